Context: an optimization exercise on an open-source flow, tuned for small area. The choices shown serve that exercise and are no tape-out recipe.
Where RTL was checked, it was by simulation tests only, not by an equivalence proof against the original.
Order is by start time. A run may have started before the one above it ended, and the first run may already hold edits.
The series may have gaps, and a smaller design here may also do less where the tests do not look.
No functional check of the RTL was part of run 1.

`design/flow/config.mk`:
```
export PLATFORM = sky130hd
export DESIGN_NAME = filter
export DESIGN_NICKNAME = filter
export VERILOG_FILES = /design/flow/design.v
export SDC_FILE = /design/flow/constraint.sdc
export NUM_CORES = 4
export LEC_CHECK = 0
export CAP_MARGIN = 20
export CORE_MARGIN = 2
export CORE_UTILIZATION = 40
export SLEW_MARGIN = 20
```
`design/flow/run.sh`:
```
#!/bin/bash
# synth_recipe.tcl (not shown) runs the flow's synth.tcl, then flattens the netlist and writes it again
# the make line also repeats each setting of config.mk as NAME=value (left out here)
make -C /OpenROAD-flow-scripts/flow DESIGN_CONFIG=/design/flow/config.mk WORK_HOME=/design/flow/orfs CLKGATE_MAP_FILE= SYNTH_SCRIPT=/design/flow/synth_recipe.tcl finish
```
`design/flow/design.v`:
```
`timescale 1ns/1ps
module therm_to_bin #(
    parameter THERM_BITS = 255
)
(
    input logic [THERM_BITS-1:0] thermometer_code,
    output logic [$clog2(THERM_BITS + 1)-1 : 0] binary_representation
);
    always_comb begin
        integer i;
        logic stop;  
        binary_representation = 8'sd127;
        stop = 1'b0;
        for (i = 0; i < THERM_BITS; i = i + 1) begin
            if (!stop) begin
                if (i == 0 && thermometer_code[i] == 0 && thermometer_code > 1) begin
                    binary_representation = {($clog2(THERM_BITS + 1)-1){1'b1}};
                end
                if(thermometer_code[i])
                    binary_representation = binary_representation - 1;
                else begin
                    binary_representation = binary_representation;
                    stop = 1'b1;
                end
            end
        end
    end
endmodule
module epu#(
    parameter ERR_SIZE = 8, 
    parameter N_SIZE = 8,
    parameter TDC_SIZE = 255
)(
    input logic clk_ref, 
    input logic n_rst,
    input logic enable,
    input logic [1 : 0] freq_lock_range,
    input logic [N_SIZE - 1: 0] n,
    input logic [TDC_SIZE - 1:0] tdc_therm,
    input logic [7:0] freq,                   
    output logic [ERR_SIZE - 1:0] epu_out,
    output logic [ERR_SIZE - 1:0] therm_to_bin_out,
    output logic freq_locked,                
    output logic phase_locked
);
    logic signed [ERR_SIZE - 1:0] tdc_error;  
    therm_to_bin #(.THERM_BITS(TDC_SIZE))
    THERM_TO_BIN(.thermometer_code(tdc_therm), .binary_representation(tdc_error));
    assign therm_to_bin_out = tdc_error;
    typedef enum logic [1:0] {RESET, F_LOCKED, F_SLOW, F_FAST} freq_mode;
    freq_mode f_mode, next_f_mode;
    logic [9:0] freq_locked_count, next_freq_locked_count;
    logic [9:0] phase_locked_count, next_phase_locked_count;
    logic signed [ERR_SIZE - 1:0] next_epu_out;
    always_comb begin
        next_f_mode = f_mode;
        next_epu_out = epu_out;
        if (freq >= (n - freq_lock_range) && freq <= (n + freq_lock_range)) begin
            next_f_mode = F_LOCKED;
            next_epu_out = tdc_error;
        end
        else if (freq < n) begin
            next_f_mode = F_SLOW;
            next_epu_out =  8'sd127;
        end
        else begin
            next_f_mode = F_FAST;
            next_epu_out = -8'sd128;
        end
        if (next_f_mode == F_LOCKED && f_mode == F_LOCKED) begin
            if (freq_locked_count == 1000) begin
                next_freq_locked_count = 1000;
            end
            else begin
                next_freq_locked_count = freq_locked_count + 1;
            end
            if (tdc_error >= -10 && tdc_error <= 10) begin
                if (phase_locked_count == 1000) begin
                    next_phase_locked_count = 1000;
                end
                else begin
                next_phase_locked_count = phase_locked_count + 1;
                end
            end
            else begin
                next_phase_locked_count = 0;
            end
        end
        else begin 
            next_freq_locked_count = 0;
            next_phase_locked_count = 0;
        end
    end
    always_ff @ (posedge clk_ref, negedge n_rst) begin
        if (!n_rst) begin
            f_mode <= RESET;
            epu_out <= 0;
            freq_locked_count <= 0;
            phase_locked_count <= 0;
        end
        else begin
            f_mode <= next_f_mode;
            epu_out <= next_epu_out;
            freq_locked_count <= next_freq_locked_count;
            phase_locked_count <= next_phase_locked_count;
        end
    end
    assign freq_locked = freq_locked_count == 1000? 1: 0;
    assign phase_locked = phase_locked_count == 1000? 1: 0;
endmodule
`timescale 1ns/1ps
module lf #(
    parameter ERR_SIZE = 8,
    parameter ACCUMULATOR_SIZE = 24,
    parameter K_INT_SIZE = 8,
    parameter K_FRAC_SIZE = 8,
    parameter LF_OUT_SIZE = 16
) (
    input wire clk_ref,
    input wire n_rst,
    input logic enable,
    input signed [ERR_SIZE - 1:0] lf_in,                 
    input signed [(K_INT_SIZE + K_FRAC_SIZE) - 1:0] Kp,  
    input signed [(K_INT_SIZE + K_FRAC_SIZE)- 1:0] Ki,   
    output logic [LF_OUT_SIZE - 1:0] lf_out              
);
logic signed [ACCUMULATOR_SIZE - 1 : 0] accumulator;
logic signed [ACCUMULATOR_SIZE - 1 : 0] temp_next_accumulator;
logic signed [ACCUMULATOR_SIZE - 1 : 0] next_accumulator;
logic signed [LF_OUT_SIZE - 1:0] intermediate_lf_out;
logic [LF_OUT_SIZE - 1:0] next_lf_out;
always_ff @ (posedge clk_ref,negedge n_rst) begin
    if (!n_rst) begin
        accumulator <= 0;
        lf_out <= 0;
    end
    else if (enable) begin
        accumulator <= next_accumulator;
        lf_out <= next_lf_out;
    end
end
always_comb begin
    temp_next_accumulator = accumulator + lf_in;
    if (!accumulator[ACCUMULATOR_SIZE-1] && !lf_in[ERR_SIZE-1] && (temp_next_accumulator) < 0)
        next_accumulator = {1'b0, {ACCUMULATOR_SIZE-1{1'b1}}};  
    else if (accumulator[ACCUMULATOR_SIZE-1] && lf_in[ERR_SIZE-1] && (temp_next_accumulator) >= 0)
        next_accumulator = {1'b1, {ACCUMULATOR_SIZE-1{1'b0}}};  
    else
        next_accumulator = accumulator + lf_in;
    intermediate_lf_out = ((lf_in * Kp) >> K_FRAC_SIZE) + ((accumulator * Ki) >> K_FRAC_SIZE);
    next_lf_out = $unsigned(intermediate_lf_out) + (1 << (LF_OUT_SIZE - 1));
end
endmodule
module dsdac_mod
	#(
		parameter DIN_W = 16,
		parameter DOUT_BITS = 5,
		parameter DOUT_W = 2**DOUT_BITS
	)
	(
		input logic clk_ref,
		input logic n_rst,
		input logic enable,
		input logic [DIN_W-1:0] din,
		input logic [DOUT_BITS-1:0] out_set,
		output logic [DOUT_BITS-1:0] mod_out,
		output logic signed [DIN_W-DOUT_BITS:0] mod_err,
		output logic [DOUT_W-1:0] dout,
		output logic [DOUT_W-1:0] dout_neg
	);
	localparam DOUT_RESET = {{(DOUT_W/2){1'b0}} , 1'b1, {(DOUT_W/2 -1){1'b0}}};
	localparam W_QUANT = DIN_W-DOUT_BITS+1;  
	localparam QUANT_THRESH = 2**(W_QUANT-1);
	logic signed [W_QUANT-1:0] accum;
	logic [DOUT_W-1:0] dout_next;
	logic signed [W_QUANT-1:0] accum_next;
	logic signed [W_QUANT:0] quant_in;
	logic quant_out;
	logic [DOUT_BITS-1:0] tw;
	logic [DOUT_BITS-1:0] din_int;
	logic signed [W_QUANT-1:0] din_frac;
	assign din_int = din[DIN_W-1:W_QUANT-1];
	assign din_frac = $signed({1'b0,din[W_QUANT-2:0]});
	integer i;
	always_comb begin
		if(enable == 1'b1) begin
			quant_in = din_frac + accum;
			quant_out = (quant_in >= QUANT_THRESH) ? 1'b1 : 1'b0;
			accum_next = {1'b0, quant_in[(DIN_W - DOUT_BITS-1):0]};
			tw = (&din_int) ? (DOUT_W-1) : din_int + quant_out;
		end else begin
			quant_in = 0;
			quant_out = 0;
			accum_next = accum;
			tw = out_set;
		end
		for(i=0; i< DOUT_W; i=i+1) begin
			if(tw == i) begin
				dout_next[i] = 1'b1;
			end else begin
				dout_next[i] = 1'b0;
			end
		end
	end
	always_ff @ (posedge clk_ref, negedge n_rst) begin
		if(n_rst == 1'b0) begin
			dout <= DOUT_RESET;
			dout_neg <= ~DOUT_RESET;
			accum <= 0;
		end else begin
			dout <= dout_next;
			dout_neg <= ~dout_next;
			accum <= accum_next;
		end
	end
	assign mod_out = tw;
	assign mod_err = $signed({quant_out, din[W_QUANT-2:0]});
endmodule
module filter#(
    parameter ERR_SIZE = 8, 
    parameter N_SIZE = 8,
    parameter TDC_SIZE = 255,
    parameter K_INT_SIZE = 8,
    parameter K_FRAC_SIZE = 8,
    parameter ACCUMULATOR_SIZE = 24,
    parameter LF_OUT_SIZE = 16,
    parameter FILTER_OUT_SIZE = 5,
    parameter DOUT_SIZE = 32
)(
    input logic clk_ref, 
    input logic n_rst,
    input logic enable,
    input logic [1 : 0] freq_lock_range,
    input logic [N_SIZE - 1: 0] n,                       
    input logic [TDC_SIZE - 1:0] tdc_therm,
    input logic [7:0] freq,                              
    input signed [(K_INT_SIZE + K_FRAC_SIZE) - 1:0] kp,  
    input signed [(K_INT_SIZE + K_FRAC_SIZE)- 1:0] ki,
    output logic [FILTER_OUT_SIZE - 1 : 0] filter_out,   
    output logic [DOUT_SIZE - 1: 0] dout,
    output logic [DOUT_SIZE - 1: 0] dout_neg,
    output logic [LF_OUT_SIZE - 1 : 0] lf_out,           
    output logic [ERR_SIZE - 1: 0] therm_to_bin_out,
    output logic freq_locked,
    output logic phase_locked
);
    logic signed [ERR_SIZE - 1:0] lf_in;
    logic [LF_OUT_SIZE - 1 : 0] int_lf_out;
    epu #(  .ERR_SIZE(ERR_SIZE), .N_SIZE(N_SIZE), .TDC_SIZE(TDC_SIZE))                                                                                                       
    epu0 (                                  
            .clk_ref(clk_ref), .n_rst(n_rst), .n(n), .enable(enable),.freq_lock_range(freq_lock_range), .tdc_therm(tdc_therm), .freq(freq),      
            .epu_out(lf_in), .therm_to_bin_out(therm_to_bin_out), .freq_locked(freq_locked), .phase_locked(phase_locked));                                                   
    lf #(   .ERR_SIZE(ERR_SIZE), .ACCUMULATOR_SIZE(ACCUMULATOR_SIZE), .K_INT_SIZE(K_INT_SIZE), .K_FRAC_SIZE(K_FRAC_SIZE), .LF_OUT_SIZE(LF_OUT_SIZE))     
    lf0 (   
            .lf_in(lf_in), .Kp(kp), .Ki(ki), .clk_ref(clk_ref), .n_rst(n_rst), .enable(enable),                                    
            .lf_out(int_lf_out));                                                                                                                        
    assign lf_out = int_lf_out;
    dsdac_mod dsdac_mod0(
            .clk_ref(clk_ref), .n_rst(n_rst), .enable(enable), .din(int_lf_out), .out_set({FILTER_OUT_SIZE{1'b0}}),                
            .mod_out(filter_out), .mod_err(), .dout(dout), .dout_neg(dout_neg));                                                                         
endmodule
```
`design/flow/constraint.sdc`:
```
create_clock -name core_clock -period 500.0 [get_ports {clk_ref}]
set_input_delay 100.0000 -clock core_clock [delete_from_list [all_inputs] [get_ports {clk_ref}]]
set_output_delay 100.0000 -clock core_clock [all_outputs]
set_load 0.01 [all_outputs]
```
==> results of run 1 <==
flip-flops by register name, indices dropped and copies added, names as in the netlist:
signal	flops
epu0.freq_locked_count	10
epu0.f_mode	2
epu0.epu_out	8
dsdac_mod0.dout_neg	32
dsdac_mod0.dout	32
lf0.lf_out	16
dsdac_mod0.accum	11
epu0.phase_locked_count	10
lf0.accumulator	24
area by class of cell:
| type | count | area (um2) | share of cell area |
|---|---|---|---|
| multi-input combinational | 7774 | 57700 | 0.803 |
| timing repair buffer | 461 | 4460 | 0.0621 |
| sequential | 145 | 3670 | 0.0511 |
| tap | 2160 | 2700 | 0.0376 |
| inverter | 715 | 2680 | 0.0374 |
| clock buffer | 17 | 425 | 0.00592 |
| clock inverter | 15 | 164 | 0.00228 |
| antenna | 12 | 30.0 | 0.000418 |
per-stage QoR:
| step | cells | hold slack, ps | worst slack, ps | instance area (um2) |
|---|---|---|---|---|
| 2_1_floorplan | 8887 | 481 | 148730 | 65000 |
| 3_3_place_gp | 11300 | 493 | 135130 | 71200 |
| 3_5_place_dp | 11300 | 503 | 129620 | 71200 |
| 4_1_cts | 11300 | 519 | 128890 | 71800 |
| 5_1_grt | 11300 | 530 | 113220 | 71800 |
| 6_report | 11300 | 514 | 127110 | 71800 |
cells in the mapped netlist (284+ instances only):
cell,count
nand3_1,359
nor3_1,284
ha_1,465
fa_1,297
nor2_1,804
o21ai_0,396
and2_1,328
nand2_1,1236
inv_1,715
a21oi_1,417
xnor2_1,656
xor2_1,354
cells by family after synthesis:
kind of cell,after synthesis,share of synthesized area
adder cells (fa/ha/maj),783,0.184
XOR/XNOR,1245,0.214
other,1,0.0000577
AND/OR/NAND/NOR,3911,0.293
flip-flops,145,0.0564
multiplexers,247,0.0397
AO/OA/AOI/OAI,1583,0.156
buffers and inverters,968,0.0569
metal layers:
layer	part of all wire	GRT usage
met5	0.0013	0
met4	0.026	0.0692
met3	0.063	0.0319
met2	0.47	0.454
met1	0.44	0.350
layout by cell type, fill, tap and decap left out, types with 58 or more instances in the layout:
master,n
nand2_1,1236
nor2_1,804
inv_1,715
xnor2_1,656
ha_1,465
a21oi_1,417
clkdlybuf4s50_1,400
o21ai_0,396
nand3_1,359
xor2_1,354
and2_1,328
fa_1,297
nor3_1,282
mux2i_1,178
nand4_1,136
and3_1,125
nand2b_1,113
xnor3_1,113
dfrtp_1,113
nor2b_1,97
a21o_1,87
o21a_1,83
nor4_1,68
mux2_2,64
or3_1,62
or2_2,62
buf_4,59
a31oi_1,58
==> out/metrics.yaml, run 1 <==
die:
  die_x_um: 407
  chipHeight_um: 407
  initial_core_util: 0.404
  die_area_mm2: 0.166
  core_area_mm2: 0.161
  rows: 147
  ios: 403
timing:
  post-route-min-period_ps: 372890
  timing.fmax_mhz: 2.68
  rsz0062_at_grt: "false"
  post-route-period-util: 0.746
  slew_headroom: 0.164
  clock_skew_ps: 16.0
  drv_slew: 0
  worstMarginPinSlew_ps: 1240
  finalHoldViolCount: 0
  finalSetupViolCount: 0
  setup_tns_ps: 0
logic_synthesis:
  netlist.area_leader.share: 0.0915
  synthArstFlopShare: 1.00
  synth_seq_cells: 145
  yosysSeqAreaShare: 0.0564
  synthCells: 8883
  synth_area_mm2: 0.0650
  ys_top_cells_by_area: "fa_1 (9.1%), ha_1 (9.0%), xnor2_1 (8.8%), nand2_1 (7.1%), xor2_1 (4.8%)"
  synthFlopType: "dfrtp_1"
  synth.avg_cell_area_um2: 7.32
  yosysWarnings: 4
  ys_types: 121
  synth_edf_count: 0
  yosys.area.top_type: "fa_1"
critical_path:
  crit_cells: 1116
  cp.buffers_inverters: 55
  path_max_fanout: 7
  crit_slowest_cell: "o21ai_0"
  critPathCaptureType: "primary output"
  worstSetupPathType: "in -> out"
  cp-start-kind: "primary input"
  regToRegEndpoint: "lf0.lf_out[15]"
  rrSetupSlack_ps: 490370
  worst_path_largest_cell_delay_ps: 600
  r2r_cells: 39
  arrival_ps: 272890
  timing.critical_path.to: "therm_to_bin_out[6]"
  r2r-start: "lf0.accumulator[6]"
  crit_family: "adder cells"
  required_ps: 400000
  startpoint: "tdc_therm[3]"
  crit_top_cell: "ha_1"
drt:
  drt_iter0_drc: 4781
  firstDrtPassIters: 6
  wirelength_mm: 225
  via_per_inst: 5.72
  num_vias: 64600
  drc_errors: 0
  post_drt_wl_per_cell_um: 19.9
  ant_nets: 0
finish:
  fillers: 16500
  nets: 10200
  drive_gt1_frac: 0.0461
  area_growth_pct: 10.5
  utilization: 0.446
cts:
  cts_hold_buffers: 0
  numCtsBuffers: 17
  clkLatencyLatePin_ps: 440
  cts_sinks: 145
  cts.repair.resized: 0
  clockBufferDepth: 2
  htree_num_levels: 4
  clkTransAtPathRegs_ps: 60
  cts_tree: "built"
  post_cts_buffers: 0
  root_buffer: "clkbuf_16"
place:
  dpl.hpwl_mm: 188
  place.gp.congestion: 0.986
  port_buffers: 402
min_path:
  hp-start: "dsdac_mod0.accum[9]"
  whs_path_depth: 1
  whs_endpoint: "dsdac_mod0.accum[9]"
  holdCritPathClass: "reg -> reg"
global_route:
  grt_pass1_vias: 62500
  grt_overflow: 0
  antenna_found_initial: 35
  grt_pass1_wl_mm: 351
  track_usage: 0.264
  grt_max_degree: 83
flow_run:
  cap_violations: 0
outcome:
  status: "no timing/DRC/antenna violations"
Power of run 1 is not shown: the default activity estimate is doubtful for this run.
==> run 2: changes to the inputs <==
==> design/flow/design.v (replaced) <==
module therm_to_bin #(
    parameter THERM_BITS = 255
)
(
    input  logic [THERM_BITS-1:0] thermometer_code,
    output logic [7:0] binary_representation
);
    logic [255:0] x;
    assign x = {{(256-THERM_BITS){1'b0}}, thermometer_code};
    genvar l, b;
    generate
        for (l = 0; l <= 8; l = l + 1) begin : lv
            logic [(256>>l)-1:0] a;
            logic [7:0] k [0:(256>>l)-1];
            for (b = 0; b < (256>>l); b = b + 1) begin : bk
                if (l == 0) begin : leaf
                    assign a[b] = x[b];
                    assign k[b] = 8'd0;
                end else begin : node
                    assign a[b] = lv[l-1].a[2*b] & lv[l-1].a[2*b+1];
                    assign k[b] = lv[l-1].a[2*b] ? (lv[l-1].k[2*b+1] | (8'd1 << (l-1)))
                                                 : lv[l-1].k[2*b];
                end
            end
        end
    endgenerate
    logic [7:0] cnt;
    assign cnt = lv[8].k[0];
    assign binary_representation = {cnt[7], ~cnt[6:0]};
endmodule
module epu (
    input  logic         clk_ref,
    input  logic         n_rst,
    input  logic [1:0]   freq_lock_range,
    input  logic [7:0]   n,
    input  logic [254:0] tdc_therm,
    input  logic [7:0]   freq,
    output logic [7:0]   epu_out,
    output logic [7:0]   therm_to_bin_out,
    output logic         freq_locked,
    output logic         phase_locked
);
    logic [7:0] tdc_error;
    therm_to_bin #(.THERM_BITS(255)) THERM_TO_BIN (
        .thermometer_code(tdc_therm), .binary_representation(tdc_error));
    assign therm_to_bin_out = tdc_error;
    logic [8:0] d;
    logic [8:0] bc;
    assign bc[0] = 1'b1;
    genvar gi;
    generate for (gi = 0; gi < 8; gi = gi + 1) begin : g_sub
        assign d[gi] = freq[gi] ^ ~n[gi] ^ bc[gi];
        assign bc[gi+1] = (freq[gi] & ~n[gi]) | (freq[gi] & bc[gi]) | (~n[gi] & bc[gi]);
    end endgenerate
    assign d[8] = ~bc[8];
    logic [1:0] r;
    logic lo_wrap, hi_wrap, d_small_pos, d_small_neg, in_win, slow;
    assign r = freq_lock_range;
    assign lo_wrap = (n[7:2] == 6'd0) & (n[1:0] < r);
    assign hi_wrap = (n[7:2] == 6'h3f) & ({1'b0, n[1:0]} + {1'b0, r} > 3'd3);
    assign d_small_pos = (d[8:2] == 7'd0) & (d[1:0] <= r);
    assign d_small_neg = (d[8:2] == 7'h7f) & ({1'b0, d[1:0]} + {1'b0, r} >= 3'd4);
    assign in_win = ~lo_wrap & ~hi_wrap & (d_small_pos | d_small_neg);
    assign slow = d[8];
    logic small_err;
    assign small_err = ($signed(tdc_error) >= -8'sd10) & ($signed(tdc_error) <= 8'sd10);
    logic locked_q;              
    logic [9:0] fcnt, pcnt;      
    logic fsat, psat, both;
    assign fsat = fcnt[9] & fcnt[8] & fcnt[7] & fcnt[6] & fcnt[5] & fcnt[3];
    assign psat = pcnt[9] & pcnt[8] & pcnt[7] & pcnt[6] & pcnt[5] & pcnt[3];
    assign both = in_win & locked_q;
    logic [10:0] fc, pc;
    logic [9:0] finc, pinc;
    assign fc[0] = ~fsat;
    assign pc[0] = ~psat;
    generate for (gi = 0; gi < 10; gi = gi + 1) begin : g_inc
        assign finc[gi] = fcnt[gi] ^ fc[gi];
        assign fc[gi+1] = fcnt[gi] & fc[gi];
        assign pinc[gi] = pcnt[gi] ^ pc[gi];
        assign pc[gi+1] = pcnt[gi] & pc[gi];
    end endgenerate
    always_ff @(posedge clk_ref, negedge n_rst) begin
        if (!n_rst) begin
            locked_q <= 1'b0;
            epu_out <= 8'd0;
            fcnt <= 10'd0;
            pcnt <= 10'd0;
        end else begin
            locked_q <= in_win;
            epu_out <= in_win ? tdc_error : {~slow, {7{slow}}};
            fcnt <= both ? finc : 10'd0;
            pcnt <= (both & small_err) ? pinc : 10'd0;
        end
    end
    assign freq_locked = fsat;
    assign phase_locked = psat;
endmodule
module lf (
    input  logic        clk_ref,
    input  logic        n_rst,
    input  logic        enable,
    input  logic [7:0]  lf_in,
    input  logic [15:0] Kp,
    input  logic [15:0] Ki,
    output logic [15:0] lf_out
);
    logic [23:0] accumulator;
    logic [23:0] next_accumulator;
    logic [15:0] sum;
    logic [7:0]  e;
    logic [24:0] ac;
    logic [23:0] t;
    logic        ovf_pos, ovf_neg;
    assign e = lf_in & {8{enable}};
    assign ac[0] = 1'b0;
    genvar gi;
    generate for (gi = 0; gi < 24; gi = gi + 1) begin : g_acc
        wire eb = e[gi < 8 ? gi : 7];
        assign t[gi] = accumulator[gi] ^ eb ^ ac[gi];
        assign ac[gi+1] = (accumulator[gi] & eb) | (accumulator[gi] & ac[gi]) | (eb & ac[gi]);
    end endgenerate
    assign ovf_pos = ~accumulator[23] & ~e[7] & t[23];
    assign ovf_neg = accumulator[23] & e[7] & ~t[23];
    assign next_accumulator[22:0] = ovf_pos ? {23{1'b1}} : (ovf_neg ? 23'd0 : t[22:0]);
    assign next_accumulator[23] = ovf_pos ? 1'b0 : (ovf_neg ? 1'b1 : t[23]);
    wire pp1;
    wire pp2;
    wire pp3;
    wire pp4;
    wire pp5;
    wire pp6;
    wire pp7;
    wire pp8;
    wire pp9;
    wire pp10;
    wire pp11;
    wire pp12;
    wire pp13;
    wire pp14;
    wire pp15;
    wire pp16;
    wire pp17;
    wire pp18;
    wire pp19;
    wire pp20;
    wire pp21;
    wire pp22;
    wire pp23;
    wire pp24;
    wire pp25;
    wire pp26;
    wire pp27;
    wire pp28;
    wire pp29;
    wire pp30;
    wire pp31;
    wire pp32;
    wire pp33;
    wire pp34;
    wire pp35;
    wire pp36;
    wire pp37;
    wire pp38;
    wire pp39;
    wire pp40;
    wire pp41;
    wire pp42;
    wire pp43;
    wire pp44;
    wire pp45;
    wire pp46;
    wire pp47;
    wire pp48;
    wire pp49;
    wire pp50;
    wire pp51;
    wire pp52;
    wire pp53;
    wire pp54;
    wire pp55;
    wire pp56;
    wire pp57;
    wire pp58;
    wire pp59;
    wire pp60;
    wire pp61;
    wire pp62;
    wire pp63;
    wire pp64;
    wire pp65;
    wire pp66;
    wire pp67;
    wire pp68;
    wire pp69;
    wire pp70;
    wire pp71;
    wire pp72;
    wire pp73;
    wire pp74;
    wire pp75;
    wire pp76;
    wire pp77;
    wire pp78;
    wire pp79;
    wire pp80;
    wire pp81;
    wire pp82;
    wire pp83;
    wire pp84;
    wire pp85;
    wire pp86;
    wire pp87;
    wire pp88;
    wire pp89;
    wire pp90;
    wire pp91;
    wire pp92;
    wire pp93;
    wire pp94;
    wire pp95;
    wire pp96;
    wire pp97;
    wire pp98;
    wire pp99;
    wire pp100;
    wire pp101;
    wire pp102;
    wire pp103;
    wire pp104;
    wire pp105;
    wire pp106;
    wire pp107;
    wire pp108;
    wire pp109;
    wire pp110;
    wire pp111;
    wire pp112;
    wire pp113;
    wire pp114;
    wire pp115;
    wire pp116;
    wire pp117;
    wire pp118;
    wire pp119;
    wire pp120;
    wire pp121;
    wire pp122;
    wire pp123;
    wire pp124;
    wire pp125;
    wire pp126;
    wire pp127;
    wire pp128;
    wire pp129;
    wire pp130;
    wire pp131;
    wire pp132;
    wire pp133;
    wire pp134;
    wire pp135;
    wire pp136;
    wire pp137;
    wire pp138;
    wire pp139;
    wire pp140;
    wire pp141;
    wire pp142;
    wire pp143;
    wire pp144;
    wire pp145;
    wire pp146;
    wire pp147;
    wire pp148;
    wire pp149;
    wire pp150;
    wire pp151;
    wire pp152;
    wire pp153;
    wire pp154;
    wire pp155;
    wire pp156;
    wire pp157;
    wire pp158;
    wire pp159;
    wire pp160;
    wire pp161;
    wire pp162;
    wire pp163;
    wire pp164;
    wire pp165;
    wire pp166;
    wire pp167;
    wire pp168;
    wire pp169;
    wire pp170;
    wire pp171;
    wire pp172;
    wire pp173;
    wire pp174;
    wire pp175;
    wire pp176;
    wire pp177;
    wire pp178;
    wire pp179;
    wire pp180;
    wire pp181;
    wire pp182;
    wire pp183;
    wire pp184;
    wire pp185;
    wire pp186;
    wire pp187;
    wire pp188;
    wire pp189;
    wire pp190;
    wire pp191;
    wire pp192;
    wire pp193;
    wire pp194;
    wire pp195;
    wire pp196;
    wire pp197;
    wire pp198;
    wire pp199;
    wire pp200;
    wire pp201;
    wire pp202;
    wire pp203;
    wire pp204;
    wire pp205;
    wire pp206;
    wire pp207;
    wire pp208;
    wire pp209;
    wire pp210;
    wire pp211;
    wire pp212;
    wire pp213;
    wire pp214;
    wire pp215;
    wire pp216;
    wire pp217;
    wire pp218;
    wire pp219;
    wire pp220;
    wire pp221;
    wire pp222;
    wire pp223;
    wire pp224;
    wire pp225;
    wire pp226;
    wire pp227;
    wire pp228;
    wire pp229;
    wire pp230;
    wire pp231;
    wire pp232;
    wire pp233;
    wire pp234;
    wire pp235;
    wire pp236;
    wire pp237;
    wire pp238;
    wire pp239;
    wire pp240;
    wire pp241;
    wire pp242;
    wire pp243;
    wire pp244;
    wire pp245;
    wire pp246;
    wire pp247;
    wire pp248;
    wire pp249;
    wire pp250;
    wire pp251;
    wire pp252;
    wire pp253;
    wire pp254;
    wire pp255;
    wire pp256;
    wire pp257;
    wire pp258;
    wire pp259;
    wire pp260;
    wire pp261;
    wire pp262;
    wire pp263;
    wire pp264;
    wire pp265;
    wire pp266;
    wire pp267;
    wire pp268;
    wire pp269;
    wire pp270;
    wire pp271;
    wire pp272;
    wire pp273;
    wire pp274;
    wire pp275;
    wire pp276;
    wire pp277;
    wire pp278;
    wire pp279;
    wire pp280;
    wire pp281;
    wire pp282;
    wire pp283;
    wire pp284;
    wire pp285;
    wire pp286;
    wire pp287;
    wire pp288;
    wire pp289;
    wire pp290;
    wire pp291;
    wire pp292;
    wire pp293;
    wire pp294;
    wire pp295;
    wire pp296;
    wire pp297;
    wire pp298;
    wire pp299;
    wire pp300;
    wire pp301;
    wire pp302;
    wire pp303;
    wire pp304;
    wire pp305;
    wire pp306;
    wire pp307;
    wire pp308;
    wire pp309;
    wire pp310;
    wire pp311;
    wire pp312;
    wire pp313;
    wire pp314;
    wire pp315;
    wire pp316;
    wire pp317;
    wire pp318;
    wire pp319;
    wire pp320;
    wire pp321;
    wire pp322;
    wire pp323;
    wire pp324;
    wire pp325;
    wire pp326;
    wire pp327;
    wire pp328;
    wire pp329;
    wire pp330;
    wire pp331;
    wire pp332;
    wire pp333;
    wire pp334;
    wire pp335;
    wire pp336;
    wire pp337;
    wire pp338;
    wire pp339;
    wire pp340;
    wire pp341;
    wire pp342;
    wire pp343;
    wire pp344;
    wire pp345;
    wire pp346;
    wire pp347;
    wire pp348;
    wire pp349;
    wire pp350;
    wire pp351;
    wire pp352;
    wire pp353;
    wire pp354;
    wire pp355;
    wire pp356;
    wire pp357;
    wire pp358;
    wire pp359;
    wire pp360;
    wire pp361;
    wire pp362;
    wire pp363;
    wire pp364;
    wire pp365;
    wire pp366;
    wire pp367;
    wire pp368;
    wire pp369;
    wire pp370;
    wire pp371;
    wire pp372;
    wire pp373;
    wire pp374;
    wire pp375;
    wire pp376;
    wire pp377;
    wire pp378;
    wire pp379;
    wire pp380;
    wire pp381;
    wire pp382;
    wire pp383;
    wire pp384;
    wire pp385;
    wire pp386;
    wire pp387;
    wire pp388;
    wire pp389;
    wire pp390;
    wire pp391;
    wire pp392;
    wire c393;
    wire c394;
    wire s395;
    wire c396;
    wire c397;
    wire s398;
    wire c399;
    wire s400;
    wire c401;
    wire c402;
    wire s403;
    wire c404;
    wire s405;
    wire c406;
    wire s407;
    wire c408;
    wire c409;
    wire s410;
    wire c411;
    wire s412;
    wire c413;
    wire s414;
    wire c415;
    wire s416;
    wire c417;
    wire c418;
    wire s419;
    wire c420;
    wire s421;
    wire c422;
    wire s423;
    wire c424;
    wire s425;
    wire c426;
    wire s427;
    wire c428;
    wire c429;
    wire s430;
    wire c431;
    wire s432;
    wire c433;
    wire s434;
    wire c435;
    wire s436;
    wire c437;
    wire s438;
    wire c439;
    wire s440;
    wire c441;
    wire c442;
    wire c443;
    wire s444;
    wire c445;
    wire c446;
    wire s447;
    wire c448;
    wire s449;
    wire c450;
    wire c451;
    wire s452;
    wire c453;
    wire s454;
    wire c455;
    wire s456;
    wire c457;
    wire c458;
    wire s459;
    wire c460;
    wire s461;
    wire c462;
    wire s463;
    wire c464;
    wire s465;
    wire c466;
    wire c467;
    wire s468;
    wire c469;
    wire s470;
    wire c471;
    wire s472;
    wire c473;
    wire s474;
    wire c475;
    wire s476;
    wire c477;
    wire c478;
    wire s479;
    wire c480;
    wire s481;
    wire c482;
    wire s483;
    wire c484;
    wire s485;
    wire c486;
    wire s487;
    wire c488;
    wire s489;
    wire c490;
    wire c491;
    wire s492;
    wire c493;
    wire s494;
    wire c495;
    wire s496;
    wire c497;
    wire s498;
    wire c499;
    wire s500;
    wire c501;
    wire s502;
    wire c503;
    wire s504;
    wire c505;
    wire s506;
    wire c507;
    wire s508;
    wire c509;
    wire s510;
    wire c511;
    wire s512;
    wire c513;
    wire s514;
    wire c515;
    wire s516;
    wire c517;
    wire s518;
    wire c519;
    wire s520;
    wire c521;
    wire s522;
    wire c523;
    wire s524;
    wire c525;
    wire s526;
    wire c527;
    wire s528;
    wire c529;
    wire s530;
    wire c531;
    wire s532;
    wire c533;
    wire s534;
    wire c535;
    wire s536;
    wire c537;
    wire s538;
    wire c539;
    wire s540;
    wire c541;
    wire s542;
    wire c543;
    wire s544;
    wire c545;
    wire s546;
    wire c547;
    wire s548;
    wire c549;
    wire s550;
    wire c551;
    wire s552;
    wire c553;
    wire s554;
    wire c555;
    wire s556;
    wire c557;
    wire s558;
    wire c559;
    wire s560;
    wire c561;
    wire s562;
    wire c563;
    wire s564;
    wire c565;
    wire s566;
    wire c567;
    wire s568;
    wire c569;
    wire s570;
    wire c571;
    wire s572;
    wire c573;
    wire s574;
    wire c575;
    wire s576;
    wire c577;
    wire s578;
    wire c579;
    wire s580;
    wire c581;
    wire s582;
    wire c583;
    wire s584;
    wire c585;
    wire s586;
    wire c587;
    wire s588;
    wire c589;
    wire s590;
    wire c591;
    wire s592;
    wire c593;
    wire s594;
    wire c595;
    wire s596;
    wire c597;
    wire s598;
    wire c599;
    wire s600;
    wire c601;
    wire s602;
    wire c603;
    wire s604;
    wire c605;
    wire s606;
    wire c607;
    wire s608;
    wire c609;
    wire s610;
    wire c611;
    wire s612;
    wire c613;
    wire s614;
    wire c615;
    wire s616;
    wire c617;
    wire s618;
    wire c619;
    wire s620;
    wire c621;
    wire s622;
    wire c623;
    wire s624;
    wire c625;
    wire s626;
    wire c627;
    wire s628;
    wire c629;
    wire s630;
    wire c631;
    wire s632;
    wire c633;
    wire s634;
    wire c635;
    wire s636;
    wire c637;
    wire s638;
    wire c639;
    wire s640;
    wire c641;
    wire s642;
    wire c643;
    wire s644;
    wire c645;
    wire s646;
    wire c647;
    wire s648;
    wire c649;
    wire s650;
    wire c651;
    wire s652;
    wire c653;
    wire s654;
    wire c655;
    wire s656;
    wire c657;
    wire s658;
    wire c659;
    wire s660;
    wire c661;
    wire s662;
    wire c663;
    wire s664;
    wire c665;
    wire s666;
    wire c667;
    wire s668;
    wire c669;
    wire s670;
    wire c671;
    wire s672;
    wire c673;
    wire s674;
    wire c675;
    wire s676;
    wire c677;
    wire s678;
    wire c679;
    wire s680;
    wire c681;
    wire s682;
    wire c683;
    wire s684;
    wire c685;
    wire s686;
    wire c687;
    wire s688;
    wire c689;
    wire s690;
    wire c691;
    wire s692;
    wire c693;
    wire s694;
    wire c695;
    wire s696;
    wire c697;
    wire s698;
    wire c699;
    wire s700;
    wire c701;
    wire s702;
    wire c703;
    wire s704;
    wire c705;
    wire s706;
    wire c707;
    wire s708;
    wire c709;
    wire s710;
    wire c711;
    wire s712;
    wire c713;
    wire s714;
    wire c715;
    wire s716;
    wire c717;
    wire s718;
    wire c719;
    wire s720;
    wire c721;
    wire s722;
    wire c723;
    wire s724;
    wire c725;
    wire s726;
    wire c727;
    wire s728;
    wire c729;
    wire s730;
    wire c731;
    wire s732;
    wire c733;
    wire s734;
    wire c735;
    wire s736;
    wire c737;
    wire s738;
    wire c739;
    wire s740;
    wire c741;
    wire s742;
    wire c743;
    wire s744;
    wire c745;
    wire s746;
    wire c747;
    wire s748;
    wire c749;
    wire s750;
    wire c751;
    wire s752;
    wire c753;
    wire s754;
    wire c755;
    wire s756;
    wire c757;
    wire s758;
    wire c759;
    wire s760;
    wire c761;
    wire s762;
    wire c763;
    wire s764;
    wire c765;
    wire s766;
    wire c767;
    wire s768;
    wire c769;
    wire s770;
    wire c771;
    wire s772;
    wire c773;
    wire s774;
    wire c775;
    wire s776;
    wire c777;
    wire s778;
    wire c779;
    wire s780;
    wire c781;
    wire s782;
    wire c783;
    wire s784;
    wire c785;
    wire s786;
    wire c787;
    wire s788;
    wire c789;
    wire s790;
    wire c791;
    wire s792;
    wire c793;
    wire s794;
    wire c795;
    wire s796;
    wire c797;
    wire s798;
    wire c799;
    wire s800;
    wire c801;
    wire s802;
    wire c803;
    wire s804;
    wire c805;
    wire s806;
    wire c807;
    wire s808;
    wire c809;
    wire s810;
    wire c811;
    wire s812;
    wire c813;
    wire s814;
    wire c815;
    wire s816;
    wire c817;
    wire s818;
    wire c819;
    wire s820;
    wire c821;
    wire s822;
    wire c823;
    wire s824;
    wire c825;
    wire s826;
    wire c827;
    wire s828;
    wire c829;
    wire s830;
    wire c831;
    wire s832;
    wire c833;
    wire s834;
    wire c835;
    wire s836;
    wire c837;
    wire s838;
    wire c839;
    wire s840;
    wire c841;
    wire s842;
    wire c843;
    wire s844;
    wire c845;
    wire s846;
    wire c847;
    wire s848;
    wire c849;
    wire s850;
    wire c851;
    wire s852;
    wire c853;
    wire s854;
    wire c855;
    wire s856;
    wire c857;
    wire s858;
    wire c859;
    wire s860;
    wire c861;
    wire s862;
    wire c863;
    wire s864;
    wire c865;
    wire s866;
    wire c867;
    wire s868;
    wire c869;
    wire s870;
    wire c871;
    wire s872;
    wire c873;
    wire s874;
    wire c875;
    wire s876;
    wire c877;
    wire s878;
    wire c879;
    wire s880;
    wire c881;
    wire s882;
    wire c883;
    wire s884;
    wire c885;
    wire s886;
    wire c887;
    wire s888;
    wire c889;
    wire s890;
    wire c891;
    wire s892;
    wire c893;
    wire s894;
    wire c895;
    wire s896;
    wire c897;
    wire s898;
    wire c899;
    wire s900;
    wire c901;
    wire s902;
    wire c903;
    wire s904;
    wire c905;
    wire s906;
    wire c907;
    wire s908;
    wire c909;
    wire s910;
    wire c911;
    wire s912;
    wire c913;
    wire s914;
    wire c915;
    wire s916;
    wire c917;
    wire s918;
    wire c919;
    wire s920;
    wire c921;
    wire s922;
    wire c923;
    wire s924;
    wire c925;
    wire s926;
    wire c927;
    wire s928;
    wire c929;
    wire s930;
    wire c931;
    wire s932;
    wire c933;
    wire s934;
    wire c935;
    wire s936;
    wire c937;
    wire s938;
    wire c939;
    wire s940;
    wire c941;
    wire s942;
    wire c943;
    wire s944;
    wire c945;
    wire s946;
    wire c947;
    wire s948;
    wire c949;
    wire s950;
    wire c951;
    wire s952;
    wire c953;
    wire s954;
    wire c955;
    wire s956;
    wire c957;
    wire s958;
    wire c959;
    wire s960;
    wire c961;
    wire s962;
    wire c963;
    wire s964;
    wire c965;
    wire s966;
    wire c967;
    wire s968;
    wire c969;
    wire s970;
    wire c971;
    wire s972;
    wire c973;
    wire s974;
    wire c975;
    wire s976;
    wire c977;
    wire s978;
    wire c979;
    wire s980;
    wire c981;
    wire s982;
    wire c983;
    wire s984;
    wire c985;
    wire s986;
    wire c987;
    wire s988;
    wire c989;
    wire s990;
    wire c991;
    wire s992;
    wire c993;
    wire s994;
    wire c995;
    wire s996;
    wire c997;
    wire s998;
    wire c999;
    wire s1000;
    wire c1001;
    wire s1002;
    wire c1003;
    wire s1004;
    wire c1005;
    wire s1006;
    wire c1007;
    wire s1008;
    wire c1009;
    wire s1010;
    wire c1011;
    wire s1012;
    wire c1013;
    wire s1014;
    wire c1015;
    wire s1016;
    wire c1017;
    wire s1018;
    wire c1019;
    wire s1020;
    wire c1021;
    wire s1022;
    wire c1023;
    wire s1024;
    wire c1025;
    wire s1026;
    wire c1027;
    wire s1028;
    wire c1029;
    wire s1030;
    wire c1031;
    wire s1032;
    wire c1033;
    wire s1034;
    wire c1035;
    wire s1036;
    wire c1037;
    wire s1038;
    wire c1039;
    wire s1040;
    wire c1041;
    wire s1042;
    wire c1043;
    wire s1044;
    wire c1045;
    wire s1046;
    wire c1047;
    wire s1048;
    wire c1049;
    wire s1050;
    wire c1051;
    wire s1052;
    wire c1053;
    wire s1054;
    wire c1055;
    wire s1056;
    wire c1057;
    wire s1058;
    wire c1059;
    wire s1060;
    wire c1061;
    wire s1062;
    wire c1063;
    wire s1064;
    wire c1065;
    wire s1066;
    wire c1067;
    wire s1068;
    wire s1069;
    wire s1070;
    wire s1071;
    wire s1072;
    wire s1073;
    wire s1074;
    wire s1075;
    wire s1076;
    wire s1077;
    wire s1078;
    wire s1079;
    wire s1080;
    wire s1081;
    wire s1082;
    wire s1083;
    wire s1084;
    wire s1085;
    assign pp1 = lf_in[0] & Kp[0];
    assign pp2 = lf_in[0] & Kp[1];
    assign pp3 = lf_in[0] & Kp[2];
    assign pp4 = lf_in[0] & Kp[3];
    assign pp5 = lf_in[0] & Kp[4];
    assign pp6 = lf_in[0] & Kp[5];
    assign pp7 = lf_in[0] & Kp[6];
    assign pp8 = lf_in[0] & Kp[7];
    assign pp9 = lf_in[0] & Kp[8];
    assign pp10 = lf_in[0] & Kp[9];
    assign pp11 = lf_in[0] & Kp[10];
    assign pp12 = lf_in[0] & Kp[11];
    assign pp13 = lf_in[0] & Kp[12];
    assign pp14 = lf_in[0] & Kp[13];
    assign pp15 = lf_in[0] & Kp[14];
    assign pp16 = ~(lf_in[0] & Kp[15]);
    assign pp17 = lf_in[1] & Kp[0];
    assign pp18 = lf_in[1] & Kp[1];
    assign pp19 = lf_in[1] & Kp[2];
    assign pp20 = lf_in[1] & Kp[3];
    assign pp21 = lf_in[1] & Kp[4];
    assign pp22 = lf_in[1] & Kp[5];
    assign pp23 = lf_in[1] & Kp[6];
    assign pp24 = lf_in[1] & Kp[7];
    assign pp25 = lf_in[1] & Kp[8];
    assign pp26 = lf_in[1] & Kp[9];
    assign pp27 = lf_in[1] & Kp[10];
    assign pp28 = lf_in[1] & Kp[11];
    assign pp29 = lf_in[1] & Kp[12];
    assign pp30 = lf_in[1] & Kp[13];
    assign pp31 = lf_in[1] & Kp[14];
    assign pp32 = ~(lf_in[1] & Kp[15]);
    assign pp33 = lf_in[2] & Kp[0];
    assign pp34 = lf_in[2] & Kp[1];
    assign pp35 = lf_in[2] & Kp[2];
    assign pp36 = lf_in[2] & Kp[3];
    assign pp37 = lf_in[2] & Kp[4];
    assign pp38 = lf_in[2] & Kp[5];
    assign pp39 = lf_in[2] & Kp[6];
    assign pp40 = lf_in[2] & Kp[7];
    assign pp41 = lf_in[2] & Kp[8];
    assign pp42 = lf_in[2] & Kp[9];
    assign pp43 = lf_in[2] & Kp[10];
    assign pp44 = lf_in[2] & Kp[11];
    assign pp45 = lf_in[2] & Kp[12];
    assign pp46 = lf_in[2] & Kp[13];
    assign pp47 = lf_in[2] & Kp[14];
    assign pp48 = ~(lf_in[2] & Kp[15]);
    assign pp49 = lf_in[3] & Kp[0];
    assign pp50 = lf_in[3] & Kp[1];
    assign pp51 = lf_in[3] & Kp[2];
    assign pp52 = lf_in[3] & Kp[3];
    assign pp53 = lf_in[3] & Kp[4];
    assign pp54 = lf_in[3] & Kp[5];
    assign pp55 = lf_in[3] & Kp[6];
    assign pp56 = lf_in[3] & Kp[7];
    assign pp57 = lf_in[3] & Kp[8];
    assign pp58 = lf_in[3] & Kp[9];
    assign pp59 = lf_in[3] & Kp[10];
    assign pp60 = lf_in[3] & Kp[11];
    assign pp61 = lf_in[3] & Kp[12];
    assign pp62 = lf_in[3] & Kp[13];
    assign pp63 = lf_in[3] & Kp[14];
    assign pp64 = ~(lf_in[3] & Kp[15]);
    assign pp65 = lf_in[4] & Kp[0];
    assign pp66 = lf_in[4] & Kp[1];
    assign pp67 = lf_in[4] & Kp[2];
    assign pp68 = lf_in[4] & Kp[3];
    assign pp69 = lf_in[4] & Kp[4];
    assign pp70 = lf_in[4] & Kp[5];
    assign pp71 = lf_in[4] & Kp[6];
    assign pp72 = lf_in[4] & Kp[7];
    assign pp73 = lf_in[4] & Kp[8];
    assign pp74 = lf_in[4] & Kp[9];
    assign pp75 = lf_in[4] & Kp[10];
    assign pp76 = lf_in[4] & Kp[11];
    assign pp77 = lf_in[4] & Kp[12];
    assign pp78 = lf_in[4] & Kp[13];
    assign pp79 = lf_in[4] & Kp[14];
    assign pp80 = ~(lf_in[4] & Kp[15]);
    assign pp81 = lf_in[5] & Kp[0];
    assign pp82 = lf_in[5] & Kp[1];
    assign pp83 = lf_in[5] & Kp[2];
    assign pp84 = lf_in[5] & Kp[3];
    assign pp85 = lf_in[5] & Kp[4];
    assign pp86 = lf_in[5] & Kp[5];
    assign pp87 = lf_in[5] & Kp[6];
    assign pp88 = lf_in[5] & Kp[7];
    assign pp89 = lf_in[5] & Kp[8];
    assign pp90 = lf_in[5] & Kp[9];
    assign pp91 = lf_in[5] & Kp[10];
    assign pp92 = lf_in[5] & Kp[11];
    assign pp93 = lf_in[5] & Kp[12];
    assign pp94 = lf_in[5] & Kp[13];
    assign pp95 = lf_in[5] & Kp[14];
    assign pp96 = ~(lf_in[5] & Kp[15]);
    assign pp97 = lf_in[6] & Kp[0];
    assign pp98 = lf_in[6] & Kp[1];
    assign pp99 = lf_in[6] & Kp[2];
    assign pp100 = lf_in[6] & Kp[3];
    assign pp101 = lf_in[6] & Kp[4];
    assign pp102 = lf_in[6] & Kp[5];
    assign pp103 = lf_in[6] & Kp[6];
    assign pp104 = lf_in[6] & Kp[7];
    assign pp105 = lf_in[6] & Kp[8];
    assign pp106 = lf_in[6] & Kp[9];
    assign pp107 = lf_in[6] & Kp[10];
    assign pp108 = lf_in[6] & Kp[11];
    assign pp109 = lf_in[6] & Kp[12];
    assign pp110 = lf_in[6] & Kp[13];
    assign pp111 = lf_in[6] & Kp[14];
    assign pp112 = ~(lf_in[6] & Kp[15]);
    assign pp113 = ~(lf_in[7] & Kp[0]);
    assign pp114 = ~(lf_in[7] & Kp[1]);
    assign pp115 = ~(lf_in[7] & Kp[2]);
    assign pp116 = ~(lf_in[7] & Kp[3]);
    assign pp117 = ~(lf_in[7] & Kp[4]);
    assign pp118 = ~(lf_in[7] & Kp[5]);
    assign pp119 = ~(lf_in[7] & Kp[6]);
    assign pp120 = ~(lf_in[7] & Kp[7]);
    assign pp121 = ~(lf_in[7] & Kp[8]);
    assign pp122 = ~(lf_in[7] & Kp[9]);
    assign pp123 = ~(lf_in[7] & Kp[10]);
    assign pp124 = ~(lf_in[7] & Kp[11]);
    assign pp125 = ~(lf_in[7] & Kp[12]);
    assign pp126 = ~(lf_in[7] & Kp[13]);
    assign pp127 = ~(lf_in[7] & Kp[14]);
    assign pp128 = lf_in[7] & Kp[15];
    assign pp129 = accumulator[0] & Ki[0];
    assign pp130 = accumulator[0] & Ki[1];
    assign pp131 = accumulator[0] & Ki[2];
    assign pp132 = accumulator[0] & Ki[3];
    assign pp133 = accumulator[0] & Ki[4];
    assign pp134 = accumulator[0] & Ki[5];
    assign pp135 = accumulator[0] & Ki[6];
    assign pp136 = accumulator[0] & Ki[7];
    assign pp137 = accumulator[0] & Ki[8];
    assign pp138 = accumulator[0] & Ki[9];
    assign pp139 = accumulator[0] & Ki[10];
    assign pp140 = accumulator[0] & Ki[11];
    assign pp141 = accumulator[0] & Ki[12];
    assign pp142 = accumulator[0] & Ki[13];
    assign pp143 = accumulator[0] & Ki[14];
    assign pp144 = ~(accumulator[0] & Ki[15]);
    assign pp145 = accumulator[1] & Ki[0];
    assign pp146 = accumulator[1] & Ki[1];
    assign pp147 = accumulator[1] & Ki[2];
    assign pp148 = accumulator[1] & Ki[3];
    assign pp149 = accumulator[1] & Ki[4];
    assign pp150 = accumulator[1] & Ki[5];
    assign pp151 = accumulator[1] & Ki[6];
    assign pp152 = accumulator[1] & Ki[7];
    assign pp153 = accumulator[1] & Ki[8];
    assign pp154 = accumulator[1] & Ki[9];
    assign pp155 = accumulator[1] & Ki[10];
    assign pp156 = accumulator[1] & Ki[11];
    assign pp157 = accumulator[1] & Ki[12];
    assign pp158 = accumulator[1] & Ki[13];
    assign pp159 = accumulator[1] & Ki[14];
    assign pp160 = ~(accumulator[1] & Ki[15]);
    assign pp161 = accumulator[2] & Ki[0];
    assign pp162 = accumulator[2] & Ki[1];
    assign pp163 = accumulator[2] & Ki[2];
    assign pp164 = accumulator[2] & Ki[3];
    assign pp165 = accumulator[2] & Ki[4];
    assign pp166 = accumulator[2] & Ki[5];
    assign pp167 = accumulator[2] & Ki[6];
    assign pp168 = accumulator[2] & Ki[7];
    assign pp169 = accumulator[2] & Ki[8];
    assign pp170 = accumulator[2] & Ki[9];
    assign pp171 = accumulator[2] & Ki[10];
    assign pp172 = accumulator[2] & Ki[11];
    assign pp173 = accumulator[2] & Ki[12];
    assign pp174 = accumulator[2] & Ki[13];
    assign pp175 = accumulator[2] & Ki[14];
    assign pp176 = ~(accumulator[2] & Ki[15]);
    assign pp177 = accumulator[3] & Ki[0];
    assign pp178 = accumulator[3] & Ki[1];
    assign pp179 = accumulator[3] & Ki[2];
    assign pp180 = accumulator[3] & Ki[3];
    assign pp181 = accumulator[3] & Ki[4];
    assign pp182 = accumulator[3] & Ki[5];
    assign pp183 = accumulator[3] & Ki[6];
    assign pp184 = accumulator[3] & Ki[7];
    assign pp185 = accumulator[3] & Ki[8];
    assign pp186 = accumulator[3] & Ki[9];
    assign pp187 = accumulator[3] & Ki[10];
    assign pp188 = accumulator[3] & Ki[11];
    assign pp189 = accumulator[3] & Ki[12];
    assign pp190 = accumulator[3] & Ki[13];
    assign pp191 = accumulator[3] & Ki[14];
    assign pp192 = ~(accumulator[3] & Ki[15]);
    assign pp193 = accumulator[4] & Ki[0];
    assign pp194 = accumulator[4] & Ki[1];
    assign pp195 = accumulator[4] & Ki[2];
    assign pp196 = accumulator[4] & Ki[3];
    assign pp197 = accumulator[4] & Ki[4];
    assign pp198 = accumulator[4] & Ki[5];
    assign pp199 = accumulator[4] & Ki[6];
    assign pp200 = accumulator[4] & Ki[7];
    assign pp201 = accumulator[4] & Ki[8];
    assign pp202 = accumulator[4] & Ki[9];
    assign pp203 = accumulator[4] & Ki[10];
    assign pp204 = accumulator[4] & Ki[11];
    assign pp205 = accumulator[4] & Ki[12];
    assign pp206 = accumulator[4] & Ki[13];
    assign pp207 = accumulator[4] & Ki[14];
    assign pp208 = ~(accumulator[4] & Ki[15]);
    assign pp209 = accumulator[5] & Ki[0];
    assign pp210 = accumulator[5] & Ki[1];
    assign pp211 = accumulator[5] & Ki[2];
    assign pp212 = accumulator[5] & Ki[3];
    assign pp213 = accumulator[5] & Ki[4];
    assign pp214 = accumulator[5] & Ki[5];
    assign pp215 = accumulator[5] & Ki[6];
    assign pp216 = accumulator[5] & Ki[7];
    assign pp217 = accumulator[5] & Ki[8];
    assign pp218 = accumulator[5] & Ki[9];
    assign pp219 = accumulator[5] & Ki[10];
    assign pp220 = accumulator[5] & Ki[11];
    assign pp221 = accumulator[5] & Ki[12];
    assign pp222 = accumulator[5] & Ki[13];
    assign pp223 = accumulator[5] & Ki[14];
    assign pp224 = ~(accumulator[5] & Ki[15]);
    assign pp225 = accumulator[6] & Ki[0];
    assign pp226 = accumulator[6] & Ki[1];
    assign pp227 = accumulator[6] & Ki[2];
    assign pp228 = accumulator[6] & Ki[3];
    assign pp229 = accumulator[6] & Ki[4];
    assign pp230 = accumulator[6] & Ki[5];
    assign pp231 = accumulator[6] & Ki[6];
    assign pp232 = accumulator[6] & Ki[7];
    assign pp233 = accumulator[6] & Ki[8];
    assign pp234 = accumulator[6] & Ki[9];
    assign pp235 = accumulator[6] & Ki[10];
    assign pp236 = accumulator[6] & Ki[11];
    assign pp237 = accumulator[6] & Ki[12];
    assign pp238 = accumulator[6] & Ki[13];
    assign pp239 = accumulator[6] & Ki[14];
    assign pp240 = ~(accumulator[6] & Ki[15]);
    assign pp241 = accumulator[7] & Ki[0];
    assign pp242 = accumulator[7] & Ki[1];
    assign pp243 = accumulator[7] & Ki[2];
    assign pp244 = accumulator[7] & Ki[3];
    assign pp245 = accumulator[7] & Ki[4];
    assign pp246 = accumulator[7] & Ki[5];
    assign pp247 = accumulator[7] & Ki[6];
    assign pp248 = accumulator[7] & Ki[7];
    assign pp249 = accumulator[7] & Ki[8];
    assign pp250 = accumulator[7] & Ki[9];
    assign pp251 = accumulator[7] & Ki[10];
    assign pp252 = accumulator[7] & Ki[11];
    assign pp253 = accumulator[7] & Ki[12];
    assign pp254 = accumulator[7] & Ki[13];
    assign pp255 = accumulator[7] & Ki[14];
    assign pp256 = ~(accumulator[7] & Ki[15]);
    assign pp257 = accumulator[8] & Ki[0];
    assign pp258 = accumulator[8] & Ki[1];
    assign pp259 = accumulator[8] & Ki[2];
    assign pp260 = accumulator[8] & Ki[3];
    assign pp261 = accumulator[8] & Ki[4];
    assign pp262 = accumulator[8] & Ki[5];
    assign pp263 = accumulator[8] & Ki[6];
    assign pp264 = accumulator[8] & Ki[7];
    assign pp265 = accumulator[8] & Ki[8];
    assign pp266 = accumulator[8] & Ki[9];
    assign pp267 = accumulator[8] & Ki[10];
    assign pp268 = accumulator[8] & Ki[11];
    assign pp269 = accumulator[8] & Ki[12];
    assign pp270 = accumulator[8] & Ki[13];
    assign pp271 = accumulator[8] & Ki[14];
    assign pp272 = ~(accumulator[8] & Ki[15]);
    assign pp273 = accumulator[9] & Ki[0];
    assign pp274 = accumulator[9] & Ki[1];
    assign pp275 = accumulator[9] & Ki[2];
    assign pp276 = accumulator[9] & Ki[3];
    assign pp277 = accumulator[9] & Ki[4];
    assign pp278 = accumulator[9] & Ki[5];
    assign pp279 = accumulator[9] & Ki[6];
    assign pp280 = accumulator[9] & Ki[7];
    assign pp281 = accumulator[9] & Ki[8];
    assign pp282 = accumulator[9] & Ki[9];
    assign pp283 = accumulator[9] & Ki[10];
    assign pp284 = accumulator[9] & Ki[11];
    assign pp285 = accumulator[9] & Ki[12];
    assign pp286 = accumulator[9] & Ki[13];
    assign pp287 = accumulator[9] & Ki[14];
    assign pp288 = accumulator[10] & Ki[0];
    assign pp289 = accumulator[10] & Ki[1];
    assign pp290 = accumulator[10] & Ki[2];
    assign pp291 = accumulator[10] & Ki[3];
    assign pp292 = accumulator[10] & Ki[4];
    assign pp293 = accumulator[10] & Ki[5];
    assign pp294 = accumulator[10] & Ki[6];
    assign pp295 = accumulator[10] & Ki[7];
    assign pp296 = accumulator[10] & Ki[8];
    assign pp297 = accumulator[10] & Ki[9];
    assign pp298 = accumulator[10] & Ki[10];
    assign pp299 = accumulator[10] & Ki[11];
    assign pp300 = accumulator[10] & Ki[12];
    assign pp301 = accumulator[10] & Ki[13];
    assign pp302 = accumulator[11] & Ki[0];
    assign pp303 = accumulator[11] & Ki[1];
    assign pp304 = accumulator[11] & Ki[2];
    assign pp305 = accumulator[11] & Ki[3];
    assign pp306 = accumulator[11] & Ki[4];
    assign pp307 = accumulator[11] & Ki[5];
    assign pp308 = accumulator[11] & Ki[6];
    assign pp309 = accumulator[11] & Ki[7];
    assign pp310 = accumulator[11] & Ki[8];
    assign pp311 = accumulator[11] & Ki[9];
    assign pp312 = accumulator[11] & Ki[10];
    assign pp313 = accumulator[11] & Ki[11];
    assign pp314 = accumulator[11] & Ki[12];
    assign pp315 = accumulator[12] & Ki[0];
    assign pp316 = accumulator[12] & Ki[1];
    assign pp317 = accumulator[12] & Ki[2];
    assign pp318 = accumulator[12] & Ki[3];
    assign pp319 = accumulator[12] & Ki[4];
    assign pp320 = accumulator[12] & Ki[5];
    assign pp321 = accumulator[12] & Ki[6];
    assign pp322 = accumulator[12] & Ki[7];
    assign pp323 = accumulator[12] & Ki[8];
    assign pp324 = accumulator[12] & Ki[9];
    assign pp325 = accumulator[12] & Ki[10];
    assign pp326 = accumulator[12] & Ki[11];
    assign pp327 = accumulator[13] & Ki[0];
    assign pp328 = accumulator[13] & Ki[1];
    assign pp329 = accumulator[13] & Ki[2];
    assign pp330 = accumulator[13] & Ki[3];
    assign pp331 = accumulator[13] & Ki[4];
    assign pp332 = accumulator[13] & Ki[5];
    assign pp333 = accumulator[13] & Ki[6];
    assign pp334 = accumulator[13] & Ki[7];
    assign pp335 = accumulator[13] & Ki[8];
    assign pp336 = accumulator[13] & Ki[9];
    assign pp337 = accumulator[13] & Ki[10];
    assign pp338 = accumulator[14] & Ki[0];
    assign pp339 = accumulator[14] & Ki[1];
    assign pp340 = accumulator[14] & Ki[2];
    assign pp341 = accumulator[14] & Ki[3];
    assign pp342 = accumulator[14] & Ki[4];
    assign pp343 = accumulator[14] & Ki[5];
    assign pp344 = accumulator[14] & Ki[6];
    assign pp345 = accumulator[14] & Ki[7];
    assign pp346 = accumulator[14] & Ki[8];
    assign pp347 = accumulator[14] & Ki[9];
    assign pp348 = accumulator[15] & Ki[0];
    assign pp349 = accumulator[15] & Ki[1];
    assign pp350 = accumulator[15] & Ki[2];
    assign pp351 = accumulator[15] & Ki[3];
    assign pp352 = accumulator[15] & Ki[4];
    assign pp353 = accumulator[15] & Ki[5];
    assign pp354 = accumulator[15] & Ki[6];
    assign pp355 = accumulator[15] & Ki[7];
    assign pp356 = accumulator[15] & Ki[8];
    assign pp357 = accumulator[16] & Ki[0];
    assign pp358 = accumulator[16] & Ki[1];
    assign pp359 = accumulator[16] & Ki[2];
    assign pp360 = accumulator[16] & Ki[3];
    assign pp361 = accumulator[16] & Ki[4];
    assign pp362 = accumulator[16] & Ki[5];
    assign pp363 = accumulator[16] & Ki[6];
    assign pp364 = accumulator[16] & Ki[7];
    assign pp365 = accumulator[17] & Ki[0];
    assign pp366 = accumulator[17] & Ki[1];
    assign pp367 = accumulator[17] & Ki[2];
    assign pp368 = accumulator[17] & Ki[3];
    assign pp369 = accumulator[17] & Ki[4];
    assign pp370 = accumulator[17] & Ki[5];
    assign pp371 = accumulator[17] & Ki[6];
    assign pp372 = accumulator[18] & Ki[0];
    assign pp373 = accumulator[18] & Ki[1];
    assign pp374 = accumulator[18] & Ki[2];
    assign pp375 = accumulator[18] & Ki[3];
    assign pp376 = accumulator[18] & Ki[4];
    assign pp377 = accumulator[18] & Ki[5];
    assign pp378 = accumulator[19] & Ki[0];
    assign pp379 = accumulator[19] & Ki[1];
    assign pp380 = accumulator[19] & Ki[2];
    assign pp381 = accumulator[19] & Ki[3];
    assign pp382 = accumulator[19] & Ki[4];
    assign pp383 = accumulator[20] & Ki[0];
    assign pp384 = accumulator[20] & Ki[1];
    assign pp385 = accumulator[20] & Ki[2];
    assign pp386 = accumulator[20] & Ki[3];
    assign pp387 = accumulator[21] & Ki[0];
    assign pp388 = accumulator[21] & Ki[1];
    assign pp389 = accumulator[21] & Ki[2];
    assign pp390 = accumulator[22] & Ki[0];
    assign pp391 = accumulator[22] & Ki[1];
    assign pp392 = ~(accumulator[23] & Ki[0]);
    assign c393 = pp2 & pp17;
    assign c394 = (pp3 & pp18) | (pp3 & pp33) | (pp18 & pp33);
    assign s395 = pp3 ^ pp18 ^ pp33;
    assign c396 = c393 & s395;
    assign c397 = (pp4 & pp19) | (pp4 & pp34) | (pp19 & pp34);
    assign s398 = pp4 ^ pp19 ^ pp34;
    assign c399 = (pp49 & c394) | (pp49 & c396) | (c394 & c396);
    assign s400 = pp49 ^ c394 ^ c396;
    assign c401 = s398 & s400;
    assign c402 = (pp5 & pp20) | (pp5 & pp35) | (pp20 & pp35);
    assign s403 = pp5 ^ pp20 ^ pp35;
    assign c404 = (pp50 & pp65) | (pp50 & c397) | (pp65 & c397);
    assign s405 = pp50 ^ pp65 ^ c397;
    assign c406 = (c399 & c401) | (c399 & s403) | (c401 & s403);
    assign s407 = c399 ^ c401 ^ s403;
    assign c408 = s405 & s407;
    assign c409 = (pp6 & pp21) | (pp6 & pp36) | (pp21 & pp36);
    assign s410 = pp6 ^ pp21 ^ pp36;
    assign c411 = (pp51 & pp66) | (pp51 & pp81) | (pp66 & pp81);
    assign s412 = pp51 ^ pp66 ^ pp81;
    assign c413 = (c402 & c404) | (c402 & c406) | (c404 & c406);
    assign s414 = c402 ^ c404 ^ c406;
    assign c415 = (c408 & s410) | (c408 & s412) | (s410 & s412);
    assign s416 = c408 ^ s410 ^ s412;
    assign c417 = s414 & s416;
    assign c418 = (pp7 & pp22) | (pp7 & pp37) | (pp22 & pp37);
    assign s419 = pp7 ^ pp22 ^ pp37;
    assign c420 = (pp52 & pp67) | (pp52 & pp82) | (pp67 & pp82);
    assign s421 = pp52 ^ pp67 ^ pp82;
    assign c422 = (pp97 & c409) | (pp97 & c411) | (c409 & c411);
    assign s423 = pp97 ^ c409 ^ c411;
    assign c424 = (c413 & c415) | (c413 & c417) | (c415 & c417);
    assign s425 = c413 ^ c415 ^ c417;
    assign c426 = (s419 & s421) | (s419 & s423) | (s421 & s423);
    assign s427 = s419 ^ s421 ^ s423;
    assign c428 = s425 & s427;
    assign c429 = (pp8 & pp23) | (pp8 & pp38) | (pp23 & pp38);
    assign s430 = pp8 ^ pp23 ^ pp38;
    assign c431 = (pp53 & pp68) | (pp53 & pp83) | (pp68 & pp83);
    assign s432 = pp53 ^ pp68 ^ pp83;
    assign c433 = (pp98 & pp113) | (pp98 & 1'b1) | (pp113 & 1'b1);
    assign s434 = pp98 ^ pp113 ^ 1'b1;
    assign c435 = (c418 & c420) | (c418 & c422) | (c420 & c422);
    assign s436 = c418 ^ c420 ^ c422;
    assign c437 = (c424 & c426) | (c424 & c428) | (c426 & c428);
    assign s438 = c424 ^ c426 ^ c428;
    assign c439 = (s430 & s432) | (s430 & s434) | (s432 & s434);
    assign s440 = s430 ^ s432 ^ s434;
    assign c441 = (s436 & s438) | (s436 & s440) | (s438 & s440);
    assign c442 = pp130 & pp145;
    assign c443 = (pp131 & pp146) | (pp131 & pp161) | (pp146 & pp161);
    assign s444 = pp131 ^ pp146 ^ pp161;
    assign c445 = c442 & s444;
    assign c446 = (pp132 & pp147) | (pp132 & pp162) | (pp147 & pp162);
    assign s447 = pp132 ^ pp147 ^ pp162;
    assign c448 = (pp177 & c443) | (pp177 & c445) | (c443 & c445);
    assign s449 = pp177 ^ c443 ^ c445;
    assign c450 = s447 & s449;
    assign c451 = (pp133 & pp148) | (pp133 & pp163) | (pp148 & pp163);
    assign s452 = pp133 ^ pp148 ^ pp163;
    assign c453 = (pp178 & pp193) | (pp178 & c446) | (pp193 & c446);
    assign s454 = pp178 ^ pp193 ^ c446;
    assign c455 = (c448 & c450) | (c448 & s452) | (c450 & s452);
    assign s456 = c448 ^ c450 ^ s452;
    assign c457 = s454 & s456;
    assign c458 = (pp134 & pp149) | (pp134 & pp164) | (pp149 & pp164);
    assign s459 = pp134 ^ pp149 ^ pp164;
    assign c460 = (pp179 & pp194) | (pp179 & pp209) | (pp194 & pp209);
    assign s461 = pp179 ^ pp194 ^ pp209;
    assign c462 = (c451 & c453) | (c451 & c455) | (c453 & c455);
    assign s463 = c451 ^ c453 ^ c455;
    assign c464 = (c457 & s459) | (c457 & s461) | (s459 & s461);
    assign s465 = c457 ^ s459 ^ s461;
    assign c466 = s463 & s465;
    assign c467 = (pp135 & pp150) | (pp135 & pp165) | (pp150 & pp165);
    assign s468 = pp135 ^ pp150 ^ pp165;
    assign c469 = (pp180 & pp195) | (pp180 & pp210) | (pp195 & pp210);
    assign s470 = pp180 ^ pp195 ^ pp210;
    assign c471 = (pp225 & c458) | (pp225 & c460) | (c458 & c460);
    assign s472 = pp225 ^ c458 ^ c460;
    assign c473 = (c462 & c464) | (c462 & c466) | (c464 & c466);
    assign s474 = c462 ^ c464 ^ c466;
    assign c475 = (s468 & s470) | (s468 & s472) | (s470 & s472);
    assign s476 = s468 ^ s470 ^ s472;
    assign c477 = s474 & s476;
    assign c478 = (pp136 & pp151) | (pp136 & pp166) | (pp151 & pp166);
    assign s479 = pp136 ^ pp151 ^ pp166;
    assign c480 = (pp181 & pp196) | (pp181 & pp211) | (pp196 & pp211);
    assign s481 = pp181 ^ pp196 ^ pp211;
    assign c482 = (pp226 & pp241) | (pp226 & c467) | (pp241 & c467);
    assign s483 = pp226 ^ pp241 ^ c467;
    assign c484 = (c469 & c471) | (c469 & c473) | (c471 & c473);
    assign s485 = c469 ^ c471 ^ c473;
    assign c486 = (c475 & c477) | (c475 & s479) | (c477 & s479);
    assign s487 = c475 ^ c477 ^ s479;
    assign c488 = (s481 & s483) | (s481 & s485) | (s483 & s485);
    assign s489 = s481 ^ s483 ^ s485;
    assign c490 = s487 & s489;
    assign c491 = (c429 & c431) | (c429 & c433) | (c431 & c433);
    assign s492 = c429 ^ c431 ^ c433;
    assign c493 = (c435 & c437) | (c435 & c439) | (c437 & c439);
    assign s494 = c435 ^ c437 ^ c439;
    assign c495 = (c441 & c478) | (c441 & c480) | (c478 & c480);
    assign s496 = c441 ^ c478 ^ c480;
    assign c497 = (c482 & c484) | (c482 & c486) | (c484 & c486);
    assign s498 = c482 ^ c484 ^ c486;
    assign c499 = (c488 & c490) | (c488 & pp9) | (c490 & pp9);
    assign s500 = c488 ^ c490 ^ pp9;
    assign c501 = (pp24 & pp39) | (pp24 & pp54) | (pp39 & pp54);
    assign s502 = pp24 ^ pp39 ^ pp54;
    assign c503 = (pp69 & pp84) | (pp69 & pp99) | (pp84 & pp99);
    assign s504 = pp69 ^ pp84 ^ pp99;
    assign c505 = (pp114 & pp137) | (pp114 & pp152) | (pp137 & pp152);
    assign s506 = pp114 ^ pp137 ^ pp152;
    assign c507 = (pp167 & pp182) | (pp167 & pp197) | (pp182 & pp197);
    assign s508 = pp167 ^ pp182 ^ pp197;
    assign c509 = (pp212 & pp227) | (pp212 & pp242) | (pp227 & pp242);
    assign s510 = pp212 ^ pp227 ^ pp242;
    assign c511 = (pp257 & s492) | (pp257 & s494) | (s492 & s494);
    assign s512 = pp257 ^ s492 ^ s494;
    assign c513 = (s496 & s498) | (s496 & s500) | (s498 & s500);
    assign s514 = s496 ^ s498 ^ s500;
    assign c515 = (s502 & s504) | (s502 & s506) | (s504 & s506);
    assign s516 = s502 ^ s504 ^ s506;
    assign c517 = (s508 & s510) | (s508 & s512) | (s510 & s512);
    assign s518 = s508 ^ s510 ^ s512;
    assign c519 = (s514 & s516) | (s514 & s518) | (s516 & s518);
    assign s520 = s514 ^ s516 ^ s518;
    assign c521 = (pp10 & pp25) | (pp10 & pp40) | (pp25 & pp40);
    assign s522 = pp10 ^ pp25 ^ pp40;
    assign c523 = (pp55 & pp70) | (pp55 & pp85) | (pp70 & pp85);
    assign s524 = pp55 ^ pp70 ^ pp85;
    assign c525 = (pp100 & pp115) | (pp100 & pp138) | (pp115 & pp138);
    assign s526 = pp100 ^ pp115 ^ pp138;
    assign c527 = (pp153 & pp168) | (pp153 & pp183) | (pp168 & pp183);
    assign s528 = pp153 ^ pp168 ^ pp183;
    assign c529 = (pp198 & pp213) | (pp198 & pp228) | (pp213 & pp228);
    assign s530 = pp198 ^ pp213 ^ pp228;
    assign c531 = (pp243 & pp258) | (pp243 & pp273) | (pp258 & pp273);
    assign s532 = pp243 ^ pp258 ^ pp273;
    assign c533 = (c491 & c493) | (c491 & c495) | (c493 & c495);
    assign s534 = c491 ^ c493 ^ c495;
    assign c535 = (c497 & c499) | (c497 & c501) | (c499 & c501);
    assign s536 = c497 ^ c499 ^ c501;
    assign c537 = (c503 & c505) | (c503 & c507) | (c505 & c507);
    assign s538 = c503 ^ c505 ^ c507;
    assign c539 = (c509 & c511) | (c509 & c513) | (c511 & c513);
    assign s540 = c509 ^ c511 ^ c513;
    assign c541 = (c515 & c517) | (c515 & c519) | (c517 & c519);
    assign s542 = c515 ^ c517 ^ c519;
    assign c543 = (s522 & s524) | (s522 & s526) | (s524 & s526);
    assign s544 = s522 ^ s524 ^ s526;
    assign c545 = (s528 & s530) | (s528 & s532) | (s530 & s532);
    assign s546 = s528 ^ s530 ^ s532;
    assign c547 = (s534 & s536) | (s534 & s538) | (s536 & s538);
    assign s548 = s534 ^ s536 ^ s538;
    assign c549 = (s540 & s542) | (s540 & s544) | (s542 & s544);
    assign s550 = s540 ^ s542 ^ s544;
    assign c551 = (s546 & s548) | (s546 & s550) | (s548 & s550);
    assign s552 = s546 ^ s548 ^ s550;
    assign c553 = (pp11 & pp26) | (pp11 & pp41) | (pp26 & pp41);
    assign s554 = pp11 ^ pp26 ^ pp41;
    assign c555 = (pp56 & pp71) | (pp56 & pp86) | (pp71 & pp86);
    assign s556 = pp56 ^ pp71 ^ pp86;
    assign c557 = (pp101 & pp116) | (pp101 & pp139) | (pp116 & pp139);
    assign s558 = pp101 ^ pp116 ^ pp139;
    assign c559 = (pp154 & pp169) | (pp154 & pp184) | (pp169 & pp184);
    assign s560 = pp154 ^ pp169 ^ pp184;
    assign c561 = (pp199 & pp214) | (pp199 & pp229) | (pp214 & pp229);
    assign s562 = pp199 ^ pp214 ^ pp229;
    assign c563 = (pp244 & pp259) | (pp244 & pp274) | (pp259 & pp274);
    assign s564 = pp244 ^ pp259 ^ pp274;
    assign c565 = (pp288 & c521) | (pp288 & c523) | (c521 & c523);
    assign s566 = pp288 ^ c521 ^ c523;
    assign c567 = (c525 & c527) | (c525 & c529) | (c527 & c529);
    assign s568 = c525 ^ c527 ^ c529;
    assign c569 = (c531 & c533) | (c531 & c535) | (c533 & c535);
    assign s570 = c531 ^ c533 ^ c535;
    assign c571 = (c537 & c539) | (c537 & c541) | (c539 & c541);
    assign s572 = c537 ^ c539 ^ c541;
    assign c573 = (c543 & c545) | (c543 & c547) | (c545 & c547);
    assign s574 = c543 ^ c545 ^ c547;
    assign c575 = (c549 & c551) | (c549 & s554) | (c551 & s554);
    assign s576 = c549 ^ c551 ^ s554;
    assign c577 = (s556 & s558) | (s556 & s560) | (s558 & s560);
    assign s578 = s556 ^ s558 ^ s560;
    assign c579 = (s562 & s564) | (s562 & s566) | (s564 & s566);
    assign s580 = s562 ^ s564 ^ s566;
    assign c581 = (s568 & s570) | (s568 & s572) | (s570 & s572);
    assign s582 = s568 ^ s570 ^ s572;
    assign c583 = (s574 & s576) | (s574 & s578) | (s576 & s578);
    assign s584 = s574 ^ s576 ^ s578;
    assign c585 = (s580 & s582) | (s580 & s584) | (s582 & s584);
    assign s586 = s580 ^ s582 ^ s584;
    assign c587 = (pp12 & pp27) | (pp12 & pp42) | (pp27 & pp42);
    assign s588 = pp12 ^ pp27 ^ pp42;
    assign c589 = (pp57 & pp72) | (pp57 & pp87) | (pp72 & pp87);
    assign s590 = pp57 ^ pp72 ^ pp87;
    assign c591 = (pp102 & pp117) | (pp102 & pp140) | (pp117 & pp140);
    assign s592 = pp102 ^ pp117 ^ pp140;
    assign c593 = (pp155 & pp170) | (pp155 & pp185) | (pp170 & pp185);
    assign s594 = pp155 ^ pp170 ^ pp185;
    assign c595 = (pp200 & pp215) | (pp200 & pp230) | (pp215 & pp230);
    assign s596 = pp200 ^ pp215 ^ pp230;
    assign c597 = (pp245 & pp260) | (pp245 & pp275) | (pp260 & pp275);
    assign s598 = pp245 ^ pp260 ^ pp275;
    assign c599 = (pp289 & pp302) | (pp289 & c553) | (pp302 & c553);
    assign s600 = pp289 ^ pp302 ^ c553;
    assign c601 = (c555 & c557) | (c555 & c559) | (c557 & c559);
    assign s602 = c555 ^ c557 ^ c559;
    assign c603 = (c561 & c563) | (c561 & c565) | (c563 & c565);
    assign s604 = c561 ^ c563 ^ c565;
    assign c605 = (c567 & c569) | (c567 & c571) | (c569 & c571);
    assign s606 = c567 ^ c569 ^ c571;
    assign c607 = (c573 & c575) | (c573 & c577) | (c575 & c577);
    assign s608 = c573 ^ c575 ^ c577;
    assign c609 = (c579 & c581) | (c579 & c583) | (c581 & c583);
    assign s610 = c579 ^ c581 ^ c583;
    assign c611 = (c585 & s588) | (c585 & s590) | (s588 & s590);
    assign s612 = c585 ^ s588 ^ s590;
    assign c613 = (s592 & s594) | (s592 & s596) | (s594 & s596);
    assign s614 = s592 ^ s594 ^ s596;
    assign c615 = (s598 & s600) | (s598 & s602) | (s600 & s602);
    assign s616 = s598 ^ s600 ^ s602;
    assign c617 = (s604 & s606) | (s604 & s608) | (s606 & s608);
    assign s618 = s604 ^ s606 ^ s608;
    assign c619 = (s610 & s612) | (s610 & s614) | (s612 & s614);
    assign s620 = s610 ^ s612 ^ s614;
    assign c621 = (s616 & s618) | (s616 & s620) | (s618 & s620);
    assign s622 = s616 ^ s618 ^ s620;
    assign c623 = (pp13 & pp28) | (pp13 & pp43) | (pp28 & pp43);
    assign s624 = pp13 ^ pp28 ^ pp43;
    assign c625 = (pp58 & pp73) | (pp58 & pp88) | (pp73 & pp88);
    assign s626 = pp58 ^ pp73 ^ pp88;
    assign c627 = (pp103 & pp118) | (pp103 & pp141) | (pp118 & pp141);
    assign s628 = pp103 ^ pp118 ^ pp141;
    assign c629 = (pp156 & pp171) | (pp156 & pp186) | (pp171 & pp186);
    assign s630 = pp156 ^ pp171 ^ pp186;
    assign c631 = (pp201 & pp216) | (pp201 & pp231) | (pp216 & pp231);
    assign s632 = pp201 ^ pp216 ^ pp231;
    assign c633 = (pp246 & pp261) | (pp246 & pp276) | (pp261 & pp276);
    assign s634 = pp246 ^ pp261 ^ pp276;
    assign c635 = (pp290 & pp303) | (pp290 & pp315) | (pp303 & pp315);
    assign s636 = pp290 ^ pp303 ^ pp315;
    assign c637 = (c587 & c589) | (c587 & c591) | (c589 & c591);
    assign s638 = c587 ^ c589 ^ c591;
    assign c639 = (c593 & c595) | (c593 & c597) | (c595 & c597);
    assign s640 = c593 ^ c595 ^ c597;
    assign c641 = (c599 & c601) | (c599 & c603) | (c601 & c603);
    assign s642 = c599 ^ c601 ^ c603;
    assign c643 = (c605 & c607) | (c605 & c609) | (c607 & c609);
    assign s644 = c605 ^ c607 ^ c609;
    assign c645 = (c611 & c613) | (c611 & c615) | (c613 & c615);
    assign s646 = c611 ^ c613 ^ c615;
    assign c647 = (c617 & c619) | (c617 & c621) | (c619 & c621);
    assign s648 = c617 ^ c619 ^ c621;
    assign c649 = (s624 & s626) | (s624 & s628) | (s626 & s628);
    assign s650 = s624 ^ s626 ^ s628;
    assign c651 = (s630 & s632) | (s630 & s634) | (s632 & s634);
    assign s652 = s630 ^ s632 ^ s634;
    assign c653 = (s636 & s638) | (s636 & s640) | (s638 & s640);
    assign s654 = s636 ^ s638 ^ s640;
    assign c655 = (s642 & s644) | (s642 & s646) | (s644 & s646);
    assign s656 = s642 ^ s644 ^ s646;
    assign c657 = (s648 & s650) | (s648 & s652) | (s650 & s652);
    assign s658 = s648 ^ s650 ^ s652;
    assign c659 = (s654 & s656) | (s654 & s658) | (s656 & s658);
    assign s660 = s654 ^ s656 ^ s658;
    assign c661 = (pp14 & pp29) | (pp14 & pp44) | (pp29 & pp44);
    assign s662 = pp14 ^ pp29 ^ pp44;
    assign c663 = (pp59 & pp74) | (pp59 & pp89) | (pp74 & pp89);
    assign s664 = pp59 ^ pp74 ^ pp89;
    assign c665 = (pp104 & pp119) | (pp104 & pp142) | (pp119 & pp142);
    assign s666 = pp104 ^ pp119 ^ pp142;
    assign c667 = (pp157 & pp172) | (pp157 & pp187) | (pp172 & pp187);
    assign s668 = pp157 ^ pp172 ^ pp187;
    assign c669 = (pp202 & pp217) | (pp202 & pp232) | (pp217 & pp232);
    assign s670 = pp202 ^ pp217 ^ pp232;
    assign c671 = (pp247 & pp262) | (pp247 & pp277) | (pp262 & pp277);
    assign s672 = pp247 ^ pp262 ^ pp277;
    assign c673 = (pp291 & pp304) | (pp291 & pp316) | (pp304 & pp316);
    assign s674 = pp291 ^ pp304 ^ pp316;
    assign c675 = (pp327 & c623) | (pp327 & c625) | (c623 & c625);
    assign s676 = pp327 ^ c623 ^ c625;
    assign c677 = (c627 & c629) | (c627 & c631) | (c629 & c631);
    assign s678 = c627 ^ c629 ^ c631;
    assign c679 = (c633 & c635) | (c633 & c637) | (c635 & c637);
    assign s680 = c633 ^ c635 ^ c637;
    assign c681 = (c639 & c641) | (c639 & c643) | (c641 & c643);
    assign s682 = c639 ^ c641 ^ c643;
    assign c683 = (c645 & c647) | (c645 & c649) | (c647 & c649);
    assign s684 = c645 ^ c647 ^ c649;
    assign c685 = (c651 & c653) | (c651 & c655) | (c653 & c655);
    assign s686 = c651 ^ c653 ^ c655;
    assign c687 = (c657 & c659) | (c657 & s662) | (c659 & s662);
    assign s688 = c657 ^ c659 ^ s662;
    assign c689 = (s664 & s666) | (s664 & s668) | (s666 & s668);
    assign s690 = s664 ^ s666 ^ s668;
    assign c691 = (s670 & s672) | (s670 & s674) | (s672 & s674);
    assign s692 = s670 ^ s672 ^ s674;
    assign c693 = (s676 & s678) | (s676 & s680) | (s678 & s680);
    assign s694 = s676 ^ s678 ^ s680;
    assign c695 = (s682 & s684) | (s682 & s686) | (s684 & s686);
    assign s696 = s682 ^ s684 ^ s686;
    assign c697 = (s688 & s690) | (s688 & s692) | (s690 & s692);
    assign s698 = s688 ^ s690 ^ s692;
    assign c699 = (s694 & s696) | (s694 & s698) | (s696 & s698);
    assign s700 = s694 ^ s696 ^ s698;
    assign c701 = (pp15 & pp30) | (pp15 & pp45) | (pp30 & pp45);
    assign s702 = pp15 ^ pp30 ^ pp45;
    assign c703 = (pp60 & pp75) | (pp60 & pp90) | (pp75 & pp90);
    assign s704 = pp60 ^ pp75 ^ pp90;
    assign c705 = (pp105 & pp120) | (pp105 & pp143) | (pp120 & pp143);
    assign s706 = pp105 ^ pp120 ^ pp143;
    assign c707 = (pp158 & pp173) | (pp158 & pp188) | (pp173 & pp188);
    assign s708 = pp158 ^ pp173 ^ pp188;
    assign c709 = (pp203 & pp218) | (pp203 & pp233) | (pp218 & pp233);
    assign s710 = pp203 ^ pp218 ^ pp233;
    assign c711 = (pp248 & pp263) | (pp248 & pp278) | (pp263 & pp278);
    assign s712 = pp248 ^ pp263 ^ pp278;
    assign c713 = (pp292 & pp305) | (pp292 & pp317) | (pp305 & pp317);
    assign s714 = pp292 ^ pp305 ^ pp317;
    assign c715 = (pp328 & pp338) | (pp328 & c661) | (pp338 & c661);
    assign s716 = pp328 ^ pp338 ^ c661;
    assign c717 = (c663 & c665) | (c663 & c667) | (c665 & c667);
    assign s718 = c663 ^ c665 ^ c667;
    assign c719 = (c669 & c671) | (c669 & c673) | (c671 & c673);
    assign s720 = c669 ^ c671 ^ c673;
    assign c721 = (c675 & c677) | (c675 & c679) | (c677 & c679);
    assign s722 = c675 ^ c677 ^ c679;
    assign c723 = (c681 & c683) | (c681 & c685) | (c683 & c685);
    assign s724 = c681 ^ c683 ^ c685;
    assign c725 = (c687 & c689) | (c687 & c691) | (c689 & c691);
    assign s726 = c687 ^ c689 ^ c691;
    assign c727 = (c693 & c695) | (c693 & c697) | (c695 & c697);
    assign s728 = c693 ^ c695 ^ c697;
    assign c729 = (c699 & s702) | (c699 & s704) | (s702 & s704);
    assign s730 = c699 ^ s702 ^ s704;
    assign c731 = (s706 & s708) | (s706 & s710) | (s708 & s710);
    assign s732 = s706 ^ s708 ^ s710;
    assign c733 = (s712 & s714) | (s712 & s716) | (s714 & s716);
    assign s734 = s712 ^ s714 ^ s716;
    assign c735 = (s718 & s720) | (s718 & s722) | (s720 & s722);
    assign s736 = s718 ^ s720 ^ s722;
    assign c737 = (s724 & s726) | (s724 & s728) | (s726 & s728);
    assign s738 = s724 ^ s726 ^ s728;
    assign c739 = (s730 & s732) | (s730 & s734) | (s732 & s734);
    assign s740 = s730 ^ s732 ^ s734;
    assign c741 = (s736 & s738) | (s736 & s740) | (s738 & s740);
    assign s742 = s736 ^ s738 ^ s740;
    assign c743 = (pp16 & pp31) | (pp16 & pp46) | (pp31 & pp46);
    assign s744 = pp16 ^ pp31 ^ pp46;
    assign c745 = (pp61 & pp76) | (pp61 & pp91) | (pp76 & pp91);
    assign s746 = pp61 ^ pp76 ^ pp91;
    assign c747 = (pp106 & pp121) | (pp106 & 1'b1) | (pp121 & 1'b1);
    assign s748 = pp106 ^ pp121 ^ 1'b1;
    assign c749 = (pp144 & pp159) | (pp144 & pp174) | (pp159 & pp174);
    assign s750 = pp144 ^ pp159 ^ pp174;
    assign c751 = (pp189 & pp204) | (pp189 & pp219) | (pp204 & pp219);
    assign s752 = pp189 ^ pp204 ^ pp219;
    assign c753 = (pp234 & pp249) | (pp234 & pp264) | (pp249 & pp264);
    assign s754 = pp234 ^ pp249 ^ pp264;
    assign c755 = (pp279 & pp293) | (pp279 & pp306) | (pp293 & pp306);
    assign s756 = pp279 ^ pp293 ^ pp306;
    assign c757 = (pp318 & pp329) | (pp318 & pp339) | (pp329 & pp339);
    assign s758 = pp318 ^ pp329 ^ pp339;
    assign c759 = (pp348 & 1'b1) | (pp348 & c701) | (1'b1 & c701);
    assign s760 = pp348 ^ 1'b1 ^ c701;
    assign c761 = (c703 & c705) | (c703 & c707) | (c705 & c707);
    assign s762 = c703 ^ c705 ^ c707;
    assign c763 = (c709 & c711) | (c709 & c713) | (c711 & c713);
    assign s764 = c709 ^ c711 ^ c713;
    assign c765 = (c715 & c717) | (c715 & c719) | (c717 & c719);
    assign s766 = c715 ^ c717 ^ c719;
    assign c767 = (c721 & c723) | (c721 & c725) | (c723 & c725);
    assign s768 = c721 ^ c723 ^ c725;
    assign c769 = (c727 & c729) | (c727 & c731) | (c729 & c731);
    assign s770 = c727 ^ c729 ^ c731;
    assign c771 = (c733 & c735) | (c733 & c737) | (c735 & c737);
    assign s772 = c733 ^ c735 ^ c737;
    assign c773 = (c739 & c741) | (c739 & s744) | (c741 & s744);
    assign s774 = c739 ^ c741 ^ s744;
    assign c775 = (s746 & s748) | (s746 & s750) | (s748 & s750);
    assign s776 = s746 ^ s748 ^ s750;
    assign c777 = (s752 & s754) | (s752 & s756) | (s754 & s756);
    assign s778 = s752 ^ s754 ^ s756;
    assign c779 = (s758 & s760) | (s758 & s762) | (s760 & s762);
    assign s780 = s758 ^ s760 ^ s762;
    assign c781 = (s764 & s766) | (s764 & s768) | (s766 & s768);
    assign s782 = s764 ^ s766 ^ s768;
    assign c783 = (s770 & s772) | (s770 & s774) | (s772 & s774);
    assign s784 = s770 ^ s772 ^ s774;
    assign c785 = (s776 & s778) | (s776 & s780) | (s778 & s780);
    assign s786 = s776 ^ s778 ^ s780;
    assign c787 = (s782 & s784) | (s782 & s786) | (s784 & s786);
    assign s788 = s782 ^ s784 ^ s786;
    assign c789 = (pp32 & pp47) | (pp32 & pp62) | (pp47 & pp62);
    assign s790 = pp32 ^ pp47 ^ pp62;
    assign c791 = (pp77 & pp92) | (pp77 & pp107) | (pp92 & pp107);
    assign s792 = pp77 ^ pp92 ^ pp107;
    assign c793 = (pp122 & pp160) | (pp122 & pp175) | (pp160 & pp175);
    assign s794 = pp122 ^ pp160 ^ pp175;
    assign c795 = (pp190 & pp205) | (pp190 & pp220) | (pp205 & pp220);
    assign s796 = pp190 ^ pp205 ^ pp220;
    assign c797 = (pp235 & pp250) | (pp235 & pp265) | (pp250 & pp265);
    assign s798 = pp235 ^ pp250 ^ pp265;
    assign c799 = (pp280 & pp294) | (pp280 & pp307) | (pp294 & pp307);
    assign s800 = pp280 ^ pp294 ^ pp307;
    assign c801 = (pp319 & pp330) | (pp319 & pp340) | (pp330 & pp340);
    assign s802 = pp319 ^ pp330 ^ pp340;
    assign c803 = (pp349 & pp357) | (pp349 & c743) | (pp357 & c743);
    assign s804 = pp349 ^ pp357 ^ c743;
    assign c805 = (c745 & c747) | (c745 & c749) | (c747 & c749);
    assign s806 = c745 ^ c747 ^ c749;
    assign c807 = (c751 & c753) | (c751 & c755) | (c753 & c755);
    assign s808 = c751 ^ c753 ^ c755;
    assign c809 = (c757 & c759) | (c757 & c761) | (c759 & c761);
    assign s810 = c757 ^ c759 ^ c761;
    assign c811 = (c763 & c765) | (c763 & c767) | (c765 & c767);
    assign s812 = c763 ^ c765 ^ c767;
    assign c813 = (c769 & c771) | (c769 & c773) | (c771 & c773);
    assign s814 = c769 ^ c771 ^ c773;
    assign c815 = (c775 & c777) | (c775 & c779) | (c777 & c779);
    assign s816 = c775 ^ c777 ^ c779;
    assign c817 = (c781 & c783) | (c781 & c785) | (c783 & c785);
    assign s818 = c781 ^ c783 ^ c785;
    assign c819 = (c787 & s790) | (c787 & s792) | (s790 & s792);
    assign s820 = c787 ^ s790 ^ s792;
    assign c821 = (s794 & s796) | (s794 & s798) | (s796 & s798);
    assign s822 = s794 ^ s796 ^ s798;
    assign c823 = (s800 & s802) | (s800 & s804) | (s802 & s804);
    assign s824 = s800 ^ s802 ^ s804;
    assign c825 = (s806 & s808) | (s806 & s810) | (s808 & s810);
    assign s826 = s806 ^ s808 ^ s810;
    assign c827 = (s812 & s814) | (s812 & s816) | (s814 & s816);
    assign s828 = s812 ^ s814 ^ s816;
    assign c829 = (s818 & s820) | (s818 & s822) | (s820 & s822);
    assign s830 = s818 ^ s820 ^ s822;
    assign c831 = (s824 & s826) | (s824 & s828) | (s826 & s828);
    assign s832 = s824 ^ s826 ^ s828;
    assign c833 = s830 & s832;
    assign s834 = s830 ^ s832;
    assign c835 = (pp48 & pp63) | (pp48 & pp78) | (pp63 & pp78);
    assign s836 = pp48 ^ pp63 ^ pp78;
    assign c837 = (pp93 & pp108) | (pp93 & pp123) | (pp108 & pp123);
    assign s838 = pp93 ^ pp108 ^ pp123;
    assign c839 = (pp176 & pp191) | (pp176 & pp206) | (pp191 & pp206);
    assign s840 = pp176 ^ pp191 ^ pp206;
    assign c841 = (pp221 & pp236) | (pp221 & pp251) | (pp236 & pp251);
    assign s842 = pp221 ^ pp236 ^ pp251;
    assign c843 = (pp266 & pp281) | (pp266 & pp295) | (pp281 & pp295);
    assign s844 = pp266 ^ pp281 ^ pp295;
    assign c845 = (pp308 & pp320) | (pp308 & pp331) | (pp320 & pp331);
    assign s846 = pp308 ^ pp320 ^ pp331;
    assign c847 = (pp341 & pp350) | (pp341 & pp358) | (pp350 & pp358);
    assign s848 = pp341 ^ pp350 ^ pp358;
    assign c849 = (pp365 & c789) | (pp365 & c791) | (c789 & c791);
    assign s850 = pp365 ^ c789 ^ c791;
    assign c851 = (c793 & c795) | (c793 & c797) | (c795 & c797);
    assign s852 = c793 ^ c795 ^ c797;
    assign c853 = (c799 & c801) | (c799 & c803) | (c801 & c803);
    assign s854 = c799 ^ c801 ^ c803;
    assign c855 = (c805 & c807) | (c805 & c809) | (c807 & c809);
    assign s856 = c805 ^ c807 ^ c809;
    assign c857 = (c811 & c813) | (c811 & c815) | (c813 & c815);
    assign s858 = c811 ^ c813 ^ c815;
    assign c859 = (c817 & c819) | (c817 & c821) | (c819 & c821);
    assign s860 = c817 ^ c819 ^ c821;
    assign c861 = (c823 & c825) | (c823 & c827) | (c825 & c827);
    assign s862 = c823 ^ c825 ^ c827;
    assign c863 = (c829 & c831) | (c829 & c833) | (c831 & c833);
    assign s864 = c829 ^ c831 ^ c833;
    assign c865 = (s836 & s838) | (s836 & s840) | (s838 & s840);
    assign s866 = s836 ^ s838 ^ s840;
    assign c867 = (s842 & s844) | (s842 & s846) | (s844 & s846);
    assign s868 = s842 ^ s844 ^ s846;
    assign c869 = (s848 & s850) | (s848 & s852) | (s850 & s852);
    assign s870 = s848 ^ s850 ^ s852;
    assign c871 = (s854 & s856) | (s854 & s858) | (s856 & s858);
    assign s872 = s854 ^ s856 ^ s858;
    assign c873 = (s860 & s862) | (s860 & s864) | (s862 & s864);
    assign s874 = s860 ^ s862 ^ s864;
    assign c875 = (s866 & s868) | (s866 & s870) | (s868 & s870);
    assign s876 = s866 ^ s868 ^ s870;
    assign c877 = (s872 & s874) | (s872 & s876) | (s874 & s876);
    assign s878 = s872 ^ s874 ^ s876;
    assign c879 = (pp64 & pp79) | (pp64 & pp94) | (pp79 & pp94);
    assign s880 = pp64 ^ pp79 ^ pp94;
    assign c881 = (pp109 & pp124) | (pp109 & pp192) | (pp124 & pp192);
    assign s882 = pp109 ^ pp124 ^ pp192;
    assign c883 = (pp207 & pp222) | (pp207 & pp237) | (pp222 & pp237);
    assign s884 = pp207 ^ pp222 ^ pp237;
    assign c885 = (pp252 & pp267) | (pp252 & pp282) | (pp267 & pp282);
    assign s886 = pp252 ^ pp267 ^ pp282;
    assign c887 = (pp296 & pp309) | (pp296 & pp321) | (pp309 & pp321);
    assign s888 = pp296 ^ pp309 ^ pp321;
    assign c889 = (pp332 & pp342) | (pp332 & pp351) | (pp342 & pp351);
    assign s890 = pp332 ^ pp342 ^ pp351;
    assign c891 = (pp359 & pp366) | (pp359 & pp372) | (pp366 & pp372);
    assign s892 = pp359 ^ pp366 ^ pp372;
    assign c893 = (c835 & c837) | (c835 & c839) | (c837 & c839);
    assign s894 = c835 ^ c837 ^ c839;
    assign c895 = (c841 & c843) | (c841 & c845) | (c843 & c845);
    assign s896 = c841 ^ c843 ^ c845;
    assign c897 = (c847 & c849) | (c847 & c851) | (c849 & c851);
    assign s898 = c847 ^ c849 ^ c851;
    assign c899 = (c853 & c855) | (c853 & c857) | (c855 & c857);
    assign s900 = c853 ^ c855 ^ c857;
    assign c901 = (c859 & c861) | (c859 & c863) | (c861 & c863);
    assign s902 = c859 ^ c861 ^ c863;
    assign c903 = (c865 & c867) | (c865 & c869) | (c867 & c869);
    assign s904 = c865 ^ c867 ^ c869;
    assign c905 = (c871 & c873) | (c871 & c875) | (c873 & c875);
    assign s906 = c871 ^ c873 ^ c875;
    assign c907 = (c877 & s880) | (c877 & s882) | (s880 & s882);
    assign s908 = c877 ^ s880 ^ s882;
    assign c909 = (s884 & s886) | (s884 & s888) | (s886 & s888);
    assign s910 = s884 ^ s886 ^ s888;
    assign c911 = (s890 & s892) | (s890 & s894) | (s892 & s894);
    assign s912 = s890 ^ s892 ^ s894;
    assign c913 = (s896 & s898) | (s896 & s900) | (s898 & s900);
    assign s914 = s896 ^ s898 ^ s900;
    assign c915 = (s902 & s904) | (s902 & s906) | (s904 & s906);
    assign s916 = s902 ^ s904 ^ s906;
    assign c917 = (s908 & s910) | (s908 & s912) | (s910 & s912);
    assign s918 = s908 ^ s910 ^ s912;
    assign c919 = (s914 & s916) | (s914 & s918) | (s916 & s918);
    assign s920 = s914 ^ s916 ^ s918;
    assign c921 = (pp80 & pp95) | (pp80 & pp110) | (pp95 & pp110);
    assign s922 = pp80 ^ pp95 ^ pp110;
    assign c923 = (pp125 & pp208) | (pp125 & pp223) | (pp208 & pp223);
    assign s924 = pp125 ^ pp208 ^ pp223;
    assign c925 = (pp238 & pp253) | (pp238 & pp268) | (pp253 & pp268);
    assign s926 = pp238 ^ pp253 ^ pp268;
    assign c927 = (pp283 & pp297) | (pp283 & pp310) | (pp297 & pp310);
    assign s928 = pp283 ^ pp297 ^ pp310;
    assign c929 = (pp322 & pp333) | (pp322 & pp343) | (pp333 & pp343);
    assign s930 = pp322 ^ pp333 ^ pp343;
    assign c931 = (pp352 & pp360) | (pp352 & pp367) | (pp360 & pp367);
    assign s932 = pp352 ^ pp360 ^ pp367;
    assign c933 = (pp373 & pp378) | (pp373 & c879) | (pp378 & c879);
    assign s934 = pp373 ^ pp378 ^ c879;
    assign c935 = (c881 & c883) | (c881 & c885) | (c883 & c885);
    assign s936 = c881 ^ c883 ^ c885;
    assign c937 = (c887 & c889) | (c887 & c891) | (c889 & c891);
    assign s938 = c887 ^ c889 ^ c891;
    assign c939 = (c893 & c895) | (c893 & c897) | (c895 & c897);
    assign s940 = c893 ^ c895 ^ c897;
    assign c941 = (c899 & c901) | (c899 & c903) | (c901 & c903);
    assign s942 = c899 ^ c901 ^ c903;
    assign c943 = (c905 & c907) | (c905 & c909) | (c907 & c909);
    assign s944 = c905 ^ c907 ^ c909;
    assign c945 = (c911 & c913) | (c911 & c915) | (c913 & c915);
    assign s946 = c911 ^ c913 ^ c915;
    assign c947 = (c917 & c919) | (c917 & s922) | (c919 & s922);
    assign s948 = c917 ^ c919 ^ s922;
    assign c949 = (s924 & s926) | (s924 & s928) | (s926 & s928);
    assign s950 = s924 ^ s926 ^ s928;
    assign c951 = (s930 & s932) | (s930 & s934) | (s932 & s934);
    assign s952 = s930 ^ s932 ^ s934;
    assign c953 = (s936 & s938) | (s936 & s940) | (s938 & s940);
    assign s954 = s936 ^ s938 ^ s940;
    assign c955 = (s942 & s944) | (s942 & s946) | (s944 & s946);
    assign s956 = s942 ^ s944 ^ s946;
    assign c957 = (s948 & s950) | (s948 & s952) | (s950 & s952);
    assign s958 = s948 ^ s950 ^ s952;
    assign c959 = (s954 & s956) | (s954 & s958) | (s956 & s958);
    assign s960 = s954 ^ s956 ^ s958;
    assign c961 = (pp96 & pp111) | (pp96 & pp126) | (pp111 & pp126);
    assign s962 = pp96 ^ pp111 ^ pp126;
    assign c963 = (pp224 & pp239) | (pp224 & pp254) | (pp239 & pp254);
    assign s964 = pp224 ^ pp239 ^ pp254;
    assign c965 = (pp269 & pp284) | (pp269 & pp298) | (pp284 & pp298);
    assign s966 = pp269 ^ pp284 ^ pp298;
    assign c967 = (pp311 & pp323) | (pp311 & pp334) | (pp323 & pp334);
    assign s968 = pp311 ^ pp323 ^ pp334;
    assign c969 = (pp344 & pp353) | (pp344 & pp361) | (pp353 & pp361);
    assign s970 = pp344 ^ pp353 ^ pp361;
    assign c971 = (pp368 & pp374) | (pp368 & pp379) | (pp374 & pp379);
    assign s972 = pp368 ^ pp374 ^ pp379;
    assign c973 = (pp383 & c921) | (pp383 & c923) | (c921 & c923);
    assign s974 = pp383 ^ c921 ^ c923;
    assign c975 = (c925 & c927) | (c925 & c929) | (c927 & c929);
    assign s976 = c925 ^ c927 ^ c929;
    assign c977 = (c931 & c933) | (c931 & c935) | (c933 & c935);
    assign s978 = c931 ^ c933 ^ c935;
    assign c979 = (c937 & c939) | (c937 & c941) | (c939 & c941);
    assign s980 = c937 ^ c939 ^ c941;
    assign c981 = (c943 & c945) | (c943 & c947) | (c945 & c947);
    assign s982 = c943 ^ c945 ^ c947;
    assign c983 = (c949 & c951) | (c949 & c953) | (c951 & c953);
    assign s984 = c949 ^ c951 ^ c953;
    assign c985 = (c955 & c957) | (c955 & c959) | (c957 & c959);
    assign s986 = c955 ^ c957 ^ c959;
    assign c987 = (s962 & s964) | (s962 & s966) | (s964 & s966);
    assign s988 = s962 ^ s964 ^ s966;
    assign c989 = (s968 & s970) | (s968 & s972) | (s970 & s972);
    assign s990 = s968 ^ s970 ^ s972;
    assign c991 = (s974 & s976) | (s974 & s978) | (s976 & s978);
    assign s992 = s974 ^ s976 ^ s978;
    assign c993 = (s980 & s982) | (s980 & s984) | (s982 & s984);
    assign s994 = s980 ^ s982 ^ s984;
    assign c995 = (s986 & s988) | (s986 & s990) | (s988 & s990);
    assign s996 = s986 ^ s988 ^ s990;
    assign c997 = (s992 & s994) | (s992 & s996) | (s994 & s996);
    assign s998 = s992 ^ s994 ^ s996;
    assign c999 = (pp112 & pp127) | (pp112 & pp240) | (pp127 & pp240);
    assign s1000 = pp112 ^ pp127 ^ pp240;
    assign c1001 = (pp255 & pp270) | (pp255 & pp285) | (pp270 & pp285);
    assign s1002 = pp255 ^ pp270 ^ pp285;
    assign c1003 = (pp299 & pp312) | (pp299 & pp324) | (pp312 & pp324);
    assign s1004 = pp299 ^ pp312 ^ pp324;
    assign c1005 = (pp335 & pp345) | (pp335 & pp354) | (pp345 & pp354);
    assign s1006 = pp335 ^ pp345 ^ pp354;
    assign c1007 = (pp362 & pp369) | (pp362 & pp375) | (pp369 & pp375);
    assign s1008 = pp362 ^ pp369 ^ pp375;
    assign c1009 = (pp380 & pp384) | (pp380 & pp387) | (pp384 & pp387);
    assign s1010 = pp380 ^ pp384 ^ pp387;
    assign c1011 = (c961 & c963) | (c961 & c965) | (c963 & c965);
    assign s1012 = c961 ^ c963 ^ c965;
    assign c1013 = (c967 & c969) | (c967 & c971) | (c969 & c971);
    assign s1014 = c967 ^ c969 ^ c971;
    assign c1015 = (c973 & c975) | (c973 & c977) | (c975 & c977);
    assign s1016 = c973 ^ c975 ^ c977;
    assign c1017 = (c979 & c981) | (c979 & c983) | (c981 & c983);
    assign s1018 = c979 ^ c981 ^ c983;
    assign c1019 = (c985 & c987) | (c985 & c989) | (c987 & c989);
    assign s1020 = c985 ^ c987 ^ c989;
    assign c1021 = (c991 & c993) | (c991 & c995) | (c993 & c995);
    assign s1022 = c991 ^ c993 ^ c995;
    assign c1023 = (c997 & s1000) | (c997 & s1002) | (s1000 & s1002);
    assign s1024 = c997 ^ s1000 ^ s1002;
    assign c1025 = (s1004 & s1006) | (s1004 & s1008) | (s1006 & s1008);
    assign s1026 = s1004 ^ s1006 ^ s1008;
    assign c1027 = (s1010 & s1012) | (s1010 & s1014) | (s1012 & s1014);
    assign s1028 = s1010 ^ s1012 ^ s1014;
    assign c1029 = (s1016 & s1018) | (s1016 & s1020) | (s1018 & s1020);
    assign s1030 = s1016 ^ s1018 ^ s1020;
    assign c1031 = (s1022 & s1024) | (s1022 & s1026) | (s1024 & s1026);
    assign s1032 = s1022 ^ s1024 ^ s1026;
    assign c1033 = (s1028 & s1030) | (s1028 & s1032) | (s1030 & s1032);
    assign s1034 = s1028 ^ s1030 ^ s1032;
    assign c1035 = (pp128 & pp256) | (pp128 & pp271) | (pp256 & pp271);
    assign s1036 = pp128 ^ pp256 ^ pp271;
    assign c1037 = (pp286 & pp300) | (pp286 & pp313) | (pp300 & pp313);
    assign s1038 = pp286 ^ pp300 ^ pp313;
    assign c1039 = (pp325 & pp336) | (pp325 & pp346) | (pp336 & pp346);
    assign s1040 = pp325 ^ pp336 ^ pp346;
    assign c1041 = (pp355 & pp363) | (pp355 & pp370) | (pp363 & pp370);
    assign s1042 = pp355 ^ pp363 ^ pp370;
    assign c1043 = (pp376 & pp381) | (pp376 & pp385) | (pp381 & pp385);
    assign s1044 = pp376 ^ pp381 ^ pp385;
    assign c1045 = (pp388 & pp390) | (pp388 & c999) | (pp390 & c999);
    assign s1046 = pp388 ^ pp390 ^ c999;
    assign c1047 = (c1001 & c1003) | (c1001 & c1005) | (c1003 & c1005);
    assign s1048 = c1001 ^ c1003 ^ c1005;
    assign c1049 = (c1007 & c1009) | (c1007 & c1011) | (c1009 & c1011);
    assign s1050 = c1007 ^ c1009 ^ c1011;
    assign c1051 = (c1013 & c1015) | (c1013 & c1017) | (c1015 & c1017);
    assign s1052 = c1013 ^ c1015 ^ c1017;
    assign c1053 = (c1019 & c1021) | (c1019 & c1023) | (c1021 & c1023);
    assign s1054 = c1019 ^ c1021 ^ c1023;
    assign c1055 = (c1025 & c1027) | (c1025 & c1029) | (c1027 & c1029);
    assign s1056 = c1025 ^ c1027 ^ c1029;
    assign c1057 = (c1031 & c1033) | (c1031 & s1036) | (c1033 & s1036);
    assign s1058 = c1031 ^ c1033 ^ s1036;
    assign c1059 = (s1038 & s1040) | (s1038 & s1042) | (s1040 & s1042);
    assign s1060 = s1038 ^ s1040 ^ s1042;
    assign c1061 = (s1044 & s1046) | (s1044 & s1048) | (s1046 & s1048);
    assign s1062 = s1044 ^ s1046 ^ s1048;
    assign c1063 = (s1050 & s1052) | (s1050 & s1054) | (s1052 & s1054);
    assign s1064 = s1050 ^ s1052 ^ s1054;
    assign c1065 = (s1056 & s1058) | (s1056 & s1060) | (s1058 & s1060);
    assign s1066 = s1056 ^ s1058 ^ s1060;
    assign c1067 = (s1062 & s1064) | (s1062 & s1066) | (s1064 & s1066);
    assign s1068 = s1062 ^ s1064 ^ s1066;
    assign s1069 = 1'b1 ^ pp272 ^ pp287;
    assign s1070 = pp301 ^ pp314 ^ pp326;
    assign s1071 = pp337 ^ pp347 ^ pp356;
    assign s1072 = pp364 ^ pp371 ^ pp377;
    assign s1073 = pp382 ^ pp386 ^ pp389;
    assign s1074 = pp391 ^ pp392 ^ 1'b1;
    assign s1075 = c1035 ^ c1037 ^ c1039;
    assign s1076 = c1041 ^ c1043 ^ c1045;
    assign s1077 = c1047 ^ c1049 ^ c1051;
    assign s1078 = c1053 ^ c1055 ^ c1057;
    assign s1079 = c1059 ^ c1061 ^ c1063;
    assign s1080 = c1065 ^ c1067 ^ s1069;
    assign s1081 = s1070 ^ s1071 ^ s1072;
    assign s1082 = s1073 ^ s1074 ^ s1075;
    assign s1083 = s1076 ^ s1077 ^ s1078;
    assign s1084 = s1079 ^ s1080 ^ s1081;
    assign s1085 = s1082 ^ s1083 ^ s1084;
    assign sum = {s1085, s1068, s1034, s998, s960, s920, s878, s834, s788, s742, s700, s660, s622, s586, s552, s520};
    always_ff @(posedge clk_ref, negedge n_rst) begin
        if (!n_rst) begin
            accumulator <= 24'd0;
            lf_out <= 16'd0;
        end else begin
            accumulator <= next_accumulator;
            if (enable)
                lf_out <= {~sum[15], sum[14:0]};
        end
    end
endmodule
module dsdac_mod (
    input  logic        clk_ref,
    input  logic        n_rst,
    input  logic        enable,
    input  logic [15:0] din,
    output logic [4:0]  mod_out,
    output logic [31:0] dout,
    output logic [31:0] dout_neg
);
    logic [10:0] accum;
    logic [10:0] f;
    logic [11:0] c;
    logic [10:0] s;
    assign f = din[10:0] & {11{enable}};
    assign c[0] = 1'b0;
    genvar gi;
    generate for (gi = 0; gi < 11; gi = gi + 1) begin : g_add
        assign s[gi] = accum[gi] ^ f[gi] ^ c[gi];
        assign c[gi+1] = (accum[gi] & f[gi]) | (accum[gi] & c[gi]) | (f[gi] & c[gi]);
    end endgenerate
    logic [4:0] di;
    logic [5:0] ic;
    logic [4:0] inc;
    assign di = din[15:11];
    assign ic[0] = c[11] & ~(&di);
    generate for (gi = 0; gi < 5; gi = gi + 1) begin : g_inc
        assign inc[gi] = di[gi] ^ ic[gi];
        assign ic[gi+1] = di[gi] & ic[gi];
    end endgenerate
    assign mod_out = inc & {5{enable}};
    logic [4:0] tw_q;    
    always_ff @(posedge clk_ref, negedge n_rst) begin
        if (!n_rst) begin
            accum <= 11'd0;
            tw_q <= 5'd15;
        end else begin
            accum <= s;
            tw_q <= mod_out;
        end
    end
    genvar gj;
    generate for (gj = 0; gj < 32; gj = gj + 1) begin : g_dec
        assign dout[gj] = (tw_q == gj);
    end endgenerate
    assign dout_neg = ~dout;
endmodule
module filter #(
    parameter ERR_SIZE = 8,
    parameter N_SIZE = 8,
    parameter TDC_SIZE = 255,
    parameter K_INT_SIZE = 8,
    parameter K_FRAC_SIZE = 8,
    parameter ACCUMULATOR_SIZE = 24,
    parameter LF_OUT_SIZE = 16,
    parameter FILTER_OUT_SIZE = 5,
    parameter DOUT_SIZE = 32
)(
    input logic clk_ref,
    input logic n_rst,
    input logic enable,
    input logic [1 : 0] freq_lock_range,
    input logic [N_SIZE - 1: 0] n,
    input logic [TDC_SIZE - 1:0] tdc_therm,
    input logic [7:0] freq,
    input signed [(K_INT_SIZE + K_FRAC_SIZE) - 1:0] kp,
    input signed [(K_INT_SIZE + K_FRAC_SIZE)- 1:0] ki,
    output logic [FILTER_OUT_SIZE - 1 : 0] filter_out,
    output logic [DOUT_SIZE - 1: 0] dout,
    output logic [DOUT_SIZE - 1: 0] dout_neg,
    output logic [LF_OUT_SIZE - 1 : 0] lf_out,
    output logic [ERR_SIZE - 1: 0] therm_to_bin_out,
    output logic freq_locked,
    output logic phase_locked
);
    logic [7:0] lf_in;
    epu epu0 (
        .clk_ref(clk_ref), .n_rst(n_rst), .freq_lock_range(freq_lock_range), .n(n),
        .tdc_therm(tdc_therm), .freq(freq),
        .epu_out(lf_in), .therm_to_bin_out(therm_to_bin_out),
        .freq_locked(freq_locked), .phase_locked(phase_locked));
    lf lf0 (
        .clk_ref(clk_ref), .n_rst(n_rst), .enable(enable), .lf_in(lf_in),
        .Kp(kp), .Ki(ki), .lf_out(lf_out));
    dsdac_mod dsdac_mod0 (
        .clk_ref(clk_ref), .n_rst(n_rst), .enable(enable), .din(lf_out),
        .mod_out(filter_out), .dout(dout), .dout_neg(dout_neg));
endmodule
==> run 2 against run 1 <==
Utilization up 6.8 points. Design area shrank 68%. Worst hold slack worse by 41 ps. Die area fell by 71%. Register-to-register slack worse by 18000 ps. Via count fell by 76%. Worst setup slack gained 170000 ps. Sequential share of layout area up 4.1 points. Flip-flop and latch count decreased by 60.
==> out/metrics.yaml, run 2 <==
outcome:
  status: "no timing/DRC/antenna violations"
finish:
  drive_gt1_frac: 0.0402
  layout.cells.most_common: "inv_1"
  top_regs: "lf0.accumulator (24), lf0.lf_out (16), dsdac_mod0.accum (11)"
  mostFrequentLayoutCells: "inv_1 (408), clkdlybuf4s50_1 (401), fa_1 (367), and2_1 (277), nand2_1 (268)"
  area_growth_pct: 27.5
  nets: 3121
  fillers: 4233
  largest_reg_flops: 24
  antenna_cells: 0
  regMostFlops: "lf0.accumulator"
cts:
  htree_num_levels: 3
  cts.repair.resized: 0
  cts_sinks: 85
  clockBufferDepth: 2
  post_cts_buffers: 0
  cts_tree: "built"
  clkLatencyLatePin_ps: 370
  clkTransAtPathRegs_ps: 70
  numCtsBuffers: 9
  cts_hold_buffers: 0
  root_buffer: "clkbuf_16"
logic_synthesis:
  synthCells: 2029
  synth_edf_count: 0
  muxShareOfSynthArea: 0.00981
  yosys.area.top_type: "fa_1"
  synth.top_cells.by_count: "inv_1 (408), fa_1 (367), and2_1 (276)"
  synthAdderAreaFrac: 0.428
  synth_compound_area_frac: 0.0946
  netlist.area_leader.share: 0.403
  synthFlopType: "dfrtp_1"
  synthXorXnorAreaFrac: 0.0168
  yosysSeqAreaShare: 0.117
  ys_top_cells_by_area: "fa_1 (40%), dfrtp_1 (11%), and2_1 (9.5%), inv_1 (8.4%), nand2_1 (5.5%)"
  synth_top_family_by_area: "adder cells"
  synth.avg_cell_area_um2: 8.99
  yosysWarnings: 13
  ys_types: 77
  synthArstFlopShare: 1.00
  yosys.area_share.simple: 0.237
  synth_area_mm2: 0.0182
  synth_seq_cells: 85
  yosysMostFrequentCell: "inv_1"
timing:
  finalHoldViolCount: 0
  post-route-period-util: 0.414
  timing.fmax_mhz: 4.83
  finalSetupViolCount: 0
  slew_headroom: 0.331
  clock_skew_ps: 12.3
  setup_slack_ps: 292860
  drv_slew: 0
  rsz0062_at_grt: "false"
  setup_tns_ps: 0
  worstMarginPinSlew_ps: 1000
  post-route-min-period_ps: 207140
critical_path:
  r2r-start: "epu0.epu_out[2]"
  critPathCaptureType: "primary output"
  arrival_ps: 107140
  required_ps: 400000
  worstSetupPathType: "in -> out"
  path_max_fanout: 8
  cp-start-kind: "primary input"
  startpoint: "enable"
  r2r_cells: 85
global_route:
  grt_pass1_vias: 17500
  grt_pass1_wl_mm: 97.2
  grt_max_degree: 54
  track_usage: 0.268
  antenna_found_initial: 0
  grt_overflow: 0
place:
  post-place-ws_ps: 292730
  place.gp.congestion: 0.949
  dpl.hpwl_mm: 51.0
  port_buffers: 402
min_path:
  holdCritPathClass: "reg -> reg"
  whs_path_depth: 1
  hp-start: "dsdac_mod0.accum[0]"
drt:
  ant_nets: 0
  via_per_inst: 5.22
  num_vias: 15700
  wirelength_mm: 61.4
  drc_errors: 0
  firstDrtPassIters: 7
  post_drt_wl_per_cell_um: 20.4
  drt_iter0_drc: 797
die:
  chipHeight_um: 218
  rows: 78
  ios: 403
  die_area_mm2: 0.0473
  die_x_um: 218
  core_area_mm2: 0.0452
  initial_core_util: 0.404
flow_run:
  cap_violations: 0
run 2: critical path, cell delays in order:
cell	delay [ps]
clkdlybuf4s50_1	650
and2_1	260
ha_1	210
fa_1	420
fa_1	440
fa_1	440
fa_1	440
fa_1	430
fa_1	430
fa_1	440
fa_1	430
fa_1	430
fa_1	420
o21a_1	120
ha_1	190
ha_1	180
ha_1	180
ha_1	180
xor2_1	130
and2_1	160
clkdlybuf4s50_1	550
run 2: area by class of cell:
type | count | area, um2 | share of cell area
clock buffer | 10 | 229 | 0.00985
inverter | 409 | 1540 | 0.0662
sequential | 85 | 2130 | 0.0917
tap | 600 | 751 | 0.0323
timing repair buffer | 425 | 4190 | 0.180
clock inverter | 6 | 57.6 | 0.00248
multi-input combinational | 1479 | 14300 | 0.617
run 2: stage by stage:
step | instances | instance area [um2] | hold slack [ps] | util
floorplan | 2029 | 18200 | 443 | -
global placement | 2998 | 23000 | 455 | 0.508
detailed placement | 2998 | 23000 | 461 | 0.508
CTS | 3014 | 23200 | 476 | 0.515
global route | 3014 | 23200 | 508 | 0.515
finish | 3014 | 23200 | 473 | 0.515
run 2: logic make-up after synthesis:
kind of cell | count (synthesis)
compound gates | 246
flops | 85
simple gates | 778
mux | 16
fa+ha+maj | 404
buf+inv | 465
xor+xnor | 35
run 2: worst paths after layout:
| path | endpoint | slack, ps |
|---|---|---|
| max reg2reg | lf0.lf_out[15] | 472270 |
| max in group asynchronous | epu0.fcnt[5] | 399340 |
| min reg2reg | dsdac_mod0.accum[0] | 470 |
| min | dsdac_mod0.accum[0] | 470 |
| max | filter_out[4] | 292860 |
| min in group asynchronous | lf0.lf_out[2] | 99600 |
run 2: metal layers:
metal,part of all wire,GRT usage,vias to the layer above
met5,0,0,-
met3,0.068,0.0544,96
met4,0.029,0.0804,0
li1,-,-,7129
met1,0.38,0.308,7946
met2,0.53,0.499,566
Power of run 2 is not shown: default switching activity piles up to over one toggle a cycle in this logic, so the estimate is an artifact.
==> run 3: changes to the inputs <==
==> design/flow/design.v (replaced) <==
module therm_to_bin #(
    parameter THERM_BITS = 255
)
(
    input  logic [THERM_BITS-1:0] thermometer_code,
    output logic [7:0] binary_representation
);
    logic [255:0] x;
    assign x = {{(256-THERM_BITS){1'b0}}, thermometer_code};
    genvar l, b;
    generate
        for (l = 0; l <= 8; l = l + 1) begin : lv
            logic [(256>>l)-1:0] a;
            logic [7:0] k [0:(256>>l)-1];
            for (b = 0; b < (256>>l); b = b + 1) begin : bk
                if (l == 0) begin : leaf
                    assign a[b] = x[b];
                    assign k[b] = 8'd0;
                end else begin : node
                    assign a[b] = lv[l-1].a[2*b] & lv[l-1].a[2*b+1];
                    assign k[b] = lv[l-1].a[2*b] ? (lv[l-1].k[2*b+1] | (8'd1 << (l-1)))
                                                 : lv[l-1].k[2*b];
                end
            end
        end
    endgenerate
    logic [7:0] cnt;
    assign cnt = lv[8].k[0];
    assign binary_representation = {cnt[7], ~cnt[6:0]};
endmodule
module epu (
    input  logic         clk_ref,
    input  logic         n_rst,
    input  logic [1:0]   freq_lock_range,
    input  logic [7:0]   n,
    input  logic [254:0] tdc_therm,
    input  logic [7:0]   freq,
    output logic [7:0]   epu_out,
    output logic [7:0]   therm_to_bin_out,
    output logic         freq_locked,
    output logic         phase_locked
);
    logic [7:0] tdc_error;
    therm_to_bin #(.THERM_BITS(255)) THERM_TO_BIN (
        .thermometer_code(tdc_therm), .binary_representation(tdc_error));
    assign therm_to_bin_out = tdc_error;
    logic [8:0] d;
    logic [8:0] bc;
    assign d[0] = freq[0] ^ n[0];
    assign bc[1] = freq[0] | ~n[0];
    genvar gi;
    generate for (gi = 1; gi < 8; gi = gi + 1) begin : g_sub
        fa_cell u (.a(freq[gi]), .b(~n[gi]), .c(bc[gi]), .s(d[gi]), .co(bc[gi+1]));
    end endgenerate
    assign d[8] = ~bc[8];
    logic [1:0] r;
    logic lo_wrap, hi_wrap, d_small_pos, d_small_neg, in_win, slow;
    assign r = freq_lock_range;
    assign lo_wrap = (n[7:2] == 6'd0) & (n[1:0] < r);
    assign hi_wrap = (n[7:2] == 6'h3f) & ({1'b0, n[1:0]} + {1'b0, r} > 3'd3);
    assign d_small_pos = (d[8:2] == 7'd0) & (d[1:0] <= r);
    assign d_small_neg = (d[8:2] == 7'h7f) & ({1'b0, d[1:0]} + {1'b0, r} >= 3'd4);
    assign in_win = ~lo_wrap & ~hi_wrap & (d_small_pos | d_small_neg);
    assign slow = d[8];
    logic small_err;
    assign small_err = ($signed(tdc_error) >= -8'sd10) & ($signed(tdc_error) <= 8'sd10);
    logic locked_q;              
    logic [9:0] fcnt, pcnt;      
    logic fsat, psat, both;
    assign fsat = fcnt[9] & fcnt[8] & fcnt[7] & fcnt[6] & fcnt[5] & fcnt[3];
    assign psat = pcnt[9] & pcnt[8] & pcnt[7] & pcnt[6] & pcnt[5] & pcnt[3];
    assign both = in_win & locked_q;
    logic [10:0] fc, pc;
    logic [9:0] finc, pinc;
    assign fc[0] = ~fsat;
    assign pc[0] = ~psat;
    generate for (gi = 0; gi < 10; gi = gi + 1) begin : g_inc
        ha_cell uf (.a(fcnt[gi]), .b(fc[gi]), .s(finc[gi]), .co(fc[gi+1]));
        ha_cell up (.a(pcnt[gi]), .b(pc[gi]), .s(pinc[gi]), .co(pc[gi+1]));
    end endgenerate
    always_ff @(posedge clk_ref, negedge n_rst) begin
        if (!n_rst) begin
            locked_q <= 1'b0;
            epu_out <= 8'd0;
            fcnt <= 10'd0;
            pcnt <= 10'd0;
        end else begin
            locked_q <= in_win;
            epu_out <= in_win ? tdc_error : {~slow, {7{slow}}};
            fcnt <= both ? finc : 10'd0;
            pcnt <= (both & small_err) ? pinc : 10'd0;
        end
    end
    assign freq_locked = fsat;
    assign phase_locked = psat;
endmodule
module lf (
    input  logic        clk_ref,
    input  logic        n_rst,
    input  logic        enable,
    input  logic [7:0]  lf_in,
    input  logic [15:0] Kp,
    input  logic [15:0] Ki,
    output logic [15:0] lf_out
);
    logic [23:0] accumulator;
    logic [23:0] next_accumulator;
    logic [15:0] sum;
    logic [7:0]  e;
    logic [24:0] ac;
    logic [23:0] t;
    logic        ovf_pos, ovf_neg;
    assign e = lf_in & {8{enable}};
    assign ac[0] = 1'b0;   
    genvar gi;
    generate for (gi = 0; gi < 24; gi = gi + 1) begin : g_acc
        wire eb = e[gi < 8 ? gi : 7];
        if (gi == 0) begin : g_h
            ha_cell u (.a(accumulator[gi]), .b(eb), .s(t[gi]), .co(ac[gi+1]));
        end else if (gi == 23) begin : g_x
            assign t[gi] = accumulator[gi] ^ eb ^ ac[gi];
        end else begin : g_f
            fa_cell u (.a(accumulator[gi]), .b(eb), .c(ac[gi]), .s(t[gi]), .co(ac[gi+1]));
        end
    end endgenerate
    assign ovf_pos = ~accumulator[23] & ~e[7] & t[23];
    assign ovf_neg = accumulator[23] & e[7] & ~t[23];
    assign next_accumulator[22:0] = ovf_pos ? {23{1'b1}} : (ovf_neg ? 23'd0 : t[22:0]);
    assign next_accumulator[23] = ovf_pos ? 1'b0 : (ovf_neg ? 1'b1 : t[23]);
    wire pp1;
    wire pp2;
    wire pp3;
    wire pp4;
    wire pp5;
    wire pp6;
    wire pp7;
    wire pp8;
    wire pp9;
    wire pp10;
    wire pp11;
    wire pp12;
    wire pp13;
    wire pp14;
    wire pp15;
    wire pp16;
    wire pp17;
    wire pp18;
    wire pp19;
    wire pp20;
    wire pp21;
    wire pp22;
    wire pp23;
    wire pp24;
    wire pp25;
    wire pp26;
    wire pp27;
    wire pp28;
    wire pp29;
    wire pp30;
    wire pp31;
    wire pp32;
    wire pp33;
    wire pp34;
    wire pp35;
    wire pp36;
    wire pp37;
    wire pp38;
    wire pp39;
    wire pp40;
    wire pp41;
    wire pp42;
    wire pp43;
    wire pp44;
    wire pp45;
    wire pp46;
    wire pp47;
    wire pp48;
    wire pp49;
    wire pp50;
    wire pp51;
    wire pp52;
    wire pp53;
    wire pp54;
    wire pp55;
    wire pp56;
    wire pp57;
    wire pp58;
    wire pp59;
    wire pp60;
    wire pp61;
    wire pp62;
    wire pp63;
    wire pp64;
    wire pp65;
    wire pp66;
    wire pp67;
    wire pp68;
    wire pp69;
    wire pp70;
    wire pp71;
    wire pp72;
    wire pp73;
    wire pp74;
    wire pp75;
    wire pp76;
    wire pp77;
    wire pp78;
    wire pp79;
    wire pp80;
    wire pp81;
    wire pp82;
    wire pp83;
    wire pp84;
    wire pp85;
    wire pp86;
    wire pp87;
    wire pp88;
    wire pp89;
    wire pp90;
    wire pp91;
    wire pp92;
    wire pp93;
    wire pp94;
    wire pp95;
    wire pp96;
    wire pp97;
    wire pp98;
    wire pp99;
    wire pp100;
    wire pp101;
    wire pp102;
    wire pp103;
    wire pp104;
    wire pp105;
    wire pp106;
    wire pp107;
    wire pp108;
    wire pp109;
    wire pp110;
    wire pp111;
    wire pp112;
    wire pp113;
    wire pp114;
    wire pp115;
    wire pp116;
    wire pp117;
    wire pp118;
    wire pp119;
    wire pp120;
    wire pp121;
    wire pp122;
    wire pp123;
    wire pp124;
    wire pp125;
    wire pp126;
    wire pp127;
    wire pp128;
    wire pp129;
    wire pp130;
    wire pp131;
    wire pp132;
    wire pp133;
    wire pp134;
    wire pp135;
    wire pp136;
    wire pp137;
    wire pp138;
    wire pp139;
    wire pp140;
    wire pp141;
    wire pp142;
    wire pp143;
    wire pp144;
    wire pp145;
    wire pp146;
    wire pp147;
    wire pp148;
    wire pp149;
    wire pp150;
    wire pp151;
    wire pp152;
    wire pp153;
    wire pp154;
    wire pp155;
    wire pp156;
    wire pp157;
    wire pp158;
    wire pp159;
    wire pp160;
    wire pp161;
    wire pp162;
    wire pp163;
    wire pp164;
    wire pp165;
    wire pp166;
    wire pp167;
    wire pp168;
    wire pp169;
    wire pp170;
    wire pp171;
    wire pp172;
    wire pp173;
    wire pp174;
    wire pp175;
    wire pp176;
    wire pp177;
    wire pp178;
    wire pp179;
    wire pp180;
    wire pp181;
    wire pp182;
    wire pp183;
    wire pp184;
    wire pp185;
    wire pp186;
    wire pp187;
    wire pp188;
    wire pp189;
    wire pp190;
    wire pp191;
    wire pp192;
    wire pp193;
    wire pp194;
    wire pp195;
    wire pp196;
    wire pp197;
    wire pp198;
    wire pp199;
    wire pp200;
    wire pp201;
    wire pp202;
    wire pp203;
    wire pp204;
    wire pp205;
    wire pp206;
    wire pp207;
    wire pp208;
    wire pp209;
    wire pp210;
    wire pp211;
    wire pp212;
    wire pp213;
    wire pp214;
    wire pp215;
    wire pp216;
    wire pp217;
    wire pp218;
    wire pp219;
    wire pp220;
    wire pp221;
    wire pp222;
    wire pp223;
    wire pp224;
    wire pp225;
    wire pp226;
    wire pp227;
    wire pp228;
    wire pp229;
    wire pp230;
    wire pp231;
    wire pp232;
    wire pp233;
    wire pp234;
    wire pp235;
    wire pp236;
    wire pp237;
    wire pp238;
    wire pp239;
    wire pp240;
    wire pp241;
    wire pp242;
    wire pp243;
    wire pp244;
    wire pp245;
    wire pp246;
    wire pp247;
    wire pp248;
    wire pp249;
    wire pp250;
    wire pp251;
    wire pp252;
    wire pp253;
    wire pp254;
    wire pp255;
    wire pp256;
    wire pp257;
    wire pp258;
    wire pp259;
    wire pp260;
    wire pp261;
    wire pp262;
    wire pp263;
    wire pp264;
    wire pp265;
    wire pp266;
    wire pp267;
    wire pp268;
    wire pp269;
    wire pp270;
    wire pp271;
    wire pp272;
    wire pp273;
    wire pp274;
    wire pp275;
    wire pp276;
    wire pp277;
    wire pp278;
    wire pp279;
    wire pp280;
    wire pp281;
    wire pp282;
    wire pp283;
    wire pp284;
    wire pp285;
    wire pp286;
    wire pp287;
    wire pp288;
    wire pp289;
    wire pp290;
    wire pp291;
    wire pp292;
    wire pp293;
    wire pp294;
    wire pp295;
    wire pp296;
    wire pp297;
    wire pp298;
    wire pp299;
    wire pp300;
    wire pp301;
    wire pp302;
    wire pp303;
    wire pp304;
    wire pp305;
    wire pp306;
    wire pp307;
    wire pp308;
    wire pp309;
    wire pp310;
    wire pp311;
    wire pp312;
    wire pp313;
    wire pp314;
    wire pp315;
    wire pp316;
    wire pp317;
    wire pp318;
    wire pp319;
    wire pp320;
    wire pp321;
    wire pp322;
    wire pp323;
    wire pp324;
    wire pp325;
    wire pp326;
    wire pp327;
    wire pp328;
    wire pp329;
    wire pp330;
    wire pp331;
    wire pp332;
    wire pp333;
    wire pp334;
    wire pp335;
    wire pp336;
    wire pp337;
    wire pp338;
    wire pp339;
    wire pp340;
    wire pp341;
    wire pp342;
    wire pp343;
    wire pp344;
    wire pp345;
    wire pp346;
    wire pp347;
    wire pp348;
    wire pp349;
    wire pp350;
    wire pp351;
    wire pp352;
    wire pp353;
    wire pp354;
    wire pp355;
    wire pp356;
    wire pp357;
    wire pp358;
    wire pp359;
    wire pp360;
    wire pp361;
    wire pp362;
    wire pp363;
    wire pp364;
    wire pp365;
    wire pp366;
    wire pp367;
    wire pp368;
    wire pp369;
    wire pp370;
    wire pp371;
    wire pp372;
    wire pp373;
    wire pp374;
    wire pp375;
    wire pp376;
    wire pp377;
    wire pp378;
    wire pp379;
    wire pp380;
    wire pp381;
    wire pp382;
    wire pp383;
    wire pp384;
    wire pp385;
    wire pp386;
    wire pp387;
    wire pp388;
    wire pp389;
    wire pp390;
    wire pp391;
    wire pp392;
    wire c393;
    wire s394;
    wire c395;
    wire c396;
    wire s397;
    wire c398;
    wire s399;
    wire c400;
    wire c401;
    wire s402;
    wire c403;
    wire s404;
    wire c405;
    wire s406;
    wire c407;
    wire c408;
    wire s409;
    wire c410;
    wire s411;
    wire c412;
    wire s413;
    wire c414;
    wire s415;
    wire c416;
    wire c417;
    wire s418;
    wire c419;
    wire s420;
    wire c421;
    wire s422;
    wire c423;
    wire s424;
    wire c425;
    wire s426;
    wire c427;
    wire c428;
    wire s429;
    wire c430;
    wire s431;
    wire c432;
    wire s433;
    wire c434;
    wire s435;
    wire c436;
    wire s437;
    wire c438;
    wire s439;
    wire c440;
    wire c441;
    wire c442;
    wire s443;
    wire c444;
    wire c445;
    wire s446;
    wire c447;
    wire s448;
    wire c449;
    wire c450;
    wire s451;
    wire c452;
    wire s453;
    wire c454;
    wire s455;
    wire c456;
    wire c457;
    wire s458;
    wire c459;
    wire s460;
    wire c461;
    wire s462;
    wire c463;
    wire s464;
    wire c465;
    wire c466;
    wire s467;
    wire c468;
    wire s469;
    wire c470;
    wire s471;
    wire c472;
    wire s473;
    wire c474;
    wire s475;
    wire c476;
    wire c477;
    wire s478;
    wire c479;
    wire s480;
    wire c481;
    wire s482;
    wire c483;
    wire s484;
    wire c485;
    wire s486;
    wire c487;
    wire s488;
    wire c489;
    wire c490;
    wire s491;
    wire c492;
    wire s493;
    wire c494;
    wire s495;
    wire c496;
    wire s497;
    wire c498;
    wire s499;
    wire c500;
    wire s501;
    wire c502;
    wire s503;
    wire c504;
    wire s505;
    wire c506;
    wire s507;
    wire c508;
    wire s509;
    wire c510;
    wire s511;
    wire c512;
    wire s513;
    wire c514;
    wire s515;
    wire c516;
    wire s517;
    wire c518;
    wire s519;
    wire c520;
    wire s521;
    wire c522;
    wire s523;
    wire c524;
    wire s525;
    wire c526;
    wire s527;
    wire c528;
    wire s529;
    wire c530;
    wire s531;
    wire c532;
    wire s533;
    wire c534;
    wire s535;
    wire c536;
    wire s537;
    wire c538;
    wire s539;
    wire c540;
    wire s541;
    wire c542;
    wire s543;
    wire c544;
    wire s545;
    wire c546;
    wire s547;
    wire c548;
    wire s549;
    wire c550;
    wire s551;
    wire c552;
    wire s553;
    wire c554;
    wire s555;
    wire c556;
    wire s557;
    wire c558;
    wire s559;
    wire c560;
    wire s561;
    wire c562;
    wire s563;
    wire c564;
    wire s565;
    wire c566;
    wire s567;
    wire c568;
    wire s569;
    wire c570;
    wire s571;
    wire c572;
    wire s573;
    wire c574;
    wire s575;
    wire c576;
    wire s577;
    wire c578;
    wire s579;
    wire c580;
    wire s581;
    wire c582;
    wire s583;
    wire c584;
    wire s585;
    wire c586;
    wire s587;
    wire c588;
    wire s589;
    wire c590;
    wire s591;
    wire c592;
    wire s593;
    wire c594;
    wire s595;
    wire c596;
    wire s597;
    wire c598;
    wire s599;
    wire c600;
    wire s601;
    wire c602;
    wire s603;
    wire c604;
    wire s605;
    wire c606;
    wire s607;
    wire c608;
    wire s609;
    wire c610;
    wire s611;
    wire c612;
    wire s613;
    wire c614;
    wire s615;
    wire c616;
    wire s617;
    wire c618;
    wire s619;
    wire c620;
    wire s621;
    wire c622;
    wire s623;
    wire c624;
    wire s625;
    wire c626;
    wire s627;
    wire c628;
    wire s629;
    wire c630;
    wire s631;
    wire c632;
    wire s633;
    wire c634;
    wire s635;
    wire c636;
    wire s637;
    wire c638;
    wire s639;
    wire c640;
    wire s641;
    wire c642;
    wire s643;
    wire c644;
    wire s645;
    wire c646;
    wire s647;
    wire c648;
    wire s649;
    wire c650;
    wire s651;
    wire c652;
    wire s653;
    wire c654;
    wire s655;
    wire c656;
    wire s657;
    wire c658;
    wire s659;
    wire c660;
    wire s661;
    wire c662;
    wire s663;
    wire c664;
    wire s665;
    wire c666;
    wire s667;
    wire c668;
    wire s669;
    wire c670;
    wire s671;
    wire c672;
    wire s673;
    wire c674;
    wire s675;
    wire c676;
    wire s677;
    wire c678;
    wire s679;
    wire c680;
    wire s681;
    wire c682;
    wire s683;
    wire c684;
    wire s685;
    wire c686;
    wire s687;
    wire c688;
    wire s689;
    wire c690;
    wire s691;
    wire c692;
    wire s693;
    wire c694;
    wire s695;
    wire c696;
    wire s697;
    wire c698;
    wire s699;
    wire c700;
    wire s701;
    wire c702;
    wire s703;
    wire c704;
    wire s705;
    wire c706;
    wire s707;
    wire c708;
    wire s709;
    wire c710;
    wire s711;
    wire c712;
    wire s713;
    wire c714;
    wire s715;
    wire c716;
    wire s717;
    wire c718;
    wire s719;
    wire c720;
    wire s721;
    wire c722;
    wire s723;
    wire c724;
    wire s725;
    wire c726;
    wire s727;
    wire c728;
    wire s729;
    wire c730;
    wire s731;
    wire c732;
    wire s733;
    wire c734;
    wire s735;
    wire c736;
    wire s737;
    wire c738;
    wire s739;
    wire c740;
    wire s741;
    wire c742;
    wire s743;
    wire c744;
    wire s745;
    wire c746;
    wire s747;
    wire c748;
    wire s749;
    wire c750;
    wire s751;
    wire c752;
    wire s753;
    wire c754;
    wire s755;
    wire c756;
    wire s757;
    wire c758;
    wire s759;
    wire c760;
    wire s761;
    wire c762;
    wire s763;
    wire c764;
    wire s765;
    wire c766;
    wire s767;
    wire c768;
    wire s769;
    wire c770;
    wire s771;
    wire c772;
    wire s773;
    wire c774;
    wire s775;
    wire c776;
    wire s777;
    wire c778;
    wire s779;
    wire c780;
    wire s781;
    wire c782;
    wire s783;
    wire c784;
    wire s785;
    wire c786;
    wire s787;
    wire c788;
    wire s789;
    wire c790;
    wire s791;
    wire c792;
    wire s793;
    wire c794;
    wire s795;
    wire c796;
    wire s797;
    wire c798;
    wire s799;
    wire c800;
    wire s801;
    wire c802;
    wire s803;
    wire c804;
    wire s805;
    wire c806;
    wire s807;
    wire c808;
    wire s809;
    wire c810;
    wire s811;
    wire c812;
    wire s813;
    wire c814;
    wire s815;
    wire c816;
    wire s817;
    wire c818;
    wire s819;
    wire c820;
    wire s821;
    wire c822;
    wire s823;
    wire c824;
    wire s825;
    wire c826;
    wire s827;
    wire c828;
    wire s829;
    wire c830;
    wire s831;
    wire c832;
    wire s833;
    wire c834;
    wire s835;
    wire c836;
    wire s837;
    wire c838;
    wire s839;
    wire c840;
    wire s841;
    wire c842;
    wire s843;
    wire c844;
    wire s845;
    wire c846;
    wire s847;
    wire c848;
    wire s849;
    wire c850;
    wire s851;
    wire c852;
    wire s853;
    wire c854;
    wire s855;
    wire c856;
    wire s857;
    wire c858;
    wire s859;
    wire c860;
    wire s861;
    wire c862;
    wire s863;
    wire c864;
    wire s865;
    wire c866;
    wire s867;
    wire c868;
    wire s869;
    wire c870;
    wire s871;
    wire c872;
    wire s873;
    wire c874;
    wire s875;
    wire c876;
    wire s877;
    wire c878;
    wire s879;
    wire c880;
    wire s881;
    wire c882;
    wire s883;
    wire c884;
    wire s885;
    wire c886;
    wire s887;
    wire c888;
    wire s889;
    wire c890;
    wire s891;
    wire c892;
    wire s893;
    wire c894;
    wire s895;
    wire c896;
    wire s897;
    wire c898;
    wire s899;
    wire c900;
    wire s901;
    wire c902;
    wire s903;
    wire c904;
    wire s905;
    wire c906;
    wire s907;
    wire c908;
    wire s909;
    wire c910;
    wire s911;
    wire c912;
    wire s913;
    wire c914;
    wire s915;
    wire c916;
    wire s917;
    wire c918;
    wire s919;
    wire c920;
    wire s921;
    wire c922;
    wire s923;
    wire c924;
    wire s925;
    wire c926;
    wire s927;
    wire c928;
    wire s929;
    wire c930;
    wire s931;
    wire c932;
    wire s933;
    wire c934;
    wire s935;
    wire c936;
    wire s937;
    wire c938;
    wire s939;
    wire c940;
    wire s941;
    wire c942;
    wire s943;
    wire c944;
    wire s945;
    wire c946;
    wire s947;
    wire c948;
    wire s949;
    wire c950;
    wire s951;
    wire c952;
    wire s953;
    wire c954;
    wire s955;
    wire c956;
    wire s957;
    wire c958;
    wire s959;
    wire c960;
    wire s961;
    wire c962;
    wire s963;
    wire c964;
    wire s965;
    wire c966;
    wire s967;
    wire c968;
    wire s969;
    wire c970;
    wire s971;
    wire c972;
    wire s973;
    wire c974;
    wire s975;
    wire c976;
    wire s977;
    wire c978;
    wire s979;
    wire c980;
    wire s981;
    wire c982;
    wire s983;
    wire c984;
    wire s985;
    wire c986;
    wire s987;
    wire c988;
    wire s989;
    wire c990;
    wire s991;
    wire c992;
    wire s993;
    wire c994;
    wire s995;
    wire c996;
    wire s997;
    wire c998;
    wire s999;
    wire c1000;
    wire s1001;
    wire c1002;
    wire s1003;
    wire c1004;
    wire s1005;
    wire c1006;
    wire s1007;
    wire c1008;
    wire s1009;
    wire c1010;
    wire s1011;
    wire c1012;
    wire s1013;
    wire c1014;
    wire s1015;
    wire c1016;
    wire s1017;
    wire c1018;
    wire s1019;
    wire c1020;
    wire s1021;
    wire c1022;
    wire s1023;
    wire c1024;
    wire s1025;
    wire c1026;
    wire s1027;
    wire c1028;
    wire s1029;
    wire c1030;
    wire s1031;
    wire c1032;
    wire s1033;
    wire c1034;
    wire s1035;
    wire c1036;
    wire s1037;
    wire c1038;
    wire s1039;
    wire c1040;
    wire s1041;
    wire c1042;
    wire s1043;
    wire c1044;
    wire s1045;
    wire c1046;
    wire s1047;
    wire c1048;
    wire s1049;
    wire c1050;
    wire s1051;
    wire c1052;
    wire s1053;
    wire c1054;
    wire s1055;
    wire c1056;
    wire s1057;
    wire c1058;
    wire s1059;
    wire c1060;
    wire s1061;
    wire c1062;
    wire s1063;
    wire c1064;
    wire s1065;
    wire c1066;
    wire s1067;
    wire c1068;
    wire s1069;
    wire s1070;
    wire s1071;
    wire s1072;
    wire s1073;
    wire s1074;
    wire s1075;
    wire s1076;
    wire s1077;
    wire s1078;
    wire s1079;
    wire s1080;
    wire s1081;
    wire s1082;
    wire s1083;
    wire s1084;
    wire s1085;
    assign pp1 = lf_in[0] & Kp[0];
    assign pp2 = lf_in[0] & Kp[1];
    assign pp3 = lf_in[0] & Kp[2];
    assign pp4 = lf_in[0] & Kp[3];
    assign pp5 = lf_in[0] & Kp[4];
    assign pp6 = lf_in[0] & Kp[5];
    assign pp7 = lf_in[0] & Kp[6];
    assign pp8 = lf_in[0] & Kp[7];
    assign pp9 = lf_in[0] & Kp[8];
    assign pp10 = lf_in[0] & Kp[9];
    assign pp11 = lf_in[0] & Kp[10];
    assign pp12 = lf_in[0] & Kp[11];
    assign pp13 = lf_in[0] & Kp[12];
    assign pp14 = lf_in[0] & Kp[13];
    assign pp15 = lf_in[0] & Kp[14];
    assign pp16 = ~(lf_in[0] & Kp[15]);
    assign pp17 = lf_in[1] & Kp[0];
    assign pp18 = lf_in[1] & Kp[1];
    assign pp19 = lf_in[1] & Kp[2];
    assign pp20 = lf_in[1] & Kp[3];
    assign pp21 = lf_in[1] & Kp[4];
    assign pp22 = lf_in[1] & Kp[5];
    assign pp23 = lf_in[1] & Kp[6];
    assign pp24 = lf_in[1] & Kp[7];
    assign pp25 = lf_in[1] & Kp[8];
    assign pp26 = lf_in[1] & Kp[9];
    assign pp27 = lf_in[1] & Kp[10];
    assign pp28 = lf_in[1] & Kp[11];
    assign pp29 = lf_in[1] & Kp[12];
    assign pp30 = lf_in[1] & Kp[13];
    assign pp31 = lf_in[1] & Kp[14];
    assign pp32 = ~(lf_in[1] & Kp[15]);
    assign pp33 = lf_in[2] & Kp[0];
    assign pp34 = lf_in[2] & Kp[1];
    assign pp35 = lf_in[2] & Kp[2];
    assign pp36 = lf_in[2] & Kp[3];
    assign pp37 = lf_in[2] & Kp[4];
    assign pp38 = lf_in[2] & Kp[5];
    assign pp39 = lf_in[2] & Kp[6];
    assign pp40 = lf_in[2] & Kp[7];
    assign pp41 = lf_in[2] & Kp[8];
    assign pp42 = lf_in[2] & Kp[9];
    assign pp43 = lf_in[2] & Kp[10];
    assign pp44 = lf_in[2] & Kp[11];
    assign pp45 = lf_in[2] & Kp[12];
    assign pp46 = lf_in[2] & Kp[13];
    assign pp47 = lf_in[2] & Kp[14];
    assign pp48 = ~(lf_in[2] & Kp[15]);
    assign pp49 = lf_in[3] & Kp[0];
    assign pp50 = lf_in[3] & Kp[1];
    assign pp51 = lf_in[3] & Kp[2];
    assign pp52 = lf_in[3] & Kp[3];
    assign pp53 = lf_in[3] & Kp[4];
    assign pp54 = lf_in[3] & Kp[5];
    assign pp55 = lf_in[3] & Kp[6];
    assign pp56 = lf_in[3] & Kp[7];
    assign pp57 = lf_in[3] & Kp[8];
    assign pp58 = lf_in[3] & Kp[9];
    assign pp59 = lf_in[3] & Kp[10];
    assign pp60 = lf_in[3] & Kp[11];
    assign pp61 = lf_in[3] & Kp[12];
    assign pp62 = lf_in[3] & Kp[13];
    assign pp63 = lf_in[3] & Kp[14];
    assign pp64 = ~(lf_in[3] & Kp[15]);
    assign pp65 = lf_in[4] & Kp[0];
    assign pp66 = lf_in[4] & Kp[1];
    assign pp67 = lf_in[4] & Kp[2];
    assign pp68 = lf_in[4] & Kp[3];
    assign pp69 = lf_in[4] & Kp[4];
    assign pp70 = lf_in[4] & Kp[5];
    assign pp71 = lf_in[4] & Kp[6];
    assign pp72 = lf_in[4] & Kp[7];
    assign pp73 = lf_in[4] & Kp[8];
    assign pp74 = lf_in[4] & Kp[9];
    assign pp75 = lf_in[4] & Kp[10];
    assign pp76 = lf_in[4] & Kp[11];
    assign pp77 = lf_in[4] & Kp[12];
    assign pp78 = lf_in[4] & Kp[13];
    assign pp79 = lf_in[4] & Kp[14];
    assign pp80 = ~(lf_in[4] & Kp[15]);
    assign pp81 = lf_in[5] & Kp[0];
    assign pp82 = lf_in[5] & Kp[1];
    assign pp83 = lf_in[5] & Kp[2];
    assign pp84 = lf_in[5] & Kp[3];
    assign pp85 = lf_in[5] & Kp[4];
    assign pp86 = lf_in[5] & Kp[5];
    assign pp87 = lf_in[5] & Kp[6];
    assign pp88 = lf_in[5] & Kp[7];
    assign pp89 = lf_in[5] & Kp[8];
    assign pp90 = lf_in[5] & Kp[9];
    assign pp91 = lf_in[5] & Kp[10];
    assign pp92 = lf_in[5] & Kp[11];
    assign pp93 = lf_in[5] & Kp[12];
    assign pp94 = lf_in[5] & Kp[13];
    assign pp95 = lf_in[5] & Kp[14];
    assign pp96 = ~(lf_in[5] & Kp[15]);
    assign pp97 = lf_in[6] & Kp[0];
    assign pp98 = lf_in[6] & Kp[1];
    assign pp99 = lf_in[6] & Kp[2];
    assign pp100 = lf_in[6] & Kp[3];
    assign pp101 = lf_in[6] & Kp[4];
    assign pp102 = lf_in[6] & Kp[5];
    assign pp103 = lf_in[6] & Kp[6];
    assign pp104 = lf_in[6] & Kp[7];
    assign pp105 = lf_in[6] & Kp[8];
    assign pp106 = lf_in[6] & Kp[9];
    assign pp107 = lf_in[6] & Kp[10];
    assign pp108 = lf_in[6] & Kp[11];
    assign pp109 = lf_in[6] & Kp[12];
    assign pp110 = lf_in[6] & Kp[13];
    assign pp111 = lf_in[6] & Kp[14];
    assign pp112 = ~(lf_in[6] & Kp[15]);
    assign pp113 = ~(lf_in[7] & Kp[0]);
    assign pp114 = ~(lf_in[7] & Kp[1]);
    assign pp115 = ~(lf_in[7] & Kp[2]);
    assign pp116 = ~(lf_in[7] & Kp[3]);
    assign pp117 = ~(lf_in[7] & Kp[4]);
    assign pp118 = ~(lf_in[7] & Kp[5]);
    assign pp119 = ~(lf_in[7] & Kp[6]);
    assign pp120 = ~(lf_in[7] & Kp[7]);
    assign pp121 = ~(lf_in[7] & Kp[8]);
    assign pp122 = ~(lf_in[7] & Kp[9]);
    assign pp123 = ~(lf_in[7] & Kp[10]);
    assign pp124 = ~(lf_in[7] & Kp[11]);
    assign pp125 = ~(lf_in[7] & Kp[12]);
    assign pp126 = ~(lf_in[7] & Kp[13]);
    assign pp127 = ~(lf_in[7] & Kp[14]);
    assign pp128 = lf_in[7] & Kp[15];
    assign pp129 = accumulator[0] & Ki[0];
    assign pp130 = accumulator[0] & Ki[1];
    assign pp131 = accumulator[0] & Ki[2];
    assign pp132 = accumulator[0] & Ki[3];
    assign pp133 = accumulator[0] & Ki[4];
    assign pp134 = accumulator[0] & Ki[5];
    assign pp135 = accumulator[0] & Ki[6];
    assign pp136 = accumulator[0] & Ki[7];
    assign pp137 = accumulator[0] & Ki[8];
    assign pp138 = accumulator[0] & Ki[9];
    assign pp139 = accumulator[0] & Ki[10];
    assign pp140 = accumulator[0] & Ki[11];
    assign pp141 = accumulator[0] & Ki[12];
    assign pp142 = accumulator[0] & Ki[13];
    assign pp143 = accumulator[0] & Ki[14];
    assign pp144 = ~(accumulator[0] & Ki[15]);
    assign pp145 = accumulator[1] & Ki[0];
    assign pp146 = accumulator[1] & Ki[1];
    assign pp147 = accumulator[1] & Ki[2];
    assign pp148 = accumulator[1] & Ki[3];
    assign pp149 = accumulator[1] & Ki[4];
    assign pp150 = accumulator[1] & Ki[5];
    assign pp151 = accumulator[1] & Ki[6];
    assign pp152 = accumulator[1] & Ki[7];
    assign pp153 = accumulator[1] & Ki[8];
    assign pp154 = accumulator[1] & Ki[9];
    assign pp155 = accumulator[1] & Ki[10];
    assign pp156 = accumulator[1] & Ki[11];
    assign pp157 = accumulator[1] & Ki[12];
    assign pp158 = accumulator[1] & Ki[13];
    assign pp159 = accumulator[1] & Ki[14];
    assign pp160 = ~(accumulator[1] & Ki[15]);
    assign pp161 = accumulator[2] & Ki[0];
    assign pp162 = accumulator[2] & Ki[1];
    assign pp163 = accumulator[2] & Ki[2];
    assign pp164 = accumulator[2] & Ki[3];
    assign pp165 = accumulator[2] & Ki[4];
    assign pp166 = accumulator[2] & Ki[5];
    assign pp167 = accumulator[2] & Ki[6];
    assign pp168 = accumulator[2] & Ki[7];
    assign pp169 = accumulator[2] & Ki[8];
    assign pp170 = accumulator[2] & Ki[9];
    assign pp171 = accumulator[2] & Ki[10];
    assign pp172 = accumulator[2] & Ki[11];
    assign pp173 = accumulator[2] & Ki[12];
    assign pp174 = accumulator[2] & Ki[13];
    assign pp175 = accumulator[2] & Ki[14];
    assign pp176 = ~(accumulator[2] & Ki[15]);
    assign pp177 = accumulator[3] & Ki[0];
    assign pp178 = accumulator[3] & Ki[1];
    assign pp179 = accumulator[3] & Ki[2];
    assign pp180 = accumulator[3] & Ki[3];
    assign pp181 = accumulator[3] & Ki[4];
    assign pp182 = accumulator[3] & Ki[5];
    assign pp183 = accumulator[3] & Ki[6];
    assign pp184 = accumulator[3] & Ki[7];
    assign pp185 = accumulator[3] & Ki[8];
    assign pp186 = accumulator[3] & Ki[9];
    assign pp187 = accumulator[3] & Ki[10];
    assign pp188 = accumulator[3] & Ki[11];
    assign pp189 = accumulator[3] & Ki[12];
    assign pp190 = accumulator[3] & Ki[13];
    assign pp191 = accumulator[3] & Ki[14];
    assign pp192 = ~(accumulator[3] & Ki[15]);
    assign pp193 = accumulator[4] & Ki[0];
    assign pp194 = accumulator[4] & Ki[1];
    assign pp195 = accumulator[4] & Ki[2];
    assign pp196 = accumulator[4] & Ki[3];
    assign pp197 = accumulator[4] & Ki[4];
    assign pp198 = accumulator[4] & Ki[5];
    assign pp199 = accumulator[4] & Ki[6];
    assign pp200 = accumulator[4] & Ki[7];
    assign pp201 = accumulator[4] & Ki[8];
    assign pp202 = accumulator[4] & Ki[9];
    assign pp203 = accumulator[4] & Ki[10];
    assign pp204 = accumulator[4] & Ki[11];
    assign pp205 = accumulator[4] & Ki[12];
    assign pp206 = accumulator[4] & Ki[13];
    assign pp207 = accumulator[4] & Ki[14];
    assign pp208 = ~(accumulator[4] & Ki[15]);
    assign pp209 = accumulator[5] & Ki[0];
    assign pp210 = accumulator[5] & Ki[1];
    assign pp211 = accumulator[5] & Ki[2];
    assign pp212 = accumulator[5] & Ki[3];
    assign pp213 = accumulator[5] & Ki[4];
    assign pp214 = accumulator[5] & Ki[5];
    assign pp215 = accumulator[5] & Ki[6];
    assign pp216 = accumulator[5] & Ki[7];
    assign pp217 = accumulator[5] & Ki[8];
    assign pp218 = accumulator[5] & Ki[9];
    assign pp219 = accumulator[5] & Ki[10];
    assign pp220 = accumulator[5] & Ki[11];
    assign pp221 = accumulator[5] & Ki[12];
    assign pp222 = accumulator[5] & Ki[13];
    assign pp223 = accumulator[5] & Ki[14];
    assign pp224 = ~(accumulator[5] & Ki[15]);
    assign pp225 = accumulator[6] & Ki[0];
    assign pp226 = accumulator[6] & Ki[1];
    assign pp227 = accumulator[6] & Ki[2];
    assign pp228 = accumulator[6] & Ki[3];
    assign pp229 = accumulator[6] & Ki[4];
    assign pp230 = accumulator[6] & Ki[5];
    assign pp231 = accumulator[6] & Ki[6];
    assign pp232 = accumulator[6] & Ki[7];
    assign pp233 = accumulator[6] & Ki[8];
    assign pp234 = accumulator[6] & Ki[9];
    assign pp235 = accumulator[6] & Ki[10];
    assign pp236 = accumulator[6] & Ki[11];
    assign pp237 = accumulator[6] & Ki[12];
    assign pp238 = accumulator[6] & Ki[13];
    assign pp239 = accumulator[6] & Ki[14];
    assign pp240 = ~(accumulator[6] & Ki[15]);
    assign pp241 = accumulator[7] & Ki[0];
    assign pp242 = accumulator[7] & Ki[1];
    assign pp243 = accumulator[7] & Ki[2];
    assign pp244 = accumulator[7] & Ki[3];
    assign pp245 = accumulator[7] & Ki[4];
    assign pp246 = accumulator[7] & Ki[5];
    assign pp247 = accumulator[7] & Ki[6];
    assign pp248 = accumulator[7] & Ki[7];
    assign pp249 = accumulator[7] & Ki[8];
    assign pp250 = accumulator[7] & Ki[9];
    assign pp251 = accumulator[7] & Ki[10];
    assign pp252 = accumulator[7] & Ki[11];
    assign pp253 = accumulator[7] & Ki[12];
    assign pp254 = accumulator[7] & Ki[13];
    assign pp255 = accumulator[7] & Ki[14];
    assign pp256 = ~(accumulator[7] & Ki[15]);
    assign pp257 = accumulator[8] & Ki[0];
    assign pp258 = accumulator[8] & Ki[1];
    assign pp259 = accumulator[8] & Ki[2];
    assign pp260 = accumulator[8] & Ki[3];
    assign pp261 = accumulator[8] & Ki[4];
    assign pp262 = accumulator[8] & Ki[5];
    assign pp263 = accumulator[8] & Ki[6];
    assign pp264 = accumulator[8] & Ki[7];
    assign pp265 = accumulator[8] & Ki[8];
    assign pp266 = accumulator[8] & Ki[9];
    assign pp267 = accumulator[8] & Ki[10];
    assign pp268 = accumulator[8] & Ki[11];
    assign pp269 = accumulator[8] & Ki[12];
    assign pp270 = accumulator[8] & Ki[13];
    assign pp271 = accumulator[8] & Ki[14];
    assign pp272 = ~(accumulator[8] & Ki[15]);
    assign pp273 = accumulator[9] & Ki[0];
    assign pp274 = accumulator[9] & Ki[1];
    assign pp275 = accumulator[9] & Ki[2];
    assign pp276 = accumulator[9] & Ki[3];
    assign pp277 = accumulator[9] & Ki[4];
    assign pp278 = accumulator[9] & Ki[5];
    assign pp279 = accumulator[9] & Ki[6];
    assign pp280 = accumulator[9] & Ki[7];
    assign pp281 = accumulator[9] & Ki[8];
    assign pp282 = accumulator[9] & Ki[9];
    assign pp283 = accumulator[9] & Ki[10];
    assign pp284 = accumulator[9] & Ki[11];
    assign pp285 = accumulator[9] & Ki[12];
    assign pp286 = accumulator[9] & Ki[13];
    assign pp287 = accumulator[9] & Ki[14];
    assign pp288 = accumulator[10] & Ki[0];
    assign pp289 = accumulator[10] & Ki[1];
    assign pp290 = accumulator[10] & Ki[2];
    assign pp291 = accumulator[10] & Ki[3];
    assign pp292 = accumulator[10] & Ki[4];
    assign pp293 = accumulator[10] & Ki[5];
    assign pp294 = accumulator[10] & Ki[6];
    assign pp295 = accumulator[10] & Ki[7];
    assign pp296 = accumulator[10] & Ki[8];
    assign pp297 = accumulator[10] & Ki[9];
    assign pp298 = accumulator[10] & Ki[10];
    assign pp299 = accumulator[10] & Ki[11];
    assign pp300 = accumulator[10] & Ki[12];
    assign pp301 = accumulator[10] & Ki[13];
    assign pp302 = accumulator[11] & Ki[0];
    assign pp303 = accumulator[11] & Ki[1];
    assign pp304 = accumulator[11] & Ki[2];
    assign pp305 = accumulator[11] & Ki[3];
    assign pp306 = accumulator[11] & Ki[4];
    assign pp307 = accumulator[11] & Ki[5];
    assign pp308 = accumulator[11] & Ki[6];
    assign pp309 = accumulator[11] & Ki[7];
    assign pp310 = accumulator[11] & Ki[8];
    assign pp311 = accumulator[11] & Ki[9];
    assign pp312 = accumulator[11] & Ki[10];
    assign pp313 = accumulator[11] & Ki[11];
    assign pp314 = accumulator[11] & Ki[12];
    assign pp315 = accumulator[12] & Ki[0];
    assign pp316 = accumulator[12] & Ki[1];
    assign pp317 = accumulator[12] & Ki[2];
    assign pp318 = accumulator[12] & Ki[3];
    assign pp319 = accumulator[12] & Ki[4];
    assign pp320 = accumulator[12] & Ki[5];
    assign pp321 = accumulator[12] & Ki[6];
    assign pp322 = accumulator[12] & Ki[7];
    assign pp323 = accumulator[12] & Ki[8];
    assign pp324 = accumulator[12] & Ki[9];
    assign pp325 = accumulator[12] & Ki[10];
    assign pp326 = accumulator[12] & Ki[11];
    assign pp327 = accumulator[13] & Ki[0];
    assign pp328 = accumulator[13] & Ki[1];
    assign pp329 = accumulator[13] & Ki[2];
    assign pp330 = accumulator[13] & Ki[3];
    assign pp331 = accumulator[13] & Ki[4];
    assign pp332 = accumulator[13] & Ki[5];
    assign pp333 = accumulator[13] & Ki[6];
    assign pp334 = accumulator[13] & Ki[7];
    assign pp335 = accumulator[13] & Ki[8];
    assign pp336 = accumulator[13] & Ki[9];
    assign pp337 = accumulator[13] & Ki[10];
    assign pp338 = accumulator[14] & Ki[0];
    assign pp339 = accumulator[14] & Ki[1];
    assign pp340 = accumulator[14] & Ki[2];
    assign pp341 = accumulator[14] & Ki[3];
    assign pp342 = accumulator[14] & Ki[4];
    assign pp343 = accumulator[14] & Ki[5];
    assign pp344 = accumulator[14] & Ki[6];
    assign pp345 = accumulator[14] & Ki[7];
    assign pp346 = accumulator[14] & Ki[8];
    assign pp347 = accumulator[14] & Ki[9];
    assign pp348 = accumulator[15] & Ki[0];
    assign pp349 = accumulator[15] & Ki[1];
    assign pp350 = accumulator[15] & Ki[2];
    assign pp351 = accumulator[15] & Ki[3];
    assign pp352 = accumulator[15] & Ki[4];
    assign pp353 = accumulator[15] & Ki[5];
    assign pp354 = accumulator[15] & Ki[6];
    assign pp355 = accumulator[15] & Ki[7];
    assign pp356 = accumulator[15] & Ki[8];
    assign pp357 = accumulator[16] & Ki[0];
    assign pp358 = accumulator[16] & Ki[1];
    assign pp359 = accumulator[16] & Ki[2];
    assign pp360 = accumulator[16] & Ki[3];
    assign pp361 = accumulator[16] & Ki[4];
    assign pp362 = accumulator[16] & Ki[5];
    assign pp363 = accumulator[16] & Ki[6];
    assign pp364 = accumulator[16] & Ki[7];
    assign pp365 = accumulator[17] & Ki[0];
    assign pp366 = accumulator[17] & Ki[1];
    assign pp367 = accumulator[17] & Ki[2];
    assign pp368 = accumulator[17] & Ki[3];
    assign pp369 = accumulator[17] & Ki[4];
    assign pp370 = accumulator[17] & Ki[5];
    assign pp371 = accumulator[17] & Ki[6];
    assign pp372 = accumulator[18] & Ki[0];
    assign pp373 = accumulator[18] & Ki[1];
    assign pp374 = accumulator[18] & Ki[2];
    assign pp375 = accumulator[18] & Ki[3];
    assign pp376 = accumulator[18] & Ki[4];
    assign pp377 = accumulator[18] & Ki[5];
    assign pp378 = accumulator[19] & Ki[0];
    assign pp379 = accumulator[19] & Ki[1];
    assign pp380 = accumulator[19] & Ki[2];
    assign pp381 = accumulator[19] & Ki[3];
    assign pp382 = accumulator[19] & Ki[4];
    assign pp383 = accumulator[20] & Ki[0];
    assign pp384 = accumulator[20] & Ki[1];
    assign pp385 = accumulator[20] & Ki[2];
    assign pp386 = accumulator[20] & Ki[3];
    assign pp387 = accumulator[21] & Ki[0];
    assign pp388 = accumulator[21] & Ki[1];
    assign pp389 = accumulator[21] & Ki[2];
    assign pp390 = accumulator[22] & Ki[0];
    assign pp391 = accumulator[22] & Ki[1];
    assign pp392 = ~(accumulator[23] & Ki[0]);
    assign c393 = pp2 & pp17;
    assign c396 = c393 & s394;
    assign c401 = s397 & s399;
    assign c408 = s404 & s406;
    assign c417 = s413 & s415;
    assign c428 = s424 & s426;
    assign c441 = (s435 & s437) | (s435 & s439) | (s437 & s439);
    assign c442 = pp130 & pp145;
    assign c445 = c442 & s443;
    assign c450 = s446 & s448;
    assign c457 = s453 & s455;
    assign c466 = s462 & s464;
    assign c477 = s473 & s475;
    assign c490 = s486 & s488;
    assign s1069 = 1'b1 ^ pp272 ^ pp287;
    assign s1070 = pp301 ^ pp314 ^ pp326;
    assign s1071 = pp337 ^ pp347 ^ pp356;
    assign s1072 = pp364 ^ pp371 ^ pp377;
    assign s1073 = pp382 ^ pp386 ^ pp389;
    assign s1074 = pp391 ^ pp392 ^ 1'b1;
    assign s1075 = c1036 ^ c1038 ^ c1040;
    assign s1076 = c1042 ^ c1044 ^ c1046;
    assign s1077 = c1048 ^ c1050 ^ c1052;
    assign s1078 = c1054 ^ c1056 ^ c1058;
    assign s1079 = c1060 ^ c1062 ^ c1064;
    assign s1080 = c1066 ^ c1068 ^ s1069;
    assign s1081 = s1070 ^ s1071 ^ s1072;
    assign s1082 = s1073 ^ s1074 ^ s1075;
    assign s1083 = s1076 ^ s1077 ^ s1078;
    assign s1084 = s1079 ^ s1080 ^ s1081;
    assign s1085 = s1082 ^ s1083 ^ s1084;
    fa_cell u_s394 (.a(pp3), .b(pp18), .c(pp33), .s(s394), .co(c395));
    fa_cell u_s397 (.a(pp4), .b(pp19), .c(pp34), .s(s397), .co(c398));
    fa_cell u_s399 (.a(pp49), .b(c395), .c(c396), .s(s399), .co(c400));
    fa_cell u_s402 (.a(pp5), .b(pp20), .c(pp35), .s(s402), .co(c403));
    fa_cell u_s404 (.a(pp50), .b(pp65), .c(c398), .s(s404), .co(c405));
    fa_cell u_s406 (.a(c400), .b(c401), .c(s402), .s(s406), .co(c407));
    fa_cell u_s409 (.a(pp6), .b(pp21), .c(pp36), .s(s409), .co(c410));
    fa_cell u_s411 (.a(pp51), .b(pp66), .c(pp81), .s(s411), .co(c412));
    fa_cell u_s413 (.a(c403), .b(c405), .c(c407), .s(s413), .co(c414));
    fa_cell u_s415 (.a(c408), .b(s409), .c(s411), .s(s415), .co(c416));
    fa_cell u_s418 (.a(pp7), .b(pp22), .c(pp37), .s(s418), .co(c419));
    fa_cell u_s420 (.a(pp52), .b(pp67), .c(pp82), .s(s420), .co(c421));
    fa_cell u_s422 (.a(pp97), .b(c410), .c(c412), .s(s422), .co(c423));
    fa_cell u_s424 (.a(c414), .b(c416), .c(c417), .s(s424), .co(c425));
    fa_cell u_s426 (.a(s418), .b(s420), .c(s422), .s(s426), .co(c427));
    fa_cell u_s429 (.a(pp8), .b(pp23), .c(pp38), .s(s429), .co(c430));
    fa_cell u_s431 (.a(pp53), .b(pp68), .c(pp83), .s(s431), .co(c432));
    fa_cell u_s433 (.a(pp98), .b(pp113), .c(1'b1), .s(s433), .co(c434));
    fa_cell u_s435 (.a(c419), .b(c421), .c(c423), .s(s435), .co(c436));
    fa_cell u_s437 (.a(c425), .b(c427), .c(c428), .s(s437), .co(c438));
    fa_cell u_s439 (.a(s429), .b(s431), .c(s433), .s(s439), .co(c440));
    fa_cell u_s443 (.a(pp131), .b(pp146), .c(pp161), .s(s443), .co(c444));
    fa_cell u_s446 (.a(pp132), .b(pp147), .c(pp162), .s(s446), .co(c447));
    fa_cell u_s448 (.a(pp177), .b(c444), .c(c445), .s(s448), .co(c449));
    fa_cell u_s451 (.a(pp133), .b(pp148), .c(pp163), .s(s451), .co(c452));
    fa_cell u_s453 (.a(pp178), .b(pp193), .c(c447), .s(s453), .co(c454));
    fa_cell u_s455 (.a(c449), .b(c450), .c(s451), .s(s455), .co(c456));
    fa_cell u_s458 (.a(pp134), .b(pp149), .c(pp164), .s(s458), .co(c459));
    fa_cell u_s460 (.a(pp179), .b(pp194), .c(pp209), .s(s460), .co(c461));
    fa_cell u_s462 (.a(c452), .b(c454), .c(c456), .s(s462), .co(c463));
    fa_cell u_s464 (.a(c457), .b(s458), .c(s460), .s(s464), .co(c465));
    fa_cell u_s467 (.a(pp135), .b(pp150), .c(pp165), .s(s467), .co(c468));
    fa_cell u_s469 (.a(pp180), .b(pp195), .c(pp210), .s(s469), .co(c470));
    fa_cell u_s471 (.a(pp225), .b(c459), .c(c461), .s(s471), .co(c472));
    fa_cell u_s473 (.a(c463), .b(c465), .c(c466), .s(s473), .co(c474));
    fa_cell u_s475 (.a(s467), .b(s469), .c(s471), .s(s475), .co(c476));
    fa_cell u_s478 (.a(pp136), .b(pp151), .c(pp166), .s(s478), .co(c479));
    fa_cell u_s480 (.a(pp181), .b(pp196), .c(pp211), .s(s480), .co(c481));
    fa_cell u_s482 (.a(pp226), .b(pp241), .c(c468), .s(s482), .co(c483));
    fa_cell u_s484 (.a(c470), .b(c472), .c(c474), .s(s484), .co(c485));
    fa_cell u_s486 (.a(c476), .b(c477), .c(s478), .s(s486), .co(c487));
    fa_cell u_s488 (.a(s480), .b(s482), .c(s484), .s(s488), .co(c489));
    fa_cell u_s491 (.a(c430), .b(c432), .c(c434), .s(s491), .co(c492));
    fa_cell u_s493 (.a(c436), .b(c438), .c(c440), .s(s493), .co(c494));
    fa_cell u_s495 (.a(c441), .b(c479), .c(c481), .s(s495), .co(c496));
    fa_cell u_s497 (.a(c483), .b(c485), .c(c487), .s(s497), .co(c498));
    fa_cell u_s499 (.a(c489), .b(c490), .c(pp9), .s(s499), .co(c500));
    fa_cell u_s501 (.a(pp24), .b(pp39), .c(pp54), .s(s501), .co(c502));
    fa_cell u_s503 (.a(pp69), .b(pp84), .c(pp99), .s(s503), .co(c504));
    fa_cell u_s505 (.a(pp114), .b(pp137), .c(pp152), .s(s505), .co(c506));
    fa_cell u_s507 (.a(pp167), .b(pp182), .c(pp197), .s(s507), .co(c508));
    fa_cell u_s509 (.a(pp212), .b(pp227), .c(pp242), .s(s509), .co(c510));
    fa_cell u_s511 (.a(pp257), .b(s491), .c(s493), .s(s511), .co(c512));
    fa_cell u_s513 (.a(s495), .b(s497), .c(s499), .s(s513), .co(c514));
    fa_cell u_s515 (.a(s501), .b(s503), .c(s505), .s(s515), .co(c516));
    fa_cell u_s517 (.a(s507), .b(s509), .c(s511), .s(s517), .co(c518));
    fa_cell u_s519 (.a(s513), .b(s515), .c(s517), .s(s519), .co(c520));
    fa_cell u_s521 (.a(pp10), .b(pp25), .c(pp40), .s(s521), .co(c522));
    fa_cell u_s523 (.a(pp55), .b(pp70), .c(pp85), .s(s523), .co(c524));
    fa_cell u_s525 (.a(pp100), .b(pp115), .c(pp138), .s(s525), .co(c526));
    fa_cell u_s527 (.a(pp153), .b(pp168), .c(pp183), .s(s527), .co(c528));
    fa_cell u_s529 (.a(pp198), .b(pp213), .c(pp228), .s(s529), .co(c530));
    fa_cell u_s531 (.a(pp243), .b(pp258), .c(pp273), .s(s531), .co(c532));
    fa_cell u_s533 (.a(c492), .b(c494), .c(c496), .s(s533), .co(c534));
    fa_cell u_s535 (.a(c498), .b(c500), .c(c502), .s(s535), .co(c536));
    fa_cell u_s537 (.a(c504), .b(c506), .c(c508), .s(s537), .co(c538));
    fa_cell u_s539 (.a(c510), .b(c512), .c(c514), .s(s539), .co(c540));
    fa_cell u_s541 (.a(c516), .b(c518), .c(c520), .s(s541), .co(c542));
    fa_cell u_s543 (.a(s521), .b(s523), .c(s525), .s(s543), .co(c544));
    fa_cell u_s545 (.a(s527), .b(s529), .c(s531), .s(s545), .co(c546));
    fa_cell u_s547 (.a(s533), .b(s535), .c(s537), .s(s547), .co(c548));
    fa_cell u_s549 (.a(s539), .b(s541), .c(s543), .s(s549), .co(c550));
    fa_cell u_s551 (.a(s545), .b(s547), .c(s549), .s(s551), .co(c552));
    fa_cell u_s553 (.a(pp11), .b(pp26), .c(pp41), .s(s553), .co(c554));
    fa_cell u_s555 (.a(pp56), .b(pp71), .c(pp86), .s(s555), .co(c556));
    fa_cell u_s557 (.a(pp101), .b(pp116), .c(pp139), .s(s557), .co(c558));
    fa_cell u_s559 (.a(pp154), .b(pp169), .c(pp184), .s(s559), .co(c560));
    fa_cell u_s561 (.a(pp199), .b(pp214), .c(pp229), .s(s561), .co(c562));
    fa_cell u_s563 (.a(pp244), .b(pp259), .c(pp274), .s(s563), .co(c564));
    fa_cell u_s565 (.a(pp288), .b(c522), .c(c524), .s(s565), .co(c566));
    fa_cell u_s567 (.a(c526), .b(c528), .c(c530), .s(s567), .co(c568));
    fa_cell u_s569 (.a(c532), .b(c534), .c(c536), .s(s569), .co(c570));
    fa_cell u_s571 (.a(c538), .b(c540), .c(c542), .s(s571), .co(c572));
    fa_cell u_s573 (.a(c544), .b(c546), .c(c548), .s(s573), .co(c574));
    fa_cell u_s575 (.a(c550), .b(c552), .c(s553), .s(s575), .co(c576));
    fa_cell u_s577 (.a(s555), .b(s557), .c(s559), .s(s577), .co(c578));
    fa_cell u_s579 (.a(s561), .b(s563), .c(s565), .s(s579), .co(c580));
    fa_cell u_s581 (.a(s567), .b(s569), .c(s571), .s(s581), .co(c582));
    fa_cell u_s583 (.a(s573), .b(s575), .c(s577), .s(s583), .co(c584));
    fa_cell u_s585 (.a(s579), .b(s581), .c(s583), .s(s585), .co(c586));
    fa_cell u_s587 (.a(pp12), .b(pp27), .c(pp42), .s(s587), .co(c588));
    fa_cell u_s589 (.a(pp57), .b(pp72), .c(pp87), .s(s589), .co(c590));
    fa_cell u_s591 (.a(pp102), .b(pp117), .c(pp140), .s(s591), .co(c592));
    fa_cell u_s593 (.a(pp155), .b(pp170), .c(pp185), .s(s593), .co(c594));
    fa_cell u_s595 (.a(pp200), .b(pp215), .c(pp230), .s(s595), .co(c596));
    fa_cell u_s597 (.a(pp245), .b(pp260), .c(pp275), .s(s597), .co(c598));
    fa_cell u_s599 (.a(pp289), .b(pp302), .c(c554), .s(s599), .co(c600));
    fa_cell u_s601 (.a(c556), .b(c558), .c(c560), .s(s601), .co(c602));
    fa_cell u_s603 (.a(c562), .b(c564), .c(c566), .s(s603), .co(c604));
    fa_cell u_s605 (.a(c568), .b(c570), .c(c572), .s(s605), .co(c606));
    fa_cell u_s607 (.a(c574), .b(c576), .c(c578), .s(s607), .co(c608));
    fa_cell u_s609 (.a(c580), .b(c582), .c(c584), .s(s609), .co(c610));
    fa_cell u_s611 (.a(c586), .b(s587), .c(s589), .s(s611), .co(c612));
    fa_cell u_s613 (.a(s591), .b(s593), .c(s595), .s(s613), .co(c614));
    fa_cell u_s615 (.a(s597), .b(s599), .c(s601), .s(s615), .co(c616));
    fa_cell u_s617 (.a(s603), .b(s605), .c(s607), .s(s617), .co(c618));
    fa_cell u_s619 (.a(s609), .b(s611), .c(s613), .s(s619), .co(c620));
    fa_cell u_s621 (.a(s615), .b(s617), .c(s619), .s(s621), .co(c622));
    fa_cell u_s623 (.a(pp13), .b(pp28), .c(pp43), .s(s623), .co(c624));
    fa_cell u_s625 (.a(pp58), .b(pp73), .c(pp88), .s(s625), .co(c626));
    fa_cell u_s627 (.a(pp103), .b(pp118), .c(pp141), .s(s627), .co(c628));
    fa_cell u_s629 (.a(pp156), .b(pp171), .c(pp186), .s(s629), .co(c630));
    fa_cell u_s631 (.a(pp201), .b(pp216), .c(pp231), .s(s631), .co(c632));
    fa_cell u_s633 (.a(pp246), .b(pp261), .c(pp276), .s(s633), .co(c634));
    fa_cell u_s635 (.a(pp290), .b(pp303), .c(pp315), .s(s635), .co(c636));
    fa_cell u_s637 (.a(c588), .b(c590), .c(c592), .s(s637), .co(c638));
    fa_cell u_s639 (.a(c594), .b(c596), .c(c598), .s(s639), .co(c640));
    fa_cell u_s641 (.a(c600), .b(c602), .c(c604), .s(s641), .co(c642));
    fa_cell u_s643 (.a(c606), .b(c608), .c(c610), .s(s643), .co(c644));
    fa_cell u_s645 (.a(c612), .b(c614), .c(c616), .s(s645), .co(c646));
    fa_cell u_s647 (.a(c618), .b(c620), .c(c622), .s(s647), .co(c648));
    fa_cell u_s649 (.a(s623), .b(s625), .c(s627), .s(s649), .co(c650));
    fa_cell u_s651 (.a(s629), .b(s631), .c(s633), .s(s651), .co(c652));
    fa_cell u_s653 (.a(s635), .b(s637), .c(s639), .s(s653), .co(c654));
    fa_cell u_s655 (.a(s641), .b(s643), .c(s645), .s(s655), .co(c656));
    fa_cell u_s657 (.a(s647), .b(s649), .c(s651), .s(s657), .co(c658));
    fa_cell u_s659 (.a(s653), .b(s655), .c(s657), .s(s659), .co(c660));
    fa_cell u_s661 (.a(pp14), .b(pp29), .c(pp44), .s(s661), .co(c662));
    fa_cell u_s663 (.a(pp59), .b(pp74), .c(pp89), .s(s663), .co(c664));
    fa_cell u_s665 (.a(pp104), .b(pp119), .c(pp142), .s(s665), .co(c666));
    fa_cell u_s667 (.a(pp157), .b(pp172), .c(pp187), .s(s667), .co(c668));
    fa_cell u_s669 (.a(pp202), .b(pp217), .c(pp232), .s(s669), .co(c670));
    fa_cell u_s671 (.a(pp247), .b(pp262), .c(pp277), .s(s671), .co(c672));
    fa_cell u_s673 (.a(pp291), .b(pp304), .c(pp316), .s(s673), .co(c674));
    fa_cell u_s675 (.a(pp327), .b(c624), .c(c626), .s(s675), .co(c676));
    fa_cell u_s677 (.a(c628), .b(c630), .c(c632), .s(s677), .co(c678));
    fa_cell u_s679 (.a(c634), .b(c636), .c(c638), .s(s679), .co(c680));
    fa_cell u_s681 (.a(c640), .b(c642), .c(c644), .s(s681), .co(c682));
    fa_cell u_s683 (.a(c646), .b(c648), .c(c650), .s(s683), .co(c684));
    fa_cell u_s685 (.a(c652), .b(c654), .c(c656), .s(s685), .co(c686));
    fa_cell u_s687 (.a(c658), .b(c660), .c(s661), .s(s687), .co(c688));
    fa_cell u_s689 (.a(s663), .b(s665), .c(s667), .s(s689), .co(c690));
    fa_cell u_s691 (.a(s669), .b(s671), .c(s673), .s(s691), .co(c692));
    fa_cell u_s693 (.a(s675), .b(s677), .c(s679), .s(s693), .co(c694));
    fa_cell u_s695 (.a(s681), .b(s683), .c(s685), .s(s695), .co(c696));
    fa_cell u_s697 (.a(s687), .b(s689), .c(s691), .s(s697), .co(c698));
    fa_cell u_s699 (.a(s693), .b(s695), .c(s697), .s(s699), .co(c700));
    fa_cell u_s701 (.a(pp15), .b(pp30), .c(pp45), .s(s701), .co(c702));
    fa_cell u_s703 (.a(pp60), .b(pp75), .c(pp90), .s(s703), .co(c704));
    fa_cell u_s705 (.a(pp105), .b(pp120), .c(pp143), .s(s705), .co(c706));
    fa_cell u_s707 (.a(pp158), .b(pp173), .c(pp188), .s(s707), .co(c708));
    fa_cell u_s709 (.a(pp203), .b(pp218), .c(pp233), .s(s709), .co(c710));
    fa_cell u_s711 (.a(pp248), .b(pp263), .c(pp278), .s(s711), .co(c712));
    fa_cell u_s713 (.a(pp292), .b(pp305), .c(pp317), .s(s713), .co(c714));
    fa_cell u_s715 (.a(pp328), .b(pp338), .c(c662), .s(s715), .co(c716));
    fa_cell u_s717 (.a(c664), .b(c666), .c(c668), .s(s717), .co(c718));
    fa_cell u_s719 (.a(c670), .b(c672), .c(c674), .s(s719), .co(c720));
    fa_cell u_s721 (.a(c676), .b(c678), .c(c680), .s(s721), .co(c722));
    fa_cell u_s723 (.a(c682), .b(c684), .c(c686), .s(s723), .co(c724));
    fa_cell u_s725 (.a(c688), .b(c690), .c(c692), .s(s725), .co(c726));
    fa_cell u_s727 (.a(c694), .b(c696), .c(c698), .s(s727), .co(c728));
    fa_cell u_s729 (.a(c700), .b(s701), .c(s703), .s(s729), .co(c730));
    fa_cell u_s731 (.a(s705), .b(s707), .c(s709), .s(s731), .co(c732));
    fa_cell u_s733 (.a(s711), .b(s713), .c(s715), .s(s733), .co(c734));
    fa_cell u_s735 (.a(s717), .b(s719), .c(s721), .s(s735), .co(c736));
    fa_cell u_s737 (.a(s723), .b(s725), .c(s727), .s(s737), .co(c738));
    fa_cell u_s739 (.a(s729), .b(s731), .c(s733), .s(s739), .co(c740));
    fa_cell u_s741 (.a(s735), .b(s737), .c(s739), .s(s741), .co(c742));
    fa_cell u_s743 (.a(pp16), .b(pp31), .c(pp46), .s(s743), .co(c744));
    fa_cell u_s745 (.a(pp61), .b(pp76), .c(pp91), .s(s745), .co(c746));
    fa_cell u_s747 (.a(pp106), .b(pp121), .c(1'b1), .s(s747), .co(c748));
    fa_cell u_s749 (.a(pp144), .b(pp159), .c(pp174), .s(s749), .co(c750));
    fa_cell u_s751 (.a(pp189), .b(pp204), .c(pp219), .s(s751), .co(c752));
    fa_cell u_s753 (.a(pp234), .b(pp249), .c(pp264), .s(s753), .co(c754));
    fa_cell u_s755 (.a(pp279), .b(pp293), .c(pp306), .s(s755), .co(c756));
    fa_cell u_s757 (.a(pp318), .b(pp329), .c(pp339), .s(s757), .co(c758));
    fa_cell u_s759 (.a(pp348), .b(1'b1), .c(c702), .s(s759), .co(c760));
    fa_cell u_s761 (.a(c704), .b(c706), .c(c708), .s(s761), .co(c762));
    fa_cell u_s763 (.a(c710), .b(c712), .c(c714), .s(s763), .co(c764));
    fa_cell u_s765 (.a(c716), .b(c718), .c(c720), .s(s765), .co(c766));
    fa_cell u_s767 (.a(c722), .b(c724), .c(c726), .s(s767), .co(c768));
    fa_cell u_s769 (.a(c728), .b(c730), .c(c732), .s(s769), .co(c770));
    fa_cell u_s771 (.a(c734), .b(c736), .c(c738), .s(s771), .co(c772));
    fa_cell u_s773 (.a(c740), .b(c742), .c(s743), .s(s773), .co(c774));
    fa_cell u_s775 (.a(s745), .b(s747), .c(s749), .s(s775), .co(c776));
    fa_cell u_s777 (.a(s751), .b(s753), .c(s755), .s(s777), .co(c778));
    fa_cell u_s779 (.a(s757), .b(s759), .c(s761), .s(s779), .co(c780));
    fa_cell u_s781 (.a(s763), .b(s765), .c(s767), .s(s781), .co(c782));
    fa_cell u_s783 (.a(s769), .b(s771), .c(s773), .s(s783), .co(c784));
    fa_cell u_s785 (.a(s775), .b(s777), .c(s779), .s(s785), .co(c786));
    fa_cell u_s787 (.a(s781), .b(s783), .c(s785), .s(s787), .co(c788));
    fa_cell u_s789 (.a(pp32), .b(pp47), .c(pp62), .s(s789), .co(c790));
    fa_cell u_s791 (.a(pp77), .b(pp92), .c(pp107), .s(s791), .co(c792));
    fa_cell u_s793 (.a(pp122), .b(pp160), .c(pp175), .s(s793), .co(c794));
    fa_cell u_s795 (.a(pp190), .b(pp205), .c(pp220), .s(s795), .co(c796));
    fa_cell u_s797 (.a(pp235), .b(pp250), .c(pp265), .s(s797), .co(c798));
    fa_cell u_s799 (.a(pp280), .b(pp294), .c(pp307), .s(s799), .co(c800));
    fa_cell u_s801 (.a(pp319), .b(pp330), .c(pp340), .s(s801), .co(c802));
    fa_cell u_s803 (.a(pp349), .b(pp357), .c(c744), .s(s803), .co(c804));
    fa_cell u_s805 (.a(c746), .b(c748), .c(c750), .s(s805), .co(c806));
    fa_cell u_s807 (.a(c752), .b(c754), .c(c756), .s(s807), .co(c808));
    fa_cell u_s809 (.a(c758), .b(c760), .c(c762), .s(s809), .co(c810));
    fa_cell u_s811 (.a(c764), .b(c766), .c(c768), .s(s811), .co(c812));
    fa_cell u_s813 (.a(c770), .b(c772), .c(c774), .s(s813), .co(c814));
    fa_cell u_s815 (.a(c776), .b(c778), .c(c780), .s(s815), .co(c816));
    fa_cell u_s817 (.a(c782), .b(c784), .c(c786), .s(s817), .co(c818));
    fa_cell u_s819 (.a(c788), .b(s789), .c(s791), .s(s819), .co(c820));
    fa_cell u_s821 (.a(s793), .b(s795), .c(s797), .s(s821), .co(c822));
    fa_cell u_s823 (.a(s799), .b(s801), .c(s803), .s(s823), .co(c824));
    fa_cell u_s825 (.a(s805), .b(s807), .c(s809), .s(s825), .co(c826));
    fa_cell u_s827 (.a(s811), .b(s813), .c(s815), .s(s827), .co(c828));
    fa_cell u_s829 (.a(s817), .b(s819), .c(s821), .s(s829), .co(c830));
    fa_cell u_s831 (.a(s823), .b(s825), .c(s827), .s(s831), .co(c832));
    ha_cell u_s833 (.a(s829), .b(s831), .s(s833), .co(c834));
    fa_cell u_s835 (.a(pp48), .b(pp63), .c(pp78), .s(s835), .co(c836));
    fa_cell u_s837 (.a(pp93), .b(pp108), .c(pp123), .s(s837), .co(c838));
    fa_cell u_s839 (.a(pp176), .b(pp191), .c(pp206), .s(s839), .co(c840));
    fa_cell u_s841 (.a(pp221), .b(pp236), .c(pp251), .s(s841), .co(c842));
    fa_cell u_s843 (.a(pp266), .b(pp281), .c(pp295), .s(s843), .co(c844));
    fa_cell u_s845 (.a(pp308), .b(pp320), .c(pp331), .s(s845), .co(c846));
    fa_cell u_s847 (.a(pp341), .b(pp350), .c(pp358), .s(s847), .co(c848));
    fa_cell u_s849 (.a(pp365), .b(c790), .c(c792), .s(s849), .co(c850));
    fa_cell u_s851 (.a(c794), .b(c796), .c(c798), .s(s851), .co(c852));
    fa_cell u_s853 (.a(c800), .b(c802), .c(c804), .s(s853), .co(c854));
    fa_cell u_s855 (.a(c806), .b(c808), .c(c810), .s(s855), .co(c856));
    fa_cell u_s857 (.a(c812), .b(c814), .c(c816), .s(s857), .co(c858));
    fa_cell u_s859 (.a(c818), .b(c820), .c(c822), .s(s859), .co(c860));
    fa_cell u_s861 (.a(c824), .b(c826), .c(c828), .s(s861), .co(c862));
    fa_cell u_s863 (.a(c830), .b(c832), .c(c834), .s(s863), .co(c864));
    fa_cell u_s865 (.a(s835), .b(s837), .c(s839), .s(s865), .co(c866));
    fa_cell u_s867 (.a(s841), .b(s843), .c(s845), .s(s867), .co(c868));
    fa_cell u_s869 (.a(s847), .b(s849), .c(s851), .s(s869), .co(c870));
    fa_cell u_s871 (.a(s853), .b(s855), .c(s857), .s(s871), .co(c872));
    fa_cell u_s873 (.a(s859), .b(s861), .c(s863), .s(s873), .co(c874));
    fa_cell u_s875 (.a(s865), .b(s867), .c(s869), .s(s875), .co(c876));
    fa_cell u_s877 (.a(s871), .b(s873), .c(s875), .s(s877), .co(c878));
    fa_cell u_s879 (.a(pp64), .b(pp79), .c(pp94), .s(s879), .co(c880));
    fa_cell u_s881 (.a(pp109), .b(pp124), .c(pp192), .s(s881), .co(c882));
    fa_cell u_s883 (.a(pp207), .b(pp222), .c(pp237), .s(s883), .co(c884));
    fa_cell u_s885 (.a(pp252), .b(pp267), .c(pp282), .s(s885), .co(c886));
    fa_cell u_s887 (.a(pp296), .b(pp309), .c(pp321), .s(s887), .co(c888));
    fa_cell u_s889 (.a(pp332), .b(pp342), .c(pp351), .s(s889), .co(c890));
    fa_cell u_s891 (.a(pp359), .b(pp366), .c(pp372), .s(s891), .co(c892));
    fa_cell u_s893 (.a(c836), .b(c838), .c(c840), .s(s893), .co(c894));
    fa_cell u_s895 (.a(c842), .b(c844), .c(c846), .s(s895), .co(c896));
    fa_cell u_s897 (.a(c848), .b(c850), .c(c852), .s(s897), .co(c898));
    fa_cell u_s899 (.a(c854), .b(c856), .c(c858), .s(s899), .co(c900));
    fa_cell u_s901 (.a(c860), .b(c862), .c(c864), .s(s901), .co(c902));
    fa_cell u_s903 (.a(c866), .b(c868), .c(c870), .s(s903), .co(c904));
    fa_cell u_s905 (.a(c872), .b(c874), .c(c876), .s(s905), .co(c906));
    fa_cell u_s907 (.a(c878), .b(s879), .c(s881), .s(s907), .co(c908));
    fa_cell u_s909 (.a(s883), .b(s885), .c(s887), .s(s909), .co(c910));
    fa_cell u_s911 (.a(s889), .b(s891), .c(s893), .s(s911), .co(c912));
    fa_cell u_s913 (.a(s895), .b(s897), .c(s899), .s(s913), .co(c914));
    fa_cell u_s915 (.a(s901), .b(s903), .c(s905), .s(s915), .co(c916));
    fa_cell u_s917 (.a(s907), .b(s909), .c(s911), .s(s917), .co(c918));
    fa_cell u_s919 (.a(s913), .b(s915), .c(s917), .s(s919), .co(c920));
    fa_cell u_s921 (.a(pp80), .b(pp95), .c(pp110), .s(s921), .co(c922));
    fa_cell u_s923 (.a(pp125), .b(pp208), .c(pp223), .s(s923), .co(c924));
    fa_cell u_s925 (.a(pp238), .b(pp253), .c(pp268), .s(s925), .co(c926));
    fa_cell u_s927 (.a(pp283), .b(pp297), .c(pp310), .s(s927), .co(c928));
    fa_cell u_s929 (.a(pp322), .b(pp333), .c(pp343), .s(s929), .co(c930));
    fa_cell u_s931 (.a(pp352), .b(pp360), .c(pp367), .s(s931), .co(c932));
    fa_cell u_s933 (.a(pp373), .b(pp378), .c(c880), .s(s933), .co(c934));
    fa_cell u_s935 (.a(c882), .b(c884), .c(c886), .s(s935), .co(c936));
    fa_cell u_s937 (.a(c888), .b(c890), .c(c892), .s(s937), .co(c938));
    fa_cell u_s939 (.a(c894), .b(c896), .c(c898), .s(s939), .co(c940));
    fa_cell u_s941 (.a(c900), .b(c902), .c(c904), .s(s941), .co(c942));
    fa_cell u_s943 (.a(c906), .b(c908), .c(c910), .s(s943), .co(c944));
    fa_cell u_s945 (.a(c912), .b(c914), .c(c916), .s(s945), .co(c946));
    fa_cell u_s947 (.a(c918), .b(c920), .c(s921), .s(s947), .co(c948));
    fa_cell u_s949 (.a(s923), .b(s925), .c(s927), .s(s949), .co(c950));
    fa_cell u_s951 (.a(s929), .b(s931), .c(s933), .s(s951), .co(c952));
    fa_cell u_s953 (.a(s935), .b(s937), .c(s939), .s(s953), .co(c954));
    fa_cell u_s955 (.a(s941), .b(s943), .c(s945), .s(s955), .co(c956));
    fa_cell u_s957 (.a(s947), .b(s949), .c(s951), .s(s957), .co(c958));
    fa_cell u_s959 (.a(s953), .b(s955), .c(s957), .s(s959), .co(c960));
    fa_cell u_s961 (.a(pp96), .b(pp111), .c(pp126), .s(s961), .co(c962));
    fa_cell u_s963 (.a(pp224), .b(pp239), .c(pp254), .s(s963), .co(c964));
    fa_cell u_s965 (.a(pp269), .b(pp284), .c(pp298), .s(s965), .co(c966));
    fa_cell u_s967 (.a(pp311), .b(pp323), .c(pp334), .s(s967), .co(c968));
    fa_cell u_s969 (.a(pp344), .b(pp353), .c(pp361), .s(s969), .co(c970));
    fa_cell u_s971 (.a(pp368), .b(pp374), .c(pp379), .s(s971), .co(c972));
    fa_cell u_s973 (.a(pp383), .b(c922), .c(c924), .s(s973), .co(c974));
    fa_cell u_s975 (.a(c926), .b(c928), .c(c930), .s(s975), .co(c976));
    fa_cell u_s977 (.a(c932), .b(c934), .c(c936), .s(s977), .co(c978));
    fa_cell u_s979 (.a(c938), .b(c940), .c(c942), .s(s979), .co(c980));
    fa_cell u_s981 (.a(c944), .b(c946), .c(c948), .s(s981), .co(c982));
    fa_cell u_s983 (.a(c950), .b(c952), .c(c954), .s(s983), .co(c984));
    fa_cell u_s985 (.a(c956), .b(c958), .c(c960), .s(s985), .co(c986));
    fa_cell u_s987 (.a(s961), .b(s963), .c(s965), .s(s987), .co(c988));
    fa_cell u_s989 (.a(s967), .b(s969), .c(s971), .s(s989), .co(c990));
    fa_cell u_s991 (.a(s973), .b(s975), .c(s977), .s(s991), .co(c992));
    fa_cell u_s993 (.a(s979), .b(s981), .c(s983), .s(s993), .co(c994));
    fa_cell u_s995 (.a(s985), .b(s987), .c(s989), .s(s995), .co(c996));
    fa_cell u_s997 (.a(s991), .b(s993), .c(s995), .s(s997), .co(c998));
    fa_cell u_s999 (.a(pp112), .b(pp127), .c(pp240), .s(s999), .co(c1000));
    fa_cell u_s1001 (.a(pp255), .b(pp270), .c(pp285), .s(s1001), .co(c1002));
    fa_cell u_s1003 (.a(pp299), .b(pp312), .c(pp324), .s(s1003), .co(c1004));
    fa_cell u_s1005 (.a(pp335), .b(pp345), .c(pp354), .s(s1005), .co(c1006));
    fa_cell u_s1007 (.a(pp362), .b(pp369), .c(pp375), .s(s1007), .co(c1008));
    fa_cell u_s1009 (.a(pp380), .b(pp384), .c(pp387), .s(s1009), .co(c1010));
    fa_cell u_s1011 (.a(c962), .b(c964), .c(c966), .s(s1011), .co(c1012));
    fa_cell u_s1013 (.a(c968), .b(c970), .c(c972), .s(s1013), .co(c1014));
    fa_cell u_s1015 (.a(c974), .b(c976), .c(c978), .s(s1015), .co(c1016));
    fa_cell u_s1017 (.a(c980), .b(c982), .c(c984), .s(s1017), .co(c1018));
    fa_cell u_s1019 (.a(c986), .b(c988), .c(c990), .s(s1019), .co(c1020));
    fa_cell u_s1021 (.a(c992), .b(c994), .c(c996), .s(s1021), .co(c1022));
    fa_cell u_s1023 (.a(c998), .b(s999), .c(s1001), .s(s1023), .co(c1024));
    fa_cell u_s1025 (.a(s1003), .b(s1005), .c(s1007), .s(s1025), .co(c1026));
    fa_cell u_s1027 (.a(s1009), .b(s1011), .c(s1013), .s(s1027), .co(c1028));
    fa_cell u_s1029 (.a(s1015), .b(s1017), .c(s1019), .s(s1029), .co(c1030));
    fa_cell u_s1031 (.a(s1021), .b(s1023), .c(s1025), .s(s1031), .co(c1032));
    fa_cell u_s1033 (.a(s1027), .b(s1029), .c(s1031), .s(s1033), .co(c1034));
    fa_cell u_s1035 (.a(pp128), .b(pp256), .c(pp271), .s(s1035), .co(c1036));
    fa_cell u_s1037 (.a(pp286), .b(pp300), .c(pp313), .s(s1037), .co(c1038));
    fa_cell u_s1039 (.a(pp325), .b(pp336), .c(pp346), .s(s1039), .co(c1040));
    fa_cell u_s1041 (.a(pp355), .b(pp363), .c(pp370), .s(s1041), .co(c1042));
    fa_cell u_s1043 (.a(pp376), .b(pp381), .c(pp385), .s(s1043), .co(c1044));
    fa_cell u_s1045 (.a(pp388), .b(pp390), .c(c1000), .s(s1045), .co(c1046));
    fa_cell u_s1047 (.a(c1002), .b(c1004), .c(c1006), .s(s1047), .co(c1048));
    fa_cell u_s1049 (.a(c1008), .b(c1010), .c(c1012), .s(s1049), .co(c1050));
    fa_cell u_s1051 (.a(c1014), .b(c1016), .c(c1018), .s(s1051), .co(c1052));
    fa_cell u_s1053 (.a(c1020), .b(c1022), .c(c1024), .s(s1053), .co(c1054));
    fa_cell u_s1055 (.a(c1026), .b(c1028), .c(c1030), .s(s1055), .co(c1056));
    fa_cell u_s1057 (.a(c1032), .b(c1034), .c(s1035), .s(s1057), .co(c1058));
    fa_cell u_s1059 (.a(s1037), .b(s1039), .c(s1041), .s(s1059), .co(c1060));
    fa_cell u_s1061 (.a(s1043), .b(s1045), .c(s1047), .s(s1061), .co(c1062));
    fa_cell u_s1063 (.a(s1049), .b(s1051), .c(s1053), .s(s1063), .co(c1064));
    fa_cell u_s1065 (.a(s1055), .b(s1057), .c(s1059), .s(s1065), .co(c1066));
    fa_cell u_s1067 (.a(s1061), .b(s1063), .c(s1065), .s(s1067), .co(c1068));
    assign sum = {s1085, s1067, s1033, s997, s959, s919, s877, s833, s787, s741, s699, s659, s621, s585, s551, s519};
    always_ff @(posedge clk_ref, negedge n_rst) begin
        if (!n_rst) begin
            accumulator <= 24'd0;
            lf_out <= 16'd0;
        end else begin
            accumulator <= next_accumulator;
            if (enable)
                lf_out <= {~sum[15], sum[14:0]};
        end
    end
endmodule
module fa_cell (input logic a, input logic b, input logic c, output logic s, output logic co);
    assign s = a ^ b ^ c;
    assign co = (a & b) | (a & c) | (b & c);
endmodule
module ha_cell (input logic a, input logic b, output logic s, output logic co);
    assign s = a ^ b;
    assign co = a & b;
endmodule
module dsdac_mod (
    input  logic        clk_ref,
    input  logic        n_rst,
    input  logic        enable,
    input  logic [15:0] din,
    output logic [4:0]  mod_out,
    output logic [31:0] dout,
    output logic [31:0] dout_neg
);
    logic [10:0] accum;
    logic [10:0] f;
    logic [11:0] c;
    logic [10:0] s;
    assign f = din[10:0] & {11{enable}};
    assign c[0] = 1'b0;   
    genvar gi;
    generate for (gi = 0; gi < 11; gi = gi + 1) begin : g_add
        if (gi == 0) begin : g_h
            ha_cell u (.a(accum[gi]), .b(f[gi]), .s(s[gi]), .co(c[gi+1]));
        end else begin : g_f
            fa_cell u (.a(accum[gi]), .b(f[gi]), .c(c[gi]), .s(s[gi]), .co(c[gi+1]));
        end
    end endgenerate
    logic [4:0] di;
    logic [5:0] ic;
    logic [4:0] inc;
    assign di = din[15:11];
    assign ic[0] = c[11] & ~(&di);
    generate for (gi = 0; gi < 5; gi = gi + 1) begin : g_inc
        ha_cell u (.a(di[gi]), .b(ic[gi]), .s(inc[gi]), .co(ic[gi+1]));
    end endgenerate
    assign mod_out = inc & {5{enable}};
    logic [4:0] tw_q;    
    always_ff @(posedge clk_ref, negedge n_rst) begin
        if (!n_rst) begin
            accum <= 11'd0;
            tw_q <= 5'd15;
        end else begin
            accum <= s;
            tw_q <= mod_out;
        end
    end
    genvar gj;
    generate for (gj = 0; gj < 32; gj = gj + 1) begin : g_dec
        assign dout[gj] = (tw_q == gj);
    end endgenerate
    assign dout_neg = ~dout;
endmodule
module filter #(
    parameter ERR_SIZE = 8,
    parameter N_SIZE = 8,
    parameter TDC_SIZE = 255,
    parameter K_INT_SIZE = 8,
    parameter K_FRAC_SIZE = 8,
    parameter ACCUMULATOR_SIZE = 24,
    parameter LF_OUT_SIZE = 16,
    parameter FILTER_OUT_SIZE = 5,
    parameter DOUT_SIZE = 32
)(
    input logic clk_ref,
    input logic n_rst,
    input logic enable,
    input logic [1 : 0] freq_lock_range,
    input logic [N_SIZE - 1: 0] n,
    input logic [TDC_SIZE - 1:0] tdc_therm,
    input logic [7:0] freq,
    input signed [(K_INT_SIZE + K_FRAC_SIZE) - 1:0] kp,
    input signed [(K_INT_SIZE + K_FRAC_SIZE)- 1:0] ki,
    output logic [FILTER_OUT_SIZE - 1 : 0] filter_out,
    output logic [DOUT_SIZE - 1: 0] dout,
    output logic [DOUT_SIZE - 1: 0] dout_neg,
    output logic [LF_OUT_SIZE - 1 : 0] lf_out,
    output logic [ERR_SIZE - 1: 0] therm_to_bin_out,
    output logic freq_locked,
    output logic phase_locked
);
    logic [7:0] lf_in;
    epu epu0 (
        .clk_ref(clk_ref), .n_rst(n_rst), .freq_lock_range(freq_lock_range), .n(n),
        .tdc_therm(tdc_therm), .freq(freq),
        .epu_out(lf_in), .therm_to_bin_out(therm_to_bin_out),
        .freq_locked(freq_locked), .phase_locked(phase_locked));
    lf lf0 (
        .clk_ref(clk_ref), .n_rst(n_rst), .enable(enable), .lf_in(lf_in),
        .Kp(kp), .Ki(ki), .lf_out(lf_out));
    dsdac_mod dsdac_mod0 (
        .clk_ref(clk_ref), .n_rst(n_rst), .enable(enable), .din(lf_out),
        .mod_out(filter_out), .dout(dout), .dout_neg(dout_neg));
endmodule
==> design/flow/flow/run.sh (new file) <==
#!/bin/bash
# Layout flow: the standard ORFS layout, with each port buffered by the
# smallest buffer cell instead of the cell buffer_ports picks by default.
set -euo pipefail
bash standard.sh BUFFER_PORTS_ARGS="-buffer_cell sky130_fd_sc_hd__buf_1" finish > standard_make.log 2>&1
==> design/flow/standard.sh (new file) <==
#!/bin/bash
# synth_recipe.tcl (not shown) runs the flow's synth.tcl, then flattens the netlist and writes it again
# the make line also repeats each setting of config.mk as NAME=value (left out here)
make -C /OpenROAD-flow-scripts/flow DESIGN_CONFIG=/design/flow/config.mk WORK_HOME=/design/flow/orfs CLKGATE_MAP_FILE= SYNTH_SCRIPT=/design/flow/synth_recipe.tcl "${@:-finish}"
--- a/design/flow/config.mk
+++ b/design/flow/config.mk
@@ -9,3 +9,5 @@
 export CORE_MARGIN = 2
 export CORE_UTILIZATION = 40
 export SLEW_MARGIN = 20
+export SYNTH_HIERARCHICAL = 1
+export SYNTH_MINIMUM_KEEP_SIZE = 0
removed: design/flow/run.sh
==> run 3 against run 2 <==
Fmax grew 0.38%. Largest cell class unchanged. Global-route usage shrank 0.66 points. Clock skew grew 5.7 ps. Flip-flop and latch count is the same. Die area shrank 5.7%. Worst setup slack gained 790 ps. Wire length shrank 7.9%. Still clean on timing, DRC and antenna. Design area shrank 16%. Utilization shrank 4.9 points. Worst hold slack gained 13 ps. Critical path type unchanged.
==> out/metrics.yaml, run 3 <==
outcome:
  status: "no timing/DRC/antenna violations"
critical_path:
  required_ps: 400000
  path_max_fanout: 41
  startpoint: "enable"
  cp-start-kind: "primary input"
  r2r_cells: 64
  critPathCaptureType: "primary output"
  r2r-start: "epu0.epu_out[1]"
  arrival_ps: 106350
  worstSetupPathType: "in -> out"
  regToRegEndpoint: "lf0.lf_out[15]"
  rrSetupSlack_ps: 472240
drt:
  wirelength_mm: 56.6
  drt-met1-wl_mm: 21.6
  firstDrtPassIters: 8
  top_layer: "met4"
  wl_met2_mm: 29.1
  drt_iter0_drc: 862
  ant_nets: 0
  via_per_inst: 5.47
  post_drt_wl_per_cell_um: 21.4
  drc_errors: 0
  dr_wl_met3_mm: 3.35
  num_vias: 14500
cts:
  root_buffer: "clkbuf_16"
  clkLatencyLatePin_ps: 370
  htree_num_levels: 3
  numCtsBuffers: 9
  clockBufferDepth: 2
  clkTransAtPathRegs_ps: 80
  cts.repair.resized: 0
  post_cts_buffers: 0
  cts_tree: "built"
  cts_sinks: 85
  cts_hold_buffers: 0
logic_synthesis:
  synth_seq_cells: 85
  synth_edf_count: 0
  synthArstFlopShare: 1.00
  yosysSeqAreaShare: 0.124
  synthFlopType: "dfrtp_1"
  synth.top_cells.by_count: "and2_1 (370), fa_1 (369), nand2_1 (166)"
  yosys.area.top_type: "fa_1"
  yosysMostFrequentCell: "and2_1"
  ys_types: 82
  ys_top_cells_by_area: "fa_1 (43%), and2_1 (13%), dfrtp_1 (12%), nand2_1 (3.6%), ha_1 (2.7%)"
  yosysWarnings: 19
  synth.avg_cell_area_um2: 9.96
  synthCells: 1725
  netlist.area_leader.share: 0.430
  synth_area_mm2: 0.0172
min_path:
  holdCritPathClass: "reg -> reg"
  hp-start: "dsdac_mod0.accum[0]"
  whs_endpoint: "dsdac_mod0.accum[0]"
  whs_path_depth: 1
timing:
  post-route-min-period_ps: 206360
  drv_slew: 0
  post-route-period-util: 0.413
  rsz0062_at_grt: "false"
  finalSetupViolCount: 0
  worstMarginPinSlew_ps: 961
  slew_headroom: 0.356
  finalHoldViolCount: 0
  timing.fmax_mhz: 4.85
  setup_tns_ps: 0
  clock_skew_ps: 18.0
finish:
  top_regs: "lf0.accumulator (24), lf0.lf_out (16), dsdac_mod0.accum (11)"
  fin_cells: 2649
  mostFrequentLayoutCells: "buf_1 (400), and2_1 (370), fa_1 (369), nand2_1 (166), dfrtp_1 (81)"
  nets: 2813
  drive_gt1_frac: 0.0556
  regMostFlops: "lf0.accumulator"
  largest_reg_flops: 24
  layout.cells.most_common: "buf_1"
  area_growth_pct: 14.1
die:
  initial_core_util: 0.408
  rows: 75
  die_area_mm2: 0.0446
  die_x_um: 211
  core_area_mm2: 0.0421
  ios: 403
  chipHeight_um: 211
global_route:
  grt_overflow: 0
  grt_pass1_vias: 15800
  grt_pass1_wl_mm: 88.5
  track_usage: 0.261
  antenna_found_initial: 7
  grt_max_degree: 54
place:
  dpl.hpwl_mm: 46.4
  port_buffers: 402
  place.gp.congestion: 0.924
  place_inst: 2627
flow_run:
  cap_violations: 0
[run 3: how the worst max path moves through the flow]
stage               depth (start not counted)            end
finish                                     21  filter_out[4]
global route                               21  filter_out[4]
global placement                           21  filter_out[4]
detailed placement                         21  filter_out[4]
floorplan                                  19  filter_out[4]
CTS                                        21  filter_out[4]
[run 3: metrics by stage]
stage,hold slack (ps),utilization,setup slack [ps],instance area (um2)
floorplan,456,-,294710,17200
global placement,468,0.458,293650,19300
detailed placement,471,0.458,293570,19300
CTS,490,0.465,293590,19600
global route,492,0.465,293330,19600
finish,486,0.465,293650,19600
[run 3: routing by layer]
| layer | GRT usage | vias to the layer above |
|---|---|---|
| met5 | 0 | - |
| met4 | 0.117 | 0 |
| met3 | 0.0400 | 98 |
| met2 | 0.468 | 578 |
| met1 | 0.309 | 7364 |
| li1 | - | 6451 |
[run 3: layout make-up]
cell class,count,area (um2)
fill,4023,22500
multi-input combinational,1498,14500
sequential,85,2130
timing repair buffer,427,1700
tap,539,674
inverter,78,293
clock buffer,9,225
clock inverter,7,80.1
antenna,6,15.0
[run 3: cell families after synthesis]
| family | synth area share |
|---|---|
| other cells | 0.000218 |
| flops | 0.124 |
| xor+xnor | 0.0179 |
| buf+inv | 0.0332 |
| simple gates | 0.266 |
| mux | 0.0154 |
| compound gates | 0.0857 |
| fa+ha+maj | 0.458 |
[run 3: critical path, stage by stage]
cell,delay (ps)
clkbuf_2,470
and2_1,330
ha_1,190
fa_1,390
fa_1,400
fa_1,410
fa_1,400
fa_1,400
fa_1,410
fa_1,400
fa_1,400
fa_1,400
fa_1,380
o21a_1,110
ha_1,170
ha_1,180
ha_1,180
ha_1,170
ha_1,260
and2_1,150
buf_1,160
[run 3: per-module statistics from Yosys (local to each module, per instance), excerpt]
module,flops+latches,cells inside,cell area [um2]
ha_cell,0,1,12.5
lf,40,576,4350
fa_cell,0,1,20.0
dsdac_mod,16,133,992
epu,29,122,1340
Power of run 3 is left out for the same reason.
==> run 4: changes to the inputs <==
==> design/flow/run.sh (new file) <==
#!/bin/bash
# synth_recipe.tcl (not shown) runs the flow's synth.tcl, then flattens the netlist and writes it again
# the make line also repeats each setting of config.mk as NAME=value (left out here)
make -C /OpenROAD-flow-scripts/flow DESIGN_CONFIG=/design/flow/config.mk WORK_HOME=/design/flow/orfs CLKGATE_MAP_FILE= SYNTH_SCRIPT=/design/flow/synth_recipe.tcl finish
removed: design/flow/flow/run.sh
removed: design/flow/standard.sh
==> run 4 against run 3 <==
Clock skew shrank 4.2 ps. Via count fell by 0.44%. Worst hold slack better by 16 ps. Worst setup slack lost 390 ps. Synthesized area unchanged. Global-route usage is 0.98 points higher. Register-to-register slack better by 160 ps. First-iteration DRC count is 0.93% lower. Synthesized cell count is the same. Non-clock buffer count unchanged. Largest cell class unchanged.
==> out/metrics.yaml, run 4 <==
drt:
  drt_iter0_drc: 854
  ant_nets: 0
  drt-met1-wl_mm: 22.8
  num_vias: 14400
  drc_errors: 0
  wl_met2_mm: 29.7
  post_drt_wl_per_cell_um: 22.1
  via_per_inst: 5.45
  top_layer: "met5"
  firstDrtPassIters: 5
  dr_wl_met3_mm: 3.80
  wirelength_mm: 58.4
critical_path:
  path_max_fanout: 41
  critPathCaptureType: "primary output"
  arrival_ps: 106750
  cp-start-kind: "primary input"
  required_ps: 400000
  worstSetupPathType: "in -> out"
die:
  core_area_mm2: 0.0421
  chipHeight_um: 211
  die_x_um: 211
  rows: 75
  initial_core_util: 0.408
  ios: 403
  die_area_mm2: 0.0446
cts:
  post_cts_buffers: 0
  cts_tree: "built"
  clkTransAtPathRegs_ps: 80
  htree_num_levels: 3
  cts_sinks: 85
  clockBufferDepth: 2
  cts_hold_buffers: 0
  root_buffer: "clkbuf_16"
  clkLatencyLatePin_ps: 360
  numCtsBuffers: 9
  cts.repair.resized: 0
finish:
  regMostFlops: "lf0.accumulator"
  stdcell_area_mm2: 0.0221
  drive_gt1_frac: 0.0551
  layout.cells.most_common: "clkdlybuf4s50_1"
  largest_reg_flops: 24
  utilization: 0.525
  area_growth_pct: 28.8
  top_regs: "lf0.accumulator (24), lf0.lf_out (16), dsdac_mod0.accum (11)"
  mostFrequentLayoutCells: "clkdlybuf4s50_1 (401), and2_1 (370), fa_1 (369), nand2_1 (166), dfrtp_1 (81)"
  fillers: 3870
  nets: 2813
logic_synthesis:
  synth_seq_cells: 85
  synth_area_mm2: 0.0172
  netlist.area_leader.share: 0.430
  synthFlopType: "dfrtp_1"
  yosysSeqAreaShare: 0.124
  yosysWarnings: 19
  synthArstFlopShare: 1.00
  synth.avg_cell_area_um2: 9.96
  yosys.area.top_type: "fa_1"
  synth.top_cells.by_count: "and2_1 (370), fa_1 (369), nand2_1 (166)"
  yosysMostFrequentCell: "and2_1"
  ys_top_cells_by_area: "fa_1 (43%), and2_1 (13%), dfrtp_1 (12%), nand2_1 (3.6%), ha_1 (2.7%)"
  synthCells: 1725
  synth_edf_count: 0
  ys_types: 82
timing:
  post-route-min-period_ps: 206750
  rsz0062_at_grt: "false"
  clock_skew_ps: 13.8
  drv_slew: 0
  finalSetupViolCount: 0
  finalHoldViolCount: 0
  timing.fmax_mhz: 4.84
  post-route-period-util: 0.413
  setup_tns_ps: 0
  slew_headroom: 0.333
  worstMarginPinSlew_ps: 1000
global_route:
  grt_pass1_wl_mm: 91.7
  grt_overflow: 0
  antenna_found_initial: 6
  grt_pass1_vias: 16100
  grt_max_degree: 73
  track_usage: 0.271
place:
  place.gp.congestion: 0.954
  dpl-instance-area_mm2: 0.0218
  dpl.hpwl_mm: 48.4
  port_buffers: 402
min_path:
  holdCritPathClass: "reg -> reg"
flow_run:
  cap_violations: 0
outcome:
  status: "no timing/DRC/antenna violations"
-- run 4: cell types whose count changed in the layout (fill, tap and decap cells not counted), sizes merged --
cell / change
buf: -399
clkinv: -3
diode: -2
inv: +2
bufinv: +1
clkdlybuf4s50: +401
clkbuf: -2
-- run 4: cells by family after synthesis --
group | share of synthesized area
AOI/OAI and AO/OA | 0.0857
xor gates and xnor gates | 0.0179
adders and majority gates | 0.458
buffers and inverters | 0.0332
DFF | 0.124
muxes | 0.0154
other | 0.000218
and+or+nand+nor | 0.266
-- run 4: layer usage --
metal | track usage | vias to the layer above
met1 | 0.325 | 7301
met2 | 0.486 | 549
met4 | 0.0993 | 4
li1 | - | 6456
met5 | 0 | -
met3 | 0.0497 | 117
-- run 4: final timing paths --
kind	start	end	slack, ps	cells past startpoint
min	dsdac_mod0.accum[0]	dsdac_mod0.accum[0]	500	1
max reg2reg	epu0.epu_out[2]	lf0.lf_out[15]	472400	64
max in group asynchronous	n_rst	epu0.epu_out[0]	399290	2
min in group asynchronous	n_rst	dsdac_mod0.accum[2]	99470	1
max	enable	filter_out[4]	293250	22
min reg2reg	dsdac_mod0.accum[0]	dsdac_mod0.accum[0]	500	1
-- run 4: per-module statistics from Yosys, one instance, submodules excluded, excerpt --
module,flops+latches,copies in the design,cell area (um2)
lf,40,1,4350
epu,29,1,1340
dsdac_mod,16,1,992
fa_cell,0,369,20.0
ha_cell,0,28,12.5
-- run 4: worst max-delay path, cell delays in order --
cell,delay (ps)
clkdlybuf4s50_1,400
buf_4,260
and2_1,200
ha_1,190
fa_1,390
fa_1,400
fa_1,400
fa_1,400
fa_1,390
fa_1,410
fa_1,400
fa_1,390
fa_1,390
fa_1,380
o21a_1,120
ha_1,170
ha_1,180
ha_1,170
ha_1,180
ha_1,260
and2_1,130
clkdlybuf4s50_1,530
-- run 4: stage by stage --
stage	hold slack [ps]	setup WS (ps)	std cells
finish	502	293250	2647
global route	523	292940	2647
CTS	514	293210	2643
detailed placement	496	293200	2627
global placement	467	293220	2627
floorplan	456	294710	1727
-- run 4: final cells by class --
cell class / count / area [um2] / share of cell area
sequential: 85 / 2130 / 0.0964
timing repair buffer: 427 / 4210 / 0.190
tap: 539 / 674 / 0.0305
clock inverter: 7 / 86.3 / 0.00390
multi-input combinational: 1498 / 14500 / 0.655
inverter: 78 / 293 / 0.0132
clock buffer: 9 / 225 / 0.0102
antenna: 4 / 10.0 / 0.000453
Power of run 4 is left out for the same reason.
==> run 5: changes to the inputs <==
==> design/flow/design.v (replaced) <==
module therm_to_bin #(
    parameter THERM_BITS = 255
)
(
    input  logic [THERM_BITS-1:0] thermometer_code,
    output logic [7:0] binary_representation
);
    logic [255:0] x;
    assign x = {{(256-THERM_BITS){1'b0}}, thermometer_code};
    genvar l, b;
    generate
        for (l = 0; l <= 8; l = l + 1) begin : lv
            logic [(256>>l)-1:0] a;
            logic [7:0] k [0:(256>>l)-1];
            for (b = 0; b < (256>>l); b = b + 1) begin : bk
                if (l == 0) begin : leaf
                    assign a[b] = x[b];
                    assign k[b] = 8'd0;
                end else begin : node
                    assign a[b] = lv[l-1].a[2*b] & lv[l-1].a[2*b+1];
                    assign k[b] = lv[l-1].a[2*b] ? (lv[l-1].k[2*b+1] | (8'd1 << (l-1)))
                                                 : lv[l-1].k[2*b];
                end
            end
        end
    endgenerate
    logic [7:0] cnt;
    assign cnt = lv[8].k[0];
    assign binary_representation = {cnt[7], ~cnt[6:0]};
endmodule
module epu (
    input  logic         clk_ref,
    input  logic         n_rst,
    input  logic [1:0]   freq_lock_range,
    input  logic [7:0]   n,
    input  logic [254:0] tdc_therm,
    input  logic [7:0]   freq,
    output logic [7:0]   epu_out,
    output logic [7:0]   therm_to_bin_out,
    output logic         freq_locked,
    output logic         phase_locked
);
    logic [7:0] tdc_error;
    therm_to_bin #(.THERM_BITS(255)) THERM_TO_BIN (
        .thermometer_code(tdc_therm), .binary_representation(tdc_error));
    assign therm_to_bin_out = tdc_error;
    logic [8:0] d;
    logic [8:0] bc;
    assign d[0] = freq[0] ^ n[0];
    assign bc[1] = freq[0] | ~n[0];
    genvar gi;
    generate for (gi = 1; gi < 8; gi = gi + 1) begin : g_sub
        fa_cell u (.a(freq[gi]), .b(~n[gi]), .c(bc[gi]), .s(d[gi]), .co(bc[gi+1]));
    end endgenerate
    assign d[8] = ~bc[8];
    logic [1:0] r;
    logic lo_wrap, hi_wrap, d_small_pos, d_small_neg, in_win, slow;
    assign r = freq_lock_range;
    assign lo_wrap = (n[7:2] == 6'd0) & (n[1:0] < r);
    assign hi_wrap = (n[7:2] == 6'h3f) & ({1'b0, n[1:0]} + {1'b0, r} > 3'd3);
    assign d_small_pos = (d[8:2] == 7'd0) & (d[1:0] <= r);
    assign d_small_neg = (d[8:2] == 7'h7f) & ({1'b0, d[1:0]} + {1'b0, r} >= 3'd4);
    assign in_win = ~lo_wrap & ~hi_wrap & (d_small_pos | d_small_neg);
    assign slow = d[8];
    logic small_err;
    assign small_err = ($signed(tdc_error) >= -8'sd10) & ($signed(tdc_error) <= 8'sd10);
    logic locked_q;              
    logic [9:0] fcnt, pcnt;      
    logic fsat, psat, both;
    assign fsat = fcnt[9] & fcnt[8] & fcnt[7] & fcnt[6] & fcnt[5] & fcnt[3];
    assign psat = pcnt[9] & pcnt[8] & pcnt[7] & pcnt[6] & pcnt[5] & pcnt[3];
    assign both = in_win & locked_q;
    logic [10:0] fc, pc;
    logic [9:0] finc, pinc;
    assign fc[0] = ~fsat;
    assign pc[0] = ~psat;
    generate for (gi = 0; gi < 10; gi = gi + 1) begin : g_inc
        ha_cell uf (.a(fcnt[gi]), .b(fc[gi]), .s(finc[gi]), .co(fc[gi+1]));
        ha_cell up (.a(pcnt[gi]), .b(pc[gi]), .s(pinc[gi]), .co(pc[gi+1]));
    end endgenerate
    always_ff @(posedge clk_ref, negedge n_rst) begin
        if (!n_rst) begin
            locked_q <= 1'b0;
            epu_out <= 8'd0;
            fcnt <= 10'd0;
            pcnt <= 10'd0;
        end else begin
            locked_q <= in_win;
            epu_out <= in_win ? tdc_error : {~slow, {7{slow}}};
            fcnt <= both ? finc : 10'd0;
            pcnt <= (both & small_err) ? pinc : 10'd0;
        end
    end
    assign freq_locked = fsat;
    assign phase_locked = psat;
endmodule
module lf (
    input  logic        clk_ref,
    input  logic        n_rst,
    input  logic        enable,
    input  logic [7:0]  lf_in,
    input  logic [15:0] Kp,
    input  logic [15:0] Ki,
    output logic [15:0] lf_out
);
    logic [23:0] accumulator;
    logic [23:0] next_accumulator;
    logic [15:0] sum;
    logic [7:0]  e;
    logic [24:0] ac;
    logic [23:0] t;
    logic        ovf_pos, ovf_neg;
    assign e = lf_in & {8{enable}};
    assign ac[0] = 1'b0;   
    genvar gi;
    generate for (gi = 0; gi < 24; gi = gi + 1) begin : g_acc
        wire eb = e[gi < 8 ? gi : 7];
        if (gi == 0) begin : g_h
            ha_cell u (.a(accumulator[gi]), .b(eb), .s(t[gi]), .co(ac[gi+1]));
        end else if (gi == 23) begin : g_x
            assign t[gi] = accumulator[gi] ^ eb ^ ac[gi];
        end else begin : g_f
            fa_cell u (.a(accumulator[gi]), .b(eb), .c(ac[gi]), .s(t[gi]), .co(ac[gi+1]));
        end
    end endgenerate
    assign ovf_pos = ~accumulator[23] & ~e[7] & t[23];
    assign ovf_neg = accumulator[23] & e[7] & ~t[23];
    assign next_accumulator[22:0] = ovf_pos ? {23{1'b1}} : (ovf_neg ? 23'd0 : t[22:0]);
    assign next_accumulator[23] = ovf_pos ? 1'b0 : (ovf_neg ? 1'b1 : t[23]);
    wire bo1;
    wire bt2;
    wire bp3;
    wire bp4;
    wire bp5;
    wire bp6;
    wire bp7;
    wire bp8;
    wire bp9;
    wire bp10;
    wire bp11;
    wire bp12;
    wire bp13;
    wire bp14;
    wire bp15;
    wire bp16;
    wire bp17;
    wire bp18;
    wire bs19;
    wire bo20;
    wire bt21;
    wire bp22;
    wire bp23;
    wire bp24;
    wire bp25;
    wire bp26;
    wire bp27;
    wire bp28;
    wire bp29;
    wire bp30;
    wire bp31;
    wire bp32;
    wire bp33;
    wire bp34;
    wire bp35;
    wire bp36;
    wire bp37;
    wire bs38;
    wire bo39;
    wire bt40;
    wire bp41;
    wire bp42;
    wire bp43;
    wire bp44;
    wire bp45;
    wire bp46;
    wire bp47;
    wire bp48;
    wire bp49;
    wire bp50;
    wire bp51;
    wire bp52;
    wire bp53;
    wire bp54;
    wire bp55;
    wire bp56;
    wire bs57;
    wire bo58;
    wire bt59;
    wire bp60;
    wire bp61;
    wire bp62;
    wire bp63;
    wire bp64;
    wire bp65;
    wire bp66;
    wire bp67;
    wire bp68;
    wire bp69;
    wire bp70;
    wire bp71;
    wire bp72;
    wire bp73;
    wire bp74;
    wire bp75;
    wire bs76;
    wire bo77;
    wire bt78;
    wire bp79;
    wire bp80;
    wire bp81;
    wire bp82;
    wire bp83;
    wire bp84;
    wire bp85;
    wire bp86;
    wire bp87;
    wire bp88;
    wire bp89;
    wire bp90;
    wire bp91;
    wire bp92;
    wire bp93;
    wire bp94;
    wire bp95;
    wire bp96;
    wire bp97;
    wire bp98;
    wire bp99;
    wire bp100;
    wire bp101;
    wire bp102;
    wire bo103;
    wire bt104;
    wire bp105;
    wire bp106;
    wire bp107;
    wire bp108;
    wire bp109;
    wire bp110;
    wire bp111;
    wire bp112;
    wire bp113;
    wire bp114;
    wire bp115;
    wire bp116;
    wire bp117;
    wire bp118;
    wire bp119;
    wire bp120;
    wire bp121;
    wire bp122;
    wire bp123;
    wire bp124;
    wire bp125;
    wire bp126;
    wire bo127;
    wire bt128;
    wire bp129;
    wire bp130;
    wire bp131;
    wire bp132;
    wire bp133;
    wire bp134;
    wire bp135;
    wire bp136;
    wire bp137;
    wire bp138;
    wire bp139;
    wire bp140;
    wire bp141;
    wire bp142;
    wire bp143;
    wire bp144;
    wire bp145;
    wire bp146;
    wire bp147;
    wire bp148;
    wire bo149;
    wire bt150;
    wire bp151;
    wire bp152;
    wire bp153;
    wire bp154;
    wire bp155;
    wire bp156;
    wire bp157;
    wire bp158;
    wire bp159;
    wire bp160;
    wire bp161;
    wire bp162;
    wire bp163;
    wire bp164;
    wire bp165;
    wire bp166;
    wire bp167;
    wire bp168;
    wire bo169;
    wire bt170;
    wire bp171;
    wire bp172;
    wire bp173;
    wire bp174;
    wire bp175;
    wire bp176;
    wire bp177;
    wire bp178;
    wire bp179;
    wire bp180;
    wire bp181;
    wire bp182;
    wire bp183;
    wire bp184;
    wire bp185;
    wire bp186;
    wire bo187;
    wire bt188;
    wire bp189;
    wire bp190;
    wire bp191;
    wire bp192;
    wire bp193;
    wire bp194;
    wire bp195;
    wire bp196;
    wire bp197;
    wire bp198;
    wire bp199;
    wire bp200;
    wire bp201;
    wire bp202;
    wire bo203;
    wire bt204;
    wire bp205;
    wire bp206;
    wire bp207;
    wire bp208;
    wire bp209;
    wire bp210;
    wire bp211;
    wire bp212;
    wire bp213;
    wire bp214;
    wire bp215;
    wire bp216;
    wire bo217;
    wire bt218;
    wire bp219;
    wire bp220;
    wire bp221;
    wire bp222;
    wire bp223;
    wire bp224;
    wire bp225;
    wire bp226;
    wire bp227;
    wire bp228;
    wire c229;
    wire c230;
    wire s231;
    wire c232;
    wire c233;
    wire s234;
    wire c235;
    wire c236;
    wire s237;
    wire c238;
    wire s239;
    wire c240;
    wire c241;
    wire s242;
    wire c243;
    wire s244;
    wire c245;
    wire c246;
    wire s247;
    wire c248;
    wire s249;
    wire c250;
    wire s251;
    wire c252;
    wire c253;
    wire s254;
    wire c255;
    wire s256;
    wire c257;
    wire s258;
    wire c259;
    wire c260;
    wire c261;
    wire c262;
    wire s263;
    wire c264;
    wire c265;
    wire s266;
    wire c267;
    wire c268;
    wire s269;
    wire c270;
    wire s271;
    wire c272;
    wire c273;
    wire s274;
    wire c275;
    wire s276;
    wire c277;
    wire c278;
    wire s279;
    wire c280;
    wire s281;
    wire c282;
    wire s283;
    wire c284;
    wire c285;
    wire s286;
    wire c287;
    wire s288;
    wire c289;
    wire s290;
    wire c291;
    wire c292;
    wire s293;
    wire c294;
    wire s295;
    wire c296;
    wire s297;
    wire c298;
    wire s299;
    wire c300;
    wire s301;
    wire c302;
    wire s303;
    wire c304;
    wire s305;
    wire c306;
    wire s307;
    wire c308;
    wire s309;
    wire c310;
    wire s311;
    wire c312;
    wire s313;
    wire c314;
    wire s315;
    wire c316;
    wire s317;
    wire c318;
    wire s319;
    wire c320;
    wire s321;
    wire c322;
    wire s323;
    wire c324;
    wire s325;
    wire c326;
    wire s327;
    wire c328;
    wire s329;
    wire c330;
    wire s331;
    wire c332;
    wire s333;
    wire c334;
    wire s335;
    wire c336;
    wire s337;
    wire c338;
    wire s339;
    wire c340;
    wire s341;
    wire c342;
    wire s343;
    wire c344;
    wire s345;
    wire c346;
    wire s347;
    wire c348;
    wire s349;
    wire c350;
    wire s351;
    wire c352;
    wire s353;
    wire c354;
    wire s355;
    wire c356;
    wire s357;
    wire c358;
    wire s359;
    wire c360;
    wire s361;
    wire c362;
    wire s363;
    wire c364;
    wire s365;
    wire c366;
    wire s367;
    wire c368;
    wire s369;
    wire c370;
    wire s371;
    wire c372;
    wire s373;
    wire c374;
    wire s375;
    wire c376;
    wire s377;
    wire c378;
    wire s379;
    wire c380;
    wire s381;
    wire c382;
    wire s383;
    wire c384;
    wire s385;
    wire c386;
    wire s387;
    wire c388;
    wire s389;
    wire c390;
    wire s391;
    wire c392;
    wire s393;
    wire c394;
    wire s395;
    wire c396;
    wire s397;
    wire c398;
    wire s399;
    wire c400;
    wire s401;
    wire c402;
    wire s403;
    wire c404;
    wire s405;
    wire c406;
    wire s407;
    wire c408;
    wire s409;
    wire c410;
    wire s411;
    wire c412;
    wire s413;
    wire c414;
    wire s415;
    wire c416;
    wire s417;
    wire c418;
    wire s419;
    wire c420;
    wire s421;
    wire c422;
    wire s423;
    wire c424;
    wire s425;
    wire c426;
    wire s427;
    wire c428;
    wire s429;
    wire c430;
    wire s431;
    wire c432;
    wire s433;
    wire c434;
    wire s435;
    wire c436;
    wire s437;
    wire c438;
    wire s439;
    wire c440;
    wire s441;
    wire c442;
    wire s443;
    wire c444;
    wire s445;
    wire c446;
    wire s447;
    wire c448;
    wire s449;
    wire c450;
    wire s451;
    wire c452;
    wire s453;
    wire c454;
    wire s455;
    wire c456;
    wire s457;
    wire c458;
    wire s459;
    wire c460;
    wire s461;
    wire c462;
    wire s463;
    wire c464;
    wire s465;
    wire c466;
    wire s467;
    wire c468;
    wire s469;
    wire c470;
    wire s471;
    wire c472;
    wire s473;
    wire c474;
    wire s475;
    wire c476;
    wire s477;
    wire c478;
    wire s479;
    wire c480;
    wire s481;
    wire c482;
    wire s483;
    wire c484;
    wire s485;
    wire c486;
    wire s487;
    wire c488;
    wire s489;
    wire c490;
    wire s491;
    wire c492;
    wire s493;
    wire c494;
    wire s495;
    wire c496;
    wire s497;
    wire c498;
    wire s499;
    wire c500;
    wire s501;
    wire c502;
    wire s503;
    wire c504;
    wire s505;
    wire c506;
    wire s507;
    wire c508;
    wire s509;
    wire c510;
    wire s511;
    wire c512;
    wire s513;
    wire c514;
    wire s515;
    wire c516;
    wire s517;
    wire c518;
    wire s519;
    wire c520;
    wire s521;
    wire c522;
    wire s523;
    wire c524;
    wire s525;
    wire c526;
    wire s527;
    wire c528;
    wire s529;
    wire c530;
    wire s531;
    wire c532;
    wire s533;
    wire c534;
    wire s535;
    wire c536;
    wire s537;
    wire c538;
    wire s539;
    wire c540;
    wire s541;
    wire c542;
    wire s543;
    wire c544;
    wire s545;
    wire c546;
    wire s547;
    wire c548;
    wire s549;
    wire c550;
    wire s551;
    wire c552;
    wire s553;
    wire c554;
    wire s555;
    wire c556;
    wire s557;
    wire c558;
    wire s559;
    wire c560;
    wire s561;
    wire c562;
    wire s563;
    wire c564;
    wire s565;
    wire c566;
    wire s567;
    wire c568;
    wire s569;
    wire c570;
    wire s571;
    wire c572;
    wire s573;
    wire c574;
    wire s575;
    wire c576;
    wire s577;
    wire c578;
    wire s579;
    wire c580;
    wire s581;
    wire c582;
    wire s583;
    wire c584;
    wire s585;
    wire c586;
    wire s587;
    wire c588;
    wire s589;
    wire c590;
    wire s591;
    wire c592;
    wire s593;
    wire c594;
    wire s595;
    wire c596;
    wire s597;
    wire c598;
    wire s599;
    wire c600;
    wire s601;
    wire c602;
    wire s603;
    wire c604;
    wire s605;
    wire c606;
    wire s607;
    wire c608;
    wire s609;
    wire c610;
    wire s611;
    wire s612;
    wire s613;
    wire s614;
    wire s615;
    wire s616;
    wire s617;
    wire s618;
    wire s619;
    assign bo1 = lf_in[0] ^ 1'b0;
    assign bt2 = (lf_in[1] & ~lf_in[0] & ~1'b0) | (~lf_in[1] & lf_in[0] & 1'b0);
    assign bp3 = (bo1 & Kp[0]) ^ lf_in[1];
    assign bp4 = ((bo1 & Kp[1]) | (bt2 & Kp[0])) ^ lf_in[1];
    assign bp5 = ((bo1 & Kp[2]) | (bt2 & Kp[1])) ^ lf_in[1];
    assign bp6 = ((bo1 & Kp[3]) | (bt2 & Kp[2])) ^ lf_in[1];
    assign bp7 = ((bo1 & Kp[4]) | (bt2 & Kp[3])) ^ lf_in[1];
    assign bp8 = ((bo1 & Kp[5]) | (bt2 & Kp[4])) ^ lf_in[1];
    assign bp9 = ((bo1 & Kp[6]) | (bt2 & Kp[5])) ^ lf_in[1];
    assign bp10 = ((bo1 & Kp[7]) | (bt2 & Kp[6])) ^ lf_in[1];
    assign bp11 = ((bo1 & Kp[8]) | (bt2 & Kp[7])) ^ lf_in[1];
    assign bp12 = ((bo1 & Kp[9]) | (bt2 & Kp[8])) ^ lf_in[1];
    assign bp13 = ((bo1 & Kp[10]) | (bt2 & Kp[9])) ^ lf_in[1];
    assign bp14 = ((bo1 & Kp[11]) | (bt2 & Kp[10])) ^ lf_in[1];
    assign bp15 = ((bo1 & Kp[12]) | (bt2 & Kp[11])) ^ lf_in[1];
    assign bp16 = ((bo1 & Kp[13]) | (bt2 & Kp[12])) ^ lf_in[1];
    assign bp17 = ((bo1 & Kp[14]) | (bt2 & Kp[13])) ^ lf_in[1];
    assign bp18 = ((bo1 & Kp[15]) | (bt2 & Kp[14])) ^ lf_in[1];
    assign bs19 = ~(((bo1 & Kp[15]) | (bt2 & Kp[15])) ^ lf_in[1]);
    assign bo20 = lf_in[2] ^ lf_in[1];
    assign bt21 = (lf_in[3] & ~lf_in[2] & ~lf_in[1]) | (~lf_in[3] & lf_in[2] & lf_in[1]);
    assign bp22 = (bo20 & Kp[0]) ^ lf_in[3];
    assign bp23 = ((bo20 & Kp[1]) | (bt21 & Kp[0])) ^ lf_in[3];
    assign bp24 = ((bo20 & Kp[2]) | (bt21 & Kp[1])) ^ lf_in[3];
    assign bp25 = ((bo20 & Kp[3]) | (bt21 & Kp[2])) ^ lf_in[3];
    assign bp26 = ((bo20 & Kp[4]) | (bt21 & Kp[3])) ^ lf_in[3];
    assign bp27 = ((bo20 & Kp[5]) | (bt21 & Kp[4])) ^ lf_in[3];
    assign bp28 = ((bo20 & Kp[6]) | (bt21 & Kp[5])) ^ lf_in[3];
    assign bp29 = ((bo20 & Kp[7]) | (bt21 & Kp[6])) ^ lf_in[3];
    assign bp30 = ((bo20 & Kp[8]) | (bt21 & Kp[7])) ^ lf_in[3];
    assign bp31 = ((bo20 & Kp[9]) | (bt21 & Kp[8])) ^ lf_in[3];
    assign bp32 = ((bo20 & Kp[10]) | (bt21 & Kp[9])) ^ lf_in[3];
    assign bp33 = ((bo20 & Kp[11]) | (bt21 & Kp[10])) ^ lf_in[3];
    assign bp34 = ((bo20 & Kp[12]) | (bt21 & Kp[11])) ^ lf_in[3];
    assign bp35 = ((bo20 & Kp[13]) | (bt21 & Kp[12])) ^ lf_in[3];
    assign bp36 = ((bo20 & Kp[14]) | (bt21 & Kp[13])) ^ lf_in[3];
    assign bp37 = ((bo20 & Kp[15]) | (bt21 & Kp[14])) ^ lf_in[3];
    assign bs38 = ~(((bo20 & Kp[15]) | (bt21 & Kp[15])) ^ lf_in[3]);
    assign bo39 = lf_in[4] ^ lf_in[3];
    assign bt40 = (lf_in[5] & ~lf_in[4] & ~lf_in[3]) | (~lf_in[5] & lf_in[4] & lf_in[3]);
    assign bp41 = (bo39 & Kp[0]) ^ lf_in[5];
    assign bp42 = ((bo39 & Kp[1]) | (bt40 & Kp[0])) ^ lf_in[5];
    assign bp43 = ((bo39 & Kp[2]) | (bt40 & Kp[1])) ^ lf_in[5];
    assign bp44 = ((bo39 & Kp[3]) | (bt40 & Kp[2])) ^ lf_in[5];
    assign bp45 = ((bo39 & Kp[4]) | (bt40 & Kp[3])) ^ lf_in[5];
    assign bp46 = ((bo39 & Kp[5]) | (bt40 & Kp[4])) ^ lf_in[5];
    assign bp47 = ((bo39 & Kp[6]) | (bt40 & Kp[5])) ^ lf_in[5];
    assign bp48 = ((bo39 & Kp[7]) | (bt40 & Kp[6])) ^ lf_in[5];
    assign bp49 = ((bo39 & Kp[8]) | (bt40 & Kp[7])) ^ lf_in[5];
    assign bp50 = ((bo39 & Kp[9]) | (bt40 & Kp[8])) ^ lf_in[5];
    assign bp51 = ((bo39 & Kp[10]) | (bt40 & Kp[9])) ^ lf_in[5];
    assign bp52 = ((bo39 & Kp[11]) | (bt40 & Kp[10])) ^ lf_in[5];
    assign bp53 = ((bo39 & Kp[12]) | (bt40 & Kp[11])) ^ lf_in[5];
    assign bp54 = ((bo39 & Kp[13]) | (bt40 & Kp[12])) ^ lf_in[5];
    assign bp55 = ((bo39 & Kp[14]) | (bt40 & Kp[13])) ^ lf_in[5];
    assign bp56 = ((bo39 & Kp[15]) | (bt40 & Kp[14])) ^ lf_in[5];
    assign bs57 = ~(((bo39 & Kp[15]) | (bt40 & Kp[15])) ^ lf_in[5]);
    assign bo58 = lf_in[6] ^ lf_in[5];
    assign bt59 = (lf_in[7] & ~lf_in[6] & ~lf_in[5]) | (~lf_in[7] & lf_in[6] & lf_in[5]);
    assign bp60 = (bo58 & Kp[0]) ^ lf_in[7];
    assign bp61 = ((bo58 & Kp[1]) | (bt59 & Kp[0])) ^ lf_in[7];
    assign bp62 = ((bo58 & Kp[2]) | (bt59 & Kp[1])) ^ lf_in[7];
    assign bp63 = ((bo58 & Kp[3]) | (bt59 & Kp[2])) ^ lf_in[7];
    assign bp64 = ((bo58 & Kp[4]) | (bt59 & Kp[3])) ^ lf_in[7];
    assign bp65 = ((bo58 & Kp[5]) | (bt59 & Kp[4])) ^ lf_in[7];
    assign bp66 = ((bo58 & Kp[6]) | (bt59 & Kp[5])) ^ lf_in[7];
    assign bp67 = ((bo58 & Kp[7]) | (bt59 & Kp[6])) ^ lf_in[7];
    assign bp68 = ((bo58 & Kp[8]) | (bt59 & Kp[7])) ^ lf_in[7];
    assign bp69 = ((bo58 & Kp[9]) | (bt59 & Kp[8])) ^ lf_in[7];
    assign bp70 = ((bo58 & Kp[10]) | (bt59 & Kp[9])) ^ lf_in[7];
    assign bp71 = ((bo58 & Kp[11]) | (bt59 & Kp[10])) ^ lf_in[7];
    assign bp72 = ((bo58 & Kp[12]) | (bt59 & Kp[11])) ^ lf_in[7];
    assign bp73 = ((bo58 & Kp[13]) | (bt59 & Kp[12])) ^ lf_in[7];
    assign bp74 = ((bo58 & Kp[14]) | (bt59 & Kp[13])) ^ lf_in[7];
    assign bp75 = ((bo58 & Kp[15]) | (bt59 & Kp[14])) ^ lf_in[7];
    assign bs76 = ~(((bo58 & Kp[15]) | (bt59 & Kp[15])) ^ lf_in[7]);
    assign bo77 = Ki[0] ^ 1'b0;
    assign bt78 = (Ki[1] & ~Ki[0] & ~1'b0) | (~Ki[1] & Ki[0] & 1'b0);
    assign bp79 = (bo77 & accumulator[0]) ^ Ki[1];
    assign bp80 = ((bo77 & accumulator[1]) | (bt78 & accumulator[0])) ^ Ki[1];
    assign bp81 = ((bo77 & accumulator[2]) | (bt78 & accumulator[1])) ^ Ki[1];
    assign bp82 = ((bo77 & accumulator[3]) | (bt78 & accumulator[2])) ^ Ki[1];
    assign bp83 = ((bo77 & accumulator[4]) | (bt78 & accumulator[3])) ^ Ki[1];
    assign bp84 = ((bo77 & accumulator[5]) | (bt78 & accumulator[4])) ^ Ki[1];
    assign bp85 = ((bo77 & accumulator[6]) | (bt78 & accumulator[5])) ^ Ki[1];
    assign bp86 = ((bo77 & accumulator[7]) | (bt78 & accumulator[6])) ^ Ki[1];
    assign bp87 = ((bo77 & accumulator[8]) | (bt78 & accumulator[7])) ^ Ki[1];
    assign bp88 = ((bo77 & accumulator[9]) | (bt78 & accumulator[8])) ^ Ki[1];
    assign bp89 = ((bo77 & accumulator[10]) | (bt78 & accumulator[9])) ^ Ki[1];
    assign bp90 = ((bo77 & accumulator[11]) | (bt78 & accumulator[10])) ^ Ki[1];
    assign bp91 = ((bo77 & accumulator[12]) | (bt78 & accumulator[11])) ^ Ki[1];
    assign bp92 = ((bo77 & accumulator[13]) | (bt78 & accumulator[12])) ^ Ki[1];
    assign bp93 = ((bo77 & accumulator[14]) | (bt78 & accumulator[13])) ^ Ki[1];
    assign bp94 = ((bo77 & accumulator[15]) | (bt78 & accumulator[14])) ^ Ki[1];
    assign bp95 = ((bo77 & accumulator[16]) | (bt78 & accumulator[15])) ^ Ki[1];
    assign bp96 = ((bo77 & accumulator[17]) | (bt78 & accumulator[16])) ^ Ki[1];
    assign bp97 = ((bo77 & accumulator[18]) | (bt78 & accumulator[17])) ^ Ki[1];
    assign bp98 = ((bo77 & accumulator[19]) | (bt78 & accumulator[18])) ^ Ki[1];
    assign bp99 = ((bo77 & accumulator[20]) | (bt78 & accumulator[19])) ^ Ki[1];
    assign bp100 = ((bo77 & accumulator[21]) | (bt78 & accumulator[20])) ^ Ki[1];
    assign bp101 = ((bo77 & accumulator[22]) | (bt78 & accumulator[21])) ^ Ki[1];
    assign bp102 = ((bo77 & accumulator[23]) | (bt78 & accumulator[22])) ^ Ki[1];
    assign bo103 = Ki[2] ^ Ki[1];
    assign bt104 = (Ki[3] & ~Ki[2] & ~Ki[1]) | (~Ki[3] & Ki[2] & Ki[1]);
    assign bp105 = (bo103 & accumulator[0]) ^ Ki[3];
    assign bp106 = ((bo103 & accumulator[1]) | (bt104 & accumulator[0])) ^ Ki[3];
    assign bp107 = ((bo103 & accumulator[2]) | (bt104 & accumulator[1])) ^ Ki[3];
    assign bp108 = ((bo103 & accumulator[3]) | (bt104 & accumulator[2])) ^ Ki[3];
    assign bp109 = ((bo103 & accumulator[4]) | (bt104 & accumulator[3])) ^ Ki[3];
    assign bp110 = ((bo103 & accumulator[5]) | (bt104 & accumulator[4])) ^ Ki[3];
    assign bp111 = ((bo103 & accumulator[6]) | (bt104 & accumulator[5])) ^ Ki[3];
    assign bp112 = ((bo103 & accumulator[7]) | (bt104 & accumulator[6])) ^ Ki[3];
    assign bp113 = ((bo103 & accumulator[8]) | (bt104 & accumulator[7])) ^ Ki[3];
    assign bp114 = ((bo103 & accumulator[9]) | (bt104 & accumulator[8])) ^ Ki[3];
    assign bp115 = ((bo103 & accumulator[10]) | (bt104 & accumulator[9])) ^ Ki[3];
    assign bp116 = ((bo103 & accumulator[11]) | (bt104 & accumulator[10])) ^ Ki[3];
    assign bp117 = ((bo103 & accumulator[12]) | (bt104 & accumulator[11])) ^ Ki[3];
    assign bp118 = ((bo103 & accumulator[13]) | (bt104 & accumulator[12])) ^ Ki[3];
    assign bp119 = ((bo103 & accumulator[14]) | (bt104 & accumulator[13])) ^ Ki[3];
    assign bp120 = ((bo103 & accumulator[15]) | (bt104 & accumulator[14])) ^ Ki[3];
    assign bp121 = ((bo103 & accumulator[16]) | (bt104 & accumulator[15])) ^ Ki[3];
    assign bp122 = ((bo103 & accumulator[17]) | (bt104 & accumulator[16])) ^ Ki[3];
    assign bp123 = ((bo103 & accumulator[18]) | (bt104 & accumulator[17])) ^ Ki[3];
    assign bp124 = ((bo103 & accumulator[19]) | (bt104 & accumulator[18])) ^ Ki[3];
    assign bp125 = ((bo103 & accumulator[20]) | (bt104 & accumulator[19])) ^ Ki[3];
    assign bp126 = ((bo103 & accumulator[21]) | (bt104 & accumulator[20])) ^ Ki[3];
    assign bo127 = Ki[4] ^ Ki[3];
    assign bt128 = (Ki[5] & ~Ki[4] & ~Ki[3]) | (~Ki[5] & Ki[4] & Ki[3]);
    assign bp129 = (bo127 & accumulator[0]) ^ Ki[5];
    assign bp130 = ((bo127 & accumulator[1]) | (bt128 & accumulator[0])) ^ Ki[5];
    assign bp131 = ((bo127 & accumulator[2]) | (bt128 & accumulator[1])) ^ Ki[5];
    assign bp132 = ((bo127 & accumulator[3]) | (bt128 & accumulator[2])) ^ Ki[5];
    assign bp133 = ((bo127 & accumulator[4]) | (bt128 & accumulator[3])) ^ Ki[5];
    assign bp134 = ((bo127 & accumulator[5]) | (bt128 & accumulator[4])) ^ Ki[5];
    assign bp135 = ((bo127 & accumulator[6]) | (bt128 & accumulator[5])) ^ Ki[5];
    assign bp136 = ((bo127 & accumulator[7]) | (bt128 & accumulator[6])) ^ Ki[5];
    assign bp137 = ((bo127 & accumulator[8]) | (bt128 & accumulator[7])) ^ Ki[5];
    assign bp138 = ((bo127 & accumulator[9]) | (bt128 & accumulator[8])) ^ Ki[5];
    assign bp139 = ((bo127 & accumulator[10]) | (bt128 & accumulator[9])) ^ Ki[5];
    assign bp140 = ((bo127 & accumulator[11]) | (bt128 & accumulator[10])) ^ Ki[5];
    assign bp141 = ((bo127 & accumulator[12]) | (bt128 & accumulator[11])) ^ Ki[5];
    assign bp142 = ((bo127 & accumulator[13]) | (bt128 & accumulator[12])) ^ Ki[5];
    assign bp143 = ((bo127 & accumulator[14]) | (bt128 & accumulator[13])) ^ Ki[5];
    assign bp144 = ((bo127 & accumulator[15]) | (bt128 & accumulator[14])) ^ Ki[5];
    assign bp145 = ((bo127 & accumulator[16]) | (bt128 & accumulator[15])) ^ Ki[5];
    assign bp146 = ((bo127 & accumulator[17]) | (bt128 & accumulator[16])) ^ Ki[5];
    assign bp147 = ((bo127 & accumulator[18]) | (bt128 & accumulator[17])) ^ Ki[5];
    assign bp148 = ((bo127 & accumulator[19]) | (bt128 & accumulator[18])) ^ Ki[5];
    assign bo149 = Ki[6] ^ Ki[5];
    assign bt150 = (Ki[7] & ~Ki[6] & ~Ki[5]) | (~Ki[7] & Ki[6] & Ki[5]);
    assign bp151 = (bo149 & accumulator[0]) ^ Ki[7];
    assign bp152 = ((bo149 & accumulator[1]) | (bt150 & accumulator[0])) ^ Ki[7];
    assign bp153 = ((bo149 & accumulator[2]) | (bt150 & accumulator[1])) ^ Ki[7];
    assign bp154 = ((bo149 & accumulator[3]) | (bt150 & accumulator[2])) ^ Ki[7];
    assign bp155 = ((bo149 & accumulator[4]) | (bt150 & accumulator[3])) ^ Ki[7];
    assign bp156 = ((bo149 & accumulator[5]) | (bt150 & accumulator[4])) ^ Ki[7];
    assign bp157 = ((bo149 & accumulator[6]) | (bt150 & accumulator[5])) ^ Ki[7];
    assign bp158 = ((bo149 & accumulator[7]) | (bt150 & accumulator[6])) ^ Ki[7];
    assign bp159 = ((bo149 & accumulator[8]) | (bt150 & accumulator[7])) ^ Ki[7];
    assign bp160 = ((bo149 & accumulator[9]) | (bt150 & accumulator[8])) ^ Ki[7];
    assign bp161 = ((bo149 & accumulator[10]) | (bt150 & accumulator[9])) ^ Ki[7];
    assign bp162 = ((bo149 & accumulator[11]) | (bt150 & accumulator[10])) ^ Ki[7];
    assign bp163 = ((bo149 & accumulator[12]) | (bt150 & accumulator[11])) ^ Ki[7];
    assign bp164 = ((bo149 & accumulator[13]) | (bt150 & accumulator[12])) ^ Ki[7];
    assign bp165 = ((bo149 & accumulator[14]) | (bt150 & accumulator[13])) ^ Ki[7];
    assign bp166 = ((bo149 & accumulator[15]) | (bt150 & accumulator[14])) ^ Ki[7];
    assign bp167 = ((bo149 & accumulator[16]) | (bt150 & accumulator[15])) ^ Ki[7];
    assign bp168 = ((bo149 & accumulator[17]) | (bt150 & accumulator[16])) ^ Ki[7];
    assign bo169 = Ki[8] ^ Ki[7];
    assign bt170 = (Ki[9] & ~Ki[8] & ~Ki[7]) | (~Ki[9] & Ki[8] & Ki[7]);
    assign bp171 = (bo169 & accumulator[0]) ^ Ki[9];
    assign bp172 = ((bo169 & accumulator[1]) | (bt170 & accumulator[0])) ^ Ki[9];
    assign bp173 = ((bo169 & accumulator[2]) | (bt170 & accumulator[1])) ^ Ki[9];
    assign bp174 = ((bo169 & accumulator[3]) | (bt170 & accumulator[2])) ^ Ki[9];
    assign bp175 = ((bo169 & accumulator[4]) | (bt170 & accumulator[3])) ^ Ki[9];
    assign bp176 = ((bo169 & accumulator[5]) | (bt170 & accumulator[4])) ^ Ki[9];
    assign bp177 = ((bo169 & accumulator[6]) | (bt170 & accumulator[5])) ^ Ki[9];
    assign bp178 = ((bo169 & accumulator[7]) | (bt170 & accumulator[6])) ^ Ki[9];
    assign bp179 = ((bo169 & accumulator[8]) | (bt170 & accumulator[7])) ^ Ki[9];
    assign bp180 = ((bo169 & accumulator[9]) | (bt170 & accumulator[8])) ^ Ki[9];
    assign bp181 = ((bo169 & accumulator[10]) | (bt170 & accumulator[9])) ^ Ki[9];
    assign bp182 = ((bo169 & accumulator[11]) | (bt170 & accumulator[10])) ^ Ki[9];
    assign bp183 = ((bo169 & accumulator[12]) | (bt170 & accumulator[11])) ^ Ki[9];
    assign bp184 = ((bo169 & accumulator[13]) | (bt170 & accumulator[12])) ^ Ki[9];
    assign bp185 = ((bo169 & accumulator[14]) | (bt170 & accumulator[13])) ^ Ki[9];
    assign bp186 = ((bo169 & accumulator[15]) | (bt170 & accumulator[14])) ^ Ki[9];
    assign bo187 = Ki[10] ^ Ki[9];
    assign bt188 = (Ki[11] & ~Ki[10] & ~Ki[9]) | (~Ki[11] & Ki[10] & Ki[9]);
    assign bp189 = (bo187 & accumulator[0]) ^ Ki[11];
    assign bp190 = ((bo187 & accumulator[1]) | (bt188 & accumulator[0])) ^ Ki[11];
    assign bp191 = ((bo187 & accumulator[2]) | (bt188 & accumulator[1])) ^ Ki[11];
    assign bp192 = ((bo187 & accumulator[3]) | (bt188 & accumulator[2])) ^ Ki[11];
    assign bp193 = ((bo187 & accumulator[4]) | (bt188 & accumulator[3])) ^ Ki[11];
    assign bp194 = ((bo187 & accumulator[5]) | (bt188 & accumulator[4])) ^ Ki[11];
    assign bp195 = ((bo187 & accumulator[6]) | (bt188 & accumulator[5])) ^ Ki[11];
    assign bp196 = ((bo187 & accumulator[7]) | (bt188 & accumulator[6])) ^ Ki[11];
    assign bp197 = ((bo187 & accumulator[8]) | (bt188 & accumulator[7])) ^ Ki[11];
    assign bp198 = ((bo187 & accumulator[9]) | (bt188 & accumulator[8])) ^ Ki[11];
    assign bp199 = ((bo187 & accumulator[10]) | (bt188 & accumulator[9])) ^ Ki[11];
    assign bp200 = ((bo187 & accumulator[11]) | (bt188 & accumulator[10])) ^ Ki[11];
    assign bp201 = ((bo187 & accumulator[12]) | (bt188 & accumulator[11])) ^ Ki[11];
    assign bp202 = ((bo187 & accumulator[13]) | (bt188 & accumulator[12])) ^ Ki[11];
    assign bo203 = Ki[12] ^ Ki[11];
    assign bt204 = (Ki[13] & ~Ki[12] & ~Ki[11]) | (~Ki[13] & Ki[12] & Ki[11]);
    assign bp205 = (bo203 & accumulator[0]) ^ Ki[13];
    assign bp206 = ((bo203 & accumulator[1]) | (bt204 & accumulator[0])) ^ Ki[13];
    assign bp207 = ((bo203 & accumulator[2]) | (bt204 & accumulator[1])) ^ Ki[13];
    assign bp208 = ((bo203 & accumulator[3]) | (bt204 & accumulator[2])) ^ Ki[13];
    assign bp209 = ((bo203 & accumulator[4]) | (bt204 & accumulator[3])) ^ Ki[13];
    assign bp210 = ((bo203 & accumulator[5]) | (bt204 & accumulator[4])) ^ Ki[13];
    assign bp211 = ((bo203 & accumulator[6]) | (bt204 & accumulator[5])) ^ Ki[13];
    assign bp212 = ((bo203 & accumulator[7]) | (bt204 & accumulator[6])) ^ Ki[13];
    assign bp213 = ((bo203 & accumulator[8]) | (bt204 & accumulator[7])) ^ Ki[13];
    assign bp214 = ((bo203 & accumulator[9]) | (bt204 & accumulator[8])) ^ Ki[13];
    assign bp215 = ((bo203 & accumulator[10]) | (bt204 & accumulator[9])) ^ Ki[13];
    assign bp216 = ((bo203 & accumulator[11]) | (bt204 & accumulator[10])) ^ Ki[13];
    assign bo217 = Ki[14] ^ Ki[13];
    assign bt218 = (Ki[15] & ~Ki[14] & ~Ki[13]) | (~Ki[15] & Ki[14] & Ki[13]);
    assign bp219 = (bo217 & accumulator[0]) ^ Ki[15];
    assign bp220 = ((bo217 & accumulator[1]) | (bt218 & accumulator[0])) ^ Ki[15];
    assign bp221 = ((bo217 & accumulator[2]) | (bt218 & accumulator[1])) ^ Ki[15];
    assign bp222 = ((bo217 & accumulator[3]) | (bt218 & accumulator[2])) ^ Ki[15];
    assign bp223 = ((bo217 & accumulator[4]) | (bt218 & accumulator[3])) ^ Ki[15];
    assign bp224 = ((bo217 & accumulator[5]) | (bt218 & accumulator[4])) ^ Ki[15];
    assign bp225 = ((bo217 & accumulator[6]) | (bt218 & accumulator[5])) ^ Ki[15];
    assign bp226 = ((bo217 & accumulator[7]) | (bt218 & accumulator[6])) ^ Ki[15];
    assign bp227 = ((bo217 & accumulator[8]) | (bt218 & accumulator[7])) ^ Ki[15];
    assign bp228 = ((bo217 & accumulator[9]) | (bt218 & accumulator[8])) ^ Ki[15];
    assign c229 = bp3 & lf_in[1];
    assign c230 = bp4 & c229;
    assign c233 = c230 & s231;
    assign c236 = c233 & s234;
    assign c241 = s237 & s239;
    assign c246 = s242 & s244;
    assign c253 = s249 & s251;
    assign c260 = s256 & s258;
    assign c261 = bp79 & Ki[1];
    assign c262 = bp80 & c261;
    assign c265 = c262 & s263;
    assign c268 = c265 & s266;
    assign c273 = s269 & s271;
    assign c278 = s274 & s276;
    assign c285 = s281 & s283;
    assign c292 = s288 & s290;
    assign s611 = 1'b1 ^ bp102 ^ bp126;
    assign s612 = bp148 ^ bp168 ^ bp186;
    assign s613 = bp202 ^ bp216 ^ bp228;
    assign s614 = c594 ^ c596 ^ c598;
    assign s615 = c600 ^ c602 ^ c604;
    assign s616 = c606 ^ c608 ^ c610;
    assign s617 = s611 ^ s612 ^ s613;
    assign s618 = s614 ^ s615 ^ s616;
    assign s619 = s617 ^ s618;
    fa_cell u_s231 (.a(bp5), .b(bp22), .c(lf_in[3]), .s(s231), .co(c232));
    fa_cell u_s234 (.a(bp6), .b(bp23), .c(c232), .s(s234), .co(c235));
    fa_cell u_s237 (.a(bp7), .b(bp24), .c(bp41), .s(s237), .co(c238));
    fa_cell u_s239 (.a(lf_in[5]), .b(c235), .c(c236), .s(s239), .co(c240));
    fa_cell u_s242 (.a(bp8), .b(bp25), .c(bp42), .s(s242), .co(c243));
    fa_cell u_s244 (.a(c238), .b(c240), .c(c241), .s(s244), .co(c245));
    fa_cell u_s247 (.a(bp9), .b(bp26), .c(bp43), .s(s247), .co(c248));
    fa_cell u_s249 (.a(bp60), .b(lf_in[7]), .c(c243), .s(s249), .co(c250));
    fa_cell u_s251 (.a(c245), .b(c246), .c(s247), .s(s251), .co(c252));
    fa_cell u_s254 (.a(bp10), .b(bp27), .c(bp44), .s(s254), .co(c255));
    fa_cell u_s256 (.a(bp61), .b(c248), .c(c250), .s(s256), .co(c257));
    fa_cell u_s258 (.a(c252), .b(c253), .c(s254), .s(s258), .co(c259));
    fa_cell u_s263 (.a(bp81), .b(bp105), .c(Ki[3]), .s(s263), .co(c264));
    fa_cell u_s266 (.a(bp82), .b(bp106), .c(c264), .s(s266), .co(c267));
    fa_cell u_s269 (.a(bp83), .b(bp107), .c(bp129), .s(s269), .co(c270));
    fa_cell u_s271 (.a(Ki[5]), .b(c267), .c(c268), .s(s271), .co(c272));
    fa_cell u_s274 (.a(bp84), .b(bp108), .c(bp130), .s(s274), .co(c275));
    fa_cell u_s276 (.a(c270), .b(c272), .c(c273), .s(s276), .co(c277));
    fa_cell u_s279 (.a(bp85), .b(bp109), .c(bp131), .s(s279), .co(c280));
    fa_cell u_s281 (.a(bp151), .b(Ki[7]), .c(c275), .s(s281), .co(c282));
    fa_cell u_s283 (.a(c277), .b(c278), .c(s279), .s(s283), .co(c284));
    fa_cell u_s286 (.a(bp86), .b(bp110), .c(bp132), .s(s286), .co(c287));
    fa_cell u_s288 (.a(bp152), .b(c280), .c(c282), .s(s288), .co(c289));
    fa_cell u_s290 (.a(c284), .b(c285), .c(s286), .s(s290), .co(c291));
    fa_cell u_s293 (.a(c255), .b(c257), .c(c259), .s(s293), .co(c294));
    fa_cell u_s295 (.a(c260), .b(c287), .c(c289), .s(s295), .co(c296));
    fa_cell u_s297 (.a(c291), .b(c292), .c(bp11), .s(s297), .co(c298));
    fa_cell u_s299 (.a(bp28), .b(bp45), .c(bp62), .s(s299), .co(c300));
    fa_cell u_s301 (.a(bp87), .b(bp111), .c(bp133), .s(s301), .co(c302));
    fa_cell u_s303 (.a(bp153), .b(bp171), .c(Ki[9]), .s(s303), .co(c304));
    fa_cell u_s305 (.a(s293), .b(s295), .c(s297), .s(s305), .co(c306));
    fa_cell u_s307 (.a(s299), .b(s301), .c(s303), .s(s307), .co(c308));
    ha_cell u_s309 (.a(s305), .b(s307), .s(s309), .co(c310));
    fa_cell u_s311 (.a(bp12), .b(bp29), .c(bp46), .s(s311), .co(c312));
    fa_cell u_s313 (.a(bp63), .b(bp88), .c(bp112), .s(s313), .co(c314));
    fa_cell u_s315 (.a(bp134), .b(bp154), .c(bp172), .s(s315), .co(c316));
    fa_cell u_s317 (.a(c294), .b(c296), .c(c298), .s(s317), .co(c318));
    fa_cell u_s319 (.a(c300), .b(c302), .c(c304), .s(s319), .co(c320));
    fa_cell u_s321 (.a(c306), .b(c308), .c(c310), .s(s321), .co(c322));
    fa_cell u_s323 (.a(s311), .b(s313), .c(s315), .s(s323), .co(c324));
    fa_cell u_s325 (.a(s317), .b(s319), .c(s321), .s(s325), .co(c326));
    ha_cell u_s327 (.a(s323), .b(s325), .s(s327), .co(c328));
    fa_cell u_s329 (.a(bp13), .b(bp30), .c(bp47), .s(s329), .co(c330));
    fa_cell u_s331 (.a(bp64), .b(bp89), .c(bp113), .s(s331), .co(c332));
    fa_cell u_s333 (.a(bp135), .b(bp155), .c(bp173), .s(s333), .co(c334));
    fa_cell u_s335 (.a(bp189), .b(Ki[11]), .c(c312), .s(s335), .co(c336));
    fa_cell u_s337 (.a(c314), .b(c316), .c(c318), .s(s337), .co(c338));
    fa_cell u_s339 (.a(c320), .b(c322), .c(c324), .s(s339), .co(c340));
    fa_cell u_s341 (.a(c326), .b(c328), .c(s329), .s(s341), .co(c342));
    fa_cell u_s343 (.a(s331), .b(s333), .c(s335), .s(s343), .co(c344));
    fa_cell u_s345 (.a(s337), .b(s339), .c(s341), .s(s345), .co(c346));
    ha_cell u_s347 (.a(s343), .b(s345), .s(s347), .co(c348));
    fa_cell u_s349 (.a(bp14), .b(bp31), .c(bp48), .s(s349), .co(c350));
    fa_cell u_s351 (.a(bp65), .b(bp90), .c(bp114), .s(s351), .co(c352));
    fa_cell u_s353 (.a(bp136), .b(bp156), .c(bp174), .s(s353), .co(c354));
    fa_cell u_s355 (.a(bp190), .b(c330), .c(c332), .s(s355), .co(c356));
    fa_cell u_s357 (.a(c334), .b(c336), .c(c338), .s(s357), .co(c358));
    fa_cell u_s359 (.a(c340), .b(c342), .c(c344), .s(s359), .co(c360));
    fa_cell u_s361 (.a(c346), .b(c348), .c(s349), .s(s361), .co(c362));
    fa_cell u_s363 (.a(s351), .b(s353), .c(s355), .s(s363), .co(c364));
    fa_cell u_s365 (.a(s357), .b(s359), .c(s361), .s(s365), .co(c366));
    ha_cell u_s367 (.a(s363), .b(s365), .s(s367), .co(c368));
    fa_cell u_s369 (.a(bp15), .b(bp32), .c(bp49), .s(s369), .co(c370));
    fa_cell u_s371 (.a(bp66), .b(bp91), .c(bp115), .s(s371), .co(c372));
    fa_cell u_s373 (.a(bp137), .b(bp157), .c(bp175), .s(s373), .co(c374));
    fa_cell u_s375 (.a(bp191), .b(bp205), .c(Ki[13]), .s(s375), .co(c376));
    fa_cell u_s377 (.a(c350), .b(c352), .c(c354), .s(s377), .co(c378));
    fa_cell u_s379 (.a(c356), .b(c358), .c(c360), .s(s379), .co(c380));
    fa_cell u_s381 (.a(c362), .b(c364), .c(c366), .s(s381), .co(c382));
    fa_cell u_s383 (.a(c368), .b(s369), .c(s371), .s(s383), .co(c384));
    fa_cell u_s385 (.a(s373), .b(s375), .c(s377), .s(s385), .co(c386));
    fa_cell u_s387 (.a(s379), .b(s381), .c(s383), .s(s387), .co(c388));
    ha_cell u_s389 (.a(s385), .b(s387), .s(s389), .co(c390));
    fa_cell u_s391 (.a(bp16), .b(bp33), .c(bp50), .s(s391), .co(c392));
    fa_cell u_s393 (.a(bp67), .b(bp92), .c(bp116), .s(s393), .co(c394));
    fa_cell u_s395 (.a(bp138), .b(bp158), .c(bp176), .s(s395), .co(c396));
    fa_cell u_s397 (.a(bp192), .b(bp206), .c(c370), .s(s397), .co(c398));
    fa_cell u_s399 (.a(c372), .b(c374), .c(c376), .s(s399), .co(c400));
    fa_cell u_s401 (.a(c378), .b(c380), .c(c382), .s(s401), .co(c402));
    fa_cell u_s403 (.a(c384), .b(c386), .c(c388), .s(s403), .co(c404));
    fa_cell u_s405 (.a(c390), .b(s391), .c(s393), .s(s405), .co(c406));
    fa_cell u_s407 (.a(s395), .b(s397), .c(s399), .s(s407), .co(c408));
    fa_cell u_s409 (.a(s401), .b(s403), .c(s405), .s(s409), .co(c410));
    ha_cell u_s411 (.a(s407), .b(s409), .s(s411), .co(c412));
    fa_cell u_s413 (.a(bp17), .b(bp34), .c(bp51), .s(s413), .co(c414));
    fa_cell u_s415 (.a(bp68), .b(bp93), .c(bp117), .s(s415), .co(c416));
    fa_cell u_s417 (.a(bp139), .b(bp159), .c(bp177), .s(s417), .co(c418));
    fa_cell u_s419 (.a(bp193), .b(bp207), .c(bp219), .s(s419), .co(c420));
    fa_cell u_s421 (.a(Ki[15]), .b(c392), .c(c394), .s(s421), .co(c422));
    fa_cell u_s423 (.a(c396), .b(c398), .c(c400), .s(s423), .co(c424));
    fa_cell u_s425 (.a(c402), .b(c404), .c(c406), .s(s425), .co(c426));
    fa_cell u_s427 (.a(c408), .b(c410), .c(c412), .s(s427), .co(c428));
    fa_cell u_s429 (.a(s413), .b(s415), .c(s417), .s(s429), .co(c430));
    fa_cell u_s431 (.a(s419), .b(s421), .c(s423), .s(s431), .co(c432));
    fa_cell u_s433 (.a(s425), .b(s427), .c(s429), .s(s433), .co(c434));
    ha_cell u_s435 (.a(s431), .b(s433), .s(s435), .co(c436));
    fa_cell u_s437 (.a(bp18), .b(bp35), .c(bp52), .s(s437), .co(c438));
    fa_cell u_s439 (.a(bp69), .b(bp94), .c(bp118), .s(s439), .co(c440));
    fa_cell u_s441 (.a(bp140), .b(bp160), .c(bp178), .s(s441), .co(c442));
    fa_cell u_s443 (.a(bp194), .b(bp208), .c(bp220), .s(s443), .co(c444));
    fa_cell u_s445 (.a(c414), .b(c416), .c(c418), .s(s445), .co(c446));
    fa_cell u_s447 (.a(c420), .b(c422), .c(c424), .s(s447), .co(c448));
    fa_cell u_s449 (.a(c426), .b(c428), .c(c430), .s(s449), .co(c450));
    fa_cell u_s451 (.a(c432), .b(c434), .c(c436), .s(s451), .co(c452));
    fa_cell u_s453 (.a(s437), .b(s439), .c(s441), .s(s453), .co(c454));
    fa_cell u_s455 (.a(s443), .b(s445), .c(s447), .s(s455), .co(c456));
    fa_cell u_s457 (.a(s449), .b(s451), .c(s453), .s(s457), .co(c458));
    ha_cell u_s459 (.a(s455), .b(s457), .s(s459), .co(c460));
    fa_cell u_s461 (.a(bs19), .b(bp36), .c(bp53), .s(s461), .co(c462));
    fa_cell u_s463 (.a(bp70), .b(1'b1), .c(bp95), .s(s463), .co(c464));
    fa_cell u_s465 (.a(bp119), .b(bp141), .c(bp161), .s(s465), .co(c466));
    fa_cell u_s467 (.a(bp179), .b(bp195), .c(bp209), .s(s467), .co(c468));
    fa_cell u_s469 (.a(bp221), .b(c438), .c(c440), .s(s469), .co(c470));
    fa_cell u_s471 (.a(c442), .b(c444), .c(c446), .s(s471), .co(c472));
    fa_cell u_s473 (.a(c448), .b(c450), .c(c452), .s(s473), .co(c474));
    fa_cell u_s475 (.a(c454), .b(c456), .c(c458), .s(s475), .co(c476));
    fa_cell u_s477 (.a(c460), .b(s461), .c(s463), .s(s477), .co(c478));
    fa_cell u_s479 (.a(s465), .b(s467), .c(s469), .s(s479), .co(c480));
    fa_cell u_s481 (.a(s471), .b(s473), .c(s475), .s(s481), .co(c482));
    fa_cell u_s483 (.a(s477), .b(s479), .c(s481), .s(s483), .co(c484));
    fa_cell u_s485 (.a(bp37), .b(bp54), .c(bp71), .s(s485), .co(c486));
    fa_cell u_s487 (.a(1'b1), .b(bp96), .c(bp120), .s(s487), .co(c488));
    fa_cell u_s489 (.a(bp142), .b(bp162), .c(bp180), .s(s489), .co(c490));
    fa_cell u_s491 (.a(bp196), .b(bp210), .c(bp222), .s(s491), .co(c492));
    fa_cell u_s493 (.a(c462), .b(c464), .c(c466), .s(s493), .co(c494));
    fa_cell u_s495 (.a(c468), .b(c470), .c(c472), .s(s495), .co(c496));
    fa_cell u_s497 (.a(c474), .b(c476), .c(c478), .s(s497), .co(c498));
    fa_cell u_s499 (.a(c480), .b(c482), .c(c484), .s(s499), .co(c500));
    fa_cell u_s501 (.a(s485), .b(s487), .c(s489), .s(s501), .co(c502));
    fa_cell u_s503 (.a(s491), .b(s493), .c(s495), .s(s503), .co(c504));
    fa_cell u_s505 (.a(s497), .b(s499), .c(s501), .s(s505), .co(c506));
    ha_cell u_s507 (.a(s503), .b(s505), .s(s507), .co(c508));
    fa_cell u_s509 (.a(bs38), .b(bp55), .c(bp72), .s(s509), .co(c510));
    fa_cell u_s511 (.a(bp97), .b(bp121), .c(bp143), .s(s511), .co(c512));
    fa_cell u_s513 (.a(bp163), .b(bp181), .c(bp197), .s(s513), .co(c514));
    fa_cell u_s515 (.a(bp211), .b(bp223), .c(c486), .s(s515), .co(c516));
    fa_cell u_s517 (.a(c488), .b(c490), .c(c492), .s(s517), .co(c518));
    fa_cell u_s519 (.a(c494), .b(c496), .c(c498), .s(s519), .co(c520));
    fa_cell u_s521 (.a(c500), .b(c502), .c(c504), .s(s521), .co(c522));
    fa_cell u_s523 (.a(c506), .b(c508), .c(s509), .s(s523), .co(c524));
    fa_cell u_s525 (.a(s511), .b(s513), .c(s515), .s(s525), .co(c526));
    fa_cell u_s527 (.a(s517), .b(s519), .c(s521), .s(s527), .co(c528));
    fa_cell u_s529 (.a(s523), .b(s525), .c(s527), .s(s529), .co(c530));
    fa_cell u_s531 (.a(bp56), .b(bp73), .c(1'b1), .s(s531), .co(c532));
    fa_cell u_s533 (.a(bp98), .b(bp122), .c(bp144), .s(s533), .co(c534));
    fa_cell u_s535 (.a(bp164), .b(bp182), .c(bp198), .s(s535), .co(c536));
    fa_cell u_s537 (.a(bp212), .b(bp224), .c(c510), .s(s537), .co(c538));
    fa_cell u_s539 (.a(c512), .b(c514), .c(c516), .s(s539), .co(c540));
    fa_cell u_s541 (.a(c518), .b(c520), .c(c522), .s(s541), .co(c542));
    fa_cell u_s543 (.a(c524), .b(c526), .c(c528), .s(s543), .co(c544));
    fa_cell u_s545 (.a(c530), .b(s531), .c(s533), .s(s545), .co(c546));
    fa_cell u_s547 (.a(s535), .b(s537), .c(s539), .s(s547), .co(c548));
    fa_cell u_s549 (.a(s541), .b(s543), .c(s545), .s(s549), .co(c550));
    ha_cell u_s551 (.a(s547), .b(s549), .s(s551), .co(c552));
    fa_cell u_s553 (.a(bs57), .b(bp74), .c(bp99), .s(s553), .co(c554));
    fa_cell u_s555 (.a(bp123), .b(bp145), .c(bp165), .s(s555), .co(c556));
    fa_cell u_s557 (.a(bp183), .b(bp199), .c(bp213), .s(s557), .co(c558));
    fa_cell u_s559 (.a(bp225), .b(c532), .c(c534), .s(s559), .co(c560));
    fa_cell u_s561 (.a(c536), .b(c538), .c(c540), .s(s561), .co(c562));
    fa_cell u_s563 (.a(c542), .b(c544), .c(c546), .s(s563), .co(c564));
    fa_cell u_s565 (.a(c548), .b(c550), .c(c552), .s(s565), .co(c566));
    fa_cell u_s567 (.a(s553), .b(s555), .c(s557), .s(s567), .co(c568));
    fa_cell u_s569 (.a(s559), .b(s561), .c(s563), .s(s569), .co(c570));
    fa_cell u_s571 (.a(s565), .b(s567), .c(s569), .s(s571), .co(c572));
    fa_cell u_s573 (.a(bp75), .b(1'b1), .c(bp100), .s(s573), .co(c574));
    fa_cell u_s575 (.a(bp124), .b(bp146), .c(bp166), .s(s575), .co(c576));
    fa_cell u_s577 (.a(bp184), .b(bp200), .c(bp214), .s(s577), .co(c578));
    fa_cell u_s579 (.a(bp226), .b(c554), .c(c556), .s(s579), .co(c580));
    fa_cell u_s581 (.a(c558), .b(c560), .c(c562), .s(s581), .co(c582));
    fa_cell u_s583 (.a(c564), .b(c566), .c(c568), .s(s583), .co(c584));
    fa_cell u_s585 (.a(c570), .b(c572), .c(s573), .s(s585), .co(c586));
    fa_cell u_s587 (.a(s575), .b(s577), .c(s579), .s(s587), .co(c588));
    fa_cell u_s589 (.a(s581), .b(s583), .c(s585), .s(s589), .co(c590));
    ha_cell u_s591 (.a(s587), .b(s589), .s(s591), .co(c592));
    fa_cell u_s593 (.a(bs76), .b(bp101), .c(bp125), .s(s593), .co(c594));
    fa_cell u_s595 (.a(bp147), .b(bp167), .c(bp185), .s(s595), .co(c596));
    fa_cell u_s597 (.a(bp201), .b(bp215), .c(bp227), .s(s597), .co(c598));
    fa_cell u_s599 (.a(c574), .b(c576), .c(c578), .s(s599), .co(c600));
    fa_cell u_s601 (.a(c580), .b(c582), .c(c584), .s(s601), .co(c602));
    fa_cell u_s603 (.a(c586), .b(c588), .c(c590), .s(s603), .co(c604));
    fa_cell u_s605 (.a(c592), .b(s593), .c(s595), .s(s605), .co(c606));
    fa_cell u_s607 (.a(s597), .b(s599), .c(s601), .s(s607), .co(c608));
    fa_cell u_s609 (.a(s603), .b(s605), .c(s607), .s(s609), .co(c610));
    assign sum = {s619, s609, s591, s571, s551, s529, s507, s483, s459, s435, s411, s389, s367, s347, s327, s309};
    always_ff @(posedge clk_ref, negedge n_rst) begin
        if (!n_rst) begin
            accumulator <= 24'd0;
            lf_out <= 16'd0;
        end else begin
            accumulator <= next_accumulator;
            if (enable)
                lf_out <= {~sum[15], sum[14:0]};
        end
    end
endmodule
module fa_cell (input logic a, input logic b, input logic c, output logic s, output logic co);
    assign s = a ^ b ^ c;
    assign co = (a & b) | (a & c) | (b & c);
endmodule
module ha_cell (input logic a, input logic b, output logic s, output logic co);
    assign s = a ^ b;
    assign co = a & b;
endmodule
module dsdac_mod (
    input  logic        clk_ref,
    input  logic        n_rst,
    input  logic        enable,
    input  logic [15:0] din,
    output logic [4:0]  mod_out,
    output logic [31:0] dout,
    output logic [31:0] dout_neg
);
    logic [10:0] accum;
    logic [10:0] f;
    logic [11:0] c;
    logic [10:0] s;
    assign f = din[10:0] & {11{enable}};
    assign c[0] = 1'b0;   
    genvar gi;
    generate for (gi = 0; gi < 11; gi = gi + 1) begin : g_add
        if (gi == 0) begin : g_h
            ha_cell u (.a(accum[gi]), .b(f[gi]), .s(s[gi]), .co(c[gi+1]));
        end else begin : g_f
            fa_cell u (.a(accum[gi]), .b(f[gi]), .c(c[gi]), .s(s[gi]), .co(c[gi+1]));
        end
    end endgenerate
    logic [4:0] di;
    logic [5:0] ic;
    logic [4:0] inc;
    assign di = din[15:11];
    assign ic[0] = c[11] & ~(&di);
    generate for (gi = 0; gi < 5; gi = gi + 1) begin : g_inc
        ha_cell u (.a(di[gi]), .b(ic[gi]), .s(inc[gi]), .co(ic[gi+1]));
    end endgenerate
    assign mod_out = inc & {5{enable}};
    logic [4:0] tw_q;    
    always_ff @(posedge clk_ref, negedge n_rst) begin
        if (!n_rst) begin
            accum <= 11'd0;
            tw_q <= 5'd15;
        end else begin
            accum <= s;
            tw_q <= mod_out;
        end
    end
    genvar gj;
    generate for (gj = 0; gj < 32; gj = gj + 1) begin : g_dec
        assign dout[gj] = (tw_q == gj);
    end endgenerate
    assign dout_neg = ~dout;
endmodule
module filter #(
    parameter ERR_SIZE = 8,
    parameter N_SIZE = 8,
    parameter TDC_SIZE = 255,
    parameter K_INT_SIZE = 8,
    parameter K_FRAC_SIZE = 8,
    parameter ACCUMULATOR_SIZE = 24,
    parameter LF_OUT_SIZE = 16,
    parameter FILTER_OUT_SIZE = 5,
    parameter DOUT_SIZE = 32
)(
    input logic clk_ref,
    input logic n_rst,
    input logic enable,
    input logic [1 : 0] freq_lock_range,
    input logic [N_SIZE - 1: 0] n,
    input logic [TDC_SIZE - 1:0] tdc_therm,
    input logic [7:0] freq,
    input signed [(K_INT_SIZE + K_FRAC_SIZE) - 1:0] kp,
    input signed [(K_INT_SIZE + K_FRAC_SIZE)- 1:0] ki,
    output logic [FILTER_OUT_SIZE - 1 : 0] filter_out,
    output logic [DOUT_SIZE - 1: 0] dout,
    output logic [DOUT_SIZE - 1: 0] dout_neg,
    output logic [LF_OUT_SIZE - 1 : 0] lf_out,
    output logic [ERR_SIZE - 1: 0] therm_to_bin_out,
    output logic freq_locked,
    output logic phase_locked
);
    logic [7:0] lf_in;
    epu epu0 (
        .clk_ref(clk_ref), .n_rst(n_rst), .freq_lock_range(freq_lock_range), .n(n),
        .tdc_therm(tdc_therm), .freq(freq),
        .epu_out(lf_in), .therm_to_bin_out(therm_to_bin_out),
        .freq_locked(freq_locked), .phase_locked(phase_locked));
    lf lf0 (
        .clk_ref(clk_ref), .n_rst(n_rst), .enable(enable), .lf_in(lf_in),
        .Kp(kp), .Ki(ki), .lf_out(lf_out));
    dsdac_mod dsdac_mod0 (
        .clk_ref(clk_ref), .n_rst(n_rst), .enable(enable), .din(lf_out),
        .mod_out(filter_out), .dout(dout), .dout_neg(dout_neg));
endmodule
==> design/flow/flow/run.sh (new file) <==
#!/bin/bash
# Layout flow: the standard ORFS layout with two changes:
#  - synthesis maps with an area-oriented abc script (flow/synth.tcl);
#  - each port is buffered by the smallest buffer cell (buf_1) instead of the
#    cell buffer_ports picks by default.
set -euo pipefail
work=$(pwd)
export FLOW_WORK=$work
export FLOW_ABC_SCRIPT=$work/flow/abc_area.script
bash standard.sh SYNTH_SCRIPT=$work/flow/synth.tcl \
  BUFFER_PORTS_ARGS="-buffer_cell sky130_fd_sc_hd__buf_1" finish > standard_make.log 2>&1
==> design/flow/flow/abc_area.script (new file) <==
strash
dch -f
map -a
topo
==> design/flow/flow/synth.tcl (new file) <==
# The standard flow's synthesis script (synth_recipe.tcl in the work folder) run unchanged,
# except that the final technology mapping by abc uses an area-oriented abc
# script (flow/abc_area.script) in place of ORFS's delay-oriented one.
proc abc {args} {
  set i [lsearch -exact $args -script]
  if {$i >= 0} { lset args [expr {$i + 1}] $::env(FLOW_ABC_SCRIPT) }
  yosys abc {*}$args
}
source $::env(FLOW_WORK)/synth_recipe.tcl
==> design/flow/standard.sh (new file) <==
#!/bin/bash
# synth_recipe.tcl (not shown) runs the flow's synth.tcl, then flattens the netlist and writes it again
# the make line also repeats each setting of config.mk as NAME=value (left out here)
make -C /OpenROAD-flow-scripts/flow DESIGN_CONFIG=/design/flow/config.mk WORK_HOME=/design/flow/orfs CLKGATE_MAP_FILE= SYNTH_SCRIPT=/design/flow/synth_recipe.tcl "${@:-finish}"
removed: design/flow/run.sh
==> run 5 against run 4 <==
Still clean. Clock-buffer cell count grew 1. Final cell count down 0.15%. First-iteration DRC count rose by 14%. Non-clock buffer count is 3 lower. Worst hold slack worse by 12 ps. Critical path depth up 2. Critical endpoint unchanged.
==> out/metrics.yaml, run 5 <==
outcome:
  status: "no timing/DRC/antenna violations"
finish:
  mostFrequentLayoutCells: "buf_1 (400), clkinv_1 (270), nand2_1 (216), fa_1 (212), xor2_1 (201)"
  top_regs: "lf0.accumulator (24), lf0.lf_out (16), dsdac_mod0.accum (11)"
  drive_gt1_frac: 0.0285
  layout.cells.most_common: "buf_1"
  area_growth_pct: 17.6
  nets: 2741
  largest_reg_flops: 24
  regMostFlops: "lf0.accumulator"
logic_synthesis:
  synth_area_mm2: 0.0145
  synthFlopType: "dfrtp_1"
  synthCells: 1737
  yosysWarnings: 19
  netlist.area_leader.share: 0.293
  yosysMostFrequentCell: "clkinv_1"
  yosys.area.top_type: "fa_1"
  ys_top_cells_by_area: "fa_1 (29%), dfrtp_1 (14%), xor2_1 (12%), o22ai_1 (7.9%), clkinv_1 (7.0%)"
  yosysSeqAreaShare: 0.147
  synth.avg_cell_area_um2: 8.35
  synth_edf_count: 0
  synth.top_cells.by_count: "clkinv_1 (270), nand2_1 (216), fa_1 (212)"
  synth_seq_cells: 85
  synthArstFlopShare: 1.00
  ys_types: 42
die:
  ios: 403
  die_x_um: 194
  die_area_mm2: 0.0378
  core_area_mm2: 0.0357
  initial_core_util: 0.407
  chipHeight_um: 194
  rows: 69
cts:
  clockBufferDepth: 2
  htree_num_levels: 3
  clkLatencyLatePin_ps: 350
  post_cts_buffers: 0
  cts_sinks: 85
  cts_tree: "built"
  clkTransAtPathRegs_ps: 60
  root_buffer: "clkbuf_16"
  cts_hold_buffers: 0
  cts.repair.resized: 0
  numCtsBuffers: 9
timing:
  rsz0062_at_grt: "false"
  drv_slew: 0
  worstMarginPinSlew_ps: 1120
  setup_tns_ps: 0
  finalHoldViolCount: 0
  clock_skew_ps: 6.20
  slew_headroom: 0.253
  post-route-period-util: 0.413
  timing.fmax_mhz: 4.85
  post-route-min-period_ps: 206250
  finalSetupViolCount: 0
global_route:
  grt_max_degree: 78
  grt_pass1_vias: 14500
  grt_pass1_wl_mm: 76.2
  grt_overflow: 0
  track_usage: 0.252
  antenna_found_initial: 2
min_path:
  holdCritPathClass: "reg -> reg"
critical_path:
  required_ps: 400000
  worst_path_largest_cell_delay_ps: 400
  cp-start-kind: "primary input"
  critPathCaptureType: "primary output"
  crit_slowest_cell: "fa_1"
  cp.buffers_inverters: 5
  crit_top_cell: "fa_1"
  worstSetupPathType: "in -> out"
  arrival_ps: 106250
  rrSetupSlack_ps: 476540
  crit_family: "adder cells"
  path_cells: "buf_1 -> buf_4 -> clkinv_1 -> nor2_1 -> ha_1 -> fa_1 -> fa_1 -> fa_1 -> fa_1 -> fa_1 -> fa_1 -> fa_1 -> fa_1 -> fa_1 -> fa_1 -> o21a_1 -> ha_1 -> ha_1 -> ha_1 -> ha_1 -> ha_1 -> clkinv_1 -> nor2_1 -> buf_1"
  path_max_fanout: 17
drt:
  num_vias: 14400
  drt_iter0_drc: 972
  drc_errors: 0
  post_drt_wl_per_cell_um: 17.9
  firstDrtPassIters: 26
  ant_nets: 0
  wirelength_mm: 47.2
  via_per_inst: 5.46
place:
  dpl.hpwl_mm: 39.9
  port_buffers: 402
  place.gp.congestion: 0.965
flow_run:
  cap_violations: 0
run 5: area by class of cell:
type	instances	area, um2
fillers	3596	18600
multi-input cells	1384	11400
flip-flops and latches	85	2130
repair buffers	424	1680
inverters	270	1010
well taps	461	577
clock buffers	10	239
clock inverters	6	45.0
diodes	3	7.51
run 5: worst paths after layout:
kind	from	to	depth (start not counted)
worst max register to register	epu0.epu_out[3]	lf0.lf_out[15]	64
min in group asynchronous	n_rst	epu0.fcnt[9]	1
worst min register to register	dsdac_mod0.accum[0]	dsdac_mod0.accum[0]	1
worst max-delay path	enable	filter_out[4]	24
worst min-delay path	dsdac_mod0.accum[0]	dsdac_mod0.accum[0]	1
max in group asynchronous	n_rst	epu0.epu_out[0]	2
run 5: worst reg2reg max path: cells and delay by family, from the launching register on:
family | cells | cell delay (ps)
AND/OR/NAND/NOR | 7 | 1090
AO/OA/AOI/OAI | 3 | 420
XOR/XNOR | 6 | 1130
flip-flops | 1 | 1010
adder cells (fa/ha/maj) | 46 | 19010
buffers and inverters | 2 | 700
run 5: cell families after synthesis:
group / count (synthesis) / share of synthesized area
AO/OA/AOI/OAI: 413 / 0.175
XOR/XNOR: 211 / 0.127
adder cells (fa/ha/maj): 259 / 0.333
buffers and inverters: 271 / 0.0704
flip-flops: 85 / 0.147
multiplexers: 1 / 0.000690
other: 1 / 0.000259
AND/OR/NAND/NOR: 496 / 0.146
run 5: modules after synthesis, one instance, submodules excluded, excerpt:
module	copies in the design	cells	flip-flops and latches
lf	1	700	40
epu	1	142	29
dsdac_mod	1	147	16
fa_cell	211	1	0
ha_cell	38	1	0
run 5: metrics by stage:
| stage | util | hold WS (ps) | worst slack [ps] | cell area (um2) | instances |
|---|---|---|---|---|---|
| CTS | 0.478 | 495 | 293690 | 17000 | 2640 |
| global placement | 0.470 | 482 | 293760 | 16800 | 2624 |
| global route | 0.478 | 505 | 293390 | 17100 | 2642 |
| floorplan | - | 456 | 294510 | 14500 | 1740 |
| detailed placement | 0.470 | 480 | 293700 | 16800 | 2624 |
| finish | 0.478 | 490 | 293750 | 17100 | 2643 |
run 5: metal layers:
metal,wire length (um),GRT usage,share of wire,vias up
li1,-,-,-,6806
met1,19300,0.314,0.41,6972
met2,23400,0.442,0.50,567
met3,2790,0.0347,0.059,77
met4,1780,0.101,0.038,0
met5,0,0,0,-
Power of run 5 is left out for the same reason.
==> run 6: changes to the inputs <==
--- a/design/flow/design.v
+++ b/design/flow/design.v
@@ -82,17 +82,17 @@
         if (!n_rst) begin
             locked_q <= 1'b0;
             epu_out <= 8'd0;
-            fcnt <= 10'd0;
-            pcnt <= 10'd0;
         end else begin
             locked_q <= in_win;
             epu_out <= in_win ? tdc_error : {~slow, {7{slow}}};
-            fcnt <= both ? finc : 10'd0;
-            pcnt <= (both & small_err) ? pinc : 10'd0;
         end
     end
-    assign freq_locked = fsat;
-    assign phase_locked = psat;
+    always_ff @(posedge clk_ref) begin
+        fcnt <= both ? finc : 10'd0;
+        pcnt <= (both & small_err) ? pinc : 10'd0;
+    end
+    assign freq_locked = fsat & locked_q;
+    assign phase_locked = psat & locked_q;
 endmodule
 module lf (
     input  logic        clk_ref,
@@ -990,7 +990,15 @@
     assign c278 = s274 & s276;
     assign c285 = s281 & s283;
     assign c292 = s288 & s290;
-    assign s611 = 1'b1 ^ bp102 ^ bp126;
+    assign s463 = ~(bp70 ^ bp95);
+    assign c464 = bp70 | bp95;
+    assign s487 = ~(bp96 ^ bp120);
+    assign c488 = bp96 | bp120;
+    assign s531 = ~(bp56 ^ bp73);
+    assign c532 = bp56 | bp73;
+    assign s573 = ~(bp75 ^ bp100);
+    assign c574 = bp75 | bp100;
+    assign s611 = ~(bp102 ^ bp126);
     assign s612 = bp148 ^ bp168 ^ bp186;
     assign s613 = bp202 ^ bp216 ^ bp228;
     assign s614 = c594 ^ c596 ^ c598;
@@ -1108,7 +1116,6 @@
     fa_cell u_s457 (.a(s449), .b(s451), .c(s453), .s(s457), .co(c458));
     ha_cell u_s459 (.a(s455), .b(s457), .s(s459), .co(c460));
     fa_cell u_s461 (.a(bs19), .b(bp36), .c(bp53), .s(s461), .co(c462));
-    fa_cell u_s463 (.a(bp70), .b(1'b1), .c(bp95), .s(s463), .co(c464));
     fa_cell u_s465 (.a(bp119), .b(bp141), .c(bp161), .s(s465), .co(c466));
     fa_cell u_s467 (.a(bp179), .b(bp195), .c(bp209), .s(s467), .co(c468));
     fa_cell u_s469 (.a(bp221), .b(c438), .c(c440), .s(s469), .co(c470));
@@ -1120,7 +1127,6 @@
     fa_cell u_s481 (.a(s471), .b(s473), .c(s475), .s(s481), .co(c482));
     fa_cell u_s483 (.a(s477), .b(s479), .c(s481), .s(s483), .co(c484));
     fa_cell u_s485 (.a(bp37), .b(bp54), .c(bp71), .s(s485), .co(c486));
-    fa_cell u_s487 (.a(1'b1), .b(bp96), .c(bp120), .s(s487), .co(c488));
     fa_cell u_s489 (.a(bp142), .b(bp162), .c(bp180), .s(s489), .co(c490));
     fa_cell u_s491 (.a(bp196), .b(bp210), .c(bp222), .s(s491), .co(c492));
     fa_cell u_s493 (.a(c462), .b(c464), .c(c466), .s(s493), .co(c494));
@@ -1142,7 +1148,6 @@
     fa_cell u_s525 (.a(s511), .b(s513), .c(s515), .s(s525), .co(c526));
     fa_cell u_s527 (.a(s517), .b(s519), .c(s521), .s(s527), .co(c528));
     fa_cell u_s529 (.a(s523), .b(s525), .c(s527), .s(s529), .co(c530));
-    fa_cell u_s531 (.a(bp56), .b(bp73), .c(1'b1), .s(s531), .co(c532));
     fa_cell u_s533 (.a(bp98), .b(bp122), .c(bp144), .s(s533), .co(c534));
     fa_cell u_s535 (.a(bp164), .b(bp182), .c(bp198), .s(s535), .co(c536));
     fa_cell u_s537 (.a(bp212), .b(bp224), .c(c510), .s(s537), .co(c538));
@@ -1163,7 +1168,6 @@
     fa_cell u_s567 (.a(s553), .b(s555), .c(s557), .s(s567), .co(c568));
     fa_cell u_s569 (.a(s559), .b(s561), .c(s563), .s(s569), .co(c570));
     fa_cell u_s571 (.a(s565), .b(s567), .c(s569), .s(s571), .co(c572));
-    fa_cell u_s573 (.a(bp75), .b(1'b1), .c(bp100), .s(s573), .co(c574));
     fa_cell u_s575 (.a(bp124), .b(bp146), .c(bp166), .s(s575), .co(c576));
     fa_cell u_s577 (.a(bp184), .b(bp200), .c(bp214), .s(s577), .co(c578));
     fa_cell u_s579 (.a(bp226), .b(c554), .c(c556), .s(s579), .co(c580));
==> design/flow/flow/abc_area.script (replaced) <==
&get -n
&st
&dch -f
&nf -a -R 1000
&put
==> run 6 against run 5 <==
Synthesized cell count is 14% lower. Via count is 6.4% lower. Still clean. Worst hold slack better by 11 ps. Synthesized area is 2.3% lower. Sequential share of layout area is 0.39 points lower. Critical endpoint unchanged. Critical path depth is 2 lower. Die area is 2.2% lower. Final cell count is 8.9% lower.
==> out/metrics.yaml, run 6 <==
outcome:
  status: "no timing/DRC/antenna violations"
critical_path:
  worstSetupPathType: "in -> out"
  arrival_ps: 106170
  rrSetupSlack_ps: 477250
  regToRegEndpoint: "lf0.lf_out[15]"
  required_ps: 400000
  r2r_cells: 65
  critPathCaptureType: "primary output"
  cp-start-kind: "primary input"
  startpoint: "enable"
  r2r-start: "epu0.epu_out[1]"
  path_max_fanout: 41
drt:
  via_per_inst: 5.61
  num_vias: 13500
  post_drt_wl_per_cell_um: 19.2
  wirelength_mm: 46.3
  ant_nets: 0
  drt_iter0_drc: 1015
  firstDrtPassIters: 6
  drc_errors: 0
place:
  dpl.hpwl_mm: 38.0
  post-place-ws_ps: 293760
  place.gp.congestion: 0.906
  port_buffers: 402
global_route:
  antenna_found_initial: 3
  track_usage: 0.255
  grt_pass1_vias: 13600
  grt_overflow: 0
  grt_max_degree: 66
  grt_pass1_wl_mm: 73.8
finish:
  drive_gt1_frac: 0.0292
  mostFrequentLayoutCells: "buf_1 (397), fa_1 (208), xnor2_1 (198), a22oi_1 (185), nand2_1 (166)"
  utilization: 0.483
  nets: 2513
  area_growth_pct: 18.4
  regMostFlops: "lf0.accumulator"
  layout.cells.most_common: "buf_1"
  largest_reg_flops: 24
  top_regs: "lf0.accumulator (24), lf0.lf_out (16), dsdac_mod0.accum (11)"
timing:
  worstMarginPinSlew_ps: 1020
  drv_slew: 0
  finalHoldViolCount: 0
  setup_tns_ps: 0
  rsz0062_at_grt: "false"
  post-route-min-period_ps: 206170
  slew_headroom: 0.315
  finalSetupViolCount: 0
  setup_slack_ps: 293830
  timing.fmax_mhz: 4.85
  post-route-period-util: 0.412
  clock_skew_ps: 17.7
logic_synthesis:
  netlist.area_leader.share: 0.294
  yosys.area.top_type: "fa_1"
  synth_seq_cells: 85
  synth_area_mm2: 0.0142
  ys_types: 43
  synth.top_cells.by_count: "fa_1 (208), xnor2_1 (198), a22oi_1 (185)"
  synthArstFlopShare: 0.765
  synth.avg_cell_area_um2: 9.43
  yosysWarnings: 19
  synth_edf_count: 0
  yosysMostFrequentCell: "fa_1"
  synthFlopType: "dfrtp_1"
  synthCells: 1502
  ys_top_cells_by_area: "fa_1 (29%), xnor2_1 (12%), dfrtp_1 (11%), a22oi_1 (9.8%), ha_1 (4.5%)"
  yosysSeqAreaShare: 0.143
min_path:
  holdCritPathClass: "reg -> reg"
  whs_path_depth: 1
  hp-start: "dsdac_mod0.accum[0]"
  whs_endpoint: "dsdac_mod0.accum[0]"
die:
  die_x_um: 192
  rows: 68
  initial_core_util: 0.408
  ios: 403
  die_area_mm2: 0.0369
  chipHeight_um: 192
  core_area_mm2: 0.0347
cts:
  htree_num_levels: 3
  cts_hold_buffers: 0
  clkTransAtPathRegs_ps: 90
  numCtsBuffers: 9
  post_cts_buffers: 0
  root_buffer: "clkbuf_16"
  clkLatencyLatePin_ps: 360
  clockBufferDepth: 2
  cts_sinks: 85
  cts_tree: "built"
  cts.repair.resized: 0
flow_run:
  cap_violations: 0
==> run 6: cell types whose count changed in the layout (fill, tap and decap cells not counted), sizes merged, moves of 25 or more <==
| cell | change |
|---|---|
| and3 | +29 |
| clkinv | -192 |
| xnor2 | +188 |
| and2 | +32 |
| xor2 | -177 |
| nand3 | -25 |
| nor2 | -114 |
| a22oi | +183 |
| nand2 | -50 |
| o22ai | -182 |
==> run 6: worst max-delay path, stage by stage <==
cell and delay (ps):
clkbuf_2 80, buf_4 260, and2_0 200, ha_1 200, fa_1 390, fa_1 400, fa_1 400, fa_1 390
fa_1 410, fa_1 400, fa_1 390, fa_1 390, fa_1 410, fa_1 370, o21a_1 110, ha_1 180
ha_1 180, ha_1 190, ha_1 190, ha_1 260, and2_0 170, buf_1 170
==> run 6: layout make-up <==
class	count	area, um2
diodes	1	2.50
clock buffers	9	225
clock inverters	7	63.8
fillers	3479	17900
inverters	81	304
multi-input cells	1335	11800
flip-flops and latches	85	2030
well taps	455	569
repair buffers	434	1760
==> run 6: through the flow <==
stage	hold slack [ps]	instances	instance area, um2
2_1_floorplan	456	1502	14200
3_3_place_gp	469	2390	16500
3_5_place_dp	488	2390	16500
4_1_cts	509	2406	16800
5_1_grt	517	2407	16800
6_report	501	2407	16800
==> run 6: per-layer routing <==
metal	up-vias	routed length, um	GRT usage
met5	-	29	0
li1	6341	-	-
met2	512	22400	0.432
met3	60	3210	0.0391
met1	6587	19500	0.338
met4	4	1200	0.0740
==> run 6: kinds of logic after synthesis <==
group	after synthesis	share of synthesized area
buffers and inverters	82	0.0220
AO/OA/AOI/OAI	428	0.202
flip-flops	85	0.143
multiplexers	16	0.0127
AND/OR/NAND/NOR	410	0.143
adder cells (fa/ha/maj)	259	0.339
XOR/XNOR	222	0.137
==> run 6: modules after synthesis, one instance, submodules excluded, a selection <==
module     copies in the design  cell area, um2  flops+latches  cells
epu                           1            1130             29    109
lf                            1            5230             40    611
ha_cell                      38            12.5              0      1
fa_cell                     207            20.0              0      1
dsdac_mod                     1             910             16    114
==> run 6: worst max-delay path by stage <==
stage                     cells past startpoint       endpoint  slack (ps)
after floorplan                              19  filter_out[4]      294690
final                                        22  filter_out[4]      293830
after detailed placement                     22  filter_out[4]      293760
after global placement                       22  filter_out[4]      293890
after global routing                         22  filter_out[4]      293560
after CTS                                    22  filter_out[4]      293750
Power of run 6 is left out for the same reason.
==> run 7: changes to the inputs <==
--- a/design/flow/design.v
+++ b/design/flow/design.v
@@ -18,8 +18,9 @@
                     assign k[b] = 8'd0;
                 end else begin : node
                     assign a[b] = lv[l-1].a[2*b] & lv[l-1].a[2*b+1];
-                    assign k[b] = lv[l-1].a[2*b] ? (lv[l-1].k[2*b+1] | (8'd1 << (l-1)))
-                                                 : lv[l-1].k[2*b];
+                    assign k[b] = (lv[l-1].k[2*b] & (~{8{lv[l-1].a[2*b]}} | lv[l-1].k[2*b+1])
+                                   & ~(8'd1 << (l-1)))
+                                | (lv[l-1].a[2*b] ? (8'd1 << (l-1)) : 8'd0);
                 end
             end
         end
@@ -1238,21 +1239,30 @@
         ha_cell u (.a(di[gi]), .b(ic[gi]), .s(inc[gi]), .co(ic[gi+1]));
     end endgenerate
     assign mod_out = inc & {5{enable}};
-    logic [4:0] tw_q;    
+    logic [4:0] tw_x, tw_q;
     always_ff @(posedge clk_ref, negedge n_rst) begin
         if (!n_rst) begin
             accum <= 11'd0;
-            tw_q <= 5'd15;
+            tw_x <= 5'd0;
         end else begin
             accum <= s;
-            tw_q <= mod_out;
+            tw_x <= mod_out ^ 5'd15;
         end
     end
+    assign tw_q = tw_x ^ 5'd15;
+    logic [3:0] lo;
+    logic [7:0] hi;
     genvar gj;
+    generate for (gj = 0; gj < 4; gj = gj + 1) begin : g_lo
+        assign lo[gj] = (tw_q[1:0] == gj);
+    end endgenerate
+    generate for (gj = 0; gj < 8; gj = gj + 1) begin : g_hi
+        assign hi[gj] = (tw_q[4:2] == gj);
+    end endgenerate
     generate for (gj = 0; gj < 32; gj = gj + 1) begin : g_dec
-        assign dout[gj] = (tw_q == gj);
+        assign dout[gj] = lo[gj % 4] & hi[gj / 4];
+        assign dout_neg[gj] = ~(lo[gj % 4] & hi[gj / 4]);
     end endgenerate
-    assign dout_neg = ~dout;
 endmodule
 module filter #(
     parameter ERR_SIZE = 8,
==> design/flow/flow/run.sh (replaced) <==
#!/bin/bash
# Layout flow: the standard ORFS layout with these changes:
#  - synthesis maps with an area-oriented abc script (flow/synth.tcl);
#  - each port is buffered by the smallest buffer cell (buf_1) instead of the
#    cell buffer_ports picks by default;
#  - clock tree synthesis uses clkbuf_4 (clkbuf_8 at the root) and inserts
#    no dummy loads.
set -euo pipefail
work=$(pwd)
export FLOW_WORK=$work
export FLOW_ABC_SCRIPT=$work/flow/abc_area.script
bash standard.sh SYNTH_SCRIPT=$work/flow/synth.tcl \
  BUFFER_PORTS_ARGS="-buffer_cell sky130_fd_sc_hd__buf_1" \
  CTS_ARGS="-sink_clustering_enable -repair_clock_nets -dont_use_dummy_load -root_buf sky130_fd_sc_hd__clkbuf_8 -buf_list sky130_fd_sc_hd__clkbuf_4" \
  finish > standard_make.log 2>&1
==> design/flow/config.mk (replaced) <==
export PLATFORM = sky130hd
export DESIGN_NAME = filter
export DESIGN_NICKNAME = filter
export VERILOG_FILES = /design/flow/design.v
export SDC_FILE = /design/flow/constraint.sdc
export NUM_CORES = 4
export LEC_CHECK = 0
export CAP_MARGIN = 0
export CORE_MARGIN = 2
export CORE_UTILIZATION = 70
export GPL_TIMING_DRIVEN = 0
export PLACE_DENSITY = 0.8
export SLEW_MARGIN = 0
export SYNTH_HIERARCHICAL = 1
export SYNTH_MINIMUM_KEEP_SIZE = 0
==> run 7 against run 6 <==
Highest routed layer unchanged. Utilization grew 34 points. Flip-flop and latch count unchanged. Worst hold slack improved by 18 ps. Largest cell class unchanged. Critical endpoint unchanged. Final cell count decreased by 7.0%. First-iteration DRC count rose by 130%. Clock-buffer cell count is the same. Via count increased by 16%. Register-to-register slack lost 2700 ps. Global-route usage rose by 26 points. Die area is 42% lower. Now fails the layout checks on max-capacitance violations, max-slew violations. Critical path type unchanged.
==> out/metrics.yaml, run 7 <==
outcome:
  status: "finished with violations"
  so_faults: "max-capacitance violations, max-slew violations"
drt:
  post_drt_wl_per_cell_um: 24.7
  drt_iter0_drc: 2286
  drc_errors: 0
  wirelength_mm: 55.4
  ant_nets: 0
  via_per_inst: 6.97
  num_vias: 15600
  firstDrtPassIters: 13
timing:
  timing.fmax_mhz: 4.85
  rsz0062_at_grt: "false"
  post-route-min-period_ps: 206370
  finalHoldViolCount: 0
  drv_slew: 61
  finalSetupViolCount: 0
  clock_skew_ps: 48.7
  worstMarginPinSlew_ps: 1560
  slew_headroom: -0.0430
  setup_tns_ps: 0
  post-route-period-util: 0.413
die:
  die_x_um: 146
  rows: 51
  chipHeight_um: 146
  die_area_mm2: 0.0212
  initial_core_util: 0.718
  core_area_mm2: 0.0196
  ios: 403
finish:
  drive_gt1_frac: 0.0163
  mostFrequentLayoutCells: "buf_1 (395), nand2_1 (222), fa_1 (208), xnor2_1 (200), a22oi_1 (185)"
  regMostFlops: "lf0.accumulator"
  largest_reg_flops: 24
  nets: 2538
  fin_cells: 2239
  layout.cells.most_common: "buf_1"
  top_regs: "lf0.accumulator (24), lf0.lf_out (16), dsdac_mod0.accum (11)"
  area_growth_pct: 15.0
critical_path:
  critPathCaptureType: "primary output"
  r2r_cells: 64
  worstSetupPathType: "in -> out"
  cp-start-kind: "primary input"
  crit_top_cell: "fa_1"
  arrival_ps: 106370
  worst_path_largest_cell_delay_ps: 440
  r2r-start: "epu0.epu_out[1]"
  regToRegEndpoint: "lf0.lf_out[15]"
  crit_slowest_cell: "fa_1"
  path_cells: "buf_2 -> and2_0 -> ha_1 -> fa_1 -> fa_1 -> fa_1 -> fa_1 -> fa_1 -> fa_1 -> fa_1 -> fa_1 -> fa_1 -> fa_1 -> o21a_1 -> ha_1 -> ha_1 -> ha_1 -> ha_1 -> ha_1 -> and2_0 -> buf_1"
  path_max_fanout: 41
  required_ps: 400000
  rrSetupSlack_ps: 474560
cts:
  htree_num_levels: 3
  clkLatencyLatePin_ps: 430
  cts.repair.resized: 0
  root_buffer: "clkbuf_8"
  post_cts_buffers: 0
  clockBufferDepth: 2
  cts_sinks: 85
  clkTransAtPathRegs_ps: 60
  cts_tree: "built"
  numCtsBuffers: 9
  cts_hold_buffers: 0
global_route:
  grt_overflow: 0
  grt_pass1_vias: 15900
  antenna_found_initial: 10
  grt_max_degree: 42
  track_usage: 0.519
  grt_pass1_wl_mm: 84.8
flow_run:
  cap_violations: 3
logic_synthesis:
  yosysMostFrequentCell: "nand2_1"
  synthCells: 1550
  synth_edf_count: 0
  synth.top_cells.by_count: "nand2_1 (222), fa_1 (208), xnor2_1 (200)"
  synthArstFlopShare: 0.765
  netlist.area_leader.share: 0.296
  ys_types: 38
  synthFlopType: "dfrtp_1"
  yosys.area.top_type: "fa_1"
  synth_area_mm2: 0.0141
  yosysWarnings: 19
  synth.avg_cell_area_um2: 9.07
  synth_seq_cells: 85
  ys_top_cells_by_area: "fa_1 (30%), xnor2_1 (12%), dfrtp_1 (12%), a22oi_1 (9.9%), nand2_1 (5.9%)"
  yosysSeqAreaShare: 0.144
place:
  place.gp.congestion: 0.989
  place_inst: 2225
  port_buffers: 402
  dpl.hpwl_mm: 44.3
min_path:
  whs_path_depth: 1
  holdCritPathClass: "reg -> reg"
  whs_endpoint: "lf0.lf_out[6]"
  hp-start: "lf0.lf_out[6]"
run 7: cell type report:
type	instances	area (um2)
timing repair buffer	410	1600
fill	1133	3420
antenna	5	12.5
clock buffer	9	124
inverter	91	342
sequential	85	2030
tap	265	332
buffer	1	7.51
multi-input combinational	1373	11700
run 7: how the worst max path moves through the flow:
| stage | start | depth (start not counted) | endpoint |
|---|---|---|---|
| after floorplan | enable | 19 | filter_out[4] |
| final | enable | 21 | filter_out[4] |
| after CTS | enable | 21 | filter_out[4] |
| after detailed placement | enable | 21 | filter_out[4] |
| after global routing | enable | 21 | filter_out[4] |
| after global placement | enable | 21 | filter_out[4] |
run 7: kinds of logic (layout without fill, tap and decap cells):
logic type / Yosys count / in the layout / share of synthesized area
adder cells (fa/ha/maj): 259 / 259 / 0.341
AND/OR/NAND/NOR: 412 / 412 / 0.136
multiplexers: 16 / 16 / 0.0128
other: 0 / 5 / 0
AO/OA/AOI/OAI: 464 / 464 / 0.203
buffers and inverters: 92 / 511 / 0.0248
XOR/XNOR: 222 / 222 / 0.138
flip-flops: 85 / 85 / 0.144
run 7: through the flow:
step,worst slack (ps),hold slack (ps),area (um2),utilization
after floorplan,294690,456,14100,-
final,293630,519,16200,0.825
after detailed placement,293670,503,16000,0.818
after global routing,293460,550,16200,0.825
after global placement,293350,463,15900,0.812
after CTS,293680,516,16100,0.824
run 7: worst max-delay path, delay by kind of cell:
kind / cells / cell delay [ps]
compound gates: 1 / 120
simple gates: 2 / 440
fa+ha+maj: 16 / 5250
buf+inv: 2 / 530
run 7: routing by layer:
layer  up-vias  global-route usage  share of wire
li1       6340                   -              -
met3       547               0.226           0.15
met2      1495               0.814           0.44
met4         6               0.327          0.089
met1      7226               0.584           0.32
met5         -                   0        0.00067
run 7: per-module statistics from Yosys, one instance, submodules excluded, excerpt:
module | flops+latches | cells | area [um2]
dsdac_mod | 16 | 117 | 846
epu | 29 | 113 | 1150
ha_cell | 0 | 1 | 12.5
lf | 40 | 611 | 5230
fa_cell | 0 | 1 | 20.0
Power of run 7 is left out for the same reason.
==> run 8: changes to the inputs <==
==> design/flow/flow/run.sh (replaced) <==
#!/bin/bash
# Layout flow: the standard ORFS layout with these changes:
#  - synthesis maps with an area-oriented abc script (flow/synth.tcl);
#  - each port is buffered by the smallest buffer cell (buf_1) instead of the
#    cell buffer_ports picks by default;
#  - clock tree synthesis uses clkbuf_8 and inserts
#    no dummy loads.
set -euo pipefail
work=$(pwd)
export FLOW_WORK=$work
export FLOW_ABC_SCRIPT=$work/flow/abc_area.script
bash standard.sh SYNTH_SCRIPT=$work/flow/synth.tcl \
  BUFFER_PORTS_ARGS="-buffer_cell sky130_fd_sc_hd__buf_1" \
  CTS_ARGS="-sink_clustering_enable -repair_clock_nets -dont_use_dummy_load -root_buf sky130_fd_sc_hd__clkbuf_8 -buf_list sky130_fd_sc_hd__clkbuf_8" \
  finish > standard_make.log 2>&1
==> design/flow/flow/abc_area.script (replaced) <==
&get -n
&st
&dch -f
&nf -a -p -F 8 -A 4 -C 32 -R 1000
&put
==> design/flow/config.mk (replaced) <==
export PLATFORM = sky130hd
export DESIGN_NAME = filter
export DESIGN_NICKNAME = filter
export VERILOG_FILES = /design/flow/design.v
export SDC_FILE = /design/flow/constraint.sdc
export NUM_CORES = 4
export LEC_CHECK = 0
export CAP_MARGIN = 10
export CORE_MARGIN = 2
export CORE_UTILIZATION = 50
export GPL_TIMING_DRIVEN = 0
export SLEW_MARGIN = 10
export SYNTH_HIERARCHICAL = 1
export SYNTH_MINIMUM_KEEP_SIZE = 0
==> run 8 against run 7 <==
Now clean on timing, DRC and antenna. Design area grew 0.84%. First-iteration DRC count shrank 62%. Synthesized cell count shrank 1.5%. Clock-buffer cell count is the same. Worst setup slack gained 130 ps. Non-clock buffer count grew 4. Fmax is essentially flat. Register-to-register slack gained 1400 ps. Synthesized area shrank 0.43%. Utilization shrank 24 points.
==> out/metrics.yaml, run 8 <==
finish:
  layout.cells.most_common: "buf_1"
  mostFrequentLayoutCells: "buf_1 (394), nand2_1 (218), fa_1 (208), xnor2_1 (200), a22oi_1 (185)"
  nets: 2518
  fin_cells: 2329
  top_regs: "lf0.accumulator (24), lf0.lf_out (16), dsdac_mod0.accum (11)"
  stdcell_area_mm2: 0.0163
  regMostFlops: "lf0.accumulator"
  largest_reg_flops: 24
  area_growth_pct: 16.4
  drive_gt1_frac: 0.0205
place:
  dpl.hpwl_mm: 36.2
  place_inst: 2317
  place.gp.congestion: 0.930
  port_buffers: 402
  dpl-instance-area_mm2: 0.0162
timing:
  hold_slack_ps: 488
  clock_skew_ps: 32.5
  drv_slew: 0
  setup_tns_ps: 0
  worstMarginPinSlew_ps: 1240
  finalHoldViolCount: 0
  post-route-period-util: 0.412
  slew_headroom: 0.171
  finalSetupViolCount: 0
  post-route-min-period_ps: 206240
  rsz0062_at_grt: "false"
  timing.fmax_mhz: 4.85
logic_synthesis:
  yosysMostFrequentCell: "nand2_1"
  yosysSeqAreaShare: 0.145
  ys_types: 40
  synthArstFlopShare: 0.765
  ys_top_cells_by_area: "fa_1 (30%), xnor2_1 (13%), dfrtp_1 (12%), a22oi_1 (9.9%), nand2_1 (5.8%)"
  synth_area_mm2: 0.0140
  synth_seq_cells: 85
  synth.avg_cell_area_um2: 9.18
  synthCells: 1526
  synth_edf_count: 0
  netlist.area_leader.share: 0.297
  yosys.area.top_type: "fa_1"
  synth.top_cells.by_count: "nand2_1 (218), fa_1 (208), xnor2_1 (200)"
  synthFlopType: "dfrtp_1"
  yosysWarnings: 19
critical_path:
  rrSetupSlack_ps: 476010
  cp-start-kind: "primary input"
  required_ps: 400000
  worstSetupPathType: "in -> out"
  arrival_ps: 106240
  r2r_cells: 63
  path_max_fanout: 41
  critPathCaptureType: "primary output"
die:
  rows: 61
  chipHeight_um: 171
  ios: 403
  die_x_um: 171
  die_area_mm2: 0.0294
  initial_core_util: 0.505
  core_area_mm2: 0.0277
global_route:
  grt_pass1_vias: 13000
  track_usage: 0.303
  antenna_found_initial: 0
  grt_max_degree: 42
  grt_pass1_wl_mm: 69.3
  grt_overflow: 0
flow_run:
  cap_violations: 0
min_path:
  whs_path_depth: 1
  holdCritPathClass: "reg -> reg"
cts:
  numCtsBuffers: 9
  post_cts_buffers: 0
  cts_tree: "built"
  cts_hold_buffers: 0
  cts_sinks: 85
  htree_num_levels: 3
  clkTransAtPathRegs_ps: 70
  clockBufferDepth: 2
  clkLatencyLatePin_ps: 390
  root_buffer: "clkbuf_8"
  cts.repair.resized: 0
drt:
  via_per_inst: 5.74
  post_drt_wl_per_cell_um: 18.8
  firstDrtPassIters: 5
  drc_errors: 0
  num_vias: 13400
  wirelength_mm: 43.9
  ant_nets: 0
  drt_iter0_drc: 870
outcome:
  status: "no timing/DRC/antenna violations"
## run 8: cell count changes in the layout (fill, tap and decap cells not counted), moves of 5 or more
cell,delta
nand4_1,-20
nand4b_1,+19
clkinv_1,-17
nor2b_1,+15
and2_0,-10
buf_6,+5
nor2b_2,+5
## run 8: worst max-delay path: stages
cell	delay, ps
buf_2	360
and2_0	270
ha_1	190
fa_1	390
fa_1	390
fa_1	400
fa_1	400
fa_1	400
fa_1	390
fa_1	410
fa_1	400
fa_1	400
fa_1	390
o21a_1	120
ha_1	180
ha_1	180
ha_1	180
ha_1	180
ha_1	270
and2_0	150
buf_1	160
## run 8: cell type report
class / instances / area (um2)
multi-input combinational: 1366 / 11700
clock buffer: 9 / 124
inverter: 74 / 278
fill: 2596 / 11400
tap: 378 / 473
timing repair buffer: 414 / 1670
antenna: 2 / 5.00
sequential: 85 / 2030
buffer: 1 / 7.51
## run 8: kinds of logic (layout without fill, tap and decap cells)
family	count (synthesis)	after routing	synth area share
compound gates	463	463	0.204
buf+inv	75	498	0.0204
other cells	0	2	0
fa+ha+maj	259	259	0.343
simple gates	414	414	0.142
mux	16	16	0.0129
flops	85	85	0.145
xor+xnor	214	214	0.134
## run 8: path summary, 6_finish.rpt
check	from	to
worst max-delay path	enable	filter_out[4]
worst min-delay path	dsdac_mod0.accum[0]	dsdac_mod0.accum[0]
worst max register to register	epu0.epu_out[1]	lf0.lf_out[15]
worst min register to register	dsdac_mod0.accum[0]	dsdac_mod0.accum[0]
max in group asynchronous	n_rst	lf0.accumulator[16]
min in group asynchronous	n_rst	dsdac_mod0.accum[0]
## run 8: per-module statistics from Yosys (local to each module, per instance), excerpt
module	copies in the design	cell area [um2]
dsdac_mod	1	846
lf	1	5200
fa_cell	207	20.0
ha_cell	38	12.5
epu	1	1150
## run 8: through the flow
step                worst slack (ps)  utilization
floorplan                     294690            -
global placement              293170        0.577
detailed placement            293650        0.583
CTS                           293660        0.588
global route                  293440        0.588
finish                        293760        0.589
## run 8: metal layers
| metal | vias up | GRT usage | share of wire | wire length (um) |
|---|---|---|---|---|
| li1 | 6290 | - | - | - |
| met1 | 6511 | 0.397 | 0.42 | 18400 |
| met2 | 510 | 0.529 | 0.50 | 21900 |
| met3 | 64 | 0.0370 | 0.055 | 2410 |
| met4 | 0 | 0.0851 | 0.027 | 1200 |
| met5 | - | 0 | 0 | 0 |
Power of run 8 is left out for the same reason.
==> run 9: changes to the inputs <==
==> design/flow/config.mk (replaced) <==
export PLATFORM = sky130hd
export DESIGN_NAME = filter
export DESIGN_NICKNAME = filter
export VERILOG_FILES = /design/flow/design.v
export SDC_FILE = /design/flow/constraint.sdc
export NUM_CORES = 4
export LEC_CHECK = 0
export CAP_MARGIN = 20
export CORE_MARGIN = 2
export CORE_UTILIZATION = 50
export GPL_TIMING_DRIVEN = 0
export SLEW_MARGIN = 20
export SYNTH_HIERARCHICAL = 1
export SYNTH_MINIMUM_KEEP_SIZE = 0
==> run 9 against run 8 <==
Synthesized area unchanged. Wire length is 0.30% higher. Global-route usage about the same. Critical path type unchanged.
==> out/metrics.yaml, run 9 <==
die:
  ios: 403
  die_area_mm2: 0.0294
  core_area_mm2: 0.0277
  die_x_um: 171
  chipHeight_um: 171
  initial_core_util: 0.505
  rows: 61
finish:
  mostFrequentLayoutCells: "buf_1 (392), nand2_1 (218), fa_1 (208), xnor2_1 (200), a22oi_1 (185)"
  regMostFlops: "lf0.accumulator"
  fin_cells: 2333
  area_growth_pct: 16.9
  top_regs: "lf0.accumulator (24), lf0.lf_out (16), dsdac_mod0.accum (11)"
  drive_gt1_frac: 0.0251
  nets: 2519
  layout.cells.most_common: "buf_1"
  utilization: 0.591
  largest_reg_flops: 24
  fillers: 2644
place:
  post-place-ws_ps: 293820
  place.gp.congestion: 0.930
  place_inst: 2319
  port_buffers: 402
  dpl.hpwl_mm: 36.4
flow_run:
  cap_violations: 0
cts:
  clockBufferDepth: 2
  cts_sinks: 85
  cts.repair.resized: 0
  numCtsBuffers: 9
  cts_tree: "built"
  root_buffer: "clkbuf_8"
  clkTransAtPathRegs_ps: 70
  clkLatencyLatePin_ps: 380
  cts_hold_buffers: 0
  htree_num_levels: 3
  post_cts_buffers: 0
timing:
  finalSetupViolCount: 0
  drv_slew: 0
  clock_skew_ps: 27.8
  setup_tns_ps: 0
  post-route-min-period_ps: 206130
  setup_slack_ps: 293870
  finalHoldViolCount: 0
  worstMarginPinSlew_ps: 1150
  slew_headroom: 0.236
  post-route-period-util: 0.412
  rsz0062_at_grt: "false"
  timing.fmax_mhz: 4.85
drt:
  drc_errors: 0
  firstDrtPassIters: 8
  num_vias: 13400
  via_per_inst: 5.73
  post_drt_wl_per_cell_um: 18.9
  ant_nets: 0
  wirelength_mm: 44.0
  drt_iter0_drc: 952
critical_path:
  startpoint: "enable"
  rrSetupSlack_ps: 476070
  path_max_fanout: 35
  worstSetupPathType: "in -> out"
  regToRegEndpoint: "lf0.lf_out[15]"
  arrival_ps: 106130
  required_ps: 400000
  critPathCaptureType: "primary output"
  r2r-start: "epu0.epu_out[1]"
  r2r_cells: 63
  cp-start-kind: "primary input"
logic_synthesis:
  synthCells: 1526
  ys_top_cells_by_area: "fa_1 (30%), xnor2_1 (13%), dfrtp_1 (12%), a22oi_1 (9.9%), nand2_1 (5.8%)"
  synth.avg_cell_area_um2: 9.18
  ys_types: 40
  yosysMostFrequentCell: "nand2_1"
  synthFlopType: "dfrtp_1"
  synthArstFlopShare: 0.765
  yosysWarnings: 19
  yosysSeqAreaShare: 0.145
  synth.top_cells.by_count: "nand2_1 (218), fa_1 (208), xnor2_1 (200)"
  synth_edf_count: 0
  synth_seq_cells: 85
  synth_area_mm2: 0.0140
  netlist.area_leader.share: 0.297
  yosys.area.top_type: "fa_1"
min_path:
  whs_path_depth: 1
  holdCritPathClass: "reg -> reg"
  whs_endpoint: "dsdac_mod0.accum[0]"
  hp-start: "dsdac_mod0.accum[0]"
global_route:
  track_usage: 0.303
  grt_overflow: 0
  grt_pass1_vias: 12900
  antenna_found_initial: 1
  grt_pass1_wl_mm: 68.9
  grt_max_degree: 36
outcome:
  status: "no timing/DRC/antenna violations"
run 9: cell count changes in the layout (fill, tap and decap cells not counted), sizes merged:
cell,before,now
diode,2,5
buf,415,414
clkbuf,9,11
run 9: worst max-delay path by stage:
| stage | endpoint | slack (ps) | depth (start not counted) |
|---|---|---|---|
| floorplan | filter_out[4] | 294690 | 19 |
| global placement | filter_out[4] | 293170 | 21 |
| detailed placement | filter_out[4] | 293820 | 22 |
| CTS | filter_out[4] | 293810 | 22 |
| global route | filter_out[4] | 293640 | 22 |
| finish | filter_out[4] | 293870 | 22 |
run 9: kinds of logic after synthesis:
family	count (synthesis)	share of synthesized area
xor+xnor	214	0.134
compound gates	463	0.204
mux	16	0.0129
buf+inv	75	0.0204
fa+ha+maj	259	0.343
flops	85	0.145
simple gates	414	0.142
run 9: cell type report:
cell class,count,area [um2],share of cell area
Antenna cell,5,12.5,0.000765
Timing Repair Buffer,415,1710,0.104
Inverter,74,278,0.0170
Clock buffer,9,124,0.00757
Multi-Input combinational cell,1366,11700,0.717
Tap cell,378,473,0.0289
Buffer,1,7.51,0.000459
Sequential cell,85,2030,0.124
run 9: worst max-delay path, stage by stage:
cell and delay [ps]:
buf_2 160, buf_12 180, and2_0 160, ha_1 180, fa_1 390, fa_1 400, fa_1 400, fa_1 400
fa_1 400, fa_1 390, fa_1 400, fa_1 400, fa_1 400, fa_1 390, o21a_1 120, ha_1 180
ha_1 180, ha_1 180, ha_1 180, ha_1 270, and2_0 160, buf_1 160
run 9: routing by layer:
metal,global-route usage,vias to the layer above,routed length [um],part of all wire
met5,0,-,0,0
met4,0.109,0,1670,0.038
met3,0.0387,75,2640,0.060
met2,0.518,524,21500,0.49
met1,0.396,6464,18200,0.41
li1,-,6297,-,-
run 9: per-module statistics from Yosys (local to each module, per instance), excerpt:
module | times used | area [um2] | flip-flops and latches
dsdac_mod | 1 | 846 | 16
fa_cell | 207 | 20.0 | 0
epu | 1 | 1150 | 29
ha_cell | 38 | 12.5 | 0
lf | 1 | 5200 | 40
run 9: metrics by stage:
step	cell area (um2)	hold slack, ps
after floorplan	14000	456
after global placement	16000	465
after detailed placement	16200	471
after CTS	16400	489
after global routing	16400	512
final	16400	481
Power of run 9 is left out for the same reason.
==> run 10: changes to the inputs <==
==> design/flow/config.mk (replaced) <==
export PLATFORM = sky130hd
export DESIGN_NAME = filter
export DESIGN_NICKNAME = filter
export VERILOG_FILES = /design/flow/design.v
export SDC_FILE = /design/flow/constraint.sdc
export NUM_CORES = 4
export LEC_CHECK = 0
export CAP_MARGIN = 5
export CORE_MARGIN = 2
export CORE_UTILIZATION = 50
export GPL_TIMING_DRIVEN = 0
export SLEW_MARGIN = 5
export SYNTH_HIERARCHICAL = 1
export SYNTH_MINIMUM_KEEP_SIZE = 0
==> run 10 against run 9 <==
Clock-buffer cell count unchanged. Still clean on timing, DRC and antenna. Critical path type unchanged. Global-route usage is 0.12 points higher. Clock skew rose by 12 ps. Flip-flop and latch count stayed put. Synthesized area unchanged. Final cell count decreased by 0.30%. Synthesized cell count is the same.
==> out/metrics.yaml, run 10 <==
outcome:
  status: "no timing/DRC/antenna violations"
logic_synthesis:
  synthCells: 1526
  synth_edf_count: 0
  synth_compound_area_frac: 0.204
  yosysWarnings: 19
  synth_area_mm2: 0.0140
  yosys.area_share.simple: 0.142
  synth.avg_cell_area_um2: 9.18
  synth.top_cells.by_count: "nand2_1 (218), fa_1 (208), xnor2_1 (200)"
  synthXorXnorAreaFrac: 0.134
  yosysSeqAreaShare: 0.145
  yosysMostFrequentCell: "nand2_1"
  netlist.area_leader.share: 0.297
  yosys.area.top_type: "fa_1"
  synthAdderAreaFrac: 0.343
  synth_seq_cells: 85
  synthArstFlopShare: 0.765
  ys_top_cells_by_area: "fa_1 (30%), xnor2_1 (13%), dfrtp_1 (12%), a22oi_1 (9.9%), nand2_1 (5.8%)"
  ys_types: 40
  synth_top_family_by_area: "adder cells"
  muxShareOfSynthArea: 0.0129
  synthFlopType: "dfrtp_1"
die:
  core_area_mm2: 0.0277
  chipHeight_um: 171
  ios: 403
  rows: 61
  initial_core_util: 0.505
  die_x_um: 171
  die_area_mm2: 0.0294
place:
  dpl.hpwl_mm: 36.2
  place.gp.congestion: 0.930
  port_buffers: 402
global_route:
  grt_max_degree: 42
  antenna_found_initial: 0
  grt_pass1_vias: 13100
  grt_overflow: 0
  track_usage: 0.304
  grt_pass1_wl_mm: 69.7
timing:
  setup_tns_ps: 0
  post-route-min-period_ps: 206250
  finalHoldViolCount: 0
  slew_headroom: 0.134
  finalSetupViolCount: 0
  worstMarginPinSlew_ps: 1300
  timing.fmax_mhz: 4.85
  drv_slew: 0
  post-route-period-util: 0.413
  clock_skew_ps: 39.7
  rsz0062_at_grt: "false"
critical_path:
  arrival_ps: 106250
  worstSetupPathType: "in -> out"
  required_ps: 400000
  path_max_fanout: 41
  critPathCaptureType: "primary output"
  cp-start-kind: "primary input"
finish:
  largest_reg_flops: 24
  mostFrequentLayoutCells: "buf_1 (394), nand2_1 (218), fa_1 (208), xnor2_1 (200), a22oi_1 (185)"
  layout.cells.most_common: "buf_1"
  fillers: 2602
  regMostFlops: "lf0.accumulator"
  nets: 2514
  area_growth_pct: 16.0
  top_regs: "lf0.accumulator (24), lf0.lf_out (16), dsdac_mod0.accum (11)"
  drive_gt1_frac: 0.0185
cts:
  clkLatencyLatePin_ps: 390
  clockBufferDepth: 2
  cts.repair.resized: 0
  cts_tree: "built"
  htree_num_levels: 3
  numCtsBuffers: 9
  root_buffer: "clkbuf_8"
  clkTransAtPathRegs_ps: 70
  cts_hold_buffers: 0
  cts_sinks: 85
  post_cts_buffers: 0
drt:
  drt_iter0_drc: 1011
  num_vias: 13400
  drc_errors: 0
  via_per_inst: 5.75
  wirelength_mm: 44.2
  ant_nets: 0
  post_drt_wl_per_cell_um: 19.0
  firstDrtPassIters: 6
flow_run:
  cap_violations: 0
min_path:
  holdCritPathClass: "reg -> reg"
[run 10: cell counts after synthesis]
Identical to the previous run, type by type.
[run 10: per-module statistics from Yosys, one instance, submodules excluded, excerpt]
module	cells inside	area [um2]
ha_cell	1	12.5
fa_cell	1	20.0
epu	112	1150
lf	611	5200
dsdac_mod	117	846
[run 10: metrics by stage]
stage | hold WS [ps] | area, um2 | utilization | worst slack [ps] | std cells
finish | 482 | 16300 | 0.587 | 293750 | 2326
global route | 512 | 16200 | 0.586 | 293460 | 2323
CTS | 489 | 16200 | 0.586 | 293680 | 2323
detailed placement | 471 | 16100 | 0.582 | 293670 | 2314
global placement | 465 | 16000 | 0.577 | 293170 | 2306
floorplan | 456 | 14000 | - | 294690 | 1526
[run 10: path summary, 6_finish.rpt]
path	start	endpoint	slack, ps	depth (start not counted)
setup / recovery	enable	filter_out[4]	293750	21
hold / removal	dsdac_mod0.accum[0]	dsdac_mod0.accum[0]	480	1
setup reg to reg	epu0.epu_out[1]	lf0.lf_out[15]	475990	63
hold reg to reg	dsdac_mod0.accum[0]	dsdac_mod0.accum[0]	480	1
max in group asynchronous	n_rst	lf0.accumulator[5]	399670	2
min in group asynchronous	n_rst	lf0.lf_out[8]	99660	1
[run 10: logic make-up after synthesis]
logic type	count (synthesis)
flops	85
xor+xnor	214
compound gates	463
buf+inv	75
mux	16
fa+ha+maj	259
simple gates	414
[run 10: routing by layer]
| layer | global-route usage | vias up | share of wire | wire (um) |
|---|---|---|---|---|
| met5 | 0 | - | 0 | 0 |
| met4 | 0.0844 | 0 | 0.025 | 1120 |
| met3 | 0.0288 | 55 | 0.055 | 2440 |
| met2 | 0.533 | 521 | 0.50 | 22000 |
| met1 | 0.403 | 6515 | 0.42 | 18600 |
| li1 | - | 6282 | - | - |
[run 10: layout make-up]
type,count,area [um2],share of cell area
Tap cell,378,473,0.0291
Clock buffer,9,124,0.00762
Multi-Input combinational cell,1366,11700,0.721
Antenna cell,3,7.51,0.000462
Inverter,74,278,0.0171
Buffer,1,7.51,0.000462
Sequential cell,85,2030,0.125
Timing Repair Buffer,410,1610,0.0993
[run 10: critical path: stages]
cell    delay, ps
buf_2         350
and2_0        270
ha_1          190
fa_1          390
fa_1          390
fa_1          400
fa_1          400
fa_1          400
fa_1          390
fa_1          410
fa_1          410
fa_1          400
fa_1          390
o21a_1        120
ha_1          180
ha_1          190
ha_1          180
ha_1          180
ha_1          260
and2_0        160
buf_1         160
Power of run 10 is left out for the same reason.

==> static timing again, ports no longer ideal <==
No port has a modelled driver above. Below, the same layouts with a new extraction and two added sets of constraints.
Step 1, drivers: a clkbuf_16 drives clk_ref and a buf_2 each remaining input, both assumed.
Step 2 adds t to the input delays and takes it off the output delays; t is the mean of the earliest and latest rising clock arrival at the registers after step 1. Input paths then give back, and output paths get back, about the clock's delay inside the block.
Slacks: ideal / step 1 / step 2; pairs: ideal / step 1.
run | t, ns | setup WS [ns] | worst register clock-pin slew, ns
run 1 | 0.470 | 127.110 / 127.084 / 127.084 | 0.08 / 0.08
run 2 | 0.409 | 292.858 / 292.826 / 292.826 | 0.08 / 0.08
run 3 | 0.410 | 293.645 / 293.621 / 293.621 | 0.08 / 0.08
run 4 | 0.402 | 293.254 / 293.230 / 293.230 | 0.08 / 0.08
run 5 | 0.397 | 293.747 / 293.724 / 293.724 | 0.07 / 0.07
run 6 | 0.402 | 293.831 / 293.807 / 293.807 | 0.09 / 0.09
run 7 | 0.452 | 293.627 / 293.608 / 293.608 | 0.12 / 0.12
run 8 | 0.416 | 293.761 / 293.743 / 293.743 | 0.10 / 0.10
run 9 | 0.411 | 293.870 / 293.851 / 293.851 | 0.09 / 0.09
run 10 | 0.414 | 293.749 / 293.731 / 293.731 | 0.11 / 0.11
The setup slack of run 2, which loses most, moves by -0.032 ns with the drivers and by -0.032 ns with both steps.
